This is an optimization exercise on Yosys and OpenROAD, whose aim is small area and a short achievable clock period, not a production implementation.
RTL that was checked went through simulation tests only; none was proved equivalent to the original.
Order is by start time. A run may have started before the one above it ended, and the first run may already hold edits.
Not every run is shown, and edits may drop behaviour that the tests do not exercise.
No functional check of the RTL was part of runs 1 to 6, 8, 10 to 12 and 16 to 18.

==> flow/design.v <==
module int_alu(
input clk_i,
input rsn_i,
input [31:0] pc_i,
input [31:0] instr_i,
input [31:0] data_a_i,
input [31:0] data_b_i,
output [31:0] data_out_o,
output	illegal_inst_o);
wire	[6:0]	opcode;
wire	[6:0]	funct7;
wire	[2:0]	funct3;
reg	[31:0]	result;
reg		illegal_inst;
wire	[31:0]	unsigned_ext_imm;
wire	[31:0]	ext_imm;
wire	[31:0] jal_ext_imm;
wire	[31:0] branch_ext_imm;
wire	[31:0] store_ext_imm;
wire	[31:0] load_ext_imm;
assign	opcode = instr_i[6:0];
assign	funct7 = instr_i[31:25];
assign	funct3 = instr_i[14:12];	
assign	ext_imm = {{20{instr_i[31]}},instr_i[31:20]};
assign	unsigned_ext_imm = {20'b0, instr_i[31:20]};
assign  jal_ext_imm = {{11{instr_i[31]}},instr_i[31],instr_i[19:12],instr_i[20],instr_i[30:21],1'b0};
assign  branch_ext_imm = { {19{instr_i[31]}}, instr_i[31], instr_i[7], instr_i[30:25], instr_i[11:8], 1'b0 };
assign  store_ext_imm = { {20{instr_i[31]}}, instr_i[31:25], instr_i[11:7] };
assign  load_ext_imm = { {20{instr_i[31]}}, instr_i[31:20] };
assign  data_out_o = result;
assign  illegal_inst_o = illegal_inst;
always@(*)
begin
	illegal_inst = 1'b0;
	result = 32'b0;
	case (opcode)
	7'b0110011: begin 
		case (funct3)
		3'b000: begin 
			case(funct7)
			7'b0000000: result = data_a_i + data_b_i;  
			7'b0100000: result = data_a_i - data_b_i;  
			7'b0000001: result = data_a_i * data_b_i;  
			endcase
		end
		3'b001: begin
			case(funct7)
			7'b0000000: result = data_a_i << data_b_i;  
			endcase
		end
		endcase
	end
	7'b0010011: begin
		case(funct3)
		3'b000: begin
			result = data_a_i + ext_imm;  
		end
		default: begin
			result = 32'b0;
			illegal_inst = 1'b1;
		end
		endcase
	end
	7'b0000011: begin
		result = data_a_i + load_ext_imm;  
	end
	7'b0100011: begin
		result = data_a_i + store_ext_imm;  
	end
	7'b1100011: begin
		result =  (data_a_i == data_b_i) ? (pc_i + branch_ext_imm) : pc_i;  
	end
	7'b1101111: begin
		result = pc_i + jal_ext_imm;  
	end
	7'b1110011: begin
		result = data_a_i;
	end
	default: begin
		result = 32'b0;
		illegal_inst = 1'b1;
	end
	endcase
end
endmodule
module exe_mult1_latch(
input		clk_i,
input		rsn_i,
input 		kill_i,
input	[31:0]	exe_int_write_data_i,
input	[4:0]	exe_write_addr_i,
input		exe_int_write_enable_i,
input	[31:0]	exe_instruction_i,
input	[31:0]	exe_pc_i,
output	[31:0]	mult1_int_write_data_o,
output	[4:0]	mult1_write_addr_o,
output		mult1_int_write_enable_o,
output	[31:0]	mult1_instruction_o,
output 	[31:0]	mult1_pc_o);
reg	[31:0]	mult1_int_write_data;
reg	[4:0]	mult1_write_addr;
reg		mult1_int_write_enable;
reg	[31:0]	mult1_instruction;
reg 	[31:0]	mult1_pc;
assign mult1_int_write_data_o = mult1_int_write_data;
assign mult1_write_addr_o = mult1_write_addr;
assign mult1_int_write_enable_o = mult1_int_write_enable;
assign mult1_instruction_o = mult1_instruction;
assign mult1_pc_o = mult1_pc;
always @(posedge clk_i)
begin
	if (!rsn_i || kill_i) begin
		mult1_int_write_data = 32'b0;
		mult1_write_addr = 5'b0;
		mult1_int_write_enable = 1'b0;
		mult1_instruction = 32'b0;
		mult1_pc = 32'b0;
	end
	else begin
		if (exe_instruction_i[31:25] == 7'b0000001 && exe_instruction_i[6:0] == 7'b0110011) begin
			mult1_int_write_data = exe_int_write_data_i;
			mult1_write_addr = exe_write_addr_i;
			mult1_int_write_enable = exe_int_write_enable_i;
			mult1_instruction = exe_instruction_i;
			mult1_pc = exe_pc_i;
		end
		else begin
			mult1_int_write_enable = 1'b0;
			mult1_instruction = exe_instruction_i;
			mult1_pc = exe_pc_i;
		end
	end
end
endmodule
module mult1_mult2_latch(
input		clk_i,
input		rsn_i,
input		kill_i,
input	[31:0]	mult1_int_write_data_i,
input	[4:0]	mult1_write_addr_i,
input		mult1_int_write_enable_i,
input	[31:0]	mult1_instruction_i,
input	[31:0]	mult1_pc_i,
output	[31:0]	mult2_int_write_data_o,
output	[4:0]	mult2_write_addr_o,
output		mult2_int_write_enable_o,
output	[31:0]	mult2_instruction_o,
output 	[31:0]	mult2_pc_o);
reg	[31:0]	mult2_int_write_data;
reg	[4:0]	mult2_write_addr;
reg		mult2_int_write_enable;
reg	[31:0]	mult2_instruction;
reg 	[31:0]	mult2_pc;
assign mult2_int_write_data_o = mult2_int_write_data;
assign mult2_write_addr_o = mult2_write_addr;
assign mult2_int_write_enable_o = mult2_int_write_enable;
assign mult2_instruction_o = mult2_instruction;
assign mult2_pc_o = mult2_pc;
always @(posedge clk_i)
begin
	if (!rsn_i || kill_i) begin
		mult2_int_write_data = 32'b0;
		mult2_write_addr = 5'b0;
		mult2_int_write_enable = 1'b0;
		mult2_instruction = 32'b0;
		mult2_pc = 32'b0;
	end
	else begin
		mult2_int_write_data = mult1_int_write_data_i;
		mult2_write_addr = mult1_write_addr_i;
		mult2_int_write_enable = mult1_int_write_enable_i;
		mult2_instruction = mult1_instruction_i;
		mult2_pc = mult1_pc_i;
	end
end
endmodule
module mult2_mult3_latch(
input		clk_i,
input		rsn_i,
input		kill_i,
input	[31:0]	mult2_int_write_data_i,
input	[4:0]	mult2_write_addr_i,
input		mult2_int_write_enable_i,
input	[31:0]	mult2_instruction_i,
input	[31:0]	mult2_pc_i,
output	[31:0]	mult3_int_write_data_o,
output	[4:0]	mult3_write_addr_o,
output		mult3_int_write_enable_o,
output	[31:0]	mult3_instruction_o,
output 	[31:0]	mult3_pc_o);
reg	[31:0]	mult3_int_write_data;
reg	[4:0]	mult3_write_addr;
reg		mult3_int_write_enable;
reg	[31:0]	mult3_instruction;
reg 	[31:0]	mult3_pc;
assign mult3_int_write_data_o = mult3_int_write_data;
assign mult3_write_addr_o = mult3_write_addr;
assign mult3_int_write_enable_o = mult3_int_write_enable;
assign mult3_instruction_o = mult3_instruction;
assign mult3_pc_o = mult3_pc;
always @(posedge clk_i)
begin
	if (!rsn_i || kill_i) begin
		mult3_int_write_data = 32'b0;
		mult3_write_addr = 5'b0;
		mult3_int_write_enable = 1'b0;
		mult3_instruction = 32'b0;
		mult3_pc = 32'b0;
	end
	else begin
		mult3_int_write_data = mult2_int_write_data_i;
		mult3_write_addr = mult2_write_addr_i;
		mult3_int_write_enable = mult2_int_write_enable_i;
		mult3_instruction = mult2_instruction_i;
		mult3_pc = mult2_pc_i;
	end
end
endmodule
module mult3_mult4_latch(
input		clk_i,
input		rsn_i,
input		kill_i,
input	[31:0]	mult3_int_write_data_i,
input	[4:0]	mult3_write_addr_i,
input		mult3_int_write_enable_i,
input	[31:0]	mult3_instruction_i,
input	[31:0]	mult3_pc_i,
output	[31:0]	mult4_int_write_data_o,
output	[4:0]	mult4_write_addr_o,
output		mult4_int_write_enable_o,
output	[31:0]	mult4_instruction_o,
output 	[31:0]	mult4_pc_o);
reg	[31:0]	mult4_int_write_data;
reg	[4:0]	mult4_write_addr;
reg		mult4_int_write_enable;
reg	[31:0]	mult4_instruction;
reg 	[31:0]	mult4_pc;
assign mult4_int_write_data_o = mult4_int_write_data;
assign mult4_write_addr_o = mult4_write_addr;
assign mult4_int_write_enable_o = mult4_int_write_enable;
assign mult4_instruction_o = mult4_instruction;
assign mult4_pc_o = mult4_pc;
always @(posedge clk_i)
begin
	if (!rsn_i || kill_i) begin
		mult4_int_write_data = 32'b0;
		mult4_write_addr = 5'b0;
		mult4_int_write_enable = 1'b0;
		mult4_instruction = 32'b0;
		mult4_pc = 32'b0;
	end
	else begin
		mult4_int_write_data = mult3_int_write_data_i;
		mult4_write_addr = mult3_write_addr_i;
		mult4_int_write_enable = mult3_int_write_enable_i;
		mult4_instruction = mult3_instruction_i;
		mult4_pc = mult3_pc_i;
	end
end
endmodule
module mult4_mult5_latch(
input		clk_i,
input		rsn_i,
input		kill_i,
input	[31:0]	mult4_int_write_data_i,
input	[4:0]	mult4_write_addr_i,
input		mult4_int_write_enable_i,
input	[31:0]	mult4_instruction_i,
input	[31:0]	mult4_pc_i,
output	[31:0]	mult5_int_write_data_o,
output	[4:0]	mult5_write_addr_o,
output		mult5_int_write_enable_o,
output	[31:0]	mult5_instruction_o,
output 	[31:0]	mult5_pc_o);
reg	[31:0]	mult5_int_write_data;
reg	[4:0]	mult5_write_addr;
reg		mult5_int_write_enable;
reg	[31:0]	mult5_instruction;
reg 	[31:0]	mult5_pc;
assign mult5_int_write_data_o = mult5_int_write_data;
assign mult5_write_addr_o = mult5_write_addr;
assign mult5_int_write_enable_o = mult5_int_write_enable;
assign mult5_instruction_o = mult5_instruction;
assign mult5_pc_o = mult5_pc;
always @(posedge clk_i)
begin
	if (!rsn_i || kill_i) begin
		mult5_int_write_data = 32'b0;
		mult5_write_addr = 5'b0;
		mult5_int_write_enable = 1'b0;
		mult5_instruction = 32'b0;
		mult5_pc = 32'b0;
	end
	else begin
		mult5_int_write_data = mult4_int_write_data_i;
		mult5_write_addr = mult4_write_addr_i;
		mult5_int_write_enable = mult4_int_write_enable_i;
		mult5_instruction = mult4_instruction_i;
		mult5_pc = mult4_pc_i;
	end
end
endmodule
module vi_exe(
input		clk_i,
input		rsn_i,
input		kill_i,
input	[31:0]	instr_i,
input	[31:0]	pc_i,
input	[31:0]	data_a_i,
input	[31:0]	data_b_i,
input	[4:0]	write_addr_i,
input		int_write_enable_i,
output	[31:0]	exe_result_o,
output		exe_illegal_o,
output	[4:0]	mult_wr_en_o,
output	[24:0]	mult_addr_o,
output	[31:0]	mult5_data_o,
output	[31:0]	mult5_instr_o,
output	[31:0]	mult5_pc_o);
reg	[31:0]	exe_instruction;
reg	[31:0]	exe_pc;
reg	[31:0]	exe_read_data_a;
reg	[31:0]	exe_read_data_b;
reg	[4:0]	exe_write_addr;
reg		exe_int_write_enable;
always @(posedge clk_i)
begin
	if (!rsn_i || kill_i) begin
		exe_instruction <= 32'b0;
		exe_pc <= 32'b0;
		exe_read_data_a <= 32'b0;
		exe_read_data_b <= 32'b0;
		exe_write_addr <= 5'b0;
		exe_int_write_enable <= 1'b0;
	end
	else begin
		exe_instruction <= instr_i;
		exe_pc <= pc_i;
		exe_read_data_a <= data_a_i;
		exe_read_data_b <= data_b_i;
		exe_write_addr <= write_addr_i;
		exe_int_write_enable <= int_write_enable_i;
	end
end
wire	[31:0]	el_int_data_out;
wire		el_illegal_inst;
int_alu int_alu(
	.clk_i			(clk_i),
	.rsn_i			(rsn_i),
	.pc_i			(exe_pc),
	.instr_i		(exe_instruction),
	.data_a_i		(exe_read_data_a),
	.data_b_i		(exe_read_data_b),
	.data_out_o		(el_int_data_out),
	.illegal_inst_o 	(el_illegal_inst)
);
reg	[31:0]	exe_result;
reg		exe_illegal;
always @(posedge clk_i)
begin
	if (!rsn_i || kill_i) begin
		exe_result <= 32'b0;
		exe_illegal <= 1'b0;
	end
	else begin
		exe_result <= el_int_data_out;
		exe_illegal <= el_illegal_inst;
	end
end
assign exe_result_o = exe_result;
assign exe_illegal_o = exe_illegal;
wire [31:0] mult1_instruction;
wire [31:0] mult1_pc;
wire [31:0] mult1_int_write_data;
wire [4:0] mult1_write_addr;
wire mult1_int_write_enable;
wire [31:0] mult2_instruction;
wire [31:0] mult2_pc;
wire [31:0] mult2_int_write_data;
wire [4:0] mult2_write_addr;
wire mult2_int_write_enable;
wire [31:0] mult3_instruction;
wire [31:0] mult3_pc;
wire [31:0] mult3_int_write_data;
wire [4:0] mult3_write_addr;
wire mult3_int_write_enable;
wire [31:0] mult4_instruction;
wire [31:0] mult4_pc;
wire [31:0] mult4_int_write_data;
wire [4:0] mult4_write_addr;
wire mult4_int_write_enable;
wire [31:0] mult5_instruction;
wire [31:0] mult5_pc;
wire [31:0] mult5_int_write_data;
wire [4:0] mult5_write_addr;
wire mult5_int_write_enable;
exe_mult1_latch exe_mult1_latch(
	.clk_i				(clk_i),
	.rsn_i				(rsn_i),
	.kill_i				(kill_i),
	.exe_int_write_data_i		(el_int_data_out),
	.exe_write_addr_i		(exe_write_addr),
	.exe_int_write_enable_i		(exe_int_write_enable),
	.exe_instruction_i		(exe_instruction),
	.exe_pc_i			(exe_pc),
	.mult1_int_write_data_o		(mult1_int_write_data),
	.mult1_write_addr_o		(mult1_write_addr),
	.mult1_int_write_enable_o	(mult1_int_write_enable),
	.mult1_instruction_o		(mult1_instruction),
	.mult1_pc_o			(mult1_pc)
);
mult1_mult2_latch mult1_mult2_latch(
	.clk_i				(clk_i),
	.rsn_i				(rsn_i),
	.kill_i				(kill_i),
	.mult1_int_write_data_i		(mult1_int_write_data),
	.mult1_write_addr_i		(mult1_write_addr),
	.mult1_int_write_enable_i	(mult1_int_write_enable),
	.mult1_instruction_i		(mult1_instruction),
	.mult1_pc_i			(mult1_pc),
	.mult2_int_write_data_o		(mult2_int_write_data),
	.mult2_write_addr_o		(mult2_write_addr),
	.mult2_int_write_enable_o	(mult2_int_write_enable),
	.mult2_instruction_o		(mult2_instruction),
	.mult2_pc_o			(mult2_pc)
);
mult2_mult3_latch mult2_mult3_latch(
	.clk_i				(clk_i),
	.rsn_i				(rsn_i),
	.kill_i				(kill_i),
	.mult2_int_write_data_i		(mult2_int_write_data),
	.mult2_write_addr_i		(mult2_write_addr),
	.mult2_int_write_enable_i	(mult2_int_write_enable),
	.mult2_instruction_i		(mult2_instruction),
	.mult2_pc_i			(mult2_pc),
	.mult3_int_write_data_o		(mult3_int_write_data),
	.mult3_write_addr_o		(mult3_write_addr),
	.mult3_int_write_enable_o	(mult3_int_write_enable),
	.mult3_instruction_o		(mult3_instruction),
	.mult3_pc_o			(mult3_pc)
);
mult3_mult4_latch mult3_mult4_latch(
	.clk_i				(clk_i),
	.rsn_i				(rsn_i),
	.kill_i				(kill_i),
	.mult3_int_write_data_i		(mult3_int_write_data),
	.mult3_write_addr_i		(mult3_write_addr),
	.mult3_int_write_enable_i	(mult3_int_write_enable),
	.mult3_instruction_i		(mult3_instruction),
	.mult3_pc_i			(mult3_pc),
	.mult4_int_write_data_o		(mult4_int_write_data),
	.mult4_write_addr_o		(mult4_write_addr),
	.mult4_int_write_enable_o	(mult4_int_write_enable),
	.mult4_instruction_o		(mult4_instruction),
	.mult4_pc_o			(mult4_pc)
);
mult4_mult5_latch mult4_mult5_latch(
	.clk_i				(clk_i),
	.rsn_i				(rsn_i),
	.kill_i				(kill_i),
	.mult4_int_write_data_i		(mult4_int_write_data),
	.mult4_write_addr_i		(mult4_write_addr),
	.mult4_int_write_enable_i	(mult4_int_write_enable),
	.mult4_instruction_i		(mult4_instruction),
	.mult4_pc_i			(mult4_pc),
	.mult5_int_write_data_o		(mult5_int_write_data),
	.mult5_write_addr_o		(mult5_write_addr),
	.mult5_int_write_enable_o	(mult5_int_write_enable),
	.mult5_instruction_o		(mult5_instruction),
	.mult5_pc_o			(mult5_pc)
);
assign mult_wr_en_o = {mult5_int_write_enable, mult4_int_write_enable, mult3_int_write_enable,
                       mult2_int_write_enable, mult1_int_write_enable};
assign mult_addr_o = {mult5_write_addr, mult4_write_addr, mult3_write_addr,
                      mult2_write_addr, mult1_write_addr};
assign mult5_data_o = mult5_int_write_data;
assign mult5_instr_o = mult5_instruction;
assign mult5_pc_o = mult5_pc;
endmodule
==> flow/run.sh <==
#!/bin/bash
# synth_recipe.tcl (not shown) runs the flow's synth.tcl, then flattens the netlist and writes it again
# the make line also repeats each setting of config.mk as NAME=value (left out here)
make -C /OpenROAD-flow-scripts/flow DESIGN_CONFIG=/design/flow/config.mk WORK_HOME=/design/flow/orfs CLKGATE_MAP_FILE= SYNTH_SCRIPT=/design/flow/synth_recipe.tcl finish
==> flow/config.mk <==
export PLATFORM = sky130hd
export DESIGN_NAME = vi_exe
export DESIGN_NICKNAME = vi_exe
export VERILOG_FILES = /design/flow/design.v
export SDC_FILE = /design/flow/constraint.sdc
export NUM_CORES = 4
export LEC_CHECK = 0
export CAP_MARGIN = 20
export CORE_MARGIN = 2
export CORE_UTILIZATION = 40
export SLEW_MARGIN = 20
==> flow/constraint.sdc <==
create_clock -name core_clock -period 10.0 [get_ports {clk_i}]
set_input_delay 2.0000 -clock core_clock [delete_from_list [all_inputs] [get_ports {clk_i}]]
set_output_delay 2.0000 -clock core_clock [all_outputs]
set_load 0.01 [all_outputs]
==> results of run 1 <==
==> cell type report <==
| cell class | instances | area, sq um |
|---|---|---|
| fillers | 11100 | 61300 |
| inverters | 472 | 1770 |
| clock inverters | 31 | 407 |
| repair buffers | 407 | 3820 |
| well taps | 1512 | 1890 |
| flip-flops and latches | 677 | 13600 |
| clock buffers | 101 | 2060 |
| multi-input cells | 3622 | 29700 |
| diodes | 3 | 7.51 |
==> critical path, cell delays in order (launching register included) <==
cell,delay (ns)
dfxtp_1,0.64
buf_4,0.36
and2_1,0.19
fa_1,0.44
fa_1,0.50
fa_1,0.51
inv_1,0.05
fa_1,0.48
inv_1,0.05
fa_1,0.50
inv_1,0.05
fa_1,0.53
inv_1,0.05
fa_1,0.40
fa_1,0.48
ha_1,0.34
a21oi_1,0.21
o21ai_0,0.20
or4_1,0.48
a41oi_1,0.27
o211ai_1,0.19
and3_1,0.20
a211o_1,0.30
a211oi_1,0.32
a21oi_1,0.13
o31a_1,0.30
==> synthesized netlist by cell type, types with 31 or more instances <==
cell	instances
xor2_1	50
nor2_1	220
o21ai_0	192
nand2_1	417
nand4_1	32
ha_1	264
and2_1	893
fa_1	414
inv_1	468
a21o_1	50
clkbuf_1	266
a21oi_1	226
xnor2_1	114
mux2i_1	35
dfxtp_1	677
nand3_1	49
nor3_1	80
a221oi_1	31
a211oi_1	45
a31oi_1	34
==> kinds of logic (layout without fill, tap and decap cells) <==
kind of cell,count (synthesis),in the layout,share of synthesized area
buf+inv,781,1011,0.0658
xor+xnor,165,165,0.0316
flops,677,677,0.293
other cells,0,3,0
compound gates,867,867,0.124
simple gates,1848,1848,0.214
fa+ha+maj,678,678,0.251
mux,64,64,0.0205
==> through the flow <==
| stage | cells | instance area, sq um | util | setup slack [ns] | hold WS, ns |
|---|---|---|---|---|---|
| 2_1_floorplan | 5080 | 46200 | - | 2.16 | 0.406 |
| 3_3_place_gp | 6689 | 50700 | 0.443 | 1.94 | 0.407 |
| 3_5_place_dp | 6690 | 50700 | 0.443 | 1.79 | 0.410 |
| 4_1_cts | 6822 | 53200 | 0.465 | 1.79 | 0.416 |
| 5_1_grt | 6822 | 53200 | 0.465 | 1.39 | 0.422 |
| 6_report | 6825 | 53200 | 0.465 | 1.72 | 0.419 |
==> metal layers <==
layer / track usage / wire, microns / up-vias
met2: 0.452 / 76000 / 1654
met4: 0.151 / 9880 / 0
met3: 0.0543 / 12400 / 403
li1: - / - / 17000
met5: 0 / 0 / -
met1: 0.338 / 65400 / 17900
==> worst paths after layout <==
kind | from | end | slack, ns | depth (start not counted)
hold / removal | exe_mult1_latch.mult1_pc[10]$_SDFF_PP0_ | mult1_mult2_latch.mult2_pc[10]$_SDFF_PP0_ | 0.42 | 1
setup reg to reg | exe_read_data_a[12]$_SDFF_PP0_ | exe_result[28]$_SDFF_PP0_ | 1.72 | 25
setup / recovery | exe_read_data_a[12]$_SDFF_PP0_ | exe_result[28]$_SDFF_PP0_ | 1.72 | 25
hold reg to reg | exe_mult1_latch.mult1_pc[10]$_SDFF_PP0_ | mult1_mult2_latch.mult2_pc[10]$_SDFF_PP0_ | 0.42 | 1
==> impl_results.md, run 1 <==
* Crit-path max FO at 19
* Die area at 0.118 sq mm
* Number of antenna violations at the first check in global routing at 1
* CTS tree: built
* Syn avg cell area at 9.10 sq um
* Core area at 0.115 sq mm
* First-pass GRT wire length at 242000 microns
* Distinct cells, synth at 94
* DPL Wire Length at 127000 microns
* CTS HTree Levels at 3
* Register area share after synthesis at 0.293
* Antenna Nets Post-Route at 0
* DRT Wirelength at 164000 microns
* Netlist Area Pre-Place at 0.0462 sq mm
* Final setup viols at 0
* Synth top area share at 0.293
* Slew @ Worst Pin at 1.09 ns
* Pin count of the biggest net entering global routing at 241
* Nets@finish at 6067
* Setup TNS at 0 ns
* RePlAce Congestion at 0.994
* Drt drc at 0
* Number of hold buffers added after cts at 0
* Kind of critical path: reg2reg
* Asr flop ratio synth at 0
* DR vias/cell at 5.42
* Prevailing post-synth register cell: dfxtp_1
* Worst EP arrival at 8.84 ns
* Initial Util at 0.404
* Number of synthesized register bits at 677
* RSZ-0062 raised after global routing: no
* Minimum clock period after layout at 8.28 ns
* Drt pass-1 iters at 6
* Layout area overhead at 15.1%
* Top cells by area, synth: dfxtp_1 (29%), fa_1 (18%), and2_1 (12%), ha_1 (7.1%), inv_1 (3.8%)
* Most frequent cells in the layout: and2_1 (893), dfxtp_1 (671), inv_1 (468)
* Fin. max-slew vios at 0
* Clk_skew at 0.0365 ns
* Post-synth EDFFs at 0
* CTS clk-pin slew, worst paths at 0.07 ns
* Die height at 344 microns
* TritonCTS buffer count at 72
* Die X at 344 microns
* Commonest non-fill, non-tap cell in the layout: and2_1
* Worst hold path class: reg2reg
* Outcome: complete, no violations
* Fmax at 0.121 GHz
* Number of global-route vias before repair at 36900
* Rows at 124
* Slew HR at 0.271
* Worst skew pair latency at 0.66 ns
* Layout cells sized above 1 at 0.0586
* Gate count of the mapped netlist at 5080
* CTS Buffer Depth at 3
* Worst EP required at 10.55 ns
* Total Routing Usage GR at 0.275
* Clk sink count at 677
* Post-CTS Setup Inserts at 0
* Routed len/inst at 24.0 microns
* Port buffer count at 295
* Routed vias at 37000
* Cell accounting for the most synthesized area: dfxtp_1
* Max_cap viols at 0
* Global route total overflow at 0
* First-iteration detailed-routing DRC count at 3203
* Period utilisation layout at 0.828
* Cts repair resizes at 0
* Hold Vio Cnt, Final at 0
* Syn. warnings at 7
* Startpoint type of the worst setup path: flop
* Clk root buf: clkbuf_16
* # IOs at 296
* Crit end category: flop
Power of run 1 is not shown: the default activity estimate is doubtful for this run.
## Run 2: large edit since run 1, in outline
flow/design.v: 479 -> 2106 lines; modules unchanged: 0
  int_alu: edited, 85 -> 41 lines
  mul_s1: new, 1841 lines, shown in part
  mul_s2: new, 99 lines
  vi_exe: edited, 177 -> 125 lines
  removed: exe_mult1_latch, mult1_mult2_latch, mult2_mult3_latch, mult3_mult4_latch, mult4_mult5_latch
==> module int_alu as of run 2 <==
module int_alu(
input	[31:0]	pc_i,
input	[31:0]	instr_i,
input	[31:0]	data_a_i,
input	[31:0]	data_b_i,
output	[31:0]	data_out_o,
output		illegal_inst_o);
wire	[6:0]	opcode = instr_i[6:0];
wire	[2:0]	funct3 = instr_i[14:12];
wire	[6:0]	funct7 = instr_i[31:25];
wire is_r    = opcode == 7'b0110011;
wire is_i    = opcode == 7'b0010011;
wire is_ld   = opcode == 7'b0000011;
wire is_st   = opcode == 7'b0100011;
wire is_br   = opcode == 7'b1100011;
wire is_jal  = opcode == 7'b1101111;
wire is_sys  = opcode == 7'b1110011;
wire f3_0    = funct3 == 3'b000;
wire r_add   = is_r & f3_0 & (funct7 == 7'b0000000);
wire r_sub   = is_r & f3_0 & (funct7 == 7'b0100000);
wire r_sll   = is_r & (funct3 == 3'b001) & (funct7 == 7'b0000000);
wire i_add   = is_i & f3_0;
wire [31:0] i_imm = {{20{instr_i[31]}}, instr_i[31:20]};
wire [31:0] s_imm = {{20{instr_i[31]}}, instr_i[31:25], instr_i[11:7]};
wire [31:0] b_imm = {{20{instr_i[31]}}, instr_i[7], instr_i[30:25], instr_i[11:8], 1'b0};
wire [31:0] j_imm = {{12{instr_i[31]}}, instr_i[19:12], instr_i[20], instr_i[30:21], 1'b0};
wire [31:0] imm = is_st ? s_imm : is_br ? b_imm : is_jal ? j_imm : i_imm;
wire		use_pc = is_br | is_jal;
wire	[31:0]	op_x = use_pc ? pc_i : data_a_i;
wire	[31:0]	op_y = (r_add | r_sub) ? (data_b_i ^ {32{r_sub}}) : imm;
wire	[32:0]	sum_c = {op_x, 1'b1} + {op_y, r_sub};
wire	[31:0]	sum = sum_c[32:1];
wire		eq = data_a_i == data_b_i;
wire	[31:0]	shl = data_a_i << data_b_i[4:0];
wire sel_sum = r_add | r_sub | i_add | is_ld | is_st | is_jal | (is_br & eq);
wire sel_pc  = is_br & ~eq;
wire sel_shl = r_sll & ~(|data_b_i[31:5]);
assign data_out_o = ({32{sel_sum}} & sum) | ({32{sel_pc}} & pc_i) |
                    ({32{sel_shl}} & shl) | ({32{is_sys}} & data_a_i);
assign illegal_inst_o = ~(is_r | i_add | is_ld | is_st | is_br | is_jal | is_sys);
endmodule
==> module mul_s1 as of run 2, first 63 of 1841 lines <==
module mul_s1(
input [31:0] a,
input [31:0] b,
output [31:0] ra_n,
output [60:0] rb_n);
wire p0_0 = ~(a[0] & b[0]);
wire p0_1 = ~(a[0] & b[1]);
wire p0_2 = ~(a[0] & b[2]);
wire p0_3 = ~(a[0] & b[3]);
wire p0_4 = ~(a[0] & b[4]);
wire p0_5 = ~(a[0] & b[5]);
wire p0_6 = ~(a[0] & b[6]);
wire p0_7 = ~(a[0] & b[7]);
wire p0_8 = ~(a[0] & b[8]);
wire p0_9 = ~(a[0] & b[9]);
wire p0_10 = ~(a[0] & b[10]);
wire p0_11 = ~(a[0] & b[11]);
wire p0_12 = ~(a[0] & b[12]);
wire p0_13 = ~(a[0] & b[13]);
wire p0_14 = ~(a[0] & b[14]);
wire p0_15 = ~(a[0] & b[15]);
wire p0_16 = ~(a[0] & b[16]);
wire p0_17 = ~(a[0] & b[17]);
wire p0_18 = ~(a[0] & b[18]);
wire p0_19 = ~(a[0] & b[19]);
wire p0_20 = ~(a[0] & b[20]);
wire p0_21 = ~(a[0] & b[21]);
wire p0_22 = ~(a[0] & b[22]);
wire p0_23 = ~(a[0] & b[23]);
wire p0_24 = ~(a[0] & b[24]);
wire p0_25 = ~(a[0] & b[25]);
wire p0_26 = ~(a[0] & b[26]);
wire p0_27 = ~(a[0] & b[27]);
wire p0_28 = ~(a[0] & b[28]);
wire p0_29 = ~(a[0] & b[29]);
wire p0_30 = ~(a[0] & b[30]);
wire p0_31 = ~(a[0] & b[31]);
wire p1_0 = ~(a[1] & b[0]);
wire p1_1 = ~(a[1] & b[1]);
wire p1_2 = ~(a[1] & b[2]);
wire p1_3 = ~(a[1] & b[3]);
wire p1_4 = ~(a[1] & b[4]);
wire p1_5 = ~(a[1] & b[5]);
wire p1_6 = ~(a[1] & b[6]);
wire p1_7 = ~(a[1] & b[7]);
wire p1_8 = ~(a[1] & b[8]);
wire p1_9 = ~(a[1] & b[9]);
wire p1_10 = ~(a[1] & b[10]);
wire p1_11 = ~(a[1] & b[11]);
wire p1_12 = ~(a[1] & b[12]);
wire p1_13 = ~(a[1] & b[13]);
wire p1_14 = ~(a[1] & b[14]);
wire p1_15 = ~(a[1] & b[15]);
wire p1_16 = ~(a[1] & b[16]);
wire p1_17 = ~(a[1] & b[17]);
wire p1_18 = ~(a[1] & b[18]);
wire p1_19 = ~(a[1] & b[19]);
wire p1_20 = ~(a[1] & b[20]);
wire p1_21 = ~(a[1] & b[21]);
wire p1_22 = ~(a[1] & b[22]);
wire p1_23 = ~(a[1] & b[23]);
wire p1_24 = ~(a[1] & b[24]);
wire p1_25 = ~(a[1] & b[25]);
==> module mul_s2 as of run 2 <==
module mul_s2(
input [31:0] ra_n,
input [60:0] rb_n,
output [31:0] p);
wire s1, c2;
assign s1 = ~(ra_n[2] ^ rb_n[1]);
assign c2 = ra_n[2] | rb_n[1];
wire s3, c4;
assign s3 = ra_n[3] ^ rb_n[3] ^ rb_n[4];
assign c4 = (ra_n[3] & rb_n[3]) | (ra_n[3] & rb_n[4]) | (rb_n[3] & rb_n[4]);
wire s5, c6;
assign s5 = ra_n[4] ^ rb_n[5] ^ rb_n[6];
assign c6 = (ra_n[4] & rb_n[5]) | (ra_n[4] & rb_n[6]) | (rb_n[5] & rb_n[6]);
wire s7, c8;
assign s7 = ra_n[5] ^ rb_n[7] ^ rb_n[8];
assign c8 = (ra_n[5] & rb_n[7]) | (ra_n[5] & rb_n[8]) | (rb_n[7] & rb_n[8]);
wire s9, c10;
assign s9 = ra_n[6] ^ rb_n[9] ^ rb_n[10];
assign c10 = (ra_n[6] & rb_n[9]) | (ra_n[6] & rb_n[10]) | (rb_n[9] & rb_n[10]);
wire s11, c12;
assign s11 = ra_n[7] ^ rb_n[11] ^ rb_n[12];
assign c12 = (ra_n[7] & rb_n[11]) | (ra_n[7] & rb_n[12]) | (rb_n[11] & rb_n[12]);
wire s13, c14;
assign s13 = ra_n[8] ^ rb_n[13] ^ rb_n[14];
assign c14 = (ra_n[8] & rb_n[13]) | (ra_n[8] & rb_n[14]) | (rb_n[13] & rb_n[14]);
wire s15, c16;
assign s15 = ra_n[9] ^ rb_n[15] ^ rb_n[16];
assign c16 = (ra_n[9] & rb_n[15]) | (ra_n[9] & rb_n[16]) | (rb_n[15] & rb_n[16]);
wire s17, c18;
assign s17 = ra_n[10] ^ rb_n[17] ^ rb_n[18];
assign c18 = (ra_n[10] & rb_n[17]) | (ra_n[10] & rb_n[18]) | (rb_n[17] & rb_n[18]);
wire s19, c20;
assign s19 = ra_n[11] ^ rb_n[19] ^ rb_n[20];
assign c20 = (ra_n[11] & rb_n[19]) | (ra_n[11] & rb_n[20]) | (rb_n[19] & rb_n[20]);
wire s21, c22;
assign s21 = ra_n[12] ^ rb_n[21] ^ rb_n[22];
assign c22 = (ra_n[12] & rb_n[21]) | (ra_n[12] & rb_n[22]) | (rb_n[21] & rb_n[22]);
wire s23, c24;
assign s23 = ra_n[13] ^ rb_n[23] ^ rb_n[24];
assign c24 = (ra_n[13] & rb_n[23]) | (ra_n[13] & rb_n[24]) | (rb_n[23] & rb_n[24]);
wire s25, c26;
assign s25 = ra_n[14] ^ rb_n[25] ^ rb_n[26];
assign c26 = (ra_n[14] & rb_n[25]) | (ra_n[14] & rb_n[26]) | (rb_n[25] & rb_n[26]);
wire s27, c28;
assign s27 = ra_n[15] ^ rb_n[27] ^ rb_n[28];
assign c28 = (ra_n[15] & rb_n[27]) | (ra_n[15] & rb_n[28]) | (rb_n[27] & rb_n[28]);
wire s29, c30;
assign s29 = ra_n[16] ^ rb_n[29] ^ rb_n[30];
assign c30 = (ra_n[16] & rb_n[29]) | (ra_n[16] & rb_n[30]) | (rb_n[29] & rb_n[30]);
wire s31, c32;
assign s31 = ra_n[17] ^ rb_n[31] ^ rb_n[32];
assign c32 = (ra_n[17] & rb_n[31]) | (ra_n[17] & rb_n[32]) | (rb_n[31] & rb_n[32]);
wire s33, c34;
assign s33 = ra_n[18] ^ rb_n[33] ^ rb_n[34];
assign c34 = (ra_n[18] & rb_n[33]) | (ra_n[18] & rb_n[34]) | (rb_n[33] & rb_n[34]);
wire s35, c36;
assign s35 = ra_n[19] ^ rb_n[35] ^ rb_n[36];
assign c36 = (ra_n[19] & rb_n[35]) | (ra_n[19] & rb_n[36]) | (rb_n[35] & rb_n[36]);
wire s37, c38;
assign s37 = ra_n[20] ^ rb_n[37] ^ rb_n[38];
assign c38 = (ra_n[20] & rb_n[37]) | (ra_n[20] & rb_n[38]) | (rb_n[37] & rb_n[38]);
wire s39, c40;
assign s39 = ra_n[21] ^ rb_n[39] ^ rb_n[40];
assign c40 = (ra_n[21] & rb_n[39]) | (ra_n[21] & rb_n[40]) | (rb_n[39] & rb_n[40]);
wire s41, c42;
assign s41 = ra_n[22] ^ rb_n[41] ^ rb_n[42];
assign c42 = (ra_n[22] & rb_n[41]) | (ra_n[22] & rb_n[42]) | (rb_n[41] & rb_n[42]);
wire s43, c44;
assign s43 = ra_n[23] ^ rb_n[43] ^ rb_n[44];
assign c44 = (ra_n[23] & rb_n[43]) | (ra_n[23] & rb_n[44]) | (rb_n[43] & rb_n[44]);
wire s45, c46;
assign s45 = ra_n[24] ^ rb_n[45] ^ rb_n[46];
assign c46 = (ra_n[24] & rb_n[45]) | (ra_n[24] & rb_n[46]) | (rb_n[45] & rb_n[46]);
wire s47, c48;
assign s47 = ra_n[25] ^ rb_n[47] ^ rb_n[48];
assign c48 = (ra_n[25] & rb_n[47]) | (ra_n[25] & rb_n[48]) | (rb_n[47] & rb_n[48]);
wire s49, c50;
assign s49 = ra_n[26] ^ rb_n[49] ^ rb_n[50];
assign c50 = (ra_n[26] & rb_n[49]) | (ra_n[26] & rb_n[50]) | (rb_n[49] & rb_n[50]);
wire s51, c52;
assign s51 = ra_n[27] ^ rb_n[51] ^ rb_n[52];
assign c52 = (ra_n[27] & rb_n[51]) | (ra_n[27] & rb_n[52]) | (rb_n[51] & rb_n[52]);
wire s53, c54;
assign s53 = ra_n[28] ^ rb_n[53] ^ rb_n[54];
assign c54 = (ra_n[28] & rb_n[53]) | (ra_n[28] & rb_n[54]) | (rb_n[53] & rb_n[54]);
wire s55, c56;
assign s55 = ra_n[29] ^ rb_n[55] ^ rb_n[56];
assign c56 = (ra_n[29] & rb_n[55]) | (ra_n[29] & rb_n[56]) | (rb_n[55] & rb_n[56]);
wire s57, c58;
assign s57 = ra_n[30] ^ rb_n[57] ^ rb_n[58];
assign c58 = (ra_n[30] & rb_n[57]) | (ra_n[30] & rb_n[58]) | (rb_n[57] & rb_n[58]);
wire s59, c60;
assign s59 = ra_n[31] ^ rb_n[59] ^ rb_n[60];
assign c60 = (ra_n[31] & rb_n[59]) | (ra_n[31] & rb_n[60]) | (rb_n[59] & rb_n[60]);
wire [31:0] x_n = {s59, s57, s55, s53, s51, s49, s47, s45, s43, s41, s39, s37, s35, s33, s31, s29, s27, s25, s23, s21, s19, s17, s15, s13, s11, s9, s7, s5, s3, rb_n[2], ra_n[1], ra_n[0]};
wire [31:0] y_n = {c58, c56, c54, c52, c50, c48, c46, c44, c42, c40, c38, c36, c34, c32, c30, c28, c26, c24, c22, c20, c18, c16, c14, c12, c10, c8, c6, c4, c2, s1, rb_n[0], 1'b1};
wire [32:0] t = {x_n, 1'b1} + {y_n, 1'b1};
assign p = ~t[32:1];
endmodule
==> module vi_exe as of run 2 <==
module vi_exe(
input		clk_i,
input		rsn_i,
input		kill_i,
input	[31:0]	instr_i,
input	[31:0]	pc_i,
input	[31:0]	data_a_i,
input	[31:0]	data_b_i,
input	[4:0]	write_addr_i,
input		int_write_enable_i,
output	[31:0]	exe_result_o,
output		exe_illegal_o,
output	[4:0]	mult_wr_en_o,
output	[24:0]	mult_addr_o,
output	[31:0]	mult5_data_o,
output	[31:0]	mult5_instr_o,
output	[31:0]	mult5_pc_o);
wire clr = !rsn_i || kill_i;
reg	[31:0]	exe_instruction;
reg	[31:0]	exe_pc;
reg	[31:0]	exe_read_data_a;
reg	[31:0]	exe_read_data_b;
reg	[4:0]	exe_write_addr;
reg		exe_int_write_enable;
reg		exe_valid;
always @(posedge clk_i)
begin
	exe_instruction[31:7] <= instr_i[31:7];
	exe_instruction[6:0] <= clr ? 7'b0 : instr_i[6:0];
	exe_pc <= pc_i;
	exe_read_data_a <= data_a_i;
	exe_read_data_b <= data_b_i;
	exe_write_addr <= write_addr_i;
	exe_int_write_enable <= int_write_enable_i;
	exe_valid <= !clr;
end
wire	[31:0]	alu_result;
wire		alu_illegal;
int_alu int_alu(
	.pc_i			(exe_pc),
	.instr_i		(exe_instruction),
	.data_a_i		(exe_read_data_a),
	.data_b_i		(exe_read_data_b),
	.data_out_o		(alu_result),
	.illegal_inst_o		(alu_illegal)
);
wire exe_is_mul = exe_instruction[6:0] == 7'b0110011 && exe_instruction[31:25] == 7'b0000001;
wire	[31:0]	mul_ra_n;
wire	[61-1:0]	mul_rb_n;
mul_s1 mul_s1(
	.a		(exe_read_data_a),
	.b		(exe_read_data_b),
	.ra_n		(mul_ra_n),
	.rb_n		(mul_rb_n)
);
reg	[31:0]	exe_result;
reg		exe_illegal;
always @(posedge clk_i)
begin
	exe_result <= clr ? 32'b0 : (alu_result | ({32{exe_is_mul}} & mul_ra_n));
	exe_illegal <= clr ? 1'b0 : alu_illegal;
end
assign exe_result_o = exe_result;
assign exe_illegal_o = exe_illegal;
reg	[31:0]	mult1_instruction;
reg	[31:0]	mult1_pc;
reg	[4:0]	mult1_write_addr;
reg		mult1_int_write_enable;
reg		mult1_valid;
reg	[61-1:0]	mult1_rb_n;
always @(posedge clk_i)
begin
	mult1_instruction <= exe_instruction;
	mult1_pc <= exe_pc;
	mult1_write_addr <= exe_write_addr;
	mult1_int_write_enable <= !clr && exe_is_mul && exe_int_write_enable;
	mult1_valid <= !clr && exe_valid;
	mult1_rb_n <= mul_rb_n;
end
wire	[31:0]	mul_p;
mul_s2 mul_s2(
	.ra_n		(exe_result),
	.rb_n		(mult1_rb_n),
	.p		(mul_p)
);
reg	[31:0]	mult2_instruction, mult3_instruction, mult4_instruction, mult5_instruction;
reg	[31:0]	mult2_pc, mult3_pc, mult4_pc, mult5_pc;
reg	[4:0]	mult2_write_addr, mult3_write_addr, mult4_write_addr, mult5_write_addr;
reg		mult2_int_write_enable, mult3_int_write_enable, mult4_int_write_enable, mult5_int_write_enable;
reg		mult2_valid, mult3_valid, mult4_valid;
reg	[31:0]	mult2_int_write_data, mult3_int_write_data, mult4_int_write_data, mult5_int_write_data;
always @(posedge clk_i)
begin
	mult2_instruction <= mult1_instruction;
	mult2_pc <= mult1_pc;
	mult2_write_addr <= mult1_write_addr;
	mult2_int_write_enable <= !clr && mult1_int_write_enable;
	mult2_valid <= !clr && mult1_valid;
	mult2_int_write_data <= (mult1_instruction[14:12] == 3'b000) ? mul_p : 32'b0;
	mult3_instruction <= mult2_instruction;
	mult3_pc <= mult2_pc;
	mult3_write_addr <= mult2_write_addr;
	mult3_int_write_enable <= !clr && mult2_int_write_enable;
	mult3_valid <= !clr && mult2_valid;
	mult3_int_write_data <= mult2_int_write_data;
	mult4_instruction <= mult3_instruction;
	mult4_pc <= mult3_pc;
	mult4_write_addr <= mult3_write_addr;
	mult4_int_write_enable <= !clr && mult3_int_write_enable;
	mult4_valid <= !clr && mult3_valid;
	mult4_int_write_data <= mult3_int_write_data;
	mult5_instruction <= (!clr && mult4_valid) ? mult4_instruction : 32'b0;
	mult5_pc <= (!clr && mult4_valid) ? mult4_pc : 32'b0;
	mult5_write_addr <= mult4_write_addr;
	mult5_int_write_enable <= !clr && mult4_int_write_enable;
	mult5_int_write_data <= mult4_int_write_data;
end
assign mult_wr_en_o = {mult5_int_write_enable, mult4_int_write_enable, mult3_int_write_enable,
                       mult2_int_write_enable, mult1_int_write_enable};
assign mult_addr_o = {mult5_write_addr, mult4_write_addr, mult3_write_addr,
                      mult2_write_addr, mult1_write_addr};
assign mult5_data_o = mult5_int_write_data;
assign mult5_instr_o = mult5_instruction;
assign mult5_pc_o = mult5_pc;
endmodule
==> run 2 against run 1 <==
- global-route usage decreased by 3.6 points
- synthesized area fell by 23%
- hold slack got worse by 0.098 ns
- first-iteration DRC count is 34% lower
- register-to-register slack improved by 3.3 ns
- maximum frequency grew 68%
==> impl_results.md, run 2 <==
* Hold Vio Cnt, Final at 0 (unchanged)
* Gate count of the mapped netlist at 3283 (-35%)
* Worst r2r path cells at 16 (-36%)
* Startpoint type of the worst setup path: flop
* Crit end category: flop
* Setup WS pre-CTS at 5.10 ns (+3.31 ns)
* Capturing point of the worst reg2reg path: exe_result[28]$_SDFF_PN0_
* RSZ-0062 raised after global routing: no
* CTS tree: built
* Crit-path max FO at 37 (+18)
* Routed len/inst at 22.9 microns (-4.5%)
* Number of synthesized register bits at 711 (+5.0%)
* Clk sink count at 711 (+5.0%)
* CTS HTree Levels at 3 (unchanged)
* # IOs at 296 (unchanged)
* Layout cells sized above 1 at 0.0721 (+0.0135)
* Distinct cells, synth at 72 (-23%)
* CTS Buffer Depth at 3 (unchanged)
* Top-count cell post-synth: dfxtp_1
* DPL Wire Length at 78400 microns (-38%)
* Core area at 0.0884 sq mm (-23%)
* Max reg flops at 61
* Synth cell count leaders: dfxtp_1 (711), and2_1 (432), fa_1 (408)
* Asr flop ratio synth at 0 (unchanged)
* Worst EP arrival at 5.41 ns (-3.43 ns)
* First-pass GRT wire length at 161000 microns (-33%)
* Global route total overflow at 0 (unchanged)
* Final hold slack at 0.321 ns (-0.0981 ns)
* Slew @ Worst Pin at 1.09 ns (+0.000268 ns)
* Slew HR at 0.270 (-0.00117)
* WHS Path Cells at 0 (-1)
* Kind of critical path: reg2reg
* Die height at 302 microns (-12%)
* Register area share after synthesis at 0.399 (+0.106)
* Die area at 0.0915 sq mm (-23%)
* DR vias/cell at 5.14 (-5.2%)
* Drt pass-1 iters at 9 (+3)
* Fin. max-slew vios at 0 (unchanged)
* Rows at 109 (-12%)
* Fmax at 0.202 GHz (+68%)
* Post-CTS Setup Inserts at 0 (unchanged)
* Clk_skew at 0.0629 ns (+0.0263 ns)
* Netlist Area Pre-Place at 0.0356 sq mm (-23%)
* Clk root buf: clkbuf_16
* RePlAce Congestion at 0.935 (-5.9%)
* Total Routing Usage GR at 0.239 (-0.0357)
* Nets@finish at 4162 (-31%)
* Pin count of the biggest net entering global routing at 84 (-65%)
* Routed vias at 24300 (-34%)
* Worst hold path class: reg2reg
* Commonest non-fill, non-tap cell in the layout: dfxtp_1
* Worst skew pair latency at 0.67 ns (about the same)
* Max_cap viols at 0 (unchanged)
* Antenna Nets Post-Route at 0 (unchanged)
* Largest register by flop count: mult1_rb_n
* Cell accounting for the most synthesized area: dfxtp_1
* Worst r2r src: exe_instruction[0]$_SDFF_PN0_
* Number of antenna violations at the first check in global routing at 13 (+12)
* Cts repair resizes at 0 (unchanged)
* Synth top area share at 0.399 (+0.106)
* Syn avg cell area at 10.9 sq um (+19%)
* Worst EP required at 10.47 ns (-0.08 ns)
* TritonCTS buffer count at 74 (+2.8%)
* Syn. warnings at 1 (-6)
* Port buffer count at 295 (unchanged)
* Prevailing post-synth register cell: dfxtp_1
* Initial Util at 0.403 (-0.000649)
* CTS clk-pin slew, worst paths at 0.06 ns (about the same)
* Fillcell total at 8145 (-26%)
* DRT Wirelength at 108000 microns (-34%)
* Die X at 302 microns (-12%)
* Period utilisation layout at 0.494 (-0.335)
* Top cells by area, synth: dfxtp_1 (40%), fa_1 (23%), and2_1 (7.6%), ha_1 (3.8%), inv_1 (3.4%)
* Drt drc at 0 (unchanged)
* Layout area overhead at 18.6%
* Post-synth EDFFs at 0 (unchanged)
* Outcome: complete, no violations
* Worst hold start: mult3_instruction[5]$_DFF_P_
* R2r setup slk at 5.06 ns (+3.35 ns)
* Minimum clock period after layout at 4.94 ns (-3.35 ns)
* Number of global-route vias before repair at 25200 (-32%)
* Most frequent cells in the layout: dfxtp_1 (698), and2_1 (432), fa_1 (408)
* Number of hold buffers added after cts at 0 (unchanged)
* Crit path setup slack, layout at 5.06 ns (+3.35 ns)
* Hold EP: mult4_instruction[5]$_DFF_P_
* First-iteration detailed-routing DRC count at 2112 (-34%)
* Setup TNS at 0 ns (unchanged)
* Final setup viols at 0 (unchanged)
-- run 2: cell count changes in the layout (fill, tap and decap cells not counted), sizes merged, moves of 67 or more --
cell | previous run | this run
o21ai | 193 | 78
inv | 473 | 331
nor2 | 221 | 90
a21oi | 226 | 91
nand2 | 417 | 220
nor3 | 81 | 14
and2 | 893 | 432
ha | 264 | 107
-- run 2: per-layer routing --
layer  GRT usage  share of wire
met5           0        0.00045
met4       0.114          0.052
met3      0.0533          0.084
met1       0.302           0.40
met2       0.390           0.46
-- run 2: metrics by stage --
step | instance area, sq um | cells | util
floorplan | 35600 | 3283 | -
global placement | 39700 | 4599 | 0.449
detailed placement | 39700 | 4599 | 0.449
CTS | 42200 | 4731 | 0.478
global route | 42200 | 4731 | 0.478
finish | 42200 | 4733 | 0.478
-- run 2: area by class of cell --
class	count	area, sq um	area share
Timing Repair Buffer	349	3360	0.0795
Multi-Input combinational cell	2046	19400	0.459
Inverter	328	1230	0.0291
Sequential cell	711	14200	0.337
Tap cell	1165	1460	0.0345
Clock inverter	35	435	0.0103
Antenna cell	2	5.00	0.000118
Clock buffer	97	2110	0.0499
-- run 2: cells by family (layout without fill, tap and decap cells) --
| family | Yosys count | in the layout | synth area share |
|---|---|---|---|
| buffers and inverters | 526 | 809 | 0.0568 |
| XOR/XNOR | 153 | 153 | 0.0376 |
| adder cells (fa/ha/maj) | 515 | 515 | 0.267 |
| multiplexers | 74 | 74 | 0.0275 |
| AO/OA/AOI/OAI | 377 | 377 | 0.0709 |
| flip-flops | 711 | 711 | 0.399 |
| other | 0 | 2 | 0 |
| AND/OR/NAND/NOR | 927 | 927 | 0.141 |
-- run 2: critical path: stages, from the launching register on --
cell and delay (ns):
dfxtp_1 0.34, and3_1 0.22, nand2_1 0.09, nor2_1 0.69, a21o_1 0.22, buf_4 0.44, mux2_2 0.40, ha_1 0.37
a21oi_1 0.20, a2bb2oi_1 0.27, o31ai_4 0.13, a211oi_2 0.50, a2111oi_4 0.15, or3_1 0.35, a21oi_2 0.15, xor2_1 0.16
o22ai_1 0.09
-- run 2: how the worst max path moves through the flow --
stage | end | depth (start not counted) | startpoint | slack, ns
after floorplan | mult1_rb_n[59]$_DFF_P_ | 18 | exe_read_data_b[1]$_DFF_P_ | 5.08
after global placement | mult1_rb_n[59]$_DFF_P_ | 17 | exe_read_data_a[0]$_DFF_P_ | 5.07
after detailed placement | mult1_rb_n[59]$_DFF_P_ | 17 | exe_read_data_a[0]$_DFF_P_ | 5.10
after CTS | mult1_rb_n[59]$_DFF_P_ | 17 | exe_read_data_a[1]$_DFF_P_ | 5.07
after global routing | exe_result[28]$_SDFF_PN0_ | 16 | exe_instruction[1]$_SDFF_PN0_ | 4.66
final | exe_result[28]$_SDFF_PN0_ | 16 | exe_instruction[0]$_SDFF_PN0_ | 5.06
Power of run 2 is not shown: the default activity estimate is doubtful for this run.
==> run 3: changes to the inputs <==
==> flow/flow/run.sh (new file) <==
#!/bin/bash
set -euo pipefail
export SETUP_SLACK_MARGIN=6.5
export BUFFER_PORTS_ARGS="-buffer_cell sky130_fd_sc_hd__buf_2"
bash standard.sh > standard.log 2>&1
==> flow/standard.sh (new file) <==
#!/bin/bash
# synth_recipe.tcl (not shown) runs the flow's synth.tcl, then flattens the netlist and writes it again
# the make line also repeats each setting of config.mk as NAME=value (left out here)
make -C /OpenROAD-flow-scripts/flow DESIGN_CONFIG=/design/flow/config.mk WORK_HOME=/design/flow/orfs CLKGATE_MAP_FILE= SYNTH_SCRIPT=/design/flow/synth_recipe.tcl "${@:-finish}"
removed: flow/run.sh
==> run 3 against run 2 <==
- still clean
- global-route usage increased by 1.9 points
- first-iteration DRC count increased by 29%
- cell count rose by 3.3%
- via count is 5.9% higher
- clock skew shrank 0.027 ns
- critical endpoint is now mult1_rb_n[59]$_DFF_P_
==> impl_results.md, run 3 <==
* Outcome: complete, no violations
* Hold EP: mult2_pc[22]$_DFF_P_
* Most frequent cells in the layout: dfxtp_1 (651), and2_1 (384), fa_1 (326)
* Distinct cells, synth at 72 (unchanged)
* Clk root buf: clkbuf_16
* Commonest non-fill, non-tap cell in the layout: dfxtp_1
* Top-count cell post-synth: dfxtp_1
* Reg area at 0.0144 sq mm (+1.1%)
* CTS tree: built
* Fin. max-slew vios at 0 (unchanged)
* Initial Util at 0.403 (unchanged)
* Clk_skew at 0.0358 ns (-0.0271 ns)
* Final setup viols at 0 (unchanged)
* CTS HTree Levels at 3 (unchanged)
* Period utilisation layout at 0.456 (-0.0375)
* Count of buffer and inverter cells on the critical path at 2 (+1)
* Prevailing post-synth register cell: dfxtp_1
* WHS Path Cells at 0 (unchanged)
* Kind of critical path: reg2reg
* Capturing point of the worst reg2reg path: mult1_rb_n[59]$_DFF_P_
* Worst path slowest cell: fa_1
* Die X at 302 microns (unchanged)
* Asr flop ratio synth at 0 (unchanged)
* DR vias/cell at 5.27 (+2.5%)
* RSZ-0062 raised after global routing: yes
* CP delay by family, top: adder cells
* Number of global-route vias before repair at 26100 (+3.3%)
* Synth cell count leaders: dfxtp_1 (711), and2_1 (432), fa_1 (408)
* Worst skew pair latency at 0.66 ns (about the same)
* Worst hold path class: reg2reg
* Worst r2r src: exe_read_data_a[2]$_DFF_P_
* RePlAce Congestion at 0.979 (+4.7%)
* R2r setup slk at 5.44 ns (+0.38 ns)
* Fmax at 0.219 GHz (+8.2%)
* Hold Vio Cnt, Final at 0 (unchanged)
* Nets@finish at 4309 (+3.5%)
* Worst EP required at 10.52 ns (+0.05 ns)
* Gate count of the mapped netlist at 3283 (unchanged)
* Crit end category: flop
* Die area at 0.0915 sq mm (unchanged)
* Syn. warnings at 1 (unchanged)
* Fillcell total at 7938 (-2.5%)
* Pin count of the biggest net entering global routing at 84 (unchanged)
* Netlist Area Pre-Place at 0.0356 sq mm (unchanged)
* Port buffer count at 295 (unchanged)
* Final Core Density at 0.504 (+0.0264)
* Startpoint type of the worst setup path: flop
* Drt pass-1 iters at 9 (unchanged)
* Die height at 302 microns (unchanged)
* Synth top area share at 0.399 (unchanged)
* Global route total overflow at 0 (unchanged)
* Layout cells sized above 1 at 0.280 (+0.208)
* Post-synth EDFFs at 0 (unchanged)
* First-pass GRT wire length at 171000 microns (+6.3%)
* Rows at 109 (unchanged)
* TritonCTS buffer count at 73 (-1.4%)
* Setup TNS at 0 ns (unchanged)
* Clk sink count at 711 (unchanged)
* Antenna Nets Post-Route at 0 (unchanged)
* Register area share after synthesis at 0.399 (unchanged)
* Routed vias at 25800 (+5.9%)
* CTS clk-pin slew, worst paths at 0.07 ns (about the same)
* Area occupied by multi-input gates at 0.0207 sq mm (+6.6%)
* Worst EP arrival at 5.08 ns (-0.33 ns)
* Number of synthesized register bits at 711 (unchanged)
* DPL Wire Length at 76500 microns (-2.5%)
* Max_cap viols at 0 (unchanged)
* # IOs at 296 (unchanged)
* DRT Wirelength at 117000 microns (+8.3%)
* Slew HR at 0.294 (+0.0240)
* Crit-path max FO at 3 (-92%)
* Minimum clock period after layout at 4.56 ns (-0.375 ns)
* CTS Buffer Depth at 3 (unchanged)
* Top cells by area, synth: dfxtp_1 (40%), fa_1 (23%), and2_1 (7.6%), ha_1 (3.8%), inv_1 (3.4%)
* Slew @ Worst Pin at 1.06 ns (-0.0371 ns)
* Drt drc at 0 (unchanged)
* Total Routing Usage GR at 0.258 (+0.0186)
* Worst r2r path cells at 15 (-1)
* Slowest cell delay on critical path at 0.58 ns (-0.11 ns)
* Cell accounting for the most synthesized area: dfxtp_1
* Number of antenna violations at the first check in global routing at 13 (unchanged)
* Core area at 0.0884 sq mm (unchanged)
* Critical-path cell list: buf_12 -> and2_4 -> fa_1 -> fa_1 -> fa_1 -> fa_1 -> fa_1 -> inv_1 -> fa_2 -> xnor2_2 -> xnor2_1 -> xnor2_1 -> xnor2_1 -> xnor2_1 -> xnor2_1
* Max reg flops at 61 (unchanged)
* Syn avg cell area at 10.9 sq um (unchanged)
* Layout area overhead at 25.1%
* Worst hold start: mult1_pc[22]$_DFF_P_
* Largest register by flop count: mult1_rb_n
* Routed len/inst at 24.0 microns (+4.8%)
* First-iteration detailed-routing DRC count at 2727 (+29%)
==> run 3: cell counts after synthesis <==
Identical to the previous run, type by type.
==> run 3: worst max path at each step <==
stage                                from                endpoint  cells past startpoint
2_1_floorplan  exe_read_data_a[3]$_DFF_P_  mult1_rb_n[59]$_DFF_P_                     18
3_3_place_gp   exe_read_data_b[3]$_DFF_P_  mult1_rb_n[59]$_DFF_P_                     15
3_5_place_dp   exe_read_data_b[3]$_DFF_P_  mult1_rb_n[59]$_DFF_P_                     15
4_1_cts        exe_read_data_a[2]$_DFF_P_  mult1_rb_n[59]$_DFF_P_                     15
5_1_grt        exe_read_data_a[4]$_DFF_P_  mult1_rb_n[59]$_DFF_P_                     17
6_report       exe_read_data_a[2]$_DFF_P_  mult1_rb_n[59]$_DFF_P_                     15
==> run 3: what timing repair did <==
| item | 4_1_cts | 5_1_grt |
|---|---|---|
| buffers inserted | 95 | 37 |
| gates cloned | 25 | 2 |
| gates resized for setup | 348 | 105 |
| endpoints found under the setup margin | 70 | 68 |
| pin swaps | 143 | 106 |
| hold buffers | 0 | 0 |
==> run 3: per-layer routing <==
layer  track usage  vias up  part of all wire
met5             0        -           0.00025
met4         0.139        4             0.059
met1         0.333    12800              0.39
met2         0.401     1432              0.45
li1              -    11200                 -
met3        0.0613      355              0.10
==> run 3: kinds of logic (layout without fill, tap and decap cells) <==
| group | count (synthesis) | in the layout | synth area share |
|---|---|---|---|
| adders and majority gates | 515 | 515 | 0.267 |
| muxes | 74 | 74 | 0.0275 |
| other | 0 | 8 | 0 |
| xor gates and xnor gates | 153 | 153 | 0.0376 |
| buffers and inverters | 526 | 957 | 0.0568 |
| AOI/OAI and AO/OA | 377 | 377 | 0.0709 |
| DFF | 711 | 711 | 0.399 |
| and+or+nand+nor | 927 | 930 | 0.141 |
==> run 3: cell type report <==
type,instances,share of cell area
Timing Repair inverter,1,0.000112
Timing Repair Buffer,493,0.0945
Antenna cell,8,0.000449
Inverter,328,0.0278
Clock inverter,34,0.0101
Tap cell,1165,0.0327
Sequential cell,711,0.323
Multi-Input combinational cell,2049,0.464
Clock buffer,101,0.0472
==> run 3: metrics by stage <==
stage               setup slack, ns  cell area (sq um)  hold WS [ns]  instances
finish                         5.44              44600         0.300       4890
global route                   5.25              44600         0.315       4884
CTS                            5.43              43800         0.302       4843
detailed placement             5.00              38500         0.312       4588
global placement               5.04              38500         0.310       4588
floorplan                      5.47              36700         0.310       3283
Power of run 3 is not shown: the default activity estimate is doubtful for this run.
==> run 4: changes to the inputs <==
==> flow/design.v (replaced) <==
module alu_decode(
input	[31:0]	instr_i,
output		use_pc_o,	 
output		use_rs2_o,	 
output		sub_o,		 
output		st_o,		 
output		br_o,		 
output		jal_o,		 
output		sum_o,		 
output		sll_o,		 
output		sys_o,		 
output		mul_o,		 
output		illegal_o);
wire	[6:0]	opcode = instr_i[6:0];
wire	[2:0]	funct3 = instr_i[14:12];
wire	[6:0]	funct7 = instr_i[31:25];
wire is_r    = opcode == 7'b0110011;
wire is_i    = opcode == 7'b0010011;
wire is_ld   = opcode == 7'b0000011;
wire is_st   = opcode == 7'b0100011;
wire is_br   = opcode == 7'b1100011;
wire is_jal  = opcode == 7'b1101111;
wire is_sys  = opcode == 7'b1110011;
wire f3_0    = funct3 == 3'b000;
wire r_add   = is_r & f3_0 & (funct7 == 7'b0000000);
wire r_sub   = is_r & f3_0 & (funct7 == 7'b0100000);
wire i_add   = is_i & f3_0;
assign use_pc_o  = is_br | is_jal;
assign use_rs2_o = r_add | r_sub;
assign sub_o     = r_sub;
assign st_o      = is_st;
assign br_o      = is_br;
assign jal_o     = is_jal;
assign sum_o     = r_add | r_sub | i_add | is_ld | is_st | is_jal;
assign sll_o     = is_r & (funct3 == 3'b001) & (funct7 == 7'b0000000);
assign sys_o     = is_sys;
assign mul_o     = is_r & (funct7 == 7'b0000001);
assign illegal_o = ~(is_r | i_add | is_ld | is_st | is_br | is_jal | is_sys);
endmodule
module int_alu(
input	[31:0]	pc_i,
input	[31:0]	instr_i,
input	[31:0]	data_a_i,
input	[31:0]	data_b_i,
input		use_pc_i,
input		use_rs2_i,
input		sub_i,
input		st_i,
input		br_i,
input		jal_i,
input		sum_i,
input		sll_i,
input		sys_i,
output	[31:0]	data_out_o);
wire	[31:0]	imm;
assign imm[0]     = st_i ? instr_i[7] : (br_i | jal_i) ? 1'b0 : instr_i[20];
assign imm[4:1]   = (st_i | br_i) ? instr_i[11:8] : instr_i[24:21];
assign imm[10:5]  = instr_i[30:25];
assign imm[11]    = br_i ? instr_i[7] : jal_i ? instr_i[20] : instr_i[31];
assign imm[19:12] = jal_i ? instr_i[19:12] : {8{instr_i[31]}};
assign imm[31:20] = {12{instr_i[31]}};
wire	[31:0]	op_x = use_pc_i ? pc_i : data_a_i;
wire	[31:0]	op_y = use_rs2_i ? (data_b_i ^ {32{sub_i}}) : imm;
wire	[32:0]	sum_c = {op_x, 1'b1} + {op_y, sub_i};
wire	[31:0]	sum = sum_c[32:1];
wire		eq = data_a_i == data_b_i;
wire	[31:0]	shl = data_a_i << data_b_i[4:0];
wire sel_sum = sum_i | (br_i & eq);
wire sel_pc  = br_i & ~eq;
wire sel_shl = sll_i & ~(|data_b_i[31:5]);
assign data_out_o = ({32{sel_sum}} & sum) | ({32{sel_pc}} & pc_i) |
                    ({32{sel_shl}} & shl) | ({32{sys_i}} & data_a_i);
endmodule
module mul_s1(
input [31:0] a,
input [31:0] b,
output [31:0] ra_n,
output [86:0] rb_n);
wire [32:0] bx = {b, 1'b0};
wire bneg0 = bx[2];
wire bone0 = bx[1] ^ bx[0];
wire btwo0 = (bx[2] & ~bx[1] & ~bx[0]) | (~bx[2] & bx[1] & bx[0]);
wire p0_0 = (bone0 & a[0]) ^ bneg0;
wire p0_1;
mul_bsel u_p0_1 (.x0(a[1]), .x1(a[0]), .one(bone0), .two(btwo0), .neg(bneg0), .p(p0_1));
wire p0_2;
mul_bsel u_p0_2 (.x0(a[2]), .x1(a[1]), .one(bone0), .two(btwo0), .neg(bneg0), .p(p0_2));
wire p0_3;
mul_bsel u_p0_3 (.x0(a[3]), .x1(a[2]), .one(bone0), .two(btwo0), .neg(bneg0), .p(p0_3));
wire p0_4;
mul_bsel u_p0_4 (.x0(a[4]), .x1(a[3]), .one(bone0), .two(btwo0), .neg(bneg0), .p(p0_4));
wire p0_5;
mul_bsel u_p0_5 (.x0(a[5]), .x1(a[4]), .one(bone0), .two(btwo0), .neg(bneg0), .p(p0_5));
wire p0_6;
mul_bsel u_p0_6 (.x0(a[6]), .x1(a[5]), .one(bone0), .two(btwo0), .neg(bneg0), .p(p0_6));
wire p0_7;
mul_bsel u_p0_7 (.x0(a[7]), .x1(a[6]), .one(bone0), .two(btwo0), .neg(bneg0), .p(p0_7));
wire p0_8;
mul_bsel u_p0_8 (.x0(a[8]), .x1(a[7]), .one(bone0), .two(btwo0), .neg(bneg0), .p(p0_8));
wire p0_9;
mul_bsel u_p0_9 (.x0(a[9]), .x1(a[8]), .one(bone0), .two(btwo0), .neg(bneg0), .p(p0_9));
wire p0_10;
mul_bsel u_p0_10 (.x0(a[10]), .x1(a[9]), .one(bone0), .two(btwo0), .neg(bneg0), .p(p0_10));
wire p0_11;
mul_bsel u_p0_11 (.x0(a[11]), .x1(a[10]), .one(bone0), .two(btwo0), .neg(bneg0), .p(p0_11));
wire p0_12;
mul_bsel u_p0_12 (.x0(a[12]), .x1(a[11]), .one(bone0), .two(btwo0), .neg(bneg0), .p(p0_12));
wire p0_13;
mul_bsel u_p0_13 (.x0(a[13]), .x1(a[12]), .one(bone0), .two(btwo0), .neg(bneg0), .p(p0_13));
wire p0_14;
mul_bsel u_p0_14 (.x0(a[14]), .x1(a[13]), .one(bone0), .two(btwo0), .neg(bneg0), .p(p0_14));
wire p0_15;
mul_bsel u_p0_15 (.x0(a[15]), .x1(a[14]), .one(bone0), .two(btwo0), .neg(bneg0), .p(p0_15));
wire p0_16;
mul_bsel u_p0_16 (.x0(a[16]), .x1(a[15]), .one(bone0), .two(btwo0), .neg(bneg0), .p(p0_16));
wire p0_17;
mul_bsel u_p0_17 (.x0(a[17]), .x1(a[16]), .one(bone0), .two(btwo0), .neg(bneg0), .p(p0_17));
wire p0_18;
mul_bsel u_p0_18 (.x0(a[18]), .x1(a[17]), .one(bone0), .two(btwo0), .neg(bneg0), .p(p0_18));
wire p0_19;
mul_bsel u_p0_19 (.x0(a[19]), .x1(a[18]), .one(bone0), .two(btwo0), .neg(bneg0), .p(p0_19));
wire p0_20;
mul_bsel u_p0_20 (.x0(a[20]), .x1(a[19]), .one(bone0), .two(btwo0), .neg(bneg0), .p(p0_20));
wire p0_21;
mul_bsel u_p0_21 (.x0(a[21]), .x1(a[20]), .one(bone0), .two(btwo0), .neg(bneg0), .p(p0_21));
wire p0_22;
mul_bsel u_p0_22 (.x0(a[22]), .x1(a[21]), .one(bone0), .two(btwo0), .neg(bneg0), .p(p0_22));
wire p0_23;
mul_bsel u_p0_23 (.x0(a[23]), .x1(a[22]), .one(bone0), .two(btwo0), .neg(bneg0), .p(p0_23));
wire p0_24;
mul_bsel u_p0_24 (.x0(a[24]), .x1(a[23]), .one(bone0), .two(btwo0), .neg(bneg0), .p(p0_24));
wire p0_25;
mul_bsel u_p0_25 (.x0(a[25]), .x1(a[24]), .one(bone0), .two(btwo0), .neg(bneg0), .p(p0_25));
wire p0_26;
mul_bsel u_p0_26 (.x0(a[26]), .x1(a[25]), .one(bone0), .two(btwo0), .neg(bneg0), .p(p0_26));
wire p0_27;
mul_bsel u_p0_27 (.x0(a[27]), .x1(a[26]), .one(bone0), .two(btwo0), .neg(bneg0), .p(p0_27));
wire p0_28;
mul_bsel u_p0_28 (.x0(a[28]), .x1(a[27]), .one(bone0), .two(btwo0), .neg(bneg0), .p(p0_28));
wire p0_29;
mul_bsel u_p0_29 (.x0(a[29]), .x1(a[28]), .one(bone0), .two(btwo0), .neg(bneg0), .p(p0_29));
wire p0_30;
mul_bsel u_p0_30 (.x0(a[30]), .x1(a[29]), .one(bone0), .two(btwo0), .neg(bneg0), .p(p0_30));
wire p0_31;
mul_bsel u_p0_31 (.x0(a[31]), .x1(a[30]), .one(bone0), .two(btwo0), .neg(bneg0), .p(p0_31));
wire bneg1 = bx[4];
wire bone1 = bx[3] ^ bx[2];
wire btwo1 = (bx[4] & ~bx[3] & ~bx[2]) | (~bx[4] & bx[3] & bx[2]);
wire p1_0 = (bone1 & a[0]) ^ bneg1;
wire p1_1;
mul_bsel u_p1_1 (.x0(a[1]), .x1(a[0]), .one(bone1), .two(btwo1), .neg(bneg1), .p(p1_1));
wire p1_2;
mul_bsel u_p1_2 (.x0(a[2]), .x1(a[1]), .one(bone1), .two(btwo1), .neg(bneg1), .p(p1_2));
wire p1_3;
mul_bsel u_p1_3 (.x0(a[3]), .x1(a[2]), .one(bone1), .two(btwo1), .neg(bneg1), .p(p1_3));
wire p1_4;
mul_bsel u_p1_4 (.x0(a[4]), .x1(a[3]), .one(bone1), .two(btwo1), .neg(bneg1), .p(p1_4));
wire p1_5;
mul_bsel u_p1_5 (.x0(a[5]), .x1(a[4]), .one(bone1), .two(btwo1), .neg(bneg1), .p(p1_5));
wire p1_6;
mul_bsel u_p1_6 (.x0(a[6]), .x1(a[5]), .one(bone1), .two(btwo1), .neg(bneg1), .p(p1_6));
wire p1_7;
mul_bsel u_p1_7 (.x0(a[7]), .x1(a[6]), .one(bone1), .two(btwo1), .neg(bneg1), .p(p1_7));
wire p1_8;
mul_bsel u_p1_8 (.x0(a[8]), .x1(a[7]), .one(bone1), .two(btwo1), .neg(bneg1), .p(p1_8));
wire p1_9;
mul_bsel u_p1_9 (.x0(a[9]), .x1(a[8]), .one(bone1), .two(btwo1), .neg(bneg1), .p(p1_9));
wire p1_10;
mul_bsel u_p1_10 (.x0(a[10]), .x1(a[9]), .one(bone1), .two(btwo1), .neg(bneg1), .p(p1_10));
wire p1_11;
mul_bsel u_p1_11 (.x0(a[11]), .x1(a[10]), .one(bone1), .two(btwo1), .neg(bneg1), .p(p1_11));
wire p1_12;
mul_bsel u_p1_12 (.x0(a[12]), .x1(a[11]), .one(bone1), .two(btwo1), .neg(bneg1), .p(p1_12));
wire p1_13;
mul_bsel u_p1_13 (.x0(a[13]), .x1(a[12]), .one(bone1), .two(btwo1), .neg(bneg1), .p(p1_13));
wire p1_14;
mul_bsel u_p1_14 (.x0(a[14]), .x1(a[13]), .one(bone1), .two(btwo1), .neg(bneg1), .p(p1_14));
wire p1_15;
mul_bsel u_p1_15 (.x0(a[15]), .x1(a[14]), .one(bone1), .two(btwo1), .neg(bneg1), .p(p1_15));
wire p1_16;
mul_bsel u_p1_16 (.x0(a[16]), .x1(a[15]), .one(bone1), .two(btwo1), .neg(bneg1), .p(p1_16));
wire p1_17;
mul_bsel u_p1_17 (.x0(a[17]), .x1(a[16]), .one(bone1), .two(btwo1), .neg(bneg1), .p(p1_17));
wire p1_18;
mul_bsel u_p1_18 (.x0(a[18]), .x1(a[17]), .one(bone1), .two(btwo1), .neg(bneg1), .p(p1_18));
wire p1_19;
mul_bsel u_p1_19 (.x0(a[19]), .x1(a[18]), .one(bone1), .two(btwo1), .neg(bneg1), .p(p1_19));
wire p1_20;
mul_bsel u_p1_20 (.x0(a[20]), .x1(a[19]), .one(bone1), .two(btwo1), .neg(bneg1), .p(p1_20));
wire p1_21;
mul_bsel u_p1_21 (.x0(a[21]), .x1(a[20]), .one(bone1), .two(btwo1), .neg(bneg1), .p(p1_21));
wire p1_22;
mul_bsel u_p1_22 (.x0(a[22]), .x1(a[21]), .one(bone1), .two(btwo1), .neg(bneg1), .p(p1_22));
wire p1_23;
mul_bsel u_p1_23 (.x0(a[23]), .x1(a[22]), .one(bone1), .two(btwo1), .neg(bneg1), .p(p1_23));
wire p1_24;
mul_bsel u_p1_24 (.x0(a[24]), .x1(a[23]), .one(bone1), .two(btwo1), .neg(bneg1), .p(p1_24));
wire p1_25;
mul_bsel u_p1_25 (.x0(a[25]), .x1(a[24]), .one(bone1), .two(btwo1), .neg(bneg1), .p(p1_25));
wire p1_26;
mul_bsel u_p1_26 (.x0(a[26]), .x1(a[25]), .one(bone1), .two(btwo1), .neg(bneg1), .p(p1_26));
wire p1_27;
mul_bsel u_p1_27 (.x0(a[27]), .x1(a[26]), .one(bone1), .two(btwo1), .neg(bneg1), .p(p1_27));
wire p1_28;
mul_bsel u_p1_28 (.x0(a[28]), .x1(a[27]), .one(bone1), .two(btwo1), .neg(bneg1), .p(p1_28));
wire p1_29;
mul_bsel u_p1_29 (.x0(a[29]), .x1(a[28]), .one(bone1), .two(btwo1), .neg(bneg1), .p(p1_29));
wire bneg2 = bx[6];
wire bone2 = bx[5] ^ bx[4];
wire btwo2 = (bx[6] & ~bx[5] & ~bx[4]) | (~bx[6] & bx[5] & bx[4]);
wire p2_0 = (bone2 & a[0]) ^ bneg2;
wire p2_1;
mul_bsel u_p2_1 (.x0(a[1]), .x1(a[0]), .one(bone2), .two(btwo2), .neg(bneg2), .p(p2_1));
wire p2_2;
mul_bsel u_p2_2 (.x0(a[2]), .x1(a[1]), .one(bone2), .two(btwo2), .neg(bneg2), .p(p2_2));
wire p2_3;
mul_bsel u_p2_3 (.x0(a[3]), .x1(a[2]), .one(bone2), .two(btwo2), .neg(bneg2), .p(p2_3));
wire p2_4;
mul_bsel u_p2_4 (.x0(a[4]), .x1(a[3]), .one(bone2), .two(btwo2), .neg(bneg2), .p(p2_4));
wire p2_5;
mul_bsel u_p2_5 (.x0(a[5]), .x1(a[4]), .one(bone2), .two(btwo2), .neg(bneg2), .p(p2_5));
wire p2_6;
mul_bsel u_p2_6 (.x0(a[6]), .x1(a[5]), .one(bone2), .two(btwo2), .neg(bneg2), .p(p2_6));
wire p2_7;
mul_bsel u_p2_7 (.x0(a[7]), .x1(a[6]), .one(bone2), .two(btwo2), .neg(bneg2), .p(p2_7));
wire p2_8;
mul_bsel u_p2_8 (.x0(a[8]), .x1(a[7]), .one(bone2), .two(btwo2), .neg(bneg2), .p(p2_8));
wire p2_9;
mul_bsel u_p2_9 (.x0(a[9]), .x1(a[8]), .one(bone2), .two(btwo2), .neg(bneg2), .p(p2_9));
wire p2_10;
mul_bsel u_p2_10 (.x0(a[10]), .x1(a[9]), .one(bone2), .two(btwo2), .neg(bneg2), .p(p2_10));
wire p2_11;
mul_bsel u_p2_11 (.x0(a[11]), .x1(a[10]), .one(bone2), .two(btwo2), .neg(bneg2), .p(p2_11));
wire p2_12;
mul_bsel u_p2_12 (.x0(a[12]), .x1(a[11]), .one(bone2), .two(btwo2), .neg(bneg2), .p(p2_12));
wire p2_13;
mul_bsel u_p2_13 (.x0(a[13]), .x1(a[12]), .one(bone2), .two(btwo2), .neg(bneg2), .p(p2_13));
wire p2_14;
mul_bsel u_p2_14 (.x0(a[14]), .x1(a[13]), .one(bone2), .two(btwo2), .neg(bneg2), .p(p2_14));
wire p2_15;
mul_bsel u_p2_15 (.x0(a[15]), .x1(a[14]), .one(bone2), .two(btwo2), .neg(bneg2), .p(p2_15));
wire p2_16;
mul_bsel u_p2_16 (.x0(a[16]), .x1(a[15]), .one(bone2), .two(btwo2), .neg(bneg2), .p(p2_16));
wire p2_17;
mul_bsel u_p2_17 (.x0(a[17]), .x1(a[16]), .one(bone2), .two(btwo2), .neg(bneg2), .p(p2_17));
wire p2_18;
mul_bsel u_p2_18 (.x0(a[18]), .x1(a[17]), .one(bone2), .two(btwo2), .neg(bneg2), .p(p2_18));
wire p2_19;
mul_bsel u_p2_19 (.x0(a[19]), .x1(a[18]), .one(bone2), .two(btwo2), .neg(bneg2), .p(p2_19));
wire p2_20;
mul_bsel u_p2_20 (.x0(a[20]), .x1(a[19]), .one(bone2), .two(btwo2), .neg(bneg2), .p(p2_20));
wire p2_21;
mul_bsel u_p2_21 (.x0(a[21]), .x1(a[20]), .one(bone2), .two(btwo2), .neg(bneg2), .p(p2_21));
wire p2_22;
mul_bsel u_p2_22 (.x0(a[22]), .x1(a[21]), .one(bone2), .two(btwo2), .neg(bneg2), .p(p2_22));
wire p2_23;
mul_bsel u_p2_23 (.x0(a[23]), .x1(a[22]), .one(bone2), .two(btwo2), .neg(bneg2), .p(p2_23));
wire p2_24;
mul_bsel u_p2_24 (.x0(a[24]), .x1(a[23]), .one(bone2), .two(btwo2), .neg(bneg2), .p(p2_24));
wire p2_25;
mul_bsel u_p2_25 (.x0(a[25]), .x1(a[24]), .one(bone2), .two(btwo2), .neg(bneg2), .p(p2_25));
wire p2_26;
mul_bsel u_p2_26 (.x0(a[26]), .x1(a[25]), .one(bone2), .two(btwo2), .neg(bneg2), .p(p2_26));
wire p2_27;
mul_bsel u_p2_27 (.x0(a[27]), .x1(a[26]), .one(bone2), .two(btwo2), .neg(bneg2), .p(p2_27));
wire bneg3 = bx[8];
wire bone3 = bx[7] ^ bx[6];
wire btwo3 = (bx[8] & ~bx[7] & ~bx[6]) | (~bx[8] & bx[7] & bx[6]);
wire p3_0 = (bone3 & a[0]) ^ bneg3;
wire p3_1;
mul_bsel u_p3_1 (.x0(a[1]), .x1(a[0]), .one(bone3), .two(btwo3), .neg(bneg3), .p(p3_1));
wire p3_2;
mul_bsel u_p3_2 (.x0(a[2]), .x1(a[1]), .one(bone3), .two(btwo3), .neg(bneg3), .p(p3_2));
wire p3_3;
mul_bsel u_p3_3 (.x0(a[3]), .x1(a[2]), .one(bone3), .two(btwo3), .neg(bneg3), .p(p3_3));
wire p3_4;
mul_bsel u_p3_4 (.x0(a[4]), .x1(a[3]), .one(bone3), .two(btwo3), .neg(bneg3), .p(p3_4));
wire p3_5;
mul_bsel u_p3_5 (.x0(a[5]), .x1(a[4]), .one(bone3), .two(btwo3), .neg(bneg3), .p(p3_5));
wire p3_6;
mul_bsel u_p3_6 (.x0(a[6]), .x1(a[5]), .one(bone3), .two(btwo3), .neg(bneg3), .p(p3_6));
wire p3_7;
mul_bsel u_p3_7 (.x0(a[7]), .x1(a[6]), .one(bone3), .two(btwo3), .neg(bneg3), .p(p3_7));
wire p3_8;
mul_bsel u_p3_8 (.x0(a[8]), .x1(a[7]), .one(bone3), .two(btwo3), .neg(bneg3), .p(p3_8));
wire p3_9;
mul_bsel u_p3_9 (.x0(a[9]), .x1(a[8]), .one(bone3), .two(btwo3), .neg(bneg3), .p(p3_9));
wire p3_10;
mul_bsel u_p3_10 (.x0(a[10]), .x1(a[9]), .one(bone3), .two(btwo3), .neg(bneg3), .p(p3_10));
wire p3_11;
mul_bsel u_p3_11 (.x0(a[11]), .x1(a[10]), .one(bone3), .two(btwo3), .neg(bneg3), .p(p3_11));
wire p3_12;
mul_bsel u_p3_12 (.x0(a[12]), .x1(a[11]), .one(bone3), .two(btwo3), .neg(bneg3), .p(p3_12));
wire p3_13;
mul_bsel u_p3_13 (.x0(a[13]), .x1(a[12]), .one(bone3), .two(btwo3), .neg(bneg3), .p(p3_13));
wire p3_14;
mul_bsel u_p3_14 (.x0(a[14]), .x1(a[13]), .one(bone3), .two(btwo3), .neg(bneg3), .p(p3_14));
wire p3_15;
mul_bsel u_p3_15 (.x0(a[15]), .x1(a[14]), .one(bone3), .two(btwo3), .neg(bneg3), .p(p3_15));
wire p3_16;
mul_bsel u_p3_16 (.x0(a[16]), .x1(a[15]), .one(bone3), .two(btwo3), .neg(bneg3), .p(p3_16));
wire p3_17;
mul_bsel u_p3_17 (.x0(a[17]), .x1(a[16]), .one(bone3), .two(btwo3), .neg(bneg3), .p(p3_17));
wire p3_18;
mul_bsel u_p3_18 (.x0(a[18]), .x1(a[17]), .one(bone3), .two(btwo3), .neg(bneg3), .p(p3_18));
wire p3_19;
mul_bsel u_p3_19 (.x0(a[19]), .x1(a[18]), .one(bone3), .two(btwo3), .neg(bneg3), .p(p3_19));
wire p3_20;
mul_bsel u_p3_20 (.x0(a[20]), .x1(a[19]), .one(bone3), .two(btwo3), .neg(bneg3), .p(p3_20));
wire p3_21;
mul_bsel u_p3_21 (.x0(a[21]), .x1(a[20]), .one(bone3), .two(btwo3), .neg(bneg3), .p(p3_21));
wire p3_22;
mul_bsel u_p3_22 (.x0(a[22]), .x1(a[21]), .one(bone3), .two(btwo3), .neg(bneg3), .p(p3_22));
wire p3_23;
mul_bsel u_p3_23 (.x0(a[23]), .x1(a[22]), .one(bone3), .two(btwo3), .neg(bneg3), .p(p3_23));
wire p3_24;
mul_bsel u_p3_24 (.x0(a[24]), .x1(a[23]), .one(bone3), .two(btwo3), .neg(bneg3), .p(p3_24));
wire p3_25;
mul_bsel u_p3_25 (.x0(a[25]), .x1(a[24]), .one(bone3), .two(btwo3), .neg(bneg3), .p(p3_25));
wire bneg4 = bx[10];
wire bone4 = bx[9] ^ bx[8];
wire btwo4 = (bx[10] & ~bx[9] & ~bx[8]) | (~bx[10] & bx[9] & bx[8]);
wire p4_0 = (bone4 & a[0]) ^ bneg4;
wire p4_1;
mul_bsel u_p4_1 (.x0(a[1]), .x1(a[0]), .one(bone4), .two(btwo4), .neg(bneg4), .p(p4_1));
wire p4_2;
mul_bsel u_p4_2 (.x0(a[2]), .x1(a[1]), .one(bone4), .two(btwo4), .neg(bneg4), .p(p4_2));
wire p4_3;
mul_bsel u_p4_3 (.x0(a[3]), .x1(a[2]), .one(bone4), .two(btwo4), .neg(bneg4), .p(p4_3));
wire p4_4;
mul_bsel u_p4_4 (.x0(a[4]), .x1(a[3]), .one(bone4), .two(btwo4), .neg(bneg4), .p(p4_4));
wire p4_5;
mul_bsel u_p4_5 (.x0(a[5]), .x1(a[4]), .one(bone4), .two(btwo4), .neg(bneg4), .p(p4_5));
wire p4_6;
mul_bsel u_p4_6 (.x0(a[6]), .x1(a[5]), .one(bone4), .two(btwo4), .neg(bneg4), .p(p4_6));
wire p4_7;
mul_bsel u_p4_7 (.x0(a[7]), .x1(a[6]), .one(bone4), .two(btwo4), .neg(bneg4), .p(p4_7));
wire p4_8;
mul_bsel u_p4_8 (.x0(a[8]), .x1(a[7]), .one(bone4), .two(btwo4), .neg(bneg4), .p(p4_8));
wire p4_9;
mul_bsel u_p4_9 (.x0(a[9]), .x1(a[8]), .one(bone4), .two(btwo4), .neg(bneg4), .p(p4_9));
wire p4_10;
mul_bsel u_p4_10 (.x0(a[10]), .x1(a[9]), .one(bone4), .two(btwo4), .neg(bneg4), .p(p4_10));
wire p4_11;
mul_bsel u_p4_11 (.x0(a[11]), .x1(a[10]), .one(bone4), .two(btwo4), .neg(bneg4), .p(p4_11));
wire p4_12;
mul_bsel u_p4_12 (.x0(a[12]), .x1(a[11]), .one(bone4), .two(btwo4), .neg(bneg4), .p(p4_12));
wire p4_13;
mul_bsel u_p4_13 (.x0(a[13]), .x1(a[12]), .one(bone4), .two(btwo4), .neg(bneg4), .p(p4_13));
wire p4_14;
mul_bsel u_p4_14 (.x0(a[14]), .x1(a[13]), .one(bone4), .two(btwo4), .neg(bneg4), .p(p4_14));
wire p4_15;
mul_bsel u_p4_15 (.x0(a[15]), .x1(a[14]), .one(bone4), .two(btwo4), .neg(bneg4), .p(p4_15));
wire p4_16;
mul_bsel u_p4_16 (.x0(a[16]), .x1(a[15]), .one(bone4), .two(btwo4), .neg(bneg4), .p(p4_16));
wire p4_17;
mul_bsel u_p4_17 (.x0(a[17]), .x1(a[16]), .one(bone4), .two(btwo4), .neg(bneg4), .p(p4_17));
wire p4_18;
mul_bsel u_p4_18 (.x0(a[18]), .x1(a[17]), .one(bone4), .two(btwo4), .neg(bneg4), .p(p4_18));
wire p4_19;
mul_bsel u_p4_19 (.x0(a[19]), .x1(a[18]), .one(bone4), .two(btwo4), .neg(bneg4), .p(p4_19));
wire p4_20;
mul_bsel u_p4_20 (.x0(a[20]), .x1(a[19]), .one(bone4), .two(btwo4), .neg(bneg4), .p(p4_20));
wire p4_21;
mul_bsel u_p4_21 (.x0(a[21]), .x1(a[20]), .one(bone4), .two(btwo4), .neg(bneg4), .p(p4_21));
wire p4_22;
mul_bsel u_p4_22 (.x0(a[22]), .x1(a[21]), .one(bone4), .two(btwo4), .neg(bneg4), .p(p4_22));
wire p4_23;
mul_bsel u_p4_23 (.x0(a[23]), .x1(a[22]), .one(bone4), .two(btwo4), .neg(bneg4), .p(p4_23));
wire bneg5 = bx[12];
wire bone5 = bx[11] ^ bx[10];
wire btwo5 = (bx[12] & ~bx[11] & ~bx[10]) | (~bx[12] & bx[11] & bx[10]);
wire p5_0 = (bone5 & a[0]) ^ bneg5;
wire p5_1;
mul_bsel u_p5_1 (.x0(a[1]), .x1(a[0]), .one(bone5), .two(btwo5), .neg(bneg5), .p(p5_1));
wire p5_2;
mul_bsel u_p5_2 (.x0(a[2]), .x1(a[1]), .one(bone5), .two(btwo5), .neg(bneg5), .p(p5_2));
wire p5_3;
mul_bsel u_p5_3 (.x0(a[3]), .x1(a[2]), .one(bone5), .two(btwo5), .neg(bneg5), .p(p5_3));
wire p5_4;
mul_bsel u_p5_4 (.x0(a[4]), .x1(a[3]), .one(bone5), .two(btwo5), .neg(bneg5), .p(p5_4));
wire p5_5;
mul_bsel u_p5_5 (.x0(a[5]), .x1(a[4]), .one(bone5), .two(btwo5), .neg(bneg5), .p(p5_5));
wire p5_6;
mul_bsel u_p5_6 (.x0(a[6]), .x1(a[5]), .one(bone5), .two(btwo5), .neg(bneg5), .p(p5_6));
wire p5_7;
mul_bsel u_p5_7 (.x0(a[7]), .x1(a[6]), .one(bone5), .two(btwo5), .neg(bneg5), .p(p5_7));
wire p5_8;
mul_bsel u_p5_8 (.x0(a[8]), .x1(a[7]), .one(bone5), .two(btwo5), .neg(bneg5), .p(p5_8));
wire p5_9;
mul_bsel u_p5_9 (.x0(a[9]), .x1(a[8]), .one(bone5), .two(btwo5), .neg(bneg5), .p(p5_9));
wire p5_10;
mul_bsel u_p5_10 (.x0(a[10]), .x1(a[9]), .one(bone5), .two(btwo5), .neg(bneg5), .p(p5_10));
wire p5_11;
mul_bsel u_p5_11 (.x0(a[11]), .x1(a[10]), .one(bone5), .two(btwo5), .neg(bneg5), .p(p5_11));
wire p5_12;
mul_bsel u_p5_12 (.x0(a[12]), .x1(a[11]), .one(bone5), .two(btwo5), .neg(bneg5), .p(p5_12));
wire p5_13;
mul_bsel u_p5_13 (.x0(a[13]), .x1(a[12]), .one(bone5), .two(btwo5), .neg(bneg5), .p(p5_13));
wire p5_14;
mul_bsel u_p5_14 (.x0(a[14]), .x1(a[13]), .one(bone5), .two(btwo5), .neg(bneg5), .p(p5_14));
wire p5_15;
mul_bsel u_p5_15 (.x0(a[15]), .x1(a[14]), .one(bone5), .two(btwo5), .neg(bneg5), .p(p5_15));
wire p5_16;
mul_bsel u_p5_16 (.x0(a[16]), .x1(a[15]), .one(bone5), .two(btwo5), .neg(bneg5), .p(p5_16));
wire p5_17;
mul_bsel u_p5_17 (.x0(a[17]), .x1(a[16]), .one(bone5), .two(btwo5), .neg(bneg5), .p(p5_17));
wire p5_18;
mul_bsel u_p5_18 (.x0(a[18]), .x1(a[17]), .one(bone5), .two(btwo5), .neg(bneg5), .p(p5_18));
wire p5_19;
mul_bsel u_p5_19 (.x0(a[19]), .x1(a[18]), .one(bone5), .two(btwo5), .neg(bneg5), .p(p5_19));
wire p5_20;
mul_bsel u_p5_20 (.x0(a[20]), .x1(a[19]), .one(bone5), .two(btwo5), .neg(bneg5), .p(p5_20));
wire p5_21;
mul_bsel u_p5_21 (.x0(a[21]), .x1(a[20]), .one(bone5), .two(btwo5), .neg(bneg5), .p(p5_21));
wire bneg6 = bx[14];
wire bone6 = bx[13] ^ bx[12];
wire btwo6 = (bx[14] & ~bx[13] & ~bx[12]) | (~bx[14] & bx[13] & bx[12]);
wire p6_0 = (bone6 & a[0]) ^ bneg6;
wire p6_1;
mul_bsel u_p6_1 (.x0(a[1]), .x1(a[0]), .one(bone6), .two(btwo6), .neg(bneg6), .p(p6_1));
wire p6_2;
mul_bsel u_p6_2 (.x0(a[2]), .x1(a[1]), .one(bone6), .two(btwo6), .neg(bneg6), .p(p6_2));
wire p6_3;
mul_bsel u_p6_3 (.x0(a[3]), .x1(a[2]), .one(bone6), .two(btwo6), .neg(bneg6), .p(p6_3));
wire p6_4;
mul_bsel u_p6_4 (.x0(a[4]), .x1(a[3]), .one(bone6), .two(btwo6), .neg(bneg6), .p(p6_4));
wire p6_5;
mul_bsel u_p6_5 (.x0(a[5]), .x1(a[4]), .one(bone6), .two(btwo6), .neg(bneg6), .p(p6_5));
wire p6_6;
mul_bsel u_p6_6 (.x0(a[6]), .x1(a[5]), .one(bone6), .two(btwo6), .neg(bneg6), .p(p6_6));
wire p6_7;
mul_bsel u_p6_7 (.x0(a[7]), .x1(a[6]), .one(bone6), .two(btwo6), .neg(bneg6), .p(p6_7));
wire p6_8;
mul_bsel u_p6_8 (.x0(a[8]), .x1(a[7]), .one(bone6), .two(btwo6), .neg(bneg6), .p(p6_8));
wire p6_9;
mul_bsel u_p6_9 (.x0(a[9]), .x1(a[8]), .one(bone6), .two(btwo6), .neg(bneg6), .p(p6_9));
wire p6_10;
mul_bsel u_p6_10 (.x0(a[10]), .x1(a[9]), .one(bone6), .two(btwo6), .neg(bneg6), .p(p6_10));
wire p6_11;
mul_bsel u_p6_11 (.x0(a[11]), .x1(a[10]), .one(bone6), .two(btwo6), .neg(bneg6), .p(p6_11));
wire p6_12;
mul_bsel u_p6_12 (.x0(a[12]), .x1(a[11]), .one(bone6), .two(btwo6), .neg(bneg6), .p(p6_12));
wire p6_13;
mul_bsel u_p6_13 (.x0(a[13]), .x1(a[12]), .one(bone6), .two(btwo6), .neg(bneg6), .p(p6_13));
wire p6_14;
mul_bsel u_p6_14 (.x0(a[14]), .x1(a[13]), .one(bone6), .two(btwo6), .neg(bneg6), .p(p6_14));
wire p6_15;
mul_bsel u_p6_15 (.x0(a[15]), .x1(a[14]), .one(bone6), .two(btwo6), .neg(bneg6), .p(p6_15));
wire p6_16;
mul_bsel u_p6_16 (.x0(a[16]), .x1(a[15]), .one(bone6), .two(btwo6), .neg(bneg6), .p(p6_16));
wire p6_17;
mul_bsel u_p6_17 (.x0(a[17]), .x1(a[16]), .one(bone6), .two(btwo6), .neg(bneg6), .p(p6_17));
wire p6_18;
mul_bsel u_p6_18 (.x0(a[18]), .x1(a[17]), .one(bone6), .two(btwo6), .neg(bneg6), .p(p6_18));
wire p6_19;
mul_bsel u_p6_19 (.x0(a[19]), .x1(a[18]), .one(bone6), .two(btwo6), .neg(bneg6), .p(p6_19));
wire bneg7 = bx[16];
wire bone7 = bx[15] ^ bx[14];
wire btwo7 = (bx[16] & ~bx[15] & ~bx[14]) | (~bx[16] & bx[15] & bx[14]);
wire p7_0 = (bone7 & a[0]) ^ bneg7;
wire p7_1;
mul_bsel u_p7_1 (.x0(a[1]), .x1(a[0]), .one(bone7), .two(btwo7), .neg(bneg7), .p(p7_1));
wire p7_2;
mul_bsel u_p7_2 (.x0(a[2]), .x1(a[1]), .one(bone7), .two(btwo7), .neg(bneg7), .p(p7_2));
wire p7_3;
mul_bsel u_p7_3 (.x0(a[3]), .x1(a[2]), .one(bone7), .two(btwo7), .neg(bneg7), .p(p7_3));
wire p7_4;
mul_bsel u_p7_4 (.x0(a[4]), .x1(a[3]), .one(bone7), .two(btwo7), .neg(bneg7), .p(p7_4));
wire p7_5;
mul_bsel u_p7_5 (.x0(a[5]), .x1(a[4]), .one(bone7), .two(btwo7), .neg(bneg7), .p(p7_5));
wire p7_6;
mul_bsel u_p7_6 (.x0(a[6]), .x1(a[5]), .one(bone7), .two(btwo7), .neg(bneg7), .p(p7_6));
wire p7_7;
mul_bsel u_p7_7 (.x0(a[7]), .x1(a[6]), .one(bone7), .two(btwo7), .neg(bneg7), .p(p7_7));
wire p7_8;
mul_bsel u_p7_8 (.x0(a[8]), .x1(a[7]), .one(bone7), .two(btwo7), .neg(bneg7), .p(p7_8));
wire p7_9;
mul_bsel u_p7_9 (.x0(a[9]), .x1(a[8]), .one(bone7), .two(btwo7), .neg(bneg7), .p(p7_9));
wire p7_10;
mul_bsel u_p7_10 (.x0(a[10]), .x1(a[9]), .one(bone7), .two(btwo7), .neg(bneg7), .p(p7_10));
wire p7_11;
mul_bsel u_p7_11 (.x0(a[11]), .x1(a[10]), .one(bone7), .two(btwo7), .neg(bneg7), .p(p7_11));
wire p7_12;
mul_bsel u_p7_12 (.x0(a[12]), .x1(a[11]), .one(bone7), .two(btwo7), .neg(bneg7), .p(p7_12));
wire p7_13;
mul_bsel u_p7_13 (.x0(a[13]), .x1(a[12]), .one(bone7), .two(btwo7), .neg(bneg7), .p(p7_13));
wire p7_14;
mul_bsel u_p7_14 (.x0(a[14]), .x1(a[13]), .one(bone7), .two(btwo7), .neg(bneg7), .p(p7_14));
wire p7_15;
mul_bsel u_p7_15 (.x0(a[15]), .x1(a[14]), .one(bone7), .two(btwo7), .neg(bneg7), .p(p7_15));
wire p7_16;
mul_bsel u_p7_16 (.x0(a[16]), .x1(a[15]), .one(bone7), .two(btwo7), .neg(bneg7), .p(p7_16));
wire p7_17;
mul_bsel u_p7_17 (.x0(a[17]), .x1(a[16]), .one(bone7), .two(btwo7), .neg(bneg7), .p(p7_17));
wire bneg8 = bx[18];
wire bone8 = bx[17] ^ bx[16];
wire btwo8 = (bx[18] & ~bx[17] & ~bx[16]) | (~bx[18] & bx[17] & bx[16]);
wire p8_0 = (bone8 & a[0]) ^ bneg8;
wire p8_1;
mul_bsel u_p8_1 (.x0(a[1]), .x1(a[0]), .one(bone8), .two(btwo8), .neg(bneg8), .p(p8_1));
wire p8_2;
mul_bsel u_p8_2 (.x0(a[2]), .x1(a[1]), .one(bone8), .two(btwo8), .neg(bneg8), .p(p8_2));
wire p8_3;
mul_bsel u_p8_3 (.x0(a[3]), .x1(a[2]), .one(bone8), .two(btwo8), .neg(bneg8), .p(p8_3));
wire p8_4;
mul_bsel u_p8_4 (.x0(a[4]), .x1(a[3]), .one(bone8), .two(btwo8), .neg(bneg8), .p(p8_4));
wire p8_5;
mul_bsel u_p8_5 (.x0(a[5]), .x1(a[4]), .one(bone8), .two(btwo8), .neg(bneg8), .p(p8_5));
wire p8_6;
mul_bsel u_p8_6 (.x0(a[6]), .x1(a[5]), .one(bone8), .two(btwo8), .neg(bneg8), .p(p8_6));
wire p8_7;
mul_bsel u_p8_7 (.x0(a[7]), .x1(a[6]), .one(bone8), .two(btwo8), .neg(bneg8), .p(p8_7));
wire p8_8;
mul_bsel u_p8_8 (.x0(a[8]), .x1(a[7]), .one(bone8), .two(btwo8), .neg(bneg8), .p(p8_8));
wire p8_9;
mul_bsel u_p8_9 (.x0(a[9]), .x1(a[8]), .one(bone8), .two(btwo8), .neg(bneg8), .p(p8_9));
wire p8_10;
mul_bsel u_p8_10 (.x0(a[10]), .x1(a[9]), .one(bone8), .two(btwo8), .neg(bneg8), .p(p8_10));
wire p8_11;
mul_bsel u_p8_11 (.x0(a[11]), .x1(a[10]), .one(bone8), .two(btwo8), .neg(bneg8), .p(p8_11));
wire p8_12;
mul_bsel u_p8_12 (.x0(a[12]), .x1(a[11]), .one(bone8), .two(btwo8), .neg(bneg8), .p(p8_12));
wire p8_13;
mul_bsel u_p8_13 (.x0(a[13]), .x1(a[12]), .one(bone8), .two(btwo8), .neg(bneg8), .p(p8_13));
wire p8_14;
mul_bsel u_p8_14 (.x0(a[14]), .x1(a[13]), .one(bone8), .two(btwo8), .neg(bneg8), .p(p8_14));
wire p8_15;
mul_bsel u_p8_15 (.x0(a[15]), .x1(a[14]), .one(bone8), .two(btwo8), .neg(bneg8), .p(p8_15));
wire bneg9 = bx[20];
wire bone9 = bx[19] ^ bx[18];
wire btwo9 = (bx[20] & ~bx[19] & ~bx[18]) | (~bx[20] & bx[19] & bx[18]);
wire p9_0 = (bone9 & a[0]) ^ bneg9;
wire p9_1;
mul_bsel u_p9_1 (.x0(a[1]), .x1(a[0]), .one(bone9), .two(btwo9), .neg(bneg9), .p(p9_1));
wire p9_2;
mul_bsel u_p9_2 (.x0(a[2]), .x1(a[1]), .one(bone9), .two(btwo9), .neg(bneg9), .p(p9_2));
wire p9_3;
mul_bsel u_p9_3 (.x0(a[3]), .x1(a[2]), .one(bone9), .two(btwo9), .neg(bneg9), .p(p9_3));
wire p9_4;
mul_bsel u_p9_4 (.x0(a[4]), .x1(a[3]), .one(bone9), .two(btwo9), .neg(bneg9), .p(p9_4));
wire p9_5;
mul_bsel u_p9_5 (.x0(a[5]), .x1(a[4]), .one(bone9), .two(btwo9), .neg(bneg9), .p(p9_5));
wire p9_6;
mul_bsel u_p9_6 (.x0(a[6]), .x1(a[5]), .one(bone9), .two(btwo9), .neg(bneg9), .p(p9_6));
wire p9_7;
mul_bsel u_p9_7 (.x0(a[7]), .x1(a[6]), .one(bone9), .two(btwo9), .neg(bneg9), .p(p9_7));
wire p9_8;
mul_bsel u_p9_8 (.x0(a[8]), .x1(a[7]), .one(bone9), .two(btwo9), .neg(bneg9), .p(p9_8));
wire p9_9;
mul_bsel u_p9_9 (.x0(a[9]), .x1(a[8]), .one(bone9), .two(btwo9), .neg(bneg9), .p(p9_9));
wire p9_10;
mul_bsel u_p9_10 (.x0(a[10]), .x1(a[9]), .one(bone9), .two(btwo9), .neg(bneg9), .p(p9_10));
wire p9_11;
mul_bsel u_p9_11 (.x0(a[11]), .x1(a[10]), .one(bone9), .two(btwo9), .neg(bneg9), .p(p9_11));
wire p9_12;
mul_bsel u_p9_12 (.x0(a[12]), .x1(a[11]), .one(bone9), .two(btwo9), .neg(bneg9), .p(p9_12));
wire p9_13;
mul_bsel u_p9_13 (.x0(a[13]), .x1(a[12]), .one(bone9), .two(btwo9), .neg(bneg9), .p(p9_13));
wire bneg10 = bx[22];
wire bone10 = bx[21] ^ bx[20];
wire btwo10 = (bx[22] & ~bx[21] & ~bx[20]) | (~bx[22] & bx[21] & bx[20]);
wire p10_0 = (bone10 & a[0]) ^ bneg10;
wire p10_1;
mul_bsel u_p10_1 (.x0(a[1]), .x1(a[0]), .one(bone10), .two(btwo10), .neg(bneg10), .p(p10_1));
wire p10_2;
mul_bsel u_p10_2 (.x0(a[2]), .x1(a[1]), .one(bone10), .two(btwo10), .neg(bneg10), .p(p10_2));
wire p10_3;
mul_bsel u_p10_3 (.x0(a[3]), .x1(a[2]), .one(bone10), .two(btwo10), .neg(bneg10), .p(p10_3));
wire p10_4;
mul_bsel u_p10_4 (.x0(a[4]), .x1(a[3]), .one(bone10), .two(btwo10), .neg(bneg10), .p(p10_4));
wire p10_5;
mul_bsel u_p10_5 (.x0(a[5]), .x1(a[4]), .one(bone10), .two(btwo10), .neg(bneg10), .p(p10_5));
wire p10_6;
mul_bsel u_p10_6 (.x0(a[6]), .x1(a[5]), .one(bone10), .two(btwo10), .neg(bneg10), .p(p10_6));
wire p10_7;
mul_bsel u_p10_7 (.x0(a[7]), .x1(a[6]), .one(bone10), .two(btwo10), .neg(bneg10), .p(p10_7));
wire p10_8;
mul_bsel u_p10_8 (.x0(a[8]), .x1(a[7]), .one(bone10), .two(btwo10), .neg(bneg10), .p(p10_8));
wire p10_9;
mul_bsel u_p10_9 (.x0(a[9]), .x1(a[8]), .one(bone10), .two(btwo10), .neg(bneg10), .p(p10_9));
wire p10_10;
mul_bsel u_p10_10 (.x0(a[10]), .x1(a[9]), .one(bone10), .two(btwo10), .neg(bneg10), .p(p10_10));
wire p10_11;
mul_bsel u_p10_11 (.x0(a[11]), .x1(a[10]), .one(bone10), .two(btwo10), .neg(bneg10), .p(p10_11));
wire bneg11 = bx[24];
wire bone11 = bx[23] ^ bx[22];
wire btwo11 = (bx[24] & ~bx[23] & ~bx[22]) | (~bx[24] & bx[23] & bx[22]);
wire p11_0 = (bone11 & a[0]) ^ bneg11;
wire p11_1;
mul_bsel u_p11_1 (.x0(a[1]), .x1(a[0]), .one(bone11), .two(btwo11), .neg(bneg11), .p(p11_1));
wire p11_2;
mul_bsel u_p11_2 (.x0(a[2]), .x1(a[1]), .one(bone11), .two(btwo11), .neg(bneg11), .p(p11_2));
wire p11_3;
mul_bsel u_p11_3 (.x0(a[3]), .x1(a[2]), .one(bone11), .two(btwo11), .neg(bneg11), .p(p11_3));
wire p11_4;
mul_bsel u_p11_4 (.x0(a[4]), .x1(a[3]), .one(bone11), .two(btwo11), .neg(bneg11), .p(p11_4));
wire p11_5;
mul_bsel u_p11_5 (.x0(a[5]), .x1(a[4]), .one(bone11), .two(btwo11), .neg(bneg11), .p(p11_5));
wire p11_6;
mul_bsel u_p11_6 (.x0(a[6]), .x1(a[5]), .one(bone11), .two(btwo11), .neg(bneg11), .p(p11_6));
wire p11_7;
mul_bsel u_p11_7 (.x0(a[7]), .x1(a[6]), .one(bone11), .two(btwo11), .neg(bneg11), .p(p11_7));
wire p11_8;
mul_bsel u_p11_8 (.x0(a[8]), .x1(a[7]), .one(bone11), .two(btwo11), .neg(bneg11), .p(p11_8));
wire p11_9;
mul_bsel u_p11_9 (.x0(a[9]), .x1(a[8]), .one(bone11), .two(btwo11), .neg(bneg11), .p(p11_9));
wire bneg12 = bx[26];
wire bone12 = bx[25] ^ bx[24];
wire btwo12 = (bx[26] & ~bx[25] & ~bx[24]) | (~bx[26] & bx[25] & bx[24]);
wire p12_0 = (bone12 & a[0]) ^ bneg12;
wire p12_1;
mul_bsel u_p12_1 (.x0(a[1]), .x1(a[0]), .one(bone12), .two(btwo12), .neg(bneg12), .p(p12_1));
wire p12_2;
mul_bsel u_p12_2 (.x0(a[2]), .x1(a[1]), .one(bone12), .two(btwo12), .neg(bneg12), .p(p12_2));
wire p12_3;
mul_bsel u_p12_3 (.x0(a[3]), .x1(a[2]), .one(bone12), .two(btwo12), .neg(bneg12), .p(p12_3));
wire p12_4;
mul_bsel u_p12_4 (.x0(a[4]), .x1(a[3]), .one(bone12), .two(btwo12), .neg(bneg12), .p(p12_4));
wire p12_5;
mul_bsel u_p12_5 (.x0(a[5]), .x1(a[4]), .one(bone12), .two(btwo12), .neg(bneg12), .p(p12_5));
wire p12_6;
mul_bsel u_p12_6 (.x0(a[6]), .x1(a[5]), .one(bone12), .two(btwo12), .neg(bneg12), .p(p12_6));
wire p12_7;
mul_bsel u_p12_7 (.x0(a[7]), .x1(a[6]), .one(bone12), .two(btwo12), .neg(bneg12), .p(p12_7));
wire bneg13 = bx[28];
wire bone13 = bx[27] ^ bx[26];
wire btwo13 = (bx[28] & ~bx[27] & ~bx[26]) | (~bx[28] & bx[27] & bx[26]);
wire p13_0 = (bone13 & a[0]) ^ bneg13;
wire p13_1;
mul_bsel u_p13_1 (.x0(a[1]), .x1(a[0]), .one(bone13), .two(btwo13), .neg(bneg13), .p(p13_1));
wire p13_2;
mul_bsel u_p13_2 (.x0(a[2]), .x1(a[1]), .one(bone13), .two(btwo13), .neg(bneg13), .p(p13_2));
wire p13_3;
mul_bsel u_p13_3 (.x0(a[3]), .x1(a[2]), .one(bone13), .two(btwo13), .neg(bneg13), .p(p13_3));
wire p13_4;
mul_bsel u_p13_4 (.x0(a[4]), .x1(a[3]), .one(bone13), .two(btwo13), .neg(bneg13), .p(p13_4));
wire p13_5;
mul_bsel u_p13_5 (.x0(a[5]), .x1(a[4]), .one(bone13), .two(btwo13), .neg(bneg13), .p(p13_5));
wire bneg14 = bx[30];
wire bone14 = bx[29] ^ bx[28];
wire btwo14 = (bx[30] & ~bx[29] & ~bx[28]) | (~bx[30] & bx[29] & bx[28]);
wire p14_0 = (bone14 & a[0]) ^ bneg14;
wire p14_1;
mul_bsel u_p14_1 (.x0(a[1]), .x1(a[0]), .one(bone14), .two(btwo14), .neg(bneg14), .p(p14_1));
wire p14_2;
mul_bsel u_p14_2 (.x0(a[2]), .x1(a[1]), .one(bone14), .two(btwo14), .neg(bneg14), .p(p14_2));
wire p14_3;
mul_bsel u_p14_3 (.x0(a[3]), .x1(a[2]), .one(bone14), .two(btwo14), .neg(bneg14), .p(p14_3));
wire bneg15 = bx[32];
wire bone15 = bx[31] ^ bx[30];
wire btwo15 = (bx[32] & ~bx[31] & ~bx[30]) | (~bx[32] & bx[31] & bx[30]);
wire p15_0 = (bone15 & a[0]) ^ bneg15;
wire p15_1;
mul_bsel u_p15_1 (.x0(a[1]), .x1(a[0]), .one(bone15), .two(btwo15), .neg(bneg15), .p(p15_1));
wire s1, c2;
mul_ha u_s1 (.a(p0_24), .b(p1_22), .s(s1), .co(c2));
wire s3, c4;
mul_ha u_s3 (.a(p0_25), .b(p1_23), .s(s3), .co(c4));
wire s5, c6;
mul_fa u_s5 (.a(p0_26), .b(p1_24), .c(p2_22), .s(s5), .co(c6));
wire s7, c8;
mul_ha u_s7 (.a(p3_20), .b(p4_18), .s(s7), .co(c8));
wire s9, c10;
mul_fa u_s9 (.a(p0_27), .b(p1_25), .c(p2_23), .s(s9), .co(c10));
wire s11, c12;
mul_ha u_s11 (.a(p3_21), .b(p4_19), .s(s11), .co(c12));
wire s13, c14;
mul_fa u_s13 (.a(p0_28), .b(p1_26), .c(p2_24), .s(s13), .co(c14));
wire s15, c16;
mul_fa u_s15 (.a(p3_22), .b(p4_20), .c(p5_18), .s(s15), .co(c16));
wire s17, c18;
mul_ha u_s17 (.a(p6_16), .b(p7_14), .s(s17), .co(c18));
wire s19, c20;
mul_fa u_s19 (.a(p0_29), .b(p1_27), .c(p2_25), .s(s19), .co(c20));
wire s21, c22;
mul_fa u_s21 (.a(p3_23), .b(p4_21), .c(p5_19), .s(s21), .co(c22));
wire s23, c24;
mul_ha u_s23 (.a(p6_17), .b(p7_15), .s(s23), .co(c24));
wire s25, c26;
mul_fa u_s25 (.a(p0_30), .b(p1_28), .c(p2_26), .s(s25), .co(c26));
wire s27, c28;
mul_fa u_s27 (.a(p3_24), .b(p4_22), .c(p5_20), .s(s27), .co(c28));
wire s29, c30;
mul_fa u_s29 (.a(p6_18), .b(p7_16), .c(p8_14), .s(s29), .co(c30));
wire s31, c32;
mul_ha u_s31 (.a(p9_12), .b(p10_10), .s(s31), .co(c32));
wire s33, c34;
mul_fa u_s33 (.a(p0_31), .b(p1_29), .c(p2_27), .s(s33), .co(c34));
wire s35, c36;
mul_fa u_s35 (.a(p3_25), .b(p4_23), .c(p5_21), .s(s35), .co(c36));
wire s37, c38;
mul_fa u_s37 (.a(p6_19), .b(p7_17), .c(p8_15), .s(s37), .co(c38));
wire s39, c40;
mul_ha u_s39 (.a(p9_13), .b(p10_11), .s(s39), .co(c40));
wire s41, c42;
mul_ha u_s41 (.a(p0_16), .b(p1_14), .s(s41), .co(c42));
wire s43, c44;
mul_ha u_s43 (.a(p0_17), .b(p1_15), .s(s43), .co(c44));
wire s45, c46;
mul_fa u_s45 (.a(p0_18), .b(p1_16), .c(p2_14), .s(s45), .co(c46));
wire s47, c48;
mul_ha u_s47 (.a(p3_12), .b(p4_10), .s(s47), .co(c48));
wire s49, c50;
mul_fa u_s49 (.a(p0_19), .b(p1_17), .c(p2_15), .s(s49), .co(c50));
wire s51, c52;
mul_ha u_s51 (.a(p3_13), .b(p4_11), .s(s51), .co(c52));
wire s53, c54;
mul_fa u_s53 (.a(p0_20), .b(p1_18), .c(p2_16), .s(s53), .co(c54));
wire s55, c56;
mul_fa u_s55 (.a(p3_14), .b(p4_12), .c(p5_10), .s(s55), .co(c56));
wire s57, c58;
mul_ha u_s57 (.a(p6_8), .b(p7_6), .s(s57), .co(c58));
wire s59, c60;
mul_fa u_s59 (.a(p0_21), .b(p1_19), .c(p2_17), .s(s59), .co(c60));
wire s61, c62;
mul_fa u_s61 (.a(p3_15), .b(p4_13), .c(p5_11), .s(s61), .co(c62));
wire s63, c64;
mul_ha u_s63 (.a(p6_9), .b(p7_7), .s(s63), .co(c64));
wire s65, c66;
mul_fa u_s65 (.a(p0_22), .b(p1_20), .c(p2_18), .s(s65), .co(c66));
wire s67, c68;
mul_fa u_s67 (.a(p3_16), .b(p4_14), .c(p5_12), .s(s67), .co(c68));
wire s69, c70;
mul_fa u_s69 (.a(p6_10), .b(p7_8), .c(p8_6), .s(s69), .co(c70));
wire s71, c72;
mul_ha u_s71 (.a(p9_4), .b(p10_2), .s(s71), .co(c72));
wire s73, c74;
mul_fa u_s73 (.a(p0_23), .b(p1_21), .c(p2_19), .s(s73), .co(c74));
wire s75, c76;
mul_fa u_s75 (.a(p3_17), .b(p4_15), .c(p5_13), .s(s75), .co(c76));
wire s77, c78;
mul_fa u_s77 (.a(p6_11), .b(p7_9), .c(p8_7), .s(s77), .co(c78));
wire s79, c80;
mul_ha u_s79 (.a(p9_5), .b(p10_3), .s(s79), .co(c80));
wire s81, c82;
mul_fa u_s81 (.a(p2_20), .b(p3_18), .c(p4_16), .s(s81), .co(c82));
wire s83, c84;
mul_fa u_s83 (.a(p5_14), .b(p6_12), .c(p7_10), .s(s83), .co(c84));
wire s85, c86;
mul_fa u_s85 (.a(p8_8), .b(p9_6), .c(p10_4), .s(s85), .co(c86));
wire s87, c88;
mul_fa u_s87 (.a(p11_2), .b(p12_0), .c(bneg12), .s(s87), .co(c88));
wire s89, c90;
mul_fa u_s89 (.a(p2_21), .b(p3_19), .c(p4_17), .s(s89), .co(c90));
wire s91, c92;
mul_fa u_s91 (.a(p5_15), .b(p6_13), .c(p7_11), .s(s91), .co(c92));
wire s93, c94;
mul_fa u_s93 (.a(p8_9), .b(p9_7), .c(p10_5), .s(s93), .co(c94));
wire s95, c96;
mul_fa u_s95 (.a(p11_3), .b(p12_1), .c(s3), .s(s95), .co(c96));
wire s97, c98;
mul_fa u_s97 (.a(p5_16), .b(p6_14), .c(p7_12), .s(s97), .co(c98));
wire s99, c100;
mul_fa u_s99 (.a(p8_10), .b(p9_8), .c(p10_6), .s(s99), .co(c100));
wire s101, c102;
mul_fa u_s101 (.a(p11_4), .b(p12_2), .c(p13_0), .s(s101), .co(c102));
wire s103, c104;
mul_fa u_s103 (.a(bneg13), .b(s5), .c(s7), .s(s103), .co(c104));
wire s105, c106;
mul_fa u_s105 (.a(p5_17), .b(p6_15), .c(p7_13), .s(s105), .co(c106));
wire s107, c108;
mul_fa u_s107 (.a(p8_11), .b(p9_9), .c(p10_7), .s(s107), .co(c108));
wire s109, c110;
mul_fa u_s109 (.a(p11_5), .b(p12_3), .c(p13_1), .s(s109), .co(c110));
wire s111, c112;
mul_fa u_s111 (.a(s9), .b(s11), .c(c6), .s(s111), .co(c112));
wire s113, c114;
mul_fa u_s113 (.a(p8_12), .b(p9_10), .c(p10_8), .s(s113), .co(c114));
wire s115, c116;
mul_fa u_s115 (.a(p11_6), .b(p12_4), .c(p13_2), .s(s115), .co(c116));
wire s117, c118;
mul_fa u_s117 (.a(p14_0), .b(bneg14), .c(s13), .s(s117), .co(c118));
wire s119, c120;
mul_fa u_s119 (.a(s15), .b(s17), .c(c10), .s(s119), .co(c120));
wire s121, c122;
mul_fa u_s121 (.a(p8_13), .b(p9_11), .c(p10_9), .s(s121), .co(c122));
wire s123, c124;
mul_fa u_s123 (.a(p11_7), .b(p12_5), .c(p13_3), .s(s123), .co(c124));
wire s125, c126;
mul_fa u_s125 (.a(p14_1), .b(s19), .c(s21), .s(s125), .co(c126));
wire s127, c128;
mul_fa u_s127 (.a(s23), .b(c14), .c(c16), .s(s127), .co(c128));
wire s129, c130;
mul_fa u_s129 (.a(p11_8), .b(p12_6), .c(p13_4), .s(s129), .co(c130));
wire s131, c132;
mul_fa u_s131 (.a(p14_2), .b(p15_0), .c(bneg15), .s(s131), .co(c132));
wire s133, c134;
mul_fa u_s133 (.a(s25), .b(s27), .c(s29), .s(s133), .co(c134));
wire s135, c136;
mul_fa u_s135 (.a(s31), .b(c20), .c(c22), .s(s135), .co(c136));
wire s137, c138;
mul_fa u_s137 (.a(p11_9), .b(p12_7), .c(p13_5), .s(s137), .co(c138));
wire s139, c140;
mul_fa u_s139 (.a(p14_3), .b(p15_1), .c(s33), .s(s139), .co(c140));
wire s141, c142;
mul_fa u_s141 (.a(s35), .b(s37), .c(s39), .s(s141), .co(c142));
wire s143, c144;
mul_fa u_s143 (.a(c26), .b(c28), .c(c30), .s(s143), .co(c144));
wire s145, c146;
mul_ha u_s145 (.a(p0_10), .b(p1_8), .s(s145), .co(c146));
wire s147, c148;
mul_ha u_s147 (.a(p0_11), .b(p1_9), .s(s147), .co(c148));
wire s149, c150;
mul_fa u_s149 (.a(p0_12), .b(p1_10), .c(p2_8), .s(s149), .co(c150));
wire s151, c152;
mul_ha u_s151 (.a(p3_6), .b(p4_4), .s(s151), .co(c152));
wire s153, c154;
mul_fa u_s153 (.a(p0_13), .b(p1_11), .c(p2_9), .s(s153), .co(c154));
wire s155, c156;
mul_ha u_s155 (.a(p3_7), .b(p4_5), .s(s155), .co(c156));
wire s157, c158;
mul_fa u_s157 (.a(p0_14), .b(p1_12), .c(p2_10), .s(s157), .co(c158));
wire s159, c160;
mul_fa u_s159 (.a(p3_8), .b(p4_6), .c(p5_4), .s(s159), .co(c160));
wire s161, c162;
mul_ha u_s161 (.a(p6_2), .b(p7_0), .s(s161), .co(c162));
wire s163, c164;
mul_fa u_s163 (.a(p0_15), .b(p1_13), .c(p2_11), .s(s163), .co(c164));
wire s165, c166;
mul_fa u_s165 (.a(p3_9), .b(p4_7), .c(p5_5), .s(s165), .co(c166));
wire s167, c168;
mul_ha u_s167 (.a(p6_3), .b(p7_1), .s(s167), .co(c168));
wire s169, c170;
mul_fa u_s169 (.a(p2_12), .b(p3_10), .c(p4_8), .s(s169), .co(c170));
wire s171, c172;
mul_fa u_s171 (.a(p5_6), .b(p6_4), .c(p7_2), .s(s171), .co(c172));
wire s173, c174;
mul_fa u_s173 (.a(p8_0), .b(bneg8), .c(s41), .s(s173), .co(c174));
wire s175, c176;
mul_fa u_s175 (.a(p2_13), .b(p3_11), .c(p4_9), .s(s175), .co(c176));
wire s177, c178;
mul_fa u_s177 (.a(p5_7), .b(p6_5), .c(p7_3), .s(s177), .co(c178));
wire s179, c180;
mul_fa u_s179 (.a(p8_1), .b(s43), .c(c42), .s(s179), .co(c180));
wire s181, c182;
mul_fa u_s181 (.a(p5_8), .b(p6_6), .c(p7_4), .s(s181), .co(c182));
wire s183, c184;
mul_fa u_s183 (.a(p8_2), .b(p9_0), .c(bneg9), .s(s183), .co(c184));
wire s185, c186;
mul_fa u_s185 (.a(s45), .b(s47), .c(c44), .s(s185), .co(c186));
wire s187, c188;
mul_fa u_s187 (.a(p5_9), .b(p6_7), .c(p7_5), .s(s187), .co(c188));
wire s189, c190;
mul_fa u_s189 (.a(p8_3), .b(p9_1), .c(s49), .s(s189), .co(c190));
wire s191, c192;
mul_fa u_s191 (.a(s51), .b(c46), .c(c48), .s(s191), .co(c192));
wire s193, c194;
mul_fa u_s193 (.a(p8_4), .b(p9_2), .c(p10_0), .s(s193), .co(c194));
wire s195, c196;
mul_fa u_s195 (.a(bneg10), .b(s53), .c(s55), .s(s195), .co(c196));
wire s197, c198;
mul_fa u_s197 (.a(s57), .b(c50), .c(c52), .s(s197), .co(c198));
wire s199, c200;
mul_fa u_s199 (.a(p8_5), .b(p9_3), .c(p10_1), .s(s199), .co(c200));
wire s201, c202;
mul_fa u_s201 (.a(s59), .b(s61), .c(s63), .s(s201), .co(c202));
wire s203, c204;
mul_fa u_s203 (.a(c54), .b(c56), .c(c58), .s(s203), .co(c204));
wire s205, c206;
mul_fa u_s205 (.a(p11_0), .b(bneg11), .c(s65), .s(s205), .co(c206));
wire s207, c208;
mul_fa u_s207 (.a(s67), .b(s69), .c(s71), .s(s207), .co(c208));
wire s209, c210;
mul_fa u_s209 (.a(c60), .b(c62), .c(c64), .s(s209), .co(c210));
wire s211, c212;
mul_fa u_s211 (.a(p11_1), .b(s73), .c(s75), .s(s211), .co(c212));
wire s213, c214;
mul_fa u_s213 (.a(s77), .b(s79), .c(c66), .s(s213), .co(c214));
wire s215, c216;
mul_fa u_s215 (.a(c68), .b(c70), .c(c72), .s(s215), .co(c216));
wire s217, c218;
mul_fa u_s217 (.a(s1), .b(s81), .c(s83), .s(s217), .co(c218));
wire s219, c220;
mul_fa u_s219 (.a(s85), .b(s87), .c(c74), .s(s219), .co(c220));
wire s221, c222;
mul_fa u_s221 (.a(c76), .b(c78), .c(c80), .s(s221), .co(c222));
wire s223, c224;
mul_fa u_s223 (.a(c2), .b(s89), .c(s91), .s(s223), .co(c224));
wire s225, c226;
mul_fa u_s225 (.a(s93), .b(s95), .c(c82), .s(s225), .co(c226));
wire s227, c228;
mul_fa u_s227 (.a(c84), .b(c86), .c(c88), .s(s227), .co(c228));
wire s229, c230;
mul_fa u_s229 (.a(c4), .b(s97), .c(s99), .s(s229), .co(c230));
wire s231, c232;
mul_fa u_s231 (.a(s101), .b(s103), .c(c90), .s(s231), .co(c232));
wire s233, c234;
mul_fa u_s233 (.a(c92), .b(c94), .c(c96), .s(s233), .co(c234));
wire s235, c236;
mul_fa u_s235 (.a(c8), .b(s105), .c(s107), .s(s235), .co(c236));
wire s237, c238;
mul_fa u_s237 (.a(s109), .b(s111), .c(c98), .s(s237), .co(c238));
wire s239, c240;
mul_fa u_s239 (.a(c100), .b(c102), .c(c104), .s(s239), .co(c240));
wire s241, c242;
mul_fa u_s241 (.a(c12), .b(s113), .c(s115), .s(s241), .co(c242));
wire s243, c244;
mul_fa u_s243 (.a(s117), .b(s119), .c(c106), .s(s243), .co(c244));
wire s245, c246;
mul_fa u_s245 (.a(c108), .b(c110), .c(c112), .s(s245), .co(c246));
wire s247, c248;
mul_fa u_s247 (.a(c18), .b(s121), .c(s123), .s(s247), .co(c248));
wire s249, c250;
mul_fa u_s249 (.a(s125), .b(s127), .c(c114), .s(s249), .co(c250));
wire s251, c252;
mul_fa u_s251 (.a(c116), .b(c118), .c(c120), .s(s251), .co(c252));
wire s253, c254;
mul_fa u_s253 (.a(c24), .b(s129), .c(s131), .s(s253), .co(c254));
wire s255, c256;
mul_fa u_s255 (.a(s133), .b(s135), .c(c122), .s(s255), .co(c256));
wire s257, c258;
mul_fa u_s257 (.a(c124), .b(c126), .c(c128), .s(s257), .co(c258));
wire s259, c260;
mul_fa u_s259 (.a(c32), .b(s137), .c(s139), .s(s259), .co(c260));
wire s261, c262;
mul_fa u_s261 (.a(s141), .b(s143), .c(c130), .s(s261), .co(c262));
wire s263, c264;
mul_fa u_s263 (.a(c132), .b(c134), .c(c136), .s(s263), .co(c264));
wire s265, c266;
mul_ha u_s265 (.a(p0_6), .b(p1_4), .s(s265), .co(c266));
wire s267, c268;
mul_ha u_s267 (.a(p0_7), .b(p1_5), .s(s267), .co(c268));
wire s269, c270;
mul_fa u_s269 (.a(p0_8), .b(p1_6), .c(p2_4), .s(s269), .co(c270));
wire s271, c272;
mul_ha u_s271 (.a(p3_2), .b(p4_0), .s(s271), .co(c272));
wire s273, c274;
mul_fa u_s273 (.a(p0_9), .b(p1_7), .c(p2_5), .s(s273), .co(c274));
wire s275, c276;
mul_ha u_s275 (.a(p3_3), .b(p4_1), .s(s275), .co(c276));
wire s277, c278;
mul_fa u_s277 (.a(p2_6), .b(p3_4), .c(p4_2), .s(s277), .co(c278));
wire s279, c280;
mul_fa u_s279 (.a(p5_0), .b(bneg5), .c(s145), .s(s279), .co(c280));
wire s281, c282;
mul_fa u_s281 (.a(p2_7), .b(p3_5), .c(p4_3), .s(s281), .co(c282));
wire s283, c284;
mul_fa u_s283 (.a(p5_1), .b(s147), .c(c146), .s(s283), .co(c284));
wire s285, c286;
mul_fa u_s285 (.a(p5_2), .b(p6_0), .c(bneg6), .s(s285), .co(c286));
wire s287, c288;
mul_fa u_s287 (.a(s149), .b(s151), .c(c148), .s(s287), .co(c288));
wire s289, c290;
mul_fa u_s289 (.a(p5_3), .b(p6_1), .c(s153), .s(s289), .co(c290));
wire s291, c292;
mul_fa u_s291 (.a(s155), .b(c150), .c(c152), .s(s291), .co(c292));
wire s293, c294;
mul_fa u_s293 (.a(bneg7), .b(s157), .c(s159), .s(s293), .co(c294));
wire s295, c296;
mul_fa u_s295 (.a(s161), .b(c154), .c(c156), .s(s295), .co(c296));
wire s297, c298;
mul_fa u_s297 (.a(s163), .b(s165), .c(s167), .s(s297), .co(c298));
wire s299, c300;
mul_fa u_s299 (.a(c158), .b(c160), .c(c162), .s(s299), .co(c300));
wire s301, c302;
mul_fa u_s301 (.a(s169), .b(s171), .c(s173), .s(s301), .co(c302));
wire s303, c304;
mul_fa u_s303 (.a(c164), .b(c166), .c(c168), .s(s303), .co(c304));
wire s305, c306;
mul_fa u_s305 (.a(s175), .b(s177), .c(s179), .s(s305), .co(c306));
wire s307, c308;
mul_fa u_s307 (.a(c170), .b(c172), .c(c174), .s(s307), .co(c308));
wire s309, c310;
mul_fa u_s309 (.a(s181), .b(s183), .c(s185), .s(s309), .co(c310));
wire s311, c312;
mul_fa u_s311 (.a(c176), .b(c178), .c(c180), .s(s311), .co(c312));
wire s313, c314;
mul_fa u_s313 (.a(s187), .b(s189), .c(s191), .s(s313), .co(c314));
wire s315, c316;
mul_fa u_s315 (.a(c182), .b(c184), .c(c186), .s(s315), .co(c316));
wire s317, c318;
mul_fa u_s317 (.a(s193), .b(s195), .c(s197), .s(s317), .co(c318));
wire s319, c320;
mul_fa u_s319 (.a(c188), .b(c190), .c(c192), .s(s319), .co(c320));
wire s321, c322;
mul_fa u_s321 (.a(s199), .b(s201), .c(s203), .s(s321), .co(c322));
wire s323, c324;
mul_fa u_s323 (.a(c194), .b(c196), .c(c198), .s(s323), .co(c324));
wire s325, c326;
mul_fa u_s325 (.a(s205), .b(s207), .c(s209), .s(s325), .co(c326));
wire s327, c328;
mul_fa u_s327 (.a(c200), .b(c202), .c(c204), .s(s327), .co(c328));
wire s329, c330;
mul_fa u_s329 (.a(s211), .b(s213), .c(s215), .s(s329), .co(c330));
wire s331, c332;
mul_fa u_s331 (.a(c206), .b(c208), .c(c210), .s(s331), .co(c332));
wire s333, c334;
mul_fa u_s333 (.a(s217), .b(s219), .c(s221), .s(s333), .co(c334));
wire s335, c336;
mul_fa u_s335 (.a(c212), .b(c214), .c(c216), .s(s335), .co(c336));
wire s337, c338;
mul_fa u_s337 (.a(s223), .b(s225), .c(s227), .s(s337), .co(c338));
wire s339, c340;
mul_fa u_s339 (.a(c218), .b(c220), .c(c222), .s(s339), .co(c340));
wire s341, c342;
mul_fa u_s341 (.a(s229), .b(s231), .c(s233), .s(s341), .co(c342));
wire s343, c344;
mul_fa u_s343 (.a(c224), .b(c226), .c(c228), .s(s343), .co(c344));
wire s345, c346;
mul_fa u_s345 (.a(s235), .b(s237), .c(s239), .s(s345), .co(c346));
wire s347, c348;
mul_fa u_s347 (.a(c230), .b(c232), .c(c234), .s(s347), .co(c348));
wire s349, c350;
mul_fa u_s349 (.a(s241), .b(s243), .c(s245), .s(s349), .co(c350));
wire s351, c352;
mul_fa u_s351 (.a(c236), .b(c238), .c(c240), .s(s351), .co(c352));
wire s353, c354;
mul_fa u_s353 (.a(s247), .b(s249), .c(s251), .s(s353), .co(c354));
wire s355, c356;
mul_fa u_s355 (.a(c242), .b(c244), .c(c246), .s(s355), .co(c356));
wire s357, c358;
mul_fa u_s357 (.a(s253), .b(s255), .c(s257), .s(s357), .co(c358));
wire s359, c360;
mul_fa u_s359 (.a(c248), .b(c250), .c(c252), .s(s359), .co(c360));
wire s361, c362;
mul_fa u_s361 (.a(s259), .b(s261), .c(s263), .s(s361), .co(c362));
wire s363, c364;
mul_fa u_s363 (.a(c254), .b(c256), .c(c258), .s(s363), .co(c364));
assign ra_n = {s361, s357, s353, s349, s345, s341, s337, s333, s329, s325, s321, s317, s313, s309, s305, s301, s297, s293, s289, s285, s281, s277, s273, bneg4, p2_3, p2_2, p0_5, p0_4, p0_3, p0_2, p0_1, p0_0};
assign rb_n = {c360, c358, s363, c356, c354, s359, c352, c350, s355, c348, c346, s351, c344, c342, s347, c340, c338, s343, c336, c334, s339, c332, c330, s335, c328, c326, s331, c324, c322, s327, c320, c318, s323, c316, c314, s319, c312, c310, s315, c308, c306, s311, c304, c302, s307, c300, c298, s303, c296, c294, s299, c292, c290, s295, c288, c286, s291, c284, c282, s287, c280, c278, s283, c276, c274, s279, c272, c270, s275, c268, s271, s269, c266, s267, p3_1, s265, bneg3, p3_0, p2_1, p1_3, bneg2, p2_0, p1_2, p1_1, bneg1, p1_0, bneg0};
endmodule
module mul_s2(
input [31:0] ra_n,
input [86:0] rb_n,
output [31:0] p);
wire s1, c2;
mul_ha u_s1 (.a(ra_n[4]), .b(rb_n[4]), .s(s1), .co(c2));
wire s3, c4;
mul_ha u_s3 (.a(ra_n[5]), .b(rb_n[7]), .s(s3), .co(c4));
wire s5, c6;
mul_fa u_s5 (.a(ra_n[6]), .b(rb_n[9]), .c(rb_n[10]), .s(s5), .co(c6));
wire s7, c8;
mul_fa u_s7 (.a(ra_n[7]), .b(rb_n[12]), .c(rb_n[13]), .s(s7), .co(c8));
wire s9, c10;
mul_fa u_s9 (.a(ra_n[8]), .b(rb_n[15]), .c(rb_n[16]), .s(s9), .co(c10));
wire s11, c12;
mul_fa u_s11 (.a(ra_n[9]), .b(rb_n[18]), .c(rb_n[19]), .s(s11), .co(c12));
wire s13, c14;
mul_fa u_s13 (.a(ra_n[10]), .b(rb_n[21]), .c(rb_n[22]), .s(s13), .co(c14));
wire s15, c16;
mul_fa u_s15 (.a(ra_n[11]), .b(rb_n[24]), .c(rb_n[25]), .s(s15), .co(c16));
wire s17, c18;
mul_fa u_s17 (.a(ra_n[12]), .b(rb_n[27]), .c(rb_n[28]), .s(s17), .co(c18));
wire s19, c20;
mul_fa u_s19 (.a(ra_n[13]), .b(rb_n[30]), .c(rb_n[31]), .s(s19), .co(c20));
wire s21, c22;
mul_fa u_s21 (.a(ra_n[14]), .b(rb_n[33]), .c(rb_n[34]), .s(s21), .co(c22));
wire s23, c24;
mul_fa u_s23 (.a(ra_n[15]), .b(rb_n[36]), .c(rb_n[37]), .s(s23), .co(c24));
wire s25, c26;
mul_fa u_s25 (.a(ra_n[16]), .b(rb_n[39]), .c(rb_n[40]), .s(s25), .co(c26));
wire s27, c28;
mul_fa u_s27 (.a(ra_n[17]), .b(rb_n[42]), .c(rb_n[43]), .s(s27), .co(c28));
wire s29, c30;
mul_fa u_s29 (.a(ra_n[18]), .b(rb_n[45]), .c(rb_n[46]), .s(s29), .co(c30));
wire s31, c32;
mul_fa u_s31 (.a(ra_n[19]), .b(rb_n[48]), .c(rb_n[49]), .s(s31), .co(c32));
wire s33, c34;
mul_fa u_s33 (.a(ra_n[20]), .b(rb_n[51]), .c(rb_n[52]), .s(s33), .co(c34));
wire s35, c36;
mul_fa u_s35 (.a(ra_n[21]), .b(rb_n[54]), .c(rb_n[55]), .s(s35), .co(c36));
wire s37, c38;
mul_fa u_s37 (.a(ra_n[22]), .b(rb_n[57]), .c(rb_n[58]), .s(s37), .co(c38));
wire s39, c40;
mul_fa u_s39 (.a(ra_n[23]), .b(rb_n[60]), .c(rb_n[61]), .s(s39), .co(c40));
wire s41, c42;
mul_fa u_s41 (.a(ra_n[24]), .b(rb_n[63]), .c(rb_n[64]), .s(s41), .co(c42));
wire s43, c44;
mul_fa u_s43 (.a(ra_n[25]), .b(rb_n[66]), .c(rb_n[67]), .s(s43), .co(c44));
wire s45, c46;
mul_fa u_s45 (.a(ra_n[26]), .b(rb_n[69]), .c(rb_n[70]), .s(s45), .co(c46));
wire s47, c48;
mul_fa u_s47 (.a(ra_n[27]), .b(rb_n[72]), .c(rb_n[73]), .s(s47), .co(c48));
wire s49, c50;
mul_fa u_s49 (.a(ra_n[28]), .b(rb_n[75]), .c(rb_n[76]), .s(s49), .co(c50));
wire s51, c52;
mul_fa u_s51 (.a(ra_n[29]), .b(rb_n[78]), .c(rb_n[79]), .s(s51), .co(c52));
wire s53, c54;
mul_fa u_s53 (.a(ra_n[30]), .b(rb_n[81]), .c(rb_n[82]), .s(s53), .co(c54));
wire s55, c56;
mul_fa u_s55 (.a(ra_n[31]), .b(rb_n[84]), .c(rb_n[85]), .s(s55), .co(c56));
wire s57, c58;
mul_ha u_s57 (.a(ra_n[2]), .b(rb_n[1]), .s(s57), .co(c58));
wire s59, c60;
mul_ha u_s59 (.a(ra_n[3]), .b(rb_n[3]), .s(s59), .co(c60));
wire s61, c62;
mul_fa u_s61 (.a(rb_n[5]), .b(rb_n[6]), .c(s1), .s(s61), .co(c62));
wire s63, c64;
mul_fa u_s63 (.a(rb_n[8]), .b(s3), .c(c2), .s(s63), .co(c64));
wire s65, c66;
mul_fa u_s65 (.a(rb_n[11]), .b(s5), .c(c4), .s(s65), .co(c66));
wire s67, c68;
mul_fa u_s67 (.a(rb_n[14]), .b(s7), .c(c6), .s(s67), .co(c68));
wire s69, c70;
mul_fa u_s69 (.a(rb_n[17]), .b(s9), .c(c8), .s(s69), .co(c70));
wire s71, c72;
mul_fa u_s71 (.a(rb_n[20]), .b(s11), .c(c10), .s(s71), .co(c72));
wire s73, c74;
mul_fa u_s73 (.a(rb_n[23]), .b(s13), .c(c12), .s(s73), .co(c74));
wire s75, c76;
mul_fa u_s75 (.a(rb_n[26]), .b(s15), .c(c14), .s(s75), .co(c76));
wire s77, c78;
mul_fa u_s77 (.a(rb_n[29]), .b(s17), .c(c16), .s(s77), .co(c78));
wire s79, c80;
mul_fa u_s79 (.a(rb_n[32]), .b(s19), .c(c18), .s(s79), .co(c80));
wire s81, c82;
mul_fa u_s81 (.a(rb_n[35]), .b(s21), .c(c20), .s(s81), .co(c82));
wire s83, c84;
mul_fa u_s83 (.a(rb_n[38]), .b(s23), .c(c22), .s(s83), .co(c84));
wire s85, c86;
mul_fa u_s85 (.a(rb_n[41]), .b(s25), .c(c24), .s(s85), .co(c86));
wire s87, c88;
mul_fa u_s87 (.a(rb_n[44]), .b(s27), .c(c26), .s(s87), .co(c88));
wire s89, c90;
mul_fa u_s89 (.a(rb_n[47]), .b(s29), .c(c28), .s(s89), .co(c90));
wire s91, c92;
mul_fa u_s91 (.a(rb_n[50]), .b(s31), .c(c30), .s(s91), .co(c92));
wire s93, c94;
mul_fa u_s93 (.a(rb_n[53]), .b(s33), .c(c32), .s(s93), .co(c94));
wire s95, c96;
mul_fa u_s95 (.a(rb_n[56]), .b(s35), .c(c34), .s(s95), .co(c96));
wire s97, c98;
mul_fa u_s97 (.a(rb_n[59]), .b(s37), .c(c36), .s(s97), .co(c98));
wire s99, c100;
mul_fa u_s99 (.a(rb_n[62]), .b(s39), .c(c38), .s(s99), .co(c100));
wire s101, c102;
mul_fa u_s101 (.a(rb_n[65]), .b(s41), .c(c40), .s(s101), .co(c102));
wire s103, c104;
mul_fa u_s103 (.a(rb_n[68]), .b(s43), .c(c42), .s(s103), .co(c104));
wire s105, c106;
mul_fa u_s105 (.a(rb_n[71]), .b(s45), .c(c44), .s(s105), .co(c106));
wire s107, c108;
mul_fa u_s107 (.a(rb_n[74]), .b(s47), .c(c46), .s(s107), .co(c108));
wire s109, c110;
mul_fa u_s109 (.a(rb_n[77]), .b(s49), .c(c48), .s(s109), .co(c110));
wire s111, c112;
mul_fa u_s111 (.a(rb_n[80]), .b(s51), .c(c50), .s(s111), .co(c112));
wire s113, c114;
mul_fa u_s113 (.a(rb_n[83]), .b(s53), .c(c52), .s(s113), .co(c114));
wire s115, c116;
mul_fa u_s115 (.a(rb_n[86]), .b(s55), .c(c54), .s(s115), .co(c116));
wire [31:0] x_n = {s115, s113, s111, s109, s107, s105, s103, s101, s99, s97, s95, s93, s91, s89, s87, s85, s83, s81, s79, s77, s75, s73, s71, s69, s67, s65, s63, s61, s59, rb_n[2], ra_n[1], ra_n[0]};
wire [31:0] y_n = {c114, c112, c110, c108, c106, c104, c102, c100, c98, c96, c94, c92, c90, c88, c86, c84, c82, c80, c78, c76, c74, c72, c70, c68, c66, c64, c62, c60, c58, s57, 1'b0, rb_n[0]};
assign p = x_n + y_n;
endmodule
module mul_fa(input a, input b, input c, output s, output co);
assign s = a ^ b ^ c;
assign co = (a & b) | (a & c) | (b & c);
endmodule
module mul_bsel(input x0, input x1, input one, input two, input neg, output p);
assign p = ((one & x0) | (two & x1)) ^ neg;
endmodule
module mul_ha(input a, input b, output s, output co);
assign s = a ^ b;
assign co = a & b;
endmodule
module vi_exe(
input		clk_i,
input		rsn_i,
input		kill_i,
input	[31:0]	instr_i,
input	[31:0]	pc_i,
input	[31:0]	data_a_i,
input	[31:0]	data_b_i,
input	[4:0]	write_addr_i,
input		int_write_enable_i,
output	[31:0]	exe_result_o,
output		exe_illegal_o,
output	[4:0]	mult_wr_en_o,
output	[24:0]	mult_addr_o,
output	[31:0]	mult5_data_o,
output	[31:0]	mult5_instr_o,
output	[31:0]	mult5_pc_o);
wire clr = !rsn_i || kill_i;
wire d_use_pc, d_use_rs2, d_sub, d_st, d_br, d_jal, d_sum, d_sll, d_sys, d_mul, d_illegal;
alu_decode alu_decode(
	.instr_i	(instr_i),
	.use_pc_o	(d_use_pc),
	.use_rs2_o	(d_use_rs2),
	.sub_o		(d_sub),
	.st_o		(d_st),
	.br_o		(d_br),
	.jal_o		(d_jal),
	.sum_o		(d_sum),
	.sll_o		(d_sll),
	.sys_o		(d_sys),
	.mul_o		(d_mul),
	.illegal_o	(d_illegal)
);
reg	[31:0]	exe_instruction;
reg	[31:0]	exe_pc;
reg	[31:0]	exe_read_data_a;
reg	[31:0]	exe_read_data_b;
reg	[4:0]	exe_write_addr;
reg		exe_int_write_enable;
reg		exe_valid;
reg		exe_use_pc, exe_use_rs2, exe_sub, exe_st, exe_jal;
reg		exe_br, exe_sum, exe_sll, exe_sys, exe_mul, exe_ill;
always @(posedge clk_i)
begin
	exe_instruction <= instr_i;
	exe_pc <= pc_i;
	exe_read_data_a <= data_a_i;
	exe_read_data_b <= data_b_i;
	exe_write_addr <= write_addr_i;
	exe_int_write_enable <= int_write_enable_i;
	exe_valid <= !clr;
	exe_use_pc <= d_use_pc;
	exe_use_rs2 <= d_use_rs2;
	exe_sub <= d_sub;
	exe_st <= d_st;
	exe_jal <= d_jal;
	exe_br <= !clr && d_br;
	exe_sum <= !clr && d_sum;
	exe_sll <= !clr && d_sll;
	exe_sys <= !clr && d_sys;
	exe_mul <= !clr && d_mul;
	exe_ill <= clr || d_illegal;
end
wire	[31:0]	alu_result;
int_alu int_alu(
	.pc_i		(exe_pc),
	.instr_i	(exe_instruction),
	.data_a_i	(exe_read_data_a),
	.data_b_i	(exe_read_data_b),
	.use_pc_i	(exe_use_pc),
	.use_rs2_i	(exe_use_rs2),
	.sub_i		(exe_sub),
	.st_i		(exe_st),
	.br_i		(exe_br),
	.jal_i		(exe_jal),
	.sum_i		(exe_sum),
	.sll_i		(exe_sll),
	.sys_i		(exe_sys),
	.data_out_o	(alu_result)
);
wire	[31:0]	mul_ra;
wire	[87-1:0]	mul_rb;
mul_s1 mul_s1(
	.a		(exe_read_data_a),
	.b		(exe_read_data_b),
	.ra_n		(mul_ra),
	.rb_n		(mul_rb)
);
reg	[31:0]	exe_result;
reg		exe_illegal;
always @(posedge clk_i)
begin
	exe_result <= clr ? 32'b0 : (alu_result | ({32{exe_mul}} & mul_ra));
	exe_illegal <= clr ? 1'b0 : exe_ill;
end
assign exe_result_o = exe_result;
assign exe_illegal_o = exe_illegal;
reg	[31:0]	mult1_instruction;
reg	[31:0]	mult1_pc;
reg	[4:0]	mult1_write_addr;
reg		mult1_int_write_enable;
reg		mult1_valid;
reg	[87-1:0]	mult1_rb;
always @(posedge clk_i)
begin
	mult1_instruction <= exe_instruction;
	mult1_pc <= exe_pc;
	mult1_write_addr <= exe_write_addr;
	mult1_int_write_enable <= !clr && exe_mul && exe_int_write_enable;
	mult1_valid <= !clr && exe_valid;
	mult1_rb <= mul_rb;
end
wire	[31:0]	mul_p;
mul_s2 mul_s2(
	.ra_n		(exe_result),
	.rb_n		(mult1_rb),
	.p		(mul_p)
);
wire	[31:0]	mult1_data = (mult1_instruction[14:12] == 3'b000) ? mul_p : 32'b0;
reg	[13:0]	mult2_pk, mult3_pk, mult4_pk;
reg	[17:0]	mult2_instr_mid, mult3_instr_mid, mult4_instr_mid;
reg	[17:0]	mult2_data_hi, mult3_data_hi, mult4_data_hi;
reg	[31:0]	mult2_pc, mult3_pc, mult4_pc;
reg	[4:0]	mult2_write_addr, mult3_write_addr, mult4_write_addr;
reg		mult2_int_write_enable, mult3_int_write_enable, mult4_int_write_enable;
reg		mult2_valid, mult3_valid, mult4_valid;
always @(posedge clk_i)
begin
	mult2_pk <= mult1_int_write_enable ? mult1_data[13:0] :
	            {mult1_instruction[31:25], mult1_instruction[6:0]};
	mult2_instr_mid <= mult1_instruction[24:7];
	mult2_data_hi <= mult1_data[31:14];
	mult2_pc <= mult1_pc;
	mult2_write_addr <= mult1_write_addr;
	mult2_int_write_enable <= !clr && mult1_int_write_enable;
	mult2_valid <= !clr && mult1_valid;
	mult3_pk <= mult2_pk;
	mult3_instr_mid <= mult2_instr_mid;
	mult3_data_hi <= mult2_data_hi;
	mult3_pc <= mult2_pc;
	mult3_write_addr <= mult2_write_addr;
	mult3_int_write_enable <= !clr && mult2_int_write_enable;
	mult3_valid <= !clr && mult2_valid;
	mult4_pk <= mult3_pk;
	mult4_instr_mid <= mult3_instr_mid;
	mult4_data_hi <= mult3_data_hi;
	mult4_pc <= mult3_pc;
	mult4_write_addr <= mult3_write_addr;
	mult4_int_write_enable <= !clr && mult3_int_write_enable;
	mult4_valid <= !clr && mult3_valid;
end
wire		m5_load = !clr && mult4_valid;
reg	[31:0]	mult5_instruction;
reg	[31:0]	mult5_pc;
reg	[4:0]	mult5_write_addr;
reg		mult5_int_write_enable;
reg	[31:0]	mult5_int_write_data;
always @(posedge clk_i)
begin
	mult5_instruction <= !m5_load ? 32'b0 :
		{mult4_int_write_enable ? 7'b0000001 : mult4_pk[13:7], mult4_instr_mid,
		 mult4_int_write_enable ? 7'b0110011 : mult4_pk[6:0]};
	mult5_pc <= m5_load ? mult4_pc : 32'b0;
	mult5_write_addr <= mult4_write_addr;
	mult5_int_write_enable <= !clr && mult4_int_write_enable;
	mult5_int_write_data <= {mult4_data_hi, mult4_pk};
end
assign mult_wr_en_o = {mult5_int_write_enable, mult4_int_write_enable, mult3_int_write_enable,
                       mult2_int_write_enable, mult1_int_write_enable};
assign mult_addr_o = {mult5_write_addr, mult4_write_addr, mult3_write_addr,
                      mult2_write_addr, mult1_write_addr};
assign mult5_data_o = mult5_int_write_data;
assign mult5_instr_o = mult5_instruction;
assign mult5_pc_o = mult5_pc;
endmodule
==> flow/flow/run.sh (replaced) <==
#!/bin/bash
set -euo pipefail
export SETUP_SLACK_MARGIN=6.7
export BUFFER_PORTS_ARGS="-buffer_cell sky130_fd_sc_hd__buf_2"
bash standard.sh > standard.log 2>&1
==> run 4 against run 3 <==
- critical path type unchanged
- sequential cell count fell by 5
- maximum frequency rose by 14%
- register-to-register slack gained 0.55 ns
- highest routed layer is now met4
==> impl_results.md, run 4 <==
* Outcome: complete, no violations
* Die area at 0.0895 sq mm (-2.2%)
* Fmax at 0.249 GHz (+14%)
* Slew HR at 0.386 (+0.0924)
* Cell accounting for the most synthesized area: dfxtp_1
* Gate count of the mapped netlist at 3504 (+6.7%)
* Synth top area share at 0.406 (+0.00606)
* Number of antenna violations at the first check in global routing at 6 (-7)
* Fillcell total at 7799 (-1.8%)
* Largest register by flop count: mult1_rb
* Core area at 0.0866 sq mm (-2.0%)
* Crit-path max FO at 6 (+3)
* Nets@finish at 4215 (-2.2%)
* CTS Buffer Depth at 3 (unchanged)
* Finished Layout Cells at 4996 (+2.2%)
* Period utilisation layout at 0.401 (-0.0550)
* DP Cell Count at 4665 (+1.7%)
* Setup TNS at 0 ns (unchanged)
* Top-count cell post-synth: dfxtp_1
* Distinct cells, synth at 83 (+15%)
* Post-synth EDFFs at 0 (unchanged)
* Routed vias at 28500 (+11%)
* Drt pass-1 iters at 8 (-1)
* Highest metal used: met4
* Syn. warnings at 1 (unchanged)
* Clk_skew at 0.0388 ns (+0.00296 ns)
* Worst EP required at 10.56 ns (+0.04 ns)
* WL met2 at 54400 microns (+4.0%)
* Post-Synth XOR/XNOR Area at 0.0800 (+0.0424)
* RSZ-0062 raised after global routing: yes
* Mux share of post-synthesis cell area at 0.0398 (+0.0123)
* DR vias/cell at 5.71 (+8.3%)
* Asr flop ratio synth at 0 (unchanged)
* Met3 routed WL at 12700 microns (+4.2%)
* Final setup viols at 0 (unchanged)
* Die X at 299 microns (-1.1%)
* Commonest non-fill, non-tap cell in the layout: dfxtp_1
* Critical Path Start: exe_read_data_b[9]$_DFF_P_
* Layout area overhead at 25.0% (about the same)
* Crit end category: flop
* Rows at 108 (-0.92%)
* Met1 WL at 48100 microns (+4.9%)
* Initial Util at 0.402 (-0.000822)
* Pin count of the biggest net entering global routing at 56 (-33%)
* Kind of critical path: reg2reg
* Register area share after synthesis at 0.406 (+0.00606)
* Synth Area in Adders at 0.158 (-0.109)
* Hold Vio Cnt, Final at 0 (unchanged)
* Number of global-route vias before repair at 26800 (+3.0%)
* Final Core Density at 0.503 (-0.00123)
* Top cells by area, synth: dfxtp_1 (41%), fa_1 (11%), xnor2_1 (6.6%), ha_1 (3.8%), a21oi_1 (3.3%)
* Number of synthesized register bits at 706 (-0.70%)
* Total Routing Usage GR at 0.271 (+0.0130)
* Port buffer count at 295 (unchanged)
* Die height at 299 microns (-1.1%)
* Startpoint type of the worst setup path: flop
* CTS clk-pin slew, worst paths at 0.07 ns (about the same)
* Most frequent cells in the layout: dfxtp_1 (638), buf_2 (294), xnor2_1 (245)
* Fin. max-slew vios at 0 (unchanged)
* TritonCTS buffer count at 76 (+4.1%)
* CTS tree: built
* Max reg flops at 87 (+43%)
* Synth Area in Compound Gates at 0.171 (+0.100)
* Drt drc at 0 (unchanged)
* Clk sink count at 706 (-0.70%)
* Slew @ Worst Pin at 0.921 ns (-0.136 ns)
* Global route total overflow at 0 (unchanged)
* Minimum clock period after layout at 4.01 ns (-0.550 ns)
* First-iteration detailed-routing DRC count at 3699 (+36%)
* Synth cell count leaders: dfxtp_1 (706), xnor2_1 (262), a21oi_1 (228)
* Worst skew pair latency at 0.69 ns (+0.03 ns)
* DPL Wire Length at 80200 microns (+4.8%)
* Worst EP arrival at 4.57 ns (-0.51 ns)
* Netlist Area Pre-Place at 0.0349 sq mm (-2.2%)
* Area occupied by multi-input gates at 0.0199 sq mm (-3.7%)
* DRT Wirelength at 124000 microns (+5.7%)
* Synth Area in Simple Gates at 0.0843 (-0.0566)
* First-pass GRT wire length at 180000 microns (+5.2%)
* Worst hold start: mult3_pc[21]$_DFF_P_
* Worst hold path class: reg2reg
* Reg area at 0.0143 sq mm (-0.61%)
* Clk root buf: clkbuf_16
* Layout cells sized above 1 at 0.282 (+0.00170)
* Max_cap viols at 0 (unchanged)
* RePlAce Congestion at 0.932 (-4.8%)
* Largest family of logic cells by synthesized area: compound AO/OA/AOI/OAI gates
* # IOs at 296 (unchanged)
* Syn avg cell area at 9.95 sq um (-8.4%)
* Worst r2r src: exe_read_data_b[9]$_DFF_P_
* Prevailing post-synth register cell: dfxtp_1
* CTS HTree Levels at 3 (unchanged)
* Number of hold buffers added after cts at 0 (unchanged)
* Routed len/inst at 24.8 microns (+3.5%)
* Antenna Nets Post-Route at 0 (unchanged)
-- run 4: final timing paths --
| path | end | slack [ns] | depth (start not counted) |
|---|---|---|---|
| max | exe_result[29]$_SDFF_PN0_ | 5.99 | 13 |
| min | mult4_pc[21]$_DFF_P_ | 0.31 | 0 |
| max reg2reg | exe_result[29]$_SDFF_PN0_ | 5.99 | 13 |
| min reg2reg | mult4_pc[21]$_DFF_P_ | 0.31 | 0 |
-- run 4: per-layer routing --
| metal | global-route usage | vias up |
|---|---|---|
| li1 | - | 12700 |
| met1 | 0.350 | 13700 |
| met2 | 0.416 | 1777 |
| met3 | 0.0570 | 363 |
| met4 | 0.165 | 0 |
| met5 | 0 | - |
-- run 4: layout make-up --
| class | instances | area share |
|---|---|---|
| well taps | 1155 | 0.0332 |
| multi-input cells | 2283 | 0.457 |
| diodes | 1 | 0.0000574 |
| repair inverters | 2 | 0.000402 |
| repair buffers | 541 | 0.104 |
| inverters | 173 | 0.0175 |
| flip-flops and latches | 706 | 0.328 |
| clock inverters | 33 | 0.0101 |
| clock buffers | 102 | 0.0491 |
-- run 4: stage by stage --
stage | area (sq um) | hold slack [ns] | worst slack (ns)
after floorplan | 35600 | 0.310 | 5.93
after detailed placement | 37100 | 0.312 | 4.90
after global routing | 43600 | 0.324 | 5.87
final | 43600 | 0.308 | 5.99
after CTS | 42700 | 0.303 | 6.03
after global placement | 37100 | 0.310 | 4.96
-- run 4: what timing repair did --
action / in CTS / in global routing
pin swaps: 147 / 135
cloned: 19 / 3
endpoints found under the hold margin: 0 / 0
gates resized for setup: 359 / 115
setup endpoints to repair: 138 / 66
buffers inserted: 128 / 45
-- run 4: cells by family (layout without fill, tap and decap cells) --
| logic type | after synthesis | count (layout) |
|---|---|---|
| AO/OA/AOI/OAI | 900 | 900 |
| XOR/XNOR | 312 | 312 |
| adder cells (fa/ha/maj) | 333 | 333 |
| buffers and inverters | 516 | 851 |
| flip-flops | 706 | 706 |
| multiplexers | 107 | 107 |
| other | 0 | 1 |
| AND/OR/NAND/NOR | 630 | 631 |
-- run 4: worst max-delay path: stages (launching register included) --
cell and delay (ns):
dfxtp_4 0.43, buf_6 0.15, o22ai_4 0.24, buf_12 0.15
a22oi_2 0.05, xnor2_1 0.24, fa_1 0.49, fa_1 0.51
fa_2 0.54, inv_2 0.04, fa_2 0.40, a222oi_1 0.32
o21ai_1 0.12, a22o_1 0.18
Power of run 4 is not shown: the default activity estimate is doubtful for this run.
==> run 5: changes to the inputs <==
--- a/flow/design.v
+++ b/flow/design.v
@@ -52,4 +52,5 @@
 input		sll_i,
 input		sys_i,
+input		en_i,		 
 output	[31:0]	data_out_o);
 wire	[31:0]	imm;
@@ -62,23 +63,166 @@
 wire	[31:0]	op_x = use_pc_i ? pc_i : data_a_i;
 wire	[31:0]	op_y = use_rs2_i ? (data_b_i ^ {32{sub_i}}) : imm;
-wire	[32:0]	sum_c = {op_x, 1'b1} + {op_y, sub_i};
-wire	[31:0]	sum = sum_c[32:1];
+wire	[31:0]	sum;
+add32 add32(
+	.x	(op_x),
+	.y	(op_y),
+	.ci	(sub_i),
+	.s	(sum)
+);
 wire		eq = data_a_i == data_b_i;
 wire	[31:0]	shl = data_a_i << data_b_i[4:0];
-wire sel_sum = sum_i | (br_i & eq);
-wire sel_pc  = br_i & ~eq;
-wire sel_shl = sll_i & ~(|data_b_i[31:5]);
+wire sel_sum = en_i & (sum_i | (br_i & eq));
+wire sel_pc  = en_i & br_i & ~eq;
+wire sel_shl = en_i & sll_i & ~(|data_b_i[31:5]);
+wire sel_a   = en_i & sys_i;
 assign data_out_o = ({32{sel_sum}} & sum) | ({32{sel_pc}} & pc_i) |
-                    ({32{sel_shl}} & shl) | ({32{sys_i}} & data_a_i);
+                    ({32{sel_shl}} & shl) | ({32{sel_a}} & data_a_i);
+endmodule
+module add32(input [31:0] x, input [31:0] y, input ci, output [31:0] s);
+wire [31:0] g0 = x & y;
+wire [31:0] p0 = x ^ y;
+wire [31:0] G0 = {g0[31:1], g0[0] | (p0[0] & ci)};
+wire g1_1 = G0[1] | (p0[1] & G0[0]);
+wire g1_3 = G0[3] | (p0[3] & G0[2]);
+wire p1_3 = p0[3] & p0[2];
+wire g1_5 = G0[5] | (p0[5] & G0[4]);
+wire p1_5 = p0[5] & p0[4];
+wire g1_7 = G0[7] | (p0[7] & G0[6]);
+wire p1_7 = p0[7] & p0[6];
+wire g1_9 = G0[9] | (p0[9] & G0[8]);
+wire p1_9 = p0[9] & p0[8];
+wire g1_11 = G0[11] | (p0[11] & G0[10]);
+wire p1_11 = p0[11] & p0[10];
+wire g1_13 = G0[13] | (p0[13] & G0[12]);
+wire p1_13 = p0[13] & p0[12];
+wire g1_15 = G0[15] | (p0[15] & G0[14]);
+wire p1_15 = p0[15] & p0[14];
+wire g1_17 = G0[17] | (p0[17] & G0[16]);
+wire p1_17 = p0[17] & p0[16];
+wire g1_19 = G0[19] | (p0[19] & G0[18]);
+wire p1_19 = p0[19] & p0[18];
+wire g1_21 = G0[21] | (p0[21] & G0[20]);
+wire p1_21 = p0[21] & p0[20];
+wire g1_23 = G0[23] | (p0[23] & G0[22]);
+wire p1_23 = p0[23] & p0[22];
+wire g1_25 = G0[25] | (p0[25] & G0[24]);
+wire p1_25 = p0[25] & p0[24];
+wire g1_27 = G0[27] | (p0[27] & G0[26]);
+wire p1_27 = p0[27] & p0[26];
+wire g1_29 = G0[29] | (p0[29] & G0[28]);
+wire p1_29 = p0[29] & p0[28];
+wire g1_31 = G0[31] | (p0[31] & G0[30]);
+wire p1_31 = p0[31] & p0[30];
+wire g2_2 = G0[2] | (p0[2] & g1_1);
+wire g2_3 = g1_3 | (p1_3 & g1_1);
+wire g2_6 = G0[6] | (p0[6] & g1_5);
+wire p2_6 = p0[6] & p1_5;
+wire g2_7 = g1_7 | (p1_7 & g1_5);
+wire p2_7 = p1_7 & p1_5;
+wire g2_10 = G0[10] | (p0[10] & g1_9);
+wire p2_10 = p0[10] & p1_9;
+wire g2_11 = g1_11 | (p1_11 & g1_9);
+wire p2_11 = p1_11 & p1_9;
+wire g2_14 = G0[14] | (p0[14] & g1_13);
+wire p2_14 = p0[14] & p1_13;
+wire g2_15 = g1_15 | (p1_15 & g1_13);
+wire p2_15 = p1_15 & p1_13;
+wire g2_18 = G0[18] | (p0[18] & g1_17);
+wire p2_18 = p0[18] & p1_17;
+wire g2_19 = g1_19 | (p1_19 & g1_17);
+wire p2_19 = p1_19 & p1_17;
+wire g2_22 = G0[22] | (p0[22] & g1_21);
+wire p2_22 = p0[22] & p1_21;
+wire g2_23 = g1_23 | (p1_23 & g1_21);
+wire p2_23 = p1_23 & p1_21;
+wire g2_26 = G0[26] | (p0[26] & g1_25);
+wire p2_26 = p0[26] & p1_25;
+wire g2_27 = g1_27 | (p1_27 & g1_25);
+wire p2_27 = p1_27 & p1_25;
+wire g2_30 = G0[30] | (p0[30] & g1_29);
+wire p2_30 = p0[30] & p1_29;
+wire g2_31 = g1_31 | (p1_31 & g1_29);
+wire p2_31 = p1_31 & p1_29;
+wire g3_4 = G0[4] | (p0[4] & g2_3);
+wire g3_5 = g1_5 | (p1_5 & g2_3);
+wire g3_6 = g2_6 | (p2_6 & g2_3);
+wire g3_7 = g2_7 | (p2_7 & g2_3);
+wire g3_12 = G0[12] | (p0[12] & g2_11);
+wire p3_12 = p0[12] & p2_11;
+wire g3_13 = g1_13 | (p1_13 & g2_11);
+wire p3_13 = p1_13 & p2_11;
+wire g3_14 = g2_14 | (p2_14 & g2_11);
+wire p3_14 = p2_14 & p2_11;
+wire g3_15 = g2_15 | (p2_15 & g2_11);
+wire p3_15 = p2_15 & p2_11;
+wire g3_20 = G0[20] | (p0[20] & g2_19);
+wire p3_20 = p0[20] & p2_19;
+wire g3_21 = g1_21 | (p1_21 & g2_19);
+wire p3_21 = p1_21 & p2_19;
+wire g3_22 = g2_22 | (p2_22 & g2_19);
+wire p3_22 = p2_22 & p2_19;
+wire g3_23 = g2_23 | (p2_23 & g2_19);
+wire p3_23 = p2_23 & p2_19;
+wire g3_28 = G0[28] | (p0[28] & g2_27);
+wire p3_28 = p0[28] & p2_27;
+wire g3_29 = g1_29 | (p1_29 & g2_27);
+wire p3_29 = p1_29 & p2_27;
+wire g3_30 = g2_30 | (p2_30 & g2_27);
+wire p3_30 = p2_30 & p2_27;
+wire g3_31 = g2_31 | (p2_31 & g2_27);
+wire p3_31 = p2_31 & p2_27;
+wire g4_8 = G0[8] | (p0[8] & g3_7);
+wire g4_9 = g1_9 | (p1_9 & g3_7);
+wire g4_10 = g2_10 | (p2_10 & g3_7);
+wire g4_11 = g2_11 | (p2_11 & g3_7);
+wire g4_12 = g3_12 | (p3_12 & g3_7);
+wire g4_13 = g3_13 | (p3_13 & g3_7);
+wire g4_14 = g3_14 | (p3_14 & g3_7);
+wire g4_15 = g3_15 | (p3_15 & g3_7);
+wire g4_24 = G0[24] | (p0[24] & g3_23);
+wire p4_24 = p0[24] & p3_23;
+wire g4_25 = g1_25 | (p1_25 & g3_23);
+wire p4_25 = p1_25 & p3_23;
+wire g4_26 = g2_26 | (p2_26 & g3_23);
+wire p4_26 = p2_26 & p3_23;
+wire g4_27 = g2_27 | (p2_27 & g3_23);
+wire p4_27 = p2_27 & p3_23;
+wire g4_28 = g3_28 | (p3_28 & g3_23);
+wire p4_28 = p3_28 & p3_23;
+wire g4_29 = g3_29 | (p3_29 & g3_23);
+wire p4_29 = p3_29 & p3_23;
+wire g4_30 = g3_30 | (p3_30 & g3_23);
+wire p4_30 = p3_30 & p3_23;
+wire g4_31 = g3_31 | (p3_31 & g3_23);
+wire p4_31 = p3_31 & p3_23;
+wire g5_16 = G0[16] | (p0[16] & g4_15);
+wire g5_17 = g1_17 | (p1_17 & g4_15);
+wire g5_18 = g2_18 | (p2_18 & g4_15);
+wire g5_19 = g2_19 | (p2_19 & g4_15);
+wire g5_20 = g3_20 | (p3_20 & g4_15);
+wire g5_21 = g3_21 | (p3_21 & g4_15);
+wire g5_22 = g3_22 | (p3_22 & g4_15);
+wire g5_23 = g3_23 | (p3_23 & g4_15);
+wire g5_24 = g4_24 | (p4_24 & g4_15);
+wire g5_25 = g4_25 | (p4_25 & g4_15);
+wire g5_26 = g4_26 | (p4_26 & g4_15);
+wire g5_27 = g4_27 | (p4_27 & g4_15);
+wire g5_28 = g4_28 | (p4_28 & g4_15);
+wire g5_29 = g4_29 | (p4_29 & g4_15);
+wire g5_30 = g4_30 | (p4_30 & g4_15);
+wire g5_31 = g4_31 | (p4_31 & g4_15);
+assign s = p0 ^ {g5_30, g5_29, g5_28, g5_27, g5_26, g5_25, g5_24, g5_23, g5_22, g5_21, g5_20, g5_19, g5_18, g5_17, g5_16, g4_15, g4_14, g4_13, g4_12, g4_11, g4_10, g4_9, g4_8, g3_7, g3_6, g3_5, g3_4, g2_3, g2_2, g1_1, G0[0], ci};
 endmodule
 module mul_s1(
 input [31:0] a,
 input [31:0] b,
+input [15:0] bone,
+input [15:0] btwo,
 output [31:0] ra_n,
 output [86:0] rb_n);
 wire [32:0] bx = {b, 1'b0};
 wire bneg0 = bx[2];
-wire bone0 = bx[1] ^ bx[0];
-wire btwo0 = (bx[2] & ~bx[1] & ~bx[0]) | (~bx[2] & bx[1] & bx[0]);
+wire bone0 = bone[0];
+wire btwo0 = btwo[0];
 wire p0_0 = (bone0 & a[0]) ^ bneg0;
 wire p0_1;
@@ -145,6 +289,6 @@
 mul_bsel u_p0_31 (.x0(a[31]), .x1(a[30]), .one(bone0), .two(btwo0), .neg(bneg0), .p(p0_31));
 wire bneg1 = bx[4];
-wire bone1 = bx[3] ^ bx[2];
-wire btwo1 = (bx[4] & ~bx[3] & ~bx[2]) | (~bx[4] & bx[3] & bx[2]);
+wire bone1 = bone[1];
+wire btwo1 = btwo[1];
 wire p1_0 = (bone1 & a[0]) ^ bneg1;
 wire p1_1;
@@ -207,6 +351,6 @@
 mul_bsel u_p1_29 (.x0(a[29]), .x1(a[28]), .one(bone1), .two(btwo1), .neg(bneg1), .p(p1_29));
 wire bneg2 = bx[6];
-wire bone2 = bx[5] ^ bx[4];
-wire btwo2 = (bx[6] & ~bx[5] & ~bx[4]) | (~bx[6] & bx[5] & bx[4]);
+wire bone2 = bone[2];
+wire btwo2 = btwo[2];
 wire p2_0 = (bone2 & a[0]) ^ bneg2;
 wire p2_1;
@@ -265,6 +409,6 @@
 mul_bsel u_p2_27 (.x0(a[27]), .x1(a[26]), .one(bone2), .two(btwo2), .neg(bneg2), .p(p2_27));
 wire bneg3 = bx[8];
-wire bone3 = bx[7] ^ bx[6];
-wire btwo3 = (bx[8] & ~bx[7] & ~bx[6]) | (~bx[8] & bx[7] & bx[6]);
+wire bone3 = bone[3];
+wire btwo3 = btwo[3];
 wire p3_0 = (bone3 & a[0]) ^ bneg3;
 wire p3_1;
@@ -319,6 +463,6 @@
 mul_bsel u_p3_25 (.x0(a[25]), .x1(a[24]), .one(bone3), .two(btwo3), .neg(bneg3), .p(p3_25));
 wire bneg4 = bx[10];
-wire bone4 = bx[9] ^ bx[8];
-wire btwo4 = (bx[10] & ~bx[9] & ~bx[8]) | (~bx[10] & bx[9] & bx[8]);
+wire bone4 = bone[4];
+wire btwo4 = btwo[4];
 wire p4_0 = (bone4 & a[0]) ^ bneg4;
 wire p4_1;
@@ -369,6 +513,6 @@
 mul_bsel u_p4_23 (.x0(a[23]), .x1(a[22]), .one(bone4), .two(btwo4), .neg(bneg4), .p(p4_23));
 wire bneg5 = bx[12];
-wire bone5 = bx[11] ^ bx[10];
-wire btwo5 = (bx[12] & ~bx[11] & ~bx[10]) | (~bx[12] & bx[11] & bx[10]);
+wire bone5 = bone[5];
+wire btwo5 = btwo[5];
 wire p5_0 = (bone5 & a[0]) ^ bneg5;
 wire p5_1;
@@ -415,6 +559,6 @@
 mul_bsel u_p5_21 (.x0(a[21]), .x1(a[20]), .one(bone5), .two(btwo5), .neg(bneg5), .p(p5_21));
 wire bneg6 = bx[14];
-wire bone6 = bx[13] ^ bx[12];
-wire btwo6 = (bx[14] & ~bx[13] & ~bx[12]) | (~bx[14] & bx[13] & bx[12]);
+wire bone6 = bone[6];
+wire btwo6 = btwo[6];
 wire p6_0 = (bone6 & a[0]) ^ bneg6;
 wire p6_1;
@@ -457,6 +601,6 @@
 mul_bsel u_p6_19 (.x0(a[19]), .x1(a[18]), .one(bone6), .two(btwo6), .neg(bneg6), .p(p6_19));
 wire bneg7 = bx[16];
-wire bone7 = bx[15] ^ bx[14];
-wire btwo7 = (bx[16] & ~bx[15] & ~bx[14]) | (~bx[16] & bx[15] & bx[14]);
+wire bone7 = bone[7];
+wire btwo7 = btwo[7];
 wire p7_0 = (bone7 & a[0]) ^ bneg7;
 wire p7_1;
@@ -495,6 +639,6 @@
 mul_bsel u_p7_17 (.x0(a[17]), .x1(a[16]), .one(bone7), .two(btwo7), .neg(bneg7), .p(p7_17));
 wire bneg8 = bx[18];
-wire bone8 = bx[17] ^ bx[16];
-wire btwo8 = (bx[18] & ~bx[17] & ~bx[16]) | (~bx[18] & bx[17] & bx[16]);
+wire bone8 = bone[8];
+wire btwo8 = btwo[8];
 wire p8_0 = (bone8 & a[0]) ^ bneg8;
 wire p8_1;
@@ -529,6 +673,6 @@
 mul_bsel u_p8_15 (.x0(a[15]), .x1(a[14]), .one(bone8), .two(btwo8), .neg(bneg8), .p(p8_15));
 wire bneg9 = bx[20];
-wire bone9 = bx[19] ^ bx[18];
-wire btwo9 = (bx[20] & ~bx[19] & ~bx[18]) | (~bx[20] & bx[19] & bx[18]);
+wire bone9 = bone[9];
+wire btwo9 = btwo[9];
 wire p9_0 = (bone9 & a[0]) ^ bneg9;
 wire p9_1;
@@ -559,6 +703,6 @@
 mul_bsel u_p9_13 (.x0(a[13]), .x1(a[12]), .one(bone9), .two(btwo9), .neg(bneg9), .p(p9_13));
 wire bneg10 = bx[22];
-wire bone10 = bx[21] ^ bx[20];
-wire btwo10 = (bx[22] & ~bx[21] & ~bx[20]) | (~bx[22] & bx[21] & bx[20]);
+wire bone10 = bone[10];
+wire btwo10 = btwo[10];
 wire p10_0 = (bone10 & a[0]) ^ bneg10;
 wire p10_1;
@@ -585,6 +729,6 @@
 mul_bsel u_p10_11 (.x0(a[11]), .x1(a[10]), .one(bone10), .two(btwo10), .neg(bneg10), .p(p10_11));
 wire bneg11 = bx[24];
-wire bone11 = bx[23] ^ bx[22];
-wire btwo11 = (bx[24] & ~bx[23] & ~bx[22]) | (~bx[24] & bx[23] & bx[22]);
+wire bone11 = bone[11];
+wire btwo11 = btwo[11];
 wire p11_0 = (bone11 & a[0]) ^ bneg11;
 wire p11_1;
@@ -607,6 +751,6 @@
 mul_bsel u_p11_9 (.x0(a[9]), .x1(a[8]), .one(bone11), .two(btwo11), .neg(bneg11), .p(p11_9));
 wire bneg12 = bx[26];
-wire bone12 = bx[25] ^ bx[24];
-wire btwo12 = (bx[26] & ~bx[25] & ~bx[24]) | (~bx[26] & bx[25] & bx[24]);
+wire bone12 = bone[12];
+wire btwo12 = btwo[12];
 wire p12_0 = (bone12 & a[0]) ^ bneg12;
 wire p12_1;
@@ -625,6 +769,6 @@
 mul_bsel u_p12_7 (.x0(a[7]), .x1(a[6]), .one(bone12), .two(btwo12), .neg(bneg12), .p(p12_7));
 wire bneg13 = bx[28];
-wire bone13 = bx[27] ^ bx[26];
-wire btwo13 = (bx[28] & ~bx[27] & ~bx[26]) | (~bx[28] & bx[27] & bx[26]);
+wire bone13 = bone[13];
+wire btwo13 = btwo[13];
 wire p13_0 = (bone13 & a[0]) ^ bneg13;
 wire p13_1;
@@ -639,6 +783,6 @@
 mul_bsel u_p13_5 (.x0(a[5]), .x1(a[4]), .one(bone13), .two(btwo13), .neg(bneg13), .p(p13_5));
 wire bneg14 = bx[30];
-wire bone14 = bx[29] ^ bx[28];
-wire btwo14 = (bx[30] & ~bx[29] & ~bx[28]) | (~bx[30] & bx[29] & bx[28]);
+wire bone14 = bone[14];
+wire btwo14 = btwo[14];
 wire p14_0 = (bone14 & a[0]) ^ bneg14;
 wire p14_1;
@@ -649,6 +793,6 @@
 mul_bsel u_p14_3 (.x0(a[3]), .x1(a[2]), .one(bone14), .two(btwo14), .neg(bneg14), .p(p14_3));
 wire bneg15 = bx[32];
-wire bone15 = bx[31] ^ bx[30];
-wire btwo15 = (bx[32] & ~bx[31] & ~bx[30]) | (~bx[32] & bx[31] & bx[30]);
+wire bone15 = bone[15];
+wire btwo15 = btwo[15];
 wire p15_0 = (bone15 & a[0]) ^ bneg15;
 wire p15_1;
@@ -1143,5 +1287,5 @@
 wire [31:0] x_n = {s115, s113, s111, s109, s107, s105, s103, s101, s99, s97, s95, s93, s91, s89, s87, s85, s83, s81, s79, s77, s75, s73, s71, s69, s67, s65, s63, s61, s59, rb_n[2], ra_n[1], ra_n[0]};
 wire [31:0] y_n = {c114, c112, c110, c108, c106, c104, c102, c100, c98, c96, c94, c92, c90, c88, c86, c84, c82, c80, c78, c76, c74, c72, c70, c68, c66, c64, c62, c60, c58, s57, 1'b0, rb_n[0]};
-assign p = x_n + y_n;
+add32 u_cpa (.x(x_n), .y(y_n), .ci(1'b0), .s(p));
 endmodule
 module mul_fa(input a, input b, input c, output s, output co);
@@ -1198,4 +1342,15 @@
 reg		exe_use_pc, exe_use_rs2, exe_sub, exe_st, exe_jal;
 reg		exe_br, exe_sum, exe_sll, exe_sys, exe_mul, exe_ill;
+reg	[15:0]	exe_booth_one, exe_booth_two;
+wire	[32:0]	b_ext = {data_b_i, 1'b0};
+wire	[15:0]	d_booth_one, d_booth_two;
+genvar gj;
+generate
+	for (gj = 0; gj < 16; gj = gj + 1) begin : booth_enc
+		assign d_booth_one[gj] = b_ext[2*gj+1] ^ b_ext[2*gj];
+		assign d_booth_two[gj] = (b_ext[2*gj+2] & ~b_ext[2*gj+1] & ~b_ext[2*gj]) |
+		                         (~b_ext[2*gj+2] & b_ext[2*gj+1] & b_ext[2*gj]);
+	end
+endgenerate
 always @(posedge clk_i)
 begin
@@ -1206,4 +1361,6 @@
 	exe_write_addr <= write_addr_i;
 	exe_int_write_enable <= int_write_enable_i;
+	exe_booth_one <= d_booth_one;
+	exe_booth_two <= d_booth_two;
 	exe_valid <= !clr;
 	exe_use_pc <= d_use_pc;
@@ -1234,4 +1391,5 @@
 	.sll_i		(exe_sll),
 	.sys_i		(exe_sys),
+	.en_i		(!clr),
 	.data_out_o	(alu_result)
 );
@@ -1241,12 +1399,22 @@
 	.a		(exe_read_data_a),
 	.b		(exe_read_data_b),
+	.bone		(exe_booth_one),
+	.btwo		(exe_booth_two),
 	.ra_n		(mul_ra),
 	.rb_n		(mul_rb)
 );
+wire	[31:0]	exe_result_d;
+wire		mul_en = exe_mul && !clr;
+genvar gi;
+generate
+	for (gi = 0; gi < 32; gi = gi + 1) begin : res_mux
+		res_or res_or(.alu(alu_result[gi]), .ra(mul_ra[gi]), .en(mul_en), .y(exe_result_d[gi]));
+	end
+endgenerate
 reg	[31:0]	exe_result;
 reg		exe_illegal;
 always @(posedge clk_i)
 begin
-	exe_result <= clr ? 32'b0 : (alu_result | ({32{exe_mul}} & mul_ra));
+	exe_result <= exe_result_d;
 	exe_illegal <= clr ? 1'b0 : exe_ill;
 end
@@ -1331,2 +1499,5 @@
 assign mult5_pc_o = mult5_pc;
 endmodule
+module res_or(input alu, input ra, input en, output y);
+assign y = alu | (ra & en);
+endmodule
==> flow/flow/run.sh (replaced) <==
#!/bin/bash
set -euo pipefail
export SETUP_SLACK_MARGIN=6.8
export BUFFER_PORTS_ARGS="-buffer_cell sky130_fd_sc_hd__buf_2"
bash standard.sh > standard.log 2>&1
==> run 5 against run 4 <==
- register-to-register slack gained 0.27 ns
- via count shrank 19%
- largest cell class unchanged
- sequential cell count grew 31
- cell count shrank 14%
- synthesized area shrank 6.6%
==> impl_results.md, run 5 <==
* Layout area overhead at 21.7%
* Kind of critical path: reg2reg
* Nets@finish at 3586 (-15%)
* # IOs at 296 (unchanged)
* Global route total overflow at 0 (unchanged)
* Outcome: complete, no violations
* Die height at 289 microns (-3.3%)
* Worst skew pair latency at 0.66 ns (-0.03 ns)
* Layout cells sized above 1 at 0.256 (-0.0262)
* Final setup viols at 0 (unchanged)
* DR vias/cell at 5.41 (-5.3%)
* CTS tree: built
* Synth cell count leaders: dfxtp_1 (737), a22oi_1 (259), xnor2_1 (236)
* Synth top area share at 0.453 (+0.0479)
* Number of antenna violations at the first check in global routing at 3 (-3)
* Fmax at 0.267 GHz (+7.2%)
* Top-count cell post-synth: dfxtp_1
* Rows at 104 (-3.7%)
* Core area at 0.0805 sq mm (-7.0%)
* Initial Util at 0.404 (+0.00164)
* Number of synthesized register bits at 737 (+4.4%)
* DPL Wire Length at 69600 microns (-13%)
* R2r setup slk at 6.25 ns (+0.27 ns)
* Hold Vio Cnt, Final at 0 (unchanged)
* Clk root buf: clkbuf_16
* Gate count of the mapped netlist at 2914 (-17%)
* Critical-path cell list: buf_12 -> buf_16 -> buf_8 -> buf_6 -> a22oi_2 -> xor2_1 -> fa_1 -> fa_2 -> fa_2 -> fa_2 -> o21ai_2 -> a221oi_2 -> o31ai_1
* Syn. warnings at 1 (unchanged)
* Slowest cell delay on critical path at 0.57 ns (+0.03 ns)
* Slew @ Worst Pin at 0.780 ns (-0.141 ns)
* Most frequent cells in the layout: dfxtp_1 (677), buf_2 (268), a22oi_1 (247)
* Worst EP arrival at 4.26 ns (-0.31 ns)
* Routed vias at 23200 (-19%)
* Drt drc at 0 (unchanged)
* Largest family of logic cells by synthesized area: adder cells
* Prevailing post-synth register cell: dfxtp_1
* Synth Area in Simple Gates at 0.0626 (-0.0217)
* CP delay by family, top: adder cells
* RSZ-0062 raised after global routing: yes
* Total Routing Usage GR at 0.244 (-0.0271)
* Crit path setup slack, layout at 6.25 ns (+0.268 ns)
* Max reg flops at 87 (unchanged)
* Number of global-route vias before repair at 23000 (-14%)
* Setup WS pre-CTS at 5.55 ns (+0.647 ns)
* Worst EP required at 10.52 ns (-0.04 ns)
* Crit-path max FO at 4 (-2)
* Slew HR at 0.479 (+0.0930)
* Commonest non-fill, non-tap cell in the layout: dfxtp_1
* Worst hold path class: reg2reg
* CTS Buffer Depth at 3 (unchanged)
* Antenna Nets Post-Route at 0 (unchanged)
* Count of buffer and inverter cells on the critical path at 4 (+1)
* Post-Synth XOR/XNOR Area at 0.111 (+0.0306)
* Die area at 0.0837 sq mm (-6.5%)
* Final hold slack at 0.299 ns (-0.00859 ns)
* TritonCTS buffer count at 77 (+1.3%)
* Synth Area in Adders at 0.157 (-0.000732)
* Minimum clock period after layout at 3.75 ns (-0.268 ns)
* Register area share after synthesis at 0.453 (+0.0479)
* Max_cap viols at 0 (unchanged)
* Fin. max-slew vios at 0 (unchanged)
* RePlAce Congestion at 0.906 (-2.8%)
* Asr flop ratio synth at 0 (unchanged)
* Clk sink count at 737 (+4.4%)
* Cell accounting for the most synthesized area: dfxtp_1
* CTS clk-pin slew, worst paths at 0.06 ns (about the same)
* Die X at 289 microns (-3.3%)
* Synth Area in Compound Gates at 0.118 (-0.0533)
* Distinct cells, synth at 60 (-28%)
* Top cells by area, synth: dfxtp_1 (45%), fa_1 (12%), xnor2_1 (6.4%), a22oi_1 (6.0%), xor2_1 (4.7%)
* DRT Wirelength at 103000 microns (-17%)
* CTS HTree Levels at 3 (unchanged)
* Netlist Area Pre-Place at 0.0325 sq mm (-6.6%)
* Syn avg cell area at 11.2 sq um (+12%)
* Setup TNS at 0 ns (unchanged)
* First-pass GRT wire length at 150000 microns (-17%)
* Mux share of post-synthesis cell area at 0.0454 (+0.00563)
* Startpoint type of the worst setup path: flop
* Worst path most repeated cell: fa_2
* Largest register by flop count: mult1_rb
* Routed len/inst at 24.1 microns (-3.1%)
* Fillcell total at 7265 (-6.8%)
* Pin count of the biggest net entering global routing at 56 (unchanged)
* Period utilisation layout at 0.375 (-0.0268)
* Port buffer count at 295 (unchanged)
* First-iteration detailed-routing DRC count at 2397 (-35%)
* Clk_skew at 0.0671 ns (+0.0283 ns)
* Worst path slowest cell: fa_2
* Drt pass-1 iters at 6 (-2)
* Crit end category: flop
* Post-synth EDFFs at 0 (unchanged)
## run 5: changes by cell type after synthesis, sizes merged, moves of 53 or more
cell	delta
a22oi	+110
nand2	-123
a31oi	-53
o21ai	-54
nor2	-104
a21oi	-144
o22ai	-65
xor2	+130
## run 5: cell type report
class	count	area (sq um)	share of cell area
diodes	2	5.00	0.000126
clock buffers	105	2140	0.0541
clock inverters	35	592	0.0149
inverters	161	612	0.0155
multi-input cells	1756	16900	0.426
flip-flops and latches	737	14900	0.377
well taps	1060	1330	0.0335
repair buffers	427	3090	0.0781
## run 5: metrics by stage
stage               std cells  cell area [sq um]   util
floorplan                2914              32900      -
global placement         4067              34800  0.432
detailed placement       4067              34800  0.432
CTS                      4248              38900  0.483
global route             4282              39600  0.491
finish                   4283              39600  0.492
## run 5: cell families (layout without fill, tap and decap cells)
group / count (synthesis) / after routing
xor gates and xnor gates: 411 / 411
DFF: 737 / 737
other: 0 / 2
adders and majority gates: 289 / 289
muxes: 102 / 102
and+or+nand+nor: 395 / 395
AOI/OAI and AO/OA: 559 / 559
buffers and inverters: 421 / 728
## run 5: worst paths after layout
check                                            startpoint                        to  cells past startpoint
worst min-delay path            mult2_data_hi[3]$_SDFF_PN0_  mult3_data_hi[3]$_DFF_P_                      0
worst max register to register     exe_booth_one[0]$_DFF_P_    exe_result[29]$_DFF_P_                     13
worst min register to register  mult2_data_hi[3]$_SDFF_PN0_  mult3_data_hi[3]$_DFF_P_                      0
worst max-delay path               exe_booth_one[0]$_DFF_P_    exe_result[29]$_DFF_P_                     13
## run 5: metal layers
layer	track usage	routed length, microns	vias up
met4	0.126	5450	0
met1	0.311	40800	11300
met5	0	0	-
met3	0.0527	9310	260
met2	0.389	47500	1197
li1	-	-	10400
## run 5: timing repair
item	4_1_cts	5_1_grt
pin swaps	91	66
gates cloned	3	1
hold buffers	0	0
endpoints found under the setup margin	122	64
resized for setup	259	81
setup buffers	38	32
Power of run 5 is not shown: the default activity estimate is doubtful for this run.
==> run 6: changes to the inputs <==
--- a/flow/config.mk
+++ b/flow/config.mk
@@ -10,2 +10,3 @@
 export CORE_UTILIZATION = 40
 export SLEW_MARGIN = 20
+export SYNTH_HIERARCHICAL = 1
==> run 6 against run 5 <==
- largest cell class unchanged
- still clean on timing, DRC and antenna
- critical path depth grew 3
- via count is 0.46% higher
- cell count rose by 0.65%
==> impl_results.md, run 6 <==
* Post-synth EDFFs at 0 (unchanged)
* GR Layer Usage met2 at 0.420 (+0.0309)
* CTS clk-pin slew, worst paths at 0.06 ns (about the same)
* Drt pass-1 iters at 6 (unchanged)
* Clk sink count at 737 (unchanged)
* Prevailing post-synth register cell: dfxtp_1
* Crit-path max FO at 5 (+1)
* Global route total overflow at 0 (unchanged)
* Worst EP required at 10.54 ns (+0.02 ns)
* Distinct cells, synth at 84 (+40%)
* CTS tree: built
* Crit end category: flop
* Netlist Area Pre-Place at 0.0341 sq mm (+4.8%)
* Fillcell total at 7572 (+4.2%)
* Worst skew pair latency at 0.67 ns (about the same)
* Fmax at 0.266 GHz (-0.34%)
* Slew @ Worst Pin at 1.05 ns (+0.270 ns)
* Clk root buf: clkbuf_16
* Period utilisation layout at 0.376 (+0.00129)
* First-iteration detailed-routing DRC count at 1872 (-22%)
* Drt drc at 0 (unchanged)
* Outcome: complete, no violations
* Die area at 0.0876 sq mm (+4.7%)
* Layout area overhead at 22.5%
* DR vias/cell at 5.40 (-0.19%)
* Pin count of the biggest net entering global routing at 56 (unchanged)
* Routed vias at 23300 (+0.46%)
* Die height at 296 microns (+2.3%)
* Number of global-route vias before repair at 24100 (+4.8%)
* CTS HTree Levels at 3 (unchanged)
* Syn avg cell area at 12.4 sq um (+11%)
* Worst EP arrival at 4.30 ns (+0.04 ns)
* Synth top area share at 0.433 (-0.0206)
* CTS Buffer Depth at 3 (unchanged)
* Worst r2r src: exe_use_rs2$_DFF_P_
* Capturing point of the worst reg2reg path: exe_result[25]$_DFF_P_
* Register area share after synthesis at 0.433 (-0.0206)
* Initial Util at 0.402 (-0.00234)
* Slowest cell delay on critical path at 0.49 ns (-0.08 ns)
* Met3 usage at 0.0461 (-0.00659)
* CP delay by family, top: compound AO/OA/AOI/OAI gates
* Worst r2r path cells at 16 (+3)
* Critical-path cell list: buf_12 -> buf_4 -> a211oi_1 -> a21oi_1 -> ha_1 -> a21oi_1 -> o21ai_0 -> a32oi_1 -> o21ai_2 -> a21boi_2 -> inv_1 -> a21oi_2 -> xnor2_1 -> a222oi_1 -> o211ai_1 -> a21o_1
* Kind of critical path: reg2reg
* Final hold slack at 0.316 ns (+0.0162 ns)
* Cell accounting for the most synthesized area: dfxtp_1
* Gate count of the mapped netlist at 2746 (-5.8%)
* Most frequent cells in the layout: dfxtp_1 (645), xnor2_1 (350), buf_2 (271)
* Largest register by flop count: mult1_rb
* Antenna Nets Post-Route at 0 (unchanged)
* RSZ-0062 raised after global routing: yes
* Number of antenna violations at the first check in global routing at 6 (+3)
* Top-count cell post-synth: dfxtp_1
* First-pass GRT wire length at 162000 microns (+8.0%)
* Routed len/inst at 26.3 microns (+9.2%)
* Worst hold path class: reg2reg
* Worst hold start: mult1_pc[1]$_DFF_P_
* Synth cell count leaders: dfxtp_1 (737), xnor2_1 (357), a22oi_2 (256)
* Hold EP: mult2_pc[1]$_DFF_P_
* Die X at 296 microns (+2.3%)
* Fin. max-slew vios at 0 (unchanged)
* DRT Wirelength at 113000 microns (+9.9%)
* Core area at 0.0849 sq mm (+5.4%)
* Met1 Use GR at 0.322 (+0.0116)
* Syn. warnings at 7 (+6)
* WHS Path Cells at 0 (unchanged)
* Startpoint type of the worst setup path: flop
* Worst path most repeated cell: a21oi_1
* DPL Wire Length at 76400 microns (+9.9%)
* Slew HR at 0.299 (-0.181)
* Final setup viols at 0 (unchanged)
* Worst path slowest cell: a211oi_1
* Minimum clock period after layout at 3.76 ns (+0.0129 ns)
* Hold Vio Cnt, Final at 0 (unchanged)
* Count of buffer and inverter cells on the critical path at 3 (-1)
* Top cells by area, synth: dfxtp_1 (43%), fa_1 (13%), a22oi_2 (9.4%), xnor2_1 (9.2%), ha_1 (3.3%)
* Most Used Layer, Global Route: met2
* Asr flop ratio synth at 0 (unchanged)
* Number of synthesized register bits at 737 (unchanged)
* Setup TNS at 0 ns (unchanged)
* Crit path setup slack, layout at 6.24 ns (-0.0129 ns)
* RePlAce Congestion at 0.924 (+2.0%)
* Total Routing Usage GR at 0.255 (+0.0111)
* TritonCTS buffer count at 78 (+1.3%)
* Port buffer count at 295 (unchanged)
* Max reg flops at 87 (unchanged)
* R2r setup slk at 6.24 ns (about the same)
* Max_cap viols at 0 (unchanged)
* Rows at 107 (+2.9%)
* # IOs at 296 (unchanged)
* Nets@finish at 3549 (-1.0%)
* Layout cells sized above 1 at 0.365 (+0.110)
* Commonest non-fill, non-tap cell in the layout: dfxtp_1
* Setup WS pre-CTS at 5.61 ns (+0.0602 ns)
* Clk_skew at 0.0477 ns (-0.0193 ns)
==> run 6: cell count changes after synthesis, sizes merged, moves of 48 or more <==
cell	before	now
and2	29	99
buf	108	156
clkbuf	152	31
inv	161	53
xnor2	236	357
xor2	175	41
==> run 6: layer usage <==
metal,share of wire,routed length (microns),up-vias
met3,0.078,8790,276
met1,0.40,45400,11700
met2,0.47,53300,1098
met4,0.051,5770,2
li1,-,-,10200
met5,0.00011,13,-
==> run 6: final cells by class <==
class / count / area (sq um) / share of cell area
antenna: 1 / 2.50 / 0.0000599
timing repair buffer: 458 / 3510 / 0.0840
sequential: 737 / 15000 / 0.360
clock inverter: 46 / 701 / 0.0168
clock buffer: 99 / 2170 / 0.0520
inverter: 53 / 199 / 0.00476
tap: 1144 / 1430 / 0.0343
multi-input combinational: 1773 / 18700 / 0.449
==> run 6: what timing repair did <==
| item | CTS | global route |
|---|---|---|
| endpoints found under the hold margin | 0 | 0 |
| gates cloned | 5 | 2 |
| setup endpoints to repair | 122 | 84 |
| buffers inserted | 83 | 25 |
| hold buffers | 0 | 0 |
| resized for setup | 247 | 89 |
| pin swaps | 77 | 51 |
==> run 6: stage by stage <==
step | cells | area [sq um] | utilization
floorplan | 2747 | 34400 | -
global placement | 4050 | 36300 | 0.428
detailed placement | 4050 | 36300 | 0.428
CTS | 4283 | 41100 | 0.484
global route | 4310 | 41800 | 0.492
finish | 4311 | 41800 | 0.492
==> run 6: logic make-up after synthesis <==
kind of cell,after synthesis,synth area share
xor gates and xnor gates,398,0.102
adders and majority gates,311,0.163
AOI/OAI and AO/OA,592,0.168
and+or+nand+nor,379,0.0600
buffers and inverters,240,0.0422
muxes,88,0.0316
DFF,737,0.433
other,1,0.000110
==> run 6: Yosys stat by module, one instance, submodules excluded <==
module / times used / flip-flops and latches / cells / cell area (sq um)
vi_exe: 1 / 737 / 962 / 16200
int_alu: 1 / 0 / 507 / 3710
add32: 2 / 0 / 155 / 1300
mul_s1: 1 / 0 / 153 / 1140
alu_decode: 1 / 0 / 29 / 184
mul_bsel: 256 / 0 / 2 / 21.3
mul_fa: 210 / 0 / 1 / 20.0
mul_ha: 30 / 0 / 1 / 12.5
res_or: 32 / 0 / 1 / 7.51
mul_s2: 1 / 0 / 1 / 3.75
==> run 6: worst max path at each step <==
stage | from | endpoint | cells after the start
final | exe_use_rs2$_DFF_P_ | exe_result[25]$_DFF_P_ | 16
after global routing | exe_use_rs2$_DFF_P_ | exe_result[25]$_DFF_P_ | 18
after CTS | exe_use_rs2$_DFF_P_ | exe_result[25]$_DFF_P_ | 18
after detailed placement | exe_br$_DFF_P_ | exe_result[25]$_DFF_P_ | 15
after global placement | kill_i | exe_result[25]$_DFF_P_ | 6
after floorplan | exe_booth_one[0]$_DFF_P_ | exe_result[26]$_DFF_P_ | 20
Power of run 6 is not shown: the default activity estimate is doubtful for this run.
==> run 7: too many edits to list; what changed since run 6 <==
flow/design.v: 1503 -> 1531 lines; modules unchanged: 4
  alu_decode: edited, 39 -> 48 lines
  int_alu: edited, 41 -> 25 lines
  mul_s1: edited, 951 -> 984 lines, shown in part
  mul_bsel: edited, 3 -> 3 lines
  vi_exe: edited, 199 -> 201 lines
  res_sel: new, 3 lines
  removed: res_or
==> module alu_decode as of run 7 <==
module alu_decode(
input	[31:0]	instr_i,
input	[31:0]	pc_i,
input	[31:0]	data_a_i,
input	[31:0]	data_b_i,
output	[31:0]	x_o,
output	[31:0]	y_o,
output		sub_o,		 
output		eq_o,		 
output		sum_o,		 
output		br_o,		 
output		sll_o,		 
output		sys_o,		 
output		mul_o,		 
output		illegal_o);
wire	[6:0]	opcode = instr_i[6:0];
wire	[2:0]	funct3 = instr_i[14:12];
wire	[6:0]	funct7 = instr_i[31:25];
wire is_r    = opcode == 7'b0110011;
wire is_i    = opcode == 7'b0010011;
wire is_ld   = opcode == 7'b0000011;
wire is_st   = opcode == 7'b0100011;
wire is_br   = opcode == 7'b1100011;
wire is_jal  = opcode == 7'b1101111;
wire is_sys  = opcode == 7'b1110011;
wire f3_0    = funct3 == 3'b000;
wire r_add   = is_r & f3_0 & (funct7 == 7'b0000000);
wire r_sub   = is_r & f3_0 & (funct7 == 7'b0100000);
wire r_sll   = is_r & (funct3 == 3'b001) & (funct7 == 7'b0000000);
wire i_add   = is_i & f3_0;
wire	[31:0]	imm;
assign imm[0]     = is_st ? instr_i[7] : (is_br | is_jal) ? 1'b0 : instr_i[20];
assign imm[4:1]   = (is_st | is_br) ? instr_i[11:8] : instr_i[24:21];
assign imm[10:5]  = instr_i[30:25];
assign imm[11]    = is_br ? instr_i[7] : is_jal ? instr_i[20] : instr_i[31];
assign imm[19:12] = is_jal ? instr_i[19:12] : {8{instr_i[31]}};
assign imm[31:20] = {12{instr_i[31]}};
assign x_o = (is_br | is_jal) ? pc_i : data_a_i;
assign y_o = (r_add | r_sub | r_sll) ? (data_b_i ^ {32{r_sub}}) : imm;
assign sub_o = r_sub;
assign eq_o = data_a_i == data_b_i;
assign sum_o = r_add | r_sub | i_add | is_ld | is_st | is_jal;
assign br_o = is_br;
assign sll_o = r_sll;
assign sys_o = is_sys;
assign mul_o = is_r & (funct7 == 7'b0000001);
assign illegal_o = ~(is_r | i_add | is_ld | is_st | is_br | is_jal | is_sys);
endmodule
==> module int_alu as of run 7 <==
module int_alu(
input	[31:0]	x_i,
input	[31:0]	y_i,
input		sub_i,
input		eq_i,
input		sum_i,
input		br_i,
input		sll_i,
input		sys_i,
input		en_i,		 
output	[31:0]	sum_o,		 
output		sel_sum_o,
output	[31:0]	other_o);	 
add32 add32(
	.x	(x_i),
	.y	(y_i),
	.ci	(sub_i),
	.s	(sum_o)
);
wire	[31:0]	shl = x_i << y_i[4:0];
assign sel_sum_o = en_i & (sum_i | (br_i & eq_i));
wire sel_x   = en_i & ((br_i & ~eq_i) | sys_i);
wire sel_shl = en_i & sll_i & ~(|y_i[31:5]);
assign other_o = ({32{sel_x}} & x_i) | ({32{sel_shl}} & shl);
endmodule
==> module mul_s1, changes in run 7, first 38 of 905 lines <==
@@ -4,583 +4,616 @@
 input [15:0] bone,
 input [15:0] btwo,
+input [15:0] bneg,
 output [31:0] ra_n,
 output [86:0] rb_n);
 wire [32:0] bx = {b, 1'b0};
-wire bneg0 = bx[2];
 wire bone0 = bone[0];
 wire btwo0 = btwo[0];
-wire p0_0 = (bone0 & a[0]) ^ bneg0;
+wire bneg0 = bneg[0];
+wire [31:0] xa0 = a[31:0] ^ {32{bneg0}};
+wire p0_0;
+mul_bsel u_p0_0 (.x0(xa0[0]), .x1(bneg0), .one(bone0), .two(btwo0), .p(p0_0));
 wire p0_1;
-mul_bsel u_p0_1 (.x0(a[1]), .x1(a[0]), .one(bone0), .two(btwo0), .neg(bneg0), .p(p0_1));
+mul_bsel u_p0_1 (.x0(xa0[1]), .x1(xa0[0]), .one(bone0), .two(btwo0), .p(p0_1));
 wire p0_2;
-mul_bsel u_p0_2 (.x0(a[2]), .x1(a[1]), .one(bone0), .two(btwo0), .neg(bneg0), .p(p0_2));
+mul_bsel u_p0_2 (.x0(xa0[2]), .x1(xa0[1]), .one(bone0), .two(btwo0), .p(p0_2));
 wire p0_3;
-mul_bsel u_p0_3 (.x0(a[3]), .x1(a[2]), .one(bone0), .two(btwo0), .neg(bneg0), .p(p0_3));
+mul_bsel u_p0_3 (.x0(xa0[3]), .x1(xa0[2]), .one(bone0), .two(btwo0), .p(p0_3));
 wire p0_4;
-mul_bsel u_p0_4 (.x0(a[4]), .x1(a[3]), .one(bone0), .two(btwo0), .neg(bneg0), .p(p0_4));
+mul_bsel u_p0_4 (.x0(xa0[4]), .x1(xa0[3]), .one(bone0), .two(btwo0), .p(p0_4));
 wire p0_5;
-mul_bsel u_p0_5 (.x0(a[5]), .x1(a[4]), .one(bone0), .two(btwo0), .neg(bneg0), .p(p0_5));
+mul_bsel u_p0_5 (.x0(xa0[5]), .x1(xa0[4]), .one(bone0), .two(btwo0), .p(p0_5));
 wire p0_6;
-mul_bsel u_p0_6 (.x0(a[6]), .x1(a[5]), .one(bone0), .two(btwo0), .neg(bneg0), .p(p0_6));
+mul_bsel u_p0_6 (.x0(xa0[6]), .x1(xa0[5]), .one(bone0), .two(btwo0), .p(p0_6));
 wire p0_7;
-mul_bsel u_p0_7 (.x0(a[7]), .x1(a[6]), .one(bone0), .two(btwo0), .neg(bneg0), .p(p0_7));
+mul_bsel u_p0_7 (.x0(xa0[7]), .x1(xa0[6]), .one(bone0), .two(btwo0), .p(p0_7));
 wire p0_8;
-mul_bsel u_p0_8 (.x0(a[8]), .x1(a[7]), .one(bone0), .two(btwo0), .neg(bneg0), .p(p0_8));
==> module mul_bsel as of run 7 <==
module mul_bsel(input x0, input x1, input one, input two, output p);
assign p = (one & x0) | (two & x1);
endmodule
==> module vi_exe as of run 7 <==
module vi_exe(
input		clk_i,
input		rsn_i,
input		kill_i,
input	[31:0]	instr_i,
input	[31:0]	pc_i,
input	[31:0]	data_a_i,
input	[31:0]	data_b_i,
input	[4:0]	write_addr_i,
input		int_write_enable_i,
output	[31:0]	exe_result_o,
output		exe_illegal_o,
output	[4:0]	mult_wr_en_o,
output	[24:0]	mult_addr_o,
output	[31:0]	mult5_data_o,
output	[31:0]	mult5_instr_o,
output	[31:0]	mult5_pc_o);
wire clr = !rsn_i || kill_i;
wire	[31:0]	d_x, d_y;
wire		d_sub, d_eq, d_sum, d_br, d_sll, d_sys, d_mul, d_illegal;
alu_decode alu_decode(
	.instr_i	(instr_i),
	.pc_i		(pc_i),
	.data_a_i	(data_a_i),
	.data_b_i	(data_b_i),
	.x_o		(d_x),
	.y_o		(d_y),
	.sub_o		(d_sub),
	.eq_o		(d_eq),
	.sum_o		(d_sum),
	.br_o		(d_br),
	.sll_o		(d_sll),
	.sys_o		(d_sys),
	.mul_o		(d_mul),
	.illegal_o	(d_illegal)
);
wire		mul_f3 = instr_i[14:12] == 3'b000;
wire	[32:0]	b_ext = {data_b_i, 1'b0};
wire	[15:0]	d_booth_one, d_booth_two, d_booth_neg;
genvar gj;
generate
	for (gj = 0; gj < 16; gj = gj + 1) begin : booth_enc
		assign d_booth_one[gj] = mul_f3 & (b_ext[2*gj+1] ^ b_ext[2*gj]);
		assign d_booth_two[gj] = mul_f3 & ((b_ext[2*gj+2] & ~b_ext[2*gj+1] & ~b_ext[2*gj]) |
		                                   (~b_ext[2*gj+2] & b_ext[2*gj+1] & b_ext[2*gj]));
		assign d_booth_neg[gj] = mul_f3 & b_ext[2*gj+2] & ~(b_ext[2*gj+1] & b_ext[2*gj]);
	end
endgenerate
reg	[31:0]	exe_instruction;
reg	[31:0]	exe_pc;
reg	[31:0]	exe_x;
reg	[31:0]	exe_y;
reg	[4:0]	exe_write_addr;
reg		exe_int_write_enable;
reg		exe_valid;
reg		exe_sub, exe_eq;
reg		exe_sum, exe_br, exe_sll, exe_sys, exe_mul, exe_ill;
reg	[15:0]	exe_booth_one, exe_booth_two, exe_booth_neg;
always @(posedge clk_i)
begin
	exe_instruction <= instr_i;
	exe_pc <= pc_i;
	exe_x <= d_x;
	exe_y <= d_y;
	exe_write_addr <= write_addr_i;
	exe_int_write_enable <= int_write_enable_i;
	exe_booth_one <= d_booth_one;
	exe_booth_two <= d_booth_two;
	exe_booth_neg <= d_booth_neg;
	exe_valid <= !clr;
	exe_sub <= d_sub;
	exe_eq <= d_eq;
	exe_sum <= !clr && d_sum;
	exe_br <= !clr && d_br;
	exe_sll <= !clr && d_sll;
	exe_sys <= !clr && d_sys;
	exe_mul <= !clr && d_mul;
	exe_ill <= clr || d_illegal;
end
wire	[31:0]	alu_sum, alu_other;
wire		alu_sel_sum;
int_alu int_alu(
	.x_i		(exe_x),
	.y_i		(exe_y),
	.sub_i		(exe_sub),
	.eq_i		(exe_eq),
	.sum_i		(exe_sum),
	.br_i		(exe_br),
	.sll_i		(exe_sll),
	.sys_i		(exe_sys),
	.en_i		(!clr),
	.sum_o		(alu_sum),
	.sel_sum_o	(alu_sel_sum),
	.other_o	(alu_other)
);
wire	[31:0]	mul_ra;
wire	[87-1:0]	mul_rb;
mul_s1 mul_s1(
	.a		(exe_x),
	.b		(exe_y),
	.bone		(exe_booth_one),
	.btwo		(exe_booth_two),
	.bneg		(exe_booth_neg),
	.ra_n		(mul_ra),
	.rb_n		(mul_rb)
);
wire	[31:0]	exe_result_d;
wire		mul_en = exe_mul && !clr;
genvar gi;
generate
	for (gi = 0; gi < 32; gi = gi + 1) begin : res_mux
		res_sel res_sel(.sum(alu_sum[gi]), .sel(alu_sel_sum), .other(alu_other[gi]),
		                .ra(mul_ra[gi]), .en(mul_en), .y(exe_result_d[gi]));
	end
endgenerate
reg	[31:0]	exe_result;
reg		exe_illegal;
always @(posedge clk_i)
begin
	exe_result <= exe_result_d;
	exe_illegal <= clr ? 1'b0 : exe_ill;
end
assign exe_result_o = exe_result;
assign exe_illegal_o = exe_illegal;
reg	[31:0]	mult1_instruction;
reg	[31:0]	mult1_pc;
reg	[4:0]	mult1_write_addr;
reg		mult1_int_write_enable;
reg		mult1_valid;
reg	[87-1:0]	mult1_rb;
always @(posedge clk_i)
begin
	mult1_instruction <= exe_instruction;
	mult1_pc <= exe_pc;
	mult1_write_addr <= exe_write_addr;
	mult1_int_write_enable <= !clr && exe_mul && exe_int_write_enable;
	mult1_valid <= !clr && exe_valid;
	mult1_rb <= mul_rb;
end
wire	[31:0]	mult1_data;
mul_s2 mul_s2(
	.ra_n		(exe_result),
	.rb_n		(mult1_rb),
	.p		(mult1_data)
);
reg	[13:0]	mult2_pk, mult3_pk, mult4_pk;
reg	[17:0]	mult2_instr_mid, mult3_instr_mid, mult4_instr_mid;
reg	[17:0]	mult2_data_hi, mult3_data_hi, mult4_data_hi;
reg	[31:0]	mult2_pc, mult3_pc, mult4_pc;
reg	[4:0]	mult2_write_addr, mult3_write_addr, mult4_write_addr;
reg		mult2_int_write_enable, mult3_int_write_enable, mult4_int_write_enable;
reg		mult2_valid, mult3_valid, mult4_valid;
always @(posedge clk_i)
begin
	mult2_pk <= mult1_int_write_enable ? mult1_data[13:0] :
	            {mult1_instruction[31:25], mult1_instruction[6:0]};
	mult2_instr_mid <= mult1_instruction[24:7];
	mult2_data_hi <= mult1_data[31:14];
	mult2_pc <= mult1_pc;
	mult2_write_addr <= mult1_write_addr;
	mult2_int_write_enable <= !clr && mult1_int_write_enable;
	mult2_valid <= !clr && mult1_valid;
	mult3_pk <= mult2_pk;
	mult3_instr_mid <= mult2_instr_mid;
	mult3_data_hi <= mult2_data_hi;
	mult3_pc <= mult2_pc;
	mult3_write_addr <= mult2_write_addr;
	mult3_int_write_enable <= !clr && mult2_int_write_enable;
	mult3_valid <= !clr && mult2_valid;
	mult4_pk <= mult3_pk;
	mult4_instr_mid <= mult3_instr_mid;
	mult4_data_hi <= mult3_data_hi;
	mult4_pc <= mult3_pc;
	mult4_write_addr <= mult3_write_addr;
	mult4_int_write_enable <= !clr && mult3_int_write_enable;
	mult4_valid <= !clr && mult3_valid;
end
wire		m5_load = !clr && mult4_valid;
reg	[31:0]	mult5_instruction;
reg	[31:0]	mult5_pc;
reg	[4:0]	mult5_write_addr;
reg		mult5_int_write_enable;
reg	[31:0]	mult5_int_write_data;
always @(posedge clk_i)
begin
	mult5_instruction <= !m5_load ? 32'b0 :
		{mult4_int_write_enable ? 7'b0000001 : mult4_pk[13:7], mult4_instr_mid,
		 mult4_int_write_enable ? 7'b0110011 : mult4_pk[6:0]};
	mult5_pc <= m5_load ? mult4_pc : 32'b0;
	mult5_write_addr <= mult4_write_addr;
	mult5_int_write_enable <= !clr && mult4_int_write_enable;
	mult5_int_write_data <= {mult4_data_hi, mult4_pk};
end
assign mult_wr_en_o = {mult5_int_write_enable, mult4_int_write_enable, mult3_int_write_enable,
                       mult2_int_write_enable, mult1_int_write_enable};
assign mult_addr_o = {mult5_write_addr, mult4_write_addr, mult3_write_addr,
                      mult2_write_addr, mult1_write_addr};
assign mult5_data_o = mult5_int_write_data;
assign mult5_instr_o = mult5_instruction;
assign mult5_pc_o = mult5_pc;
endmodule
==> module res_sel as of run 7 <==
module res_sel(input sum, input sel, input other, input ra, input en, output y);
assign y = (sum & sel) | other | (ra & en);
endmodule
==> run 7 against run 6 <==
- still clean on timing, DRC and antenna
- register-to-register slack improved by 0.30 ns
- via count fell by 3.6%
- first-iteration DRC count down 12%
- critical endpoint is now exe_result[30]$_DFF_P_
- highest routed layer unchanged
==> impl_results.md, run 7 <==
* CTS Buffer Depth at 3 (unchanged)
* Count of buffer and inverter cells on the critical path at 1 (-2)
* Hold Vio Cnt, Final at 0 (unchanged)
* Distinct cells, synth at 82 (-2.4%)
* CTS tree: built
* First-iteration detailed-routing DRC count at 1650 (-12%)
* Global route total overflow at 0 (unchanged)
* Slew @ Worst Pin at 0.854 ns (-0.196 ns)
* Die area at 0.0876 sq mm (about the same)
* First-pass GRT wire length at 151000 microns (-6.9%)
* Max reg flops at 87 (unchanged)
* Kind of critical path: reg2reg
* Largest register by flop count: mult1_rb
* Number of antenna violations at the first check in global routing at 3 (-3)
* Layout area overhead at 19.5%
* Gate count of the mapped netlist at 2714 (-1.2%)
* Core area at 0.0849 sq mm (unchanged)
* Worst r2r src: exe_booth_neg[2]$_DFF_P_
* Critical-path cell list: buf_12 -> xor2_2 -> a22o_1 -> fa_1 -> fa_1 -> fa_1 -> fa_1 -> a221o_1
* Clk root buf: clkbuf_16
* DPL Wire Length at 71300 microns (-6.7%)
* Number of hold buffers added after cts at 0 (unchanged)
* Prevailing post-synth register cell: dfxtp_1
* RSZ-0062 raised after global routing: yes
* Nets@finish at 3445 (-2.9%)
* Worst EP required at 10.53 ns (about the same)
* CP delay by family, top: adder cells
* Commonest non-fill, non-tap cell in the layout: dfxtp_1
* Startpoint type of the worst setup path: flop
* Clk_skew at 0.0612 ns (+0.0135 ns)
* Crit end category: flop
* Crit-path max FO at 8 (+3)
* DRT Wirelength at 102000 microns (-10%)
* Drt pass-1 iters at 6 (unchanged)
* Max_cap viols at 0 (unchanged)
* Fmax at 0.289 GHz (+8.7%)
* Top-count cell post-synth: dfxtp_1
* Routed vias at 22400 (-3.6%)
* Register area share after synthesis at 0.441 (+0.00796)
* Final hold slack at 0.310 ns (-0.00582 ns)
* Clk sink count at 751 (+1.9%)
* Worst hold path class: reg2reg
* CTS clk-pin slew, worst paths at 0.07 ns (about the same)
* Total Routing Usage GR at 0.232 (-0.0222)
* TritonCTS buffer count at 78 (unchanged)
* Netlist Area Pre-Place at 0.0341 sq mm (about the same)
* Pin count of the biggest net entering global routing at 56 (unchanged)
* Synth top area share at 0.441 (+0.00796)
* Final setup viols at 0 (unchanged)
* RePlAce Congestion at 0.867 (-6.2%)
* Rows at 107 (unchanged)
* Initial Util at 0.402 (about the same)
* Cell accounting for the most synthesized area: dfxtp_1
* Port buffer count at 295 (unchanged)
* Number of global-route vias before repair at 23700 (-1.8%)
* Most frequent cells in the layout: dfxtp_1 (677), xor2_1 (295), buf_2 (285)
* Die X at 296 microns (about the same)
* Routed len/inst at 24.3 microns (-7.5%)
* Layout cells sized above 1 at 0.292 (-0.0733)
* Asr flop ratio synth at 0 (unchanged)
* Worst path slowest cell: fa_1
* Syn. warnings at 7 (unchanged)
* Period utilisation layout at 0.346 (-0.0301)
* Synth cell count leaders: dfxtp_1 (751), xor2_1 (325), a22o_1 (281)
* # IOs at 296 (unchanged)
* Post-synth EDFFs at 0 (unchanged)
* Minimum clock period after layout at 3.46 ns (-0.301 ns)
* Drt drc at 0 (unchanged)
* Worst EP arrival at 3.99 ns (-0.31 ns)
* Worst hold start: mult3_data_hi[8]$_DFF_P_
* Slowest cell delay on critical path at 0.59 ns (+0.10 ns)
* Syn avg cell area at 12.6 sq um (+1.2%)
* Die height at 296 microns (about the same)
* Critical Path Start: exe_booth_neg[2]$_DFF_P_
* Top cells by area, synth: dfxtp_1 (44%), fa_1 (13%), xor2_1 (8.3%), a22o_1 (7.2%), ha_1 (3.8%)
* Fin. max-slew vios at 0 (unchanged)
* Antenna Nets Post-Route at 0 (unchanged)
* CTS HTree Levels at 3 (unchanged)
* Slew HR at 0.426 (+0.128)
* Outcome: complete, no violations
* Setup TNS at 0 ns (unchanged)
* Worst path most repeated cell: fa_1
* DR vias/cell at 5.35 (-0.82%)
* Worst skew pair latency at 0.67 ns (about the same)
* Number of synthesized register bits at 751 (+1.9%)
==> run 7: changes by cell type in the layout (fill, tap and decap cells not counted), sizes merged, moves of 20 or more <==
cell / delta
a21o: -33
inv: -20
xor2: +285
a22o: +272
a22oi: -274
buf: -35
nand2: -67
xnor2: -300
==> run 7: final timing paths <==
path	to	slack [ns]	depth (start not counted)
setup / recovery	exe_result[30]$_DFF_P_	6.54	8
hold / removal	mult4_data_hi[8]$_DFF_P_	0.31	0
setup reg to reg	exe_result[30]$_DFF_P_	6.54	8
hold reg to reg	mult4_data_hi[8]$_DFF_P_	0.31	0
==> run 7: kinds of logic (layout without fill, tap and decap cells) <==
logic type	Yosys count	after routing	synth area share
other	1	4	0.000110
xor gates and xnor gates	383	383	0.0986
AOI/OAI and AO/OA	528	528	0.126
buffers and inverters	278	607	0.0580
adders and majority gates	325	325	0.168
and+or+nand+nor	323	325	0.0593
DFF	751	751	0.441
muxes	125	125	0.0491
==> run 7: metrics by stage <==
| step | worst slack [ns] | instances | util | cell area [sq um] |
|---|---|---|---|---|
| floorplan | 6.55 | 2715 | - | 34300 |
| global placement | 5.62 | 3969 | 0.420 | 35700 |
| detailed placement | 5.46 | 3969 | 0.420 | 35700 |
| CTS | 6.57 | 4176 | 0.474 | 40300 |
| global route | 6.47 | 4192 | 0.480 | 40800 |
| finish | 6.54 | 4192 | 0.480 | 40800 |
==> run 7: metal layers <==
layer,vias up,global-route usage,part of all wire
li1,9903,-,-
met1,11300,0.284,0.40
met2,928,0.401,0.49
met3,268,0.0410,0.066
met4,2,0.103,0.046
met5,-,0,0.00011
==> run 7: cell type report <==
| type | count | area [sq um] |
|---|---|---|
| fillers | 7594 | 44100 |
| multi-input cells | 1688 | 17800 |
| flip-flops and latches | 751 | 15300 |
| repair buffers | 426 | 3100 |
| clock buffers | 98 | 2150 |
| well taps | 1144 | 1430 |
| clock inverters | 45 | 838 |
| inverters | 38 | 158 |
| diodes | 2 | 5.00 |
==> run 7: per-module statistics from Yosys (local to each module, per instance), excerpt <==
module,flip-flops and latches,cells,area [sq um]
mul_bsel,0,1,8.76
mul_s1,0,455,3900
vi_exe,751,963,16700
mul_ha,0,1,12.5
alu_decode,0,203,1640
mul_fa,0,1,20.0
add32,0,155,1300
mul_s2,0,1,3.75
==> run 7: timing repair <==
| action | 4_1_cts | 5_1_grt |
|---|---|---|
| resized for setup | 237 | 82 |
| pin swaps | 106 | 59 |
| cloned | 9 | 0 |
| setup endpoints to repair | 164 | 81 |
| hold endpoints to repair | 0 | 0 |
| buffers inserted | 55 | 14 |
Power of run 7 is not shown: the default activity estimate is doubtful for this run.
==> run 8: changes to the inputs <==
--- a/flow/design.v
+++ b/flow/design.v
@@ -56,5 +56,4 @@
 input		sll_i,
 input		sys_i,
-input		en_i,		 
 output	[31:0]	sum_o,		 
 output		sel_sum_o,
@@ -67,7 +66,7 @@
 );
 wire	[31:0]	shl = x_i << y_i[4:0];
-assign sel_sum_o = en_i & (sum_i | (br_i & eq_i));
-wire sel_x   = en_i & ((br_i & ~eq_i) | sys_i);
-wire sel_shl = en_i & sll_i & ~(|y_i[31:5]);
+assign sel_sum_o = sum_i | (br_i & eq_i);
+wire sel_x   = (br_i & ~eq_i) | sys_i;
+wire sel_shl = sll_i & ~(|y_i[31:5]);
 assign other_o = ({32{sel_x}} & x_i) | ({32{sel_shl}} & shl);
 endmodule
@@ -1313,5 +1312,5 @@
 wire [31:0] x_n = {s115, s113, s111, s109, s107, s105, s103, s101, s99, s97, s95, s93, s91, s89, s87, s85, s83, s81, s79, s77, s75, s73, s71, s69, s67, s65, s63, s61, s59, rb_n[2], ra_n[1], ra_n[0]};
 wire [31:0] y_n = {c114, c112, c110, c108, c106, c104, c102, c100, c98, c96, c94, c92, c90, c88, c86, c84, c82, c80, c78, c76, c74, c72, c70, c68, c66, c64, c62, c60, c58, s57, 1'b0, rb_n[0]};
-add32 u_cpa (.x(x_n), .y(y_n), .ci(1'b0), .s(p));
+assign p = x_n + y_n;
 endmodule
 module mul_fa(input a, input b, input c, output s, output co);
@@ -1379,8 +1378,7 @@
 reg	[31:0]	exe_y;
 reg	[4:0]	exe_write_addr;
-reg		exe_int_write_enable;
 reg		exe_valid;
 reg		exe_sub, exe_eq;
-reg		exe_sum, exe_br, exe_sll, exe_sys, exe_mul, exe_ill;
+reg		exe_sum, exe_br, exe_sll, exe_sys, exe_mul_we, exe_ill;
 reg	[15:0]	exe_booth_one, exe_booth_two, exe_booth_neg;
 always @(posedge clk_i)
@@ -1391,5 +1389,4 @@
 	exe_y <= d_y;
 	exe_write_addr <= write_addr_i;
-	exe_int_write_enable <= int_write_enable_i;
 	exe_booth_one <= d_booth_one;
 	exe_booth_two <= d_booth_two;
@@ -1402,5 +1399,5 @@
 	exe_sll <= !clr && d_sll;
 	exe_sys <= !clr && d_sys;
-	exe_mul <= !clr && d_mul;
+	exe_mul_we <= !clr && d_mul && int_write_enable_i;	 
 	exe_ill <= clr || d_illegal;
 end
@@ -1416,5 +1413,4 @@
 	.sll_i		(exe_sll),
 	.sys_i		(exe_sys),
-	.en_i		(!clr),
 	.sum_o		(alu_sum),
 	.sel_sum_o	(alu_sel_sum),
@@ -1433,10 +1429,10 @@
 );
 wire	[31:0]	exe_result_d;
-wire		mul_en = exe_mul && !clr;
+wire		en = !clr;
 genvar gi;
 generate
 	for (gi = 0; gi < 32; gi = gi + 1) begin : res_mux
 		res_sel res_sel(.sum(alu_sum[gi]), .sel(alu_sel_sum), .other(alu_other[gi]),
-		                .ra(mul_ra[gi]), .en(mul_en), .y(exe_result_d[gi]));
+		                .en(en), .y(exe_result_d[gi]));
 	end
 endgenerate
@@ -1455,4 +1451,5 @@
 reg		mult1_int_write_enable;
 reg		mult1_valid;
+reg	[31:0]	mult1_ra;
 reg	[87-1:0]	mult1_rb;
 always @(posedge clk_i)
@@ -1461,11 +1458,12 @@
 	mult1_pc <= exe_pc;
 	mult1_write_addr <= exe_write_addr;
-	mult1_int_write_enable <= !clr && exe_mul && exe_int_write_enable;
+	mult1_int_write_enable <= !clr && exe_mul_we;
 	mult1_valid <= !clr && exe_valid;
+	mult1_ra <= mul_ra;
 	mult1_rb <= mul_rb;
 end
 wire	[31:0]	mult1_data;
 mul_s2 mul_s2(
-	.ra_n		(exe_result),
+	.ra_n		(mult1_ra),
 	.rb_n		(mult1_rb),
 	.p		(mult1_data)
@@ -1527,5 +1525,5 @@
 assign mult5_pc_o = mult5_pc;
 endmodule
-module res_sel(input sum, input sel, input other, input ra, input en, output y);
-assign y = (sum & sel) | other | (ra & en);
+module res_sel(input sum, input sel, input other, input en, output y);
+assign y = ((sum & sel) | other) & en;
 endmodule
==> run 8 against run 7 <==
- sequential cell count rose by 31
- first-iteration DRC count increased by 18%
- cell area down 0.26%
- routed wire length down 3.9%
- cell count up 2.5%
- worst setup slack gained 0.13 ns
- hold slack worse by 0.020 ns
- highest routed layer is now met4
- clock-buffer cell count up 11
- sequential share of layout area increased by 1.3 points
- register-to-register slack improved by 0.13 ns
- via count grew 0.18%
==> impl_results.md, run 8 <==
* Outcome: complete, no violations
* Worst hold path class: reg2reg
* Number of hold buffers added after cts at 0 (unchanged)
* Worst r2r path cells at 9 (+1)
* Setup TNS at 0 ns (unchanged)
* Clk sink count at 782 (+4.1%)
* Largest register by flop count: mult1_rb
* Drt drc at 0 (unchanged)
* Routed len/inst at 22.8 microns (-6.2%)
* Worst EP required at 10.58 ns (+0.05 ns)
* CTS HTree Levels at 3 (unchanged)
* Port buffer count at 295 (unchanged)
* Layout area overhead at 15.3%
* Syn. warnings at 7 (unchanged)
* Synth cell count leaders: dfxtp_1 (782), xor2_1 (327), a22o_1 (280)
* Antenna Nets Post-Route at 0 (unchanged)
* Rows at 108 (+0.93%)
* Layout cells sized above 1 at 0.244 (-0.0485)
* Slew HR at 0.290 (-0.136)
* Worst skew pair latency at 0.67 ns (about the same)
* Syn avg cell area at 12.3 sq um (-1.8%)
* DRT Wirelength at 97900 microns (-3.9%)
* Top cells by area, synth: dfxtp_1 (44%), fa_1 (12%), xor2_1 (8.1%), a22o_1 (6.9%), ha_1 (3.7%)
* CTS tree: built
* Number of antenna violations at the first check in global routing at 9 (+6)
* Crit path setup slack, layout at 6.67 ns (+0.128 ns)
* # IOs at 296 (unchanged)
* R2r setup slk at 6.67 ns (+0.13 ns)
* Synth top area share at 0.444 (+0.00287)
* Drt pass-1 iters at 5 (-1)
* Die height at 301 microns (+1.7%)
* Commonest non-fill, non-tap cell in the layout: dfxtp_1
* Setup WS pre-CTS at 5.53 ns (+0.0613 ns)
* Startpoint type of the worst setup path: flop
* Global route total overflow at 0 (unchanged)
* Gate count of the mapped netlist at 2859 (+5.3%)
* Cell accounting for the most synthesized area: dfxtp_1
* Post-synth EDFFs at 0 (unchanged)
* Max reg flops at 87 (unchanged)
* RSZ-0062 raised after global routing: yes
* Distinct cells, synth at 98 (+20%)
* WHS Path Cells at 0 (unchanged)
* Fmax at 0.300 GHz (+3.8%)
* Fin. max-slew vios at 0 (unchanged)
* Clk root buf: clkbuf_16
* Final hold slack at 0.289 ns (-0.0204 ns)
* Top-count cell post-synth: dfxtp_1
* CTS Buffer Depth at 3 (unchanged)
* Number of synthesized register bits at 782 (+4.1%)
* Kind of critical path: reg2reg
* Asr flop ratio synth at 0 (unchanged)
* Worst EP arrival at 3.91 ns (-0.08 ns)
* Minimum clock period after layout at 3.33 ns (-0.128 ns)
* Die area at 0.0906 sq mm (+3.4%)
* Hold Vio Cnt, Final at 0 (unchanged)
* Final setup viols at 0 (unchanged)
* Netlist Area Pre-Place at 0.0353 sq mm (+3.5%)
* First-pass GRT wire length at 144000 microns (-4.1%)
* Most frequent cells in the layout: dfxtp_1 (742), xor2_1 (320), buf_2 (293)
* Number of global-route vias before repair at 22600 (-4.3%)
* Max_cap viols at 0 (unchanged)
* Prevailing post-synth register cell: dfxtp_1
* DP Cell Count at 4103 (+3.4%)
* Finished Layout Cells at 4297 (+2.5%)
* Clk_skew at 0.0713 ns (+0.0101 ns)
* Total Routing Usage GR at 0.213 (-0.0190)
* Pin count of the biggest net entering global routing at 56 (unchanged)
* Core area at 0.0872 sq mm (+2.7%)
* Slew @ Worst Pin at 1.06 ns (+0.207 ns)
* Nets@finish at 3528 (+2.4%)
* DR vias/cell at 5.23 (-2.3%)
* Crit-path max FO at 5 (-3)
* DPL Wire Length at 70700 microns (-0.88%)
* Period utilisation layout at 0.333 (-0.0128)
* CTS clk-pin slew, worst paths at 0.06 ns (about the same)
* Crit end category: flop
* RePlAce Congestion at 0.915 (+5.6%)
* Initial Util at 0.405 (+0.00301)
* Die X at 301 microns (+1.7%)
* First-iteration detailed-routing DRC count at 1949 (+18%)
* Register area share after synthesis at 0.444 (+0.00287)
* TritonCTS buffer count at 81 (+3.8%)
* Routed vias at 22500 (+0.18%)
-- run 8: changes by cell type after synthesis, moves of 15 or more --
cell     before  now
dfxtp_1     751  782
nand3_1       9   24
nand2_1      57   79
a21oi_1      57  103
a221o_1      32    0
nor2b_1       7   42
-- run 8: per-module statistics from Yosys, one instance, submodules excluded --
module / flip-flops and latches / area (sq um) / times used / cells inside
res_sel: 0 / 11.3 / 32 / 2
mul_bsel: 0 / 8.76 / 272 / 1
mul_fa: 0 / 20.0 / 210 / 1
vi_exe: 782 / 17300 / 1 / 993
mul_ha: 0 / 12.5 / 30 / 1
mul_s2: 0 / 1690 / 1 / 226
int_alu: 0 / 2150 / 1 / 251
add32: 0 / 1280 / 1 / 155
alu_decode: 0 / 1640 / 1 / 203
mul_s1: 0 / 3900 / 1 / 455
-- run 8: timing repair --
action | CTS | global route
pin swaps | 27 | 34
resized for setup | 92 | 82
endpoints found under the setup margin | 131 | 76
buffers inserted | 19 | 12
gates cloned | 3 | 5
-- run 8: path summary, 6_finish.rpt --
| kind | startpoint | to |
|---|---|---|
| max | mult1_ra[6]$_DFF_P_ | mult2_data_hi[17]$_DFF_P_ |
| min | mult4_data_hi[9]$_DFF_P_ | mult5_int_write_data[23]$_DFF_P_ |
| max reg2reg | mult1_ra[6]$_DFF_P_ | mult2_data_hi[17]$_DFF_P_ |
| min reg2reg | mult4_data_hi[9]$_DFF_P_ | mult5_int_write_data[23]$_DFF_P_ |
-- run 8: per-layer routing --
metal  vias up  global-route usage  part of all wire  routed length, microns
met4         0              0.0681             0.029                    2840
met2       843               0.348              0.47                   45900
li1      10300                   -                 -                       -
met3       171              0.0421             0.075                    7340
met5         -                   0                 0                       0
met1     11200               0.285              0.43                   41800
-- run 8: layout make-up --
class / count / area, sq um
tap: 1155 / 1450
inverter: 29 / 113
clock inverter: 39 / 618
sequential: 782 / 15700
antenna: 7 / 17.5
fill: 7956 / 46500
clock buffer: 109 / 2300
multi-input combinational: 1802 / 18100
timing repair buffer: 374 / 2360
-- run 8: worst max-delay path, cell delays in order, from the launching register on --
cell,delay (ns)
dfxtp_2,0.32
fa_1,0.54
fa_1,0.45
ha_4,0.31
nand4_1,0.12
o311a_4,0.37
a2111oi_4,0.49
o21ai_4,0.14
o41ai_4,0.33
xnor2_1,0.16
-- run 8: kinds of logic (layout without fill, tap and decap cells) --
family / Yosys count / after routing / share of synthesized area
compound gates: 559 / 560 / 0.123
xor+xnor: 388 / 388 / 0.0965
fa+ha+maj: 321 / 321 / 0.160
buf+inv: 277 / 551 / 0.0590
flops: 782 / 782 / 0.444
mux: 132 / 132 / 0.0500
other cells: 0 / 7 / 0
simple gates: 400 / 401 / 0.0684
-- run 8: stage by stage --
step                      instance area, sq um   util
after detailed placement                 36600  0.420
after global routing                     40700  0.467
after floorplan                          35300      -
after global placement                   36600  0.420
after CTS                                40100  0.460
final                                    40700  0.467
Power of run 8 is not shown: the default activity estimate is doubtful for this run.
==> run 9: changes to the inputs <==
==> flow/design.v: back to that of run 7 <==
--- a/flow/config.mk
+++ b/flow/config.mk
@@ -9,4 +9,6 @@
 export CORE_MARGIN = 2
 export CORE_UTILIZATION = 40
+export CTS_CLUSTER_DIAMETER = 80
+export CTS_CLUSTER_SIZE = 28
 export SLEW_MARGIN = 20
 export SYNTH_HIERARCHICAL = 1
==> run 9 against run 8 <==
- critical path type unchanged
- routed wire length is 2.6% higher
- worst setup slack worse by 0.12 ns
- utilization is 0.46 points lower
- hold slack better by 0.030 ns
- clock-buffer cell count is 66 lower
- cell count is 4.3% lower
- critical path depth is 1 lower
- global-route usage is 1.5 points higher
- non-clock buffer count is 51 higher
- register-to-register slack worse by 0.12 ns
- sequential cell count is 31 lower
- sequential share of layout area is 0.19 points higher
==> impl_results.md, run 9 <==
* Worst r2r src: exe_booth_neg[2]$_DFF_P_
* Drt pass-1 iters at 6 (+1)
* Top-count cell post-synth: dfxtp_1
* Core area at 0.0849 sq mm (-2.6%)
* Distinct cells, synth at 82 (-16%)
* DPL Wire Length at 71300 microns (+0.89%)
* Prevailing post-synth register cell: dfxtp_1
* Clk root buf: clkbuf_16
* Hold EP: mult4_pk[10]$_DFF_P_
* Commonest non-fill, non-tap cell in the layout: dfxtp_1
* Crit end category: flop
* CTS Buffer Depth at 3 (unchanged)
* Layout cells sized above 1 at 0.275 (+0.0311)
* Routed vias at 22100 (-1.6%)
* Worst hold start: mult3_pk[10]$_DFF_P_
* Layout area overhead at 15.0%
* Clk sink count at 751 (-4.0%)
* Kind of critical path: reg2reg
* Crit-path max FO at 15 (+10)
* First-iteration detailed-routing DRC count at 1806 (-7.3%)
* Syn avg cell area at 12.6 sq um (+1.8%)
* Post-Layout Inst Area at 0.0392 sq mm (-3.6%)
* Worst path slowest cell: fa_1
* R2r setup slk at 6.56 ns (-0.12 ns)
* Outcome: complete, no violations
* Startpoint type of the worst setup path: flop
* CTS clk-pin slew, worst paths at 0.10 ns (+0.04 ns)
* Number of global-route vias before repair at 23200 (+2.6%)
* Mux share of post-synthesis cell area at 0.0491 (-0.000949)
* Die X at 296 microns (-1.7%)
* Fin. max-slew vios at 0 (unchanged)
* Netlist Area Pre-Place at 0.0341 sq mm (-3.3%)
* Largest family of logic cells by synthesized area: adder cells
* Setup WS pre-CTS at 5.46 ns (-0.0613 ns)
* Synth Area in Simple Gates at 0.0593 (-0.00908)
* Hold Vio Cnt, Final at 0 (unchanged)
* CTS tree: built
* TritonCTS buffer count at 43 (-47%)
* Slowest cell delay on critical path at 0.56 ns (+0.02 ns)
* Global route total overflow at 0 (unchanged)
* Total Routing Usage GR at 0.228 (+0.0148)
* Slew @ Worst Pin at 0.850 ns (-0.211 ns)
* Port buffer count at 295 (unchanged)
* Number of antenna violations at the first check in global routing at 2 (-7)
* Worst r2r path cells at 8 (-1)
* Fmax at 0.290 GHz (-3.3%)
* Capturing point of the worst reg2reg path: exe_result[30]$_DFF_P_
* Register area share after synthesis at 0.441 (-0.00287)
* Worst path most repeated cell: fa_1
* Post-Synth XOR/XNOR Area at 0.0986 (+0.00205)
* DP Cell Count at 3969 (-3.3%)
* Minimum clock period after layout at 3.44 ns (+0.115 ns)
* DR vias/cell at 5.38 (+2.8%)
* Antenna Nets Post-Route at 0 (unchanged)
* Finished Layout Cells at 4114 (-4.3%)
* Placed instance area at 0.0357 sq mm (-2.5%)
* Rows at 107 (-0.93%)
* Most frequent cells in the layout: dfxtp_1 (673), xor2_1 (299), buf_2 (287)
* Fillcell total at 7763 (-2.4%)
* Setup TNS at 0 ns (unchanged)
* Final setup viols at 0 (unchanged)
* RSZ-0062 raised after global routing: yes
* Die area at 0.0876 sq mm (-3.3%)
* Worst EP arrival at 3.96 ns (+0.05 ns)
* Critical-path cell list: buf_12 -> xor2_1 -> a22o_1 -> fa_2 -> fa_1 -> fa_1 -> fa_1 -> a221o_1
* Synth top area share at 0.441 (-0.00287)
* Nets@finish at 3409 (-3.4%)
* Slew HR at 0.433 (+0.142)
* Drt drc at 0 (unchanged)
* Pin count of the biggest net entering global routing at 56 (unchanged)
* Die height at 296 microns (-1.7%)
* # IOs at 296 (unchanged)
* WHS Path Cells at 0 (unchanged)
* Synth cell count leaders: dfxtp_1 (751), xor2_1 (325), a22o_1 (281)
* Period utilisation layout at 0.344 (+0.0115)
* DRT Wirelength at 100000 microns (+2.6%)
* Count of buffer and inverter cells on the critical path at 1 (+1)
* Max_cap viols at 0 (unchanged)
* Clk_skew at 0.0487 ns (-0.0226 ns)
* Routed len/inst at 24.4 microns (+7.1%)
* Top cells by area, synth: dfxtp_1 (44%), fa_1 (13%), xor2_1 (8.3%), a22o_1 (7.2%), ha_1 (3.8%)
* CTS HTree Levels at 2 (-1)
* Crit path setup slack, layout at 6.56 ns (-0.115 ns)
* Worst hold path class: reg2reg
* Number of synthesized register bits at 751 (-4.0%)
* Largest register by flop count: mult1_rb
* Asr flop ratio synth at 0 (unchanged)
* RePlAce Congestion at 0.867 (-5.3%)
* Synth Area in Adders at 0.168 (+0.00831)
* Cell accounting for the most synthesized area: dfxtp_1
* Gate count of the mapped netlist at 2714 (-5.1%)
* Syn. warnings at 7 (unchanged)
* Initial Util at 0.402 (-0.00301)
* CP delay by family, top: adder cells
* Max reg flops at 87 (unchanged)
* Synth Area in Compound Gates at 0.126 (+0.00343)
* Worst EP required at 10.51 ns (-0.07 ns)
* Post-synth EDFFs at 0 (unchanged)
* First-pass GRT wire length at 148000 microns (+2.8%)
* Worst skew pair latency at 0.64 ns (-0.03 ns)
## run 9: cell count changes after synthesis, moves of 12 or more
| cell | previous run | this run |
|---|---|---|
| a21oi_1 | 103 | 57 |
| nor2b_1 | 42 | 7 |
| a221o_1 | 0 | 32 |
| dfxtp_1 | 782 | 751 |
| nand2_1 | 79 | 57 |
| nand3_1 | 24 | 9 |
| inv_1 | 26 | 38 |
## run 9: worst max-delay path by stage
| stage | start | endpoint | slack [ns] | cells past startpoint |
|---|---|---|---|---|
| 2_1_floorplan | rsn_i | exe_result[13]$_DFF_P_ | 6.55 | 8 |
| 3_3_place_gp | instr_i[2] | exe_y[6]$_DFF_P_ | 5.62 | 5 |
| 3_5_place_dp | instr_i[2] | exe_y[8]$_DFF_P_ | 5.46 | 5 |
| 4_1_cts | exe_booth_neg[0]$_DFF_P_ | exe_result[30]$_DFF_P_ | 6.56 | 8 |
| 5_1_grt | exe_result[6]$_DFF_P_ | mult2_data_hi[13]$_DFF_P_ | 6.49 | 13 |
| 6_report | exe_booth_neg[2]$_DFF_P_ | exe_result[30]$_DFF_P_ | 6.56 | 8 |
## run 9: cells by family after synthesis
family | after synthesis
flops | 751
compound gates | 528
xor+xnor | 383
fa+ha+maj | 325
simple gates | 323
buf+inv | 278
mux | 125
other cells | 1
## run 9: timing repair
action	in CTS	in global routing
setup buffers	48	18
endpoints found under the setup margin	167	79
pin swaps	83	59
hold buffers	0	0
cloned	9	2
resized for setup	223	83
## run 9: through the flow
| step | hold slack, ns | utilization |
|---|---|---|
| 6_report | 0.320 | 0.462 |
| 3_5_place_dp | 0.312 | 0.420 |
| 5_1_grt | 0.322 | 0.462 |
| 2_1_floorplan | 0.310 | - |
| 4_1_cts | 0.322 | 0.455 |
| 3_3_place_gp | 0.310 | 0.420 |
## run 9: per-module statistics from Yosys (local to each module, per instance)
module      flops+latches  times used  cells inside
vi_exe                751           1           963
mul_s2                  0           1             1
add32                   0           2           155
int_alu                 0           1           238
mul_bsel                0         272             1
mul_fa                  0         210             1
mul_ha                  0          30             1
alu_decode              0           1           203
mul_s1                  0           1           455
res_sel                 0          32             1
## run 9: worst register-to-register path: cells and delay by family, from the launching register on
kind	cells	cell delay, ns
AO/OA/AOI/OAI	2	0.53
XOR/XNOR	1	0.25
adder cells (fa/ha/maj)	4	1.97
buffers and inverters	1	0.20
flip-flops	1	0.40
## run 9: area by class of cell
class | instances | area [sq um] | share of cell area
multi-input combinational | 1688 | 17800 | 0.454
sequential | 751 | 15300 | 0.389
timing repair buffer | 425 | 3070 | 0.0782
tap | 1144 | 1430 | 0.0365
clock buffer | 43 | 1080 | 0.0274
clock inverter | 24 | 418 | 0.0107
inverter | 38 | 148 | 0.00376
antenna | 1 | 2.50 | 0.0000638
## run 9: layer usage
layer / up-vias / GRT usage / wire (microns)
met5: - / 0 / 11
met4: 2 / 0.0896 / 4310
met3: 242 / 0.0372 / 6740
met2: 912 / 0.398 / 49100
met1: 11200 / 0.281 / 40300
li1: 9805 / - / -
Power of run 9 is not shown: the default activity estimate is doubtful for this run.
==> run 10: changes to the inputs <==
--- a/flow/design.v
+++ b/flow/design.v
@@ -56,5 +56,4 @@
 input		sll_i,
 input		sys_i,
-input		en_i,		 
 output	[31:0]	sum_o,		 
 output		sel_sum_o,
@@ -67,7 +66,7 @@
 );
 wire	[31:0]	shl = x_i << y_i[4:0];
-assign sel_sum_o = en_i & (sum_i | (br_i & eq_i));
-wire sel_x   = en_i & ((br_i & ~eq_i) | sys_i);
-wire sel_shl = en_i & sll_i & ~(|y_i[31:5]);
+assign sel_sum_o = sum_i | (br_i & eq_i);
+wire sel_x   = (br_i & ~eq_i) | sys_i;
+wire sel_shl = sll_i & ~(|y_i[31:5]);
 assign other_o = ({32{sel_x}} & x_i) | ({32{sel_shl}} & shl);
 endmodule
@@ -1194,5 +1193,6 @@
 input [31:0] ra_n,
 input [86:0] rb_n,
-output [31:0] p);
+output [31:0] x,
+output [31:0] y);
 wire s1, c2;
 mul_ha u_s1 (.a(ra_n[4]), .b(rb_n[4]), .s(s1), .co(c2));
@@ -1313,5 +1313,6 @@
 wire [31:0] x_n = {s115, s113, s111, s109, s107, s105, s103, s101, s99, s97, s95, s93, s91, s89, s87, s85, s83, s81, s79, s77, s75, s73, s71, s69, s67, s65, s63, s61, s59, rb_n[2], ra_n[1], ra_n[0]};
 wire [31:0] y_n = {c114, c112, c110, c108, c106, c104, c102, c100, c98, c96, c94, c92, c90, c88, c86, c84, c82, c80, c78, c76, c74, c72, c70, c68, c66, c64, c62, c60, c58, s57, 1'b0, rb_n[0]};
-add32 u_cpa (.x(x_n), .y(y_n), .ci(1'b0), .s(p));
+assign x = x_n;
+assign y = y_n;
 endmodule
 module mul_fa(input a, input b, input c, output s, output co);
@@ -1379,8 +1380,7 @@
 reg	[31:0]	exe_y;
 reg	[4:0]	exe_write_addr;
-reg		exe_int_write_enable;
 reg		exe_valid;
 reg		exe_sub, exe_eq;
-reg		exe_sum, exe_br, exe_sll, exe_sys, exe_mul, exe_ill;
+reg		exe_sum, exe_br, exe_sll, exe_sys, exe_mul_we, exe_ill;
 reg	[15:0]	exe_booth_one, exe_booth_two, exe_booth_neg;
 always @(posedge clk_i)
@@ -1391,5 +1391,4 @@
 	exe_y <= d_y;
 	exe_write_addr <= write_addr_i;
-	exe_int_write_enable <= int_write_enable_i;
 	exe_booth_one <= d_booth_one;
 	exe_booth_two <= d_booth_two;
@@ -1402,5 +1401,5 @@
 	exe_sll <= !clr && d_sll;
 	exe_sys <= !clr && d_sys;
-	exe_mul <= !clr && d_mul;
+	exe_mul_we <= !clr && d_mul && int_write_enable_i;	 
 	exe_ill <= clr || d_illegal;
 end
@@ -1416,5 +1415,4 @@
 	.sll_i		(exe_sll),
 	.sys_i		(exe_sys),
-	.en_i		(!clr),
 	.sum_o		(alu_sum),
 	.sel_sum_o	(alu_sel_sum),
@@ -1433,10 +1431,10 @@
 );
 wire	[31:0]	exe_result_d;
-wire		mul_en = exe_mul && !clr;
+wire		en = !clr;
 genvar gi;
 generate
 	for (gi = 0; gi < 32; gi = gi + 1) begin : res_mux
 		res_sel res_sel(.sum(alu_sum[gi]), .sel(alu_sel_sum), .other(alu_other[gi]),
-		                .ra(mul_ra[gi]), .en(mul_en), .y(exe_result_d[gi]));
+		                .en(en), .y(exe_result_d[gi]));
 	end
 endgenerate
@@ -1455,4 +1453,5 @@
 reg		mult1_int_write_enable;
 reg		mult1_valid;
+reg	[31:0]	mult1_ra;
 reg	[87-1:0]	mult1_rb;
 always @(posedge clk_i)
@@ -1461,27 +1460,37 @@
 	mult1_pc <= exe_pc;
 	mult1_write_addr <= exe_write_addr;
-	mult1_int_write_enable <= !clr && exe_mul && exe_int_write_enable;
+	mult1_int_write_enable <= !clr && exe_mul_we;
 	mult1_valid <= !clr && exe_valid;
+	mult1_ra <= mul_ra;
 	mult1_rb <= mul_rb;
 end
-wire	[31:0]	mult1_data;
+wire	[31:0]	mul_x, mul_y;
 mul_s2 mul_s2(
-	.ra_n		(exe_result),
+	.ra_n		(mult1_ra),
 	.rb_n		(mult1_rb),
-	.p		(mult1_data)
+	.x		(mul_x),
+	.y		(mul_y)
 );
+wire	[16:0]	mult1_lo = mul_x[15:0] + mul_y[15:0];
 reg	[13:0]	mult2_pk, mult3_pk, mult4_pk;
 reg	[17:0]	mult2_instr_mid, mult3_instr_mid, mult4_instr_mid;
-reg	[17:0]	mult2_data_hi, mult3_data_hi, mult4_data_hi;
+reg	[1:0]	mult2_data_lo;
+reg	[15:0]	mult2_x_hi, mult2_y_hi;
+reg		mult2_carry;
+reg	[17:0]	mult3_data_hi, mult4_data_hi;
 reg	[31:0]	mult2_pc, mult3_pc, mult4_pc;
 reg	[4:0]	mult2_write_addr, mult3_write_addr, mult4_write_addr;
 reg		mult2_int_write_enable, mult3_int_write_enable, mult4_int_write_enable;
 reg		mult2_valid, mult3_valid, mult4_valid;
+wire	[15:0]	mult2_hi = mult2_x_hi + mult2_y_hi + mult2_carry;
 always @(posedge clk_i)
 begin
-	mult2_pk <= mult1_int_write_enable ? mult1_data[13:0] :
+	mult2_pk <= mult1_int_write_enable ? mult1_lo[13:0] :
 	            {mult1_instruction[31:25], mult1_instruction[6:0]};
 	mult2_instr_mid <= mult1_instruction[24:7];
-	mult2_data_hi <= mult1_data[31:14];
+	mult2_data_lo <= mult1_lo[15:14];
+	mult2_x_hi <= mul_x[31:16];
+	mult2_y_hi <= mul_y[31:16];
+	mult2_carry <= mult1_lo[16];
 	mult2_pc <= mult1_pc;
 	mult2_write_addr <= mult1_write_addr;
@@ -1490,5 +1499,5 @@
 	mult3_pk <= mult2_pk;
 	mult3_instr_mid <= mult2_instr_mid;
-	mult3_data_hi <= mult2_data_hi;
+	mult3_data_hi <= {mult2_hi, mult2_data_lo};
 	mult3_pc <= mult2_pc;
 	mult3_write_addr <= mult2_write_addr;
@@ -1527,5 +1536,5 @@
 assign mult5_pc_o = mult5_pc;
 endmodule
-module res_sel(input sum, input sel, input other, input ra, input en, output y);
-assign y = (sum & sel) | other | (ra & en);
+module res_sel(input sum, input sel, input other, input en, output y);
+assign y = ((sum & sel) | other) & en;
 endmodule
==> run 10 against run 9 <==
- critical path type unchanged
- clock-buffer cell count increased by 3
- register-to-register slack improved by 0.19 ns
- sequential cell count up 48
- synthesized cell count up 9.2%
- worst setup slack improved by 0.19 ns
- maximum frequency grew 5.7%
- sequential share of layout area rose by 2.0 points
- synthesized area increased by 5.0%
- die area increased by 4.9%
- global-route usage down 2.0 points
- via count grew 1.5%
- non-clock buffer count decreased by 32
==> impl_results.md, run 10 <==
* Netlist Area Pre-Place at 0.0358 sq mm (+5.0%)
* Worst skew pair latency at 0.65 ns (about the same)
* Prevailing post-synth register cell: dfxtp_1
* Outcome: complete, no violations
* Kind of critical path: reg2reg
* DR vias/cell at 5.24 (-2.5%)
* DP Cell Count at 4156 (+4.7%)
* Clk sink count at 799 (+6.4%)
* Number of antenna violations at the first check in global routing at 11 (+9)
* Setup TNS at 0 ns (unchanged)
* CTS clk-pin slew, worst paths at 0.11 ns (about the same)
* Syn. warnings at 7 (unchanged)
* DPL Wire Length at 70200 microns (-1.6%)
* Global route total overflow at 0 (unchanged)
* WHS Path Cells at 0 (unchanged)
* Register area share after synthesis at 0.447 (+0.00589)
* Layout area overhead at 10.0%
* Worst EP required at 10.46 ns (-0.05 ns)
* Routed len/inst at 22.5 microns (-7.7%)
* Pin count of the biggest net entering global routing at 77 (+38%)
* R2r setup slk at 6.74 ns (+0.19 ns)
* Minimum clock period after layout at 3.26 ns (-0.187 ns)
* Max reg flops at 87 (unchanged)
* Top cells by area, synth: dfxtp_1 (45%), fa_1 (12%), xor2_1 (7.9%), a22o_1 (6.8%), buf_4 (4.4%)
* Clk_skew at 0.0765 ns (+0.0278 ns)
* Number of hold buffers added after cts at 0 (unchanged)
* CTS Buffer Depth at 3 (unchanged)
* Max_cap viols at 0 (unchanged)
* Crit-path max FO at 7 (-8)
* Worst EP arrival at 3.72 ns (-0.24 ns)
* Slew HR at 0.273 (-0.160)
* Period utilisation layout at 0.326 (-0.0187)
* Commonest non-fill, non-tap cell in the layout: dfxtp_1
* Area occupied by multi-input gates at 0.0175 sq mm (-1.5%)
* Distinct cells, synth at 99 (+21%)
* CTS HTree Levels at 2 (unchanged)
* First-iteration detailed-routing DRC count at 2049 (+13%)
* Hold Vio Cnt, Final at 0 (unchanged)
* Most frequent cells in the layout: dfxtp_1 (750), xor2_1 (311), buf_2 (292)
* Fin. max-slew vios at 0 (unchanged)
* Syn avg cell area at 12.1 sq um (-3.9%)
* Drt pass-1 iters at 6 (unchanged)
* Slew @ Worst Pin at 1.09 ns (+0.237 ns)
* Core area at 0.0885 sq mm (+4.3%)
* Rows at 109 (+1.9%)
* DRT Wirelength at 96600 microns (-3.9%)
* Cell accounting for the most synthesized area: dfxtp_1
* Total Routing Usage GR at 0.208 (-0.0199)
* Asr flop ratio synth at 0 (unchanged)
* Port buffer count at 295 (unchanged)
* Worst r2r path cells at 9 (+1)
* Finished Layout Cells at 4285 (+4.2%)
* Synth cell count leaders: dfxtp_1 (799), xor2_1 (323), a22o_1 (280)
* CTS tree: built
* Nets@finish at 3552 (+4.2%)
* Final setup viols at 0 (unchanged)
* Worst hold path class: reg2reg
* Hold EP: mult1_pc[7]$_DFF_P_
* First-pass GRT wire length at 143000 microns (-3.6%)
* Die X at 303 microns (+2.4%)
* Worst r2r src: exe_booth_neg[1]$_DFF_P_
* # IOs at 296 (unchanged)
* Die area at 0.0919 sq mm (+4.9%)
* Top-count cell post-synth: dfxtp_1
* Number of global-route vias before repair at 22300 (-4.2%)
* TritonCTS buffer count at 43 (unchanged)
* Routed vias at 22500 (+1.5%)
* Die height at 303 microns (+2.4%)
* Startpoint type of the worst setup path: flop
* Number of synthesized register bits at 799 (+6.4%)
* RSZ-0062 raised after global routing: yes
* Drt drc at 0 (unchanged)
* Capturing point of the worst reg2reg path: mult1_ra[25]$_DFF_P_
* Antenna Nets Post-Route at 0 (unchanged)
* Post-synth EDFFs at 0 (unchanged)
* Fmax at 0.307 GHz (+5.7%)
* Worst hold start: exe_pc[7]$_DFF_P_
* Clk root buf: clkbuf_16
* Gate count of the mapped netlist at 2964 (+9.2%)
* Synth top area share at 0.447 (+0.00589)
* RePlAce Congestion at 0.914 (+5.4%)
* Layout cells sized above 1 at 0.211 (-0.0640)
* Crit end category: flop
* Reg area at 0.0161 sq mm (+5.6%)
* Fillcell total at 8157 (+5.1%)
* Largest register by flop count: mult1_rb
* Initial Util at 0.405 (+0.00273)
* Final Core Density at 0.445 (-0.0169)
## run 10: cell count changes after synthesis, moves of 18 or more
cell / previous run / this run
a221o_1: 32 / 1
nand3b_1: 19 / 1
nand2_1: 57 / 85
nor2_1: 35 / 100
buf_4: 145 / 209
a21oi_1: 57 / 96
and3_1: 13 / 59
dfxtp_1: 751 / 799
and2_1: 96 / 45
nor2b_1: 7 / 44
## run 10: worst max-delay path by stage
stage,startpoint,to,slack (ns),cells past startpoint
floorplan,instr_i[28],exe_y[1]$_DFF_P_,6.59,5
global placement,instr_i[2],exe_y[26]$_DFF_P_,5.50,5
detailed placement,instr_i[2],exe_y[26]$_DFF_P_,5.48,5
CTS,mult1_int_write_enable$_DFF_P_,mult_wr_en_o[0],6.65,1
global route,exe_booth_neg[1]$_DFF_P_,mult1_ra[25]$_DFF_P_,6.67,9
finish,exe_booth_neg[1]$_DFF_P_,mult1_ra[25]$_DFF_P_,6.74,9
## run 10: critical path, cell delays in order (launching register included)
cell	delay, ns
dfxtp_4	0.38
buf_12	0.14
clkbuf_4	0.21
buf_4	0.13
xor2_1	0.25
a22o_1	0.26
ha_1	0.26
fa_1	0.48
fa_1	0.55
fa_1	0.42
## run 10: final cells by class
type / count / area share
Multi-Input combinational cell: 1819 / 0.445
Sequential cell: 799 / 0.409
Timing Repair Buffer: 393 / 0.0688
Tap cell: 1165 / 0.0370
Clock buffer: 46 / 0.0281
Clock inverter: 19 / 0.00768
Inverter: 36 / 0.00359
Antenna cell: 8 / 0.000508
## run 10: metrics by stage
stage	area [sq um]	hold WS, ns	setup WS [ns]
5_1_grt	39400	0.321	6.67
3_3_place_gp	36700	0.310	5.50
2_1_floorplan	35800	0.310	6.59
3_5_place_dp	36700	0.312	5.48
4_1_cts	38700	0.313	6.65
6_report	39400	0.312	6.74
## run 10: timing repair
action	4_1_cts	5_1_grt
setup endpoints to repair	116	33
buffers inserted	8	37
gates cloned	10	1
pin swaps	13	45
resized for setup	88	75
## run 10: cell families (layout without fill, tap and decap cells)
logic type,Yosys count,after routing,share of synthesized area
flops,799,799,0.447
compound gates,549,549,0.118
simple gates,433,434,0.0641
xor+xnor,384,384,0.0941
buf+inv,347,494,0.0700
fa+ha+maj,323,323,0.159
mux,128,128,0.0480
other cells,1,9,0.000105
## run 10: metal layers
metal  vias to the layer above  global-route usage  wire (microns)
li1                      10300                   -               -
met1                     11200               0.278           41100
met2                       801               0.345           45200
met3                       176              0.0356            6930
met4                         2              0.0652            3300
met5                         -                   0              13
## run 10: per-module statistics from Yosys, one instance, submodules excluded
module / cells inside / flops+latches / area, sq um
mul_bsel: 1 / 0 / 8.76
vi_exe: 1260 / 799 / 19000
mul_s2: 65 / 0 / 484
int_alu: 251 / 0 / 2150
alu_decode: 203 / 0 / 1640
add32: 154 / 0 / 1280
mul_s1: 455 / 0 / 3900
res_sel: 2 / 0 / 11.3
mul_fa: 1 / 0 / 20.0
mul_ha: 1 / 0 / 12.5
Power of run 10 is not shown: the default activity estimate is doubtful for this run.
==> run 11: changes to the inputs <==
==> flow/flow/run.sh (replaced) <==
#!/bin/bash
set -euo pipefail
export SETUP_SLACK_MARGIN=7.0
export BUFFER_PORTS_ARGS="-buffer_cell sky130_fd_sc_hd__buf_2"
bash standard.sh > standard.log 2>&1
==> run 11 against run 10 <==
- still clean
- clock-buffer cell count down 2
- critical path depth up 7
- non-clock buffer count up 24
- sequential share of layout area down 1.2 points
- register-to-register slack better by 0.09 ns
- cell area up 3.9%
==> impl_results.md, run 11 <==
* Post-synth EDFFs at 0 (unchanged)
* Clk_skew at 0.0591 ns (-0.0173 ns)
* Prevailing post-synth register cell: dfxtp_1
* Die area at 0.0919 sq mm (unchanged)
* Final setup viols at 0 (unchanged)
* Nets@finish at 3576 (+0.68%)
* DPL Wire Length at 69900 microns (-0.42%)
* RSZ-0062 raised after global routing: yes
* Top-count cell post-synth: dfxtp_1
* Cell accounting for the most synthesized area: dfxtp_1
* Port buffer count at 295 (unchanged)
* Hold Vio Cnt, Final at 0 (unchanged)
* Routed vias at 22500 (+0.22%)
* DRT Wirelength at 98500 microns (+2.0%)
* Routed len/inst at 22.9 microns (+1.6%)
* Number of hold buffers added after cts at 0 (unchanged)
* # IOs at 296 (unchanged)
* Rows at 109 (unchanged)
* Slew @ Worst Pin at 0.971 ns (-0.116 ns)
* Register area share after synthesis at 0.447 (unchanged)
* Asr flop ratio synth at 0 (unchanged)
* Synth top area share at 0.447 (unchanged)
* Initial Util at 0.405 (unchanged)
* RePlAce Congestion at 0.920 (+0.69%)
* Most frequent cells in the layout: dfxtp_1 (636), xor2_1 (302), a22o_1 (279)
* Setup TNS at 0 ns (unchanged)
* Pin count of the biggest net entering global routing at 80 (+3.9%)
* Antenna Nets Post-Route at 0 (unchanged)
* Global route total overflow at 0 (unchanged)
* Number of global-route vias before repair at 22500 (+1.3%)
* Syn avg cell area at 12.1 sq um (unchanged)
* Clk root buf: clkbuf_16
* Startpoint type of the worst setup path: flop
* First-iteration detailed-routing DRC count at 1767 (-14%)
* Die X at 303 microns (unchanged)
* Core area at 0.0885 sq mm (unchanged)
* Max reg flops at 87 (unchanged)
* Crit-path max FO at 4 (-3)
* Number of antenna violations at the first check in global routing at 6 (-5)
* TritonCTS buffer count at 43 (unchanged)
* Slew HR at 0.353 (+0.0802)
* Outcome: complete, no violations
* Synth cell count leaders: dfxtp_1 (799), xor2_1 (323), a22o_1 (280)
* CTS HTree Levels at 2 (unchanged)
* Max_cap viols at 0 (unchanged)
* CTS clk-pin slew, worst paths at 0.11 ns (about the same)
* Crit end category: flop
* Fmax at 0.316 GHz (+3.0%)
* Fillcell total at 8037 (-1.5%)
* CTS tree: built
* Layout area overhead at 14.3%
* Number of synthesized register bits at 799 (unchanged)
* First-pass GRT wire length at 145000 microns (+1.2%)
* Netlist Area Pre-Place at 0.0358 sq mm (unchanged)
* Minimum clock period after layout at 3.16 ns (-0.0942 ns)
* Layout cells sized above 1 at 0.268 (+0.0577)
* Fin. max-slew vios at 0 (unchanged)
* Total Routing Usage GR at 0.211 (+0.00305)
* Worst EP arrival at 3.65 ns (-0.07 ns)
* Clk sink count at 799 (unchanged)
* Distinct cells, synth at 99 (unchanged)
* Period utilisation layout at 0.316 (-0.00942)
* Drt pass-1 iters at 5 (-1)
* Die height at 303 microns (unchanged)
* Gate count of the mapped netlist at 2964 (unchanged)
* Drt drc at 0 (unchanged)
* DR vias/cell at 5.23 (-0.22%)
* Top cells by area, synth: dfxtp_1 (45%), fa_1 (12%), xor2_1 (7.9%), a22o_1 (6.8%), buf_4 (4.4%)
* Worst skew pair latency at 0.64 ns (about the same)
* Commonest non-fill, non-tap cell in the layout: dfxtp_1
* Worst hold path class: reg2reg
* Largest register by flop count: mult1_rb
* Kind of critical path: reg2reg
* Worst EP required at 10.49 ns (+0.03 ns)
* CTS Buffer Depth at 3 (unchanged)
* Syn. warnings at 7 (unchanged)
[run 11: cell counts after synthesis]
No cell type changed its count.
[run 11: timing repair]
| item | 4_1_cts | 5_1_grt |
|---|---|---|
| endpoints found under the setup margin | 287 | 281 |
| gates resized for setup | 337 | 144 |
| gates cloned | 9 | 1 |
| endpoints found under the hold margin | 0 | 0 |
| buffers inserted | 45 | 26 |
| pin swaps | 35 | 39 |
[run 11: critical path, cell delays in order (launching register included)]
cell	delay, ns
dfxtp_4	0.37
buf_12	0.13
clkinv_4	0.04
fa_2	0.19
inv_2	0.04
fa_2	0.36
a211oi_2	0.26
o211ai_1	0.12
buf_4	0.17
a32oi_2	0.21
o21ai_4	0.14
nand4_1	0.17
nand2_2	0.10
a2111oi_4	0.32
xnor2_1	0.10
a21oi_1	0.19
nor2b_1	0.07
[run 11: Yosys stat by module, one instance, submodules excluded]
module / cell area [sq um] / times used / flops+latches / cells
mul_s1: 3900 / 1 / 0 / 455
mul_s2: 484 / 1 / 0 / 65
int_alu: 2150 / 1 / 0 / 251
add32: 1280 / 1 / 0 / 154
res_sel: 11.3 / 32 / 0 / 2
mul_ha: 12.5 / 30 / 0 / 1
mul_bsel: 8.76 / 272 / 0 / 1
mul_fa: 20.0 / 210 / 0 / 1
alu_decode: 1640 / 1 / 0 / 203
vi_exe: 19000 / 1 / 799 / 1260
[run 11: logic make-up after synthesis]
| group | Yosys count | synth area share |
|---|---|---|
| AOI/OAI and AO/OA | 549 | 0.118 |
| muxes | 128 | 0.0480 |
| buffers and inverters | 347 | 0.0700 |
| xor gates and xnor gates | 384 | 0.0941 |
| and+or+nand+nor | 433 | 0.0641 |
| DFF | 799 | 0.447 |
| adders and majority gates | 323 | 0.159 |
| other | 1 | 0.000105 |
[run 11: per-stage QoR]
stage,utilization,instances,hold slack [ns],setup WS (ns),instance area [sq um]
2_1_floorplan,-,2964,0.310,6.59,36100
3_5_place_dp,0.417,4155,0.312,5.47,36900
3_3_place_gp,0.417,4155,0.310,5.50,36900
6_report,0.462,4304,0.309,6.84,40900
5_1_grt,0.462,4302,0.317,6.69,40900
4_1_cts,0.453,4274,0.309,6.81,40100
[run 11: routing by layer]
metal,share of wire,vias to the layer above,GRT usage,wire [microns]
met3,0.071,162,0.0339,6990
met1,0.43,11200,0.284,42200
met2,0.47,808,0.355,46600
met4,0.027,2,0.0547,2680
li1,-,10300,-,-
met5,0.00013,-,0,13
[run 11: final timing paths]
path	start	endpoint	slack, ns	cells after the start
max	exe_y[0]$_DFF_P_	exe_result[31]$_DFF_P_	6.84	16
min	mult4_data_hi[14]$_DFF_P_	mult5_int_write_data[28]$_DFF_P_	0.31	0
max reg2reg	exe_y[0]$_DFF_P_	exe_result[31]$_DFF_P_	6.84	16
min reg2reg	mult4_data_hi[14]$_DFF_P_	mult5_int_write_data[28]$_DFF_P_	0.31	0
[run 11: area by class of cell]
class                           instances  area (sq um)  area share
Clock buffer                           44          1090      0.0266
Sequential cell                       799         16300       0.397
Multi-Input combinational cell       1819         17900       0.438
Tap cell                             1165          1460      0.0356
Antenna cell                            3          7.51    0.000183
Inverter                               36           141     0.00345
Timing Repair Buffer                  417          3660      0.0894
Clock inverter                         21           383     0.00936
Power of run 11 is not shown: the default activity estimate is doubtful for this run.
==> run 12: changes to the inputs <==
==> flow/flow/run.sh (replaced) <==
#!/bin/bash
set -euo pipefail
export SETUP_SLACK_MARGIN=6.8
export BUFFER_PORTS_ARGS="-buffer_cell sky130_fd_sc_hd__buf_2"
bash standard.sh > standard.log 2>&1
--- a/flow/config.mk
+++ b/flow/config.mk
@@ -8,5 +8,5 @@
 export CAP_MARGIN = 20
 export CORE_MARGIN = 2
-export CORE_UTILIZATION = 40
+export CORE_UTILIZATION = 55
 export CTS_CLUSTER_DIAMETER = 80
 export CTS_CLUSTER_SIZE = 28
==> run 12 against run 11 <==
- still clean on timing, DRC and antenna
- clock skew decreased by 0.019 ns
- cell area decreased by 5.2%
- utilization increased by 14 points
- clock-buffer cell count decreased by 1
- global-route usage increased by 8.1 points
- critical path depth decreased by 12
- hold slack improved by 0.015 ns
- worst setup slack got worse by 0.052 ns
- sequential cell count unchanged
- largest cell class unchanged
==> impl_results.md, run 12 <==
* Mux share of post-synthesis cell area at 0.0480 (unchanged)
* Commonest non-fill, non-tap cell in the layout: dfxtp_1
* Max reg flops at 87 (unchanged)
* CTS tree: built
* Hold Vio Cnt, Final at 0 (unchanged)
* Slowest cell delay on critical path at 0.92 ns (+0.55 ns)
* Nets@finish at 3539 (-1.0%)
* Number of synthesized register bits at 799 (unchanged)
* Reg area at 0.0161 sq mm (-1.2%)
* Setup TNS at 0 ns (unchanged)
* Pin count of the biggest net entering global routing at 68 (-15%)
* # IOs at 296 (unchanged)
* Fillcell total at 5360 (-33%)
* Fin. max-slew vios at 0 (unchanged)
* Number of global-route vias before repair at 22700 (+0.64%)
* Final Core Density at 0.602 (+0.140)
* Port buffer count at 295 (unchanged)
* Capturing point of the worst reg2reg path: mult1_ra[28]$_DFF_P_
* Fmax at 0.311 GHz (-1.6%)
* RSZ-0062 raised after global routing: yes
* Hold EP: mult4_pc[18]$_DFF_P_
* Die height at 259 microns (-15%)
* Number of antenna violations at the first check in global routing at 0 (-6)
* DPL Wire Length at 71900 microns (+2.9%)
* # diodes at 0 (-3)
* Distinct cells, synth at 99 (unchanged)
* Worst hold path class: reg2reg
* Die area at 0.0672 sq mm (-27%)
* Asr flop ratio synth at 0 (unchanged)
* Netlist Area Pre-Place at 0.0358 sq mm (unchanged)
* Syn. warnings at 7 (unchanged)
* Routed len/inst at 25.1 microns (+9.9%)
* R2r setup slk at 6.85 ns (about the same)
* Crit end category: flop
* Synth cell count leaders: dfxtp_1 (799), xor2_1 (323), a22o_1 (280)
* Kind of critical path: in2reg
* Clk sink count at 799 (unchanged)
* Core area at 0.0645 sq mm (-27%)
* Layout area overhead at 8.34%
* Clk root buf: clkbuf_16
* Startpoint type of the worst setup path: primary input
* Final setup viols at 0 (unchanged)
* Period utilisation layout at 0.322 (+0.00522)
* Synth Area in Simple Gates at 0.0641 (unchanged)
* Worst skew pair latency at 0.64 ns (about the same)
* Synth Area in Adders at 0.159 (unchanged)
* Die X at 259 microns (-15%)
* Setup WS pre-CTS at 5.47 ns (+0.00211 ns)
* Layout cells sized above 1 at 0.200 (-0.0686)
* Cell accounting for the most synthesized area: dfxtp_1
* Synth Area in Compound Gates at 0.118 (unchanged)
* Clk_skew at 0.0401 ns (-0.0190 ns)
* Routed vias at 22700 (+1.0%)
* First-iteration detailed-routing DRC count at 2037 (+15%)
* Critical Path Start: instr_i[14]
* Critical-path cell list: buf_2 -> nor3_1 -> nand3_4 -> mux2i_1
* WHS Path Cells at 0 (unchanged)
* Area occupied by multi-input gates at 0.0176 sq mm (-1.9%)
* Outcome: complete, no violations
* Worst EP required at 10.51 ns (+0.02 ns)
* Register area share after synthesis at 0.447 (unchanged)
* Finished Layout Cells at 3952 (-8.2%)
* Worst path slowest cell: nor3_1
* Slew @ Worst Pin at 1.14 ns (+0.171 ns)
* Drt pass-1 iters at 5 (unchanged)
* Slew HR at 0.233 (-0.120)
* Worst r2r src: exe_x[20]$_DFF_P_
* Antenna Nets Post-Route at 0 (unchanged)
* Initial Util at 0.556 (+0.151)
* Top cells by area, synth: dfxtp_1 (45%), fa_1 (12%), xor2_1 (7.9%), a22o_1 (6.8%), buf_4 (4.4%)
* Max_cap viols at 0 (unchanged)
* Gate count of the mapped netlist at 2964 (unchanged)
* DR vias/cell at 5.75 (+10%)
* Worst hold start: mult3_pc[18]$_DFF_P_
* Post-Synth XOR/XNOR Area at 0.0941 (unchanged)
* Minimum clock period after layout at 3.22 ns (+0.0522 ns)
* Crit path setup slack, layout at 6.78 ns (-0.0522 ns)
* Most frequent cells in the layout: dfxtp_1 (770), xor2_1 (307), buf_2 (293)
* Top-count cell post-synth: dfxtp_1
* TritonCTS buffer count at 40 (-7.0%)
* First-pass GRT wire length at 146000 microns (+0.95%)
* Post-synth EDFFs at 0 (unchanged)
* Largest family of logic cells by synthesized area: adder cells
* Largest register by flop count: mult1_rb
* DP Cell Count at 3862 (-7.1%)
* Crit-path max FO at 15 (+11)
* RePlAce Congestion at 0.930 (+1.2%)
* CTS Buffer Depth at 3 (unchanged)
* DRT Wirelength at 99400 microns (+0.90%)
* Drt drc at 0 (unchanged)
* Worst EP arrival at 3.73 ns (+0.08 ns)
* Syn avg cell area at 12.1 sq um (unchanged)
* Synth top area share at 0.447 (unchanged)
* CTS HTree Levels at 2 (unchanged)
* Global route total overflow at 0 (unchanged)
* Worst r2r path cells at 7 (-9)
* Prevailing post-synth register cell: dfxtp_1
* Rows at 93 (-15%)
* Total Routing Usage GR at 0.293 (+0.0814)
* CTS clk-pin slew, worst paths at 0.10 ns (about the same)
[run 12: changes by cell type in the layout (fill, tap and decap cells not counted), sizes merged]
cell      before  now
diode          3    0
clkinvlp       1    0
bufinv         2    1
inv           46   44
bufbuf         8    7
buf          407  373
[run 12: cell type report]
type	instances	area share
Clock buffer	43	0.0263
Clock inverter	17	0.00780
Inverter	36	0.00358
Multi-Input combinational cell	1819	0.453
Sequential cell	799	0.414
Tap cell	855	0.0276
Timing Repair Buffer	383	0.0677
[run 12: worst max path at each step]
stage | end | slack (ns) | depth (start not counted)
floorplan | exe_y[1]$_DFF_P_ | 6.59 | 5
global placement | exe_y[19]$_DFF_P_ | 5.58 | 5
detailed placement | exe_y[29]$_DFF_P_ | 5.47 | 5
CTS | exe_result[30]$_DFF_P_ | 6.76 | 12
global route | exe_result[30]$_DFF_P_ | 6.75 | 13
finish | exe_y[2]$_DFF_P_ | 6.78 | 4
[run 12: kinds of logic after synthesis]
family	after synthesis
DFF	799
AOI/OAI and AO/OA	549
and+or+nand+nor	433
xor gates and xnor gates	384
buffers and inverters	347
adders and majority gates	323
muxes	128
other	1
[run 12: routing by layer]
metal | global-route usage | wire length, microns
met1 | 0.406 | 43200
met2 | 0.486 | 47000
met3 | 0.0418 | 6900
met4 | 0.0702 | 2280
met5 | 0 | 0
[run 12: per-stage QoR]
step	hold WS (ns)	area [sq um]
after global placement	0.310	36500
after detailed placement	0.312	36500
after floorplan	0.310	35800
after global routing	0.322	38800
final	0.324	38800
after CTS	0.323	38400
[run 12: what timing repair did]
action                     CTS  global route
buffers inserted            17             3
resized for setup           87            52
hold buffers                 0             0
pin swaps                   18            28
gates cloned                 8             2
setup endpoints to repair  111            40
[run 12: modules after synthesis (local to each module, per instance)]
module | cell area [sq um] | cells inside
add32 | 1280 | 154
int_alu | 2150 | 251
mul_fa | 20.0 | 1
mul_s1 | 3900 | 455
mul_bsel | 8.76 | 1
alu_decode | 1640 | 203
mul_s2 | 484 | 65
vi_exe | 19000 | 1260
mul_ha | 12.5 | 1
res_sel | 11.3 | 2
[run 12: worst max-delay path: cells and delay by family]
family / cells / cell delay [ns]
simple gates: 2 / 1.34
mux: 1 / 0.21
buf+inv: 1 / 0.16
Power of run 12 is not shown: the default activity estimate is doubtful for this run.
==> run 13: changes to the inputs <==
--- a/flow/design.v
+++ b/flow/design.v
@@ -29,14 +29,18 @@
 wire r_sll   = is_r & (funct3 == 3'b001) & (funct7 == 7'b0000000);
 wire i_add   = is_i & f3_0;
+wire	imm_s = ~opcode[6] & opcode[5];
+wire	imm_b = opcode[6] & ~opcode[3];
+wire	imm_j = opcode[3];
+wire	y_inv = is_r & funct7[5];
 wire	[31:0]	imm;
-assign imm[0]     = is_st ? instr_i[7] : (is_br | is_jal) ? 1'b0 : instr_i[20];
-assign imm[4:1]   = (is_st | is_br) ? instr_i[11:8] : instr_i[24:21];
+assign imm[0]     = imm_s ? instr_i[7] : (imm_b | imm_j) ? 1'b0 : instr_i[20];
+assign imm[4:1]   = (imm_s | imm_b) ? instr_i[11:8] : instr_i[24:21];
 assign imm[10:5]  = instr_i[30:25];
-assign imm[11]    = is_br ? instr_i[7] : is_jal ? instr_i[20] : instr_i[31];
-assign imm[19:12] = is_jal ? instr_i[19:12] : {8{instr_i[31]}};
+assign imm[11]    = imm_b ? instr_i[7] : imm_j ? instr_i[20] : instr_i[31];
+assign imm[19:12] = imm_j ? instr_i[19:12] : {8{instr_i[31]}};
 assign imm[31:20] = {12{instr_i[31]}};
-assign x_o = (is_br | is_jal) ? pc_i : data_a_i;
-assign y_o = (r_add | r_sub | r_sll) ? (data_b_i ^ {32{r_sub}}) : imm;
-assign sub_o = r_sub;
+assign x_o = (opcode[6] & ~opcode[4]) ? pc_i : data_a_i;
+assign y_o = is_r ? (data_b_i ^ {32{y_inv}}) : imm;
+assign sub_o = y_inv;
 assign eq_o = data_a_i == data_b_i;
 assign sum_o = r_add | r_sub | i_add | is_ld | is_st | is_jal;
==> flow/flow/run.sh (replaced) <==
#!/bin/bash
set -euo pipefail
export SETUP_SLACK_MARGIN=6.6
export BUFFER_PORTS_ARGS="-buffer_cell sky130_fd_sc_hd__buf_2"
bash standard.sh > standard.log 2>&1
--- a/flow/config.mk
+++ b/flow/config.mk
@@ -8,5 +8,5 @@
 export CAP_MARGIN = 20
 export CORE_MARGIN = 2
-export CORE_UTILIZATION = 55
+export CORE_UTILIZATION = 40
 export CTS_CLUSTER_DIAMETER = 80
 export CTS_CLUSTER_SIZE = 28
==> run 13 against run 12 <==
- cell area is 0.58% lower
- cell count is 7.9% higher
- worst setup slack worse by 0.12 ns
- utilization is 17 points lower
- synthesized cell count is 0.37% higher
- hold slack worse by 0.038 ns
- critical endpoint is now mult1_ra[26]$_DFF_P_
- highest routed layer is now met5
==> impl_results.md, run 13 <==
* Outcome: complete, no violations
* Slew HR at 0.296 (+0.0629)
* Prevailing post-synth register cell: dfxtp_1
* Fmax at 0.300 GHz (-3.6%)
* Pin count of the biggest net entering global routing at 57 (-16%)
* Core area at 0.0885 sq mm (+37%)
* Die area at 0.0918 sq mm (+37%)
* Routed vias at 22300 (-1.9%)
* CTS Buffer Depth at 3 (unchanged)
* Worst EP arrival at 3.81 ns (+0.08 ns)
* Synth cell count leaders: dfxtp_1 (799), xor2_1 (329), a22o_1 (281)
* Finished Layout Cells at 4266 (+7.9%)
* Reg area at 0.0160 sq mm (-0.10%)
* Area occupied by multi-input gates at 0.0173 sq mm (-1.7%)
* Max reg flops at 87 (unchanged)
* Drt pass-1 iters at 8 (+3)
* Clk root buf: clkbuf_16
* Final setup viols at 0 (unchanged)
* Top cells by area, synth: dfxtp_1 (45%), fa_1 (12%), xor2_1 (8.1%), a22o_1 (6.9%), buf_4 (4.4%)
* Period utilisation layout at 0.334 (+0.0120)
* First-pass GRT wire length at 141000 microns (-3.5%)
* Top-count cell post-synth: dfxtp_1
* Die height at 303 microns (+17%)
* Fin. max-slew vios at 0 (unchanged)
* Layout cells sized above 1 at 0.186 (-0.0143)
* DR vias/cell at 5.23 (-9.1%)
* Number of antenna violations at the first check in global routing at 20 (+20)
* Die X at 303 microns (+17%)
* Syn. warnings at 7 (unchanged)
* Distinct cells, synth at 94 (-5.1%)
* TritonCTS buffer count at 45 (+13%)
* Slew @ Worst Pin at 1.05 ns (-0.0894 ns)
* Worst skew pair latency at 0.65 ns (about the same)
* Synth top area share at 0.447 (+0.000500)
* Nets@finish at 3525 (-0.40%)
* Port buffer count at 295 (unchanged)
* # IOs at 296 (unchanged)
* Largest register by flop count: mult1_rb
* DPL Wire Length at 70600 microns (-1.8%)
* Fillcell total at 8324 (+55%)
* CTS HTree Levels at 2 (unchanged)
* Post-synth EDFFs at 0 (unchanged)
* Worst hold path class: reg2reg
* DP Cell Count at 4165 (+7.8%)
* Crit end category: flop
* Syn avg cell area at 12.0 sq um (-0.48%)
* RePlAce Congestion at 0.912 (-1.9%)
* Startpoint type of the worst setup path: flop
* Number of hold buffers added after cts at 0 (unchanged)
* Hold Vio Cnt, Final at 0 (unchanged)
* Minimum clock period after layout at 3.34 ns (+0.120 ns)
* Routed len/inst at 22.3 microns (-11%)
* Drt drc at 0 (unchanged)
* DRT Wirelength at 95200 microns (-4.2%)
* RSZ-0062 raised after global routing: no
* CTS tree: built
* Max_cap viols at 0 (unchanged)
* Layout area overhead at 7.83%
* Clk_skew at 0.0690 ns (+0.0288 ns)
* Clk sink count at 799 (unchanged)
* Commonest non-fill, non-tap cell in the layout: dfxtp_1
* Gate count of the mapped netlist at 2975 (+0.37%)
* Worst EP required at 10.47 ns (-0.04 ns)
* Cell accounting for the most synthesized area: dfxtp_1
* Final hold slack at 0.286 ns (-0.0376 ns)
* Asr flop ratio synth at 0 (unchanged)
* Rows at 109 (+17%)
* Number of global-route vias before repair at 22400 (-1.4%)
* Antenna Nets Post-Route at 0 (unchanged)
* Number of synthesized register bits at 799 (unchanged)
* Total Routing Usage GR at 0.205 (-0.0881)
* Register area share after synthesis at 0.447 (+0.000500)
* Most frequent cells in the layout: dfxtp_1 (767), xor2_1 (329), buf_2 (295)
* Setup TNS at 0 ns (unchanged)
* First-iteration detailed-routing DRC count at 1940 (-4.8%)
* Kind of critical path: reg2reg
* Initial Util at 0.404 (-0.151)
* CTS clk-pin slew, worst paths at 0.11 ns (about the same)
* Crit-path max FO at 30 (+15)
* Netlist Area Pre-Place at 0.0358 sq mm (-0.11%)
* Global route total overflow at 0 (unchanged)
run 13: changes by cell type in the layout (fill, tap and decap cells not counted), moves of 7 or more:
| cell | delta |
|---|---|
| a21oi_1 | +17 |
| xor2_2 | -16 |
| nor2_1 | +8 |
| xor2_1 | +22 |
| diode_2 | +13 |
| o21ai_1 | -13 |
| buf_12 | -15 |
| bufbuf_16 | -7 |
| dfxtp_2 | +11 |
| dfxtp_4 | -8 |
| mux2i_1 | -7 |
run 13: per-module statistics from Yosys (local to each module, per instance):
module / cells inside / copies in the design / area (sq um) / flip-flops and latches
alu_decode: 214 / 1 / 1600 / 0
mul_bsel: 1 / 272 / 8.76 / 0
mul_ha: 1 / 30 / 12.5 / 0
res_sel: 2 / 32 / 11.3 / 0
vi_exe: 1260 / 1 / 19000 / 799
int_alu: 251 / 1 / 2150 / 0
mul_s2: 65 / 1 / 484 / 0
mul_s1: 455 / 1 / 3900 / 0
mul_fa: 1 / 210 / 20.0 / 0
add32: 154 / 1 / 1280 / 0
run 13: layer usage:
| metal | vias up | share of wire | global-route usage |
|---|---|---|---|
| met4 | 2 | 0.034 | 0.0764 |
| met2 | 811 | 0.47 | 0.335 |
| met5 | - | 0.00013 | 0 |
| met1 | 11100 | 0.44 | 0.277 |
| met3 | 159 | 0.062 | 0.0270 |
| li1 | 10300 | - | - |
run 13: layout make-up:
type,instances,share of cell area
multi-input combinational,1825,0.448
inverter,35,0.00341
clock buffer,45,0.0292
sequential,799,0.416
antenna,13,0.000843
timing repair buffer,359,0.0545
tap,1165,0.0378
clock inverter,25,0.0103
run 13: logic make-up (layout without fill, tap and decap cells):
logic type               count (synthesis)  count (layout)  share of synthesized area
AND/OR/NAND/NOR                        443             443                     0.0645
adder cells (fa/ha/maj)                323             323                      0.159
multiplexers                           119             119                     0.0455
flip-flops                             799             799                      0.447
XOR/XNOR                               385             385                     0.0945
other                                    1              14                   0.000105
buffers and inverters                  351             464                     0.0702
AO/OA/AOI/OAI                          554             554                      0.119
run 13: timing repair:
item                       in CTS  in global routing
gates cloned                    0                  3
setup endpoints to repair      31                 22
setup buffers                   0                 15
pin swaps                       0                  9
gates resized for setup        26                 33
run 13: stage by stage:
step / setup slack [ns] / utilization / cell area, sq um
2_1_floorplan: 6.60 / - / 35800
3_3_place_gp: 5.96 / 0.415 / 36700
3_5_place_dp: 5.91 / 0.415 / 36700
4_1_cts: 6.58 / 0.432 / 38300
5_1_grt: 6.61 / 0.436 / 38600
6_report: 6.66 / 0.436 / 38600
run 13: final timing paths:
path	startpoint	endpoint	slack [ns]	cells past startpoint
setup reg to reg	exe_booth_neg[2]$_DFF_P_	mult1_ra[26]$_DFF_P_	6.66	7
hold / removal	exe_pc[24]$_DFF_P_	mult1_pc[24]$_DFF_P_	0.29	0
setup / recovery	exe_booth_neg[2]$_DFF_P_	mult1_ra[26]$_DFF_P_	6.66	7
hold reg to reg	exe_pc[24]$_DFF_P_	mult1_pc[24]$_DFF_P_	0.29	0
run 13: critical path, cell delays in order, from the launching register on:
cell	delay (ns)
dfxtp_1	0.34
buf_6	0.31
xor2_1	0.31
a22o_1	0.20
fa_1	0.47
fa_1	0.52
fa_1	0.55
fa_1	0.42
Power of run 13 is not shown: the default activity estimate is doubtful for this run.
==> run 14: changes to the inputs <==
==> flow/flow/run.sh (replaced) <==
#!/bin/bash
set -euo pipefail
export SETUP_SLACK_MARGIN=6.8
export BUFFER_PORTS_ARGS="-buffer_cell sky130_fd_sc_hd__buf_2"
bash standard.sh > standard.log 2>&1
==> run 14 against run 13 <==
- still clean on timing, DRC and antenna
- via count is 0.10% higher
- global-route usage about the same
- synthesized cell count unchanged
- worst setup slack improved by 0.18 ns
- register-to-register slack improved by 0.19 ns
- synthesized area did not move
- cell area grew 1.6%
- routed wire length grew 0.98%
- first-iteration DRC count down 12%
- sequential share of layout area fell by 0.51 points
==> impl_results.md, run 14 <==
* Layout cells sized above 1 at 0.207 (+0.0216)
* Worst hold path class: reg2reg
* Max reg flops at 87 (unchanged)
* Syn avg cell area at 12.0 sq um (unchanged)
* Commonest non-fill, non-tap cell in the layout: dfxtp_1
* Met1 Use GR at 0.275 (-0.00148)
* Kind of critical path: reg2out
* Synth cell count leaders: dfxtp_1 (799), xor2_1 (329), a22o_1 (281)
* Die area at 0.0918 sq mm (unchanged)
* Routed vias at 22300 (+0.10%)
* Worst r2r path cells at 8 (+1)
* Prevailing post-synth register cell: dfxtp_1
* Minimum clock period after layout at 3.16 ns (-0.176 ns)
* TritonCTS buffer count at 44 (-2.2%)
* Number of hold buffers added after cts at 0 (unchanged)
* Worst EP arrival at 1.16 ns (-2.65 ns)
* RePlAce Congestion at 0.915 (+0.32%)
* Startpoint type of the worst setup path: flop
* CP delay by family, top: flip-flops
* Pin count of the biggest net entering global routing at 66 (+16%)
* Nets@finish at 3549 (+0.68%)
* WHS Path Cells at 0 (unchanged)
* Register area share after synthesis at 0.447 (unchanged)
* Gate count of the mapped netlist at 2975 (unchanged)
* Final setup viols at 0 (unchanged)
* Slew @ Worst Pin at 1.02 ns (-0.0275 ns)
* # IOs at 296 (unchanged)
* Asr flop ratio synth at 0 (unchanged)
* Largest register by flop count: mult1_rb
* Worst EP required at 8.00 ns (-2.47 ns)
* Syn. warnings at 7 (unchanged)
* Met3 usage at 0.0337 (+0.00666)
* Hold Vio Cnt, Final at 0 (unchanged)
* Top cells by area, synth: dfxtp_1 (45%), fa_1 (12%), xor2_1 (8.1%), a22o_1 (6.9%), buf_4 (4.4%)
* Die height at 303 microns (unchanged)
* Final Core Density at 0.443 (+0.00696)
* Clk sink count at 799 (unchanged)
* Initial Util at 0.404 (unchanged)
* DPL Wire Length at 71500 microns (+1.3%)
* Total Routing Usage GR at 0.205 (about the same)
* CTS clk-pin slew, worst paths at 0.11 ns (about the same)
* Top-count cell post-synth: dfxtp_1
* Number of synthesized register bits at 799 (unchanged)
* Port buffer count at 295 (unchanged)
* Distinct cells, synth at 94 (unchanged)
* Crit end category: output port
* Count of buffer and inverter cells on the critical path at 1 (unchanged)
* Worst path slowest cell: dfxtp_1
* Clk_skew at 0.0353 ns (-0.0337 ns)
* GR Layer Usage met2 at 0.331 (-0.00380)
* Drt pass-1 iters at 5 (-3)
* DR vias/cell at 5.21 (-0.41%)
* CTS Buffer Depth at 3 (unchanged)
* Stages on the worst setup path at 1 (-6)
* Rows at 109 (unchanged)
* Outcome: complete, no violations
* Antenna Nets Post-Route at 0 (unchanged)
* Worst skew pair latency at 0.64 ns (about the same)
* Fmax at 0.316 GHz (+5.6%)
* Slew HR at 0.314 (+0.0184)
* DRT Wirelength at 96100 microns (+0.98%)
* Setup TNS at 0 ns (unchanged)
* Post-synth EDFFs at 0 (unchanged)
* Fin. max-slew vios at 0 (unchanged)
* RSZ-0062 raised after global routing: yes
* Fillcell total at 8237 (-1.0%)
* Most Used Layer, Global Route: met2
* Cell accounting for the most synthesized area: dfxtp_1
* Synth top area share at 0.447 (unchanged)
* Period utilisation layout at 0.316 (-0.0176)
* Die X at 303 microns (unchanged)
* Global route total overflow at 0 (unchanged)
* Core area at 0.0885 sq mm (unchanged)
* Number of antenna violations at the first check in global routing at 18 (-10%)
* CTS tree: built
* Slowest cell delay on critical path at 0.37 ns (-0.18 ns)
* Clk root buf: clkbuf_16
* First-iteration detailed-routing DRC count at 1702 (-12%)
* CTS HTree Levels at 2 (unchanged)
* Critical-path cell list: buf_2
* Routed len/inst at 22.4 microns (+0.47%)
* Most frequent cells in the layout: dfxtp_1 (747), xor2_1 (317), buf_2 (295)
* Drt drc at 0 (unchanged)
* Number of global-route vias before repair at 22200 (-0.71%)
* Max_cap viols at 0 (unchanged)
* Layout area overhead at 9.56%
* Netlist Area Pre-Place at 0.0358 sq mm (unchanged)
* Crit-path max FO at 1 (-97%)
* First-pass GRT wire length at 141000 microns (-0.11%)
==> run 14: cell counts after synthesis <==
No cell type changed its count.
==> run 14: final timing paths <==
path / from / slack, ns / end
max: mult5_instruction[11]$_SDFF_PN0_ / 6.84 / mult5_instr_o[11]
max reg2reg: exe_booth_neg[2]$_DFF_P_ / 6.85 / mult1_ra[31]$_DFF_P_
min reg2reg: mult1_instruction[15]$_DFF_P_ / 0.32 / mult2_instr_mid[8]$_DFF_P_
min: mult1_instruction[15]$_DFF_P_ / 0.32 / mult2_instr_mid[8]$_DFF_P_
==> run 14: final cells by class <==
cell class | instances | area (sq um) | area share
Inverter | 35 | 143 | 0.00364
Sequential cell | 799 | 16100 | 0.411
Tap cell | 1165 | 1460 | 0.0372
Clock inverter | 20 | 363 | 0.00926
Antenna cell | 10 | 25.0 | 0.000638
Clock buffer | 50 | 1200 | 0.0305
Multi-Input combinational cell | 1825 | 17400 | 0.445
Timing Repair Buffer | 384 | 2470 | 0.0630
==> run 14: repair_timing <==
| item | in CTS | in global routing |
|---|---|---|
| pin swaps | 6 | 29 |
| cloned | 2 | 6 |
| endpoints found under the setup margin | 63 | 50 |
| gates resized for setup | 72 | 68 |
| setup buffers | 6 | 32 |
==> run 14: kinds of logic (layout without fill, tap and decap cells) <==
logic type	after synthesis	after routing	share of synthesized area
AOI/OAI and AO/OA	554	554	0.119
xor gates and xnor gates	385	385	0.0945
adders and majority gates	323	323	0.159
buffers and inverters	351	489	0.0702
DFF	799	799	0.447
muxes	119	119	0.0455
other	1	11	0.000105
and+or+nand+nor	443	443	0.0645
==> run 14: layer usage <==
metal / vias up / wire [microns]
met5: - / 57
met4: 12 / 3610
met3: 183 / 6240
met2: 805 / 44100
met1: 11000 / 42100
li1: 10300 / -
==> run 14: through the flow <==
step	instances	worst slack, ns	cell area, sq um	hold WS, ns
after floorplan	2975	6.66	35800	0.310
after global placement	4162	5.98	36700	0.309
after detailed placement	4162	5.93	36700	0.312
after CTS	4240	6.80	38500	0.321
after global routing	4287	6.69	39200	0.326
final	4288	6.84	39200	0.320
==> run 14: per-module statistics from Yosys, one instance, submodules excluded <==
| module | cells | times used | cell area, sq um | flip-flops and latches |
|---|---|---|---|---|
| add32 | 154 | 1 | 1280 | 0 |
| alu_decode | 214 | 1 | 1600 | 0 |
| int_alu | 251 | 1 | 2150 | 0 |
| mul_bsel | 1 | 272 | 8.76 | 0 |
| mul_fa | 1 | 210 | 20.0 | 0 |
| mul_ha | 1 | 30 | 12.5 | 0 |
| mul_s1 | 455 | 1 | 3900 | 0 |
| mul_s2 | 65 | 1 | 484 | 0 |
| res_sel | 2 | 32 | 11.3 | 0 |
| vi_exe | 1260 | 1 | 19000 | 799 |
==> run 14: worst reg2reg max path, delay by kind of cell (launching register included) <==
kind,cells,cell delay [ns]
AOI/OAI and AO/OA,1,0.23
DFF,1,0.38
adders and majority gates,4,1.98
buffers and inverters,2,0.30
xor gates and xnor gates,1,0.15
Power of run 14 is not shown: the default activity estimate is doubtful for this run.
==> run 15: changes to the inputs <==
--- a/flow/config.mk
+++ b/flow/config.mk
@@ -9,6 +9,6 @@
 export CORE_MARGIN = 2
 export CORE_UTILIZATION = 40
-export CTS_CLUSTER_DIAMETER = 80
-export CTS_CLUSTER_SIZE = 28
+export CTS_CLUSTER_DIAMETER = 90
+export CTS_CLUSTER_SIZE = 32
 export SLEW_MARGIN = 20
 export SYNTH_HIERARCHICAL = 1
==> run 15 against run 14 <==
- critical path depth grew 5
- largest cell class unchanged
- utilization shrank 0.14 points
- critical path type is now reg2reg
- die area is the same
==> impl_results.md, run 15 <==
* First-pass GRT wire length at 141000 microns (+0.27%)
* Slew HR at 0.329 (+0.0151)
* Mux share of post-synthesis cell area at 0.0455 (unchanged)
* Nets@finish at 3540 (-0.25%)
* Post-Synth XOR/XNOR Area at 0.0945 (unchanged)
* Clk_skew at 0.0621 ns (+0.0268 ns)
* CTS HTree Levels at 2 (unchanged)
* Final hold slack at 0.323 ns (+0.00331 ns)
* Routed len/inst at 22.4 microns (+0.10%)
* Core area at 0.0885 sq mm (unchanged)
* Synth Area in Simple Gates at 0.0645 (unchanged)
* Crit end category: flop
* Fin. max-slew vios at 0 (unchanged)
* Synth Area in Compound Gates at 0.119 (unchanged)
* Most frequent cells in the layout: dfxtp_1 (749), xor2_1 (325), buf_2 (295)
* Die area at 0.0918 sq mm (unchanged)
* Clk root buf: clkbuf_16
* Fillcell total at 8225 (-0.15%)
* Met1 Use GR at 0.277 (+0.00206)
* Post-synth EDFFs at 0 (unchanged)
* Met3 usage at 0.0323 (-0.00136)
* CTS tree: built
* Most Used Layer, Global Route: met2
* Cell accounting for the most synthesized area: dfxtp_1
* Synth top area share at 0.447 (unchanged)
* Number of global-route vias before repair at 22200 (-0.16%)
* Number of antenna violations at the first check in global routing at 18 (unchanged)
* DR vias/cell at 5.19 (-0.31%)
* Syn avg cell area at 12.0 sq um (unchanged)
* Area occupied by multi-input gates at 0.0174 sq mm (-0.26%)
* GR Layer Usage met2 at 0.332 (+0.00125)
* Slew @ Worst Pin at 1.00 ns (-0.0226 ns)
* Clk sink count at 799 (unchanged)
* First-iteration detailed-routing DRC count at 1838 (+8.0%)
* Worst r2r path cells at 6 (-2)
* CP delay by family, top: adder cells
* Routed vias at 22200 (-0.64%)
* Layout cells sized above 1 at 0.202 (-0.00494)
* Critical-path cell list: xor2_1 -> a22o_1 -> fa_1 -> fa_1 -> fa_1 -> fa_1
* Rows at 109 (unchanged)
* Register area share after synthesis at 0.447 (unchanged)
* Hold Vio Cnt, Final at 0 (unchanged)
* Number of synthesized register bits at 799 (unchanged)
* Die X at 303 microns (unchanged)
* Antenna Nets Post-Route at 0 (unchanged)
* Gate count of the mapped netlist at 2975 (unchanged)
* Asr flop ratio synth at 0 (unchanged)
* Worst hold path class: reg2reg
* Synth cell count leaders: dfxtp_1 (799), xor2_1 (329), a22o_1 (281)
* Worst path slowest cell: fa_1
* Startpoint type of the worst setup path: flop
* Period utilisation layout at 0.318 (+0.00186)
* Commonest non-fill, non-tap cell in the layout: dfxtp_1
* Reg area at 0.0161 sq mm (about the same)
* Layout area overhead at 9.21%
* Fmax at 0.315 GHz (-0.58%)
* Worst path most repeated cell: fa_1
* Worst skew pair latency at 0.64 ns (about the same)
* Top cells by area, synth: dfxtp_1 (45%), fa_1 (12%), xor2_1 (8.1%), a22o_1 (6.9%), buf_4 (4.4%)
* CTS Buffer Depth at 3 (unchanged)
* Netlist Area Pre-Place at 0.0358 sq mm (unchanged)
* Crit-path max FO at 10 (+9)
* Max_cap viols at 0 (unchanged)
* Largest register by flop count: mult1_rb
* Final setup viols at 0 (unchanged)
* Port buffer count at 295 (unchanged)
* Outcome: complete, no violations
* Syn. warnings at 7 (unchanged)
* Slowest cell delay on critical path at 0.61 ns (+0.24 ns)
* DPL Wire Length at 71500 microns (unchanged)
* RePlAce Congestion at 0.915 (unchanged)
* Count of buffer and inverter cells on the critical path at 0 (-1)
* Pin count of the biggest net entering global routing at 66 (unchanged)
* Max reg flops at 87 (unchanged)
* Initial Util at 0.404 (unchanged)
* Top-count cell post-synth: dfxtp_1
* Worst EP arrival at 3.64 ns (+2.48 ns)
* Total Routing Usage GR at 0.205 (+0.000260)
* Worst EP required at 10.47 ns (+2.47 ns)
* Minimum clock period after layout at 3.18 ns (+0.0186 ns)
* Distinct cells, synth at 94 (unchanged)
* Finished Layout Cells at 4274 (-0.33%)
* # IOs at 296 (unchanged)
* Drt drc at 0 (unchanged)
* Final Core Density at 0.441 (-0.00140)
* CTS clk-pin slew, worst paths at 0.11 ns (about the same)
* TritonCTS buffer count at 41 (-6.8%)
* Synth Area in Adders at 0.159 (unchanged)
* Global route total overflow at 0 (unchanged)
* Prevailing post-synth register cell: dfxtp_1
* RSZ-0062 raised after global routing: yes
* WHS Path Cells at 0 (unchanged)
* Setup TNS at 0 ns (unchanged)
* DP Cell Count at 4162 (unchanged)
* DRT Wirelength at 95900 microns (-0.23%)
* Die height at 303 microns (unchanged)
* Largest family of logic cells by synthesized area: adder cells
* Drt pass-1 iters at 5 (unchanged)
* Stages on the worst setup path at 6 (+5)
* Kind of critical path: reg2reg
## run 15: cell count changes in the layout (fill, tap and decap cells not counted), moves of 3 or more
| cell | before | now |
|---|---|---|
| a21oi_1 | 104 | 101 |
| a21oi_2 | 9 | 12 |
| buf_4 | 62 | 56 |
| bufbuf_16 | 2 | 6 |
| clkbuf_16 | 52 | 45 |
| clkbuf_8 | 3 | 0 |
| inv_16 | 2 | 5 |
| xor2_1 | 317 | 325 |
| xor2_2 | 13 | 5 |
## run 15: layout make-up
cell class	instances	share of cell area
antenna	9	0.000576
tap	1165	0.0373
timing repair buffer	378	0.0631
multi-input combinational	1825	0.445
clock buffer	42	0.0269
clock inverter	21	0.0112
sequential	799	0.412
inverter	35	0.00365
## run 15: timing repair
action,4_1_cts,5_1_grt
gates resized for setup,80,54
buffers inserted,13,18
setup endpoints to repair,63,46
hold buffers,0,0
gates cloned,6,3
pin swaps,16,30
hold endpoints to repair,0,0
## run 15: final timing paths
check	startpoint	slack, ns	endpoint
setup reg to reg	exe_x[24]$_DFF_P_	6.82	mult1_ra[28]$_DFF_P_
hold reg to reg	mult1_instruction[15]$_DFF_P_	0.32	mult2_instr_mid[8]$_DFF_P_
hold / removal	mult1_instruction[15]$_DFF_P_	0.32	mult2_instr_mid[8]$_DFF_P_
setup / recovery	exe_x[24]$_DFF_P_	6.82	mult1_ra[28]$_DFF_P_
## run 15: modules after synthesis, one instance, submodules excluded
module | copies in the design | flip-flops and latches | cell area [sq um] | cells inside
int_alu | 1 | 0 | 2150 | 251
mul_fa | 210 | 0 | 20.0 | 1
mul_ha | 30 | 0 | 12.5 | 1
mul_bsel | 272 | 0 | 8.76 | 1
add32 | 1 | 0 | 1280 | 154
mul_s2 | 1 | 0 | 484 | 65
res_sel | 32 | 0 | 11.3 | 2
vi_exe | 1 | 799 | 19000 | 1260
mul_s1 | 1 | 0 | 3900 | 455
alu_decode | 1 | 0 | 1600 | 214
## run 15: logic make-up (layout without fill, tap and decap cells)
| kind of cell | count (synthesis) | count (layout) |
|---|---|---|
| muxes | 119 | 119 |
| and+or+nand+nor | 443 | 443 |
| adders and majority gates | 323 | 323 |
| AOI/OAI and AO/OA | 554 | 554 |
| xor gates and xnor gates | 385 | 385 |
| other | 1 | 10 |
| buffers and inverters | 351 | 476 |
| DFF | 799 | 799 |
## run 15: per-stage QoR
stage,worst slack [ns],instance area [sq um]
after global placement,5.98,36700
after detailed placement,5.93,36700
final,6.82,39100
after global routing,6.64,39100
after CTS,6.80,38700
after floorplan,6.66,35800
## run 15: layer usage
metal	share of wire	vias up
met5	0.00059	-
met4	0.035	12
met3	0.060	178
met2	0.46	741
met1	0.44	11000
li1	-	10300
Power of run 15 is not shown: the default activity estimate is doubtful for this run.
==> run 16: changes to the inputs <==
--- a/flow/design.v
+++ b/flow/design.v
@@ -1191,6 +1191,6 @@
 wire s363, c364;
 mul_fa u_s363 (.a(c254), .b(c256), .c(c258), .s(s363), .co(c364));
-assign ra_n = {s361, s357, s353, s349, s345, s341, s337, s333, s329, s325, s321, s317, s313, s309, s305, s301, s297, s293, s289, s285, s281, s277, s273, bneg4, p2_3, p2_2, p0_5, p0_4, p0_3, p0_2, p0_1, p0_0};
-assign rb_n = {c360, c358, s363, c356, c354, s359, c352, c350, s355, c348, c346, s351, c344, c342, s347, c340, c338, s343, c336, c334, s339, c332, c330, s335, c328, c326, s331, c324, c322, s327, c320, c318, s323, c316, c314, s319, c312, c310, s315, c308, c306, s311, c304, c302, s307, c300, c298, s303, c296, c294, s299, c292, c290, s295, c288, c286, s291, c284, c282, s287, c280, c278, s283, c276, c274, s279, c272, c270, s275, c268, s271, s269, c266, s267, p3_1, s265, bneg3, p3_0, p2_1, p1_3, bneg2, p2_0, p1_2, p1_1, bneg1, p1_0, bneg0};
+assign ra_n = {s277, s275, s273, c272, c270, s271, s269, c268, bneg4, s267, p3_1, p2_3, c266, s265, p3_0, p2_2, bneg3, p2_1, p1_3, p0_5, p2_0, p1_2, p0_4, bneg2, p1_1, p0_3, p1_0, p0_2, bneg1, p0_1, p0_0, bneg0};
+assign rb_n = {c360, c358, s363, s361, c356, c354, s359, s357, c352, c350, s355, s353, c348, c346, s351, s349, c344, c342, s347, s345, c340, c338, s343, s341, c336, c334, s339, s337, c332, c330, s335, s333, c328, c326, s331, s329, c324, c322, s327, s325, c320, c318, s323, s321, c316, c314, s319, s317, c312, c310, s315, s313, c308, c306, s311, s309, c304, c302, s307, s305, c300, c298, s303, s301, c296, c294, s299, s297, c292, c290, s295, s293, c288, c286, s291, s289, c284, c282, s287, s285, c280, c278, s283, s281, c276, c274, s279};
 endmodule
 module mul_s2(
@@ -1200,121 +1200,121 @@
 output [31:0] y);
 wire s1, c2;
-mul_ha u_s1 (.a(ra_n[4]), .b(rb_n[4]), .s(s1), .co(c2));
+mul_ha u_s1 (.a(ra_n[8]), .b(ra_n[9]), .s(s1), .co(c2));
 wire s3, c4;
-mul_ha u_s3 (.a(ra_n[5]), .b(rb_n[7]), .s(s3), .co(c4));
+mul_ha u_s3 (.a(ra_n[12]), .b(ra_n[13]), .s(s3), .co(c4));
 wire s5, c6;
-mul_fa u_s5 (.a(ra_n[6]), .b(rb_n[9]), .c(rb_n[10]), .s(s5), .co(c6));
+mul_fa u_s5 (.a(ra_n[15]), .b(ra_n[16]), .c(ra_n[17]), .s(s5), .co(c6));
 wire s7, c8;
-mul_fa u_s7 (.a(ra_n[7]), .b(rb_n[12]), .c(rb_n[13]), .s(s7), .co(c8));
+mul_fa u_s7 (.a(ra_n[19]), .b(ra_n[20]), .c(ra_n[21]), .s(s7), .co(c8));
 wire s9, c10;
-mul_fa u_s9 (.a(ra_n[8]), .b(rb_n[15]), .c(rb_n[16]), .s(s9), .co(c10));
+mul_fa u_s9 (.a(ra_n[23]), .b(ra_n[24]), .c(ra_n[25]), .s(s9), .co(c10));
 wire s11, c12;
-mul_fa u_s11 (.a(ra_n[9]), .b(rb_n[18]), .c(rb_n[19]), .s(s11), .co(c12));
+mul_fa u_s11 (.a(ra_n[27]), .b(ra_n[28]), .c(ra_n[29]), .s(s11), .co(c12));
 wire s13, c14;
-mul_fa u_s13 (.a(ra_n[10]), .b(rb_n[21]), .c(rb_n[22]), .s(s13), .co(c14));
+mul_fa u_s13 (.a(ra_n[31]), .b(rb_n[0]), .c(rb_n[1]), .s(s13), .co(c14));
 wire s15, c16;
-mul_fa u_s15 (.a(ra_n[11]), .b(rb_n[24]), .c(rb_n[25]), .s(s15), .co(c16));
+mul_fa u_s15 (.a(rb_n[3]), .b(rb_n[4]), .c(rb_n[5]), .s(s15), .co(c16));
 wire s17, c18;
-mul_fa u_s17 (.a(ra_n[12]), .b(rb_n[27]), .c(rb_n[28]), .s(s17), .co(c18));
+mul_fa u_s17 (.a(rb_n[7]), .b(rb_n[8]), .c(rb_n[9]), .s(s17), .co(c18));
 wire s19, c20;
-mul_fa u_s19 (.a(ra_n[13]), .b(rb_n[30]), .c(rb_n[31]), .s(s19), .co(c20));
+mul_fa u_s19 (.a(rb_n[11]), .b(rb_n[12]), .c(rb_n[13]), .s(s19), .co(c20));
 wire s21, c22;
-mul_fa u_s21 (.a(ra_n[14]), .b(rb_n[33]), .c(rb_n[34]), .s(s21), .co(c22));
+mul_fa u_s21 (.a(rb_n[15]), .b(rb_n[16]), .c(rb_n[17]), .s(s21), .co(c22));
 wire s23, c24;
-mul_fa u_s23 (.a(ra_n[15]), .b(rb_n[36]), .c(rb_n[37]), .s(s23), .co(c24));
+mul_fa u_s23 (.a(rb_n[19]), .b(rb_n[20]), .c(rb_n[21]), .s(s23), .co(c24));
 wire s25, c26;
-mul_fa u_s25 (.a(ra_n[16]), .b(rb_n[39]), .c(rb_n[40]), .s(s25), .co(c26));
+mul_fa u_s25 (.a(rb_n[23]), .b(rb_n[24]), .c(rb_n[25]), .s(s25), .co(c26));
 wire s27, c28;
-mul_fa u_s27 (.a(ra_n[17]), .b(rb_n[42]), .c(rb_n[43]), .s(s27), .co(c28));
+mul_fa u_s27 (.a(rb_n[27]), .b(rb_n[28]), .c(rb_n[29]), .s(s27), .co(c28));
 wire s29, c30;
-mul_fa u_s29 (.a(ra_n[18]), .b(rb_n[45]), .c(rb_n[46]), .s(s29), .co(c30));
+mul_fa u_s29 (.a(rb_n[31]), .b(rb_n[32]), .c(rb_n[33]), .s(s29), .co(c30));
 wire s31, c32;
-mul_fa u_s31 (.a(ra_n[19]), .b(rb_n[48]), .c(rb_n[49]), .s(s31), .co(c32));
+mul_fa u_s31 (.a(rb_n[35]), .b(rb_n[36]), .c(rb_n[37]), .s(s31), .co(c32));
 wire s33, c34;
-mul_fa u_s33 (.a(ra_n[20]), .b(rb_n[51]), .c(rb_n[52]), .s(s33), .co(c34));
+mul_fa u_s33 (.a(rb_n[39]), .b(rb_n[40]), .c(rb_n[41]), .s(s33), .co(c34));
 wire s35, c36;
-mul_fa u_s35 (.a(ra_n[21]), .b(rb_n[54]), .c(rb_n[55]), .s(s35), .co(c36));
+mul_fa u_s35 (.a(rb_n[43]), .b(rb_n[44]), .c(rb_n[45]), .s(s35), .co(c36));
 wire s37, c38;
-mul_fa u_s37 (.a(ra_n[22]), .b(rb_n[57]), .c(rb_n[58]), .s(s37), .co(c38));
+mul_fa u_s37 (.a(rb_n[47]), .b(rb_n[48]), .c(rb_n[49]), .s(s37), .co(c38));
 wire s39, c40;
-mul_fa u_s39 (.a(ra_n[23]), .b(rb_n[60]), .c(rb_n[61]), .s(s39), .co(c40));
+mul_fa u_s39 (.a(rb_n[51]), .b(rb_n[52]), .c(rb_n[53]), .s(s39), .co(c40));
 wire s41, c42;
-mul_fa u_s41 (.a(ra_n[24]), .b(rb_n[63]), .c(rb_n[64]), .s(s41), .co(c42));
+mul_fa u_s41 (.a(rb_n[55]), .b(rb_n[56]), .c(rb_n[57]), .s(s41), .co(c42));
 wire s43, c44;
-mul_fa u_s43 (.a(ra_n[25]), .b(rb_n[66]), .c(rb_n[67]), .s(s43), .co(c44));
+mul_fa u_s43 (.a(rb_n[59]), .b(rb_n[60]), .c(rb_n[61]), .s(s43), .co(c44));
 wire s45, c46;
-mul_fa u_s45 (.a(ra_n[26]), .b(rb_n[69]), .c(rb_n[70]), .s(s45), .co(c46));
+mul_fa u_s45 (.a(rb_n[63]), .b(rb_n[64]), .c(rb_n[65]), .s(s45), .co(c46));
 wire s47, c48;
-mul_fa u_s47 (.a(ra_n[27]), .b(rb_n[72]), .c(rb_n[73]), .s(s47), .co(c48));
+mul_fa u_s47 (.a(rb_n[67]), .b(rb_n[68]), .c(rb_n[69]), .s(s47), .co(c48));
 wire s49, c50;
-mul_fa u_s49 (.a(ra_n[28]), .b(rb_n[75]), .c(rb_n[76]), .s(s49), .co(c50));
+mul_fa u_s49 (.a(rb_n[71]), .b(rb_n[72]), .c(rb_n[73]), .s(s49), .co(c50));
 wire s51, c52;
-mul_fa u_s51 (.a(ra_n[29]), .b(rb_n[78]), .c(rb_n[79]), .s(s51), .co(c52));
+mul_fa u_s51 (.a(rb_n[75]), .b(rb_n[76]), .c(rb_n[77]), .s(s51), .co(c52));
 wire s53, c54;
-mul_fa u_s53 (.a(ra_n[30]), .b(rb_n[81]), .c(rb_n[82]), .s(s53), .co(c54));
+mul_fa u_s53 (.a(rb_n[79]), .b(rb_n[80]), .c(rb_n[81]), .s(s53), .co(c54));
 wire s55, c56;
-mul_fa u_s55 (.a(ra_n[31]), .b(rb_n[84]), .c(rb_n[85]), .s(s55), .co(c56));
+mul_fa u_s55 (.a(rb_n[83]), .b(rb_n[84]), .c(rb_n[85]), .s(s55), .co(c56));
 wire s57, c58;
-mul_ha u_s57 (.a(ra_n[2]), .b(rb_n[1]), .s(s57), .co(c58));
+mul_ha u_s57 (.a(ra_n[3]), .b(ra_n[4]), .s(s57), .co(c58));
 wire s59, c60;
-mul_ha u_s59 (.a(ra_n[3]), .b(rb_n[3]), .s(s59), .co(c60));
+mul_ha u_s59 (.a(ra_n[6]), .b(ra_n[7]), .s(s59), .co(c60));
 wire s61, c62;
-mul_fa u_s61 (.a(rb_n[5]), .b(rb_n[6]), .c(s1), .s(s61), .co(c62));
+mul_fa u_s61 (.a(ra_n[10]), .b(ra_n[11]), .c(s1), .s(s61), .co(c62));
 wire s63, c64;
-mul_fa u_s63 (.a(rb_n[8]), .b(s3), .c(c2), .s(s63), .co(c64));
+mul_fa u_s63 (.a(ra_n[14]), .b(s3), .c(c2), .s(s63), .co(c64));
 wire s65, c66;
-mul_fa u_s65 (.a(rb_n[11]), .b(s5), .c(c4), .s(s65), .co(c66));
+mul_fa u_s65 (.a(ra_n[18]), .b(s5), .c(c4), .s(s65), .co(c66));
 wire s67, c68;
-mul_fa u_s67 (.a(rb_n[14]), .b(s7), .c(c6), .s(s67), .co(c68));
+mul_fa u_s67 (.a(ra_n[22]), .b(s7), .c(c6), .s(s67), .co(c68));
 wire s69, c70;
-mul_fa u_s69 (.a(rb_n[17]), .b(s9), .c(c8), .s(s69), .co(c70));
+mul_fa u_s69 (.a(ra_n[26]), .b(s9), .c(c8), .s(s69), .co(c70));
 wire s71, c72;
-mul_fa u_s71 (.a(rb_n[20]), .b(s11), .c(c10), .s(s71), .co(c72));
+mul_fa u_s71 (.a(ra_n[30]), .b(s11), .c(c10), .s(s71), .co(c72));
 wire s73, c74;
-mul_fa u_s73 (.a(rb_n[23]), .b(s13), .c(c12), .s(s73), .co(c74));
+mul_fa u_s73 (.a(rb_n[2]), .b(s13), .c(c12), .s(s73), .co(c74));
 wire s75, c76;
-mul_fa u_s75 (.a(rb_n[26]), .b(s15), .c(c14), .s(s75), .co(c76));
+mul_fa u_s75 (.a(rb_n[6]), .b(s15), .c(c14), .s(s75), .co(c76));
 wire s77, c78;
-mul_fa u_s77 (.a(rb_n[29]), .b(s17), .c(c16), .s(s77), .co(c78));
+mul_fa u_s77 (.a(rb_n[10]), .b(s17), .c(c16), .s(s77), .co(c78));
 wire s79, c80;
-mul_fa u_s79 (.a(rb_n[32]), .b(s19), .c(c18), .s(s79), .co(c80));
+mul_fa u_s79 (.a(rb_n[14]), .b(s19), .c(c18), .s(s79), .co(c80));
 wire s81, c82;
-mul_fa u_s81 (.a(rb_n[35]), .b(s21), .c(c20), .s(s81), .co(c82));
+mul_fa u_s81 (.a(rb_n[18]), .b(s21), .c(c20), .s(s81), .co(c82));
 wire s83, c84;
-mul_fa u_s83 (.a(rb_n[38]), .b(s23), .c(c22), .s(s83), .co(c84));
+mul_fa u_s83 (.a(rb_n[22]), .b(s23), .c(c22), .s(s83), .co(c84));
 wire s85, c86;
-mul_fa u_s85 (.a(rb_n[41]), .b(s25), .c(c24), .s(s85), .co(c86));
+mul_fa u_s85 (.a(rb_n[26]), .b(s25), .c(c24), .s(s85), .co(c86));
 wire s87, c88;
-mul_fa u_s87 (.a(rb_n[44]), .b(s27), .c(c26), .s(s87), .co(c88));
+mul_fa u_s87 (.a(rb_n[30]), .b(s27), .c(c26), .s(s87), .co(c88));
 wire s89, c90;
-mul_fa u_s89 (.a(rb_n[47]), .b(s29), .c(c28), .s(s89), .co(c90));
+mul_fa u_s89 (.a(rb_n[34]), .b(s29), .c(c28), .s(s89), .co(c90));
 wire s91, c92;
-mul_fa u_s91 (.a(rb_n[50]), .b(s31), .c(c30), .s(s91), .co(c92));
+mul_fa u_s91 (.a(rb_n[38]), .b(s31), .c(c30), .s(s91), .co(c92));
 wire s93, c94;
-mul_fa u_s93 (.a(rb_n[53]), .b(s33), .c(c32), .s(s93), .co(c94));
+mul_fa u_s93 (.a(rb_n[42]), .b(s33), .c(c32), .s(s93), .co(c94));
 wire s95, c96;
-mul_fa u_s95 (.a(rb_n[56]), .b(s35), .c(c34), .s(s95), .co(c96));
+mul_fa u_s95 (.a(rb_n[46]), .b(s35), .c(c34), .s(s95), .co(c96));
 wire s97, c98;
-mul_fa u_s97 (.a(rb_n[59]), .b(s37), .c(c36), .s(s97), .co(c98));
+mul_fa u_s97 (.a(rb_n[50]), .b(s37), .c(c36), .s(s97), .co(c98));
 wire s99, c100;
-mul_fa u_s99 (.a(rb_n[62]), .b(s39), .c(c38), .s(s99), .co(c100));
+mul_fa u_s99 (.a(rb_n[54]), .b(s39), .c(c38), .s(s99), .co(c100));
 wire s101, c102;
-mul_fa u_s101 (.a(rb_n[65]), .b(s41), .c(c40), .s(s101), .co(c102));
+mul_fa u_s101 (.a(rb_n[58]), .b(s41), .c(c40), .s(s101), .co(c102));
 wire s103, c104;
-mul_fa u_s103 (.a(rb_n[68]), .b(s43), .c(c42), .s(s103), .co(c104));
+mul_fa u_s103 (.a(rb_n[62]), .b(s43), .c(c42), .s(s103), .co(c104));
 wire s105, c106;
-mul_fa u_s105 (.a(rb_n[71]), .b(s45), .c(c44), .s(s105), .co(c106));
+mul_fa u_s105 (.a(rb_n[66]), .b(s45), .c(c44), .s(s105), .co(c106));
 wire s107, c108;
-mul_fa u_s107 (.a(rb_n[74]), .b(s47), .c(c46), .s(s107), .co(c108));
+mul_fa u_s107 (.a(rb_n[70]), .b(s47), .c(c46), .s(s107), .co(c108));
 wire s109, c110;
-mul_fa u_s109 (.a(rb_n[77]), .b(s49), .c(c48), .s(s109), .co(c110));
+mul_fa u_s109 (.a(rb_n[74]), .b(s49), .c(c48), .s(s109), .co(c110));
 wire s111, c112;
-mul_fa u_s111 (.a(rb_n[80]), .b(s51), .c(c50), .s(s111), .co(c112));
+mul_fa u_s111 (.a(rb_n[78]), .b(s51), .c(c50), .s(s111), .co(c112));
 wire s113, c114;
-mul_fa u_s113 (.a(rb_n[83]), .b(s53), .c(c52), .s(s113), .co(c114));
+mul_fa u_s113 (.a(rb_n[82]), .b(s53), .c(c52), .s(s113), .co(c114));
 wire s115, c116;
 mul_fa u_s115 (.a(rb_n[86]), .b(s55), .c(c54), .s(s115), .co(c116));
-wire [31:0] x_n = {s115, s113, s111, s109, s107, s105, s103, s101, s99, s97, s95, s93, s91, s89, s87, s85, s83, s81, s79, s77, s75, s73, s71, s69, s67, s65, s63, s61, s59, rb_n[2], ra_n[1], ra_n[0]};
-wire [31:0] y_n = {c114, c112, c110, c108, c106, c104, c102, c100, c98, c96, c94, c92, c90, c88, c86, c84, c82, c80, c78, c76, c74, c72, c70, c68, c66, c64, c62, c60, c58, s57, 1'b0, rb_n[0]};
+wire [31:0] x_n = {s115, s113, s111, s109, s107, s105, s103, s101, s99, s97, s95, s93, s91, s89, s87, s85, s83, s81, s79, s77, s75, s73, s71, s69, s67, s65, s63, s61, s59, ra_n[5], ra_n[2], ra_n[0]};
+wire [31:0] y_n = {c114, c112, c110, c108, c106, c104, c102, c100, c98, c96, c94, c92, c90, c88, c86, c84, c82, c80, c78, c76, c74, c72, c70, c68, c66, c64, c62, c60, c58, s57, 1'b0, ra_n[1]};
 assign x = x_n;
 assign y = y_n;
@@ -1440,5 +1440,5 @@
 	for (gi = 0; gi < 32; gi = gi + 1) begin : res_mux
 		res_sel res_sel(.sum(alu_sum[gi]), .sel(alu_sel_sum), .other(alu_other[gi]),
-		                .en(en), .y(exe_result_d[gi]));
+		                .ra(mul_ra[gi]), .mul(exe_mul_we), .en(en), .y(exe_result_d[gi]));
 	end
 endgenerate
@@ -1457,5 +1457,4 @@
 reg		mult1_int_write_enable;
 reg		mult1_valid;
-reg	[31:0]	mult1_ra;
 reg	[87-1:0]	mult1_rb;
 always @(posedge clk_i)
@@ -1466,10 +1465,9 @@
 	mult1_int_write_enable <= !clr && exe_mul_we;
 	mult1_valid <= !clr && exe_valid;
-	mult1_ra <= mul_ra;
 	mult1_rb <= mul_rb;
 end
 wire	[31:0]	mul_x, mul_y;
 mul_s2 mul_s2(
-	.ra_n		(mult1_ra),
+	.ra_n		(exe_result),
 	.rb_n		(mult1_rb),
 	.x		(mul_x),
@@ -1540,5 +1538,5 @@
 assign mult5_pc_o = mult5_pc;
 endmodule
-module res_sel(input sum, input sel, input other, input en, output y);
-assign y = ((sum & sel) | other) & en;
+module res_sel(input sum, input sel, input other, input ra, input mul, input en, output y);
+assign y = ((sum & sel) | other | (ra & mul)) & en;
 endmodule
--- a/flow/config.mk
+++ b/flow/config.mk
@@ -9,6 +9,6 @@
 export CORE_MARGIN = 2
 export CORE_UTILIZATION = 40
-export CTS_CLUSTER_DIAMETER = 90
-export CTS_CLUSTER_SIZE = 32
+export CTS_CLUSTER_DIAMETER = 80
+export CTS_CLUSTER_SIZE = 28
 export SLEW_MARGIN = 20
 export SYNTH_HIERARCHICAL = 1
==> run 16 against run 15 <==
- synthesized area down 0.90%
- via count increased by 1.5%
- global-route usage up 0.41 points
- cell count fell by 0.80%
- critical endpoint is now exe_result[27]$_DFF_P_
- still clean
- non-clock buffer count is 2 lower
- cell area is 0.70% lower
- highest routed layer unchanged
- largest cell class unchanged
- routed wire length grew 0.89%
- die area is 0.89% lower
==> impl_results.md, run 16 <==
* Die height at 302 microns (-0.44%)
* Number of synthesized register bits at 767 (-4.0%)
* Layout cells sized above 1 at 0.222 (+0.0196)
* Hold Vio Cnt, Final at 0 (unchanged)
* Commonest non-fill, non-tap cell in the layout: dfxtp_1
* Setup WS pre-CTS at 5.98 ns (+0.0503 ns)
* Period utilisation layout at 0.327 (+0.00928)
* Worst EP required at 10.51 ns (+0.04 ns)
* Placed instance area at 0.0364 sq mm (-0.69%)
* Fmax at 0.306 GHz (-2.8%)
* Minimum clock period after layout at 3.27 ns (+0.0928 ns)
* Worst r2r src: exe_x[11]$_DFF_P_
* Largest register by flop count: mult1_rb
* Critical Path Start: exe_x[11]$_DFF_P_
* Number of antenna violations at the first check in global routing at 10 (-8)
* Register area share after synthesis at 0.433 (-0.0140)
* Cell accounting for the most synthesized area: dfxtp_1
* RePlAce Congestion at 0.936 (+2.2%)
* # IOs at 296 (unchanged)
* DPL Wire Length at 69700 microns (-2.5%)
* Post-synth EDFFs at 0 (unchanged)
* DR vias/cell at 5.31 (+2.3%)
* Global route total overflow at 0 (unchanged)
* Number of hold buffers added after cts at 0 (unchanged)
* DP Cell Count at 4138 (-0.58%)
* Syn. warnings at 7 (unchanged)
* First-iteration detailed-routing DRC count at 1987 (+8.1%)
* Layout area overhead at 9.43%
* Crit path setup slack, layout at 6.73 ns (-0.0928 ns)
* Most frequent cells in the layout: dfxtp_1 (708), xor2_1 (316), buf_2 (294)
* CTS HTree Levels at 2 (unchanged)
* Die area at 0.0910 sq mm (-0.89%)
* Post-Layout Inst Area at 0.0388 sq mm (-0.70%)
* Routed vias at 22500 (+1.5%)
* Synth cell count leaders: dfxtp_1 (767), xor2_1 (329), a22o_1 (281)
* Pin count of the biggest net entering global routing at 61 (-7.6%)
* Routed len/inst at 22.8 microns (+1.7%)
* Fin. max-slew vios at 0 (unchanged)
* Outcome: complete, no violations
* Number of global-route vias before repair at 22600 (+1.7%)
* Worst hold start: mult2_data_lo[1]$_DFF_P_
* Drt drc at 0 (unchanged)
* Core area at 0.0881 sq mm (-0.46%)
* Finished Layout Cells at 4240 (-0.80%)
* CTS clk-pin slew, worst paths at 0.10 ns (about the same)
* Top-count cell post-synth: dfxtp_1
* Drt pass-1 iters at 5 (unchanged)
* Clk root buf: clkbuf_16
* Worst skew pair latency at 0.64 ns (about the same)
* Prevailing post-synth register cell: dfxtp_1
* Total Routing Usage GR at 0.209 (+0.00406)
* Antenna Nets Post-Route at 0 (unchanged)
* Final setup viols at 0 (unchanged)
* Syn avg cell area at 12.0 sq um (+0.18%)
* Worst EP arrival at 3.78 ns (+0.14 ns)
* Die X at 302 microns (-0.44%)
* Max reg flops at 87 (unchanged)
* Clk_skew at 0.0511 ns (-0.0110 ns)
* Distinct cells, synth at 94 (unchanged)
* Startpoint type of the worst setup path: flop
* Worst hold path class: reg2reg
* Top cells by area, synth: dfxtp_1 (43%), fa_1 (12%), xor2_1 (8.1%), a22o_1 (6.9%), buf_4 (4.5%)
* Initial Util at 0.402 (-0.00176)
* DRT Wirelength at 96800 microns (+0.89%)
* Crit end category: flop
* Max_cap viols at 0 (unchanged)
* Synth top area share at 0.433 (-0.0140)
* Asr flop ratio synth at 0 (unchanged)
* Crit-path max FO at 17 (+7)
* Netlist Area Pre-Place at 0.0355 sq mm (-0.90%)
* Nets@finish at 3508 (-0.90%)
* CTS Buffer Depth at 3 (unchanged)
* Gate count of the mapped netlist at 2943 (-1.1%)
* RSZ-0062 raised after global routing: yes
* Clk sink count at 767 (-4.0%)
* First-pass GRT wire length at 143000 microns (+1.3%)
* Slew @ Worst Pin at 1.07 ns (+0.0661 ns)
* Kind of critical path: reg2reg
* TritonCTS buffer count at 43 (+4.9%)
* CTS tree: built
* Rows at 109 (unchanged)
* Slew HR at 0.288 (-0.0416)
* Setup TNS at 0 ns (unchanged)
* Port buffer count at 295 (unchanged)
## run 16: layout make-up
type | instances | area (sq um)
Sequential cell | 767 | 15500
Clock inverter | 21 | 315
Timing Repair Buffer | 376 | 2450
Clock buffer | 45 | 1100
Fill cell | 8298 | 49300
Multi-Input combinational cell | 1825 | 17800
Tap cell | 1165 | 1460
Inverter | 35 | 140
Antenna cell | 6 | 15.0
## run 16: worst max-delay path, stage by stage, from the launching register on
cell and delay [ns]:
dfxtp_1 0.38, buf_8 0.26, ha_1 0.32, a21oi_1 0.25
o21ai_1 0.14, a221oi_2 0.39, o21ai_2 0.17, a21boi_2 0.23
buf_4 0.15, inv_2 0.03, a41o_1 0.20, xor2_2 0.18
a221oi_2 0.34, nor2b_1 0.08
## run 16: routing by layer
metal  global-route usage  vias to the layer above  wire length [microns]
li1                     -                    10200                      -
met1                0.281                    11200                  41800
met2                0.341                      917                  44200
met3               0.0367                      184                   7240
met4               0.0697                        8                   3440
met5                    0                        -                     51
## run 16: cells by family (layout without fill, tap and decap cells)
logic type                 count (synthesis)  count (layout)  share of synthesized area
and+or+nand+nor                          443             443                     0.0650
muxes                                    119             119                     0.0459
buffers and inverters                    351             477                     0.0709
AOI/OAI and AO/OA                        554             554                      0.129
other                                      1               7                   0.000106
DFF                                      767             767                      0.433
adders and majority gates                323             323                      0.160
xor gates and xnor gates                 385             385                     0.0953
## run 16: timing repair
item,CTS,global route
gates resized for setup,106,67
setup endpoints to repair,89,55
pin swaps,18,33
endpoints found under the hold margin,0,0
setup buffers,14,10
gates cloned,5,1
## run 16: modules after synthesis (local to each module, per instance), a selection
module	flops+latches	cells inside	copies in the design
mul_fa	0	1	210
add32	0	154	1
vi_exe	767	1228	1
alu_decode	0	214	1
mul_s2	0	65	1
int_alu	0	251	1
## run 16: final timing paths
check,slack [ns],end,cells after the start
worst min register to register,0.33,mult3_data_hi[1]$_DFF_P_,0
worst max-delay path,6.73,exe_result[27]$_DFF_P_,13
worst max register to register,6.73,exe_result[27]$_DFF_P_,13
worst min-delay path,0.33,mult3_data_hi[1]$_DFF_P_,0
## run 16: per-stage QoR
stage / util / hold WS [ns]
after floorplan: - / 0.310
after global placement: 0.413 / 0.310
after detailed placement: 0.413 / 0.312
after CTS: 0.436 / 0.317
after global routing: 0.440 / 0.320
final: 0.440 / 0.327
Power of run 16 is not shown: the default activity estimate is doubtful for this run.
==> run 17: changes to the inputs <==
--- a/flow/design.v
+++ b/flow/design.v
@@ -32,5 +32,6 @@
 wire	imm_b = opcode[6] & ~opcode[3];
 wire	imm_j = opcode[3];
-wire	y_inv = is_r & funct7[5];
+wire	y_rs2 = ~opcode[6] & opcode[5] & opcode[4];
+wire	y_inv = y_rs2 & funct7[5];
 wire	[31:0]	imm;
 assign imm[0]     = imm_s ? instr_i[7] : (imm_b | imm_j) ? 1'b0 : instr_i[20];
@@ -41,5 +42,5 @@
 assign imm[31:20] = {12{instr_i[31]}};
 assign x_o = (opcode[6] & ~opcode[4]) ? pc_i : data_a_i;
-assign y_o = is_r ? (data_b_i ^ {32{y_inv}}) : imm;
+assign y_o = y_rs2 ? (data_b_i ^ {32{y_inv}}) : imm;
 assign sub_o = y_inv;
 assign eq_o = data_a_i == data_b_i;
@@ -63,10 +64,6 @@
 output		sel_sum_o,
 output	[31:0]	other_o);	 
-add32 add32(
-	.x	(x_i),
-	.y	(y_i),
-	.ci	(sub_i),
-	.s	(sum_o)
-);
+wire	[32:0]	sum_c = {x_i, 1'b1} + {y_i, sub_i};
+assign sum_o = sum_c[32:1];
 wire	[31:0]	shl = x_i << y_i[4:0];
 assign sel_sum_o = sum_i | (br_i & eq_i);
@@ -75,139 +72,4 @@
 assign other_o = ({32{sel_x}} & x_i) | ({32{sel_shl}} & shl);
 endmodule
-module add32(input [31:0] x, input [31:0] y, input ci, output [31:0] s);
-wire [31:0] g0 = x & y;
-wire [31:0] p0 = x ^ y;
-wire [31:0] G0 = {g0[31:1], g0[0] | (p0[0] & ci)};
-wire g1_1 = G0[1] | (p0[1] & G0[0]);
-wire g1_3 = G0[3] | (p0[3] & G0[2]);
-wire p1_3 = p0[3] & p0[2];
-wire g1_5 = G0[5] | (p0[5] & G0[4]);
-wire p1_5 = p0[5] & p0[4];
-wire g1_7 = G0[7] | (p0[7] & G0[6]);
-wire p1_7 = p0[7] & p0[6];
-wire g1_9 = G0[9] | (p0[9] & G0[8]);
-wire p1_9 = p0[9] & p0[8];
-wire g1_11 = G0[11] | (p0[11] & G0[10]);
-wire p1_11 = p0[11] & p0[10];
-wire g1_13 = G0[13] | (p0[13] & G0[12]);
-wire p1_13 = p0[13] & p0[12];
-wire g1_15 = G0[15] | (p0[15] & G0[14]);
-wire p1_15 = p0[15] & p0[14];
-wire g1_17 = G0[17] | (p0[17] & G0[16]);
-wire p1_17 = p0[17] & p0[16];
-wire g1_19 = G0[19] | (p0[19] & G0[18]);
-wire p1_19 = p0[19] & p0[18];
-wire g1_21 = G0[21] | (p0[21] & G0[20]);
-wire p1_21 = p0[21] & p0[20];
-wire g1_23 = G0[23] | (p0[23] & G0[22]);
-wire p1_23 = p0[23] & p0[22];
-wire g1_25 = G0[25] | (p0[25] & G0[24]);
-wire p1_25 = p0[25] & p0[24];
-wire g1_27 = G0[27] | (p0[27] & G0[26]);
-wire p1_27 = p0[27] & p0[26];
-wire g1_29 = G0[29] | (p0[29] & G0[28]);
-wire p1_29 = p0[29] & p0[28];
-wire g1_31 = G0[31] | (p0[31] & G0[30]);
-wire p1_31 = p0[31] & p0[30];
-wire g2_2 = G0[2] | (p0[2] & g1_1);
-wire g2_3 = g1_3 | (p1_3 & g1_1);
-wire g2_6 = G0[6] | (p0[6] & g1_5);
-wire p2_6 = p0[6] & p1_5;
-wire g2_7 = g1_7 | (p1_7 & g1_5);
-wire p2_7 = p1_7 & p1_5;
-wire g2_10 = G0[10] | (p0[10] & g1_9);
-wire p2_10 = p0[10] & p1_9;
-wire g2_11 = g1_11 | (p1_11 & g1_9);
-wire p2_11 = p1_11 & p1_9;
-wire g2_14 = G0[14] | (p0[14] & g1_13);
-wire p2_14 = p0[14] & p1_13;
-wire g2_15 = g1_15 | (p1_15 & g1_13);
-wire p2_15 = p1_15 & p1_13;
-wire g2_18 = G0[18] | (p0[18] & g1_17);
-wire p2_18 = p0[18] & p1_17;
-wire g2_19 = g1_19 | (p1_19 & g1_17);
-wire p2_19 = p1_19 & p1_17;
-wire g2_22 = G0[22] | (p0[22] & g1_21);
-wire p2_22 = p0[22] & p1_21;
-wire g2_23 = g1_23 | (p1_23 & g1_21);
-wire p2_23 = p1_23 & p1_21;
-wire g2_26 = G0[26] | (p0[26] & g1_25);
-wire p2_26 = p0[26] & p1_25;
-wire g2_27 = g1_27 | (p1_27 & g1_25);
-wire p2_27 = p1_27 & p1_25;
-wire g2_30 = G0[30] | (p0[30] & g1_29);
-wire p2_30 = p0[30] & p1_29;
-wire g2_31 = g1_31 | (p1_31 & g1_29);
-wire p2_31 = p1_31 & p1_29;
-wire g3_4 = G0[4] | (p0[4] & g2_3);
-wire g3_5 = g1_5 | (p1_5 & g2_3);
-wire g3_6 = g2_6 | (p2_6 & g2_3);
-wire g3_7 = g2_7 | (p2_7 & g2_3);
-wire g3_12 = G0[12] | (p0[12] & g2_11);
-wire p3_12 = p0[12] & p2_11;
-wire g3_13 = g1_13 | (p1_13 & g2_11);
-wire p3_13 = p1_13 & p2_11;
-wire g3_14 = g2_14 | (p2_14 & g2_11);
-wire p3_14 = p2_14 & p2_11;
-wire g3_15 = g2_15 | (p2_15 & g2_11);
-wire p3_15 = p2_15 & p2_11;
-wire g3_20 = G0[20] | (p0[20] & g2_19);
-wire p3_20 = p0[20] & p2_19;
-wire g3_21 = g1_21 | (p1_21 & g2_19);
-wire p3_21 = p1_21 & p2_19;
-wire g3_22 = g2_22 | (p2_22 & g2_19);
-wire p3_22 = p2_22 & p2_19;
-wire g3_23 = g2_23 | (p2_23 & g2_19);
-wire p3_23 = p2_23 & p2_19;
-wire g3_28 = G0[28] | (p0[28] & g2_27);
-wire p3_28 = p0[28] & p2_27;
-wire g3_29 = g1_29 | (p1_29 & g2_27);
-wire p3_29 = p1_29 & p2_27;
-wire g3_30 = g2_30 | (p2_30 & g2_27);
-wire p3_30 = p2_30 & p2_27;
-wire g3_31 = g2_31 | (p2_31 & g2_27);
-wire p3_31 = p2_31 & p2_27;
-wire g4_8 = G0[8] | (p0[8] & g3_7);
-wire g4_9 = g1_9 | (p1_9 & g3_7);
-wire g4_10 = g2_10 | (p2_10 & g3_7);
-wire g4_11 = g2_11 | (p2_11 & g3_7);
-wire g4_12 = g3_12 | (p3_12 & g3_7);
-wire g4_13 = g3_13 | (p3_13 & g3_7);
-wire g4_14 = g3_14 | (p3_14 & g3_7);
-wire g4_15 = g3_15 | (p3_15 & g3_7);
-wire g4_24 = G0[24] | (p0[24] & g3_23);
-wire p4_24 = p0[24] & p3_23;
-wire g4_25 = g1_25 | (p1_25 & g3_23);
-wire p4_25 = p1_25 & p3_23;
-wire g4_26 = g2_26 | (p2_26 & g3_23);
-wire p4_26 = p2_26 & p3_23;
-wire g4_27 = g2_27 | (p2_27 & g3_23);
-wire p4_27 = p2_27 & p3_23;
-wire g4_28 = g3_28 | (p3_28 & g3_23);
-wire p4_28 = p3_28 & p3_23;
-wire g4_29 = g3_29 | (p3_29 & g3_23);
-wire p4_29 = p3_29 & p3_23;
-wire g4_30 = g3_30 | (p3_30 & g3_23);
-wire p4_30 = p3_30 & p3_23;
-wire g4_31 = g3_31 | (p3_31 & g3_23);
-wire p4_31 = p3_31 & p3_23;
-wire g5_16 = G0[16] | (p0[16] & g4_15);
-wire g5_17 = g1_17 | (p1_17 & g4_15);
-wire g5_18 = g2_18 | (p2_18 & g4_15);
-wire g5_19 = g2_19 | (p2_19 & g4_15);
-wire g5_20 = g3_20 | (p3_20 & g4_15);
-wire g5_21 = g3_21 | (p3_21 & g4_15);
-wire g5_22 = g3_22 | (p3_22 & g4_15);
-wire g5_23 = g3_23 | (p3_23 & g4_15);
-wire g5_24 = g4_24 | (p4_24 & g4_15);
-wire g5_25 = g4_25 | (p4_25 & g4_15);
-wire g5_26 = g4_26 | (p4_26 & g4_15);
-wire g5_27 = g4_27 | (p4_27 & g4_15);
-wire g5_28 = g4_28 | (p4_28 & g4_15);
-wire g5_29 = g4_29 | (p4_29 & g4_15);
-wire g5_30 = g4_30 | (p4_30 & g4_15);
-wire g5_31 = g4_31 | (p4_31 & g4_15);
-assign s = p0 ^ {g5_30, g5_29, g5_28, g5_27, g5_26, g5_25, g5_24, g5_23, g5_22, g5_21, g5_20, g5_19, g5_18, g5_17, g5_16, g4_15, g4_14, g4_13, g4_12, g4_11, g4_10, g4_9, g4_8, g3_7, g3_6, g3_5, g3_4, g2_3, g2_2, g1_1, G0[0], ci};
-endmodule
 module mul_s1(
 input [31:0] a,
@@ -1485,5 +1347,11 @@
 reg		mult2_int_write_enable, mult3_int_write_enable, mult4_int_write_enable;
 reg		mult2_valid, mult3_valid, mult4_valid;
-wire	[15:0]	mult2_hi = mult2_x_hi + mult2_y_hi + mult2_carry;
+wire	[15:0]	mult2_hi;
+add16bk add16bk(
+	.x	(mult2_x_hi),
+	.y	(mult2_y_hi),
+	.ci	(mult2_carry),
+	.s	(mult2_hi)
+);
 always @(posedge clk_i)
 begin
@@ -1541,2 +1409,49 @@
 assign y = ((sum & sel) | other | (ra & mul)) & en;
 endmodule
+module add16bk(input [15:0] x, input [15:0] y, input ci, output [15:0] s);
+wire [15:0] g0 = x & y;
+wire [15:0] p0 = x ^ y;
+wire [15:0] G0 = {g0[15:1], g0[0] | (p0[0] & ci)};
+wire g1_1 = G0[1] | (p0[1] & G0[0]);
+wire p1_1 = p0[1] & p0[0];
+wire g1_3 = G0[3] | (p0[3] & G0[2]);
+wire p1_3 = p0[3] & p0[2];
+wire g1_5 = G0[5] | (p0[5] & G0[4]);
+wire p1_5 = p0[5] & p0[4];
+wire g1_7 = G0[7] | (p0[7] & G0[6]);
+wire p1_7 = p0[7] & p0[6];
+wire g1_9 = G0[9] | (p0[9] & G0[8]);
+wire p1_9 = p0[9] & p0[8];
+wire g1_11 = G0[11] | (p0[11] & G0[10]);
+wire p1_11 = p0[11] & p0[10];
+wire g1_13 = G0[13] | (p0[13] & G0[12]);
+wire p1_13 = p0[13] & p0[12];
+wire g1_15 = G0[15] | (p0[15] & G0[14]);
+wire p1_15 = p0[15] & p0[14];
+wire g2_3 = g1_3 | (p1_3 & g1_1);
+wire p2_3 = p1_3 & p1_1;
+wire g2_7 = g1_7 | (p1_7 & g1_5);
+wire p2_7 = p1_7 & p1_5;
+wire g2_11 = g1_11 | (p1_11 & g1_9);
+wire p2_11 = p1_11 & p1_9;
+wire g2_15 = g1_15 | (p1_15 & g1_13);
+wire p2_15 = p1_15 & p1_13;
+wire g3_7 = g2_7 | (p2_7 & g2_3);
+wire p3_7 = p2_7 & p2_3;
+wire g3_15 = g2_15 | (p2_15 & g2_11);
+wire p3_15 = p2_15 & p2_11;
+wire g4_15 = g3_15 | (p3_15 & g3_7);
+wire p4_15 = p3_15 & p3_7;
+wire g5_11 = g2_11 | (p2_11 & g3_7);
+wire g6_5 = g1_5 | (p1_5 & g2_3);
+wire g6_9 = g1_9 | (p1_9 & g3_7);
+wire g6_13 = g1_13 | (p1_13 & g5_11);
+wire g7_2 = G0[2] | (p0[2] & g1_1);
+wire g7_4 = G0[4] | (p0[4] & g2_3);
+wire g7_6 = G0[6] | (p0[6] & g6_5);
+wire g7_8 = G0[8] | (p0[8] & g3_7);
+wire g7_10 = G0[10] | (p0[10] & g6_9);
+wire g7_12 = G0[12] | (p0[12] & g5_11);
+wire g7_14 = G0[14] | (p0[14] & g6_13);
+assign s = p0 ^ {g7_14, g6_13, g7_12, g5_11, g7_10, g6_9, g7_8, g3_7, g7_6, g6_5, g7_4, g2_3, g7_2, g1_1, G0[0], ci};
+endmodule
==> run 17 against run 16 <==
- die area decreased by 0.22%
- via count decreased by 1.2%
- synthesized cell count increased by 0.34%
- routed wire length decreased by 0.27%
- worst setup slack improved by 0.049 ns
- critical path type is now reg2out
- first-iteration DRC count decreased by 9.5%
- sequential share of layout area increased by 0.13 points
- cell count about the same
- register-to-register slack improved by 0.12 ns
==> impl_results.md, run 17 <==
* Setup TNS at 0 ns (unchanged)
* Met3 routed WL at 6560 microns (-9.5%)
* Crit-path max FO at 2 (-15)
* Port buffer count at 295 (unchanged)
* Top cells by area, synth: dfxtp_1 (43%), fa_1 (13%), xor2_1 (8.0%), a22o_1 (7.3%), buf_4 (4.5%)
* CTS clk-pin slew, worst paths at 0.10 ns (about the same)
* Period utilisation layout at 0.322 (-0.00489)
* DPL Wire Length at 70000 microns (+0.42%)
* Slowest cell delay on critical path at 0.36 ns (-0.03 ns)
* Core area at 0.0880 sq mm (-0.15%)
* Max reg flops at 87 (unchanged)
* Kind of critical path: reg2out
* Number of synthesized register bits at 767 (unchanged)
* Post-synth EDFFs at 0 (unchanged)
* Die area at 0.0908 sq mm (-0.22%)
* Register area share after synthesis at 0.434 (+0.000965)
* Pin count of the biggest net entering global routing at 101 (+66%)
* Commonest non-fill, non-tap cell in the layout: dfxtp_1
* Gate count of the mapped netlist at 2953 (+0.34%)
* Global route total overflow at 0 (unchanged)
* Nets@finish at 3513 (+0.14%)
* Startpoint type of the worst setup path: flop
* Worst EP required at 8.00 ns (-2.51 ns)
* Prevailing post-synth register cell: dfxtp_1
* Initial Util at 0.402 (about the same)
* Fin. max-slew vios at 0 (unchanged)
* WL met2 at 44800 microns (+1.2%)
* Max_cap viols at 0 (unchanged)
* Number of antenna violations at the first check in global routing at 6 (-4)
* Most frequent cells in the layout: dfxtp_1 (700), xor2_1 (316), a22o_1 (293)
* Slew HR at 0.253 (-0.0352)
* Hold Vio Cnt, Final at 0 (unchanged)
* Asr flop ratio synth at 0 (unchanged)
* Highest metal used: met5
* Number of hold buffers added after cts at 0 (unchanged)
* Layout area overhead at 9.34% (about the same)
* RePlAce Congestion at 0.906 (-3.2%)
* CTS HTree Levels at 2 (unchanged)
* Drt pass-1 iters at 5 (unchanged)
* Fillcell total at 8227 (-0.86%)
* First-pass GRT wire length at 143000 microns (+0.23%)
* Drt drc at 0 (unchanged)
* First-iteration detailed-routing DRC count at 1799 (-9.5%)
* Antenna Nets Post-Route at 0 (unchanged)
* Post-Layout Inst Area at 0.0387 sq mm (-0.30%)
* Syn avg cell area at 12.0 sq um (-0.56%)
* Clk root buf: clkbuf_16
* Outcome: complete, no violations
* Worst skew pair latency at 0.65 ns (about the same)
* Distinct cells, synth at 86 (-8.5%)
* CTS Buffer Depth at 3 (unchanged)
* Clk sink count at 767 (unchanged)
* Minimum clock period after layout at 3.22 ns (-0.0489 ns)
* Syn. warnings at 7 (unchanged)
* Crit end category: output port
* Slew @ Worst Pin at 1.12 ns (+0.0528 ns)
* Worst EP arrival at 1.22 ns (-2.56 ns)
* Placed instance area at 0.0363 sq mm (-0.32%)
* Number of global-route vias before repair at 23000 (+1.8%)
* Rows at 109 (unchanged)
* CTS tree: built
* Worst hold path class: reg2reg
* Synth cell count leaders: dfxtp_1 (767), xor2_1 (325), a22o_1 (293)
* Synth top area share at 0.434 (+0.000965)
* Largest register by flop count: mult1_rb
* Critical-path cell list: buf_12 -> buf_6
* Fmax at 0.310 GHz (+1.5%)
* Die height at 301 microns (-0.11%)
* Routed vias at 22300 (-1.2%)
* Routed len/inst at 22.7 microns (-0.37%)
* # IOs at 296 (unchanged)
* Final setup viols at 0 (unchanged)
* Met1 WL at 42300 microns (+1.2%)
* Die X at 301 microns (-0.11%)
* Clk_skew at 0.0376 ns (-0.0135 ns)
* TritonCTS buffer count at 46 (+7.0%)
* DRT Wirelength at 96500 microns (-0.27%)
* Netlist Area Pre-Place at 0.0354 sq mm (-0.22%)
* RSZ-0062 raised after global routing: yes
* Layout cells sized above 1 at 0.215 (-0.00668)
* Total Routing Usage GR at 0.210 (+0.000666)
* Worst path slowest cell: dfxtp_4
* DR vias/cell at 5.24 (-1.3%)
* Top-count cell post-synth: dfxtp_1
* Cell accounting for the most synthesized area: dfxtp_1
[run 17: cell types whose count changed after synthesis, sizes merged, moves of 9 or more]
cell	change
o21ai	+25
nand2	+17
a21oi	+12
a22o	+12
a32o	-11
mux2i	-10
and3	-9
[run 17: stage by stage]
stage                     setup slack (ns)  cells   util  hold WS, ns
after floorplan                       6.81   2953      -        0.310
after global placement                5.99   4144  0.413        0.310
after detailed placement              5.91   4144  0.413        0.312
after CTS                             6.72   4224  0.435        0.322
after global routing                  6.74   4243  0.440        0.322
final                                 6.78   4244  0.440        0.315
[run 17: critical path: cells and delay by family, from the launching register on]
| kind | cells | cell delay (ns) |
|---|---|---|
| DFF | 1 | 0.36 |
| buffers and inverters | 2 | 0.23 |
[run 17: area by class of cell]
type / count / area [sq um] / share of cell area
Clock buffer: 48 / 1180 / 0.0305
Multi-Input combinational cell: 1845 / 17700 / 0.457
Antenna cell: 3 / 7.51 / 0.000194
Timing Repair Buffer: 359 / 2280 / 0.0590
Inverter: 31 / 119 / 0.00307
Sequential cell: 767 / 15500 / 0.400
Tap cell: 1165 / 1460 / 0.0377
Clock inverter: 26 / 462 / 0.0119
[run 17: kinds of logic after synthesis]
kind of cell | count (synthesis) | synth area share
compound gates | 599 | 0.139
xor+xnor | 386 | 0.0958
fa+ha+maj | 326 | 0.162
buf+inv | 341 | 0.0692
flops | 767 | 0.434
mux | 97 | 0.0365
other cells | 1 | 0.000106
simple gates | 436 | 0.0634
[run 17: final timing paths]
path / cells after the start / startpoint / end / slack, ns
max: 2 / mult1_int_write_enable$_DFF_P_ / mult_wr_en_o[0] / 6.78
min: 0 / mult1_pc[15]$_DFF_P_ / mult2_pc[15]$_DFF_P_ / 0.31
max reg2reg: 7 / exe_x[18]$_DFF_P_ / mult1_rb[79]$_DFF_P_ / 6.85
min reg2reg: 0 / mult1_pc[15]$_DFF_P_ / mult2_pc[15]$_DFF_P_ / 0.31
[run 17: per-module statistics from Yosys, one instance, submodules excluded]
module	area, sq um	flip-flops and latches
add16bk	588	0
mul_s1	3900	0
mul_fa	20.0	0
int_alu	3480	0
mul_s2	484	0
res_sel	21.3	0
vi_exe	17600	767
mul_ha	12.5	0
alu_decode	1640	0
mul_bsel	8.76	0
[run 17: routing by layer]
metal | vias to the layer above | GRT usage
met5 | - | 0
li1 | 10300 | -
met4 | 2 | 0.0657
met3 | 142 | 0.0410
met2 | 820 | 0.346
met1 | 11000 | 0.278
[run 17: timing repair]
action | CTS | global route
buffers inserted | 4 | 15
resized for setup | 83 | 73
setup endpoints to repair | 90 | 51
pin swaps | 1 | 15
gates cloned | 2 | 2
Power of run 17 is not shown: the default activity estimate is doubtful for this run.
==> run 18: changes to the inputs <==
--- a/flow/design.v
+++ b/flow/design.v
@@ -914,43 +914,43 @@
 mul_fa u_s223 (.a(c2), .b(s89), .c(s91), .s(s223), .co(c224));
 wire s225, c226;
-mul_fa u_s225 (.a(s93), .b(s95), .c(c82), .s(s225), .co(c226));
+mul_fa u_s225 (.a(s93), .b(c82), .c(c84), .s(s225), .co(c226));
 wire s227, c228;
-mul_fa u_s227 (.a(c84), .b(c86), .c(c88), .s(s227), .co(c228));
+mul_fa u_s227 (.a(c86), .b(c88), .c(s95), .s(s227), .co(c228));
 wire s229, c230;
 mul_fa u_s229 (.a(c4), .b(s97), .c(s99), .s(s229), .co(c230));
 wire s231, c232;
-mul_fa u_s231 (.a(s101), .b(s103), .c(c90), .s(s231), .co(c232));
+mul_fa u_s231 (.a(s101), .b(c90), .c(c92), .s(s231), .co(c232));
 wire s233, c234;
-mul_fa u_s233 (.a(c92), .b(c94), .c(c96), .s(s233), .co(c234));
+mul_fa u_s233 (.a(c94), .b(s103), .c(c96), .s(s233), .co(c234));
 wire s235, c236;
 mul_fa u_s235 (.a(c8), .b(s105), .c(s107), .s(s235), .co(c236));
 wire s237, c238;
-mul_fa u_s237 (.a(s109), .b(s111), .c(c98), .s(s237), .co(c238));
+mul_fa u_s237 (.a(s109), .b(c98), .c(c100), .s(s237), .co(c238));
 wire s239, c240;
-mul_fa u_s239 (.a(c100), .b(c102), .c(c104), .s(s239), .co(c240));
+mul_fa u_s239 (.a(c102), .b(s111), .c(c104), .s(s239), .co(c240));
 wire s241, c242;
 mul_fa u_s241 (.a(c12), .b(s113), .c(s115), .s(s241), .co(c242));
 wire s243, c244;
-mul_fa u_s243 (.a(s117), .b(s119), .c(c106), .s(s243), .co(c244));
+mul_fa u_s243 (.a(c106), .b(c108), .c(c110), .s(s243), .co(c244));
 wire s245, c246;
-mul_fa u_s245 (.a(c108), .b(c110), .c(c112), .s(s245), .co(c246));
+mul_fa u_s245 (.a(s117), .b(s119), .c(c112), .s(s245), .co(c246));
 wire s247, c248;
 mul_fa u_s247 (.a(c18), .b(s121), .c(s123), .s(s247), .co(c248));
 wire s249, c250;
-mul_fa u_s249 (.a(s125), .b(s127), .c(c114), .s(s249), .co(c250));
+mul_fa u_s249 (.a(c114), .b(c116), .c(s125), .s(s249), .co(c250));
 wire s251, c252;
-mul_fa u_s251 (.a(c116), .b(c118), .c(c120), .s(s251), .co(c252));
+mul_fa u_s251 (.a(s127), .b(c118), .c(c120), .s(s251), .co(c252));
 wire s253, c254;
 mul_fa u_s253 (.a(c24), .b(s129), .c(s131), .s(s253), .co(c254));
 wire s255, c256;
-mul_fa u_s255 (.a(s133), .b(s135), .c(c122), .s(s255), .co(c256));
+mul_fa u_s255 (.a(c122), .b(c124), .c(s133), .s(s255), .co(c256));
 wire s257, c258;
-mul_fa u_s257 (.a(c124), .b(c126), .c(c128), .s(s257), .co(c258));
+mul_fa u_s257 (.a(s135), .b(c126), .c(c128), .s(s257), .co(c258));
 wire s259, c260;
-mul_fa u_s259 (.a(c32), .b(s137), .c(s139), .s(s259), .co(c260));
+mul_fa u_s259 (.a(c32), .b(s137), .c(c130), .s(s259), .co(c260));
 wire s261, c262;
-mul_fa u_s261 (.a(s141), .b(s143), .c(c130), .s(s261), .co(c262));
+mul_fa u_s261 (.a(c132), .b(s139), .c(s141), .s(s261), .co(c262));
 wire s263, c264;
-mul_fa u_s263 (.a(c132), .b(c134), .c(c136), .s(s263), .co(c264));
+mul_fa u_s263 (.a(s143), .b(c134), .c(c136), .s(s263), .co(c264));
 wire s265, c266;
 mul_ha u_s265 (.a(p0_6), .b(p1_4), .s(s265), .co(c266));
@@ -990,31 +990,31 @@
 mul_fa u_s299 (.a(c158), .b(c160), .c(c162), .s(s299), .co(c300));
 wire s301, c302;
-mul_fa u_s301 (.a(s169), .b(s171), .c(s173), .s(s301), .co(c302));
+mul_fa u_s301 (.a(s169), .b(s171), .c(c164), .s(s301), .co(c302));
 wire s303, c304;
-mul_fa u_s303 (.a(c164), .b(c166), .c(c168), .s(s303), .co(c304));
+mul_fa u_s303 (.a(c166), .b(c168), .c(s173), .s(s303), .co(c304));
 wire s305, c306;
-mul_fa u_s305 (.a(s175), .b(s177), .c(s179), .s(s305), .co(c306));
+mul_fa u_s305 (.a(s175), .b(s177), .c(c170), .s(s305), .co(c306));
 wire s307, c308;
-mul_fa u_s307 (.a(c170), .b(c172), .c(c174), .s(s307), .co(c308));
+mul_fa u_s307 (.a(c172), .b(s179), .c(c174), .s(s307), .co(c308));
 wire s309, c310;
-mul_fa u_s309 (.a(s181), .b(s183), .c(s185), .s(s309), .co(c310));
+mul_fa u_s309 (.a(s181), .b(s183), .c(c176), .s(s309), .co(c310));
 wire s311, c312;
-mul_fa u_s311 (.a(c176), .b(c178), .c(c180), .s(s311), .co(c312));
+mul_fa u_s311 (.a(c178), .b(s185), .c(c180), .s(s311), .co(c312));
 wire s313, c314;
-mul_fa u_s313 (.a(s187), .b(s189), .c(s191), .s(s313), .co(c314));
+mul_fa u_s313 (.a(s187), .b(c182), .c(c184), .s(s313), .co(c314));
 wire s315, c316;
-mul_fa u_s315 (.a(c182), .b(c184), .c(c186), .s(s315), .co(c316));
+mul_fa u_s315 (.a(s189), .b(s191), .c(c186), .s(s315), .co(c316));
 wire s317, c318;
-mul_fa u_s317 (.a(s193), .b(s195), .c(s197), .s(s317), .co(c318));
+mul_fa u_s317 (.a(s193), .b(c188), .c(s195), .s(s317), .co(c318));
 wire s319, c320;
-mul_fa u_s319 (.a(c188), .b(c190), .c(c192), .s(s319), .co(c320));
+mul_fa u_s319 (.a(s197), .b(c190), .c(c192), .s(s319), .co(c320));
 wire s321, c322;
-mul_fa u_s321 (.a(s199), .b(s201), .c(s203), .s(s321), .co(c322));
+mul_fa u_s321 (.a(s199), .b(c194), .c(s201), .s(s321), .co(c322));
 wire s323, c324;
-mul_fa u_s323 (.a(c194), .b(c196), .c(c198), .s(s323), .co(c324));
+mul_fa u_s323 (.a(s203), .b(c196), .c(c198), .s(s323), .co(c324));
 wire s325, c326;
-mul_fa u_s325 (.a(s205), .b(s207), .c(s209), .s(s325), .co(c326));
+mul_fa u_s325 (.a(c200), .b(s205), .c(s207), .s(s325), .co(c326));
 wire s327, c328;
-mul_fa u_s327 (.a(c200), .b(c202), .c(c204), .s(s327), .co(c328));
+mul_fa u_s327 (.a(s209), .b(c202), .c(c204), .s(s327), .co(c328));
 wire s329, c330;
 mul_fa u_s329 (.a(s211), .b(s213), .c(s215), .s(s329), .co(c330));
@@ -1026,33 +1026,33 @@
 mul_fa u_s335 (.a(c212), .b(c214), .c(c216), .s(s335), .co(c336));
 wire s337, c338;
-mul_fa u_s337 (.a(s223), .b(s225), .c(s227), .s(s337), .co(c338));
+mul_fa u_s337 (.a(s223), .b(s225), .c(c218), .s(s337), .co(c338));
 wire s339, c340;
-mul_fa u_s339 (.a(c218), .b(c220), .c(c222), .s(s339), .co(c340));
+mul_fa u_s339 (.a(c220), .b(c222), .c(s227), .s(s339), .co(c340));
 wire s341, c342;
-mul_fa u_s341 (.a(s229), .b(s231), .c(s233), .s(s341), .co(c342));
+mul_fa u_s341 (.a(s229), .b(s231), .c(c224), .s(s341), .co(c342));
 wire s343, c344;
-mul_fa u_s343 (.a(c224), .b(c226), .c(c228), .s(s343), .co(c344));
+mul_fa u_s343 (.a(c226), .b(s233), .c(c228), .s(s343), .co(c344));
 wire s345, c346;
-mul_fa u_s345 (.a(s235), .b(s237), .c(s239), .s(s345), .co(c346));
+mul_fa u_s345 (.a(s235), .b(s237), .c(c230), .s(s345), .co(c346));
 wire s347, c348;
-mul_fa u_s347 (.a(c230), .b(c232), .c(c234), .s(s347), .co(c348));
+mul_fa u_s347 (.a(c232), .b(s239), .c(c234), .s(s347), .co(c348));
 wire s349, c350;
-mul_fa u_s349 (.a(s241), .b(s243), .c(s245), .s(s349), .co(c350));
+mul_fa u_s349 (.a(s241), .b(s243), .c(c236), .s(s349), .co(c350));
 wire s351, c352;
-mul_fa u_s351 (.a(c236), .b(c238), .c(c240), .s(s351), .co(c352));
+mul_fa u_s351 (.a(c238), .b(s245), .c(c240), .s(s351), .co(c352));
 wire s353, c354;
-mul_fa u_s353 (.a(s247), .b(s249), .c(s251), .s(s353), .co(c354));
+mul_fa u_s353 (.a(s247), .b(c242), .c(c244), .s(s353), .co(c354));
 wire s355, c356;
-mul_fa u_s355 (.a(c242), .b(c244), .c(c246), .s(s355), .co(c356));
+mul_fa u_s355 (.a(s249), .b(s251), .c(c246), .s(s355), .co(c356));
 wire s357, c358;
-mul_fa u_s357 (.a(s253), .b(s255), .c(s257), .s(s357), .co(c358));
+mul_fa u_s357 (.a(s253), .b(c248), .c(s255), .s(s357), .co(c358));
 wire s359, c360;
-mul_fa u_s359 (.a(c248), .b(c250), .c(c252), .s(s359), .co(c360));
+mul_fa u_s359 (.a(s257), .b(c250), .c(c252), .s(s359), .co(c360));
 wire s361, c362;
-mul_fa u_s361 (.a(s259), .b(s261), .c(s263), .s(s361), .co(c362));
+mul_fa u_s361 (.a(s259), .b(c254), .c(s261), .s(s361), .co(c362));
 wire s363, c364;
-mul_fa u_s363 (.a(c254), .b(c256), .c(c258), .s(s363), .co(c364));
-assign ra_n = {s277, s275, s273, c272, c270, s271, s269, c268, bneg4, s267, p3_1, p2_3, c266, s265, p3_0, p2_2, bneg3, p2_1, p1_3, p0_5, p2_0, p1_2, p0_4, bneg2, p1_1, p0_3, p1_0, p0_2, bneg1, p0_1, p0_0, bneg0};
-assign rb_n = {c360, c358, s363, s361, c356, c354, s359, s357, c352, c350, s355, s353, c348, c346, s351, s349, c344, c342, s347, s345, c340, c338, s343, s341, c336, c334, s339, s337, c332, c330, s335, s333, c328, c326, s331, s329, c324, c322, s327, s325, c320, c318, s323, s321, c316, c314, s319, s317, c312, c310, s315, s313, c308, c306, s311, s309, c304, c302, s307, s305, c300, c298, s303, s301, c296, c294, s299, s297, c292, c290, s295, s293, c288, c286, s291, s289, c284, c282, s287, s285, c280, c278, s283, s281, c276, c274, s279};
+mul_fa u_s363 (.a(s263), .b(c256), .c(c258), .s(s363), .co(c364));
+assign ra_n = {s361, s357, s353, s349, s345, s341, s337, s333, s329, s325, s321, s317, s313, s309, s305, s301, s297, s293, s289, s285, s281, s277, s273, bneg4, p2_3, p2_2, p0_5, p0_4, p0_3, p0_2, p0_1, p0_0};
+assign rb_n = {c360, c358, s363, c356, c354, s359, c352, c350, s355, c348, c346, s351, c344, c342, s347, c340, c338, s343, c336, c334, s339, c332, c330, s335, c328, c326, s331, c324, c322, s327, c320, c318, s323, c316, c314, s319, c312, c310, s315, c308, c306, s311, c304, c302, s307, c300, c298, s303, c296, c294, s299, c292, c290, s295, c288, c286, s291, c284, c282, s287, c280, c278, s283, c276, c274, s279, c272, c270, s275, c268, s271, s269, c266, s267, p3_1, s265, bneg3, p3_0, p2_1, p1_3, bneg2, p2_0, p1_2, p1_1, bneg1, p1_0, bneg0};
 endmodule
 module mul_s2(
@@ -1062,121 +1062,121 @@
 output [31:0] y);
 wire s1, c2;
-mul_ha u_s1 (.a(ra_n[8]), .b(ra_n[9]), .s(s1), .co(c2));
+mul_ha u_s1 (.a(ra_n[4]), .b(rb_n[4]), .s(s1), .co(c2));
 wire s3, c4;
-mul_ha u_s3 (.a(ra_n[12]), .b(ra_n[13]), .s(s3), .co(c4));
+mul_ha u_s3 (.a(ra_n[5]), .b(rb_n[7]), .s(s3), .co(c4));
 wire s5, c6;
-mul_fa u_s5 (.a(ra_n[15]), .b(ra_n[16]), .c(ra_n[17]), .s(s5), .co(c6));
+mul_fa u_s5 (.a(ra_n[6]), .b(rb_n[9]), .c(rb_n[10]), .s(s5), .co(c6));
 wire s7, c8;
-mul_fa u_s7 (.a(ra_n[19]), .b(ra_n[20]), .c(ra_n[21]), .s(s7), .co(c8));
+mul_fa u_s7 (.a(ra_n[7]), .b(rb_n[12]), .c(rb_n[13]), .s(s7), .co(c8));
 wire s9, c10;
-mul_fa u_s9 (.a(ra_n[23]), .b(ra_n[24]), .c(ra_n[25]), .s(s9), .co(c10));
+mul_fa u_s9 (.a(ra_n[8]), .b(rb_n[15]), .c(rb_n[16]), .s(s9), .co(c10));
 wire s11, c12;
-mul_fa u_s11 (.a(ra_n[27]), .b(ra_n[28]), .c(ra_n[29]), .s(s11), .co(c12));
+mul_fa u_s11 (.a(ra_n[9]), .b(rb_n[18]), .c(rb_n[19]), .s(s11), .co(c12));
 wire s13, c14;
-mul_fa u_s13 (.a(ra_n[31]), .b(rb_n[0]), .c(rb_n[1]), .s(s13), .co(c14));
+mul_fa u_s13 (.a(ra_n[10]), .b(rb_n[21]), .c(rb_n[22]), .s(s13), .co(c14));
 wire s15, c16;
-mul_fa u_s15 (.a(rb_n[3]), .b(rb_n[4]), .c(rb_n[5]), .s(s15), .co(c16));
+mul_fa u_s15 (.a(ra_n[11]), .b(rb_n[24]), .c(rb_n[25]), .s(s15), .co(c16));
 wire s17, c18;
-mul_fa u_s17 (.a(rb_n[7]), .b(rb_n[8]), .c(rb_n[9]), .s(s17), .co(c18));
+mul_fa u_s17 (.a(ra_n[12]), .b(rb_n[27]), .c(rb_n[28]), .s(s17), .co(c18));
 wire s19, c20;
-mul_fa u_s19 (.a(rb_n[11]), .b(rb_n[12]), .c(rb_n[13]), .s(s19), .co(c20));
+mul_fa u_s19 (.a(ra_n[13]), .b(rb_n[30]), .c(rb_n[31]), .s(s19), .co(c20));
 wire s21, c22;
-mul_fa u_s21 (.a(rb_n[15]), .b(rb_n[16]), .c(rb_n[17]), .s(s21), .co(c22));
+mul_fa u_s21 (.a(ra_n[14]), .b(rb_n[33]), .c(rb_n[34]), .s(s21), .co(c22));
 wire s23, c24;
-mul_fa u_s23 (.a(rb_n[19]), .b(rb_n[20]), .c(rb_n[21]), .s(s23), .co(c24));
+mul_fa u_s23 (.a(ra_n[15]), .b(rb_n[36]), .c(rb_n[37]), .s(s23), .co(c24));
 wire s25, c26;
-mul_fa u_s25 (.a(rb_n[23]), .b(rb_n[24]), .c(rb_n[25]), .s(s25), .co(c26));
+mul_fa u_s25 (.a(ra_n[16]), .b(rb_n[39]), .c(rb_n[40]), .s(s25), .co(c26));
 wire s27, c28;
-mul_fa u_s27 (.a(rb_n[27]), .b(rb_n[28]), .c(rb_n[29]), .s(s27), .co(c28));
+mul_fa u_s27 (.a(ra_n[17]), .b(rb_n[42]), .c(rb_n[43]), .s(s27), .co(c28));
 wire s29, c30;
-mul_fa u_s29 (.a(rb_n[31]), .b(rb_n[32]), .c(rb_n[33]), .s(s29), .co(c30));
+mul_fa u_s29 (.a(ra_n[18]), .b(rb_n[45]), .c(rb_n[46]), .s(s29), .co(c30));
 wire s31, c32;
-mul_fa u_s31 (.a(rb_n[35]), .b(rb_n[36]), .c(rb_n[37]), .s(s31), .co(c32));
+mul_fa u_s31 (.a(ra_n[19]), .b(rb_n[48]), .c(rb_n[49]), .s(s31), .co(c32));
 wire s33, c34;
-mul_fa u_s33 (.a(rb_n[39]), .b(rb_n[40]), .c(rb_n[41]), .s(s33), .co(c34));
+mul_fa u_s33 (.a(ra_n[20]), .b(rb_n[51]), .c(rb_n[52]), .s(s33), .co(c34));
 wire s35, c36;
-mul_fa u_s35 (.a(rb_n[43]), .b(rb_n[44]), .c(rb_n[45]), .s(s35), .co(c36));
+mul_fa u_s35 (.a(ra_n[21]), .b(rb_n[54]), .c(rb_n[55]), .s(s35), .co(c36));
 wire s37, c38;
-mul_fa u_s37 (.a(rb_n[47]), .b(rb_n[48]), .c(rb_n[49]), .s(s37), .co(c38));
+mul_fa u_s37 (.a(ra_n[22]), .b(rb_n[57]), .c(rb_n[58]), .s(s37), .co(c38));
 wire s39, c40;
-mul_fa u_s39 (.a(rb_n[51]), .b(rb_n[52]), .c(rb_n[53]), .s(s39), .co(c40));
+mul_fa u_s39 (.a(ra_n[23]), .b(rb_n[60]), .c(rb_n[61]), .s(s39), .co(c40));
 wire s41, c42;
-mul_fa u_s41 (.a(rb_n[55]), .b(rb_n[56]), .c(rb_n[57]), .s(s41), .co(c42));
+mul_fa u_s41 (.a(ra_n[24]), .b(rb_n[63]), .c(rb_n[64]), .s(s41), .co(c42));
 wire s43, c44;
-mul_fa u_s43 (.a(rb_n[59]), .b(rb_n[60]), .c(rb_n[61]), .s(s43), .co(c44));
+mul_fa u_s43 (.a(ra_n[25]), .b(rb_n[66]), .c(rb_n[67]), .s(s43), .co(c44));
 wire s45, c46;
-mul_fa u_s45 (.a(rb_n[63]), .b(rb_n[64]), .c(rb_n[65]), .s(s45), .co(c46));
+mul_fa u_s45 (.a(ra_n[26]), .b(rb_n[69]), .c(rb_n[70]), .s(s45), .co(c46));
 wire s47, c48;
-mul_fa u_s47 (.a(rb_n[67]), .b(rb_n[68]), .c(rb_n[69]), .s(s47), .co(c48));
+mul_fa u_s47 (.a(ra_n[27]), .b(rb_n[72]), .c(rb_n[73]), .s(s47), .co(c48));
 wire s49, c50;
-mul_fa u_s49 (.a(rb_n[71]), .b(rb_n[72]), .c(rb_n[73]), .s(s49), .co(c50));
+mul_fa u_s49 (.a(ra_n[28]), .b(rb_n[75]), .c(rb_n[76]), .s(s49), .co(c50));
 wire s51, c52;
-mul_fa u_s51 (.a(rb_n[75]), .b(rb_n[76]), .c(rb_n[77]), .s(s51), .co(c52));
+mul_fa u_s51 (.a(ra_n[29]), .b(rb_n[78]), .c(rb_n[79]), .s(s51), .co(c52));
 wire s53, c54;
-mul_fa u_s53 (.a(rb_n[79]), .b(rb_n[80]), .c(rb_n[81]), .s(s53), .co(c54));
+mul_fa u_s53 (.a(ra_n[30]), .b(rb_n[81]), .c(rb_n[82]), .s(s53), .co(c54));
 wire s55, c56;
-mul_fa u_s55 (.a(rb_n[83]), .b(rb_n[84]), .c(rb_n[85]), .s(s55), .co(c56));
+mul_fa u_s55 (.a(ra_n[31]), .b(rb_n[84]), .c(rb_n[85]), .s(s55), .co(c56));
 wire s57, c58;
-mul_ha u_s57 (.a(ra_n[3]), .b(ra_n[4]), .s(s57), .co(c58));
+mul_ha u_s57 (.a(ra_n[2]), .b(rb_n[1]), .s(s57), .co(c58));
 wire s59, c60;
-mul_ha u_s59 (.a(ra_n[6]), .b(ra_n[7]), .s(s59), .co(c60));
+mul_ha u_s59 (.a(ra_n[3]), .b(rb_n[3]), .s(s59), .co(c60));
 wire s61, c62;
-mul_fa u_s61 (.a(ra_n[10]), .b(ra_n[11]), .c(s1), .s(s61), .co(c62));
+mul_fa u_s61 (.a(rb_n[5]), .b(rb_n[6]), .c(s1), .s(s61), .co(c62));
 wire s63, c64;
-mul_fa u_s63 (.a(ra_n[14]), .b(s3), .c(c2), .s(s63), .co(c64));
+mul_fa u_s63 (.a(rb_n[8]), .b(s3), .c(c2), .s(s63), .co(c64));
 wire s65, c66;
-mul_fa u_s65 (.a(ra_n[18]), .b(s5), .c(c4), .s(s65), .co(c66));
+mul_fa u_s65 (.a(rb_n[11]), .b(s5), .c(c4), .s(s65), .co(c66));
 wire s67, c68;
-mul_fa u_s67 (.a(ra_n[22]), .b(s7), .c(c6), .s(s67), .co(c68));
+mul_fa u_s67 (.a(rb_n[14]), .b(s7), .c(c6), .s(s67), .co(c68));
 wire s69, c70;
-mul_fa u_s69 (.a(ra_n[26]), .b(s9), .c(c8), .s(s69), .co(c70));
+mul_fa u_s69 (.a(rb_n[17]), .b(s9), .c(c8), .s(s69), .co(c70));
 wire s71, c72;
-mul_fa u_s71 (.a(ra_n[30]), .b(s11), .c(c10), .s(s71), .co(c72));
+mul_fa u_s71 (.a(rb_n[20]), .b(s11), .c(c10), .s(s71), .co(c72));
 wire s73, c74;
-mul_fa u_s73 (.a(rb_n[2]), .b(s13), .c(c12), .s(s73), .co(c74));
+mul_fa u_s73 (.a(rb_n[23]), .b(s13), .c(c12), .s(s73), .co(c74));
 wire s75, c76;
-mul_fa u_s75 (.a(rb_n[6]), .b(s15), .c(c14), .s(s75), .co(c76));
+mul_fa u_s75 (.a(rb_n[26]), .b(s15), .c(c14), .s(s75), .co(c76));
 wire s77, c78;
-mul_fa u_s77 (.a(rb_n[10]), .b(s17), .c(c16), .s(s77), .co(c78));
+mul_fa u_s77 (.a(rb_n[29]), .b(s17), .c(c16), .s(s77), .co(c78));
 wire s79, c80;
-mul_fa u_s79 (.a(rb_n[14]), .b(s19), .c(c18), .s(s79), .co(c80));
+mul_fa u_s79 (.a(rb_n[32]), .b(s19), .c(c18), .s(s79), .co(c80));
 wire s81, c82;
-mul_fa u_s81 (.a(rb_n[18]), .b(s21), .c(c20), .s(s81), .co(c82));
+mul_fa u_s81 (.a(rb_n[35]), .b(s21), .c(c20), .s(s81), .co(c82));
 wire s83, c84;
-mul_fa u_s83 (.a(rb_n[22]), .b(s23), .c(c22), .s(s83), .co(c84));
+mul_fa u_s83 (.a(rb_n[38]), .b(s23), .c(c22), .s(s83), .co(c84));
 wire s85, c86;
-mul_fa u_s85 (.a(rb_n[26]), .b(s25), .c(c24), .s(s85), .co(c86));
+mul_fa u_s85 (.a(rb_n[41]), .b(s25), .c(c24), .s(s85), .co(c86));
 wire s87, c88;
-mul_fa u_s87 (.a(rb_n[30]), .b(s27), .c(c26), .s(s87), .co(c88));
+mul_fa u_s87 (.a(rb_n[44]), .b(s27), .c(c26), .s(s87), .co(c88));
 wire s89, c90;
-mul_fa u_s89 (.a(rb_n[34]), .b(s29), .c(c28), .s(s89), .co(c90));
+mul_fa u_s89 (.a(rb_n[47]), .b(s29), .c(c28), .s(s89), .co(c90));
 wire s91, c92;
-mul_fa u_s91 (.a(rb_n[38]), .b(s31), .c(c30), .s(s91), .co(c92));
+mul_fa u_s91 (.a(rb_n[50]), .b(s31), .c(c30), .s(s91), .co(c92));
 wire s93, c94;
-mul_fa u_s93 (.a(rb_n[42]), .b(s33), .c(c32), .s(s93), .co(c94));
+mul_fa u_s93 (.a(rb_n[53]), .b(s33), .c(c32), .s(s93), .co(c94));
 wire s95, c96;
-mul_fa u_s95 (.a(rb_n[46]), .b(s35), .c(c34), .s(s95), .co(c96));
+mul_fa u_s95 (.a(rb_n[56]), .b(s35), .c(c34), .s(s95), .co(c96));
 wire s97, c98;
-mul_fa u_s97 (.a(rb_n[50]), .b(s37), .c(c36), .s(s97), .co(c98));
+mul_fa u_s97 (.a(rb_n[59]), .b(s37), .c(c36), .s(s97), .co(c98));
 wire s99, c100;
-mul_fa u_s99 (.a(rb_n[54]), .b(s39), .c(c38), .s(s99), .co(c100));
+mul_fa u_s99 (.a(rb_n[62]), .b(s39), .c(c38), .s(s99), .co(c100));
 wire s101, c102;
-mul_fa u_s101 (.a(rb_n[58]), .b(s41), .c(c40), .s(s101), .co(c102));
+mul_fa u_s101 (.a(rb_n[65]), .b(s41), .c(c40), .s(s101), .co(c102));
 wire s103, c104;
-mul_fa u_s103 (.a(rb_n[62]), .b(s43), .c(c42), .s(s103), .co(c104));
+mul_fa u_s103 (.a(rb_n[68]), .b(s43), .c(c42), .s(s103), .co(c104));
 wire s105, c106;
-mul_fa u_s105 (.a(rb_n[66]), .b(s45), .c(c44), .s(s105), .co(c106));
+mul_fa u_s105 (.a(rb_n[71]), .b(s45), .c(c44), .s(s105), .co(c106));
 wire s107, c108;
-mul_fa u_s107 (.a(rb_n[70]), .b(s47), .c(c46), .s(s107), .co(c108));
+mul_fa u_s107 (.a(rb_n[74]), .b(s47), .c(c46), .s(s107), .co(c108));
 wire s109, c110;
-mul_fa u_s109 (.a(rb_n[74]), .b(s49), .c(c48), .s(s109), .co(c110));
+mul_fa u_s109 (.a(rb_n[77]), .b(s49), .c(c48), .s(s109), .co(c110));
 wire s111, c112;
-mul_fa u_s111 (.a(rb_n[78]), .b(s51), .c(c50), .s(s111), .co(c112));
+mul_fa u_s111 (.a(rb_n[80]), .b(s51), .c(c50), .s(s111), .co(c112));
 wire s113, c114;
-mul_fa u_s113 (.a(rb_n[82]), .b(s53), .c(c52), .s(s113), .co(c114));
+mul_fa u_s113 (.a(rb_n[83]), .b(s53), .c(c52), .s(s113), .co(c114));
 wire s115, c116;
 mul_fa u_s115 (.a(rb_n[86]), .b(s55), .c(c54), .s(s115), .co(c116));
-wire [31:0] x_n = {s115, s113, s111, s109, s107, s105, s103, s101, s99, s97, s95, s93, s91, s89, s87, s85, s83, s81, s79, s77, s75, s73, s71, s69, s67, s65, s63, s61, s59, ra_n[5], ra_n[2], ra_n[0]};
-wire [31:0] y_n = {c114, c112, c110, c108, c106, c104, c102, c100, c98, c96, c94, c92, c90, c88, c86, c84, c82, c80, c78, c76, c74, c72, c70, c68, c66, c64, c62, c60, c58, s57, 1'b0, ra_n[1]};
+wire [31:0] x_n = {s115, s113, s111, s109, s107, s105, s103, s101, s99, s97, s95, s93, s91, s89, s87, s85, s83, s81, s79, s77, s75, s73, s71, s69, s67, s65, s63, s61, s59, rb_n[2], ra_n[1], ra_n[0]};
+wire [31:0] y_n = {c114, c112, c110, c108, c106, c104, c102, c100, c98, c96, c94, c92, c90, c88, c86, c84, c82, c80, c78, c76, c74, c72, c70, c68, c66, c64, c62, c60, c58, s57, 1'b0, rb_n[0]};
 assign x = x_n;
 assign y = y_n;
@@ -1302,5 +1302,5 @@
 	for (gi = 0; gi < 32; gi = gi + 1) begin : res_mux
 		res_sel res_sel(.sum(alu_sum[gi]), .sel(alu_sel_sum), .other(alu_other[gi]),
-		                .ra(mul_ra[gi]), .mul(exe_mul_we), .en(en), .y(exe_result_d[gi]));
+		                .en(en), .y(exe_result_d[gi]));
 	end
 endgenerate
@@ -1319,4 +1319,6 @@
 reg		mult1_int_write_enable;
 reg		mult1_valid;
+reg		mult1_pk_sel;	 
+reg	[31:0]	mult1_ra;
 reg	[87-1:0]	mult1_rb;
 always @(posedge clk_i)
@@ -1326,10 +1328,12 @@
 	mult1_write_addr <= exe_write_addr;
 	mult1_int_write_enable <= !clr && exe_mul_we;
+	mult1_pk_sel <= exe_mul_we;
 	mult1_valid <= !clr && exe_valid;
+	mult1_ra <= mul_ra;
 	mult1_rb <= mul_rb;
 end
 wire	[31:0]	mul_x, mul_y;
 mul_s2 mul_s2(
-	.ra_n		(exe_result),
+	.ra_n		(mult1_ra),
 	.rb_n		(mult1_rb),
 	.x		(mul_x),
@@ -1356,5 +1360,5 @@
 always @(posedge clk_i)
 begin
-	mult2_pk <= mult1_int_write_enable ? mult1_lo[13:0] :
+	mult2_pk <= mult1_pk_sel ? mult1_lo[13:0] :
 	            {mult1_instruction[31:25], mult1_instruction[6:0]};
 	mult2_instr_mid <= mult1_instruction[24:7];
@@ -1406,6 +1410,6 @@
 assign mult5_pc_o = mult5_pc;
 endmodule
-module res_sel(input sum, input sel, input other, input ra, input mul, input en, output y);
-assign y = ((sum & sel) | other | (ra & mul)) & en;
+module res_sel(input sum, input sel, input other, input en, output y);
+assign y = ((sum & sel) | other) & en;
 endmodule
 module add16bk(input [15:0] x, input [15:0] y, input ci, output [15:0] s);
==> run 18 against run 17 <==
- sequential share of layout area rose by 1.4 points
- non-clock buffer count fell by 7
- clock-buffer cell count fell by 3
- via count fell by 0.29%
- synthesized cell count rose by 1.0%
- maximum frequency rose by 1.2%
- first-iteration DRC count rose by 2.5%
- routed wire length fell by 3.7%
- global-route usage fell by 1.1 points
- clock skew rose by 0.038 ns
- sequential cell count rose by 33
- largest cell class unchanged
- highest routed layer unchanged
==> impl_results.md, run 18 <==
* CTS Buffer Depth at 3 (unchanged)
* Top-count cell post-synth: dfxtp_1
* Max reg flops at 87 (unchanged)
* Synth top area share at 0.447 (+0.0134)
* Hold Vio Cnt, Final at 0 (unchanged)
* Crit-path max FO at 17 (+15)
* WHS Path Cells at 0 (unchanged)
* Routed vias at 22200 (-0.29%)
* Clk sink count at 800 (+4.3%)
* RePlAce Congestion at 0.953 (+5.2%)
* Final setup viols at 0 (unchanged)
* First-iteration detailed-routing DRC count at 1844 (+2.5%)
* Drt drc at 0 (unchanged)
* Post-synth EDFFs at 0 (unchanged)
* Slew HR at 0.459 (+0.206)
* Number of hold buffers added after cts at 0 (unchanged)
* Clk root buf: clkbuf_16
* Worst EP required at 10.49 ns (+2.49 ns)
* Port buffer count at 295 (unchanged)
* Gate count of the mapped netlist at 2983 (+1.0%)
* Syn. warnings at 7 (unchanged)
* Antenna Nets Post-Route at 0 (unchanged)
* Global route total overflow at 0 (unchanged)
* Setup TNS at 0 ns (unchanged)
* Critical-path cell list: buf_12 -> xor2_1 -> a22o_1 -> fa_1 -> fa_1 -> fa_1 -> fa_1
* Netlist Area Pre-Place at 0.0358 sq mm (+1.2%)
* RSZ-0062 raised after global routing: yes
* Total Routing Usage GR at 0.199 (-0.0113)
* Drt pass-1 iters at 6 (+1)
* Pin count of the biggest net entering global routing at 101 (unchanged)
* Cell accounting for the most synthesized area: dfxtp_1
* CTS tree: built
* DR vias/cell at 5.20 (-0.80%)
* Stages on the worst setup path at 7 (+5)
* Asr flop ratio synth at 0 (unchanged)
* Kind of critical path: reg2reg
* Worst hold path class: reg2reg
* Slowest cell delay on critical path at 0.60 ns (+0.24 ns)
* Count of buffer and inverter cells on the critical path at 1 (-1)
* Worst path most repeated cell: fa_1
* Number of global-route vias before repair at 22000 (-4.1%)
* Commonest non-fill, non-tap cell in the layout: dfxtp_1
* # IOs at 296 (unchanged)
* Minimum clock period after layout at 3.19 ns (-0.0367 ns)
* Largest register by flop count: mult1_rb
* Top cells by area, synth: dfxtp_1 (45%), fa_1 (12%), xor2_1 (8.0%), a22o_1 (7.2%), buf_4 (4.4%)
* Layout cells sized above 1 at 0.194 (-0.0214)
* Fin. max-slew vios at 0 (unchanged)
* Worst EP arrival at 3.67 ns (+2.45 ns)
* Layout area overhead at 8.62%
* DRT Wirelength at 92900 microns (-3.7%)
* Initial Util at 0.404 (+0.00226)
* Max_cap viols at 0 (unchanged)
* Die area at 0.0919 sq mm (+1.2%)
* Worst skew pair latency at 0.66 ns (about the same)
* Syn avg cell area at 12.0 sq um (+0.17%)
* Fmax at 0.314 GHz (+1.2%)
* Die height at 303 microns (+0.58%)
* Slew @ Worst Pin at 0.809 ns (-0.312 ns)
* Clk_skew at 0.0754 ns (+0.0378 ns)
* CTS HTree Levels at 2 (unchanged)
* CTS clk-pin slew, worst paths at 0.11 ns (about the same)
* Register area share after synthesis at 0.447 (+0.0134)
* Worst r2r path cells at 7 (unchanged)
* Period utilisation layout at 0.319 (-0.00367)
* First-pass GRT wire length at 137000 microns (-4.4%)
* TritonCTS buffer count at 45 (-2.2%)
* Crit end category: flop
* Routed len/inst at 21.8 microns (-4.2%)
* Fillcell total at 8280 (+0.64%)
* Worst path slowest cell: fa_1
* Number of synthesized register bits at 800 (+4.3%)
* Core area at 0.0885 sq mm (+0.62%)
* Prevailing post-synth register cell: dfxtp_1
* Outcome: complete, no violations
* Nets@finish at 3532 (+0.54%)
* Most frequent cells in the layout: dfxtp_1 (757), xor2_1 (319), buf_2 (295)
* Startpoint type of the worst setup path: flop
* Distinct cells, synth at 87 (+1.2%)
* DPL Wire Length at 68900 microns (-1.5%)
* Synth cell count leaders: dfxtp_1 (800), xor2_1 (325), a22o_1 (293)
* CP delay by family, top: adder cells
* Die X at 303 microns (+0.58%)
* Rows at 109 (unchanged)
* Number of antenna violations at the first check in global routing at 27 (+21)
run 18: cell type report:
cell class | count | area [sq um] | share of cell area
Timing Repair Buffer | 352 | 2250 | 0.0578
Multi-Input combinational cell | 1839 | 17400 | 0.447
Sequential cell | 800 | 16100 | 0.414
Clock buffer | 45 | 1130 | 0.0290
Clock inverter | 23 | 420 | 0.0108
Inverter | 31 | 116 | 0.00299
Tap cell | 1165 | 1460 | 0.0375
Antenna cell | 11 | 27.5 | 0.000708
run 18: kinds of logic after synthesis:
group                    Yosys count  synth area share
AO/OA/AOI/OAI                    595             0.128
XOR/XNOR                         387            0.0949
adder cells (fa/ha/maj)          326             0.160
buffers and inverters            344            0.0694
flip-flops                       800             0.447
multiplexers                      99            0.0368
other                              1          0.000105
AND/OR/NAND/NOR                  431            0.0633
run 18: through the flow:
step           cells  cell area, sq um  setup slack (ns)  utilization  hold WS, ns
2_1_floorplan   2983             35800              6.82            -        0.310
3_3_place_gp    4170             36700              5.92        0.414        0.310
3_5_place_dp    4170             36700              5.87        0.414        0.312
4_1_cts         4240             38400              6.78        0.434        0.310
5_1_grt         4263             38900              6.79        0.439        0.311
6_report        4266             38900              6.81        0.439        0.298
run 18: worst register-to-register path, delay by kind of cell (launching register included):
family	cells	cell delay [ns]
AOI/OAI and AO/OA	1	0.24
xor gates and xnor gates	1	0.18
adders and majority gates	4	2.04
DFF	1	0.39
buffers and inverters	1	0.16
run 18: what timing repair did:
item / in CTS / in global routing
setup buffers: 1 / 9
pin swaps: 0 / 12
setup endpoints to repair: 38 / 32
gates cloned: 1 / 6
resized for setup: 48 / 58
run 18: layer usage:
metal | vias to the layer above | part of all wire | track usage | wire (microns)
met5 | - | 0.0016 | 0 | 148
met2 | 796 | 0.45 | 0.317 | 41700
li1 | 10300 | - | - | -
met3 | 178 | 0.081 | 0.0458 | 7550
met1 | 10900 | 0.43 | 0.265 | 40400
met4 | 26 | 0.034 | 0.0684 | 3160
run 18: worst paths after layout:
| path | start | end | slack, ns |
|---|---|---|---|
| max reg2reg | exe_booth_neg[0]$_DFF_P_ | mult1_rb[69]$_DFF_P_ | 6.81 |
| min reg2reg | mult3_pc[25]$_DFF_P_ | mult4_pc[25]$_DFF_P_ | 0.30 |
| min | mult3_pc[25]$_DFF_P_ | mult4_pc[25]$_DFF_P_ | 0.30 |
| max | exe_booth_neg[0]$_DFF_P_ | mult1_rb[69]$_DFF_P_ | 6.81 |
run 18: Yosys stat by module (local to each module, per instance), a selection:
module	flops+latches	cell area [sq um]	times used	cells inside
alu_decode	0	1640	1	209
mul_s1	0	3900	1	455
int_alu	0	3480	1	456
mul_bsel	0	8.76	272	1
vi_exe	800	18400	1	1157
add16bk	0	588	1	65
mul_s2	0	484	1	65
mul_fa	0	20.0	210	1
mul_ha	0	12.5	30	1
Power of run 18 is not shown: the default activity estimate is doubtful for this run.
==> run 19: changes to the inputs <==
--- a/flow/design.v
+++ b/flow/design.v
@@ -914,43 +914,43 @@
 mul_fa u_s223 (.a(c2), .b(s89), .c(s91), .s(s223), .co(c224));
 wire s225, c226;
-mul_fa u_s225 (.a(s93), .b(c82), .c(c84), .s(s225), .co(c226));
+mul_fa u_s225 (.a(s93), .b(s95), .c(c82), .s(s225), .co(c226));
 wire s227, c228;
-mul_fa u_s227 (.a(c86), .b(c88), .c(s95), .s(s227), .co(c228));
+mul_fa u_s227 (.a(c84), .b(c86), .c(c88), .s(s227), .co(c228));
 wire s229, c230;
 mul_fa u_s229 (.a(c4), .b(s97), .c(s99), .s(s229), .co(c230));
 wire s231, c232;
-mul_fa u_s231 (.a(s101), .b(c90), .c(c92), .s(s231), .co(c232));
+mul_fa u_s231 (.a(s101), .b(s103), .c(c90), .s(s231), .co(c232));
 wire s233, c234;
-mul_fa u_s233 (.a(c94), .b(s103), .c(c96), .s(s233), .co(c234));
+mul_fa u_s233 (.a(c92), .b(c94), .c(c96), .s(s233), .co(c234));
 wire s235, c236;
 mul_fa u_s235 (.a(c8), .b(s105), .c(s107), .s(s235), .co(c236));
 wire s237, c238;
-mul_fa u_s237 (.a(s109), .b(c98), .c(c100), .s(s237), .co(c238));
+mul_fa u_s237 (.a(s109), .b(s111), .c(c98), .s(s237), .co(c238));
 wire s239, c240;
-mul_fa u_s239 (.a(c102), .b(s111), .c(c104), .s(s239), .co(c240));
+mul_fa u_s239 (.a(c100), .b(c102), .c(c104), .s(s239), .co(c240));
 wire s241, c242;
 mul_fa u_s241 (.a(c12), .b(s113), .c(s115), .s(s241), .co(c242));
 wire s243, c244;
-mul_fa u_s243 (.a(c106), .b(c108), .c(c110), .s(s243), .co(c244));
+mul_fa u_s243 (.a(s117), .b(s119), .c(c106), .s(s243), .co(c244));
 wire s245, c246;
-mul_fa u_s245 (.a(s117), .b(s119), .c(c112), .s(s245), .co(c246));
+mul_fa u_s245 (.a(c108), .b(c110), .c(c112), .s(s245), .co(c246));
 wire s247, c248;
 mul_fa u_s247 (.a(c18), .b(s121), .c(s123), .s(s247), .co(c248));
 wire s249, c250;
-mul_fa u_s249 (.a(c114), .b(c116), .c(s125), .s(s249), .co(c250));
+mul_fa u_s249 (.a(s125), .b(s127), .c(c114), .s(s249), .co(c250));
 wire s251, c252;
-mul_fa u_s251 (.a(s127), .b(c118), .c(c120), .s(s251), .co(c252));
+mul_fa u_s251 (.a(c116), .b(c118), .c(c120), .s(s251), .co(c252));
 wire s253, c254;
 mul_fa u_s253 (.a(c24), .b(s129), .c(s131), .s(s253), .co(c254));
 wire s255, c256;
-mul_fa u_s255 (.a(c122), .b(c124), .c(s133), .s(s255), .co(c256));
+mul_fa u_s255 (.a(s133), .b(s135), .c(c122), .s(s255), .co(c256));
 wire s257, c258;
-mul_fa u_s257 (.a(s135), .b(c126), .c(c128), .s(s257), .co(c258));
+mul_fa u_s257 (.a(c124), .b(c126), .c(c128), .s(s257), .co(c258));
 wire s259, c260;
-mul_fa u_s259 (.a(c32), .b(s137), .c(c130), .s(s259), .co(c260));
+mul_fa u_s259 (.a(c32), .b(s137), .c(s139), .s(s259), .co(c260));
 wire s261, c262;
-mul_fa u_s261 (.a(c132), .b(s139), .c(s141), .s(s261), .co(c262));
+mul_fa u_s261 (.a(s141), .b(s143), .c(c130), .s(s261), .co(c262));
 wire s263, c264;
-mul_fa u_s263 (.a(s143), .b(c134), .c(c136), .s(s263), .co(c264));
+mul_fa u_s263 (.a(c132), .b(c134), .c(c136), .s(s263), .co(c264));
 wire s265, c266;
 mul_ha u_s265 (.a(p0_6), .b(p1_4), .s(s265), .co(c266));
@@ -990,31 +990,31 @@
 mul_fa u_s299 (.a(c158), .b(c160), .c(c162), .s(s299), .co(c300));
 wire s301, c302;
-mul_fa u_s301 (.a(s169), .b(s171), .c(c164), .s(s301), .co(c302));
+mul_fa u_s301 (.a(s169), .b(s171), .c(s173), .s(s301), .co(c302));
 wire s303, c304;
-mul_fa u_s303 (.a(c166), .b(c168), .c(s173), .s(s303), .co(c304));
+mul_fa u_s303 (.a(c164), .b(c166), .c(c168), .s(s303), .co(c304));
 wire s305, c306;
-mul_fa u_s305 (.a(s175), .b(s177), .c(c170), .s(s305), .co(c306));
+mul_fa u_s305 (.a(s175), .b(s177), .c(s179), .s(s305), .co(c306));
 wire s307, c308;
-mul_fa u_s307 (.a(c172), .b(s179), .c(c174), .s(s307), .co(c308));
+mul_fa u_s307 (.a(c170), .b(c172), .c(c174), .s(s307), .co(c308));
 wire s309, c310;
-mul_fa u_s309 (.a(s181), .b(s183), .c(c176), .s(s309), .co(c310));
+mul_fa u_s309 (.a(s181), .b(s183), .c(s185), .s(s309), .co(c310));
 wire s311, c312;
-mul_fa u_s311 (.a(c178), .b(s185), .c(c180), .s(s311), .co(c312));
+mul_fa u_s311 (.a(c176), .b(c178), .c(c180), .s(s311), .co(c312));
 wire s313, c314;
-mul_fa u_s313 (.a(s187), .b(c182), .c(c184), .s(s313), .co(c314));
+mul_fa u_s313 (.a(s187), .b(s189), .c(s191), .s(s313), .co(c314));
 wire s315, c316;
-mul_fa u_s315 (.a(s189), .b(s191), .c(c186), .s(s315), .co(c316));
+mul_fa u_s315 (.a(c182), .b(c184), .c(c186), .s(s315), .co(c316));
 wire s317, c318;
-mul_fa u_s317 (.a(s193), .b(c188), .c(s195), .s(s317), .co(c318));
+mul_fa u_s317 (.a(s193), .b(s195), .c(s197), .s(s317), .co(c318));
 wire s319, c320;
-mul_fa u_s319 (.a(s197), .b(c190), .c(c192), .s(s319), .co(c320));
+mul_fa u_s319 (.a(c188), .b(c190), .c(c192), .s(s319), .co(c320));
 wire s321, c322;
-mul_fa u_s321 (.a(s199), .b(c194), .c(s201), .s(s321), .co(c322));
+mul_fa u_s321 (.a(s199), .b(s201), .c(s203), .s(s321), .co(c322));
 wire s323, c324;
-mul_fa u_s323 (.a(s203), .b(c196), .c(c198), .s(s323), .co(c324));
+mul_fa u_s323 (.a(c194), .b(c196), .c(c198), .s(s323), .co(c324));
 wire s325, c326;
-mul_fa u_s325 (.a(c200), .b(s205), .c(s207), .s(s325), .co(c326));
+mul_fa u_s325 (.a(s205), .b(s207), .c(s209), .s(s325), .co(c326));
 wire s327, c328;
-mul_fa u_s327 (.a(s209), .b(c202), .c(c204), .s(s327), .co(c328));
+mul_fa u_s327 (.a(c200), .b(c202), .c(c204), .s(s327), .co(c328));
 wire s329, c330;
 mul_fa u_s329 (.a(s211), .b(s213), .c(s215), .s(s329), .co(c330));
@@ -1026,31 +1026,31 @@
 mul_fa u_s335 (.a(c212), .b(c214), .c(c216), .s(s335), .co(c336));
 wire s337, c338;
-mul_fa u_s337 (.a(s223), .b(s225), .c(c218), .s(s337), .co(c338));
+mul_fa u_s337 (.a(s223), .b(s225), .c(s227), .s(s337), .co(c338));
 wire s339, c340;
-mul_fa u_s339 (.a(c220), .b(c222), .c(s227), .s(s339), .co(c340));
+mul_fa u_s339 (.a(c218), .b(c220), .c(c222), .s(s339), .co(c340));
 wire s341, c342;
-mul_fa u_s341 (.a(s229), .b(s231), .c(c224), .s(s341), .co(c342));
+mul_fa u_s341 (.a(s229), .b(s231), .c(s233), .s(s341), .co(c342));
 wire s343, c344;
-mul_fa u_s343 (.a(c226), .b(s233), .c(c228), .s(s343), .co(c344));
+mul_fa u_s343 (.a(c224), .b(c226), .c(c228), .s(s343), .co(c344));
 wire s345, c346;
-mul_fa u_s345 (.a(s235), .b(s237), .c(c230), .s(s345), .co(c346));
+mul_fa u_s345 (.a(s235), .b(s237), .c(s239), .s(s345), .co(c346));
 wire s347, c348;
-mul_fa u_s347 (.a(c232), .b(s239), .c(c234), .s(s347), .co(c348));
+mul_fa u_s347 (.a(c230), .b(c232), .c(c234), .s(s347), .co(c348));
 wire s349, c350;
-mul_fa u_s349 (.a(s241), .b(s243), .c(c236), .s(s349), .co(c350));
+mul_fa u_s349 (.a(s241), .b(s243), .c(s245), .s(s349), .co(c350));
 wire s351, c352;
-mul_fa u_s351 (.a(c238), .b(s245), .c(c240), .s(s351), .co(c352));
+mul_fa u_s351 (.a(c236), .b(c238), .c(c240), .s(s351), .co(c352));
 wire s353, c354;
-mul_fa u_s353 (.a(s247), .b(c242), .c(c244), .s(s353), .co(c354));
+mul_fa u_s353 (.a(s247), .b(s249), .c(s251), .s(s353), .co(c354));
 wire s355, c356;
-mul_fa u_s355 (.a(s249), .b(s251), .c(c246), .s(s355), .co(c356));
+mul_fa u_s355 (.a(c242), .b(c244), .c(c246), .s(s355), .co(c356));
 wire s357, c358;
-mul_fa u_s357 (.a(s253), .b(c248), .c(s255), .s(s357), .co(c358));
+mul_fa u_s357 (.a(s253), .b(s255), .c(s257), .s(s357), .co(c358));
 wire s359, c360;
-mul_fa u_s359 (.a(s257), .b(c250), .c(c252), .s(s359), .co(c360));
+mul_fa u_s359 (.a(c248), .b(c250), .c(c252), .s(s359), .co(c360));
 wire s361, c362;
-mul_fa u_s361 (.a(s259), .b(c254), .c(s261), .s(s361), .co(c362));
+mul_fa u_s361 (.a(s259), .b(s261), .c(s263), .s(s361), .co(c362));
 wire s363, c364;
-mul_fa u_s363 (.a(s263), .b(c256), .c(c258), .s(s363), .co(c364));
+mul_fa u_s363 (.a(c254), .b(c256), .c(c258), .s(s363), .co(c364));
 assign ra_n = {s361, s357, s353, s349, s345, s341, s337, s333, s329, s325, s321, s317, s313, s309, s305, s301, s297, s293, s289, s285, s281, s277, s273, bneg4, p2_3, p2_2, p0_5, p0_4, p0_3, p0_2, p0_1, p0_0};
 assign rb_n = {c360, c358, s363, c356, c354, s359, c352, c350, s355, c348, c346, s351, c344, c342, s347, c340, c338, s343, c336, c334, s339, c332, c330, s335, c328, c326, s331, c324, c322, s327, c320, c318, s323, c316, c314, s319, c312, c310, s315, c308, c306, s311, c304, c302, s307, c300, c298, s303, c296, c294, s299, c292, c290, s295, c288, c286, s291, c284, c282, s287, c280, c278, s283, c276, c274, s279, c272, c270, s275, c268, s271, s269, c266, s267, p3_1, s265, bneg3, p3_0, p2_1, p1_3, bneg2, p2_0, p1_2, p1_1, bneg1, p1_0, bneg0};
@@ -1319,5 +1319,4 @@
 reg		mult1_int_write_enable;
 reg		mult1_valid;
-reg		mult1_pk_sel;	 
 reg	[31:0]	mult1_ra;
 reg	[87-1:0]	mult1_rb;
@@ -1328,5 +1327,4 @@
 	mult1_write_addr <= exe_write_addr;
 	mult1_int_write_enable <= !clr && exe_mul_we;
-	mult1_pk_sel <= exe_mul_we;
 	mult1_valid <= !clr && exe_valid;
 	mult1_ra <= mul_ra;
@@ -1360,5 +1358,5 @@
 always @(posedge clk_i)
 begin
-	mult2_pk <= mult1_pk_sel ? mult1_lo[13:0] :
+	mult2_pk <= mult1_int_write_enable ? mult1_lo[13:0] :
 	            {mult1_instruction[31:25], mult1_instruction[6:0]};
 	mult2_instr_mid <= mult1_instruction[24:7];
==> flow/flow/run.sh (replaced) <==
#!/bin/bash
set -euo pipefail
export SETUP_SLACK_MARGIN=6.9
export BUFFER_PORTS_ARGS="-buffer_cell sky130_fd_sc_hd__buf_2"
bash standard.sh > standard.log 2>&1
==> run 19 against run 18 <==
- via count barely moved
- synthesized area is 0.28% lower
- first-iteration DRC count rose by 14%
- cell count rose by 0.59%
- register-to-register slack improved by 0.13 ns
- clock skew shrank 0.041 ns
- routed wire length fell by 0.37%
- global-route usage rose by 0.30 points
- hold slack improved by 0.030 ns
- sequential cell count fell by 1
- critical path type is now reg2out
- sequential share of layout area decreased by 0.46 points
- maximum frequency down 0.88%
==> impl_results.md, run 19 <==
* Total Routing Usage GR at 0.202 (+0.00298)
* TritonCTS buffer count at 42 (-6.7%)
* Minimum clock period after layout at 3.21 ns (+0.0282 ns)
* Gate count of the mapped netlist at 2985 (+0.067%)
* Kind of critical path: reg2out
* First-pass GRT wire length at 140000 microns (+1.9%)
* Slew HR at 0.465 (+0.00584)
* Synth top area share at 0.448 (+0.000678)
* Drt pass-1 iters at 6 (unchanged)
* Fillcell total at 8157 (-1.5%)
* Top cells by area, synth: dfxtp_1 (45%), fa_1 (12%), xor2_1 (8.0%), a22o_1 (7.2%), buf_4 (4.4%)
* Post-synth EDFFs at 0 (unchanged)
* Setup TNS at 0 ns (unchanged)
* Antenna Nets Post-Route at 0 (unchanged)
* Worst EP required at 8.00 ns (-2.49 ns)
* Clk_skew at 0.0341 ns (-0.0413 ns)
* Prevailing post-synth register cell: dfxtp_1
* CTS HTree Levels at 2 (unchanged)
* WHS Path Cells at 0 (unchanged)
* Rows at 109 (unchanged)
* Layout area overhead at 11.2%
* RSZ-0062 raised after global routing: yes
* Asr flop ratio synth at 0 (unchanged)
* Hold Vio Cnt, Final at 0 (unchanged)
* Number of global-route vias before repair at 22500 (+2.0%)
* Most frequent cells in the layout: dfxtp_1 (655), xor2_1 (315), a22o_1 (293)
* R2r setup slk at 6.94 ns (+0.13 ns)
* Max reg flops at 87 (unchanged)
* Syn avg cell area at 12.0 sq um (-0.34%)
* Number of hold buffers added after cts at 0 (unchanged)
* Core area at 0.0884 sq mm (-0.15%)
* Clk sink count at 799 (-0.13%)
* Layout cells sized above 1 at 0.231 (+0.0368)
* Outcome: complete, no violations
* Fin. max-slew vios at 0 (unchanged)
* Worst hold path class: reg2reg
* Global route total overflow at 0 (unchanged)
* CTS clk-pin slew, worst paths at 0.10 ns (about the same)
* # IOs at 296 (unchanged)
* Worst r2r src: exe_booth_neg[2]$_DFF_P_
* First-iteration detailed-routing DRC count at 2106 (+14%)
* Die height at 303 microns (-0.14%)
* Synth cell count leaders: dfxtp_1 (799), xor2_1 (325), a22o_1 (293)
* CTS Buffer Depth at 3 (unchanged)
* Final hold slack at 0.328 ns (+0.0298 ns)
* Initial Util at 0.404 (-0.000494)
* Cell accounting for the most synthesized area: dfxtp_1
* DRT Wirelength at 92600 microns (-0.37%)
* Worst EP arrival at 1.21 ns (-2.46 ns)
* Nets@finish at 3560 (+0.79%)
* Die X at 303 microns (-0.14%)
* Worst r2r path cells at 7 (unchanged)
* Drt drc at 0 (unchanged)
* Crit path setup slack, layout at 6.79 ns (-0.0282 ns)
* Worst hold start: mult1_instruction[23]$_DFF_P_
* Max_cap viols at 0 (unchanged)
* CTS tree: built
* Setup WS pre-CTS at 6.31 ns (+0.439 ns)
* Routed len/inst at 21.6 microns (-0.95%)
* Crit-path max FO at 2 (-15)
* Reg area at 0.0163 sq mm (+0.91%)
* DR vias/cell at 5.18 (-0.50%)
* Die area at 0.0916 sq mm (-0.27%)
* Capturing point of the worst reg2reg path: mult1_ra[30]$_DFF_P_
* Fmax at 0.311 GHz (-0.88%)
* Largest register by flop count: mult1_rb
* Commonest non-fill, non-tap cell in the layout: dfxtp_1
* Number of synthesized register bits at 799 (-0.13%)
* DPL Wire Length at 69500 microns (+0.89%)
* Number of antenna violations at the first check in global routing at 25 (-7.4%)
* Pin count of the biggest net entering global routing at 83 (-18%)
* Top-count cell post-synth: dfxtp_1
* Slew @ Worst Pin at 0.800 ns (-0.00873 ns)
* Port buffer count at 295 (unchanged)
* RePlAce Congestion at 0.939 (-1.5%)
* Period utilisation layout at 0.321 (+0.00282)
* Hold EP: mult2_instr_mid[16]$_DFF_P_
* Routed vias at 22200 (+0.086%)
* Area occupied by multi-input gates at 0.0174 sq mm (about the same)
* Final setup viols at 0 (unchanged)
* Register area share after synthesis at 0.448 (+0.000678)
* Startpoint type of the worst setup path: flop
* Netlist Area Pre-Place at 0.0357 sq mm (-0.28%)
* Distinct cells, synth at 85 (-2.3%)
* Clk root buf: clkbuf_16
* Crit end category: output port
* Worst skew pair latency at 0.63 ns (-0.03 ns)
* Syn. warnings at 7 (unchanged)
==> run 19: cell types whose count changed after synthesis, sizes merged, moves of 3 or more <==
cell,previous run,this run
a21o,26,20
nor2,97,103
a21oi,120,125
nand2,105,109
o21ai,66,70
a211oi,19,22
==> run 19: logic make-up (layout without fill, tap and decap cells) <==
group	after synthesis	count (layout)	share of synthesized area
buf+inv	341	473	0.0686
fa+ha+maj	326	326	0.161
simple gates	436	436	0.0628
compound gates	599	599	0.129
xor+xnor	386	386	0.0949
mux	97	97	0.0362
flops	799	799	0.448
other cells	1	10	0.000105
==> run 19: Yosys stat by module (local to each module, per instance), a selection <==
module / area, sq um / times used / cells
vi_exe: 18300 / 1 / 1159
int_alu: 3480 / 1 / 456
mul_bsel: 8.76 / 272 / 1
mul_s1: 3900 / 1 / 455
alu_decode: 1640 / 1 / 209
res_sel: 11.3 / 32 / 2
mul_s2: 484 / 1 / 65
mul_ha: 12.5 / 30 / 1
mul_fa: 20.0 / 210 / 1
==> run 19: worst max path at each step <==
| stage | start | endpoint | slack [ns] | cells past startpoint |
|---|---|---|---|---|
| 2_1_floorplan | exe_booth_neg[0]$_DFF_P_ | mult1_ra[31]$_DFF_P_ | 6.87 | 9 |
| 3_3_place_gp | exe_booth_neg[7]$_DFF_P_ | mult1_ra[30]$_DFF_P_ | 6.39 | 6 |
| 3_5_place_dp | exe_booth_neg[7]$_DFF_P_ | mult1_ra[30]$_DFF_P_ | 6.31 | 6 |
| 4_1_cts | mult1_int_write_enable$_DFF_P_ | mult_wr_en_o[0] | 6.75 | 2 |
| 5_1_grt | mult1_int_write_enable$_DFF_P_ | mult_wr_en_o[0] | 6.74 | 2 |
| 6_report | mult1_int_write_enable$_DFF_P_ | mult_wr_en_o[0] | 6.79 | 2 |
==> run 19: critical path, stage by stage (launching register included) <==
cell and delay (ns):
dfxtp_2 0.35, buf_12 0.13, buf_6 0.11
==> run 19: layout make-up <==
class / instances / area share
flip-flops and latches: 799 / 0.410
diodes: 9 / 0.000568
clock inverters: 22 / 0.00911
inverters: 31 / 0.00293
well taps: 1165 / 0.0367
multi-input cells: 1845 / 0.438
repair buffers: 378 / 0.0768
clock buffers: 42 / 0.0265
==> run 19: stage by stage <==
stage,instance area [sq um],utilization,cells
2_1_floorplan,35700,-,2985
3_3_place_gp,36600,0.414,4171
3_5_place_dp,36600,0.414,4171
4_1_cts,38900,0.440,4249
5_1_grt,39700,0.449,4288
6_report,39700,0.449,4291
==> run 19: repair_timing <==
action                                  in CTS  in global routing
setup buffers                               10                 32
resized for setup                          211                130
pin swaps                                    3                 18
endpoints found under the setup margin     169                161
cloned                                       4                  1
==> run 19: layer usage <==
| layer | vias up | wire, microns | GRT usage | share of wire |
|---|---|---|---|---|
| met5 | - | 145 | 0 | 0.0016 |
| met4 | 20 | 2840 | 0.0597 | 0.031 |
| met3 | 159 | 6460 | 0.0403 | 0.070 |
| met2 | 756 | 42300 | 0.325 | 0.46 |
| met1 | 11000 | 40900 | 0.274 | 0.44 |
| li1 | 10300 | - | - | - |
Power of run 19 is not shown: the default activity estimate is doubtful for this run.
==> run 20: changes to the inputs <==
==> flow/flow/run.sh (replaced) <==
#!/bin/bash
set -euo pipefail
export SETUP_SLACK_MARGIN=6.8
export BUFFER_PORTS_ARGS="-buffer_cell sky130_fd_sc_hd__buf_2"
bash standard.sh > standard.log 2>&1
==> run 20 against run 19 <==
- highest routed layer unchanged
- sequential cell count did not move
- clock skew rose by 0.036 ns
- still clean
- cell count fell by 0.54%
- synthesized area did not move
- clock-buffer cell count rose by 3
- worst setup slack improved by 0.0031 ns
- largest cell class unchanged
- maximum frequency barely moved
==> impl_results.md, run 20 <==
* Worst r2r src: exe_x[13]$_DFF_P_
* TritonCTS buffer count at 44 (+4.8%)
* Kind of critical path: reg2out
* Die area at 0.0916 sq mm (unchanged)
* Drt drc at 0 (unchanged)
* Slew HR at 0.426 (-0.0383)
* Startpoint type of the worst setup path: flop
* Post-synth EDFFs at 0 (unchanged)
* Worst hold path class: reg2reg
* CP delay by family, top: flip-flops
* Port buffer count at 295 (unchanged)
* Worst skew pair latency at 0.65 ns (+0.02 ns)
* Crit end category: output port
* Layout area overhead at 8.66%
* Synth cell count leaders: dfxtp_1 (799), xor2_1 (325), a22o_1 (293)
* RePlAce Congestion at 0.927 (-1.2%)
* Reg area at 0.0161 sq mm (-0.88%)
* Number of global-route vias before repair at 22100 (-1.5%)
* Crit-path max FO at 2 (unchanged)
* Fin. max-slew vios at 0 (unchanged)
* Number of hold buffers added after cts at 0 (unchanged)
* Worst hold start: mult2_pc[21]$_DFF_P_
* Hold Vio Cnt, Final at 0 (unchanged)
* Finished Layout Cells at 4268 (-0.54%)
* RSZ-0062 raised after global routing: yes
* Fmax at 0.311 GHz (about the same)
* Minimum clock period after layout at 3.21 ns (-0.00306 ns)
* CTS tree: built
* DP Cell Count at 4172 (+0.024%)
* Setup TNS at 0 ns (unchanged)
* DRT Wirelength at 93600 microns (+1.1%)
* Die height at 303 microns (unchanged)
* Distinct cells, synth at 85 (unchanged)
* Final setup viols at 0 (unchanged)
* Worst path slowest cell: dfxtp_2
* Clk root buf: clkbuf_16
* Total Routing Usage GR at 0.201 (-0.000850)
* Syn. warnings at 7 (unchanged)
* Capturing point of the worst reg2reg path: mult1_ra[30]$_DFF_P_
* Initial Util at 0.404 (unchanged)
* Count of buffer and inverter cells on the critical path at 2 (unchanged)
* Stages on the worst setup path at 2 (unchanged)
* Synth top area share at 0.448 (unchanged)
* Worst EP required at 8.00 ns (about the same)
* DPL Wire Length at 68700 microns (-1.2%)
* Cell accounting for the most synthesized area: dfxtp_1
* CTS Buffer Depth at 3 (unchanged)
* Routed len/inst at 21.9 microns (+1.6%)
* Antenna Nets Post-Route at 0 (unchanged)
* DR vias/cell at 5.19 (+0.35%)
* CTS clk-pin slew, worst paths at 0.10 ns (about the same)
* Top-count cell post-synth: dfxtp_1
* Worst EP arrival at 1.21 ns (about the same)
* Hold EP: mult3_pc[21]$_DFF_P_
* Commonest non-fill, non-tap cell in the layout: dfxtp_1
* Core area at 0.0884 sq mm (unchanged)
* Layout cells sized above 1 at 0.194 (-0.0364)
* Nets@finish at 3537 (-0.65%)
* Gate count of the mapped netlist at 2985 (unchanged)
* Clk_skew at 0.0703 ns (+0.0362 ns)
* WHS Path Cells at 0 (unchanged)
* Top cells by area, synth: dfxtp_1 (45%), fa_1 (12%), xor2_1 (8.0%), a22o_1 (7.2%), buf_4 (4.4%)
* Slew @ Worst Pin at 0.857 ns (+0.0572 ns)
* CTS HTree Levels at 2 (unchanged)
* Drt pass-1 iters at 6 (unchanged)
* Routed vias at 22200 (-0.19%)
* R2r setup slk at 6.86 ns (-0.08 ns)
* Prevailing post-synth register cell: dfxtp_1
* Number of antenna violations at the first check in global routing at 27 (+8.0%)
* Slowest cell delay on critical path at 0.35 ns (about the same)
* Critical-path cell list: buf_12 -> buf_6
* Most frequent cells in the layout: dfxtp_1 (747), xor2_1 (311), buf_2 (294)
* Final Core Density at 0.439 (-0.0101)
* Worst r2r path cells at 7 (unchanged)
* Netlist Area Pre-Place at 0.0357 sq mm (unchanged)
* First-pass GRT wire length at 138000 microns (-0.86%)
* # IOs at 296 (unchanged)
* Largest register by flop count: mult1_rb
* Syn avg cell area at 12.0 sq um (unchanged)
* Die X at 303 microns (unchanged)
* Max_cap viols at 0 (unchanged)
* Rows at 109 (unchanged)
* Number of synthesized register bits at 799 (unchanged)
* Outcome: complete, no violations
* Clk sink count at 799 (unchanged)
* Area occupied by multi-input gates at 0.0174 sq mm (about the same)
* First-iteration detailed-routing DRC count at 2004 (-4.8%)
* Max reg flops at 87 (unchanged)
* Pin count of the biggest net entering global routing at 101 (+22%)
* Asr flop ratio synth at 0 (unchanged)
* Global route total overflow at 0 (unchanged)
* Fillcell total at 8295 (+1.7%)
* Register area share after synthesis at 0.448 (unchanged)
* Period utilisation layout at 0.321 (about the same)
-- run 20: cell counts after synthesis --
No cell type changed its count.
-- run 20: how the worst max path moves through the flow --
stage	start	to	slack (ns)
CTS	mult1_int_write_enable$_DFF_P_	mult_wr_en_o[0]	6.75
global route	mult1_int_write_enable$_DFF_P_	mult_wr_en_o[0]	6.75
finish	mult1_int_write_enable$_DFF_P_	mult_wr_en_o[0]	6.79
detailed placement	kill_i	mult5_instruction[3]$_SDFF_PP0_	5.89
floorplan	exe_booth_one[0]$_DFF_P_	mult1_ra[29]$_DFF_P_	6.81
global placement	kill_i	mult5_instruction[30]$_SDFF_PP0_	5.93
-- run 20: metal layers --
layer,wire [microns],up-vias,track usage
met5,187,-,0
met3,6930,177,0.0377
met4,2410,28,0.0584
li1,-,10300,-
met1,40400,10900,0.268
met2,43700,784,0.332
-- run 20: kinds of logic after synthesis --
group / Yosys count / synth area share
flip-flops: 799 / 0.448
AO/OA/AOI/OAI: 599 / 0.129
AND/OR/NAND/NOR: 436 / 0.0628
XOR/XNOR: 386 / 0.0949
buffers and inverters: 341 / 0.0686
adder cells (fa/ha/maj): 326 / 0.161
multiplexers: 97 / 0.0362
other: 1 / 0.000105
-- run 20: worst register-to-register path, delay by kind of cell (launching register included) --
family | cells | cell delay, ns
adders and majority gates | 4 | 1.97
buffers and inverters | 1 | 0.24
DFF | 1 | 0.36
AOI/OAI and AO/OA | 1 | 0.20
xor gates and xnor gates | 1 | 0.23
-- run 20: stage by stage --
stage	instance area (sq um)	hold slack, ns	setup WS [ns]
after floorplan	35700	0.310	6.81
after global placement	36600	0.310	5.93
after detailed placement	36600	0.312	5.89
after CTS	38300	0.318	6.75
after global routing	38800	0.323	6.75
final	38800	0.310	6.79
-- run 20: layout make-up --
| class | instances | share of cell area |
|---|---|---|
| well taps | 1165 | 0.0376 |
| repair buffers | 353 | 0.0573 |
| inverters | 31 | 0.00300 |
| flip-flops and latches | 799 | 0.415 |
| diodes | 9 | 0.000581 |
| clock buffers | 45 | 0.0285 |
| multi-input cells | 1845 | 0.448 |
| clock inverters | 21 | 0.00955 |
-- run 20: Yosys stat by module, one instance, submodules excluded --
module,times used,cells inside
vi_exe,1,1159
res_sel,32,2
mul_bsel,272,1
mul_ha,30,1
mul_s2,1,65
mul_fa,210,1
alu_decode,1,209
mul_s1,1,455
int_alu,1,456
add16bk,1,65
-- run 20: timing repair --
| item | CTS | global route |
|---|---|---|
| cloned | 1 | 5 |
| gates resized for setup | 63 | 52 |
| pin swaps | 0 | 16 |
| setup buffers | 4 | 11 |
| endpoints found under the setup margin | 56 | 38 |
Power of run 20 is not shown: the default activity estimate is doubtful for this run.
==> run 21: changes to the inputs <==
--- a/flow/design.v
+++ b/flow/design.v
@@ -914,43 +914,43 @@
 mul_fa u_s223 (.a(c2), .b(s89), .c(s91), .s(s223), .co(c224));
 wire s225, c226;
-mul_fa u_s225 (.a(s93), .b(s95), .c(c82), .s(s225), .co(c226));
+mul_fa u_s225 (.a(s93), .b(c82), .c(c84), .s(s225), .co(c226));
 wire s227, c228;
-mul_fa u_s227 (.a(c84), .b(c86), .c(c88), .s(s227), .co(c228));
+mul_fa u_s227 (.a(c86), .b(c88), .c(s95), .s(s227), .co(c228));
 wire s229, c230;
 mul_fa u_s229 (.a(c4), .b(s97), .c(s99), .s(s229), .co(c230));
 wire s231, c232;
-mul_fa u_s231 (.a(s101), .b(s103), .c(c90), .s(s231), .co(c232));
+mul_fa u_s231 (.a(s101), .b(c90), .c(c92), .s(s231), .co(c232));
 wire s233, c234;
-mul_fa u_s233 (.a(c92), .b(c94), .c(c96), .s(s233), .co(c234));
+mul_fa u_s233 (.a(c94), .b(s103), .c(c96), .s(s233), .co(c234));
 wire s235, c236;
 mul_fa u_s235 (.a(c8), .b(s105), .c(s107), .s(s235), .co(c236));
 wire s237, c238;
-mul_fa u_s237 (.a(s109), .b(s111), .c(c98), .s(s237), .co(c238));
+mul_fa u_s237 (.a(s109), .b(c98), .c(c100), .s(s237), .co(c238));
 wire s239, c240;
-mul_fa u_s239 (.a(c100), .b(c102), .c(c104), .s(s239), .co(c240));
+mul_fa u_s239 (.a(c102), .b(s111), .c(c104), .s(s239), .co(c240));
 wire s241, c242;
 mul_fa u_s241 (.a(c12), .b(s113), .c(s115), .s(s241), .co(c242));
 wire s243, c244;
-mul_fa u_s243 (.a(s117), .b(s119), .c(c106), .s(s243), .co(c244));
+mul_fa u_s243 (.a(c106), .b(c108), .c(c110), .s(s243), .co(c244));
 wire s245, c246;
-mul_fa u_s245 (.a(c108), .b(c110), .c(c112), .s(s245), .co(c246));
+mul_fa u_s245 (.a(s117), .b(s119), .c(c112), .s(s245), .co(c246));
 wire s247, c248;
 mul_fa u_s247 (.a(c18), .b(s121), .c(s123), .s(s247), .co(c248));
 wire s249, c250;
-mul_fa u_s249 (.a(s125), .b(s127), .c(c114), .s(s249), .co(c250));
+mul_fa u_s249 (.a(c114), .b(c116), .c(s125), .s(s249), .co(c250));
 wire s251, c252;
-mul_fa u_s251 (.a(c116), .b(c118), .c(c120), .s(s251), .co(c252));
+mul_fa u_s251 (.a(s127), .b(c118), .c(c120), .s(s251), .co(c252));
 wire s253, c254;
 mul_fa u_s253 (.a(c24), .b(s129), .c(s131), .s(s253), .co(c254));
 wire s255, c256;
-mul_fa u_s255 (.a(s133), .b(s135), .c(c122), .s(s255), .co(c256));
+mul_fa u_s255 (.a(c122), .b(c124), .c(s133), .s(s255), .co(c256));
 wire s257, c258;
-mul_fa u_s257 (.a(c124), .b(c126), .c(c128), .s(s257), .co(c258));
+mul_fa u_s257 (.a(s135), .b(c126), .c(c128), .s(s257), .co(c258));
 wire s259, c260;
-mul_fa u_s259 (.a(c32), .b(s137), .c(s139), .s(s259), .co(c260));
+mul_fa u_s259 (.a(c32), .b(s137), .c(c130), .s(s259), .co(c260));
 wire s261, c262;
-mul_fa u_s261 (.a(s141), .b(s143), .c(c130), .s(s261), .co(c262));
+mul_fa u_s261 (.a(c132), .b(s139), .c(s141), .s(s261), .co(c262));
 wire s263, c264;
-mul_fa u_s263 (.a(c132), .b(c134), .c(c136), .s(s263), .co(c264));
+mul_fa u_s263 (.a(s143), .b(c134), .c(c136), .s(s263), .co(c264));
 wire s265, c266;
 mul_ha u_s265 (.a(p0_6), .b(p1_4), .s(s265), .co(c266));
@@ -990,31 +990,31 @@
 mul_fa u_s299 (.a(c158), .b(c160), .c(c162), .s(s299), .co(c300));
 wire s301, c302;
-mul_fa u_s301 (.a(s169), .b(s171), .c(s173), .s(s301), .co(c302));
+mul_fa u_s301 (.a(s169), .b(s171), .c(c164), .s(s301), .co(c302));
 wire s303, c304;
-mul_fa u_s303 (.a(c164), .b(c166), .c(c168), .s(s303), .co(c304));
+mul_fa u_s303 (.a(c166), .b(c168), .c(s173), .s(s303), .co(c304));
 wire s305, c306;
-mul_fa u_s305 (.a(s175), .b(s177), .c(s179), .s(s305), .co(c306));
+mul_fa u_s305 (.a(s175), .b(s177), .c(c170), .s(s305), .co(c306));
 wire s307, c308;
-mul_fa u_s307 (.a(c170), .b(c172), .c(c174), .s(s307), .co(c308));
+mul_fa u_s307 (.a(c172), .b(s179), .c(c174), .s(s307), .co(c308));
 wire s309, c310;
-mul_fa u_s309 (.a(s181), .b(s183), .c(s185), .s(s309), .co(c310));
+mul_fa u_s309 (.a(s181), .b(s183), .c(c176), .s(s309), .co(c310));
 wire s311, c312;
-mul_fa u_s311 (.a(c176), .b(c178), .c(c180), .s(s311), .co(c312));
+mul_fa u_s311 (.a(c178), .b(s185), .c(c180), .s(s311), .co(c312));
 wire s313, c314;
-mul_fa u_s313 (.a(s187), .b(s189), .c(s191), .s(s313), .co(c314));
+mul_fa u_s313 (.a(s187), .b(c182), .c(c184), .s(s313), .co(c314));
 wire s315, c316;
-mul_fa u_s315 (.a(c182), .b(c184), .c(c186), .s(s315), .co(c316));
+mul_fa u_s315 (.a(s189), .b(s191), .c(c186), .s(s315), .co(c316));
 wire s317, c318;
-mul_fa u_s317 (.a(s193), .b(s195), .c(s197), .s(s317), .co(c318));
+mul_fa u_s317 (.a(s193), .b(c188), .c(s195), .s(s317), .co(c318));
 wire s319, c320;
-mul_fa u_s319 (.a(c188), .b(c190), .c(c192), .s(s319), .co(c320));
+mul_fa u_s319 (.a(s197), .b(c190), .c(c192), .s(s319), .co(c320));
 wire s321, c322;
-mul_fa u_s321 (.a(s199), .b(s201), .c(s203), .s(s321), .co(c322));
+mul_fa u_s321 (.a(s199), .b(c194), .c(s201), .s(s321), .co(c322));
 wire s323, c324;
-mul_fa u_s323 (.a(c194), .b(c196), .c(c198), .s(s323), .co(c324));
+mul_fa u_s323 (.a(s203), .b(c196), .c(c198), .s(s323), .co(c324));
 wire s325, c326;
-mul_fa u_s325 (.a(s205), .b(s207), .c(s209), .s(s325), .co(c326));
+mul_fa u_s325 (.a(c200), .b(s205), .c(s207), .s(s325), .co(c326));
 wire s327, c328;
-mul_fa u_s327 (.a(c200), .b(c202), .c(c204), .s(s327), .co(c328));
+mul_fa u_s327 (.a(s209), .b(c202), .c(c204), .s(s327), .co(c328));
 wire s329, c330;
 mul_fa u_s329 (.a(s211), .b(s213), .c(s215), .s(s329), .co(c330));
@@ -1026,33 +1026,33 @@
 mul_fa u_s335 (.a(c212), .b(c214), .c(c216), .s(s335), .co(c336));
 wire s337, c338;
-mul_fa u_s337 (.a(s223), .b(s225), .c(s227), .s(s337), .co(c338));
+mul_fa u_s337 (.a(s223), .b(s225), .c(c218), .s(s337), .co(c338));
 wire s339, c340;
-mul_fa u_s339 (.a(c218), .b(c220), .c(c222), .s(s339), .co(c340));
+mul_fa u_s339 (.a(c220), .b(c222), .c(s227), .s(s339), .co(c340));
 wire s341, c342;
-mul_fa u_s341 (.a(s229), .b(s231), .c(s233), .s(s341), .co(c342));
+mul_fa u_s341 (.a(s229), .b(s231), .c(c224), .s(s341), .co(c342));
 wire s343, c344;
-mul_fa u_s343 (.a(c224), .b(c226), .c(c228), .s(s343), .co(c344));
+mul_fa u_s343 (.a(c226), .b(s233), .c(c228), .s(s343), .co(c344));
 wire s345, c346;
-mul_fa u_s345 (.a(s235), .b(s237), .c(s239), .s(s345), .co(c346));
+mul_fa u_s345 (.a(s235), .b(s237), .c(c230), .s(s345), .co(c346));
 wire s347, c348;
-mul_fa u_s347 (.a(c230), .b(c232), .c(c234), .s(s347), .co(c348));
+mul_fa u_s347 (.a(c232), .b(s239), .c(c234), .s(s347), .co(c348));
 wire s349, c350;
-mul_fa u_s349 (.a(s241), .b(s243), .c(s245), .s(s349), .co(c350));
+mul_fa u_s349 (.a(s241), .b(s243), .c(c236), .s(s349), .co(c350));
 wire s351, c352;
-mul_fa u_s351 (.a(c236), .b(c238), .c(c240), .s(s351), .co(c352));
+mul_fa u_s351 (.a(c238), .b(s245), .c(c240), .s(s351), .co(c352));
 wire s353, c354;
-mul_fa u_s353 (.a(s247), .b(s249), .c(s251), .s(s353), .co(c354));
+mul_fa u_s353 (.a(s247), .b(c242), .c(c244), .s(s353), .co(c354));
 wire s355, c356;
-mul_fa u_s355 (.a(c242), .b(c244), .c(c246), .s(s355), .co(c356));
+mul_fa u_s355 (.a(s249), .b(s251), .c(c246), .s(s355), .co(c356));
 wire s357, c358;
-mul_fa u_s357 (.a(s253), .b(s255), .c(s257), .s(s357), .co(c358));
+mul_fa u_s357 (.a(s253), .b(c248), .c(s255), .s(s357), .co(c358));
 wire s359, c360;
-mul_fa u_s359 (.a(c248), .b(c250), .c(c252), .s(s359), .co(c360));
+mul_fa u_s359 (.a(s257), .b(c250), .c(c252), .s(s359), .co(c360));
 wire s361, c362;
-mul_fa u_s361 (.a(s259), .b(s261), .c(s263), .s(s361), .co(c362));
+mul_fa u_s361 (.a(s259), .b(c254), .c(s261), .s(s361), .co(c362));
 wire s363, c364;
-mul_fa u_s363 (.a(c254), .b(c256), .c(c258), .s(s363), .co(c364));
+mul_fa u_s363 (.a(s263), .b(c256), .c(c258), .s(s363), .co(c364));
 assign ra_n = {s361, s357, s353, s349, s345, s341, s337, s333, s329, s325, s321, s317, s313, s309, s305, s301, s297, s293, s289, s285, s281, s277, s273, bneg4, p2_3, p2_2, p0_5, p0_4, p0_3, p0_2, p0_1, p0_0};
-assign rb_n = {c360, c358, s363, c356, c354, s359, c352, c350, s355, c348, c346, s351, c344, c342, s347, c340, c338, s343, c336, c334, s339, c332, c330, s335, c328, c326, s331, c324, c322, s327, c320, c318, s323, c316, c314, s319, c312, c310, s315, c308, c306, s311, c304, c302, s307, c300, c298, s303, c296, c294, s299, c292, c290, s295, c288, c286, s291, c284, c282, s287, c280, c278, s283, c276, c274, s279, c272, c270, s275, c268, s271, s269, c266, s267, p3_1, s265, bneg3, p3_0, p2_1, p1_3, bneg2, p2_0, p1_2, p1_1, bneg1, p1_0, bneg0};
+assign rb_n = {c360, c358, s363, c356, c354, s359, c352, c350, s355, c348, c346, s351, c344, c342, s347, c340, c338, s343, c336, c334, s339, c332, c330, s335, c328, c326, s331, c324, c322, s327, c320, c318, s323, c316, c314, s319, c312, c310, s315, c308, c306, s311, c304, c302, s307, c300, c298, s303, c296, c294, s299, c292, c290, s295, c288, c286, s291, c284, c282, s287, c280, c278, s283, c276, c274, s279, c272, c270, s275, c268, s271, s269, c266, s267, s265, p3_1, bneg3, p3_0, p2_1, p1_3, bneg2, p2_0, p1_2, p1_1, bneg1, p1_0, bneg0};
 endmodule
 module mul_s2(
@@ -1068,5 +1068,5 @@
 mul_fa u_s5 (.a(ra_n[6]), .b(rb_n[9]), .c(rb_n[10]), .s(s5), .co(c6));
 wire s7, c8;
-mul_fa u_s7 (.a(ra_n[7]), .b(rb_n[12]), .c(rb_n[13]), .s(s7), .co(c8));
+mul_fa u_s7 (.a(ra_n[7]), .b(rb_n[11]), .c(rb_n[13]), .s(s7), .co(c8));
 wire s9, c10;
 mul_fa u_s9 (.a(ra_n[8]), .b(rb_n[15]), .c(rb_n[16]), .s(s9), .co(c10));
@@ -1126,5 +1126,5 @@
 mul_fa u_s63 (.a(rb_n[8]), .b(s3), .c(c2), .s(s63), .co(c64));
 wire s65, c66;
-mul_fa u_s65 (.a(rb_n[11]), .b(s5), .c(c4), .s(s65), .co(c66));
+mul_fa u_s65 (.a(rb_n[12]), .b(s5), .c(c4), .s(s65), .co(c66));
 wire s67, c68;
 mul_fa u_s67 (.a(rb_n[14]), .b(s7), .c(c6), .s(s67), .co(c68));
@@ -1319,20 +1319,24 @@
 reg		mult1_int_write_enable;
 reg		mult1_valid;
+reg		mult1_pk_sel;	 
 reg	[31:0]	mult1_ra;
-reg	[87-1:0]	mult1_rb;
+reg	[87-1:14]	mult1_rb;
 always @(posedge clk_i)
 begin
-	mult1_instruction <= exe_instruction;
+	mult1_instruction[24:7] <= exe_instruction[24:7];
+	{mult1_instruction[31:25], mult1_instruction[6:0]} <= exe_mul_we ? mul_rb[13:0] :
+		{exe_instruction[31:25], exe_instruction[6:0]};
 	mult1_pc <= exe_pc;
 	mult1_write_addr <= exe_write_addr;
 	mult1_int_write_enable <= !clr && exe_mul_we;
+	mult1_pk_sel <= exe_mul_we;
 	mult1_valid <= !clr && exe_valid;
 	mult1_ra <= mul_ra;
-	mult1_rb <= mul_rb;
+	mult1_rb <= mul_rb[87-1:14];
 end
 wire	[31:0]	mul_x, mul_y;
 mul_s2 mul_s2(
 	.ra_n		(mult1_ra),
-	.rb_n		(mult1_rb),
+	.rb_n		({mult1_rb, mult1_instruction[31:25], mult1_instruction[6:0]}),
 	.x		(mul_x),
 	.y		(mul_y)
@@ -1358,5 +1362,5 @@
 always @(posedge clk_i)
 begin
-	mult2_pk <= mult1_int_write_enable ? mult1_lo[13:0] :
+	mult2_pk <= mult1_pk_sel ? mult1_lo[13:0] :
 	            {mult1_instruction[31:25], mult1_instruction[6:0]};
 	mult2_instr_mid <= mult1_instruction[24:7];
==> flow/flow/run.sh (replaced) <==
#!/bin/bash
set -euo pipefail
export SETUP_SLACK_MARGIN=6.8
export PRE_GLOBAL_PLACE_TCL="$PWD/flow/ports.tcl"
export BUFFER_PORTS_ARGS="-inputs -buffer_cell sky130_fd_sc_hd__buf_1"
bash standard.sh > standard.log 2>&1
==> flow/flow/ports.tcl (new file) <==
# Run before global placement: buffer the outputs with buf_2 here; the flow's
# own buffer_ports call (BUFFER_PORTS_ARGS) then buffers the inputs with buf_1.
buffer_ports -outputs -buffer_cell sky130_fd_sc_hd__buf_2
==> run 21 against run 20 <==
- clock-buffer cell count down 2
- hold slack better by 0.0024 ns
- worst setup slack better by 0.057 ns
- utilization down 1.3 points
- sequential share of layout area up 0.46 points
- critical endpoint is now mult1_rb[75]$_DFF_P_
==> impl_results.md, run 21 <==
* Most frequent cells in the layout: dfxtp_1 (751), xor2_1 (318), a22o_1 (293)
* Startpoint type of the worst setup path: flop
* Final setup viols at 0 (unchanged)
* CTS clk-pin slew, worst paths at 0.10 ns (about the same)
* First-pass GRT wire length at 137000 microns (-1.2%)
* Hold Vio Cnt, Final at 0 (unchanged)
* DR vias/cell at 5.26 (+1.3%)
* Slowest cell delay on critical path at 0.61 ns (+0.26 ns)
* Cell accounting for the most synthesized area: dfxtp_1
* CTS tree: built
* Global route total overflow at 0 (unchanged)
* Number of hold buffers added after cts at 0 (unchanged)
* Setup TNS at 0 ns (unchanged)
* Drt drc at 0 (unchanged)
* Asr flop ratio synth at 0 (unchanged)
* Number of global-route vias before repair at 21400 (-3.2%)
* # IOs at 296 (unchanged)
* Antenna Nets Post-Route at 0 (unchanged)
* CTS HTree Levels at 2 (unchanged)
* Fin. max-slew vios at 0 (unchanged)
* Synth top area share at 0.441 (-0.00709)
* Worst EP arrival at 3.66 ns (+2.45 ns)
* Number of synthesized register bits at 786 (-1.6%)
* Rows at 109 (unchanged)
* GR Layer Usage met2 at 0.320 (-0.0116)
* Top cells by area, synth: dfxtp_1 (44%), fa_1 (12%), xor2_1 (8.0%), a22o_1 (7.2%), buf_4 (4.4%)
* Commonest non-fill, non-tap cell in the layout: dfxtp_1
* Largest register by flop count: mult1_rb
* Clk root buf: clkbuf_16
* Layout cells sized above 1 at 0.106 (-0.0885)
* RSZ-0062 raised after global routing: yes
* Slew HR at 0.362 (-0.0640)
* Prevailing post-synth register cell: dfxtp_1
* Register area share after synthesis at 0.441 (-0.00709)
* Worst path slowest cell: fa_1
* Drt pass-1 iters at 5 (-1)
* Minimum clock period after layout at 3.15 ns (-0.0567 ns)
* Crit-path max FO at 17 (+15)
* Distinct cells, synth at 87 (+2.4%)
* Layout area overhead at 5.44%
* Worst hold path class: reg2reg
* CTS Buffer Depth at 3 (unchanged)
* Clk_skew at 0.0383 ns (-0.0320 ns)
* Fmax at 0.317 GHz (+1.8%)
* TritonCTS buffer count at 42 (-4.5%)
* Kind of critical path: reg2reg
* Critical-path cell list: buf_12 -> xor2_1 -> a22o_1 -> fa_1 -> fa_1 -> fa_1 -> fa_1
* Routed len/inst at 22.8 microns (+3.8%)
* DPL Wire Length at 69400 microns (+0.97%)
* Met1 Use GR at 0.271 (+0.00298)
* Gate count of the mapped netlist at 2985 (unchanged)
* Met3 usage at 0.0372 (-0.000501)
* Nets@finish at 3375 (-4.6%)
* Period utilisation layout at 0.315 (-0.00567)
* Worst path most repeated cell: fa_1
* Most Used Layer, Global Route: met2
* Routed vias at 21600 (-2.7%)
* Worst EP required at 10.51 ns (+2.51 ns)
* Total Routing Usage GR at 0.199 (-0.00182)
* Post-synth EDFFs at 0 (unchanged)
* Syn. warnings at 7 (unchanged)
* Die height at 303 microns (about the same)
* Outcome: complete, no violations
* Netlist Area Pre-Place at 0.0357 sq mm (about the same)
* Pin count of the biggest net entering global routing at 101 (unchanged)
* Slew @ Worst Pin at 0.948 ns (+0.0904 ns)
* Syn avg cell area at 12.0 sq um (about the same)
* Max_cap viols at 0 (unchanged)
* Synth cell count leaders: dfxtp_1 (786), xor2_1 (325), a22o_1 (293)
* Number of antenna violations at the first check in global routing at 10 (-63%)
* Top-count cell post-synth: dfxtp_1
* Clk sink count at 786 (-1.6%)
* Initial Util at 0.404 (about the same)
* Core area at 0.0884 sq mm (unchanged)
* Max reg flops at 73 (-16%)
* First-iteration detailed-routing DRC count at 1673 (-17%)
* Crit end category: flop
* CP delay by family, top: adder cells
* Die area at 0.0916 sq mm (about the same)
* DRT Wirelength at 93300 microns (-0.31%)
* Count of buffer and inverter cells on the critical path at 1 (-1)
* Port buffer count at 295 (unchanged)
* Die X at 303 microns (about the same)
* RePlAce Congestion at 0.981 (+5.9%)
* Worst skew pair latency at 0.65 ns (about the same)
## run 21: changes by cell type in the layout (fill, tap and decap cells not counted), moves of 7 or more
cell | previous run | this run
diode_2 | 9 | 2
buf_2 | 294 | 0
dfxtp_4 | 21 | 9
mux2_2 | 46 | 60
buf_1 | 0 | 135
xor2_2 | 15 | 8
xor2_1 | 311 | 318
## run 21: through the flow
step	utilization	std cells	instance area [sq um]	hold slack (ns)	worst slack, ns
global placement	0.404	4022	35700	0.309	6.13
CTS	0.422	4087	37300	0.304	6.78
floorplan	-	2985	35700	0.310	6.82
finish	0.426	4099	37600	0.312	6.85
detailed placement	0.404	4022	35700	0.312	6.11
global route	0.426	4099	37600	0.309	6.78
## run 21: modules after synthesis (local to each module, per instance)
module      area [sq um]  cells  flops+latches  copies in the design
add16bk              588     65              0                     1
alu_decode          1640    209              0                     1
int_alu             3480    456              0                     1
mul_fa              20.0      1              0                   210
mul_ha              12.5      1              0                    30
res_sel             11.3      2              0                    32
mul_bsel            8.76      1              0                   272
mul_s1              3900    455              0                     1
vi_exe             18300   1159            786                     1
mul_s2               484     65              0                     1
## run 21: cell families (layout without fill, tap and decap cells)
logic type	count (synthesis)	in the layout	synth area share
other cells	1	3	0.000105
compound gates	595	595	0.128
buf+inv	346	293	0.0698
flops	786	786	0.441
mux	113	113	0.0413
xor+xnor	387	387	0.0952
simple gates	431	431	0.0635
fa+ha+maj	326	326	0.161
## run 21: worst paths after layout
path | startpoint | to | slack (ns) | cells past startpoint
max | exe_booth_neg[0]$_DFF_P_ | mult1_rb[75]$_DFF_P_ | 6.85 | 7
min | mult3_data_hi[11]$_DFF_P_ | mult4_data_hi[11]$_DFF_P_ | 0.31 | 0
max reg2reg | exe_booth_neg[0]$_DFF_P_ | mult1_rb[75]$_DFF_P_ | 6.85 | 7
min reg2reg | mult3_data_hi[11]$_DFF_P_ | mult4_data_hi[11]$_DFF_P_ | 0.31 | 0
## run 21: timing repair
action | CTS | global route
gates resized for setup | 47 | 47
endpoints found under the setup margin | 38 | 26
pin swaps | 1 | 12
buffers inserted | 0 | 6
gates cloned | 1 | 4
## run 21: layout make-up
cell class	count	area, sq um
clock buffers	43	1050
well taps	1165	1460
diodes	2	5.00
multi-input cells	1853	17500
flip-flops and latches	786	15800
inverters	31	116
fillers	8317	50800
repair buffers	198	1250
clock inverters	21	402
## run 21: metal layers
layer  share of wire  vias up
li1                -     9934
met1            0.43    10700
met2            0.46      781
met3           0.069      184
met4           0.033       12
met5         0.00068        -
Power of run 21 is not shown: the default activity estimate is doubtful for this run.
==> run 22: changes to the inputs <==
==> flow/flow/run.sh (replaced) <==
#!/bin/bash
set -euo pipefail
export SETUP_SLACK_MARGIN=6.8
export BUFFER_PORTS_ARGS="-buffer_cell sky130_fd_sc_hd__buf_2"
bash standard.sh > standard.log 2>&1
removed: flow/flow/ports.tcl
==> run 22 against run 21 <==
- critical endpoint is now mult1_rb[72]$_DFF_P_
- synthesized area did not move
- worst setup slack improved by 0.0063 ns
- cell area rose by 3.0%
- routed wire length rose by 1.6%
- largest cell class unchanged
- maximum frequency rose by 0.20%
- critical path depth did not move
- first-iteration DRC count rose by 19%
- highest routed layer unchanged
- hold slack got worse by 0.011 ns
- global-route usage rose by 0.12 points
- non-clock buffer count rose by 181
==> impl_results.md, run 22 <==
* Outcome: complete, no violations
* Asr flop ratio synth at 0 (unchanged)
* Worst r2r src: exe_booth_neg[1]$_DFF_P_
* Clk sink count at 786 (unchanged)
* Capturing point of the worst reg2reg path: mult1_rb[72]$_DFF_P_
* Worst EP arrival at 3.64 ns (-0.02 ns)
* Largest register by flop count: mult1_rb
* Post-synth EDFFs at 0 (unchanged)
* Die height at 303 microns (unchanged)
* Fillcell total at 8296 (-0.25%)
* Global route total overflow at 0 (unchanged)
* Fmax at 0.318 GHz (+0.20%)
* Nets@finish at 3557 (+5.4%)
* Final setup viols at 0 (unchanged)
* # IOs at 296 (unchanged)
* Synth cell count leaders: dfxtp_1 (786), xor2_1 (325), a22o_1 (293)
* Setup TNS at 0 ns (unchanged)
* Routed len/inst at 22.1 microns (-2.8%)
* Final Core Density at 0.439 (+0.0128)
* Slew HR at 0.297 (-0.0656)
* Die X at 303 microns (unchanged)
* Number of synthesized register bits at 786 (unchanged)
* RSZ-0062 raised after global routing: yes
* Port buffer count at 295 (unchanged)
* Number of global-route vias before repair at 22200 (+3.6%)
* Number of hold buffers added after cts at 0 (unchanged)
* Netlist Area Pre-Place at 0.0357 sq mm (unchanged)
* Pin count of the biggest net entering global routing at 63 (-38%)
* Worst EP required at 10.49 ns (-0.02 ns)
* TritonCTS buffer count at 42 (unchanged)
* DPL Wire Length at 70200 microns (+1.1%)
* Startpoint type of the worst setup path: flop
* Register area share after synthesis at 0.441 (unchanged)
* Top-count cell post-synth: dfxtp_1
* Crit end category: flop
* Core area at 0.0884 sq mm (unchanged)
* Total Routing Usage GR at 0.200 (+0.00124)
* R2r setup slk at 6.85 ns (about the same)
* CTS Buffer Depth at 3 (unchanged)
* Prevailing post-synth register cell: dfxtp_1
* RePlAce Congestion at 0.951 (-3.1%)
* Fin. max-slew vios at 0 (unchanged)
* Commonest non-fill, non-tap cell in the layout: dfxtp_1
* Minimum clock period after layout at 3.15 ns (-0.00625 ns)
* Worst Setup EP: mult1_rb[72]$_DFF_P_
* Worst hold path class: reg2reg
* Worst skew pair latency at 0.65 ns (about the same)
* Rows at 109 (unchanged)
* Crit-path max FO at 16 (-1)
* Top cells by area, synth: dfxtp_1 (44%), fa_1 (12%), xor2_1 (8.0%), a22o_1 (7.2%), buf_4 (4.4%)
* Slew @ Worst Pin at 1.05 ns (+0.107 ns)
* Initial Util at 0.404 (unchanged)
* Gate count of the mapped netlist at 2985 (unchanged)
* Number of antenna violations at the first check in global routing at 10 (unchanged)
* First-iteration detailed-routing DRC count at 1995 (+19%)
* Kind of critical path: reg2reg
* Die area at 0.0916 sq mm (unchanged)
* Syn. warnings at 7 (unchanged)
* DRT Wirelength at 94800 microns (+1.6%)
* Routed vias at 22300 (+3.5%)
* Synth top area share at 0.441 (unchanged)
* Clk root buf: clkbuf_16
* Cell accounting for the most synthesized area: dfxtp_1
* Distinct cells, synth at 87 (unchanged)
* Layout cells sized above 1 at 0.202 (+0.0965)
* CTS tree: built
* Syn avg cell area at 12.0 sq um (unchanged)
* Clk_skew at 0.0462 ns (+0.00786 ns)
* CTS clk-pin slew, worst paths at 0.11 ns (about the same)
* CTS HTree Levels at 2 (unchanged)
* Period utilisation layout at 0.315 (-0.000625)
* Hold Vio Cnt, Final at 0 (unchanged)
* Critical Path Start: exe_booth_neg[1]$_DFF_P_
* DR vias/cell at 5.21 (-1.0%)
* Layout area overhead at 8.62%
* First-pass GRT wire length at 138000 microns (+1.1%)
* Drt drc at 0 (unchanged)
* Most frequent cells in the layout: dfxtp_1 (752), xor2_1 (314), buf_2 (294)
* Worst r2r path cells at 7 (unchanged)
* Max reg flops at 73 (unchanged)
* Max_cap viols at 0 (unchanged)
* Antenna Nets Post-Route at 0 (unchanged)
* Drt pass-1 iters at 5 (unchanged)
run 22: layer usage:
metal,vias up,GRT usage,share of wire
met5,-,0,0.00038
met4,8,0.0637,0.028
met3,152,0.0361,0.070
met2,766,0.323,0.46
met1,11100,0.272,0.44
li1,10300,-,-
run 22: kinds of logic (layout without fill, tap and decap cells):
family,after synthesis,after routing,share of synthesized area
AOI/OAI and AO/OA,595,595,0.128
xor gates and xnor gates,387,387,0.0952
adders and majority gates,326,326,0.161
buffers and inverters,346,475,0.0698
DFF,786,786,0.441
muxes,113,113,0.0413
other,1,7,0.000105
and+or+nand+nor,431,432,0.0635
run 22: through the flow:
step	hold slack, ns	instances	area, sq um	setup WS, ns
5_1_grt	0.309	4285	38800	6.77
3_5_place_dp	0.312	4180	36600	6.25
4_1_cts	0.302	4249	38300	6.80
2_1_floorplan	0.310	2985	35700	6.82
6_report	0.301	4286	38800	6.85
3_3_place_gp	0.310	4180	36600	6.31
run 22: what timing repair did:
item / in CTS / in global routing
resized for setup: 45 / 46
setup buffers: 1 / 27
pin swaps: 1 / 13
gates cloned: 3 / 4
endpoints found under the setup margin: 35 / 26
endpoints found under the hold margin: 0 / 0
run 22: layout make-up:
cell class	count	area [sq um]	area share
sequential	786	15800	0.408
tap	1165	1460	0.0376
clock inverter	21	335	0.00865
inverter	31	116	0.00300
clock buffer	44	1070	0.0276
multi-input combinational	1854	17600	0.454
antenna	6	15.0	0.000387
timing repair buffer	379	2370	0.0611
run 22: critical path, stage by stage, from the launching register on:
cell,delay (ns)
dfxtp_2,0.36
buf_12,0.16
xor2_2,0.17
a22o_1,0.24
fa_1,0.57
fa_1,0.47
fa_1,0.58
fa_1,0.42
run 22: worst min-delay path by stage:
stage | start | to | slack [ns] | cells past startpoint
after global placement | exe_instruction[20]$_DFF_P_ | mult1_instruction[20]$_DFF_P_ | 0.31 | 0
final | mult1_pc[26]$_DFF_P_ | mult2_pc[26]$_DFF_P_ | 0.30 | 0
after detailed placement | exe_instruction[23]$_DFF_P_ | mult1_instruction[23]$_DFF_P_ | 0.31 | 0
after global routing | mult4_pk[8]$_DFF_P_ | mult5_int_write_data[8]$_DFF_P_ | 0.31 | 0
after CTS | mult1_pc[26]$_DFF_P_ | mult2_pc[26]$_DFF_P_ | 0.30 | 0
after floorplan | exe_instruction[10]$_DFF_P_ | mult1_instruction[10]$_DFF_P_ | 0.31 | 0
run 22: modules after synthesis (local to each module, per instance):
| module | flops+latches | cells | copies in the design |
|---|---|---|---|
| mul_s1 | 0 | 455 | 1 |
| res_sel | 0 | 2 | 32 |
| mul_s2 | 0 | 65 | 1 |
| alu_decode | 0 | 209 | 1 |
| add16bk | 0 | 65 | 1 |
| mul_ha | 0 | 1 | 30 |
| vi_exe | 786 | 1159 | 1 |
| mul_fa | 0 | 1 | 210 |
| int_alu | 0 | 456 | 1 |
| mul_bsel | 0 | 1 | 272 |
Power of run 22 is not shown: the default activity estimate is doubtful for this run.
==> run 23: changes to the inputs <==
==> flow/flow/run.sh (replaced) <==
#!/bin/bash
set -euo pipefail
export SETUP_SLACK_MARGIN=6.8
export POST_GLOBAL_PLACE_TCL="$PWD/flow/ports.tcl"
export BUFFER_PORTS_ARGS="-buffer_cell sky130_fd_sc_hd__buf_2"
bash standard.sh > standard.log 2>&1
==> flow/flow/ports.tcl (new file) <==
# Run after global placement (POST_GLOBAL_PLACE_TCL): the flow's buffer_ports
# gave every port a buf_2; the input ports' buffers become buf_1 (the
# resizer may size them up again where timing needs it).
foreach inst [get_cells input*] {
  if {[get_property [get_lib_cells -of_objects $inst] name] == "sky130_fd_sc_hd__buf_2"} {
    replace_cell $inst sky130_fd_sc_hd__buf_1
  }
}
==> run 23 against run 22 <==
- worst setup slack lost 0.0036 ns
- cell area shrank 1.1%
- maximum frequency shrank 0.11%
- critical path depth shrank 1
- die area is the same
==> impl_results.md, run 23 <==
* Cell accounting for the most synthesized area: dfxtp_1
* DRT Wirelength at 94200 microns (-0.70%)
* Number of global-route vias before repair at 22200 (+0.063%)
* Hold EP: mult2_pc[26]$_DFF_P_
* Drt pass-1 iters at 6 (+1)
* Kind of critical path: reg2reg
* Crit-path max FO at 10 (-6)
* Slew HR at 0.253 (-0.0434)
* Outcome: complete, no violations
* Port buffer count at 295 (unchanged)
* Asr flop ratio synth at 0 (unchanged)
* Slew @ Worst Pin at 1.12 ns (+0.0651 ns)
* Drt drc at 0 (unchanged)
* Startpoint type of the worst setup path: flop
* Core area at 0.0884 sq mm (unchanged)
* RSZ-0062 raised after global routing: yes
* Die X at 303 microns (unchanged)
* Clk sink count at 786 (unchanged)
* CTS tree: built
* Number of hold buffers added after cts at 0 (unchanged)
* R2r setup slk at 6.85 ns (about the same)
* Worst skew pair latency at 0.64 ns (about the same)
* # IOs at 296 (unchanged)
* Slowest cell delay on critical path at 0.59 ns (about the same)
* Critical-path cell list: xor2_1 -> a22o_1 -> fa_1 -> fa_1 -> fa_1 -> fa_1
* Number of antenna violations at the first check in global routing at 9 (-1)
* Fillcell total at 8409 (+1.4%)
* CTS HTree Levels at 2 (unchanged)
* Most frequent cells in the layout: dfxtp_1 (752), xor2_1 (316), a22o_1 (293)
* Hold Vio Cnt, Final at 0 (unchanged)
* Commonest non-fill, non-tap cell in the layout: dfxtp_1
* Final hold slack at 0.292 ns (-0.00933 ns)
* Routed vias at 22100 (-0.85%)
* Fmax at 0.317 GHz (-0.11%)
* Die height at 303 microns (unchanged)
* Final setup viols at 0 (unchanged)
* Number of synthesized register bits at 786 (unchanged)
* Register area share after synthesis at 0.441 (unchanged)
* Max_cap viols at 0 (unchanged)
* Worst hold path class: reg2reg
* CP delay by family, top: adder cells
* First-pass GRT wire length at 139000 microns (+0.24%)
* Capturing point of the worst reg2reg path: mult1_rb[75]$_DFF_P_
* Worst r2r src: exe_x[23]$_DFF_P_
* Syn avg cell area at 12.0 sq um (unchanged)
* Routed len/inst at 22.1 microns (-0.16%)
* Layout cells sized above 1 at 0.151 (-0.0516)
* Netlist Area Pre-Place at 0.0357 sq mm (unchanged)
* Crit end category: flop
* Pin count of the biggest net entering global routing at 63 (unchanged)
* CTS Buffer Depth at 3 (unchanged)
* Gate count of the mapped netlist at 2985 (unchanged)
* Synth top area share at 0.441 (unchanged)
* DR vias/cell at 5.19 (-0.31%)
* Clk root buf: clkbuf_16
* Die area at 0.0916 sq mm (unchanged)
* Distinct cells, synth at 87 (unchanged)
* Post-synth EDFFs at 0 (unchanged)
* WHS Path Cells at 0 (unchanged)
* Period utilisation layout at 0.315 (+0.000361)
* Setup TNS at 0 ns (unchanged)
* Top-count cell post-synth: dfxtp_1
* Top cells by area, synth: dfxtp_1 (44%), fa_1 (12%), xor2_1 (8.0%), a22o_1 (7.2%), buf_4 (4.4%)
* Worst hold start: mult1_pc[26]$_DFF_P_
* Clk_skew at 0.0434 ns (-0.00275 ns)
* Global route total overflow at 0 (unchanged)
* Fin. max-slew vios at 0 (unchanged)
* Total Routing Usage GR at 0.201 (+0.00123)
* Antenna Nets Post-Route at 0 (unchanged)
* Largest register by flop count: mult1_rb
* Worst path slowest cell: fa_1
* Rows at 109 (unchanged)
* Nets@finish at 3538 (-0.53%)
* Worst EP arrival at 3.65 ns (about the same)
* Worst path most repeated cell: fa_1
* Syn. warnings at 7 (unchanged)
* DPL Wire Length at 70200 microns (about the same)
* Count of buffer and inverter cells on the critical path at 0 (-1)
* Max reg flops at 73 (unchanged)
* Worst r2r path cells at 6 (-1)
* First-iteration detailed-routing DRC count at 1956 (-2.0%)
* Final Core Density at 0.434 (-0.00486)
* Worst EP required at 10.50 ns (about the same)
* Minimum clock period after layout at 3.15 ns (+0.00361 ns)
* Layout area overhead at 7.42%
* Initial Util at 0.404 (unchanged)
* CTS clk-pin slew, worst paths at 0.11 ns (about the same)
* Synth cell count leaders: dfxtp_1 (786), xor2_1 (325), a22o_1 (293)
* Prevailing post-synth register cell: dfxtp_1
* TritonCTS buffer count at 41 (-2.4%)
[run 23: cell count changes in the layout (fill, tap and decap cells not counted), sizes merged]
cell,before,now
inv,37,39
clkbuf,48,47
clkinv,15,9
nor2b,43,42
diode,6,5
buf,372,356
[run 23: cell families (layout without fill, tap and decap cells)]
logic type | Yosys count | in the layout | synth area share
muxes | 113 | 113 | 0.0413
buffers and inverters | 346 | 454 | 0.0698
xor gates and xnor gates | 387 | 387 | 0.0952
other | 1 | 6 | 0.000105
AOI/OAI and AO/OA | 595 | 595 | 0.128
DFF | 786 | 786 | 0.441
adders and majority gates | 326 | 326 | 0.161
and+or+nand+nor | 431 | 431 | 0.0635
[run 23: worst max path at each step]
stage / start / endpoint / slack, ns / cells past startpoint
after CTS: exe_x[16]$_DFF_P_ / mult1_ra[30]$_DFF_P_ / 6.80 / 6
after floorplan: exe_booth_one[0]$_DFF_P_ / mult1_rb[72]$_DFF_P_ / 6.82 / 6
after global placement: kill_i / mult5_pc[26]$_SDFF_PN0_ / 6.31 / 4
after detailed placement: data_b_i[13] / exe_eq$_DFF_P_ / 6.19 / 5
after global routing: exe_booth_neg[8]$_DFF_P_ / mult1_ra[31]$_DFF_P_ / 6.76 / 6
final: exe_x[23]$_DFF_P_ / mult1_rb[75]$_DFF_P_ / 6.85 / 6
[run 23: per-layer routing]
layer	vias up	track usage	routed length, microns
met4	8	0.0537	2330
met1	10900	0.275	41100
met2	783	0.327	43700
li1	10300	-	-
met5	-	0	51
met3	139	0.0386	6940
[run 23: per-stage QoR]
step	setup WS [ns]	instances	area, sq um
after global routing	6.76	4260	38300
after detailed placement	6.19	4180	36500
after global placement	6.31	4180	36600
final	6.85	4263	38300
after CTS	6.80	4245	38000
after floorplan	6.82	2985	35700
[run 23: cell type report]
type	instances	area [sq um]	area share
Sequential cell	786	15800	0.412
Timing Repair Buffer	362	2020	0.0526
Antenna cell	5	12.5	0.000326
Clock inverter	17	317	0.00826
Multi-Input combinational cell	1853	17600	0.458
Inverter	31	116	0.00304
Tap cell	1165	1460	0.0380
Clock buffer	44	1040	0.0271
[run 23: modules after synthesis, one instance, submodules excluded, excerpt]
| module | cells | flip-flops and latches | cell area, sq um |
|---|---|---|---|
| mul_ha | 1 | 0 | 12.5 |
| vi_exe | 1159 | 786 | 18300 |
| mul_fa | 1 | 0 | 20.0 |
| alu_decode | 209 | 0 | 1640 |
| res_sel | 2 | 0 | 11.3 |
| mul_bsel | 1 | 0 | 8.76 |
| mul_s2 | 65 | 0 | 484 |
[run 23: worst register-to-register path: cells and delay by family (launching register included)]
| family | cells | cell delay, ns |
|---|---|---|
| adders and majority gates | 4 | 2.00 |
| AOI/OAI and AO/OA | 1 | 0.20 |
| xor gates and xnor gates | 1 | 0.23 |
| DFF | 1 | 0.57 |
[run 23: what timing repair did]
action / CTS / global route
setup buffers: 1 / 11
gates resized for setup: 41 / 38
setup endpoints to repair: 34 / 23
endpoints found under the hold margin: 0 / 0
pin swaps: 0 / 13
gates cloned: 3 / 2
Power of run 23 is not shown: the default activity estimate is doubtful for this run.
==> run 24: changes to the inputs <==
--- a/flow/config.mk
+++ b/flow/config.mk
@@ -6,9 +6,9 @@
 export NUM_CORES = 4
 export LEC_CHECK = 0
-export CAP_MARGIN = 20
+export CAP_MARGIN = 5
 export CORE_MARGIN = 2
 export CORE_UTILIZATION = 40
 export CTS_CLUSTER_DIAMETER = 80
 export CTS_CLUSTER_SIZE = 28
-export SLEW_MARGIN = 20
+export SLEW_MARGIN = 5
 export SYNTH_HIERARCHICAL = 1
==> run 24 against run 23 <==
- sequential share of layout area is essentially flat
- clock skew grew 0.0010 ns
- die area is the same
- synthesized area is the same
- cell area is essentially flat
- routed wire length is essentially flat
- global-route usage is the same
- hold slack lost 0.0010 ns
- synthesized cell count is the same
- clock-buffer cell count is the same
- first-iteration DRC count shrank 3.4%
- highest routed layer unchanged
==> impl_results.md, run 24 <==
* Outcome: complete, no violations
* Hold Vio Cnt, Final at 0 (unchanged)
* RSZ-0062 raised after global routing: yes
* DR vias/cell at 5.19 (-0.14%)
* First-pass GRT wire length at 139000 microns (unchanged)
* Setup TNS at 0 ns (unchanged)
* Synth cell count leaders: dfxtp_1 (786), xor2_1 (325), a22o_1 (293)
* Syn avg cell area at 12.0 sq um (unchanged)
* Final setup viols at 0 (unchanged)
* Final Core Density at 0.434 (about the same)
* CTS clk-pin slew, worst paths at 0.11 ns (about the same)
* Die area at 0.0916 sq mm (unchanged)
* Antenna Nets Post-Route at 0 (unchanged)
* Total Routing Usage GR at 0.201 (unchanged)
* Number of synthesized register bits at 786 (unchanged)
* Capturing point of the worst reg2reg path: mult1_rb[75]$_DFF_P_
* Most frequent cells in the layout: dfxtp_1 (752), xor2_1 (316), a22o_1 (293)
* DP Cell Count at 4180 (unchanged)
* CTS tree: built
* Crit-path max FO at 10 (unchanged)
* R2r setup slk at 6.85 ns (about the same)
* Port buffer count at 295 (unchanged)
* Finished Layout Cells at 4262 (-0.023%)
* Top cells by area, synth: dfxtp_1 (44%), fa_1 (12%), xor2_1 (8.0%), a22o_1 (7.2%), buf_4 (4.4%)
* Post-synth EDFFs at 0 (unchanged)
* Routed vias at 22100 (-0.16%)
* TritonCTS buffer count at 41 (unchanged)
* Die X at 303 microns (unchanged)
* Worst skew pair latency at 0.64 ns (about the same)
* # IOs at 296 (unchanged)
* Startpoint type of the worst setup path: flop
* CTS Buffer Depth at 3 (unchanged)
* Minimum clock period after layout at 3.15 ns (+0.00213 ns)
* First-iteration detailed-routing DRC count at 1889 (-3.4%)
* Worst EP required at 10.49 ns (about the same)
* Worst hold start: mult1_pc[26]$_DFF_P_
* Initial Util at 0.404 (unchanged)
* Max_cap viols at 0 (unchanged)
* Register area share after synthesis at 0.441 (unchanged)
* Period utilisation layout at 0.315 (about the same)
* Hold EP: mult2_pc[26]$_DFF_P_
* Prevailing post-synth register cell: dfxtp_1
* Gate count of the mapped netlist at 2985 (unchanged)
* DPL Wire Length at 70200 microns (unchanged)
* CTS HTree Levels at 2 (unchanged)
* Worst EP arrival at 3.65 ns (about the same)
* Largest register by flop count: mult1_rb
* Syn. warnings at 7 (unchanged)
* Layout area overhead at 7.40% (about the same)
* DRT Wirelength at 94100 microns (about the same)
* Clk sink count at 786 (unchanged)
* Netlist Area Pre-Place at 0.0357 sq mm (unchanged)
* Asr flop ratio synth at 0 (unchanged)
* Slew @ Worst Pin at 1.23 ns (+0.112 ns)
* Fmax at 0.317 GHz (about the same)
* Crit end category: flop
* Routed len/inst at 22.1 microns (about the same)
* Kind of critical path: reg2reg
* Worst r2r path cells at 6 (unchanged)
* Die height at 303 microns (unchanged)
* Clk root buf: clkbuf_16
* Number of global-route vias before repair at 22200 (unchanged)
* Rows at 109 (unchanged)
* Number of antenna violations at the first check in global routing at 9 (unchanged)
* Fin. max-slew vios at 0 (unchanged)
* Distinct cells, synth at 87 (unchanged)
* WHS Path Cells at 0 (unchanged)
* Worst hold path class: reg2reg
* Core area at 0.0884 sq mm (unchanged)
* Max reg flops at 73 (unchanged)
* Nets@finish at 3538 (unchanged)
* Slew HR at 0.179 (-0.0744)
* Top-count cell post-synth: dfxtp_1
* Synth top area share at 0.441 (unchanged)
* Commonest non-fill, non-tap cell in the layout: dfxtp_1
* Cell accounting for the most synthesized area: dfxtp_1
* Pin count of the biggest net entering global routing at 63 (unchanged)
* Layout cells sized above 1 at 0.151 (+0.000323)
* Worst r2r src: exe_x[23]$_DFF_P_
* Global route total overflow at 0 (unchanged)
* Clk_skew at 0.0444 ns (+0.00103 ns)
* Drt pass-1 iters at 5 (-1)
* Drt drc at 0 (unchanged)
==> run 24: cell counts after synthesis <==
Identical to the previous run, type by type.
==> run 24: cells by family (layout without fill, tap and decap cells) <==
kind of cell    Yosys count  in the layout  share of synthesized area
compound gates          595            595                      0.128
xor+xnor                387            387                     0.0952
fa+ha+maj               326            326                      0.161
buf+inv                 346            454                     0.0698
flops                   786            786                      0.441
mux                     113            113                     0.0413
other cells               1              5                   0.000105
simple gates            431            431                     0.0635
==> run 24: metrics by stage <==
stage	area [sq um]	setup slack [ns]	hold slack [ns]
after CTS	38000	6.80	0.294
after global routing	38300	6.76	0.307
final	38300	6.85	0.291
after global placement	36600	6.31	0.310
after detailed placement	36500	6.19	0.312
after floorplan	35700	6.82	0.310
==> run 24: what timing repair did <==
action / in CTS / in global routing
cloned: 3 / 2
pin swaps: 0 / 12
hold buffers: 0 / 0
endpoints found under the setup margin: 34 / 23
buffers inserted: 1 / 11
endpoints found under the hold margin: 0 / 0
gates resized for setup: 41 / 39
==> run 24: worst max-delay path, stage by stage (launching register included) <==
cell and delay (ns):
dfxtp_2 0.58, xor2_1 0.22, a22o_1 0.20, fa_1 0.46, fa_1 0.53, fa_1 0.59
fa_1 0.41
==> run 24: how the worst max path moves through the flow <==
stage	startpoint	end	slack, ns	cells past startpoint
2_1_floorplan	exe_booth_one[0]$_DFF_P_	mult1_rb[72]$_DFF_P_	6.82	6
3_3_place_gp	kill_i	mult5_pc[26]$_SDFF_PN0_	6.31	4
3_5_place_dp	data_b_i[13]	exe_eq$_DFF_P_	6.19	5
4_1_cts	exe_x[16]$_DFF_P_	mult1_ra[30]$_DFF_P_	6.80	6
5_1_grt	exe_booth_neg[8]$_DFF_P_	mult1_ra[31]$_DFF_P_	6.76	6
6_report	exe_x[23]$_DFF_P_	mult1_rb[75]$_DFF_P_	6.85	6
==> run 24: cell type report <==
| type | count | area, sq um |
|---|---|---|
| sequential | 786 | 15800 |
| tap | 1165 | 1460 |
| timing repair buffer | 362 | 2020 |
| fill | 8407 | 50100 |
| clock buffer | 44 | 1040 |
| antenna | 4 | 10.0 |
| multi-input combinational | 1853 | 17600 |
| inverter | 31 | 116 |
| clock inverter | 17 | 317 |
==> run 24: per-module statistics from Yosys (local to each module, per instance), a selection <==
module	cell area, sq um	cells inside	times used
int_alu	3480	456	1
mul_bsel	8.76	1	272
mul_s1	3900	455	1
vi_exe	18300	1159	1
alu_decode	1640	209	1
res_sel	11.3	2	32
mul_fa	20.0	1	210
mul_s2	484	65	1
mul_ha	12.5	1	30
==> run 24: routing by layer <==
| metal | track usage | vias to the layer above | wire [microns] |
|---|---|---|---|
| met5 | 0 | - | 59 |
| li1 | - | 10300 | - |
| met3 | 0.0386 | 138 | 6860 |
| met2 | 0.327 | 789 | 43800 |
| met4 | 0.0537 | 10 | 2280 |
| met1 | 0.275 | 10900 | 41200 |
Power of run 24 is not shown: the default activity estimate is doubtful for this run.
==> run 25: changes to the inputs <==
==> flow/config.mk (replaced) <==
export PLATFORM = sky130hd
export DESIGN_NAME = vi_exe
export DESIGN_NICKNAME = vi_exe
export VERILOG_FILES = /design/flow/design.v
export SDC_FILE = /design/flow/constraint.sdc
export NUM_CORES = 4
export LEC_CHECK = 0
export CAP_MARGIN = 20
export CORE_MARGIN = 2
export CORE_UTILIZATION = 40
export CTS_BUF_LIST = sky130_fd_sc_hd__clkbuf_8
export CTS_CLUSTER_DIAMETER = 60
export CTS_CLUSTER_SIZE = 20
export SLEW_MARGIN = 20
export SYNTH_HIERARCHICAL = 1
==> run 25 against run 24 <==
- still clean
- clock-buffer cell count rose by 32
- critical path depth fell by 5
- die area stayed put
- routed wire length is 1.4% higher
- clock skew grew 0.043 ns
- cell area is 2.5% higher
- sequential cell count stayed put
- synthesized cell count unchanged
- cell count is 1.3% higher
- sequential share of layout area is 0.70 points lower
==> impl_results.md, run 25 <==
* Outcome: complete, no violations
* DPL Wire Length at 70200 microns (unchanged)
* Commonest non-fill, non-tap cell in the layout: dfxtp_1
* Top-count cell post-synth: dfxtp_1
* Pin count of the biggest net entering global routing at 63 (unchanged)
* Number of antenna violations at the first check in global routing at 9 (unchanged)
* Top cells by area, synth: dfxtp_1 (44%), fa_1 (12%), xor2_1 (8.0%), a22o_1 (7.2%), buf_4 (4.4%)
* Die area at 0.0916 sq mm (unchanged)
* Period utilisation layout at 0.323 (+0.00790)
* Max_cap viols at 0 (unchanged)
* CTS tree: built
* Port buffer count at 295 (unchanged)
* Routed vias at 22300 (+0.67%)
* TritonCTS buffer count at 69 (+68%)
* Largest register by flop count: mult1_rb
* Prevailing post-synth register cell: dfxtp_1
* Hold Vio Cnt, Final at 0 (unchanged)
* Setup TNS at 0 ns (unchanged)
* Clk sink count at 786 (unchanged)
* Antenna Nets Post-Route at 0 (unchanged)
* CTS Buffer Depth at 3 (unchanged)
* Gate count of the mapped netlist at 2985 (unchanged)
* Worst EP arrival at 1.23 ns (-2.42 ns)
* Netlist Area Pre-Place at 0.0357 sq mm (unchanged)
* Syn avg cell area at 12.0 sq um (unchanged)
* DR vias/cell at 5.15 (-0.63%)
* Core area at 0.0884 sq mm (unchanged)
* CTS HTree Levels at 3 (+1)
* Worst hold path class: reg2reg
* Most frequent cells in the layout: dfxtp_1 (656), xor2_1 (317), a22o_1 (293)
* Post-synth EDFFs at 0 (unchanged)
* Synth cell count leaders: dfxtp_1 (786), xor2_1 (325), a22o_1 (293)
* Drt drc at 0 (unchanged)
* Clk_skew at 0.0874 ns (+0.0430 ns)
* Slew @ Worst Pin at 1.09 ns (-0.137 ns)
* Kind of critical path: reg2out
* Slowest cell delay on critical path at 0.35 ns (-0.24 ns)
* Synth top area share at 0.441 (unchanged)
* Number of hold buffers added after cts at 0 (unchanged)
* Slew HR at 0.271 (+0.0916)
* Global route total overflow at 0 (unchanged)
* RSZ-0062 raised after global routing: yes
* Fin. max-slew vios at 0 (unchanged)
* Routed len/inst at 22.1 microns (about the same)
* # IOs at 296 (unchanged)
* R2r setup slk at 6.80 ns (-0.05 ns)
* Minimum clock period after layout at 3.23 ns (+0.0790 ns)
* CTS clk-pin slew, worst paths at 0.11 ns (about the same)
* Startpoint type of the worst setup path: flop
* Nets@finish at 3573 (+0.99%)
* Max reg flops at 73 (unchanged)
* DRT Wirelength at 95400 microns (+1.4%)
* First-pass GRT wire length at 139000 microns (+0.59%)
* Drt pass-1 iters at 7 (+2)
* CP delay by family, top: flip-flops
* Rows at 109 (unchanged)
* Register area share after synthesis at 0.441 (unchanged)
* Fmax at 0.309 GHz (-2.4%)
* Worst skew pair latency at 0.77 ns (+0.13 ns)
* Critical-path cell list: buf_6
* Die height at 303 microns (unchanged)
* Final setup viols at 0 (unchanged)
* Layout area overhead at 10.1%
* Crit end category: output port
* Count of buffer and inverter cells on the critical path at 1 (+1)
* Worst path slowest cell: dfxtp_2
* Fillcell total at 8301 (-1.3%)
* Total Routing Usage GR at 0.204 (+0.00304)
* Layout cells sized above 1 at 0.197 (+0.0455)
* First-iteration detailed-routing DRC count at 1949 (+3.2%)
* Worst EP required at 8.00 ns (-2.49 ns)
* Asr flop ratio synth at 0 (unchanged)
* Number of synthesized register bits at 786 (unchanged)
* Cell accounting for the most synthesized area: dfxtp_1
* Crit-path max FO at 1 (-9)
* Syn. warnings at 7 (unchanged)
* Initial Util at 0.404 (unchanged)
* Clk root buf: clkbuf_8
* Die X at 303 microns (unchanged)
* Number of global-route vias before repair at 22400 (+0.96%)
* Distinct cells, synth at 87 (unchanged)
run 25: cell types whose count changed in the layout (fill, tap and decap cells not counted), moves of 3 or more:
cell / before / now
dfxtp_2: 24 / 118
dfxtp_1: 752 / 656
clkinv_2: 1 / 7
clkinvlp_4: 0 / 5
buf_2: 159 / 58
clkbuf_16: 43 / 2
clkbuf_1: 3 / 0
bufinv_16: 0 / 4
clkbuf_8: 0 / 76
clkinv_16: 3 / 0
buf_6: 9 / 114
run 25: Yosys stat by module, one instance, submodules excluded:
module | flip-flops and latches | copies in the design | cells
add16bk | 0 | 1 | 65
mul_s1 | 0 | 1 | 455
mul_fa | 0 | 210 | 1
vi_exe | 786 | 1 | 1159
alu_decode | 0 | 1 | 209
int_alu | 0 | 1 | 456
mul_ha | 0 | 30 | 1
mul_s2 | 0 | 1 | 65
res_sel | 0 | 32 | 2
mul_bsel | 0 | 272 | 1
run 25: path summary, 6_finish.rpt:
check,start,to,depth (start not counted)
max reg2reg,exe_booth_neg[2]$_DFF_P_,mult1_rb[72]$_DFF_P_,7
min reg2reg,mult3_pc[25]$_DFF_P_,mult4_pc[25]$_DFF_P_,0
max,exe_result[31]$_DFF_P_,exe_result_o[31],1
min,mult3_pc[25]$_DFF_P_,mult4_pc[25]$_DFF_P_,0
run 25: per-layer routing:
layer | vias to the layer above | GRT usage | wire (microns)
met1 | 10900 | 0.270 | 40900
met4 | 10 | 0.0725 | 2810
met3 | 157 | 0.0486 | 7520
met2 | 839 | 0.327 | 44100
met5 | - | 0 | 61
li1 | 10400 | - | -
run 25: cells by family (layout without fill, tap and decap cells):
family,after synthesis,in the layout,synth area share
simple gates,431,431,0.0635
compound gates,595,595,0.128
flops,786,786,0.441
xor+xnor,387,387,0.0952
other cells,1,4,0.000105
mux,113,113,0.0413
buf+inv,346,511,0.0698
fa+ha+maj,326,326,0.161
run 25: area by class of cell:
cell class / instances / area (sq um) / area share
tap: 1165 / 1460 / 0.0371
clock inverter: 35 / 467 / 0.0119
sequential: 786 / 15900 / 0.405
clock buffer: 76 / 1050 / 0.0266
antenna: 3 / 7.51 / 0.000191
inverter: 31 / 116 / 0.00296
multi-input combinational: 1853 / 17500 / 0.447
timing repair buffer: 369 / 2720 / 0.0693
run 25: worst reg2reg max path: stages, from the launching register on:
cell and delay [ns]:
dfxtp_4 0.37, buf_12 0.14, xor2_1 0.16, a22o_1 0.26
fa_1 0.61, fa_1 0.47, fa_1 0.58, fa_1 0.43
run 25: stage by stage:
step / setup slack, ns / cell area, sq um / utilization / cells / hold slack [ns]
6_report: 6.77 / 39300 / 0.445 / 4318 / 0.274
5_1_grt: 6.70 / 39300 / 0.445 / 4317 / 0.295
4_1_cts: 6.68 / 38700 / 0.438 / 4296 / 0.280
3_5_place_dp: 6.19 / 36500 / 0.413 / 4180 / 0.312
3_3_place_gp: 6.31 / 36600 / 0.414 / 4180 / 0.310
2_1_floorplan: 6.82 / 35700 / - / 2985 / 0.310
run 25: what timing repair did:
| item | CTS | global route |
|---|---|---|
| pin swaps | 3 | 16 |
| setup buffers | 2 | 17 |
| resized for setup | 185 | 109 |
| setup endpoints to repair | 192 | 170 |
| gates cloned | 3 | 2 |
Power of run 25 is not shown: the default activity estimate is doubtful for this run.
==> run 26: changes to the inputs <==
--- a/flow/config.mk
+++ b/flow/config.mk
@@ -8,8 +8,7 @@
 export CAP_MARGIN = 20
 export CORE_MARGIN = 2
-export CORE_UTILIZATION = 40
-export CTS_BUF_LIST = sky130_fd_sc_hd__clkbuf_8
-export CTS_CLUSTER_DIAMETER = 60
-export CTS_CLUSTER_SIZE = 20
+export CORE_UTILIZATION = 55
+export CTS_CLUSTER_DIAMETER = 80
+export CTS_CLUSTER_SIZE = 28
 export SLEW_MARGIN = 20
 export SYNTH_HIERARCHICAL = 1
==> run 26 against run 25 <==
- largest cell class unchanged
- clock-buffer cell count fell by 32
- synthesized cell count did not move
- cell count down 8.8%
- worst setup slack gained 0.084 ns
==> impl_results.md, run 26 <==
* CTS HTree Levels at 2 (-1)
* Period utilisation layout at 0.315 (-0.00838)
* Fin. max-slew vios at 0 (unchanged)
* Worst EP required at 10.48 ns (+2.48 ns)
* Prevailing post-synth register cell: dfxtp_1
* Global route total overflow at 0 (unchanged)
* Syn. warnings at 7 (unchanged)
* Register area share after synthesis at 0.441 (unchanged)
* Fillcell total at 5400 (-35%)
* DRT Wirelength at 93700 microns (-1.8%)
* Distinct cells, synth at 87 (unchanged)
* R2r setup slk at 6.85 ns (+0.05 ns)
* Slew @ Worst Pin at 1.03 ns (-0.0651 ns)
* Critical-path cell list: buf_12 -> xor2_1 -> a22o_1 -> fa_1 -> fa_1 -> fa_1 -> fa_1
* Drt pass-1 iters at 5 (-2)
* TritonCTS buffer count at 39 (-43%)
* Pin count of the biggest net entering global routing at 99 (+57%)
* Layout cells sized above 1 at 0.150 (-0.0469)
* RSZ-0062 raised after global routing: yes
* Crit-path max FO at 17 (+16)
* Clk sink count at 786 (unchanged)
* Outcome: complete, no violations
* Post-synth EDFFs at 0 (unchanged)
* Cell accounting for the most synthesized area: dfxtp_1
* Syn avg cell area at 12.0 sq um (unchanged)
* Capturing point of the worst reg2reg path: mult1_rb[75]$_DFF_P_
* Crit end category: flop
* Hold Vio Cnt, Final at 0 (unchanged)
* First-iteration detailed-routing DRC count at 1883 (-3.4%)
* Routed vias at 22400 (+0.80%)
* DPL Wire Length at 69600 microns (-0.85%)
* Synth cell count leaders: dfxtp_1 (786), xor2_1 (325), a22o_1 (293)
* First-pass GRT wire length at 139000 microns (-0.52%)
* CTS tree: built
* Kind of critical path: reg2reg
* CTS clk-pin slew, worst paths at 0.11 ns (about the same)
* Antenna Nets Post-Route at 0 (unchanged)
* Die area at 0.0669 sq mm (-27%)
* # IOs at 296 (unchanged)
* Clk_skew at 0.0244 ns (-0.0630 ns)
* Hold EP: mult2_pc[3]$_DFF_P_
* Largest register by flop count: mult1_rb
* Initial Util at 0.554 (+0.151)
* Die height at 259 microns (-15%)
* Most frequent cells in the layout: dfxtp_1 (750), xor2_1 (312), a22o_1 (293)
* Worst path most repeated cell: fa_1
* Max reg flops at 73 (unchanged)
* Worst hold start: mult1_pc[3]$_DFF_P_
* Top-count cell post-synth: dfxtp_1
* Rows at 93 (-15%)
* Drt drc at 0 (unchanged)
* Minimum clock period after layout at 3.15 ns (-0.0838 ns)
* Top cells by area, synth: dfxtp_1 (44%), fa_1 (12%), xor2_1 (8.0%), a22o_1 (7.2%), buf_4 (4.4%)
* Nets@finish at 3527 (-1.3%)
* Worst r2r path cells at 7 (unchanged)
* Slew HR at 0.314 (+0.0434)
* Gate count of the mapped netlist at 2985 (unchanged)
* Final setup viols at 0 (unchanged)
* Slowest cell delay on critical path at 0.60 ns (+0.25 ns)
* CTS Buffer Depth at 3 (unchanged)
* Core area at 0.0643 sq mm (-27%)
* Commonest non-fill, non-tap cell in the layout: dfxtp_1
* Die X at 259 microns (-15%)
* Number of antenna violations at the first check in global routing at 2 (-7)
* Clk root buf: clkbuf_16
* Worst EP arrival at 3.63 ns (+2.40 ns)
* Setup TNS at 0 ns (unchanged)
* Worst path slowest cell: fa_1
* Routed len/inst at 23.8 microns (+7.7%)
* Worst skew pair latency at 0.60 ns (-0.17 ns)
* Fmax at 0.318 GHz (+2.7%)
* Netlist Area Pre-Place at 0.0357 sq mm (unchanged)
* Number of synthesized register bits at 786 (unchanged)
* DR vias/cell at 5.70 (+11%)
* Max_cap viols at 0 (unchanged)
* Startpoint type of the worst setup path: flop
* Asr flop ratio synth at 0 (unchanged)
* Synth top area share at 0.441 (unchanged)
* Number of global-route vias before repair at 22800 (+1.9%)
* Total Routing Usage GR at 0.273 (+0.0687)
* Worst hold path class: reg2reg
* Port buffer count at 295 (unchanged)
* Layout area overhead at 6.19%
* WHS Path Cells at 0 (unchanged)
* Worst r2r src: exe_booth_neg[0]$_DFF_P_
## run 26: worst max path at each step
stage	startpoint	end	slack (ns)	cells past startpoint
2_1_floorplan	exe_booth_one[0]$_DFF_P_	mult1_rb[72]$_DFF_P_	6.82	6
3_3_place_gp	data_b_i[3]	exe_eq$_DFF_P_	6.29	5
3_5_place_dp	data_b_i[17]	exe_eq$_DFF_P_	6.17	5
4_1_cts	exe_booth_neg[4]$_DFF_P_	mult1_rb[75]$_DFF_P_	6.80	7
5_1_grt	exe_booth_neg[0]$_DFF_P_	mult1_rb[75]$_DFF_P_	6.77	7
6_report	exe_booth_neg[0]$_DFF_P_	mult1_rb[75]$_DFF_P_	6.85	7
## run 26: Yosys stat by module (local to each module, per instance)
module | cells | cell area [sq um] | flops+latches
mul_ha | 1 | 12.5 | 0
mul_bsel | 1 | 8.76 | 0
mul_s2 | 65 | 484 | 0
add16bk | 65 | 588 | 0
res_sel | 2 | 11.3 | 0
alu_decode | 209 | 1640 | 0
mul_s1 | 455 | 3900 | 0
vi_exe | 1159 | 18300 | 786
mul_fa | 1 | 20.0 | 0
int_alu | 456 | 3480 | 0
## run 26: metrics by stage
step / cells / area, sq um / setup WS [ns] / hold slack [ns] / util
floorplan: 2985 / 35700 / 6.82 / 0.310 / -
global placement: 3867 / 36200 / 6.29 / 0.310 / 0.563
detailed placement: 3869 / 36100 / 6.17 / 0.312 / 0.561
CTS: 3928 / 37600 / 6.80 / 0.331 / 0.584
global route: 3937 / 37900 / 6.77 / 0.329 / 0.589
finish: 3937 / 37900 / 6.85 / 0.327 / 0.589
## run 26: worst max-delay path, delay by kind of cell (launching register included)
family,cells,cell delay [ns]
XOR/XNOR,1,0.18
buffers and inverters,1,0.16
AO/OA/AOI/OAI,1,0.24
adder cells (fa/ha/maj),4,2.06
flip-flops,1,0.36
## run 26: per-layer routing
layer | vias to the layer above | routed length (microns) | track usage
li1 | 10200 | - | -
met1 | 11200 | 40300 | 0.368
met2 | 817 | 45000 | 0.458
met3 | 170 | 5470 | 0.0354
met4 | 2 | 2920 | 0.0870
met5 | - | 8 | 0
## run 26: repair_timing
action | in CTS | in global routing
hold buffers | 0 | 0
cloned | 1 | 4
setup endpoints to repair | 30 | 32
pin swaps | 0 | 1
setup buffers | 0 | 4
gates resized for setup | 40 | 45
## run 26: final cells by class
class                   instances  area, sq um  area share
diodes                          1         2.50   0.0000661
clock buffers                  44         1050      0.0276
clock inverters                14          270     0.00713
inverters                      31          116     0.00307
multi-input cells            1853        17600       0.464
flip-flops and latches        786        15800       0.417
well taps                     855         1070      0.0282
repair buffers                353         1990      0.0526
## run 26: cells by family after synthesis
logic type / share of synthesized area
AOI/OAI and AO/OA: 0.128
xor gates and xnor gates: 0.0952
adders and majority gates: 0.161
buffers and inverters: 0.0698
DFF: 0.441
muxes: 0.0413
other: 0.000105
and+or+nand+nor: 0.0635
Power of run 26 is not shown: the default activity estimate is doubtful for this run.
==> run 27: changes to the inputs <==
--- a/flow/config.mk
+++ b/flow/config.mk
@@ -8,7 +8,8 @@
 export CAP_MARGIN = 20
 export CORE_MARGIN = 2
-export CORE_UTILIZATION = 55
+export CORE_UTILIZATION = 40
 export CTS_CLUSTER_DIAMETER = 80
 export CTS_CLUSTER_SIZE = 28
+export PLACE_DENSITY = 0.75
 export SLEW_MARGIN = 20
 export SYNTH_HIERARCHICAL = 1
==> run 27 against run 26 <==
- maximum frequency is 1.0% lower
- largest cell class unchanged
- sequential share of layout area is 0.60 points lower
- still clean on timing, DRC and antenna
- clock-buffer cell count stayed put
- sequential cell count stayed put
- cell count is 8.2% higher
- routed wire length is 2.0% lower
- first-iteration DRC count is 1.9% lower
==> impl_results.md, run 27 <==
* Top-count cell post-synth: dfxtp_1
* Core area at 0.0884 sq mm (+37%)
* TritonCTS buffer count at 43 (+10%)
* Most frequent cells in the layout: dfxtp_1 (742), xor2_1 (314), a22o_1 (293)
* Fmax at 0.314 GHz (-1.0%)
* Initial Util at 0.404 (-0.151)
* Number of antenna violations at the first check in global routing at 18 (+16)
* Period utilisation layout at 0.318 (+0.00325)
* Startpoint type of the worst setup path: flop
* Antenna Nets Post-Route at 0 (unchanged)
* Global route total overflow at 0 (unchanged)
* Nets@finish at 3531 (+0.11%)
* Total Routing Usage GR at 0.194 (-0.0787)
* Prevailing post-synth register cell: dfxtp_1
* # IOs at 296 (unchanged)
* Routed len/inst at 21.6 microns (-9.4%)
* Clk sink count at 786 (unchanged)
* Number of synthesized register bits at 786 (unchanged)
* Final setup viols at 0 (unchanged)
* Setup TNS at 0 ns (unchanged)
* Die X at 303 microns (+17%)
* Outcome: complete, no violations
* Layout cells sized above 1 at 0.154 (+0.00484)
* CTS clk-pin slew, worst paths at 0.10 ns (about the same)
* Synth cell count leaders: dfxtp_1 (786), xor2_1 (325), a22o_1 (293)
* Post-synth EDFFs at 0 (unchanged)
* Worst EP required at 10.55 ns (+0.07 ns)
* Number of global-route vias before repair at 22200 (-2.8%)
* Crit-path max FO at 15 (-2)
* Worst EP arrival at 3.73 ns (+0.10 ns)
* Clk_skew at 0.0379 ns (+0.0136 ns)
* Clk root buf: clkbuf_16
* Syn. warnings at 7 (unchanged)
* Top cells by area, synth: dfxtp_1 (44%), fa_1 (12%), xor2_1 (8.0%), a22o_1 (7.2%), buf_4 (4.4%)
* Largest register by flop count: mult1_rb
* Die height at 303 microns (+17%)
* DRT Wirelength at 91800 microns (-2.0%)
* Minimum clock period after layout at 3.18 ns (+0.0325 ns)
* CTS Buffer Depth at 3 (unchanged)
* Layout area overhead at 7.83%
* Register area share after synthesis at 0.441 (unchanged)
* Max_cap viols at 0 (unchanged)
* RSZ-0062 raised after global routing: yes
* Kind of critical path: reg2reg
* Routed vias at 22300 (-0.47%)
* R2r setup slk at 6.82 ns (-0.03 ns)
* Pin count of the biggest net entering global routing at 78 (-21%)
* Slew @ Worst Pin at 1.06 ns (+0.0351 ns)
* First-pass GRT wire length at 134000 microns (-3.2%)
* CTS HTree Levels at 2 (unchanged)
* DR vias/cell at 5.24 (-8.0%)
* Crit end category: flop
* Cell accounting for the most synthesized area: dfxtp_1
* Asr flop ratio synth at 0 (unchanged)
* DP Cell Count at 4178 (+8.0%)
* CTS tree: built
* First-iteration detailed-routing DRC count at 1847 (-1.9%)
* Worst hold path class: reg2reg
* Gate count of the mapped netlist at 2985 (unchanged)
* Die area at 0.0916 sq mm (+37%)
* Fin. max-slew vios at 0 (unchanged)
* Hold Vio Cnt, Final at 0 (unchanged)
* Slew HR at 0.291 (-0.0234)
* Rows at 109 (+17%)
* Synth top area share at 0.441 (unchanged)
* Worst skew pair latency at 0.66 ns (+0.06 ns)
* Drt drc at 0 (unchanged)
* Fillcell total at 8120 (+50%)
* Syn avg cell area at 12.0 sq um (unchanged)
* Netlist Area Pre-Place at 0.0357 sq mm (unchanged)
* Finished Layout Cells at 4258 (+8.2%)
* Commonest non-fill, non-tap cell in the layout: dfxtp_1
* Max reg flops at 73 (unchanged)
* DPL Wire Length at 68000 microns (-2.3%)
* Number of hold buffers added after cts at 0 (unchanged)
* Drt pass-1 iters at 6 (+1)
* Port buffer count at 295 (unchanged)
* Distinct cells, synth at 87 (unchanged)
* Final hold slack at 0.313 ns (-0.0142 ns)
## run 27: cell counts after synthesis
No cell type changed its count.
## run 27: layer usage
| layer | part of all wire | global-route usage | vias up |
|---|---|---|---|
| li1 | - | - | 10300 |
| met1 | 0.40 | 0.242 | 10900 |
| met2 | 0.46 | 0.310 | 897 |
| met3 | 0.096 | 0.0635 | 225 |
| met4 | 0.037 | 0.0798 | 22 |
| met5 | 0.0016 | 0 | - |
## run 27: logic make-up (layout without fill, tap and decap cells)
family                   after synthesis  after routing  share of synthesized area
multiplexers                         113            113                     0.0413
AND/OR/NAND/NOR                      431            431                     0.0635
XOR/XNOR                             387            387                     0.0952
adder cells (fa/ha/maj)              326            326                      0.161
AO/OA/AOI/OAI                        595            595                      0.128
buffers and inverters                346            449                     0.0698
other                                  1              6                   0.000105
flip-flops                           786            786                      0.441
## run 27: Yosys stat by module (local to each module, per instance)
module / flops+latches / cells / cell area [sq um]
mul_fa: 0 / 1 / 20.0
res_sel: 0 / 2 / 11.3
vi_exe: 786 / 1159 / 18300
alu_decode: 0 / 209 / 1640
mul_s2: 0 / 65 / 484
add16bk: 0 / 65 / 588
int_alu: 0 / 456 / 3480
mul_bsel: 0 / 1 / 8.76
mul_ha: 0 / 1 / 12.5
mul_s1: 0 / 455 / 3900
## run 27: critical path, stage by stage (launching register included)
cell	delay [ns]
dfxtp_1	0.32
buf_4	0.34
xor2_1	0.23
a22o_1	0.19
fa_1	0.44
fa_1	0.63
fa_1	0.46
fa_1	0.44
## run 27: worst paths after layout
check / from / to / cells after the start
worst max-delay path: exe_x[14]$_DFF_P_ / mult1_ra[30]$_DFF_P_ / 7
worst min-delay path: mult3_pc[27]$_DFF_P_ / mult4_pc[27]$_DFF_P_ / 0
worst max register to register: exe_x[14]$_DFF_P_ / mult1_ra[30]$_DFF_P_ / 7
worst min register to register: mult3_pc[27]$_DFF_P_ / mult4_pc[27]$_DFF_P_ / 0
## run 27: repair_timing
item                                   in CTS  in global routing
setup endpoints to repair                  21                 30
gates resized for setup                    38                 63
buffers inserted                            1                  4
gates cloned                                0                  5
pin swaps                                   0                 12
endpoints found under the hold margin       0                  0
## run 27: cell type report
class	count	area [sq um]	share of cell area
diodes	5	12.5	0.000325
clock buffers	44	1080	0.0281
clock inverters	21	420	0.0109
inverters	31	116	0.00302
multi-input cells	1853	17600	0.457
flip-flops and latches	786	15800	0.411
well taps	1165	1460	0.0379
repair buffers	353	2000	0.0521
## run 27: per-stage QoR
step	area [sq um]	setup slack [ns]	utilization
floorplan	35700	6.82	-
global placement	36600	6.42	0.414
detailed placement	36500	6.31	0.413
CTS	38100	6.80	0.431
global route	38500	6.78	0.435
finish	38500	6.82	0.435
Power of run 27 is not shown: the default activity estimate is doubtful for this run.
==> run 28: changes to the inputs <==
==> flow/flow/ports.tcl (replaced) <==
# Run after global placement (POST_GLOBAL_PLACE_TCL): the flow's buffer_ports
# gave every port a buf_2; the input ports' buffers become buf_1 (the
# resizer may size them up again where timing needs it).
foreach inst [concat [get_cells input*] [get_cells output*]] {
  if {[get_property [get_lib_cells -of_objects $inst] name] == "sky130_fd_sc_hd__buf_2"} {
    replace_cell $inst sky130_fd_sc_hd__buf_1
  }
}
--- a/flow/config.mk
+++ b/flow/config.mk
@@ -11,5 +11,4 @@
 export CTS_CLUSTER_DIAMETER = 80
 export CTS_CLUSTER_SIZE = 28
-export PLACE_DENSITY = 0.75
 export SLEW_MARGIN = 20
 export SYNTH_HIERARCHICAL = 1
==> run 28 against run 27 <==
- via count is 0.76% lower
- worst setup slack improved by 0.037 ns
- global-route usage increased by 0.82 points
- maximum frequency grew 1.2%
- sequential cell count did not move
- largest cell class unchanged
==> impl_results.md, run 28 <==
* R2r setup slk at 6.86 ns (+0.04 ns)
* Prevailing post-synth register cell: dfxtp_1
* First-pass GRT wire length at 140000 microns (+4.1%)
* First-iteration detailed-routing DRC count at 1746 (-5.5%)
* Fillcell total at 8346 (+2.8%)
* Synth top area share at 0.441 (unchanged)
* Met3 usage at 0.0420 (-0.0215)
* Port buffer count at 295 (unchanged)
* RSZ-0062 raised after global routing: yes
* Crit-path max FO at 1 (-14)
* Cell accounting for the most synthesized area: dfxtp_1
* Max_cap viols at 0 (unchanged)
* Slowest cell delay on critical path at 0.37 ns (-0.26 ns)
* Most Used Layer, Global Route: met2
* Nets@finish at 3534 (+0.085%)
* Most frequent cells in the layout: dfxtp_1 (750), xor2_1 (316), a22o_1 (293)
* DRT Wirelength at 94900 microns (+3.4%)
* Asr flop ratio synth at 0 (unchanged)
* Setup TNS at 0 ns (unchanged)
* Slew HR at 0.297 (+0.00603)
* Crit end category: output port
* Synth cell count leaders: dfxtp_1 (786), xor2_1 (325), a22o_1 (293)
* Worst hold path class: reg2reg
* Clk_skew at 0.0319 ns (-0.00605 ns)
* CTS clk-pin slew, worst paths at 0.10 ns (about the same)
* DR vias/cell at 5.20 (-0.85%)
* Routed vias at 22200 (-0.76%)
* Final setup viols at 0 (unchanged)
* DPL Wire Length at 70100 microns (+3.1%)
* Worst skew pair latency at 0.64 ns (-0.02 ns)
* Total Routing Usage GR at 0.203 (+0.00821)
* Core area at 0.0884 sq mm (unchanged)
* Syn avg cell area at 12.0 sq um (unchanged)
* Fmax at 0.318 GHz (+1.2%)
* Max reg flops at 73 (unchanged)
* Netlist Area Pre-Place at 0.0357 sq mm (unchanged)
* Register area share after synthesis at 0.441 (unchanged)
* Kind of critical path: reg2out
* Post-synth EDFFs at 0 (unchanged)
* Commonest non-fill, non-tap cell in the layout: dfxtp_1
* Period utilisation layout at 0.314 (-0.00370)
* Top-count cell post-synth: dfxtp_1
* Die area at 0.0916 sq mm (unchanged)
* Startpoint type of the worst setup path: flop
* Pin count of the biggest net entering global routing at 63 (-19%)
* Count of buffer and inverter cells on the critical path at 1 (unchanged)
* Distinct cells, synth at 87 (unchanged)
* Slew @ Worst Pin at 1.06 ns (-0.00904 ns)
* Global route total overflow at 0 (unchanged)
* Number of hold buffers added after cts at 0 (unchanged)
* Number of global-route vias before repair at 22300 (+0.52%)
* Critical-path cell list: buf_2
* Antenna Nets Post-Route at 0 (unchanged)
* Initial Util at 0.404 (unchanged)
* CP delay by family, top: flip-flops
* Layout cells sized above 1 at 0.116 (-0.0386)
* Die X at 303 microns (unchanged)
* Number of antenna violations at the first check in global routing at 10 (-8)
* CTS Buffer Depth at 3 (unchanged)
* Rows at 109 (unchanged)
* Fin. max-slew vios at 0 (unchanged)
* Worst path slowest cell: dfxtp_2
* Top cells by area, synth: dfxtp_1 (44%), fa_1 (12%), xor2_1 (8.0%), a22o_1 (7.2%), buf_4 (4.4%)
* Worst EP required at 8.00 ns (-2.55 ns)
* TritonCTS buffer count at 43 (unchanged)
* Die height at 303 microns (unchanged)
* Met1 Use GR at 0.274 (+0.0319)
* Clk sink count at 786 (unchanged)
* Drt pass-1 iters at 5 (-1)
* CTS tree: built
* Clk root buf: clkbuf_16
* CTS HTree Levels at 2 (unchanged)
* Number of synthesized register bits at 786 (unchanged)
* Largest register by flop count: mult1_rb
* Syn. warnings at 7 (unchanged)
* # IOs at 296 (unchanged)
* Drt drc at 0 (unchanged)
* GR Layer Usage met2 at 0.324 (+0.0141)
* Routed len/inst at 22.3 microns (+3.3%)
* Hold Vio Cnt, Final at 0 (unchanged)
* Gate count of the mapped netlist at 2985 (unchanged)
* Worst EP arrival at 1.14 ns (-2.59 ns)
* Layout area overhead at 7.45%
* Minimum clock period after layout at 3.14 ns (-0.0370 ns)
* Outcome: complete, no violations
-- run 28: kinds of logic after synthesis --
group | synth area share
compound gates | 0.128
xor+xnor | 0.0952
fa+ha+maj | 0.161
buf+inv | 0.0698
flops | 0.441
mux | 0.0413
other cells | 0.000105
simple gates | 0.0635
-- run 28: stage by stage --
stage	hold WS, ns	cells	setup slack, ns	instance area [sq um]	util
global route	0.312	4261	6.74	38300	0.434
finish	0.319	4262	6.86	38300	0.434
floorplan	0.310	2985	6.82	35700	-
CTS	0.309	4249	6.78	38000	0.430
global placement	0.310	4180	6.31	36600	0.414
detailed placement	0.312	4180	6.20	36300	0.410
-- run 28: routing by layer --
layer  vias to the layer above  routed length, microns
met5                         -                      55
met4                         8                    2800
met3                       162                    7210
met2                       802                   43700
met1                     10900                   41200
li1                      10300                       -
-- run 28: Yosys stat by module, one instance, submodules excluded --
module / cells inside / flip-flops and latches
alu_decode: 209 / 0
int_alu: 456 / 0
add16bk: 65 / 0
mul_ha: 1 / 0
mul_s2: 65 / 0
res_sel: 2 / 0
mul_fa: 1 / 0
vi_exe: 1159 / 786
mul_bsel: 1 / 0
mul_s1: 455 / 0
-- run 28: area by class of cell --
class / count / area, sq um / share of cell area
Tap cell: 1165 / 1460 / 0.0380
Inverter: 31 / 116 / 0.00304
Clock inverter: 20 / 415 / 0.0108
Timing Repair Buffer: 355 / 1860 / 0.0485
Clock buffer: 45 / 1090 / 0.0285
Antenna cell: 6 / 15.0 / 0.000392
Multi-Input combinational cell: 1854 / 17600 / 0.458
Sequential cell: 786 / 15800 / 0.412
-- run 28: final timing paths --
kind	start	to	depth (start not counted)
setup / recovery	mult5_pc[23]$_SDFF_PN0_	mult5_pc_o[23]	1
hold / removal	mult4_data_hi[17]$_DFF_P_	mult5_int_write_data[31]$_DFF_P_	0
setup reg to reg	exe_booth_neg[1]$_DFF_P_	mult1_rb[72]$_DFF_P_	7
hold reg to reg	mult4_data_hi[17]$_DFF_P_	mult5_int_write_data[31]$_DFF_P_	0
-- run 28: repair_timing --
action	in CTS	in global routing
pin swaps	0	12
setup endpoints to repair	50	55
setup buffers	1	4
resized for setup	64	75
cloned	3	3
Power of run 28 is not shown: the default activity estimate is doubtful for this run.

port drivers added, routing unchanged:
Ports are ideal in the flow. The routed layouts listed here were re-timed in OpenROAD.
Step 1: set_driving_cell puts a clkbuf_16 on clk_i and a buf_2 on each other input, an assumption about the parent block.
Step 2 times the ports against the registers' clock, not the clock port: input delays grow and output delays shrink by t, the midpoint of the rising clock arrivals with the driver on.
Three values: no drivers, after step 1, after step 2; two values: the first two.
run	shift t [ns]	setup slack, ns	clock arrival spread, ns
run 1	0.712	1.716 / 1.716 / 1.716	0.037 / 0.037
run 2	0.697	5.062 / 5.062 / 5.062	0.063 / 0.063
run 3	0.714	5.437 / 5.437 / 5.437	0.043 / 0.042
run 4	0.740	5.987 / 5.987 / 5.987	0.039 / 0.039
run 5	0.698	6.255 / 6.255 / 5.999	0.074 / 0.075
run 6	0.713	6.242 / 6.242 / 6.030	0.048 / 0.048
run 7	0.706	6.543 / 6.543 / 6.073	0.064 / 0.063
run 8	0.701	6.671 / 6.671 / 6.138	0.085 / 0.086
run 9	0.683	6.556 / 6.556 / 6.031	0.049 / 0.049
run 10	0.679	6.743 / 6.743 / 6.168	0.080 / 0.080
run 11	0.678	6.837 / 6.820 / 6.221	0.062 / 0.062
run 12	0.684	6.785 / 6.758 / 6.117	0.045 / 0.045
run 13	0.682	6.665 / 6.627 / 6.052	0.069 / 0.069
run 14	0.689	6.840 / 6.775 / 6.275	0.041 / 0.040
run 15	0.679	6.822 / 6.788 / 6.279	0.064 / 0.063
run 16	0.684	6.729 / 6.729 / 6.232	0.052 / 0.051
run 17	0.690	6.778 / 6.716 / 6.359	0.041 / 0.042
run 18	0.685	6.814 / 6.782 / 6.404	0.076 / 0.075
run 19	0.679	6.786 / 6.722 / 6.448	0.034 / 0.035
run 20	0.690	6.789 / 6.718 / 6.421	0.071 / 0.070
run 21	0.693	6.846 / 6.812 / 6.304	0.046 / 0.047
run 22	0.676	6.852 / 6.800 / 6.389	0.063 / 0.063
run 23	0.679	6.849 / 6.794 / 6.253	0.043 / 0.044
run 24	0.678	6.847 / 6.791 / 6.241	0.045 / 0.045
run 25	0.780	6.768 / 6.712 / 6.180	0.093 / 0.093
run 26	0.657	6.851 / 6.791 / 6.226	0.035 / 0.035
run 27	0.702	6.819 / 6.794 / 6.225	0.047 / 0.047
run 28	0.693	6.856 / 6.787 / 6.219	0.042 / 0.042
After both steps every run listed still meets setup and hold. The setup slack of run 12, which loses most, moves by -0.027 ns with the drivers and by -0.668 ns with both steps.
